From an optimization exercise on the open Yosys and OpenROAD flow, aimed at small area and a short achievable clock period; shortcuts taken in it are not production practice. At most, simulation tests tie the RTL to the original design; equivalence was not proved. Order is by start time. A run may have started before the one above it ended, and the first run may already hold edits. The series may have gaps, and a smaller design here may also do less where the tests do not look. For runs 2 to 7, 13, 15, 16, 18 and 21, only the layout was checked, not whether the RTL still works. Power figures rest on the tool's default switching activity, not on a simulated workload.

===== design/flow/design.v =====
`timescale 1ns / 1ps
module DSP(
input clk, 
input rst,
input [15:0] dout,
output G2,
output [15:0] o
    );
reg [15:0] Output; 
reg[18:0] m0, m1, m2, m3, m4, m5, m6, m7;
wire myG = 1'b0;
   always@(posedge clk) begin  
    if (rst) begin              
      m7 <= 0;
      m6 <= 0;
      m5 <= 0;
      m4 <= 0;
      m3 <= 0;
      m2 <= 0;
      m1 <= 0;
      m0 <= 0;
      Output <= 0;
    end else begin
      m7 <= m6;                           
      m6 <= m5;
      m5 <= m4;
      m4 <= m3;
      m3 <= m2;
      m2 <= m1;
      m1 <= m0;
      m0[15:0] <= dout;
      m0[18:16] <=0;                
        Output <= ((m0+m1+m2+m3+m4+m5+m6+m7  >>3)/65);  
    end
    end 
assign o = Output;
assign G2 = myG;
endmodule

===== design/flow/run.sh =====
#!/bin/bash
# synth_recipe.tcl (not shown) runs the flow's synth.tcl, then flattens the netlist and writes it again
# the make line also repeats each setting of config.mk as NAME=value (left out here)
make -C /OpenROAD-flow-scripts/flow DESIGN_CONFIG=/design/flow/config.mk WORK_HOME=/design/flow/orfs CLKGATE_MAP_FILE= SYNTH_SCRIPT=/design/flow/synth_recipe.tcl finish

===== design/flow/config.mk =====
export PLATFORM = sky130hd
export DESIGN_NAME = DSP
export DESIGN_NICKNAME = DSP
export VERILOG_FILES = /design/flow/design.v
export SDC_FILE = /design/flow/constraint.sdc
export NUM_CORES = 4
export LEC_CHECK = 0
export CAP_MARGIN = 20
export CORE_MARGIN = 2
export CORE_UTILIZATION = 40
export SLEW_MARGIN = 20

===== design/flow/constraint.sdc =====
create_clock -name core_clock -period 16.0 [get_ports {clk}]
set_input_delay 3.2000 -clock core_clock [delete_from_list [all_inputs] [get_ports {clk}]]
set_output_delay 3.2000 -clock core_clock [all_outputs]
set_load 0.01 [all_outputs]

==> reports/qor.yml, run 1 <==
layout:
  multi_input_area_mm2: 0.00703
  area_growth_pct: 10.2
  diodes: 0
  regArea_mm2: 0.00276
  layout.nets: 1393
  drive_gt1_share_pct: 8.72
  nFillCells: 2568
  final_util_pct: 45.1
cts:
  cts_sinks: 138
  cts_tree: "yes"
  postCtsHoldBufs: 0
  clock_latency_ps: 430
  clkTransAtPathRegs_ps: 70
  h-tree-depth: 4
  cts_buffer_depth: 2
  cts_resized: 0
  cts.root.buffer_cell: "clkbuf_16"
  cts_buffers: 17
  cts_setup_buffers: 0
synth:
  synthTopCellsByArea: "dfxtp_1 26%, fa_1 18%, inv_1 6.5%"
  avgSynthCellArea_um2: 8.56
  async_flop_share_pct: 0
  synth_edf_count: 0
  synthCells: 1248
  synth_top_area_share_pct: 25.9
  synth_area_mm2: 0.0107
  yosysWarnings: 1
  dominantRegCellSynth: "dfxtp_1"
  ys_types: 111
  synth_most_common_cell: "inv_1"
  synth_top_area_cell: "dfxtp_1"
  yosys_register_bits: 138
  ys_seq_area_share_pct: 25.9
  synth_common_cells: "186 x inv_1, 138 x dfxtp_1, 138 x nor2_1"
grt:
  grt_max_degree: 94
  grt_pass1_wl_mm: 40.1
  use_met2_pct: 31.0
  met3_usage_pct: 2.41
  grt_usage_pct: 17.2
  overflow: 0
  grt_antenna_before_repair: 0
  grt.busiest_layer: "met2"
  grt_pass1_vias: 8510
  met1_usage_pct: 21.6
detailed_routing:
  antenna_left: 0
  wl_per_cell_um: 14.4
  drtIter0Drc: 574
  drt_pass1_iterations: 16
  via_per_inst: 5.33
  wirelength_mm: 23.1
  drc: 0
  vias: 8575
timing:
  hold_violations: 0
  fmax_mhz: 72.5
  min_period_ps: 13790
  relSlewSlack_pct: 34.9
  rsz0062_at_grt: "false"
  worst_pin_slew_ps: 974
  slew_violations: 0
  skew_ps: 16.1
  setup_viol_count_final: 0
  timing.setup.tns_ps: 0
  fin_crit_sh_pct: 86.2
job:
  cap_violations: 0
hold_path:
  holdPathEnd: "m6[4]$_SDFF_PP0_"
  hold_start: "m5[4]$_SDFF_PP0_"
  hold_class: "register to register"
  hold_depth: 2
power_and_ir_drop:
  power_frac_comb_pct: 61.0
  vdd_drop_max_mv: 0.0761
  power_switching_uw: 929
  seqPwrFrac_pct: 18.9
  power.density_mw_per_mm2: 162
  swShare_pct: 48.6
  p_int_uw: 983
  clock_power_share_pct: 20.1
  power_leakage_nw: 4.85
die:
  start_util_pct: 40.9
  core_mm2: 0.0261
  io_pins: 35
  die_x_um: 167
  fp.dieH_um: 167
  die_area_mm2: 0.0280
  rows: 59
place:
  gp_congestion: 0.887
  numPortBuffers: 27
  dp_hpwl_mm: 17.9
critical_path:
  crit_type: "register to register"
  cpPeakStageDelay_ps: 820
  cp_max_fo: 11
  rr_endpoint: "Output[0]$_SDFF_PP0_"
  startpoint_type: "register"
  cp.required_ps: 16350
  arrival_ps: 14140
  critPathSlowestCell: "nor4b_2"
  cp_common_cell: "inv_1"
  worst_setup_path_end_kind: "register"
  r2r-start: "m0[9]$_SDFF_PP0_"
  reg2reg_slack_ps: 2210
  rr_worst_depth: 42
run_status:
  outcome: "complete, no violations"
-- how the worst max path moves through the flow --
stage	cells past startpoint	from	slack, ps	end
floorplan	47	m0[4]$_SDFF_PP0_	4250	Output[0]$_SDFF_PP0_
global placement	43	m0[9]$_SDFF_PP0_	2640	Output[0]$_SDFF_PP0_
detailed placement	43	m0[9]$_SDFF_PP0_	2460	Output[0]$_SDFF_PP0_
CTS	43	m0[9]$_SDFF_PP0_	2380	Output[0]$_SDFF_PP0_
global route	44	m0[9]$_SDFF_PP0_	1310	Output[0]$_SDFF_PP0_
finish	42	m0[9]$_SDFF_PP0_	2210	Output[0]$_SDFF_PP0_
-- layer usage --
layer / up-vias / share of wire, %
met2: 183 / 49
met4: 0 / 1.8
met1: 4127 / 46
li1: 4226 / -
met3: 39 / 3.4
met5: - / 0
-- layout by cell type, fill, tap and decap left out, drive strengths merged, types with 7 or more instances in the layout --
master and count:
a21oi 61, clkbuf 17, nand3 29, nor2b 61, a21o 9, conb 7
o211ai 20, o21ai 64, nand4 9, ha 21, dfxtp 138, nand2b 9
or3 7, nor2 140, xnor2 26, and3 13, clkdlybuf4s50 26, a211oi 8
xor2 15, nor3 39, and2 15, o211a 9, o21a 14, inv 196
a31oi 14, or4 10, fa 94, or2 9, nor4 9, nand2 69
-- worst max-delay path: cells and delay by family (launching register included) --
kind	cells	cell delay (ps)
AOI/OAI and AO/OA	17	4940
adders and majority gates	6	2910
buffers and inverters	6	470
DFF	1	310
muxes	2	930
and+or+nand+nor	11	4180
-- power groups by stage --
stage | Sequential, mW | Clock [mW] | Combinational, mW
after floorplan | 0.373 | 0 | 0.903
after global placement | 0.369 | 0 | 1.15
after detailed placement | 0.369 | 0 | 1.14
after CTS | 0.361 | 0.399 | 1.15
after global routing | 0.362 | 0.413 | 1.29
final | 0.361 | 0.384 | 1.17
-- area by class of cell --
type | count | area share [%]
inverters | 188 | 5.99
clock buffers | 17 | 3.61
well taps | 335 | 3.56
clock inverters | 15 | 1.27
multi-input cells | 886 | 59.7
repair buffers | 29 | 2.40
flip-flops and latches | 138 | 23.5
-- cell families (layout without fill, tap and decap cells) --
logic type                 Yosys count  after routing  share of synthesized area [%]
muxes                                8              8                          0.831
AOI/OAI and AO/OA                  274            274                           19.2
and+or+nand+nor                    440            440                           21.8
adders and majority gates          116            116                           20.2
DFF                                138            138                           25.9
other                                1              7                         0.0351
buffers and inverters              230            249                           8.55
xor gates and xnor gates            41             41                           3.50
-- stage by stage --
| stage | hold WS, ps | power (mW) | worst slack [ps] | std cells | instance area [um^2] |
|---|---|---|---|---|---|
| after floorplan | 434 | 1.28 | 4250 | 1254 | 10700 |
| after global placement | 439 | 1.52 | 2640 | 1576 | 11200 |
| after detailed placement | 448 | 1.51 | 2460 | 1576 | 11200 |
| after CTS | 454 | 1.91 | 2380 | 1608 | 11800 |
| after global routing | 471 | 2.06 | 1310 | 1608 | 11800 |
| final | 445 | 1.91 | 2210 | 1608 | 11800 |
-- state kept, by name (all words and copies together), names as in the netlist --
register  cells
m5           16
m6           16
m3           16
Output       10
m2           16
m7           16
m0           16
m4           16
m1           16
==> inputs of run 2 (changes only) <==
==> design/flow/design.v (replaced) <==
module DSP(
input clk,
input rst,
input [15:0] dout,
output G2,
output [15:0] o
    );
reg [15:0] d0, d1, d2, d3, d4, d5, d6, d7;  
reg [18:0] s;                               
reg [3:0]  c;                               
reg [9:0]  q;                               
wire        old_ok = c[3];                  
wire [15:0] nd7    = ~(d7 & {16{old_ok}});    
wire [15:0] y      = s[18:3];
wire ap_g0;
wire ap_p0;
wire ap_g1;
wire ap_p1;
wire ap_g2;
wire ap_p2;
wire ap_g3;
wire ap_p3;
wire ap_g4;
wire ap_p4;
wire ap_g5;
wire ap_p5;
wire ap_g6;
wire ap_p6;
wire ap_g7;
wire ap_p7;
wire ap_g8;
wire ap_p8;
wire ap_g9;
wire ap_p9;
wire ap_g10;
wire ap_p10;
wire ap_g11;
wire ap_p11;
wire ap_g12;
wire ap_p12;
wire ap_g13;
wire ap_p13;
wire ap_g14;
wire ap_p14;
wire ap_g15;
wire ap_p15;
wire ap_g16;
wire ap_p16;
wire ap_g17;
wire ap_p17;
wire ap_g18;
wire ap_p18;
wire ap_g0c;
wire ap_G1;
wire ap_G2;
wire ap_P2;
wire ap_G3;
wire ap_P3;
wire ap_G4;
wire ap_P4;
wire ap_G5;
wire ap_P5;
wire ap_G6;
wire ap_P6;
wire ap_G7;
wire ap_P7;
wire ap_G8;
wire ap_P8;
wire ap_G9;
wire ap_P9;
wire ap_G10;
wire ap_G11;
wire ap_P11;
wire ap_G12;
wire ap_P12;
wire ap_G13;
wire ap_P13;
wire ap_G14;
wire ap_G15;
wire ap_P15;
wire ap_G16;
wire ap_G17;
wire ap_G18;
wire ap_G19;
wire ap_G20;
wire ap_G21;
wire ap_G22;
wire ap_G23;
wire ap_G24;
wire ap_G25;
wire ap_G26;
wire ap_G27;
wire ap_G28;
wire ap_G29;
wire ap_G30;
wire ap_s0;
wire ap_s1;
wire ap_s2;
wire ap_s3;
wire ap_s4;
wire ap_s5;
wire ap_s6;
wire ap_s7;
wire ap_s8;
wire ap_s9;
wire ap_s10;
wire ap_s11;
wire ap_s12;
wire ap_s13;
wire ap_s14;
wire ap_s15;
wire ap_s16;
wire ap_s17;
wire ap_s18;
wire as_g0;
wire as_p0;
wire as_g1;
wire as_p1;
wire as_g2;
wire as_p2;
wire as_g3;
wire as_p3;
wire as_g4;
wire as_p4;
wire as_g5;
wire as_p5;
wire as_g6;
wire as_p6;
wire as_g7;
wire as_p7;
wire as_g8;
wire as_p8;
wire as_g9;
wire as_p9;
wire as_g10;
wire as_p10;
wire as_g11;
wire as_p11;
wire as_g12;
wire as_p12;
wire as_g13;
wire as_p13;
wire as_g14;
wire as_p14;
wire as_g15;
wire as_p15;
wire as_G1;
wire as_G2;
wire as_P2;
wire as_G3;
wire as_P3;
wire as_G4;
wire as_P4;
wire as_G5;
wire as_P5;
wire as_G6;
wire as_P6;
wire as_G7;
wire as_P7;
wire as_G8;
wire as_P8;
wire as_G9;
wire as_G10;
wire as_G11;
wire as_P11;
wire as_G12;
wire as_P12;
wire as_G13;
wire as_P13;
wire as_G14;
wire as_P14;
wire as_G15;
wire as_P15;
wire as_G16;
wire as_P16;
wire as_G17;
wire as_G18;
wire as_G19;
wire as_G20;
wire as_G21;
wire as_P21;
wire as_G22;
wire as_P22;
wire as_G23;
wire as_P23;
wire as_G24;
wire as_P24;
wire as_G25;
wire as_G26;
wire as_G27;
wire as_G28;
wire as_G29;
wire as_G30;
wire as_G31;
wire as_G32;
wire as_s0;
wire as_s1;
wire as_s2;
wire as_s3;
wire as_s4;
wire as_s5;
wire as_s6;
wire as_s7;
wire as_s8;
wire as_s9;
wire as_s10;
wire as_s11;
wire as_s12;
wire as_s13;
wire as_s14;
wire as_s15;
wire c16;
wire [15:0] sum_lo;
wire [2:0] p_hi;
wire tx0;
wire tk1;
wire tx1;
wire tk2;
wire tx2;
wire tk3;
wire tx3;
wire tk4;
wire tx4;
wire tk5;
wire tx5;
wire tk6;
wire tx6;
wire tk7;
wire tx7;
wire tk8;
wire tx8;
wire tk9;
wire tx9;
wire tk10;
wire tx10;
wire tk11;
wire tx11;
wire tk12;
wire tx12;
wire tk13;
wire tx13;
wire tk14;
wire tx14;
wire tk15;
wire tx15;
wire tk16;
wire tx16;
wire tk17;
wire tx17;
wire tk18;
wire tx18;
wire tk19;
wire tx19;
wire tk20;
wire tx20;
wire tk21;
wire tx21;
wire tk22;
wire aq_g0;
wire aq_p0;
wire aq_g1;
wire aq_p1;
wire aq_g2;
wire aq_p2;
wire aq_g3;
wire aq_p3;
wire aq_g4;
wire aq_p4;
wire aq_g5;
wire aq_p5;
wire aq_g6;
wire aq_p6;
wire aq_g7;
wire aq_p7;
wire aq_g8;
wire aq_p8;
wire aq_g9;
wire aq_p9;
wire aq_g10;
wire aq_p10;
wire aq_g11;
wire aq_p11;
wire aq_g12;
wire aq_p12;
wire aq_g13;
wire aq_p13;
wire aq_g14;
wire aq_p14;
wire aq_g15;
wire aq_p15;
wire aq_g16;
wire aq_p16;
wire aq_g17;
wire aq_p17;
wire aq_g18;
wire aq_p18;
wire aq_g19;
wire aq_p19;
wire aq_g20;
wire aq_p20;
wire aq_g21;
wire aq_p21;
wire aq_g0c;
wire aq_G1;
wire aq_G2;
wire aq_P2;
wire aq_G3;
wire aq_P3;
wire aq_G4;
wire aq_P4;
wire aq_G5;
wire aq_P5;
wire aq_G6;
wire aq_P6;
wire aq_G7;
wire aq_P7;
wire aq_G8;
wire aq_P8;
wire aq_G9;
wire aq_P9;
wire aq_G10;
wire aq_P10;
wire aq_G11;
wire aq_P11;
wire aq_G12;
wire aq_G13;
wire aq_P13;
wire aq_G14;
wire aq_P14;
wire aq_G15;
wire aq_P15;
wire aq_G16;
wire aq_P16;
wire aq_G17;
wire aq_G18;
wire aq_P18;
wire aq_G19;
wire aq_G20;
wire aq_G21;
wire aq_G22;
wire aq_G23;
wire aq_G24;
wire aq_G25;
wire aq_G26;
wire aq_G27;
wire aq_G28;
wire aq_G29;
wire aq_G30;
wire aq_G31;
wire aq_G32;
wire aq_G33;
wire aq_G34;
wire aq_G35;
wire aq_G36;
wire aq_s0;
wire aq_s1;
wire aq_s2;
wire aq_s3;
wire aq_s4;
wire aq_s5;
wire aq_s6;
wire aq_s7;
wire aq_s8;
wire aq_s9;
wire aq_s10;
wire aq_s11;
wire aq_s12;
wire aq_s13;
wire aq_s14;
wire aq_s15;
wire aq_s16;
wire aq_s17;
wire aq_s18;
wire aq_s19;
wire aq_s20;
wire aq_s21;
wire [9:0] qn;
assign ap_g0 = s[0] & nd7[0];
assign ap_p0 = s[0] ^ nd7[0];
assign ap_g1 = s[1] & nd7[1];
assign ap_p1 = s[1] ^ nd7[1];
assign ap_g2 = s[2] & nd7[2];
assign ap_p2 = s[2] ^ nd7[2];
assign ap_g3 = s[3] & nd7[3];
assign ap_p3 = s[3] ^ nd7[3];
assign ap_g4 = s[4] & nd7[4];
assign ap_p4 = s[4] ^ nd7[4];
assign ap_g5 = s[5] & nd7[5];
assign ap_p5 = s[5] ^ nd7[5];
assign ap_g6 = s[6] & nd7[6];
assign ap_p6 = s[6] ^ nd7[6];
assign ap_g7 = s[7] & nd7[7];
assign ap_p7 = s[7] ^ nd7[7];
assign ap_g8 = s[8] & nd7[8];
assign ap_p8 = s[8] ^ nd7[8];
assign ap_g9 = s[9] & nd7[9];
assign ap_p9 = s[9] ^ nd7[9];
assign ap_g10 = s[10] & nd7[10];
assign ap_p10 = s[10] ^ nd7[10];
assign ap_g11 = s[11] & nd7[11];
assign ap_p11 = s[11] ^ nd7[11];
assign ap_g12 = s[12] & nd7[12];
assign ap_p12 = s[12] ^ nd7[12];
assign ap_g13 = s[13] & nd7[13];
assign ap_p13 = s[13] ^ nd7[13];
assign ap_g14 = s[14] & nd7[14];
assign ap_p14 = s[14] ^ nd7[14];
assign ap_g15 = s[15] & nd7[15];
assign ap_p15 = s[15] ^ nd7[15];
assign ap_g16 = s[16] & 1'b1;
assign ap_p16 = s[16] ^ 1'b1;
assign ap_g17 = s[17] & 1'b1;
assign ap_p17 = s[17] ^ 1'b1;
assign ap_g18 = s[18] & 1'b1;
assign ap_p18 = s[18] ^ 1'b1;
assign ap_g0c = ap_g0 | (ap_p0 & 1'b1);
assign ap_G1 = ap_g1 | (ap_p1 & ap_g0c);
assign ap_G2 = ap_g3 | (ap_p3 & ap_g2);
assign ap_P2 = ap_p3 & ap_p2;
assign ap_G3 = ap_g5 | (ap_p5 & ap_g4);
assign ap_P3 = ap_p5 & ap_p4;
assign ap_G4 = ap_g7 | (ap_p7 & ap_g6);
assign ap_P4 = ap_p7 & ap_p6;
assign ap_G5 = ap_g9 | (ap_p9 & ap_g8);
assign ap_P5 = ap_p9 & ap_p8;
assign ap_G6 = ap_g11 | (ap_p11 & ap_g10);
assign ap_P6 = ap_p11 & ap_p10;
assign ap_G7 = ap_g13 | (ap_p13 & ap_g12);
assign ap_P7 = ap_p13 & ap_p12;
assign ap_G8 = ap_g15 | (ap_p15 & ap_g14);
assign ap_P8 = ap_p15 & ap_p14;
assign ap_G9 = ap_g17 | (ap_p17 & ap_g16);
assign ap_P9 = ap_p17 & ap_p16;
assign ap_G10 = ap_G2 | (ap_P2 & ap_G1);
assign ap_G11 = ap_G4 | (ap_P4 & ap_G3);
assign ap_P11 = ap_P4 & ap_P3;
assign ap_G12 = ap_G6 | (ap_P6 & ap_G5);
assign ap_P12 = ap_P6 & ap_P5;
assign ap_G13 = ap_G8 | (ap_P8 & ap_G7);
assign ap_P13 = ap_P8 & ap_P7;
assign ap_G14 = ap_G11 | (ap_P11 & ap_G10);
assign ap_G15 = ap_G13 | (ap_P13 & ap_G12);
assign ap_P15 = ap_P13 & ap_P12;
assign ap_G16 = ap_G15 | (ap_P15 & ap_G14);
assign ap_G17 = ap_G12 | (ap_P12 & ap_G14);
assign ap_G18 = ap_G3 | (ap_P3 & ap_G10);
assign ap_G19 = ap_G5 | (ap_P5 & ap_G14);
assign ap_G20 = ap_G7 | (ap_P7 & ap_G17);
assign ap_G21 = ap_G9 | (ap_P9 & ap_G16);
assign ap_G22 = ap_g2 | (ap_p2 & ap_G1);
assign ap_G23 = ap_g4 | (ap_p4 & ap_G10);
assign ap_G24 = ap_g6 | (ap_p6 & ap_G18);
assign ap_G25 = ap_g8 | (ap_p8 & ap_G14);
assign ap_G26 = ap_g10 | (ap_p10 & ap_G19);
assign ap_G27 = ap_g12 | (ap_p12 & ap_G17);
assign ap_G28 = ap_g14 | (ap_p14 & ap_G20);
assign ap_G29 = ap_g16 | (ap_p16 & ap_G16);
assign ap_G30 = ap_g18 | (ap_p18 & ap_G21);
assign ap_s0 = ap_p0 ^ 1'b1;
assign ap_s1 = ap_p1 ^ ap_g0c;
assign ap_s2 = ap_p2 ^ ap_G1;
assign ap_s3 = ap_p3 ^ ap_G22;
assign ap_s4 = ap_p4 ^ ap_G10;
assign ap_s5 = ap_p5 ^ ap_G23;
assign ap_s6 = ap_p6 ^ ap_G18;
assign ap_s7 = ap_p7 ^ ap_G24;
assign ap_s8 = ap_p8 ^ ap_G14;
assign ap_s9 = ap_p9 ^ ap_G25;
assign ap_s10 = ap_p10 ^ ap_G19;
assign ap_s11 = ap_p11 ^ ap_G26;
assign ap_s12 = ap_p12 ^ ap_G17;
assign ap_s13 = ap_p13 ^ ap_G27;
assign ap_s14 = ap_p14 ^ ap_G20;
assign ap_s15 = ap_p15 ^ ap_G28;
assign ap_s16 = ap_p16 ^ ap_G16;
assign ap_s17 = ap_p17 ^ ap_G29;
assign ap_s18 = ap_p18 ^ ap_G21;
assign as_g0 = ap_s0 & dout[0];
assign as_p0 = ap_s0 ^ dout[0];
assign as_g1 = ap_s1 & dout[1];
assign as_p1 = ap_s1 ^ dout[1];
assign as_g2 = ap_s2 & dout[2];
assign as_p2 = ap_s2 ^ dout[2];
assign as_g3 = ap_s3 & dout[3];
assign as_p3 = ap_s3 ^ dout[3];
assign as_g4 = ap_s4 & dout[4];
assign as_p4 = ap_s4 ^ dout[4];
assign as_g5 = ap_s5 & dout[5];
assign as_p5 = ap_s5 ^ dout[5];
assign as_g6 = ap_s6 & dout[6];
assign as_p6 = ap_s6 ^ dout[6];
assign as_g7 = ap_s7 & dout[7];
assign as_p7 = ap_s7 ^ dout[7];
assign as_g8 = ap_s8 & dout[8];
assign as_p8 = ap_s8 ^ dout[8];
assign as_g9 = ap_s9 & dout[9];
assign as_p9 = ap_s9 ^ dout[9];
assign as_g10 = ap_s10 & dout[10];
assign as_p10 = ap_s10 ^ dout[10];
assign as_g11 = ap_s11 & dout[11];
assign as_p11 = ap_s11 ^ dout[11];
assign as_g12 = ap_s12 & dout[12];
assign as_p12 = ap_s12 ^ dout[12];
assign as_g13 = ap_s13 & dout[13];
assign as_p13 = ap_s13 ^ dout[13];
assign as_g14 = ap_s14 & dout[14];
assign as_p14 = ap_s14 ^ dout[14];
assign as_g15 = ap_s15 & dout[15];
assign as_p15 = ap_s15 ^ dout[15];
assign as_G1 = as_g1 | (as_p1 & as_g0);
assign as_G2 = as_g3 | (as_p3 & as_g2);
assign as_P2 = as_p3 & as_p2;
assign as_G3 = as_g5 | (as_p5 & as_g4);
assign as_P3 = as_p5 & as_p4;
assign as_G4 = as_g7 | (as_p7 & as_g6);
assign as_P4 = as_p7 & as_p6;
assign as_G5 = as_g9 | (as_p9 & as_g8);
assign as_P5 = as_p9 & as_p8;
assign as_G6 = as_g11 | (as_p11 & as_g10);
assign as_P6 = as_p11 & as_p10;
assign as_G7 = as_g13 | (as_p13 & as_g12);
assign as_P7 = as_p13 & as_p12;
assign as_G8 = as_g15 | (as_p15 & as_g14);
assign as_P8 = as_p15 & as_p14;
assign as_G9 = as_g2 | (as_p2 & as_G1);
assign as_G10 = as_G2 | (as_P2 & as_G1);
assign as_G11 = as_g6 | (as_p6 & as_G3);
assign as_P11 = as_p6 & as_P3;
assign as_G12 = as_G4 | (as_P4 & as_G3);
assign as_P12 = as_P4 & as_P3;
assign as_G13 = as_g10 | (as_p10 & as_G5);
assign as_P13 = as_p10 & as_P5;
assign as_G14 = as_G6 | (as_P6 & as_G5);
assign as_P14 = as_P6 & as_P5;
assign as_G15 = as_g14 | (as_p14 & as_G7);
assign as_P15 = as_p14 & as_P7;
assign as_G16 = as_G8 | (as_P8 & as_G7);
assign as_P16 = as_P8 & as_P7;
assign as_G17 = as_g4 | (as_p4 & as_G10);
assign as_G18 = as_G3 | (as_P3 & as_G10);
assign as_G19 = as_G11 | (as_P11 & as_G10);
assign as_G20 = as_G12 | (as_P12 & as_G10);
assign as_G21 = as_g12 | (as_p12 & as_G14);
assign as_P21 = as_p12 & as_P14;
assign as_G22 = as_G7 | (as_P7 & as_G14);
assign as_P22 = as_P7 & as_P14;
assign as_G23 = as_G15 | (as_P15 & as_G14);
assign as_P23 = as_P15 & as_P14;
assign as_G24 = as_G16 | (as_P16 & as_G14);
assign as_P24 = as_P16 & as_P14;
assign as_G25 = as_g8 | (as_p8 & as_G20);
assign as_G26 = as_G5 | (as_P5 & as_G20);
assign as_G27 = as_G13 | (as_P13 & as_G20);
assign as_G28 = as_G14 | (as_P14 & as_G20);
assign as_G29 = as_G21 | (as_P21 & as_G20);
assign as_G30 = as_G22 | (as_P22 & as_G20);
assign as_G31 = as_G23 | (as_P23 & as_G20);
assign as_G32 = as_G24 | (as_P24 & as_G20);
assign as_s0 = as_p0 ^ 1'b0;
assign as_s1 = as_p1 ^ as_g0;
assign as_s2 = as_p2 ^ as_G1;
assign as_s3 = as_p3 ^ as_G9;
assign as_s4 = as_p4 ^ as_G10;
assign as_s5 = as_p5 ^ as_G17;
assign as_s6 = as_p6 ^ as_G18;
assign as_s7 = as_p7 ^ as_G19;
assign as_s8 = as_p8 ^ as_G20;
assign as_s9 = as_p9 ^ as_G25;
assign as_s10 = as_p10 ^ as_G26;
assign as_s11 = as_p11 ^ as_G27;
assign as_s12 = as_p12 ^ as_G28;
assign as_s13 = as_p13 ^ as_G29;
assign as_s14 = as_p14 ^ as_G30;
assign as_s15 = as_p15 ^ as_G31;
assign c16 = as_G32;
assign sum_lo = {as_s15, as_s14, as_s13, as_s12, as_s11, as_s10, as_s9, as_s8, as_s7, as_s6, as_s5, as_s4, as_s3, as_s2, as_s1, as_s0};
assign p_hi = {ap_s18, ap_s17, ap_s16};
assign tx0 = ~y[0] ^ y[6];
assign tk1 = ~y[0] & y[6];
assign tx1 = ~y[1] ^ y[7];
assign tk2 = ~y[1] & y[7];
assign tx2 = ~y[2] ^ y[8];
assign tk3 = ~y[2] & y[8];
assign tx3 = ~y[3] ^ y[9];
assign tk4 = ~y[3] & y[9];
assign tx4 = ~y[4] ^ y[10];
assign tk5 = ~y[4] & y[10];
assign tx5 = ~y[5] ^ y[11];
assign tk6 = ~y[5] & y[11];
assign tx6 = y[0] ^ ~y[6] ^ y[12];
assign tk7 = (y[0] & ~y[6]) | (y[0] & y[12]) | (~y[6] & y[12]);
assign tx7 = y[1] ^ ~y[7] ^ y[13];
assign tk8 = (y[1] & ~y[7]) | (y[1] & y[13]) | (~y[7] & y[13]);
assign tx8 = y[2] ^ ~y[8] ^ y[14];
assign tk9 = (y[2] & ~y[8]) | (y[2] & y[14]) | (~y[8] & y[14]);
assign tx9 = y[3] ^ ~y[9] ^ y[15];
assign tk10 = (y[3] & ~y[9]) | (y[3] & y[15]) | (~y[9] & y[15]);
assign tx10 = y[4] ^ ~y[10];
assign tk11 = y[4] & ~y[10];
assign tx11 = y[5] ^ ~y[11];
assign tk12 = y[5] & ~y[11];
assign tx12 = y[6] ^ ~y[12];
assign tk13 = y[6] & ~y[12];
assign tx13 = y[7] ^ ~y[13];
assign tk14 = y[7] & ~y[13];
assign tx14 = y[8] ^ ~y[14];
assign tk15 = y[8] & ~y[14];
assign tx15 = y[9] ^ ~y[15];
assign tk16 = y[9] & ~y[15];
assign tx16 = y[10] ^ 1'b1;
assign tk17 = y[10] & 1'b1;
assign tx17 = y[11] ^ 1'b1;
assign tk18 = y[11] & 1'b1;
assign tx18 = y[12] ^ 1'b1;
assign tk19 = y[12] & 1'b1;
assign tx19 = y[13] ^ 1'b1;
assign tk20 = y[13] & 1'b1;
assign tx20 = y[14] ^ 1'b1;
assign tk21 = y[14] & 1'b1;
assign tx21 = y[15] ^ 1'b1;
assign tk22 = y[15] & 1'b1;
assign aq_g0 = tx0 & 1'b0;
assign aq_p0 = tx0 ^ 1'b0;
assign aq_g1 = tx1 & tk1;
assign aq_p1 = tx1 ^ tk1;
assign aq_g2 = tx2 & tk2;
assign aq_p2 = tx2 ^ tk2;
assign aq_g3 = tx3 & tk3;
assign aq_p3 = tx3 ^ tk3;
assign aq_g4 = tx4 & tk4;
assign aq_p4 = tx4 ^ tk4;
assign aq_g5 = tx5 & tk5;
assign aq_p5 = tx5 ^ tk5;
assign aq_g6 = tx6 & tk6;
assign aq_p6 = tx6 ^ tk6;
assign aq_g7 = tx7 & tk7;
assign aq_p7 = tx7 ^ tk7;
assign aq_g8 = tx8 & tk8;
assign aq_p8 = tx8 ^ tk8;
assign aq_g9 = tx9 & tk9;
assign aq_p9 = tx9 ^ tk9;
assign aq_g10 = tx10 & tk10;
assign aq_p10 = tx10 ^ tk10;
assign aq_g11 = tx11 & tk11;
assign aq_p11 = tx11 ^ tk11;
assign aq_g12 = tx12 & tk12;
assign aq_p12 = tx12 ^ tk12;
assign aq_g13 = tx13 & tk13;
assign aq_p13 = tx13 ^ tk13;
assign aq_g14 = tx14 & tk14;
assign aq_p14 = tx14 ^ tk14;
assign aq_g15 = tx15 & tk15;
assign aq_p15 = tx15 ^ tk15;
assign aq_g16 = tx16 & tk16;
assign aq_p16 = tx16 ^ tk16;
assign aq_g17 = tx17 & tk17;
assign aq_p17 = tx17 ^ tk17;
assign aq_g18 = tx18 & tk18;
assign aq_p18 = tx18 ^ tk18;
assign aq_g19 = tx19 & tk19;
assign aq_p19 = tx19 ^ tk19;
assign aq_g20 = tx20 & tk20;
assign aq_p20 = tx20 ^ tk20;
assign aq_g21 = tx21 & tk21;
assign aq_p21 = tx21 ^ tk21;
assign aq_g0c = aq_g0 | (aq_p0 & 1'b1);
assign aq_G1 = aq_g1 | (aq_p1 & aq_g0c);
assign aq_G2 = aq_g3 | (aq_p3 & aq_g2);
assign aq_P2 = aq_p3 & aq_p2;
assign aq_G3 = aq_g5 | (aq_p5 & aq_g4);
assign aq_P3 = aq_p5 & aq_p4;
assign aq_G4 = aq_g7 | (aq_p7 & aq_g6);
assign aq_P4 = aq_p7 & aq_p6;
assign aq_G5 = aq_g9 | (aq_p9 & aq_g8);
assign aq_P5 = aq_p9 & aq_p8;
assign aq_G6 = aq_g11 | (aq_p11 & aq_g10);
assign aq_P6 = aq_p11 & aq_p10;
assign aq_G7 = aq_g13 | (aq_p13 & aq_g12);
assign aq_P7 = aq_p13 & aq_p12;
assign aq_G8 = aq_g15 | (aq_p15 & aq_g14);
assign aq_P8 = aq_p15 & aq_p14;
assign aq_G9 = aq_g17 | (aq_p17 & aq_g16);
assign aq_P9 = aq_p17 & aq_p16;
assign aq_G10 = aq_g19 | (aq_p19 & aq_g18);
assign aq_P10 = aq_p19 & aq_p18;
assign aq_G11 = aq_g21 | (aq_p21 & aq_g20);
assign aq_P11 = aq_p21 & aq_p20;
assign aq_G12 = aq_G2 | (aq_P2 & aq_G1);
assign aq_G13 = aq_G4 | (aq_P4 & aq_G3);
assign aq_P13 = aq_P4 & aq_P3;
assign aq_G14 = aq_G6 | (aq_P6 & aq_G5);
assign aq_P14 = aq_P6 & aq_P5;
assign aq_G15 = aq_G8 | (aq_P8 & aq_G7);
assign aq_P15 = aq_P8 & aq_P7;
assign aq_G16 = aq_G10 | (aq_P10 & aq_G9);
assign aq_P16 = aq_P10 & aq_P9;
assign aq_G17 = aq_G13 | (aq_P13 & aq_G12);
assign aq_G18 = aq_G15 | (aq_P15 & aq_G14);
assign aq_P18 = aq_P15 & aq_P14;
assign aq_G19 = aq_G18 | (aq_P18 & aq_G17);
assign aq_G20 = aq_G14 | (aq_P14 & aq_G17);
assign aq_G21 = aq_G16 | (aq_P16 & aq_G19);
assign aq_G22 = aq_G3 | (aq_P3 & aq_G12);
assign aq_G23 = aq_G5 | (aq_P5 & aq_G17);
assign aq_G24 = aq_G7 | (aq_P7 & aq_G20);
assign aq_G25 = aq_G9 | (aq_P9 & aq_G19);
assign aq_G26 = aq_G11 | (aq_P11 & aq_G21);
assign aq_G27 = aq_g2 | (aq_p2 & aq_G1);
assign aq_G28 = aq_g4 | (aq_p4 & aq_G12);
assign aq_G29 = aq_g6 | (aq_p6 & aq_G22);
assign aq_G30 = aq_g8 | (aq_p8 & aq_G17);
assign aq_G31 = aq_g10 | (aq_p10 & aq_G23);
assign aq_G32 = aq_g12 | (aq_p12 & aq_G20);
assign aq_G33 = aq_g14 | (aq_p14 & aq_G24);
assign aq_G34 = aq_g16 | (aq_p16 & aq_G19);
assign aq_G35 = aq_g18 | (aq_p18 & aq_G25);
assign aq_G36 = aq_g20 | (aq_p20 & aq_G21);
assign aq_s0 = aq_p0 ^ 1'b1;
assign aq_s1 = aq_p1 ^ aq_g0c;
assign aq_s2 = aq_p2 ^ aq_G1;
assign aq_s3 = aq_p3 ^ aq_G27;
assign aq_s4 = aq_p4 ^ aq_G12;
assign aq_s5 = aq_p5 ^ aq_G28;
assign aq_s6 = aq_p6 ^ aq_G22;
assign aq_s7 = aq_p7 ^ aq_G29;
assign aq_s8 = aq_p8 ^ aq_G17;
assign aq_s9 = aq_p9 ^ aq_G30;
assign aq_s10 = aq_p10 ^ aq_G23;
assign aq_s11 = aq_p11 ^ aq_G31;
assign aq_s12 = aq_p12 ^ aq_G20;
assign aq_s13 = aq_p13 ^ aq_G32;
assign aq_s14 = aq_p14 ^ aq_G24;
assign aq_s15 = aq_p15 ^ aq_G33;
assign aq_s16 = aq_p16 ^ aq_G19;
assign aq_s17 = aq_p17 ^ aq_G34;
assign aq_s18 = aq_p18 ^ aq_G25;
assign aq_s19 = aq_p19 ^ aq_G35;
assign aq_s20 = aq_p20 ^ aq_G21;
assign aq_s21 = aq_p21 ^ aq_G36;
assign qn = {aq_s21, aq_s20, aq_s19, aq_s18, aq_s17, aq_s16, aq_s15, aq_s14, aq_s13, aq_s12};
wire [2:0]  p_hi1  = p_hi + 3'd1;
wire [18:0] s_next = {c16 ? p_hi1 : p_hi, sum_lo};
always @(posedge clk) begin
  d0 <= dout;
  d1 <= d0;
  d2 <= d1;
  d3 <= d2;
  d4 <= d3;
  d5 <= d4;
  d6 <= d5;
  d7 <= d6;
  if (rst) begin
    s <= 19'd0;
    c <= 4'd0;
    q <= 10'd0;
  end else begin
    s <= s_next;
    c <= c + {3'd0, ~old_ok};
    q <= qn;
  end
end
assign o  = {6'd0, q};
assign G2 = 1'b0;
endmodule
--- a/design/flow/config.mk
+++ b/design/flow/config.mk
@@ -8,4 +8,5 @@
 export CAP_MARGIN = 20
 export CORE_MARGIN = 2
 export CORE_UTILIZATION = 40
+export CTS_BUF_LIST = sky130_fd_sc_hd__clkbuf_4 sky130_fd_sc_hd__clkbuf_8
 export SLEW_MARGIN = 20
==> run 2 against run 1 <==
Still clean on timing, DRC and antenna. Clock-buffer cell count up 2. Wire length shrank 59%. Cell area shrank 42%. Area after synthesis decreased by 44%.
==> reports/qor.yml, run 2 <==
run_status:
  outcome: "complete, no violations"
layout:
  top_register: "s"
  area_growth_pct: 13.8
  drive_gt1_share_pct: 10.1  # +1.4 points
  nFillCells: 1332  # -48%
  fin_area_mm2: 0.00678  # -42%
  final_common_cell: "dfxtp_1"
  largest_reg_flops: 19
  diodes: 0  # unchanged
  mostFrequentLayoutCells: "161 x dfxtp_1, 71 x ha_1, 45 x inv_1"
  layout.nets: 641  # -54%
detailed_routing:
  via_per_inst: 4.55  # -15%
  wirelength_mm: 9.46  # -59%
  wl_per_cell_um: 13.0  # -9.5%
  vias: 3314  # -61%
  drc: 0  # unchanged
  drtIter0Drc: 130  # -77%
  antenna_left: 0  # unchanged
  drt_pass1_iterations: 4  # -12
timing:
  layout_setup_ws_ps: 10750  # +8540 ps
  fmax_mhz: 191  # +160%
  hold_violations: 0  # unchanged
  min_period_ps: 5250  # -8540 ps
  worst_pin_slew_ps: 716  # -259 ps
  timing.setup.tns_ps: 0  # unchanged
  skew_ps: 9.41  # -6.73 ps
  setup_viol_count_final: 0  # unchanged
  rsz0062_at_grt: "false"
  relSlewSlack_pct: 52.2  # +17 points
  slew_violations: 0  # unchanged
  fin_crit_sh_pct: 32.8  # -53 points
die:
  io_pins: 35  # unchanged
  rows: 44  # -25%
  core_mm2: 0.0145  # -44%
  start_util_pct: 41.0  # +0.086 points
  fp.dieH_um: 126  # -25%
  die_area_mm2: 0.0159  # -43%
  die_x_um: 126  # -25%
cts:
  cts_resized: 0  # unchanged
  postCtsHoldBufs: 0  # unchanged
  clkTransAtPathRegs_ps: 90  # +20 ps
  h-tree-depth: 4  # unchanged
  cts_buffers: 17  # unchanged
  cts.root.buffer_cell: "clkbuf_8"
  clock_latency_ps: 450  # +20 ps
  cts_sinks: 161  # +17%
  cts_tree: "yes"
  cts_setup_buffers: 0  # unchanged
  cts_buffer_depth: 2  # unchanged
place:
  gp_congestion: 0.792  # -11%
  pre_cts_slack_ps: 10270  # +7810 ps
  numPortBuffers: 27  # unchanged
  dp_hpwl_mm: 7.03  # -61%
  placed_area_mm2: 0.00641  # -43%
synth:
  synthTopCellsByArea: "dfxtp_1 54%, ha_1 15%, fa_1 7.1%"
  synth_common_cells: "161 x dfxtp_1, 71 x ha_1, 45 x inv_1"
  yosysWarnings: 1  # unchanged
  synth_most_common_cell: "dfxtp_1"
  dominantRegCellSynth: "dfxtp_1"
  ys_types: 46  # -59%
  yosys_register_bits: 161  # +17%
  synth_edf_count: 0  # unchanged
  synth_top_area_cell: "dfxtp_1"
  synth_top_area_share_pct: 54.1  # +28 points
  avgSynthCellArea_um2: 12.2  # +42%
  async_flop_share_pct: 0  # unchanged
  synth_area_mm2: 0.00595  # -44%
  ys_seq_area_share_pct: 54.1  # +28 points
  synthCells: 490  # -61%
hold_path:
  hold_class: "register to register"
critical_path:
  crit_start: "dout[0]"
  cp_max_fo: 4  # -7
  reg2reg_slack_ps: 11120  # +8910 ps
  cpPeakStageDelay_ps: 440  # -380 ps
  worstPathCellList: "clkdlybuf4s50_1, ha_1, fa_1, a211oi_2, o21ai_2, a21oi_1, nor2b_1, nor2_1, fa_1, nor2_1"
  arrival_ps: 5630  # -8510 ps
  worst_setup_path_end_kind: "register"
  startpoint_type: "input pin"
  rr_worst_depth: 20  # -52%
  setup.worst_path.end: "s[8]$_SDFF_PP0_"
  cp.required_ps: 16390  # +40 ps
  critPathSlowestCell: "fa_1"
  rr_endpoint: "s[18]$_SDFF_PP0_"
  r2r-start: "c[3]$_SDFF_PP0_"
  crit_type: "input pin to register"
grt:
  overflow: 0  # unchanged
  grt_antenna_before_repair: 0  # unchanged
  grt_pass1_wl_mm: 16.0  # -60%
  met1_usage_pct: 15.9  # -5.8 points
  use_met2_pct: 21.1  # -9.9 points
  grt.busiest_layer: "met2"
  grt_usage_pct: 13.1  # -4.1 points
  grt_pass1_vias: 3450  # -59%
  grt_max_degree: 34  # -64%
  met3_usage_pct: 4.59  # +2.2 points
job:
  cap_violations: 0  # unchanged
-- run 2: cells by family (layout without fill, tap and decap cells) --
group | after synthesis | in the layout | share of synthesized area, %
buffers and inverters | 57 | 105 | 4.03
multiplexers | 2 | 2 | 0.336
flip-flops | 161 | 161 | 54.1
other | 1 | 7 | 0.0630
AND/OR/NAND/NOR | 78 | 78 | 5.90
AO/OA/AOI/OAI | 68 | 68 | 8.99
XOR/XNOR | 31 | 31 | 4.56
adder cells (fa/ha/maj) | 92 | 92 | 22.0
-- run 2: metal layers --
metal	routed length, um	up-vias
met3	305	11
met4	177	0
met2	4510	48
met1	4470	1575
li1	-	1680
met5	0	-
-- run 2: worst min path at each step --
stage / startpoint / end / slack (ps) / cells past startpoint
after floorplan: d0[0]$_DFF_P_ / d1[0]$_DFF_P_ / 310 / 0
after global placement: d0[2]$_DFF_P_ / d1[2]$_DFF_P_ / 310 / 0
after detailed placement: d0[12]$_DFF_P_ / d1[12]$_DFF_P_ / 310 / 0
after CTS: d6[12]$_DFF_P_ / d7[12]$_DFF_P_ / 330 / 0
after global routing: d3[4]$_DFF_P_ / d4[4]$_DFF_P_ / 330 / 0
final: d3[4]$_DFF_P_ / d4[4]$_DFF_P_ / 320 / 0
-- run 2: per-stage QoR --
stage / util [%] / hold slack (ps) / std cells
after floorplan: - / 310 / 496
after global placement: 44.1 / 310 / 696
after detailed placement: 44.1 / 312 / 696
after CTS: 46.6 / 329 / 728
after global routing: 46.6 / 330 / 728
final: 46.6 / 325 / 728
-- run 2: layout make-up --
cell class / count / area [um^2] / area share, %
multi-input combinational: 278 / 2510 / 37.1
tap: 184 / 230 / 3.40
inverter: 45 / 169 / 2.49
sequential: 161 / 3220 / 47.6
timing repair buffer: 28 / 278 / 4.10
clock inverter: 13 / 103 / 1.51
clock buffer: 19 / 262 / 3.86
-- run 2: critical path, delay by kind of cell --
| kind | cells | cell delay [ps] |
|---|---|---|
| simple gates | 3 | 300 |
| fa+ha+maj | 3 | 1080 |
| buf+inv | 1 | 420 |
| compound gates | 3 | 620 |
Power of run 2 is not shown: the default activity estimate is doubtful for this run.
==> inputs of run 3 (changes only) <==
==> design/flow/flow/run.sh (new file) <==
#!/bin/bash
# Standard layout, with the port buffers made of buf_2 cells instead of the
# default choice (clkdlybuf4s50_1, a delay cell). Every port is still buffered.
set -euo pipefail
export BUFFER_PORTS_ARGS="-buffer_cell sky130_fd_sc_hd__buf_2"
bash standard.sh > standard.log 2>&1
==> design/flow/standard.sh (new file) <==
#!/bin/bash
# synth_recipe.tcl (not shown) runs the flow's synth.tcl, then flattens the netlist and writes it again
# the make line also repeats each setting of config.mk as NAME=value (left out here)
make -C /OpenROAD-flow-scripts/flow DESIGN_CONFIG=/design/flow/config.mk WORK_HOME=/design/flow/orfs CLKGATE_MAP_FILE= SYNTH_SCRIPT=/design/flow/synth_recipe.tcl "${@:-finish}"
removed: design/flow/run.sh
==> run 3 against run 2 <==
First-iteration DRC count grew 3.8%. Area after synthesis is the same. Non-clock buffer count down 1. Critical path depth did not move. Via count shrank 1.4%. Worst setup slack better by 320 ps. Cell count decreased by 0.14%. Cell area decreased by 1.8%. Register-to-register slack gained 50 ps. Clock skew rose by 5.3 ps. Clock-buffer cell count fell by 1. Core utilization down 0.84 points.
==> reports/qor.yml, run 3 <==
layout:
  largest_reg_flops: 19  # unchanged
  diodes: 0  # unchanged
  top_register: "s"
  mostFrequentLayoutCells: "161 x dfxtp_1, 71 x ha_1, 45 x inv_1"
  area_growth_pct: 11.8
  layout.nets: 640  # -0.16%
  instances_no_fill: 727  # -0.14%
  nFillCells: 1382  # +3.8%
  final_common_cell: "dfxtp_1"
  drive_gt1_share_pct: 14.9  # +4.8 points
place:
  dp_hpwl_mm: 6.95  # -1.2%
  dp_cells: 695  # -0.14%
  gp_congestion: 0.770  # -2.7%
  numPortBuffers: 27  # unchanged
hold_path:
  hold_class: "register to register"
  hold_start: "d4[12]$_DFF_P_"
  holdPathEnd: "d5[12]$_DFF_P_"
  hold_depth: 0  # unchanged
cts:
  cts_buffers: 17  # unchanged
  cts.root.buffer_cell: "clkbuf_8"
  cts_setup_buffers: 0  # unchanged
  clkTransAtPathRegs_ps: 90  # about the same
  clock_latency_ps: 430  # -20 ps
  h-tree-depth: 4  # unchanged
  cts_buffer_depth: 2  # unchanged
  postCtsHoldBufs: 0  # unchanged
  cts_resized: 0  # unchanged
  cts_tree: "yes"
  cts_sinks: 161  # unchanged
detailed_routing:
  vias: 3267  # -1.4%
  drtIter0Drc: 135  # +3.8%
  drc: 0  # unchanged
  antenna_left: 0  # unchanged
  drt_pass1_iterations: 6  # +2
  wl_per_cell_um: 12.8  # -1.7%
  via_per_inst: 4.49  # -1.3%
  wirelength_mm: 9.30  # -1.8%
timing:
  fmax_mhz: 203  # +6.4%
  hold_slack_ps: 323  # -2.16 ps
  min_period_ps: 4930  # -317 ps
  relSlewSlack_pct: 51.8  # -0.43 points
  skew_ps: 14.7  # +5.34 ps
  timing.setup.tns_ps: 0  # unchanged
  setup_viol_count_final: 0  # unchanged
  fin_crit_sh_pct: 30.8  # -2.0 points
  slew_violations: 0  # unchanged
  rsz0062_at_grt: "false"
  hold_violations: 0  # unchanged
  worst_pin_slew_ps: 722  # +6.43 ps
grt:
  grt_max_degree: 34  # unchanged
  grt_pass1_wl_mm: 16.1  # +0.17%
  grt_pass1_vias: 3405  # -1.3%
  grt_antenna_before_repair: 0  # unchanged
  overflow: 0  # unchanged
  grt_usage_pct: 13.1  # -0.025 points
critical_path:
  r2r-start: "c[3]$_SDFF_PP0_"
  arrival_ps: 5290  # -340 ps
  cp.required_ps: 16360  # -30 ps
  cp_max_fo: 4  # unchanged
  rr_endpoint: "s[18]$_SDFF_PP0_"
  rr_worst_depth: 20  # unchanged
  worst_setup_path_end_kind: "register"
  crit_type: "input pin to register"
  startpoint_type: "input pin"
  reg2reg_slack_ps: 11170  # +50 ps
  crit_start: "dout[0]"
synth:
  synthTopCellsByArea: "dfxtp_1 54%, ha_1 15%, fa_1 7.1%"
  synth_most_common_cell: "dfxtp_1"
  async_flop_share_pct: 0  # unchanged
  yosysWarnings: 1  # unchanged
  dominantRegCellSynth: "dfxtp_1"
  synth_edf_count: 0  # unchanged
  synth_common_cells: "161 x dfxtp_1, 71 x ha_1, 45 x inv_1"
  ys_seq_area_share_pct: 54.1  # unchanged
  synth_area_mm2: 0.00595  # unchanged
  synthCells: 490  # unchanged
  ys_types: 46  # unchanged
  synth_top_area_cell: "dfxtp_1"
  avgSynthCellArea_um2: 12.2  # unchanged
  yosys_register_bits: 161  # unchanged
  synth_top_area_share_pct: 54.1  # unchanged
job:
  cap_violations: 0  # unchanged
die:
  die_area_mm2: 0.0159  # unchanged
  die_x_um: 126  # unchanged
  start_util_pct: 41.0  # unchanged
  io_pins: 35  # unchanged
  rows: 44  # unchanged
  fp.dieH_um: 126  # unchanged
  core_mm2: 0.0145  # unchanged
run_status:
  outcome: "complete, no violations"
[run 3: cell types whose count changed in the layout (fill, tap and decap cells not counted)]
| cell | before | now |
|---|---|---|
| inv_8 | 0 | 3 |
| inv_6 | 4 | 6 |
| clkbuf_4 | 0 | 1 |
| buf_4 | 1 | 0 |
| clkinvlp_4 | 3 | 0 |
| clkbuf_8 | 19 | 17 |
| buf_2 | 0 | 27 |
| clkdlybuf4s50_1 | 27 | 0 |
| bufinv_16 | 0 | 1 |
| clkinv_4 | 4 | 2 |
[run 3: per-layer routing]
metal / vias to the layer above / routed length [um] / global-route usage (%)
met5: - / 0 / 0
met4: 0 / 153 / 5.69
met3: 14 / 374 / 4.76
met2: 55 / 4340 / 20.8
met1: 1517 / 4430 / 16.0
li1: 1681 / - / -
[run 3: worst max path at each step]
stage                            end  slack, ps  cells after the start
finish               s[8]$_SDFF_PP0_      11070                     10
global route        s[18]$_SDFF_PP0_      10780                     20
CTS                 s[18]$_SDFF_PP0_      11060                     20
detailed placement   s[8]$_SDFF_PP0_      10600                     10
global placement     s[8]$_SDFF_PP0_      10680                     10
floorplan            s[8]$_SDFF_PP0_      10930                      9
[run 3: cells by family after synthesis]
kind of cell / count (synthesis) / synth area share, %
DFF: 161 / 54.1
adders and majority gates: 92 / 22.0
and+or+nand+nor: 78 / 5.90
AOI/OAI and AO/OA: 68 / 8.99
buffers and inverters: 57 / 4.03
xor gates and xnor gates: 31 / 4.56
muxes: 2 / 0.336
other: 1 / 0.0630
[run 3: area by class of cell]
cell class                 count  area, um^2  area share (%)
sequential                   161        3220            48.4
multi-input combinational    278        2510            37.8
clock buffer                  18         241            3.63
tap                          184         230            3.46
inverter                      45         169            2.54
clock inverter                14         144            2.16
timing repair buffer          27         135            2.03
[run 3: per-stage QoR]
stage                     util, %  setup WS [ps]  instance area (um^2)
after floorplan                 -          10930                  5980
after global placement       43.1          10680                  6270
after detailed placement     43.1          10600                  6270
after CTS                    45.8          11060                  6660
after global routing         45.8          10780                  6660
final                        45.8          11070                  6660
[run 3: critical path: stages]
cell      delay (ps)
buf_2            100
ha_1             200
fa_1             430
a211oi_2         230
o21ai_2          150
a21oi_1          240
nor2b_1           80
nor2_1           130
fa_1             430
nor2_1           100
Power of run 3 is not shown: the default activity estimate is doubtful for this run.
==> inputs of run 4 (changes only) <==
==> design/flow/design.v (replaced) <==
module DSP(
input clk,
input rst,
input [15:0] dout,
output G2,
output [15:0] o
    );
reg [15:0] d0, d1, d2, d3, d4, d5, d6, d7;  
reg [18:0] sb;                              
reg [3:0]  co;                               
reg [3:0]  c;                               
reg [9:0]  q;                               
wire        old_ok = c[3];                  
wire [15:0] nd7    = ~(d7 & {16{old_ok}});    
wire [15:0] y;
wire ar_g0;
wire ar_p0;
wire ar_g1;
wire ar_p1;
wire ar_g2;
wire ar_p2;
wire ar_g3;
wire ar_p3;
wire ar_g4;
wire ar_p4;
wire ar_g5;
wire ar_p5;
wire ar_g6;
wire ar_p6;
wire ar_g7;
wire ar_p7;
wire ar_g8;
wire ar_p8;
wire ar_g9;
wire ar_p9;
wire ar_g10;
wire ar_p10;
wire ar_g11;
wire ar_p11;
wire ar_g12;
wire ar_p12;
wire ar_g13;
wire ar_p13;
wire ar_g14;
wire ar_p14;
wire ar_G1;
wire ar_G2;
wire ar_P2;
wire ar_G3;
wire ar_P3;
wire ar_G4;
wire ar_P4;
wire ar_G5;
wire ar_P5;
wire ar_G6;
wire ar_P6;
wire ar_G7;
wire ar_P7;
wire ar_G8;
wire ar_G9;
wire ar_G10;
wire ar_P10;
wire ar_G11;
wire ar_P11;
wire ar_G12;
wire ar_P12;
wire ar_G13;
wire ar_P13;
wire ar_G14;
wire ar_P14;
wire ar_G15;
wire ar_G16;
wire ar_G17;
wire ar_G18;
wire ar_G19;
wire ar_P19;
wire ar_G20;
wire ar_P20;
wire ar_G21;
wire ar_P21;
wire ar_G22;
wire ar_G23;
wire ar_G24;
wire ar_G25;
wire ar_G26;
wire ar_G27;
wire ar_G28;
wire ar_s0;
wire ar_s1;
wire ar_s2;
wire ar_s3;
wire ar_s4;
wire ar_s5;
wire ar_s6;
wire ar_s7;
wire ar_s8;
wire ar_s9;
wire ar_s10;
wire ar_s11;
wire ar_s12;
wire ar_s13;
wire ar_s14;
wire [18:0] r;
wire ap_g0;
wire ap_p0;
wire ap_g1;
wire ap_p1;
wire ap_g2;
wire ap_p2;
wire ap_g3;
wire ap_p3;
wire ap_g4;
wire ap_p4;
wire ap_g5;
wire ap_p5;
wire ap_g6;
wire ap_p6;
wire ap_g7;
wire ap_p7;
wire ap_g8;
wire ap_p8;
wire ap_g9;
wire ap_p9;
wire ap_g10;
wire ap_p10;
wire ap_g11;
wire ap_p11;
wire ap_g12;
wire ap_p12;
wire ap_g13;
wire ap_p13;
wire ap_g14;
wire ap_p14;
wire ap_g15;
wire ap_p15;
wire ap_g16;
wire ap_p16;
wire ap_g17;
wire ap_p17;
wire ap_g18;
wire ap_p18;
wire ap_g0c;
wire ap_G1;
wire ap_P1;
wire ap_G2;
wire ap_P2;
wire ap_G3;
wire ap_P3;
wire ap_G4;
wire ap_P4;
wire ap_G5;
wire ap_P5;
wire ap_G6;
wire ap_P6;
wire ap_G7;
wire ap_P7;
wire ap_G8;
wire ap_P8;
wire ap_G9;
wire ap_P9;
wire ap_G10;
wire ap_P10;
wire ap_G11;
wire ap_P11;
wire ap_G12;
wire ap_P12;
wire ap_G13;
wire ap_P13;
wire ap_G14;
wire ap_P14;
wire ap_G15;
wire ap_P15;
wire ap_G16;
wire ap_P16;
wire ap_G17;
wire ap_P17;
wire ap_G18;
wire ap_G19;
wire ap_P19;
wire ap_G20;
wire ap_P20;
wire ap_G21;
wire ap_P21;
wire ap_G22;
wire ap_P22;
wire ap_G23;
wire ap_P23;
wire ap_G24;
wire ap_P24;
wire ap_G25;
wire ap_P25;
wire ap_G26;
wire ap_P26;
wire ap_G27;
wire ap_P27;
wire ap_G28;
wire ap_P28;
wire ap_G29;
wire ap_P29;
wire ap_G30;
wire ap_P30;
wire ap_G31;
wire ap_P31;
wire ap_G32;
wire ap_P32;
wire ap_G33;
wire ap_P33;
wire ap_G34;
wire ap_G35;
wire ap_G36;
wire ap_P36;
wire ap_G37;
wire ap_P37;
wire ap_G38;
wire ap_P38;
wire ap_G39;
wire ap_P39;
wire ap_G40;
wire ap_P40;
wire ap_G41;
wire ap_P41;
wire ap_G42;
wire ap_P42;
wire ap_G43;
wire ap_P43;
wire ap_G44;
wire ap_P44;
wire ap_G45;
wire ap_P45;
wire ap_G46;
wire ap_P46;
wire ap_G47;
wire ap_G48;
wire ap_G49;
wire ap_G50;
wire ap_G51;
wire ap_P51;
wire ap_G52;
wire ap_P52;
wire ap_G53;
wire ap_P53;
wire ap_G54;
wire ap_G55;
wire ap_G56;
wire ap_G57;
wire ap_G58;
wire ap_G59;
wire ap_G60;
wire ap_G61;
wire ap_G62;
wire ap_G63;
wire ap_G64;
wire ap_s0;
wire ap_s1;
wire ap_s2;
wire ap_s3;
wire ap_s4;
wire ap_s5;
wire ap_s6;
wire ap_s7;
wire ap_s8;
wire ap_s9;
wire ap_s10;
wire ap_s11;
wire ap_s12;
wire ap_s13;
wire ap_s14;
wire ap_s15;
wire ap_s16;
wire ap_s17;
wire ap_s18;
wire [18:0] p;
wire ab0__g0;
wire ab0__p0;
wire ab0__g1;
wire ab0__p1;
wire ab0__g2;
wire ab0__p2;
wire ab0__g3;
wire ab0__p3;
wire ab0__G1;
wire ab0__P1;
wire ab0__G2;
wire ab0__P2;
wire ab0__G3;
wire ab0__G4;
wire ab0__G5;
wire ab0__s0;
wire ab0__s1;
wire ab0__s2;
wire ab0__s3;
wire ab1__g0;
wire ab1__p0;
wire ab1__g1;
wire ab1__p1;
wire ab1__g2;
wire ab1__p2;
wire ab1__g3;
wire ab1__p3;
wire ab1__G1;
wire ab1__P1;
wire ab1__G2;
wire ab1__P2;
wire ab1__G3;
wire ab1__G4;
wire ab1__G5;
wire ab1__s0;
wire ab1__s1;
wire ab1__s2;
wire ab1__s3;
wire ab2__g0;
wire ab2__p0;
wire ab2__g1;
wire ab2__p1;
wire ab2__g2;
wire ab2__p2;
wire ab2__g3;
wire ab2__p3;
wire ab2__G1;
wire ab2__P1;
wire ab2__G2;
wire ab2__P2;
wire ab2__G3;
wire ab2__G4;
wire ab2__G5;
wire ab2__s0;
wire ab2__s1;
wire ab2__s2;
wire ab2__s3;
wire ab3__g0;
wire ab3__p0;
wire ab3__g1;
wire ab3__p1;
wire ab3__g2;
wire ab3__p2;
wire ab3__g3;
wire ab3__p3;
wire ab3__G1;
wire ab3__P1;
wire ab3__G2;
wire ab3__P2;
wire ab3__G3;
wire ab3__G4;
wire ab3__G5;
wire ab3__s0;
wire ab3__s1;
wire ab3__s2;
wire ab3__s3;
wire [18:0] sb_next;
wire [3:0] co_next;
wire tx0;
wire tk1;
wire tx1;
wire tk2;
wire tx2;
wire tk3;
wire tx3;
wire tk4;
wire tx4;
wire tk5;
wire tx5;
wire tk6;
wire tx6;
wire tk7;
wire tx7;
wire tk8;
wire tx8;
wire tk9;
wire tx9;
wire tk10;
wire tx10;
wire tk11;
wire tx11;
wire tk12;
wire tx12;
wire tk13;
wire tx13;
wire tk14;
wire tx14;
wire tk15;
wire tx15;
wire tk16;
wire tx16;
wire tk17;
wire tx17;
wire tk18;
wire tx18;
wire tk19;
wire tx19;
wire tk20;
wire tx20;
wire tk21;
wire tx21;
wire tk22;
wire aq_g0;
wire aq_p0;
wire aq_g1;
wire aq_p1;
wire aq_g2;
wire aq_p2;
wire aq_g3;
wire aq_p3;
wire aq_g4;
wire aq_p4;
wire aq_g5;
wire aq_p5;
wire aq_g6;
wire aq_p6;
wire aq_g7;
wire aq_p7;
wire aq_g8;
wire aq_p8;
wire aq_g9;
wire aq_p9;
wire aq_g10;
wire aq_p10;
wire aq_g11;
wire aq_p11;
wire aq_g12;
wire aq_p12;
wire aq_g13;
wire aq_p13;
wire aq_g14;
wire aq_p14;
wire aq_g15;
wire aq_p15;
wire aq_g16;
wire aq_p16;
wire aq_g17;
wire aq_p17;
wire aq_g18;
wire aq_p18;
wire aq_g19;
wire aq_p19;
wire aq_g20;
wire aq_p20;
wire aq_g21;
wire aq_p21;
wire aq_g0c;
wire aq_G1;
wire aq_P1;
wire aq_G2;
wire aq_P2;
wire aq_G3;
wire aq_P3;
wire aq_G4;
wire aq_P4;
wire aq_G5;
wire aq_P5;
wire aq_G6;
wire aq_P6;
wire aq_G7;
wire aq_P7;
wire aq_G8;
wire aq_P8;
wire aq_G9;
wire aq_P9;
wire aq_G10;
wire aq_P10;
wire aq_G11;
wire aq_P11;
wire aq_G12;
wire aq_P12;
wire aq_G13;
wire aq_P13;
wire aq_G14;
wire aq_P14;
wire aq_G15;
wire aq_P15;
wire aq_G16;
wire aq_P16;
wire aq_G17;
wire aq_P17;
wire aq_G18;
wire aq_P18;
wire aq_G19;
wire aq_P19;
wire aq_G20;
wire aq_P20;
wire aq_G21;
wire aq_G22;
wire aq_P22;
wire aq_G23;
wire aq_P23;
wire aq_G24;
wire aq_P24;
wire aq_G25;
wire aq_P25;
wire aq_G26;
wire aq_P26;
wire aq_G27;
wire aq_P27;
wire aq_G28;
wire aq_P28;
wire aq_G29;
wire aq_P29;
wire aq_G30;
wire aq_P30;
wire aq_G31;
wire aq_P31;
wire aq_G32;
wire aq_P32;
wire aq_G33;
wire aq_P33;
wire aq_G34;
wire aq_P34;
wire aq_G35;
wire aq_P35;
wire aq_G36;
wire aq_P36;
wire aq_G37;
wire aq_P37;
wire aq_G38;
wire aq_P38;
wire aq_G39;
wire aq_P39;
wire aq_G40;
wire aq_G41;
wire aq_G42;
wire aq_P42;
wire aq_G43;
wire aq_P43;
wire aq_G44;
wire aq_P44;
wire aq_G45;
wire aq_P45;
wire aq_G46;
wire aq_P46;
wire aq_G47;
wire aq_P47;
wire aq_G48;
wire aq_P48;
wire aq_G49;
wire aq_P49;
wire aq_G50;
wire aq_P50;
wire aq_G51;
wire aq_P51;
wire aq_G52;
wire aq_P52;
wire aq_G53;
wire aq_P53;
wire aq_G54;
wire aq_P54;
wire aq_G55;
wire aq_P55;
wire aq_G56;
wire aq_G57;
wire aq_G58;
wire aq_G59;
wire aq_G60;
wire aq_P60;
wire aq_G61;
wire aq_P61;
wire aq_G62;
wire aq_P62;
wire aq_G63;
wire aq_P63;
wire aq_G64;
wire aq_P64;
wire aq_G65;
wire aq_P65;
wire aq_G66;
wire aq_G67;
wire aq_G68;
wire aq_G69;
wire aq_G70;
wire aq_G71;
wire aq_G72;
wire aq_G73;
wire aq_G74;
wire aq_G75;
wire aq_G76;
wire aq_G77;
wire aq_G78;
wire aq_G79;
wire aq_s0;
wire aq_s1;
wire aq_s2;
wire aq_s3;
wire aq_s4;
wire aq_s5;
wire aq_s6;
wire aq_s7;
wire aq_s8;
wire aq_s9;
wire aq_s10;
wire aq_s11;
wire aq_s12;
wire aq_s13;
wire aq_s14;
wire aq_s15;
wire aq_s16;
wire aq_s17;
wire aq_s18;
wire aq_s19;
wire aq_s20;
wire aq_s21;
wire [9:0] qn;
assign ar_g0 = sb[4] & co[0];
assign ar_p0 = sb[4] ^ co[0];
assign ar_g1 = sb[5] & 1'b0;
assign ar_p1 = sb[5] ^ 1'b0;
assign ar_g2 = sb[6] & 1'b0;
assign ar_p2 = sb[6] ^ 1'b0;
assign ar_g3 = sb[7] & 1'b0;
assign ar_p3 = sb[7] ^ 1'b0;
assign ar_g4 = sb[8] & co[1];
assign ar_p4 = sb[8] ^ co[1];
assign ar_g5 = sb[9] & 1'b0;
assign ar_p5 = sb[9] ^ 1'b0;
assign ar_g6 = sb[10] & 1'b0;
assign ar_p6 = sb[10] ^ 1'b0;
assign ar_g7 = sb[11] & 1'b0;
assign ar_p7 = sb[11] ^ 1'b0;
assign ar_g8 = sb[12] & co[2];
assign ar_p8 = sb[12] ^ co[2];
assign ar_g9 = sb[13] & 1'b0;
assign ar_p9 = sb[13] ^ 1'b0;
assign ar_g10 = sb[14] & 1'b0;
assign ar_p10 = sb[14] ^ 1'b0;
assign ar_g11 = sb[15] & 1'b0;
assign ar_p11 = sb[15] ^ 1'b0;
assign ar_g12 = sb[16] & co[3];
assign ar_p12 = sb[16] ^ co[3];
assign ar_g13 = sb[17] & 1'b0;
assign ar_p13 = sb[17] ^ 1'b0;
assign ar_g14 = sb[18] & 1'b0;
assign ar_p14 = sb[18] ^ 1'b0;
assign ar_G1 = ar_g1 | (ar_p1 & ar_g0);
assign ar_G2 = ar_g3 | (ar_p3 & ar_g2);
assign ar_P2 = ar_p3 & ar_p2;
assign ar_G3 = ar_g5 | (ar_p5 & ar_g4);
assign ar_P3 = ar_p5 & ar_p4;
assign ar_G4 = ar_g7 | (ar_p7 & ar_g6);
assign ar_P4 = ar_p7 & ar_p6;
assign ar_G5 = ar_g9 | (ar_p9 & ar_g8);
assign ar_P5 = ar_p9 & ar_p8;
assign ar_G6 = ar_g11 | (ar_p11 & ar_g10);
assign ar_P6 = ar_p11 & ar_p10;
assign ar_G7 = ar_g13 | (ar_p13 & ar_g12);
assign ar_P7 = ar_p13 & ar_p12;
assign ar_G8 = ar_g2 | (ar_p2 & ar_G1);
assign ar_G9 = ar_G2 | (ar_P2 & ar_G1);
assign ar_G10 = ar_g6 | (ar_p6 & ar_G3);
assign ar_P10 = ar_p6 & ar_P3;
assign ar_G11 = ar_G4 | (ar_P4 & ar_G3);
assign ar_P11 = ar_P4 & ar_P3;
assign ar_G12 = ar_g10 | (ar_p10 & ar_G5);
assign ar_P12 = ar_p10 & ar_P5;
assign ar_G13 = ar_G6 | (ar_P6 & ar_G5);
assign ar_P13 = ar_P6 & ar_P5;
assign ar_G14 = ar_g14 | (ar_p14 & ar_G7);
assign ar_P14 = ar_p14 & ar_P7;
assign ar_G15 = ar_g4 | (ar_p4 & ar_G9);
assign ar_G16 = ar_G3 | (ar_P3 & ar_G9);
assign ar_G17 = ar_G10 | (ar_P10 & ar_G9);
assign ar_G18 = ar_G11 | (ar_P11 & ar_G9);
assign ar_G19 = ar_g12 | (ar_p12 & ar_G13);
assign ar_P19 = ar_p12 & ar_P13;
assign ar_G20 = ar_G7 | (ar_P7 & ar_G13);
assign ar_P20 = ar_P7 & ar_P13;
assign ar_G21 = ar_G14 | (ar_P14 & ar_G13);
assign ar_P21 = ar_P14 & ar_P13;
assign ar_G22 = ar_g8 | (ar_p8 & ar_G18);
assign ar_G23 = ar_G5 | (ar_P5 & ar_G18);
assign ar_G24 = ar_G12 | (ar_P12 & ar_G18);
assign ar_G25 = ar_G13 | (ar_P13 & ar_G18);
assign ar_G26 = ar_G19 | (ar_P19 & ar_G18);
assign ar_G27 = ar_G20 | (ar_P20 & ar_G18);
assign ar_G28 = ar_G21 | (ar_P21 & ar_G18);
assign ar_s0 = ar_p0 ^ 1'b0;
assign ar_s1 = ar_p1 ^ ar_g0;
assign ar_s2 = ar_p2 ^ ar_G1;
assign ar_s3 = ar_p3 ^ ar_G8;
assign ar_s4 = ar_p4 ^ ar_G9;
assign ar_s5 = ar_p5 ^ ar_G15;
assign ar_s6 = ar_p6 ^ ar_G16;
assign ar_s7 = ar_p7 ^ ar_G17;
assign ar_s8 = ar_p8 ^ ar_G18;
assign ar_s9 = ar_p9 ^ ar_G22;
assign ar_s10 = ar_p10 ^ ar_G23;
assign ar_s11 = ar_p11 ^ ar_G24;
assign ar_s12 = ar_p12 ^ ar_G25;
assign ar_s13 = ar_p13 ^ ar_G26;
assign ar_s14 = ar_p14 ^ ar_G27;
assign r = {ar_s14, ar_s13, ar_s12, ar_s11, ar_s10, ar_s9, ar_s8, ar_s7, ar_s6, ar_s5, ar_s4, ar_s3, ar_s2, ar_s1, ar_s0, sb[3], sb[2], sb[1], sb[0]};
assign ap_g0 = r[0] & nd7[0];
assign ap_p0 = r[0] ^ nd7[0];
assign ap_g1 = r[1] & nd7[1];
assign ap_p1 = r[1] ^ nd7[1];
assign ap_g2 = r[2] & nd7[2];
assign ap_p2 = r[2] ^ nd7[2];
assign ap_g3 = r[3] & nd7[3];
assign ap_p3 = r[3] ^ nd7[3];
assign ap_g4 = r[4] & nd7[4];
assign ap_p4 = r[4] ^ nd7[4];
assign ap_g5 = r[5] & nd7[5];
assign ap_p5 = r[5] ^ nd7[5];
assign ap_g6 = r[6] & nd7[6];
assign ap_p6 = r[6] ^ nd7[6];
assign ap_g7 = r[7] & nd7[7];
assign ap_p7 = r[7] ^ nd7[7];
assign ap_g8 = r[8] & nd7[8];
assign ap_p8 = r[8] ^ nd7[8];
assign ap_g9 = r[9] & nd7[9];
assign ap_p9 = r[9] ^ nd7[9];
assign ap_g10 = r[10] & nd7[10];
assign ap_p10 = r[10] ^ nd7[10];
assign ap_g11 = r[11] & nd7[11];
assign ap_p11 = r[11] ^ nd7[11];
assign ap_g12 = r[12] & nd7[12];
assign ap_p12 = r[12] ^ nd7[12];
assign ap_g13 = r[13] & nd7[13];
assign ap_p13 = r[13] ^ nd7[13];
assign ap_g14 = r[14] & nd7[14];
assign ap_p14 = r[14] ^ nd7[14];
assign ap_g15 = r[15] & nd7[15];
assign ap_p15 = r[15] ^ nd7[15];
assign ap_g16 = r[16] & 1'b1;
assign ap_p16 = r[16] ^ 1'b1;
assign ap_g17 = r[17] & 1'b1;
assign ap_p17 = r[17] ^ 1'b1;
assign ap_g18 = r[18] & 1'b1;
assign ap_p18 = r[18] ^ 1'b1;
assign ap_g0c = ap_g0 | (ap_p0 & 1'b1);
assign ap_G1 = ap_g18 | (ap_p18 & ap_g17);
assign ap_P1 = ap_p18 & ap_p17;
assign ap_G2 = ap_g17 | (ap_p17 & ap_g16);
assign ap_P2 = ap_p17 & ap_p16;
assign ap_G3 = ap_g16 | (ap_p16 & ap_g15);
assign ap_P3 = ap_p16 & ap_p15;
assign ap_G4 = ap_g15 | (ap_p15 & ap_g14);
assign ap_P4 = ap_p15 & ap_p14;
assign ap_G5 = ap_g14 | (ap_p14 & ap_g13);
assign ap_P5 = ap_p14 & ap_p13;
assign ap_G6 = ap_g13 | (ap_p13 & ap_g12);
assign ap_P6 = ap_p13 & ap_p12;
assign ap_G7 = ap_g12 | (ap_p12 & ap_g11);
assign ap_P7 = ap_p12 & ap_p11;
assign ap_G8 = ap_g11 | (ap_p11 & ap_g10);
assign ap_P8 = ap_p11 & ap_p10;
assign ap_G9 = ap_g10 | (ap_p10 & ap_g9);
assign ap_P9 = ap_p10 & ap_p9;
assign ap_G10 = ap_g9 | (ap_p9 & ap_g8);
assign ap_P10 = ap_p9 & ap_p8;
assign ap_G11 = ap_g8 | (ap_p8 & ap_g7);
assign ap_P11 = ap_p8 & ap_p7;
assign ap_G12 = ap_g7 | (ap_p7 & ap_g6);
assign ap_P12 = ap_p7 & ap_p6;
assign ap_G13 = ap_g6 | (ap_p6 & ap_g5);
assign ap_P13 = ap_p6 & ap_p5;
assign ap_G14 = ap_g5 | (ap_p5 & ap_g4);
assign ap_P14 = ap_p5 & ap_p4;
assign ap_G15 = ap_g4 | (ap_p4 & ap_g3);
assign ap_P15 = ap_p4 & ap_p3;
assign ap_G16 = ap_g3 | (ap_p3 & ap_g2);
assign ap_P16 = ap_p3 & ap_p2;
assign ap_G17 = ap_g2 | (ap_p2 & ap_g1);
assign ap_P17 = ap_p2 & ap_p1;
assign ap_G18 = ap_g1 | (ap_p1 & ap_g0c);
assign ap_G19 = ap_G1 | (ap_P1 & ap_G3);
assign ap_P19 = ap_P1 & ap_P3;
assign ap_G20 = ap_G2 | (ap_P2 & ap_G4);
assign ap_P20 = ap_P2 & ap_P4;
assign ap_G21 = ap_G3 | (ap_P3 & ap_G5);
assign ap_P21 = ap_P3 & ap_P5;
assign ap_G22 = ap_G4 | (ap_P4 & ap_G6);
assign ap_P22 = ap_P4 & ap_P6;
assign ap_G23 = ap_G5 | (ap_P5 & ap_G7);
assign ap_P23 = ap_P5 & ap_P7;
assign ap_G24 = ap_G6 | (ap_P6 & ap_G8);
assign ap_P24 = ap_P6 & ap_P8;
assign ap_G25 = ap_G7 | (ap_P7 & ap_G9);
assign ap_P25 = ap_P7 & ap_P9;
assign ap_G26 = ap_G8 | (ap_P8 & ap_G10);
assign ap_P26 = ap_P8 & ap_P10;
assign ap_G27 = ap_G9 | (ap_P9 & ap_G11);
assign ap_P27 = ap_P9 & ap_P11;
assign ap_G28 = ap_G10 | (ap_P10 & ap_G12);
assign ap_P28 = ap_P10 & ap_P12;
assign ap_G29 = ap_G11 | (ap_P11 & ap_G13);
assign ap_P29 = ap_P11 & ap_P13;
assign ap_G30 = ap_G12 | (ap_P12 & ap_G14);
assign ap_P30 = ap_P12 & ap_P14;
assign ap_G31 = ap_G13 | (ap_P13 & ap_G15);
assign ap_P31 = ap_P13 & ap_P15;
assign ap_G32 = ap_G14 | (ap_P14 & ap_G16);
assign ap_P32 = ap_P14 & ap_P16;
assign ap_G33 = ap_G15 | (ap_P15 & ap_G17);
assign ap_P33 = ap_P15 & ap_P17;
assign ap_G34 = ap_G16 | (ap_P16 & ap_G18);
assign ap_G35 = ap_G17 | (ap_P17 & ap_g0c);
assign ap_G36 = ap_G19 | (ap_P19 & ap_G23);
assign ap_P36 = ap_P19 & ap_P23;
assign ap_G37 = ap_G20 | (ap_P20 & ap_G24);
assign ap_P37 = ap_P20 & ap_P24;
assign ap_G38 = ap_G21 | (ap_P21 & ap_G25);
assign ap_P38 = ap_P21 & ap_P25;
assign ap_G39 = ap_G22 | (ap_P22 & ap_G26);
assign ap_P39 = ap_P22 & ap_P26;
assign ap_G40 = ap_G23 | (ap_P23 & ap_G27);
assign ap_P40 = ap_P23 & ap_P27;
assign ap_G41 = ap_G24 | (ap_P24 & ap_G28);
assign ap_P41 = ap_P24 & ap_P28;
assign ap_G42 = ap_G25 | (ap_P25 & ap_G29);
assign ap_P42 = ap_P25 & ap_P29;
assign ap_G43 = ap_G26 | (ap_P26 & ap_G30);
assign ap_P43 = ap_P26 & ap_P30;
assign ap_G44 = ap_G27 | (ap_P27 & ap_G31);
assign ap_P44 = ap_P27 & ap_P31;
assign ap_G45 = ap_G28 | (ap_P28 & ap_G32);
assign ap_P45 = ap_P28 & ap_P32;
assign ap_G46 = ap_G29 | (ap_P29 & ap_G33);
assign ap_P46 = ap_P29 & ap_P33;
assign ap_G47 = ap_G30 | (ap_P30 & ap_G34);
assign ap_G48 = ap_G31 | (ap_P31 & ap_G35);
assign ap_G49 = ap_G32 | (ap_P32 & ap_G18);
assign ap_G50 = ap_G33 | (ap_P33 & ap_g0c);
assign ap_G51 = ap_G36 | (ap_P36 & ap_G44);
assign ap_P51 = ap_P36 & ap_P44;
assign ap_G52 = ap_G37 | (ap_P37 & ap_G45);
assign ap_P52 = ap_P37 & ap_P45;
assign ap_G53 = ap_G38 | (ap_P38 & ap_G46);
assign ap_P53 = ap_P38 & ap_P46;
assign ap_G54 = ap_G39 | (ap_P39 & ap_G47);
assign ap_G55 = ap_G40 | (ap_P40 & ap_G48);
assign ap_G56 = ap_G41 | (ap_P41 & ap_G49);
assign ap_G57 = ap_G42 | (ap_P42 & ap_G50);
assign ap_G58 = ap_G43 | (ap_P43 & ap_G34);
assign ap_G59 = ap_G44 | (ap_P44 & ap_G35);
assign ap_G60 = ap_G45 | (ap_P45 & ap_G18);
assign ap_G61 = ap_G46 | (ap_P46 & ap_g0c);
assign ap_G62 = ap_G51 | (ap_P51 & ap_G35);
assign ap_G63 = ap_G52 | (ap_P52 & ap_G18);
assign ap_G64 = ap_G53 | (ap_P53 & ap_g0c);
assign ap_s0 = ap_p0 ^ 1'b1;
assign ap_s1 = ap_p1 ^ ap_g0c;
assign ap_s2 = ap_p2 ^ ap_G18;
assign ap_s3 = ap_p3 ^ ap_G35;
assign ap_s4 = ap_p4 ^ ap_G34;
assign ap_s5 = ap_p5 ^ ap_G50;
assign ap_s6 = ap_p6 ^ ap_G49;
assign ap_s7 = ap_p7 ^ ap_G48;
assign ap_s8 = ap_p8 ^ ap_G47;
assign ap_s9 = ap_p9 ^ ap_G61;
assign ap_s10 = ap_p10 ^ ap_G60;
assign ap_s11 = ap_p11 ^ ap_G59;
assign ap_s12 = ap_p12 ^ ap_G58;
assign ap_s13 = ap_p13 ^ ap_G57;
assign ap_s14 = ap_p14 ^ ap_G56;
assign ap_s15 = ap_p15 ^ ap_G55;
assign ap_s16 = ap_p16 ^ ap_G54;
assign ap_s17 = ap_p17 ^ ap_G64;
assign ap_s18 = ap_p18 ^ ap_G63;
assign p = {ap_s18, ap_s17, ap_s16, ap_s15, ap_s14, ap_s13, ap_s12, ap_s11, ap_s10, ap_s9, ap_s8, ap_s7, ap_s6, ap_s5, ap_s4, ap_s3, ap_s2, ap_s1, ap_s0};
assign ab0__g0 = p[0] & dout[0];
assign ab0__p0 = p[0] ^ dout[0];
assign ab0__g1 = p[1] & dout[1];
assign ab0__p1 = p[1] ^ dout[1];
assign ab0__g2 = p[2] & dout[2];
assign ab0__p2 = p[2] ^ dout[2];
assign ab0__g3 = p[3] & dout[3];
assign ab0__p3 = p[3] ^ dout[3];
assign ab0__G1 = ab0__g3 | (ab0__p3 & ab0__g2);
assign ab0__P1 = ab0__p3 & ab0__p2;
assign ab0__G2 = ab0__g2 | (ab0__p2 & ab0__g1);
assign ab0__P2 = ab0__p2 & ab0__p1;
assign ab0__G3 = ab0__g1 | (ab0__p1 & ab0__g0);
assign ab0__G4 = ab0__G1 | (ab0__P1 & ab0__G3);
assign ab0__G5 = ab0__G2 | (ab0__P2 & ab0__g0);
assign ab0__s0 = ab0__p0 ^ 1'b0;
assign ab0__s1 = ab0__p1 ^ ab0__g0;
assign ab0__s2 = ab0__p2 ^ ab0__G3;
assign ab0__s3 = ab0__p3 ^ ab0__G5;
assign ab1__g0 = p[4] & dout[4];
assign ab1__p0 = p[4] ^ dout[4];
assign ab1__g1 = p[5] & dout[5];
assign ab1__p1 = p[5] ^ dout[5];
assign ab1__g2 = p[6] & dout[6];
assign ab1__p2 = p[6] ^ dout[6];
assign ab1__g3 = p[7] & dout[7];
assign ab1__p3 = p[7] ^ dout[7];
assign ab1__G1 = ab1__g3 | (ab1__p3 & ab1__g2);
assign ab1__P1 = ab1__p3 & ab1__p2;
assign ab1__G2 = ab1__g2 | (ab1__p2 & ab1__g1);
assign ab1__P2 = ab1__p2 & ab1__p1;
assign ab1__G3 = ab1__g1 | (ab1__p1 & ab1__g0);
assign ab1__G4 = ab1__G1 | (ab1__P1 & ab1__G3);
assign ab1__G5 = ab1__G2 | (ab1__P2 & ab1__g0);
assign ab1__s0 = ab1__p0 ^ 1'b0;
assign ab1__s1 = ab1__p1 ^ ab1__g0;
assign ab1__s2 = ab1__p2 ^ ab1__G3;
assign ab1__s3 = ab1__p3 ^ ab1__G5;
assign ab2__g0 = p[8] & dout[8];
assign ab2__p0 = p[8] ^ dout[8];
assign ab2__g1 = p[9] & dout[9];
assign ab2__p1 = p[9] ^ dout[9];
assign ab2__g2 = p[10] & dout[10];
assign ab2__p2 = p[10] ^ dout[10];
assign ab2__g3 = p[11] & dout[11];
assign ab2__p3 = p[11] ^ dout[11];
assign ab2__G1 = ab2__g3 | (ab2__p3 & ab2__g2);
assign ab2__P1 = ab2__p3 & ab2__p2;
assign ab2__G2 = ab2__g2 | (ab2__p2 & ab2__g1);
assign ab2__P2 = ab2__p2 & ab2__p1;
assign ab2__G3 = ab2__g1 | (ab2__p1 & ab2__g0);
assign ab2__G4 = ab2__G1 | (ab2__P1 & ab2__G3);
assign ab2__G5 = ab2__G2 | (ab2__P2 & ab2__g0);
assign ab2__s0 = ab2__p0 ^ 1'b0;
assign ab2__s1 = ab2__p1 ^ ab2__g0;
assign ab2__s2 = ab2__p2 ^ ab2__G3;
assign ab2__s3 = ab2__p3 ^ ab2__G5;
assign ab3__g0 = p[12] & dout[12];
assign ab3__p0 = p[12] ^ dout[12];
assign ab3__g1 = p[13] & dout[13];
assign ab3__p1 = p[13] ^ dout[13];
assign ab3__g2 = p[14] & dout[14];
assign ab3__p2 = p[14] ^ dout[14];
assign ab3__g3 = p[15] & dout[15];
assign ab3__p3 = p[15] ^ dout[15];
assign ab3__G1 = ab3__g3 | (ab3__p3 & ab3__g2);
assign ab3__P1 = ab3__p3 & ab3__p2;
assign ab3__G2 = ab3__g2 | (ab3__p2 & ab3__g1);
assign ab3__P2 = ab3__p2 & ab3__p1;
assign ab3__G3 = ab3__g1 | (ab3__p1 & ab3__g0);
assign ab3__G4 = ab3__G1 | (ab3__P1 & ab3__G3);
assign ab3__G5 = ab3__G2 | (ab3__P2 & ab3__g0);
assign ab3__s0 = ab3__p0 ^ 1'b0;
assign ab3__s1 = ab3__p1 ^ ab3__g0;
assign ab3__s2 = ab3__p2 ^ ab3__G3;
assign ab3__s3 = ab3__p3 ^ ab3__G5;
assign sb_next = {p[18:16], ab3__s3, ab3__s2, ab3__s1, ab3__s0, ab2__s3, ab2__s2, ab2__s1, ab2__s0, ab1__s3, ab1__s2, ab1__s1, ab1__s0, ab0__s3, ab0__s2, ab0__s1, ab0__s0};
assign co_next = {ab3__G4, ab2__G4, ab1__G4, ab0__G4};
assign tx0 = ~y[0] ^ y[6];
assign tk1 = ~y[0] & y[6];
assign tx1 = ~y[1] ^ y[7];
assign tk2 = ~y[1] & y[7];
assign tx2 = ~y[2] ^ y[8];
assign tk3 = ~y[2] & y[8];
assign tx3 = ~y[3] ^ y[9];
assign tk4 = ~y[3] & y[9];
assign tx4 = ~y[4] ^ y[10];
assign tk5 = ~y[4] & y[10];
assign tx5 = ~y[5] ^ y[11];
assign tk6 = ~y[5] & y[11];
assign tx6 = y[0] ^ ~y[6] ^ y[12];
assign tk7 = (y[0] & ~y[6]) | (y[0] & y[12]) | (~y[6] & y[12]);
assign tx7 = y[1] ^ ~y[7] ^ y[13];
assign tk8 = (y[1] & ~y[7]) | (y[1] & y[13]) | (~y[7] & y[13]);
assign tx8 = y[2] ^ ~y[8] ^ y[14];
assign tk9 = (y[2] & ~y[8]) | (y[2] & y[14]) | (~y[8] & y[14]);
assign tx9 = y[3] ^ ~y[9] ^ y[15];
assign tk10 = (y[3] & ~y[9]) | (y[3] & y[15]) | (~y[9] & y[15]);
assign tx10 = y[4] ^ ~y[10];
assign tk11 = y[4] & ~y[10];
assign tx11 = y[5] ^ ~y[11];
assign tk12 = y[5] & ~y[11];
assign tx12 = y[6] ^ ~y[12];
assign tk13 = y[6] & ~y[12];
assign tx13 = y[7] ^ ~y[13];
assign tk14 = y[7] & ~y[13];
assign tx14 = y[8] ^ ~y[14];
assign tk15 = y[8] & ~y[14];
assign tx15 = y[9] ^ ~y[15];
assign tk16 = y[9] & ~y[15];
assign tx16 = y[10] ^ 1'b1;
assign tk17 = y[10] & 1'b1;
assign tx17 = y[11] ^ 1'b1;
assign tk18 = y[11] & 1'b1;
assign tx18 = y[12] ^ 1'b1;
assign tk19 = y[12] & 1'b1;
assign tx19 = y[13] ^ 1'b1;
assign tk20 = y[13] & 1'b1;
assign tx20 = y[14] ^ 1'b1;
assign tk21 = y[14] & 1'b1;
assign tx21 = y[15] ^ 1'b1;
assign tk22 = y[15] & 1'b1;
assign aq_g0 = tx0 & 1'b0;
assign aq_p0 = tx0 ^ 1'b0;
assign aq_g1 = tx1 & tk1;
assign aq_p1 = tx1 ^ tk1;
assign aq_g2 = tx2 & tk2;
assign aq_p2 = tx2 ^ tk2;
assign aq_g3 = tx3 & tk3;
assign aq_p3 = tx3 ^ tk3;
assign aq_g4 = tx4 & tk4;
assign aq_p4 = tx4 ^ tk4;
assign aq_g5 = tx5 & tk5;
assign aq_p5 = tx5 ^ tk5;
assign aq_g6 = tx6 & tk6;
assign aq_p6 = tx6 ^ tk6;
assign aq_g7 = tx7 & tk7;
assign aq_p7 = tx7 ^ tk7;
assign aq_g8 = tx8 & tk8;
assign aq_p8 = tx8 ^ tk8;
assign aq_g9 = tx9 & tk9;
assign aq_p9 = tx9 ^ tk9;
assign aq_g10 = tx10 & tk10;
assign aq_p10 = tx10 ^ tk10;
assign aq_g11 = tx11 & tk11;
assign aq_p11 = tx11 ^ tk11;
assign aq_g12 = tx12 & tk12;
assign aq_p12 = tx12 ^ tk12;
assign aq_g13 = tx13 & tk13;
assign aq_p13 = tx13 ^ tk13;
assign aq_g14 = tx14 & tk14;
assign aq_p14 = tx14 ^ tk14;
assign aq_g15 = tx15 & tk15;
assign aq_p15 = tx15 ^ tk15;
assign aq_g16 = tx16 & tk16;
assign aq_p16 = tx16 ^ tk16;
assign aq_g17 = tx17 & tk17;
assign aq_p17 = tx17 ^ tk17;
assign aq_g18 = tx18 & tk18;
assign aq_p18 = tx18 ^ tk18;
assign aq_g19 = tx19 & tk19;
assign aq_p19 = tx19 ^ tk19;
assign aq_g20 = tx20 & tk20;
assign aq_p20 = tx20 ^ tk20;
assign aq_g21 = tx21 & tk21;
assign aq_p21 = tx21 ^ tk21;
assign aq_g0c = aq_g0 | (aq_p0 & 1'b1);
assign aq_G1 = aq_g21 | (aq_p21 & aq_g20);
assign aq_P1 = aq_p21 & aq_p20;
assign aq_G2 = aq_g20 | (aq_p20 & aq_g19);
assign aq_P2 = aq_p20 & aq_p19;
assign aq_G3 = aq_g19 | (aq_p19 & aq_g18);
assign aq_P3 = aq_p19 & aq_p18;
assign aq_G4 = aq_g18 | (aq_p18 & aq_g17);
assign aq_P4 = aq_p18 & aq_p17;
assign aq_G5 = aq_g17 | (aq_p17 & aq_g16);
assign aq_P5 = aq_p17 & aq_p16;
assign aq_G6 = aq_g16 | (aq_p16 & aq_g15);
assign aq_P6 = aq_p16 & aq_p15;
assign aq_G7 = aq_g15 | (aq_p15 & aq_g14);
assign aq_P7 = aq_p15 & aq_p14;
assign aq_G8 = aq_g14 | (aq_p14 & aq_g13);
assign aq_P8 = aq_p14 & aq_p13;
assign aq_G9 = aq_g13 | (aq_p13 & aq_g12);
assign aq_P9 = aq_p13 & aq_p12;
assign aq_G10 = aq_g12 | (aq_p12 & aq_g11);
assign aq_P10 = aq_p12 & aq_p11;
assign aq_G11 = aq_g11 | (aq_p11 & aq_g10);
assign aq_P11 = aq_p11 & aq_p10;
assign aq_G12 = aq_g10 | (aq_p10 & aq_g9);
assign aq_P12 = aq_p10 & aq_p9;
assign aq_G13 = aq_g9 | (aq_p9 & aq_g8);
assign aq_P13 = aq_p9 & aq_p8;
assign aq_G14 = aq_g8 | (aq_p8 & aq_g7);
assign aq_P14 = aq_p8 & aq_p7;
assign aq_G15 = aq_g7 | (aq_p7 & aq_g6);
assign aq_P15 = aq_p7 & aq_p6;
assign aq_G16 = aq_g6 | (aq_p6 & aq_g5);
assign aq_P16 = aq_p6 & aq_p5;
assign aq_G17 = aq_g5 | (aq_p5 & aq_g4);
assign aq_P17 = aq_p5 & aq_p4;
assign aq_G18 = aq_g4 | (aq_p4 & aq_g3);
assign aq_P18 = aq_p4 & aq_p3;
assign aq_G19 = aq_g3 | (aq_p3 & aq_g2);
assign aq_P19 = aq_p3 & aq_p2;
assign aq_G20 = aq_g2 | (aq_p2 & aq_g1);
assign aq_P20 = aq_p2 & aq_p1;
assign aq_G21 = aq_g1 | (aq_p1 & aq_g0c);
assign aq_G22 = aq_G1 | (aq_P1 & aq_G3);
assign aq_P22 = aq_P1 & aq_P3;
assign aq_G23 = aq_G2 | (aq_P2 & aq_G4);
assign aq_P23 = aq_P2 & aq_P4;
assign aq_G24 = aq_G3 | (aq_P3 & aq_G5);
assign aq_P24 = aq_P3 & aq_P5;
assign aq_G25 = aq_G4 | (aq_P4 & aq_G6);
assign aq_P25 = aq_P4 & aq_P6;
assign aq_G26 = aq_G5 | (aq_P5 & aq_G7);
assign aq_P26 = aq_P5 & aq_P7;
assign aq_G27 = aq_G6 | (aq_P6 & aq_G8);
assign aq_P27 = aq_P6 & aq_P8;
assign aq_G28 = aq_G7 | (aq_P7 & aq_G9);
assign aq_P28 = aq_P7 & aq_P9;
assign aq_G29 = aq_G8 | (aq_P8 & aq_G10);
assign aq_P29 = aq_P8 & aq_P10;
assign aq_G30 = aq_G9 | (aq_P9 & aq_G11);
assign aq_P30 = aq_P9 & aq_P11;
assign aq_G31 = aq_G10 | (aq_P10 & aq_G12);
assign aq_P31 = aq_P10 & aq_P12;
assign aq_G32 = aq_G11 | (aq_P11 & aq_G13);
assign aq_P32 = aq_P11 & aq_P13;
assign aq_G33 = aq_G12 | (aq_P12 & aq_G14);
assign aq_P33 = aq_P12 & aq_P14;
assign aq_G34 = aq_G13 | (aq_P13 & aq_G15);
assign aq_P34 = aq_P13 & aq_P15;
assign aq_G35 = aq_G14 | (aq_P14 & aq_G16);
assign aq_P35 = aq_P14 & aq_P16;
assign aq_G36 = aq_G15 | (aq_P15 & aq_G17);
assign aq_P36 = aq_P15 & aq_P17;
assign aq_G37 = aq_G16 | (aq_P16 & aq_G18);
assign aq_P37 = aq_P16 & aq_P18;
assign aq_G38 = aq_G17 | (aq_P17 & aq_G19);
assign aq_P38 = aq_P17 & aq_P19;
assign aq_G39 = aq_G18 | (aq_P18 & aq_G20);
assign aq_P39 = aq_P18 & aq_P20;
assign aq_G40 = aq_G19 | (aq_P19 & aq_G21);
assign aq_G41 = aq_G20 | (aq_P20 & aq_g0c);
assign aq_G42 = aq_G22 | (aq_P22 & aq_G26);
assign aq_P42 = aq_P22 & aq_P26;
assign aq_G43 = aq_G23 | (aq_P23 & aq_G27);
assign aq_P43 = aq_P23 & aq_P27;
assign aq_G44 = aq_G24 | (aq_P24 & aq_G28);
assign aq_P44 = aq_P24 & aq_P28;
assign aq_G45 = aq_G25 | (aq_P25 & aq_G29);
assign aq_P45 = aq_P25 & aq_P29;
assign aq_G46 = aq_G26 | (aq_P26 & aq_G30);
assign aq_P46 = aq_P26 & aq_P30;
assign aq_G47 = aq_G27 | (aq_P27 & aq_G31);
assign aq_P47 = aq_P27 & aq_P31;
assign aq_G48 = aq_G28 | (aq_P28 & aq_G32);
assign aq_P48 = aq_P28 & aq_P32;
assign aq_G49 = aq_G29 | (aq_P29 & aq_G33);
assign aq_P49 = aq_P29 & aq_P33;
assign aq_G50 = aq_G30 | (aq_P30 & aq_G34);
assign aq_P50 = aq_P30 & aq_P34;
assign aq_G51 = aq_G31 | (aq_P31 & aq_G35);
assign aq_P51 = aq_P31 & aq_P35;
assign aq_G52 = aq_G32 | (aq_P32 & aq_G36);
assign aq_P52 = aq_P32 & aq_P36;
assign aq_G53 = aq_G33 | (aq_P33 & aq_G37);
assign aq_P53 = aq_P33 & aq_P37;
assign aq_G54 = aq_G34 | (aq_P34 & aq_G38);
assign aq_P54 = aq_P34 & aq_P38;
assign aq_G55 = aq_G35 | (aq_P35 & aq_G39);
assign aq_P55 = aq_P35 & aq_P39;
assign aq_G56 = aq_G36 | (aq_P36 & aq_G40);
assign aq_G57 = aq_G37 | (aq_P37 & aq_G41);
assign aq_G58 = aq_G38 | (aq_P38 & aq_G21);
assign aq_G59 = aq_G39 | (aq_P39 & aq_g0c);
assign aq_G60 = aq_G42 | (aq_P42 & aq_G50);
assign aq_P60 = aq_P42 & aq_P50;
assign aq_G61 = aq_G43 | (aq_P43 & aq_G51);
assign aq_P61 = aq_P43 & aq_P51;
assign aq_G62 = aq_G44 | (aq_P44 & aq_G52);
assign aq_P62 = aq_P44 & aq_P52;
assign aq_G63 = aq_G45 | (aq_P45 & aq_G53);
assign aq_P63 = aq_P45 & aq_P53;
assign aq_G64 = aq_G46 | (aq_P46 & aq_G54);
assign aq_P64 = aq_P46 & aq_P54;
assign aq_G65 = aq_G47 | (aq_P47 & aq_G55);
assign aq_P65 = aq_P47 & aq_P55;
assign aq_G66 = aq_G48 | (aq_P48 & aq_G56);
assign aq_G67 = aq_G49 | (aq_P49 & aq_G57);
assign aq_G68 = aq_G50 | (aq_P50 & aq_G58);
assign aq_G69 = aq_G51 | (aq_P51 & aq_G59);
assign aq_G70 = aq_G52 | (aq_P52 & aq_G40);
assign aq_G71 = aq_G53 | (aq_P53 & aq_G41);
assign aq_G72 = aq_G54 | (aq_P54 & aq_G21);
assign aq_G73 = aq_G55 | (aq_P55 & aq_g0c);
assign aq_G74 = aq_G60 | (aq_P60 & aq_G58);
assign aq_G75 = aq_G61 | (aq_P61 & aq_G59);
assign aq_G76 = aq_G62 | (aq_P62 & aq_G40);
assign aq_G77 = aq_G63 | (aq_P63 & aq_G41);
assign aq_G78 = aq_G64 | (aq_P64 & aq_G21);
assign aq_G79 = aq_G65 | (aq_P65 & aq_g0c);
assign aq_s0 = aq_p0 ^ 1'b1;
assign aq_s1 = aq_p1 ^ aq_g0c;
assign aq_s2 = aq_p2 ^ aq_G21;
assign aq_s3 = aq_p3 ^ aq_G41;
assign aq_s4 = aq_p4 ^ aq_G40;
assign aq_s5 = aq_p5 ^ aq_G59;
assign aq_s6 = aq_p6 ^ aq_G58;
assign aq_s7 = aq_p7 ^ aq_G57;
assign aq_s8 = aq_p8 ^ aq_G56;
assign aq_s9 = aq_p9 ^ aq_G73;
assign aq_s10 = aq_p10 ^ aq_G72;
assign aq_s11 = aq_p11 ^ aq_G71;
assign aq_s12 = aq_p12 ^ aq_G70;
assign aq_s13 = aq_p13 ^ aq_G69;
assign aq_s14 = aq_p14 ^ aq_G68;
assign aq_s15 = aq_p15 ^ aq_G67;
assign aq_s16 = aq_p16 ^ aq_G66;
assign aq_s17 = aq_p17 ^ aq_G79;
assign aq_s18 = aq_p18 ^ aq_G78;
assign aq_s19 = aq_p19 ^ aq_G77;
assign aq_s20 = aq_p20 ^ aq_G76;
assign aq_s21 = aq_p21 ^ aq_G75;
assign qn = {aq_s21, aq_s20, aq_s19, aq_s18, aq_s17, aq_s16, aq_s15, aq_s14, aq_s13, aq_s12};
assign y = r[18:3];
always @(posedge clk) begin
  d0 <= dout;
  d1 <= d0;
  d2 <= d1;
  d3 <= d2;
  d4 <= d3;
  d5 <= d4;
  d6 <= d5;
  d7 <= d6;
  if (rst) begin
    sb <= 19'd0;
    co <= 4'd0;
    c  <= 4'd0;
    q  <= 10'd0;
  end else begin
    sb <= sb_next;
    co <= co_next;
    c  <= c + {3'd0, ~old_ok};
    q  <= qn;
  end
end
assign o  = {6'd0, q};
assign G2 = 1'b0;
endmodule
==> run 4 against run 3 <==
Sequential cell count rose by 4. Critical path depth grew 7. Critical path type is now register to register. Critical endpoint is now q[7]$_SDFF_PP0_. Wire length is 14% higher. Via count grew 19%. Still clean on timing, DRC and antenna. First-iteration DRC count increased by 42%. Global-route usage is 0.63 points higher. Clock skew decreased by 9.1 ps. Worst setup slack better by 560 ps. Cell area increased by 6.4%.
==> reports/qor.yml, run 4 <==
cts:
  clock_latency_ps: 450  # +20 ps
  postCtsHoldBufs: 0  # unchanged
  cts.root.buffer_cell: "clkbuf_8"
  clkTransAtPathRegs_ps: 90  # about the same
  cts_tree: "yes"
  cts_buffer_depth: 2  # unchanged
  h-tree-depth: 4  # unchanged
  cts_setup_buffers: 0  # unchanged
  cts_resized: 0  # unchanged
  cts_buffers: 17  # unchanged
  cts_sinks: 165  # +2.5%
grt:
  grt_antenna_before_repair: 0  # unchanged
  overflow: 0  # unchanged
  grt_usage_pct: 13.7  # +0.63 points
  grt_pass1_vias: 3785  # +11%
  grt_max_degree: 38  # +12%
  grt_pass1_wl_mm: 17.6  # +9.8%
place:
  dp_hpwl_mm: 7.80  # +12%
  gp_congestion: 0.788  # +2.2%
  placed_area_mm2: 0.00669  # +6.7%
  numPortBuffers: 27  # unchanged
  dp_cells: 804  # +16%
layout:
  largest_reg_flops: 19  # unchanged
  instances_no_fill: 835  # +15%
  top_register: "sb"
  fin_area_mm2: 0.00708  # +6.4%
  diodes: 0  # unchanged
  final_common_cell: "dfxtp_1"
  drive_gt1_share_pct: 10.5  # -4.4 points
  nFillCells: 1470  # +6.4%
  area_growth_pct: 11.3
  layout.nets: 709  # +11%
  mostFrequentLayoutCells: "165 x dfxtp_1, 73 x ha_1, 40 x nor2_1"
  final_util_pct: 45.1  # -0.72 points
timing:
  timing.setup.tns_ps: 0  # unchanged
  min_period_ps: 4370  # -559 ps
  hold_violations: 0  # unchanged
  setup_viol_count_final: 0  # unchanged
  relSlewSlack_pct: 53.4  # +1.6 points
  rsz0062_at_grt: "false"
  slew_violations: 0  # unchanged
  fin_crit_sh_pct: 27.3  # -3.5 points
  worst_pin_slew_ps: 699  # -23.5 ps
  fmax_mhz: 229  # +13%
  skew_ps: 5.68  # -9.07 ps
detailed_routing:
  wirelength_mm: 10.6  # +14%
  drtIter0Drc: 192  # +42%
  antenna_left: 0  # unchanged
  drt_pass1_iterations: 4  # -2
  via_per_inst: 4.67  # +3.9%
  vias: 3897  # +19%
  drc: 0  # unchanged
  wl_per_cell_um: 12.6  # -1.2%
die:
  fp.dieH_um: 130  # +3.3%
  rows: 46  # +4.5%
  start_util_pct: 40.5  # -0.47 points
  die_area_mm2: 0.0169  # +6.6%
  io_pins: 35  # unchanged
  core_mm2: 0.0157  # +8.1%
  die_x_um: 130  # +3.3%
critical_path:
  crit_type: "register to register"
  cp.required_ps: 16320  # -40 ps
  worst_setup_path_end_kind: "register"
  arrival_ps: 4690  # -600 ps
  cp_max_fo: 6  # +2
  startpoint_type: "register"
synth:
  synth_top_area_share_pct: 51.9  # -2.2 points
  yosys_register_bits: 165  # +2.5%
  avgSynthCellArea_um2: 11.1  # -8.4%
  synth_common_cells: "165 x dfxtp_1, 73 x ha_1, 40 x nor2_1"
  ys_seq_area_share_pct: 51.9  # -2.2 points
  dominantRegCellSynth: "dfxtp_1"
  async_flop_share_pct: 0  # unchanged
  yosysWarnings: 1  # unchanged
  synthCells: 572  # +17%
  synth_edf_count: 0  # unchanged
  synth_most_common_cell: "dfxtp_1"
  synthTopCellsByArea: "dfxtp_1 52%, ha_1 14%, xnor2_1 3.7%"
  synth_area_mm2: 0.00636  # +6.9%
  synth_top_area_cell: "dfxtp_1"
  ys_types: 46  # unchanged
hold_path:
  hold_class: "register to register"
job:
  cap_violations: 0  # unchanged
run_status:
  outcome: "complete, no violations"
## run 4: changes by cell type after synthesis, sizes merged, moves of 5 or more
| cell | change |
|---|---|
| xor2 | +5 |
| a21oi | +13 |
| a21o | +12 |
| nand2 | +5 |
| inv | -17 |
| o21a | +6 |
| nor2 | +9 |
| o21ai | +12 |
| nor2b | +6 |
| fa | -10 |
| xnor2 | +11 |
## run 4: cells by family after synthesis
logic type / count (synthesis) / synth area share [%]
xor gates and xnor gates: 47 / 6.47
DFF: 165 / 51.9
AOI/OAI and AO/OA: 119 / 12.4
adders and majority gates: 85 / 18.0
buffers and inverters: 45 / 3.19
and+or+nand+nor: 110 / 8.02
other: 1 / 0.0589
## run 4: worst paths after layout
check,startpoint,endpoint,slack (ps),cells after the start
setup reg to reg,co[0]$_SDFF_PP0_,q[7]$_SDFF_PP0_,11630,17
hold reg to reg,d6[1]$_DFF_P_,d7[1]$_DFF_P_,330,0
hold / removal,d6[1]$_DFF_P_,d7[1]$_DFF_P_,330,0
setup / recovery,co[0]$_SDFF_PP0_,q[7]$_SDFF_PP0_,11630,17
## run 4: layer usage
metal	global-route usage, %	wire length [um]
met5	0	0
met4	7.21	255
met3	4.39	435
met2	21.3	4640
met1	17.0	5220
## run 4: worst max-delay path, cell delays in order (launching register included)
cell and delay (ps):
dfxtp_1 340, ha_1 190, ha_1 210, a41o_1 290, a21oi_1 240, nor2_1 120, o21ai_0 250, xor2_1 330
inv_1 110, fa_1 450, ha_1 270, maj3_2 320, a2111o_1 410, nor2_1 130, a21oi_2 120, a31oi_1 220
xor2_1 160, nor2_1 50
## run 4: stage by stage
step                      hold slack, ps  worst slack [ps]
after global placement               310             11580
after floorplan                      310             11760
after global routing                 337             11240
final                                329             11630
after CTS                            330             11580
after detailed placement             312             11490
## run 4: area by class of cell
type / count / area [um^2] / share of cell area [%]
clock buffer: 18 / 241 / 3.41
clock inverter: 13 / 148 / 2.08
inverter: 28 / 105 / 1.48
multi-input combinational: 368 / 2880 / 40.7
sequential: 165 / 3300 / 46.6
tap: 216 / 270 / 3.82
timing repair buffer: 27 / 135 / 1.91
Power of run 4 is not shown: the default activity estimate is doubtful for this run.
==> inputs of run 5 (changes only) <==
==> design/flow/flow/run.sh (replaced) <==
#!/bin/bash
# Standard layout, with the port buffers made of buf_2 cells instead of the
# default choice (clkdlybuf4s50_1, a delay cell), and timing repair aiming
# for more setup slack than the clock period needs. Every port is still buffered.
set -euo pipefail
export BUFFER_PORTS_ARGS="-buffer_cell sky130_fd_sc_hd__buf_2"
export SETUP_SLACK_MARGIN=11.7
bash standard.sh > standard.log 2>&1
==> run 5 against run 4 <==
Core utilization rose by 0.45 points. Still clean. Sequential share of layout area shrank 0.46 points. Worst setup slack improved by 250 ps. Die area is the same. Global-route usage about the same. Area after synthesis unchanged. Hold slack worse by 1.4 ps. Register-to-register slack better by 250 ps. Fmax grew 6.0%. Non-clock buffer count rose by 1.
==> reports/qor.yml, run 5 <==
die:
  start_util_pct: 40.5  # unchanged
  die_x_um: 130  # unchanged
  fp.dieH_um: 130  # unchanged
  io_pins: 35  # unchanged
  rows: 46  # unchanged
  core_mm2: 0.0157  # unchanged
  die_area_mm2: 0.0169  # unchanged
cts:
  cts.root.buffer_cell: "clkbuf_8"
  cts_buffer_depth: 2  # unchanged
  clock_latency_ps: 450  # about the same
  cts_tree: "yes"
  postCtsHoldBufs: 0  # unchanged
  cts_buffers: 17  # unchanged
  h-tree-depth: 4  # unchanged
  clkTransAtPathRegs_ps: 90  # about the same
  cts_sinks: 165  # unchanged
critical_path:
  cp_top_family: "compound AO/OA/AOI/OAI gates"
  cp_max_fo: 4  # -2
  path_buf_inv: 0  # -1
  cp_common_cell: "ha_1"
  r2r-start: "co[0]$_SDFF_PP0_"
  cp.required_ps: 16310  # about the same
  crit_type: "register to register"
  worst_setup_path_end_kind: "register"
  critPathSlowestCell: "fa_1"
  rr_endpoint: "q[5]$_SDFF_PP0_"
  worstPathCellList: "ha_1, ha_1, a41o_1, a21oi_2, nor2_1, or3_1, and2_1, fa_1, ha_1, o21a_1, o31ai_1, a21oi_1, o2bb2ai_1, o21ai_2, a211oi_1, a2111oi_1"
  startpoint_type: "register"
  reg2reg_slack_ps: 11880  # +250 ps
  rr_worst_depth: 16  # -1
  arrival_ps: 4430  # -260 ps
  cpPeakStageDelay_ps: 450  # about the same
job:
  cap_violations: 0  # unchanged
synth:
  ys_seq_area_share_pct: 51.9  # unchanged
  ys_types: 46  # unchanged
  yosys_register_bits: 165  # unchanged
  synthCells: 572  # unchanged
  yosysWarnings: 1  # unchanged
  synth_area_mm2: 0.00636  # unchanged
  synth_top_area_share_pct: 51.9  # unchanged
  synth_most_common_cell: "dfxtp_1"
  dominantRegCellSynth: "dfxtp_1"
  synth_edf_count: 0  # unchanged
  synth_common_cells: "165 x dfxtp_1, 73 x ha_1, 40 x nor2_1"
  synthTopCellsByArea: "dfxtp_1 52%, ha_1 14%, xnor2_1 3.7%"
  avgSynthCellArea_um2: 11.1  # unchanged
  synth_top_area_cell: "dfxtp_1"
  async_flop_share_pct: 0  # unchanged
layout:
  area_growth_pct: 12.4
  layout.nets: 710  # +0.14%
  top_register: "sb"
  drive_gt1_share_pct: 12.1  # +1.6 points
  mostFrequentLayoutCells: "165 x dfxtp_1, 72 x ha_1, 40 x nor2_1"
  nFillCells: 1463  # -0.48%
  diodes: 0  # unchanged
  final_common_cell: "dfxtp_1"
  largest_reg_flops: 19  # unchanged
timing:
  skew_ps: 5.18  # -0.492 ps
  fmax_mhz: 243  # +6.0%
  setup_viol_count_final: 0  # unchanged
  rsz0062_at_grt: "true"
  slew_violations: 0  # unchanged
  hold_violations: 0  # unchanged
  worst_pin_slew_ps: 696  # -2.32 ps
  hold_slack_ps: 328  # -1.43 ps
  timing.setup.tns_ps: 0  # unchanged
  relSlewSlack_pct: 53.6  # +0.22 points
  min_period_ps: 4120  # -247 ps
  fin_crit_sh_pct: 25.8  # -1.5 points
place:
  numPortBuffers: 27  # unchanged
  gp_congestion: 0.788  # unchanged
  dp_hpwl_mm: 7.80  # unchanged
grt:
  grt_antenna_before_repair: 0  # unchanged
  grt_max_degree: 38  # unchanged
  grt_pass1_wl_mm: 17.6  # -0.20%
  grt_pass1_vias: 3772  # -0.34%
  overflow: 0  # unchanged
  grt_usage_pct: 13.7  # -0.025 points
detailed_routing:
  wirelength_mm: 10.6  # +0.57%
  drtIter0Drc: 232  # +21%
  drc: 0  # unchanged
  wl_per_cell_um: 12.7  # +0.45%
  drt_pass1_iterations: 4  # unchanged
  via_per_inst: 4.66  # about the same
  antenna_left: 0  # unchanged
  vias: 3898  # +0.026%
run_status:
  outcome: "complete, no violations"
hold_path:
  hold_depth: 0  # unchanged
  holdPathEnd: "d7[1]$_DFF_P_"
  hold_class: "register to register"
  hold_start: "d6[1]$_DFF_P_"
[run 5: logic make-up (layout without fill, tap and decap cells)]
kind of cell | count (synthesis) | in the layout | synth area share (%)
AO/OA/AOI/OAI | 119 | 119 | 12.4
other | 1 | 7 | 0.0589
adder cells (fa/ha/maj) | 85 | 85 | 18.0
buffers and inverters | 45 | 87 | 3.19
AND/OR/NAND/NOR | 110 | 110 | 8.02
flip-flops | 165 | 165 | 51.9
XOR/XNOR | 47 | 47 | 6.47
[run 5: how the worst max path moves through the flow]
| stage | cells past startpoint | slack [ps] | from | to |
|---|---|---|---|---|
| after detailed placement | 6 | 11490 | dout[8] | co[2]$_SDFF_PP0_ |
| after CTS | 17 | 11780 | co[0]$_SDFF_PP0_ | q[7]$_SDFF_PP0_ |
| after global routing | 16 | 11610 | co[0]$_SDFF_PP0_ | q[5]$_SDFF_PP0_ |
| after floorplan | 5 | 11760 | dout[0] | co[0]$_SDFF_PP0_ |
| after global placement | 6 | 11580 | dout[0] | co[0]$_SDFF_PP0_ |
| final | 16 | 11880 | co[0]$_SDFF_PP0_ | q[5]$_SDFF_PP0_ |
[run 5: through the flow]
| stage | instances | utilization [%] | worst slack [ps] | instance area, um^2 |
|---|---|---|---|---|
| after floorplan | 578 | - | 11760 | 6390 |
| after global placement | 804 | 42.6 | 11580 | 6690 |
| after detailed placement | 804 | 42.6 | 11490 | 6690 |
| after CTS | 836 | 45.2 | 11780 | 7100 |
| after global routing | 836 | 45.5 | 11610 | 7150 |
| final | 836 | 45.5 | 11880 | 7150 |
[run 5: cell type report]
| cell class | count | area [um^2] | area share (%) |
|---|---|---|---|
| clock inverters | 13 | 148 | 2.06 |
| repair buffers | 28 | 143 | 1.99 |
| well taps | 216 | 270 | 3.78 |
| inverters | 28 | 105 | 1.47 |
| multi-input cells | 368 | 2940 | 41.2 |
| flip-flops and latches | 165 | 3300 | 46.2 |
| clock buffers | 18 | 241 | 3.38 |
[run 5: repair_timing]
| action | in CTS | in global routing |
|---|---|---|
| gates resized for setup | 2 | 10 |
| endpoints found under the setup margin | 5 | 7 |
| pin swaps | 1 | 4 |
| buffers inserted | 1 | 0 |
[run 5: routing by layer]
metal  track usage, %  wire length (um)  up-vias
li1                 -                 -     2012
met1             17.0              5260     1790
met2             21.2              4700       75
met4             7.21               247        0
met3             4.39               407       21
met5                0                 0        -
Power of run 5 is not shown: the default activity estimate is doubtful for this run.
==> inputs of run 6 (changes only) <==
--- a/design/flow/flow/run.sh
+++ b/design/flow/flow/run.sh
@@ -4,5 +4,5 @@
 # for more setup slack than the clock period needs. Every port is still buffered.
 set -euo pipefail
 export BUFFER_PORTS_ARGS="-buffer_cell sky130_fd_sc_hd__buf_2"
-export SETUP_SLACK_MARGIN=11.7
+export SETUP_SLACK_MARGIN=12.0
 bash standard.sh > standard.log 2>&1
==> run 6 against run 5 <==
Via count grew 1.6%. Area after synthesis is the same. Register-to-register slack improved by 260 ps.
==> reports/qor.yml, run 6 <==
cts:
  cts.root.buffer_cell: "clkbuf_8"
  cts_tree: "yes"
  cts_buffers: 17  # unchanged
  h-tree-depth: 4  # unchanged
  clkTransAtPathRegs_ps: 90  # about the same
  clock_latency_ps: 450  # about the same
  cts_buffer_depth: 2  # unchanged
  cts_sinks: 165  # unchanged
layout:
  final_common_cell: "dfxtp_1"
  diodes: 0  # unchanged
  drive_gt1_share_pct: 19.8  # +7.7 points
  mostFrequentLayoutCells: "159 x dfxtp_1, 63 x ha_1, 37 x nor2_1"
  area_growth_pct: 18.8
  top_register: "sb"
  largest_reg_flops: 19  # unchanged
  layout.nets: 716  # +0.85%
  nFillCells: 1445  # -1.2%
timing:
  rsz0062_at_grt: "true"
  relSlewSlack_pct: 49.7  # -3.9 points
  timing.setup.tns_ps: 0  # unchanged
  hold_violations: 0  # unchanged
  min_period_ps: 4090  # -34.8 ps
  slew_violations: 0  # unchanged
  fin_crit_sh_pct: 25.5  # -0.22 points
  setup_viol_count_final: 0  # unchanged
  skew_ps: 6.03  # +0.842 ps
  worst_pin_slew_ps: 754  # +57.9 ps
  fmax_mhz: 245  # +0.85%
critical_path:
  cp_max_fo: 1  # -3
  crit_type: "register to primary output"
  path_buf_inv: 1  # +1
  worstPathCellList: "buf_2"
  cpPeakStageDelay_ps: 320  # -130 ps
  startpoint_type: "register"
  cp.required_ps: 12800  # -3510 ps
  critPathSlowestCell: "dfxtp_1"
  cp_top_family: "flip-flops"
  arrival_ps: 890  # -3540 ps
  worst_setup_path_end_kind: "primary output"
detailed_routing:
  wirelength_mm: 10.9  # +3.1%
  drt_pass1_iterations: 4  # unchanged
  via_per_inst: 4.70  # +0.77%
  wl_per_cell_um: 13.0  # +2.2%
  drc: 0  # unchanged
  drtIter0Drc: 201  # -13%
  antenna_left: 0  # unchanged
  vias: 3961  # +1.6%
synth:
  synth_edf_count: 0  # unchanged
  yosysWarnings: 1  # unchanged
  avgSynthCellArea_um2: 11.1  # unchanged
  synthTopCellsByArea: "dfxtp_1 52%, ha_1 14%, xnor2_1 3.7%"
  synth_most_common_cell: "dfxtp_1"
  dominantRegCellSynth: "dfxtp_1"
  yosys_register_bits: 165  # unchanged
  ys_types: 46  # unchanged
  synth_area_mm2: 0.00636  # unchanged
  synth_top_area_share_pct: 51.9  # unchanged
  ys_seq_area_share_pct: 51.9  # unchanged
  synthCells: 572  # unchanged
  synth_top_area_cell: "dfxtp_1"
  synth_common_cells: "165 x dfxtp_1, 73 x ha_1, 40 x nor2_1"
  async_flop_share_pct: 0  # unchanged
grt:
  grt_pass1_wl_mm: 18.4  # +4.4%
  grt_usage_pct: 14.1  # +0.45 points
  grt_antenna_before_repair: 0  # unchanged
  grt_pass1_vias: 3914  # +3.8%
  overflow: 0  # unchanged
  grt_max_degree: 38  # unchanged
die:
  fp.dieH_um: 130  # unchanged
  rows: 46  # unchanged
  core_mm2: 0.0157  # unchanged
  die_area_mm2: 0.0169  # unchanged
  die_x_um: 130  # unchanged
  start_util_pct: 40.5  # unchanged
  io_pins: 35  # unchanged
run_status:
  outcome: "complete, no violations"
place:
  gp_congestion: 0.807  # +2.4%
  numPortBuffers: 27  # unchanged
  dp_hpwl_mm: 7.79  # -0.21%
hold_path:
  hold_class: "register to register"
job:
  cap_violations: 0  # unchanged
==> run 6: changes by cell type in the layout (fill, tap and decap cells not counted), sizes merged <==
cell	change
buf	+6
bufinv	+3
clkbuf	-1
clkinv	-2
inv	+1
==> run 6: kinds of logic after synthesis <==
| group | count (synthesis) | share of synthesized area [%] |
|---|---|---|
| other | 1 | 0.0589 |
| flip-flops | 165 | 51.9 |
| XOR/XNOR | 47 | 6.47 |
| AND/OR/NAND/NOR | 110 | 8.02 |
| adder cells (fa/ha/maj) | 85 | 18.0 |
| AO/OA/AOI/OAI | 119 | 12.4 |
| buffers and inverters | 45 | 3.19 |
==> run 6: timing repair <==
item | in CTS | in global routing
resized for setup | 11 | 42
endpoints found under the setup margin | 20 | 25
pin swaps | 5 | 15
gates cloned | 0 | 0
setup buffers | 3 | 4
hold buffers | 0 | 0
==> run 6: through the flow <==
stage                     setup WS [ps]  cells  hold WS [ps]  area (um^2)  util, %
after CTS                         11860    839           328         7320     46.6
after floorplan                   11820    578           310         6470        -
after detailed placement          11590    804           312         6780     43.2
after global routing              11850    843           327         7560     48.1
final                             11910    843           323         7560     48.1
after global placement            11620    804           310         6780     43.2
==> run 6: path summary, 6_finish.rpt <==
check                           slack, ps        startpoint               to  depth (start not counted)
worst max-delay path                11910   q[2]$_SDFF_PP0_             o[2]                          1
worst min-delay path                  320    d4[13]$_DFF_P_   d5[13]$_DFF_P_                          0
worst max register to register      12140  co[0]$_SDFF_PP0_  q[7]$_SDFF_PP0_                         15
worst min register to register        320    d4[13]$_DFF_P_   d5[13]$_DFF_P_                          0
==> run 6: final cells by class <==
class	count	area, um^2	share of cell area (%)
clock buffers	17	234	3.09
repair buffers	34	198	2.61
flip-flops and latches	165	3310	43.8
clock inverters	15	239	3.16
multi-input cells	368	3200	42.4
well taps	216	270	3.57
inverters	28	105	1.39
==> run 6: metal layers <==
layer | vias up | share of wire [%] | global-route usage (%) | wire [um]
met5 | - | 0 | 0 | 0
met4 | 0 | 2.2 | 6.89 | 242
met3 | 18 | 3.6 | 4.76 | 397
met2 | 56 | 45 | 21.7 | 4970
met1 | 1856 | 49 | 17.9 | 5330
li1 | 2031 | - | - | -
Power of run 6 is left out: the tool's default activity adds up to more than one toggle a clock period on the data nets, which glitch-free logic cannot reach.
==> inputs of run 7 (changes only) <==
==> design/flow/design.v (replaced) <==
module DSP(
input clk,
input rst,
input [15:0] dout,
output G2,
output [15:0] o
    );
reg [15:0] d0, d1, d2, d3, d4, d5, d6, d7;  
reg [18:0] sb;                              
reg [2:0]  co;                               
reg [3:0]  c;                               
reg [9:0]  q;                               
wire        old_ok = c[3];                  
wire [15:0] nd7    = ~(d7 & {16{old_ok}});    
wire [15:0] y;
wire rc1;
wire [5:0] ri1;
wire rc2;
wire [3:0] ri2;
wire rc3;
wire [2:0] rit;
wire [18:0] r;
wire ap_g0;
wire ap_p0;
wire ap_g1;
wire ap_p1;
wire ap_g2;
wire ap_p2;
wire ap_g3;
wire ap_p3;
wire ap_g4;
wire ap_p4;
wire ap_g5;
wire ap_p5;
wire ap_g6;
wire ap_p6;
wire ap_g7;
wire ap_p7;
wire ap_g8;
wire ap_p8;
wire ap_g9;
wire ap_p9;
wire ap_g10;
wire ap_p10;
wire ap_g11;
wire ap_p11;
wire ap_g12;
wire ap_p12;
wire ap_g13;
wire ap_p13;
wire ap_g14;
wire ap_p14;
wire ap_g15;
wire ap_p15;
wire ap_g16;
wire ap_p16;
wire ap_g17;
wire ap_p17;
wire ap_g18;
wire ap_p18;
wire ap_g0c;
wire ap_G1;
wire ap_G2;
wire ap_P2;
wire ap_G3;
wire ap_P3;
wire ap_G4;
wire ap_P4;
wire ap_G5;
wire ap_P5;
wire ap_G6;
wire ap_P6;
wire ap_G7;
wire ap_P7;
wire ap_G8;
wire ap_P8;
wire ap_G9;
wire ap_P9;
wire ap_G10;
wire ap_G11;
wire ap_P11;
wire ap_G12;
wire ap_P12;
wire ap_G13;
wire ap_P13;
wire ap_G14;
wire ap_G15;
wire ap_P15;
wire ap_G16;
wire ap_G17;
wire ap_G18;
wire ap_G19;
wire ap_G20;
wire ap_G21;
wire ap_G22;
wire ap_G23;
wire ap_G24;
wire ap_G25;
wire ap_G26;
wire ap_G27;
wire ap_G28;
wire ap_G29;
wire ap_G30;
wire ap_s0;
wire ap_s1;
wire ap_s2;
wire ap_s3;
wire ap_s4;
wire ap_s5;
wire ap_s6;
wire ap_s7;
wire ap_s8;
wire ap_s9;
wire ap_s10;
wire ap_s11;
wire ap_s12;
wire ap_s13;
wire ap_s14;
wire ap_s15;
wire ap_s16;
wire ap_s17;
wire ap_s18;
wire [18:0] p;
wire ab0__g0;
wire ab0__p0;
wire ab0__g1;
wire ab0__p1;
wire ab0__g2;
wire ab0__p2;
wire ab0__g3;
wire ab0__p3;
wire ab0__g4;
wire ab0__p4;
wire ab0__g5;
wire ab0__p5;
wire ab0__G1;
wire ab0__P1;
wire ab0__G2;
wire ab0__P2;
wire ab0__G3;
wire ab0__P3;
wire ab0__G4;
wire ab0__P4;
wire ab0__G5;
wire ab0__G6;
wire ab0__P6;
wire ab0__G7;
wire ab0__P7;
wire ab0__G8;
wire ab0__G9;
wire ab0__G10;
wire ab0__G11;
wire ab0__s0;
wire ab0__s1;
wire ab0__s2;
wire ab0__s3;
wire ab0__s4;
wire ab0__s5;
wire ab1__g0;
wire ab1__p0;
wire ab1__g1;
wire ab1__p1;
wire ab1__g2;
wire ab1__p2;
wire ab1__g3;
wire ab1__p3;
wire ab1__g4;
wire ab1__p4;
wire ab1__g5;
wire ab1__p5;
wire ab1__G1;
wire ab1__P1;
wire ab1__G2;
wire ab1__P2;
wire ab1__G3;
wire ab1__P3;
wire ab1__G4;
wire ab1__P4;
wire ab1__G5;
wire ab1__G6;
wire ab1__P6;
wire ab1__G7;
wire ab1__P7;
wire ab1__G8;
wire ab1__G9;
wire ab1__G10;
wire ab1__G11;
wire ab1__s0;
wire ab1__s1;
wire ab1__s2;
wire ab1__s3;
wire ab1__s4;
wire ab1__s5;
wire ab2__g0;
wire ab2__p0;
wire ab2__g1;
wire ab2__p1;
wire ab2__g2;
wire ab2__p2;
wire ab2__g3;
wire ab2__p3;
wire ab2__G1;
wire ab2__P1;
wire ab2__G2;
wire ab2__P2;
wire ab2__G3;
wire ab2__G4;
wire ab2__G5;
wire ab2__s0;
wire ab2__s1;
wire ab2__s2;
wire ab2__s3;
wire [18:0] sb_next;
wire [2:0] co_next;
wire tx0;
wire tk1;
wire tx1;
wire tk2;
wire tx2;
wire tk3;
wire tx3;
wire tk4;
wire tx4;
wire tk5;
wire tx5;
wire tk6;
wire tx6;
wire tk7;
wire tx7;
wire tk8;
wire tx8;
wire tk9;
wire tx9;
wire tk10;
wire tx10;
wire tk11;
wire tx11;
wire tk12;
wire tx12;
wire tk13;
wire tx13;
wire tk14;
wire tx14;
wire tk15;
wire tx15;
wire tk16;
wire tx16;
wire tk17;
wire tx17;
wire tk18;
wire tx18;
wire tk19;
wire tx19;
wire tk20;
wire tx20;
wire tk21;
wire tx21;
wire tk22;
wire aq_g0;
wire aq_p0;
wire aq_g1;
wire aq_p1;
wire aq_g2;
wire aq_p2;
wire aq_g3;
wire aq_p3;
wire aq_g4;
wire aq_p4;
wire aq_g5;
wire aq_p5;
wire aq_g6;
wire aq_p6;
wire aq_g7;
wire aq_p7;
wire aq_g8;
wire aq_p8;
wire aq_g9;
wire aq_p9;
wire aq_g10;
wire aq_p10;
wire aq_g11;
wire aq_p11;
wire aq_g12;
wire aq_p12;
wire aq_g13;
wire aq_p13;
wire aq_g14;
wire aq_p14;
wire aq_g15;
wire aq_p15;
wire aq_g16;
wire aq_p16;
wire aq_g17;
wire aq_p17;
wire aq_g18;
wire aq_p18;
wire aq_g19;
wire aq_p19;
wire aq_g20;
wire aq_p20;
wire aq_g21;
wire aq_p21;
wire aq_g0c;
wire aq_G1;
wire aq_G2;
wire aq_P2;
wire aq_G3;
wire aq_P3;
wire aq_G4;
wire aq_P4;
wire aq_G5;
wire aq_P5;
wire aq_G6;
wire aq_P6;
wire aq_G7;
wire aq_P7;
wire aq_G8;
wire aq_P8;
wire aq_G9;
wire aq_P9;
wire aq_G10;
wire aq_P10;
wire aq_G11;
wire aq_P11;
wire aq_G12;
wire aq_G13;
wire aq_G14;
wire aq_P14;
wire aq_G15;
wire aq_P15;
wire aq_G16;
wire aq_P16;
wire aq_G17;
wire aq_P17;
wire aq_G18;
wire aq_P18;
wire aq_G19;
wire aq_P19;
wire aq_G20;
wire aq_P20;
wire aq_G21;
wire aq_P21;
wire aq_G22;
wire aq_G23;
wire aq_G24;
wire aq_G25;
wire aq_G26;
wire aq_P26;
wire aq_G27;
wire aq_P27;
wire aq_G28;
wire aq_P28;
wire aq_G29;
wire aq_P29;
wire aq_G30;
wire aq_P30;
wire aq_G31;
wire aq_P31;
wire aq_G32;
wire aq_G33;
wire aq_G34;
wire aq_G35;
wire aq_G36;
wire aq_G37;
wire aq_G38;
wire aq_G39;
wire aq_G40;
wire aq_G41;
wire aq_G42;
wire aq_G43;
wire aq_G44;
wire aq_G45;
wire aq_s0;
wire aq_s1;
wire aq_s2;
wire aq_s3;
wire aq_s4;
wire aq_s5;
wire aq_s6;
wire aq_s7;
wire aq_s8;
wire aq_s9;
wire aq_s10;
wire aq_s11;
wire aq_s12;
wire aq_s13;
wire aq_s14;
wire aq_s15;
wire aq_s16;
wire aq_s17;
wire aq_s18;
wire aq_s19;
wire aq_s20;
wire aq_s21;
wire [9:0] qn;
assign rc1 = co[0];
assign ri1 = sb[11:6] + 6'd1;
assign rc2 = co[1] | (sb[6] & sb[7] & sb[8] & sb[9] & sb[10] & sb[11] & rc1);
assign ri2 = sb[15:12] + 4'd1;
assign rc3 = co[2] | (sb[12] & sb[13] & sb[14] & sb[15] & rc2);
assign rit = sb[18:16] + 3'd1;
assign r = {(rc3 ? rit[2] : sb[18]), (rc3 ? rit[1] : sb[17]), (rc3 ? rit[0] : sb[16]), (rc2 ? ri2[3] : sb[15]), (rc2 ? ri2[2] : sb[14]), (rc2 ? ri2[1] : sb[13]), (rc2 ? ri2[0] : sb[12]), (rc1 ? ri1[5] : sb[11]), (rc1 ? ri1[4] : sb[10]), (rc1 ? ri1[3] : sb[9]), (rc1 ? ri1[2] : sb[8]), (rc1 ? ri1[1] : sb[7]), (rc1 ? ri1[0] : sb[6]), sb[5], sb[4], sb[3], sb[2], sb[1], sb[0]};
assign ap_g0 = r[0] & nd7[0];
assign ap_p0 = r[0] ^ nd7[0];
assign ap_g1 = r[1] & nd7[1];
assign ap_p1 = r[1] ^ nd7[1];
assign ap_g2 = r[2] & nd7[2];
assign ap_p2 = r[2] ^ nd7[2];
assign ap_g3 = r[3] & nd7[3];
assign ap_p3 = r[3] ^ nd7[3];
assign ap_g4 = r[4] & nd7[4];
assign ap_p4 = r[4] ^ nd7[4];
assign ap_g5 = r[5] & nd7[5];
assign ap_p5 = r[5] ^ nd7[5];
assign ap_g6 = r[6] & nd7[6];
assign ap_p6 = r[6] ^ nd7[6];
assign ap_g7 = r[7] & nd7[7];
assign ap_p7 = r[7] ^ nd7[7];
assign ap_g8 = r[8] & nd7[8];
assign ap_p8 = r[8] ^ nd7[8];
assign ap_g9 = r[9] & nd7[9];
assign ap_p9 = r[9] ^ nd7[9];
assign ap_g10 = r[10] & nd7[10];
assign ap_p10 = r[10] ^ nd7[10];
assign ap_g11 = r[11] & nd7[11];
assign ap_p11 = r[11] ^ nd7[11];
assign ap_g12 = r[12] & nd7[12];
assign ap_p12 = r[12] ^ nd7[12];
assign ap_g13 = r[13] & nd7[13];
assign ap_p13 = r[13] ^ nd7[13];
assign ap_g14 = r[14] & nd7[14];
assign ap_p14 = r[14] ^ nd7[14];
assign ap_g15 = r[15] & nd7[15];
assign ap_p15 = r[15] ^ nd7[15];
assign ap_g16 = r[16] & 1'b1;
assign ap_p16 = r[16] ^ 1'b1;
assign ap_g17 = r[17] & 1'b1;
assign ap_p17 = r[17] ^ 1'b1;
assign ap_g18 = r[18] & 1'b1;
assign ap_p18 = r[18] ^ 1'b1;
assign ap_g0c = ap_g0 | (ap_p0 & 1'b1);
assign ap_G1 = ap_g1 | (ap_p1 & ap_g0c);
assign ap_G2 = ap_g3 | (ap_p3 & ap_g2);
assign ap_P2 = ap_p3 & ap_p2;
assign ap_G3 = ap_g5 | (ap_p5 & ap_g4);
assign ap_P3 = ap_p5 & ap_p4;
assign ap_G4 = ap_g7 | (ap_p7 & ap_g6);
assign ap_P4 = ap_p7 & ap_p6;
assign ap_G5 = ap_g9 | (ap_p9 & ap_g8);
assign ap_P5 = ap_p9 & ap_p8;
assign ap_G6 = ap_g11 | (ap_p11 & ap_g10);
assign ap_P6 = ap_p11 & ap_p10;
assign ap_G7 = ap_g13 | (ap_p13 & ap_g12);
assign ap_P7 = ap_p13 & ap_p12;
assign ap_G8 = ap_g15 | (ap_p15 & ap_g14);
assign ap_P8 = ap_p15 & ap_p14;
assign ap_G9 = ap_g17 | (ap_p17 & ap_g16);
assign ap_P9 = ap_p17 & ap_p16;
assign ap_G10 = ap_G2 | (ap_P2 & ap_G1);
assign ap_G11 = ap_G4 | (ap_P4 & ap_G3);
assign ap_P11 = ap_P4 & ap_P3;
assign ap_G12 = ap_G6 | (ap_P6 & ap_G5);
assign ap_P12 = ap_P6 & ap_P5;
assign ap_G13 = ap_G8 | (ap_P8 & ap_G7);
assign ap_P13 = ap_P8 & ap_P7;
assign ap_G14 = ap_G11 | (ap_P11 & ap_G10);
assign ap_G15 = ap_G13 | (ap_P13 & ap_G12);
assign ap_P15 = ap_P13 & ap_P12;
assign ap_G16 = ap_G15 | (ap_P15 & ap_G14);
assign ap_G17 = ap_G12 | (ap_P12 & ap_G14);
assign ap_G18 = ap_G3 | (ap_P3 & ap_G10);
assign ap_G19 = ap_G5 | (ap_P5 & ap_G14);
assign ap_G20 = ap_G7 | (ap_P7 & ap_G17);
assign ap_G21 = ap_G9 | (ap_P9 & ap_G16);
assign ap_G22 = ap_g2 | (ap_p2 & ap_G1);
assign ap_G23 = ap_g4 | (ap_p4 & ap_G10);
assign ap_G24 = ap_g6 | (ap_p6 & ap_G18);
assign ap_G25 = ap_g8 | (ap_p8 & ap_G14);
assign ap_G26 = ap_g10 | (ap_p10 & ap_G19);
assign ap_G27 = ap_g12 | (ap_p12 & ap_G17);
assign ap_G28 = ap_g14 | (ap_p14 & ap_G20);
assign ap_G29 = ap_g16 | (ap_p16 & ap_G16);
assign ap_G30 = ap_g18 | (ap_p18 & ap_G21);
assign ap_s0 = ap_p0 ^ 1'b1;
assign ap_s1 = ap_p1 ^ ap_g0c;
assign ap_s2 = ap_p2 ^ ap_G1;
assign ap_s3 = ap_p3 ^ ap_G22;
assign ap_s4 = ap_p4 ^ ap_G10;
assign ap_s5 = ap_p5 ^ ap_G23;
assign ap_s6 = ap_p6 ^ ap_G18;
assign ap_s7 = ap_p7 ^ ap_G24;
assign ap_s8 = ap_p8 ^ ap_G14;
assign ap_s9 = ap_p9 ^ ap_G25;
assign ap_s10 = ap_p10 ^ ap_G19;
assign ap_s11 = ap_p11 ^ ap_G26;
assign ap_s12 = ap_p12 ^ ap_G17;
assign ap_s13 = ap_p13 ^ ap_G27;
assign ap_s14 = ap_p14 ^ ap_G20;
assign ap_s15 = ap_p15 ^ ap_G28;
assign ap_s16 = ap_p16 ^ ap_G16;
assign ap_s17 = ap_p17 ^ ap_G29;
assign ap_s18 = ap_p18 ^ ap_G21;
assign p = {ap_s18, ap_s17, ap_s16, ap_s15, ap_s14, ap_s13, ap_s12, ap_s11, ap_s10, ap_s9, ap_s8, ap_s7, ap_s6, ap_s5, ap_s4, ap_s3, ap_s2, ap_s1, ap_s0};
assign ab0__g0 = p[0] & dout[0];
assign ab0__p0 = p[0] ^ dout[0];
assign ab0__g1 = p[1] & dout[1];
assign ab0__p1 = p[1] ^ dout[1];
assign ab0__g2 = p[2] & dout[2];
assign ab0__p2 = p[2] ^ dout[2];
assign ab0__g3 = p[3] & dout[3];
assign ab0__p3 = p[3] ^ dout[3];
assign ab0__g4 = p[4] & dout[4];
assign ab0__p4 = p[4] ^ dout[4];
assign ab0__g5 = p[5] & dout[5];
assign ab0__p5 = p[5] ^ dout[5];
assign ab0__G1 = ab0__g5 | (ab0__p5 & ab0__g4);
assign ab0__P1 = ab0__p5 & ab0__p4;
assign ab0__G2 = ab0__g4 | (ab0__p4 & ab0__g3);
assign ab0__P2 = ab0__p4 & ab0__p3;
assign ab0__G3 = ab0__g3 | (ab0__p3 & ab0__g2);
assign ab0__P3 = ab0__p3 & ab0__p2;
assign ab0__G4 = ab0__g2 | (ab0__p2 & ab0__g1);
assign ab0__P4 = ab0__p2 & ab0__p1;
assign ab0__G5 = ab0__g1 | (ab0__p1 & ab0__g0);
assign ab0__G6 = ab0__G1 | (ab0__P1 & ab0__G3);
assign ab0__P6 = ab0__P1 & ab0__P3;
assign ab0__G7 = ab0__G2 | (ab0__P2 & ab0__G4);
assign ab0__P7 = ab0__P2 & ab0__P4;
assign ab0__G8 = ab0__G3 | (ab0__P3 & ab0__G5);
assign ab0__G9 = ab0__G4 | (ab0__P4 & ab0__g0);
assign ab0__G10 = ab0__G6 | (ab0__P6 & ab0__G5);
assign ab0__G11 = ab0__G7 | (ab0__P7 & ab0__g0);
assign ab0__s0 = ab0__p0 ^ 1'b0;
assign ab0__s1 = ab0__p1 ^ ab0__g0;
assign ab0__s2 = ab0__p2 ^ ab0__G5;
assign ab0__s3 = ab0__p3 ^ ab0__G9;
assign ab0__s4 = ab0__p4 ^ ab0__G8;
assign ab0__s5 = ab0__p5 ^ ab0__G11;
assign ab1__g0 = p[6] & dout[6];
assign ab1__p0 = p[6] ^ dout[6];
assign ab1__g1 = p[7] & dout[7];
assign ab1__p1 = p[7] ^ dout[7];
assign ab1__g2 = p[8] & dout[8];
assign ab1__p2 = p[8] ^ dout[8];
assign ab1__g3 = p[9] & dout[9];
assign ab1__p3 = p[9] ^ dout[9];
assign ab1__g4 = p[10] & dout[10];
assign ab1__p4 = p[10] ^ dout[10];
assign ab1__g5 = p[11] & dout[11];
assign ab1__p5 = p[11] ^ dout[11];
assign ab1__G1 = ab1__g5 | (ab1__p5 & ab1__g4);
assign ab1__P1 = ab1__p5 & ab1__p4;
assign ab1__G2 = ab1__g4 | (ab1__p4 & ab1__g3);
assign ab1__P2 = ab1__p4 & ab1__p3;
assign ab1__G3 = ab1__g3 | (ab1__p3 & ab1__g2);
assign ab1__P3 = ab1__p3 & ab1__p2;
assign ab1__G4 = ab1__g2 | (ab1__p2 & ab1__g1);
assign ab1__P4 = ab1__p2 & ab1__p1;
assign ab1__G5 = ab1__g1 | (ab1__p1 & ab1__g0);
assign ab1__G6 = ab1__G1 | (ab1__P1 & ab1__G3);
assign ab1__P6 = ab1__P1 & ab1__P3;
assign ab1__G7 = ab1__G2 | (ab1__P2 & ab1__G4);
assign ab1__P7 = ab1__P2 & ab1__P4;
assign ab1__G8 = ab1__G3 | (ab1__P3 & ab1__G5);
assign ab1__G9 = ab1__G4 | (ab1__P4 & ab1__g0);
assign ab1__G10 = ab1__G6 | (ab1__P6 & ab1__G5);
assign ab1__G11 = ab1__G7 | (ab1__P7 & ab1__g0);
assign ab1__s0 = ab1__p0 ^ 1'b0;
assign ab1__s1 = ab1__p1 ^ ab1__g0;
assign ab1__s2 = ab1__p2 ^ ab1__G5;
assign ab1__s3 = ab1__p3 ^ ab1__G9;
assign ab1__s4 = ab1__p4 ^ ab1__G8;
assign ab1__s5 = ab1__p5 ^ ab1__G11;
assign ab2__g0 = p[12] & dout[12];
assign ab2__p0 = p[12] ^ dout[12];
assign ab2__g1 = p[13] & dout[13];
assign ab2__p1 = p[13] ^ dout[13];
assign ab2__g2 = p[14] & dout[14];
assign ab2__p2 = p[14] ^ dout[14];
assign ab2__g3 = p[15] & dout[15];
assign ab2__p3 = p[15] ^ dout[15];
assign ab2__G1 = ab2__g3 | (ab2__p3 & ab2__g2);
assign ab2__P1 = ab2__p3 & ab2__p2;
assign ab2__G2 = ab2__g2 | (ab2__p2 & ab2__g1);
assign ab2__P2 = ab2__p2 & ab2__p1;
assign ab2__G3 = ab2__g1 | (ab2__p1 & ab2__g0);
assign ab2__G4 = ab2__G1 | (ab2__P1 & ab2__G3);
assign ab2__G5 = ab2__G2 | (ab2__P2 & ab2__g0);
assign ab2__s0 = ab2__p0 ^ 1'b0;
assign ab2__s1 = ab2__p1 ^ ab2__g0;
assign ab2__s2 = ab2__p2 ^ ab2__G3;
assign ab2__s3 = ab2__p3 ^ ab2__G5;
assign sb_next = {p[18:16], ab2__s3, ab2__s2, ab2__s1, ab2__s0, ab1__s5, ab1__s4, ab1__s3, ab1__s2, ab1__s1, ab1__s0, ab0__s5, ab0__s4, ab0__s3, ab0__s2, ab0__s1, ab0__s0};
assign co_next = {ab2__G4, ab1__G10, ab0__G10};
assign tx0 = ~y[0] ^ y[6];
assign tk1 = ~y[0] & y[6];
assign tx1 = ~y[1] ^ y[7];
assign tk2 = ~y[1] & y[7];
assign tx2 = ~y[2] ^ y[8];
assign tk3 = ~y[2] & y[8];
assign tx3 = ~y[3] ^ y[9];
assign tk4 = ~y[3] & y[9];
assign tx4 = ~y[4] ^ y[10];
assign tk5 = ~y[4] & y[10];
assign tx5 = ~y[5] ^ y[11];
assign tk6 = ~y[5] & y[11];
assign tx6 = y[0] ^ ~y[6] ^ y[12];
assign tk7 = (y[0] & ~y[6]) | (y[0] & y[12]) | (~y[6] & y[12]);
assign tx7 = y[1] ^ ~y[7] ^ y[13];
assign tk8 = (y[1] & ~y[7]) | (y[1] & y[13]) | (~y[7] & y[13]);
assign tx8 = y[2] ^ ~y[8] ^ y[14];
assign tk9 = (y[2] & ~y[8]) | (y[2] & y[14]) | (~y[8] & y[14]);
assign tx9 = y[3] ^ ~y[9] ^ y[15];
assign tk10 = (y[3] & ~y[9]) | (y[3] & y[15]) | (~y[9] & y[15]);
assign tx10 = y[4] ^ ~y[10];
assign tk11 = y[4] & ~y[10];
assign tx11 = y[5] ^ ~y[11];
assign tk12 = y[5] & ~y[11];
assign tx12 = y[6] ^ ~y[12];
assign tk13 = y[6] & ~y[12];
assign tx13 = y[7] ^ ~y[13];
assign tk14 = y[7] & ~y[13];
assign tx14 = y[8] ^ ~y[14];
assign tk15 = y[8] & ~y[14];
assign tx15 = y[9] ^ ~y[15];
assign tk16 = y[9] & ~y[15];
assign tx16 = y[10] ^ 1'b1;
assign tk17 = y[10] & 1'b1;
assign tx17 = y[11] ^ 1'b1;
assign tk18 = y[11] & 1'b1;
assign tx18 = y[12] ^ 1'b1;
assign tk19 = y[12] & 1'b1;
assign tx19 = y[13] ^ 1'b1;
assign tk20 = y[13] & 1'b1;
assign tx20 = y[14] ^ 1'b1;
assign tk21 = y[14] & 1'b1;
assign tx21 = y[15] ^ 1'b1;
assign tk22 = y[15] & 1'b1;
assign aq_g0 = tx0 & 1'b0;
assign aq_p0 = tx0 ^ 1'b0;
assign aq_g1 = tx1 & tk1;
assign aq_p1 = tx1 ^ tk1;
assign aq_g2 = tx2 & tk2;
assign aq_p2 = tx2 ^ tk2;
assign aq_g3 = tx3 & tk3;
assign aq_p3 = tx3 ^ tk3;
assign aq_g4 = tx4 & tk4;
assign aq_p4 = tx4 ^ tk4;
assign aq_g5 = tx5 & tk5;
assign aq_p5 = tx5 ^ tk5;
assign aq_g6 = tx6 & tk6;
assign aq_p6 = tx6 ^ tk6;
assign aq_g7 = tx7 & tk7;
assign aq_p7 = tx7 ^ tk7;
assign aq_g8 = tx8 & tk8;
assign aq_p8 = tx8 ^ tk8;
assign aq_g9 = tx9 & tk9;
assign aq_p9 = tx9 ^ tk9;
assign aq_g10 = tx10 & tk10;
assign aq_p10 = tx10 ^ tk10;
assign aq_g11 = tx11 & tk11;
assign aq_p11 = tx11 ^ tk11;
assign aq_g12 = tx12 & tk12;
assign aq_p12 = tx12 ^ tk12;
assign aq_g13 = tx13 & tk13;
assign aq_p13 = tx13 ^ tk13;
assign aq_g14 = tx14 & tk14;
assign aq_p14 = tx14 ^ tk14;
assign aq_g15 = tx15 & tk15;
assign aq_p15 = tx15 ^ tk15;
assign aq_g16 = tx16 & tk16;
assign aq_p16 = tx16 ^ tk16;
assign aq_g17 = tx17 & tk17;
assign aq_p17 = tx17 ^ tk17;
assign aq_g18 = tx18 & tk18;
assign aq_p18 = tx18 ^ tk18;
assign aq_g19 = tx19 & tk19;
assign aq_p19 = tx19 ^ tk19;
assign aq_g20 = tx20 & tk20;
assign aq_p20 = tx20 ^ tk20;
assign aq_g21 = tx21 & tk21;
assign aq_p21 = tx21 ^ tk21;
assign aq_g0c = aq_g0 | (aq_p0 & 1'b1);
assign aq_G1 = aq_g1 | (aq_p1 & aq_g0c);
assign aq_G2 = aq_g3 | (aq_p3 & aq_g2);
assign aq_P2 = aq_p3 & aq_p2;
assign aq_G3 = aq_g5 | (aq_p5 & aq_g4);
assign aq_P3 = aq_p5 & aq_p4;
assign aq_G4 = aq_g7 | (aq_p7 & aq_g6);
assign aq_P4 = aq_p7 & aq_p6;
assign aq_G5 = aq_g9 | (aq_p9 & aq_g8);
assign aq_P5 = aq_p9 & aq_p8;
assign aq_G6 = aq_g11 | (aq_p11 & aq_g10);
assign aq_P6 = aq_p11 & aq_p10;
assign aq_G7 = aq_g13 | (aq_p13 & aq_g12);
assign aq_P7 = aq_p13 & aq_p12;
assign aq_G8 = aq_g15 | (aq_p15 & aq_g14);
assign aq_P8 = aq_p15 & aq_p14;
assign aq_G9 = aq_g17 | (aq_p17 & aq_g16);
assign aq_P9 = aq_p17 & aq_p16;
assign aq_G10 = aq_g19 | (aq_p19 & aq_g18);
assign aq_P10 = aq_p19 & aq_p18;
assign aq_G11 = aq_g21 | (aq_p21 & aq_g20);
assign aq_P11 = aq_p21 & aq_p20;
assign aq_G12 = aq_g2 | (aq_p2 & aq_G1);
assign aq_G13 = aq_G2 | (aq_P2 & aq_G1);
assign aq_G14 = aq_g6 | (aq_p6 & aq_G3);
assign aq_P14 = aq_p6 & aq_P3;
assign aq_G15 = aq_G4 | (aq_P4 & aq_G3);
assign aq_P15 = aq_P4 & aq_P3;
assign aq_G16 = aq_g10 | (aq_p10 & aq_G5);
assign aq_P16 = aq_p10 & aq_P5;
assign aq_G17 = aq_G6 | (aq_P6 & aq_G5);
assign aq_P17 = aq_P6 & aq_P5;
assign aq_G18 = aq_g14 | (aq_p14 & aq_G7);
assign aq_P18 = aq_p14 & aq_P7;
assign aq_G19 = aq_G8 | (aq_P8 & aq_G7);
assign aq_P19 = aq_P8 & aq_P7;
assign aq_G20 = aq_g18 | (aq_p18 & aq_G9);
assign aq_P20 = aq_p18 & aq_P9;
assign aq_G21 = aq_G10 | (aq_P10 & aq_G9);
assign aq_P21 = aq_P10 & aq_P9;
assign aq_G22 = aq_g4 | (aq_p4 & aq_G13);
assign aq_G23 = aq_G3 | (aq_P3 & aq_G13);
assign aq_G24 = aq_G14 | (aq_P14 & aq_G13);
assign aq_G25 = aq_G15 | (aq_P15 & aq_G13);
assign aq_G26 = aq_g12 | (aq_p12 & aq_G17);
assign aq_P26 = aq_p12 & aq_P17;
assign aq_G27 = aq_G7 | (aq_P7 & aq_G17);
assign aq_P27 = aq_P7 & aq_P17;
assign aq_G28 = aq_G18 | (aq_P18 & aq_G17);
assign aq_P28 = aq_P18 & aq_P17;
assign aq_G29 = aq_G19 | (aq_P19 & aq_G17);
assign aq_P29 = aq_P19 & aq_P17;
assign aq_G30 = aq_g20 | (aq_p20 & aq_G21);
assign aq_P30 = aq_p20 & aq_P21;
assign aq_G31 = aq_G11 | (aq_P11 & aq_G21);
assign aq_P31 = aq_P11 & aq_P21;
assign aq_G32 = aq_g8 | (aq_p8 & aq_G25);
assign aq_G33 = aq_G5 | (aq_P5 & aq_G25);
assign aq_G34 = aq_G16 | (aq_P16 & aq_G25);
assign aq_G35 = aq_G17 | (aq_P17 & aq_G25);
assign aq_G36 = aq_G26 | (aq_P26 & aq_G25);
assign aq_G37 = aq_G27 | (aq_P27 & aq_G25);
assign aq_G38 = aq_G28 | (aq_P28 & aq_G25);
assign aq_G39 = aq_G29 | (aq_P29 & aq_G25);
assign aq_G40 = aq_g16 | (aq_p16 & aq_G39);
assign aq_G41 = aq_G9 | (aq_P9 & aq_G39);
assign aq_G42 = aq_G20 | (aq_P20 & aq_G39);
assign aq_G43 = aq_G21 | (aq_P21 & aq_G39);
assign aq_G44 = aq_G30 | (aq_P30 & aq_G39);
assign aq_G45 = aq_G31 | (aq_P31 & aq_G39);
assign aq_s0 = aq_p0 ^ 1'b1;
assign aq_s1 = aq_p1 ^ aq_g0c;
assign aq_s2 = aq_p2 ^ aq_G1;
assign aq_s3 = aq_p3 ^ aq_G12;
assign aq_s4 = aq_p4 ^ aq_G13;
assign aq_s5 = aq_p5 ^ aq_G22;
assign aq_s6 = aq_p6 ^ aq_G23;
assign aq_s7 = aq_p7 ^ aq_G24;
assign aq_s8 = aq_p8 ^ aq_G25;
assign aq_s9 = aq_p9 ^ aq_G32;
assign aq_s10 = aq_p10 ^ aq_G33;
assign aq_s11 = aq_p11 ^ aq_G34;
assign aq_s12 = aq_p12 ^ aq_G35;
assign aq_s13 = aq_p13 ^ aq_G36;
assign aq_s14 = aq_p14 ^ aq_G37;
assign aq_s15 = aq_p15 ^ aq_G38;
assign aq_s16 = aq_p16 ^ aq_G39;
assign aq_s17 = aq_p17 ^ aq_G40;
assign aq_s18 = aq_p18 ^ aq_G41;
assign aq_s19 = aq_p19 ^ aq_G42;
assign aq_s20 = aq_p20 ^ aq_G43;
assign aq_s21 = aq_p21 ^ aq_G44;
assign qn = {aq_s21, aq_s20, aq_s19, aq_s18, aq_s17, aq_s16, aq_s15, aq_s14, aq_s13, aq_s12};
assign y = r[18:3];
always @(posedge clk) begin
  d0 <= dout;
  d1 <= d0;
  d2 <= d1;
  d3 <= d2;
  d4 <= d3;
  d5 <= d4;
  d6 <= d5;
  d7 <= d6;
  if (rst) begin
    sb <= 19'd0;
    co <= 3'd0;
    c  <= 4'd0;
    q  <= 10'd0;
  end else begin
    sb <= sb_next;
    co <= co_next;
    c  <= c + {3'd0, ~old_ok};
    q  <= qn;
  end
end
assign o  = {6'd0, q};
assign G2 = 1'b0;
endmodule
==> design/flow/flow/run.sh (replaced) <==
#!/bin/bash
# Standard layout (bash standard.sh: the standard flow's own synthesis and ORFS steps), with
# two changes:
# - the port buffers are buf_2 cells instead of the default choice
#   (clkdlybuf4s50_1, a delay cell); every port is still buffered;
# - timing repair aims for 11.7 ns of setup slack at the design's clock period,
#   so the resizer speeds up the critical paths instead of stopping once the
#   16 ns period is met.
# The full output of the layout goes to standard.log.
set -euo pipefail
export BUFFER_PORTS_ARGS="-buffer_cell sky130_fd_sc_hd__buf_2"
export SETUP_SLACK_MARGIN=11.7
bash standard.sh > standard.log 2>&1
==> run 7 against run 6 <==
Critical path depth is 7 higher. Hold slack better by 1.2 ps. Cell count is 10% lower. Highest routed layer unchanged.
==> reports/qor.yml, run 7 <==
run_status:
  outcome: "complete, no violations"
timing:
  worst_pin_slew_ps: 778  # +23.6 ps
  slew_violations: 0  # unchanged
  fmax_mhz: 238  # -2.6%
  rsz0062_at_grt: "true"
  fin_crit_sh_pct: 26.2  # +0.68 points
  relSlewSlack_pct: 47.8  # -1.9 points
  hold_violations: 0  # unchanged
  setup_viol_count_final: 0  # unchanged
  min_period_ps: 4200  # +109 ps
  skew_ps: 8.86  # +2.83 ps
  timing.setup.tns_ps: 0  # unchanged
cts:
  clkTransAtPathRegs_ps: 80  # about the same
  cts_buffer_depth: 2  # unchanged
  cts_sinks: 164  # -0.61%
  cts_buffers: 17  # unchanged
  h-tree-depth: 4  # unchanged
  cts_tree: "yes"
  cts.root.buffer_cell: "clkbuf_8"
  clock_latency_ps: 450  # about the same
  postCtsHoldBufs: 0  # unchanged
grt:
  grt_pass1_vias: 3521  # -10%
  grt_pass1_wl_mm: 16.0  # -13%
  grt_max_degree: 40  # +5.3%
  overflow: 0  # unchanged
  grt_usage_pct: 12.8  # -1.3 points
  grt_antenna_before_repair: 0  # unchanged
hold_path:
  hold_class: "register to register"
die:
  fp.dieH_um: 127  # -2.4%
  start_util_pct: 41.3  # +0.83 points
  io_pins: 35  # unchanged
  die_area_mm2: 0.0161  # -4.7%
  core_mm2: 0.0146  # -6.8%
  die_x_um: 127  # -2.4%
  rows: 44  # -4.3%
critical_path:
  cp_max_fo: 2  # +1
  path_buf_inv: 1  # unchanged
  startpoint_type: "input pin"
  cp.required_ps: 16300  # +3500 ps
  worstPathCellList: "buf_2, ha_2, fa_2, a21oi_2, nor2_1, o21a_1, o21ai_1, a21oi_1"
  crit_type: "input pin to register"
  cp_top_family: "adder cells"
  critPathSlowestCell: "fa_2"
  arrival_ps: 4490  # +3600 ps
  cpPeakStageDelay_ps: 410  # +90 ps
  worst_setup_path_end_kind: "register"
synth:
  synth_top_family_by_area: "adder cells"
  synthSimpleGateAreaFrac_pct: 7.65  # -0.37 points
  synth_top_area_cell: "dfxtp_1"
  avgSynthCellArea_um2: 11.8  # +5.8%
  yosysWarnings: 1  # unchanged
  synth_common_cells: "164 x dfxtp_1, 74 x ha_1, 32 x inv_1"
  yosys_register_bits: 164  # -0.61%
  synth_most_common_cell: "dfxtp_1"
  synth_compound_area_share_pct: 8.19  # -4.2 points
  synth_top_area_share_pct: 54.2  # +2.3 points
  async_flop_share_pct: 0  # unchanged
  synth_edf_count: 0  # unchanged
  dominantRegCellSynth: "dfxtp_1"
  synth_xor_area_share_pct: 4.34  # -2.1 points
  ys_types: 45  # -2.2%
  synth_area_mm2: 0.00605  # -4.9%
  ys_seq_area_share_pct: 54.2  # +2.3 points
  synthMuxAreaShare_pct: 1.61  # +1.6 points
  synthCells: 514  # -10%
  synthTopCellsByArea: "dfxtp_1 54%, ha_1 15%, fa_1 5.3%"
  synth_fa_ha_area_share_pct: 20.6  # +2.6 points
detailed_routing:
  via_per_inst: 4.64  # -1.3%
  routed-wl-met3_um: 320  # -19%
  drtIter0Drc: 71  # -65%
  met2WireLength_mm: 4.22  # -15%
  drt_pass1_iterations: 4  # unchanged
  vias: 3512  # -11%
  wirelength_mm: 9.25  # -15%
  wl_met1_mm: 4.51  # -15%
  drc: 0  # unchanged
  wl_per_cell_um: 12.2  # -5.8%
  antenna_left: 0  # unchanged
  highest_layer: "met4"
place:
  dp_hpwl_mm: 6.80  # -13%
  numPortBuffers: 27  # unchanged
  gp_congestion: 0.801  # -0.76%
layout:
  regArea_mm2: 0.00329  # -0.53%
  largest_reg_flops: 19  # unchanged
  area_growth_pct: 14.9
  nFillCells: 1357  # -6.1%
  diodes: 0  # unchanged
  final_common_cell: "dfxtp_1"
  mostFrequentLayoutCells: "160 x dfxtp_1, 70 x ha_1, 31 x nand2_1"
  drive_gt1_share_pct: 18.2  # -1.6 points
  layout.nets: 669  # -6.6%
  top_register: "sb"
  final_util_pct: 47.5  # -0.65 points
  multi_input_area_mm2: 0.00271  # -15%
job:
  cap_violations: 0  # unchanged
[run 7: cell count changes after synthesis, moves of 11 or more]
| cell | previous run | this run |
|---|---|---|
| a21o_1 | 25 | 13 |
| nor2_1 | 40 | 28 |
| nor3_1 | 1 | 12 |
| o21ai_0 | 21 | 6 |
| xnor2_1 | 27 | 14 |
[run 7: layer usage]
layer,GRT usage [%],vias to the layer above
met5,0,-
met4,6.85,0
met3,3.48,12
met2,21.0,53
met1,15.5,1654
li1,-,1793
[run 7: area by class of cell]
cell class / count / area share, %
Tap cell: 184 / 3.31
Inverter: 32 / 1.73
Clock buffer: 22 / 4.27
Clock inverter: 9 / 1.35
Multi-Input combinational cell: 310 / 39.0
Sequential cell: 164 / 47.4
Timing Repair Buffer: 36 / 2.97
[run 7: stage by stage]
stage	instance area [um^2]	hold WS, ps	std cells	worst slack, ps
floorplan	6100	310	520	11590
global placement	6380	310	717	11390
detailed placement	6380	312	717	11350
CTS	6870	323	753	11720
global route	6950	329	757	11630
finish	6950	324	757	11800
[run 7: what timing repair did]
| item | in CTS | in global routing |
|---|---|---|
| gates cloned | 0 | 0 |
| setup endpoints to repair | 3 | 3 |
| pin swaps | 4 | 6 |
| buffers inserted | 5 | 4 |
| gates resized for setup | 9 | 17 |
[run 7: worst paths after layout]
path	startpoint	endpoint	slack, ps	depth (start not counted)
worst min-delay path	d5[9]$_DFF_P_	d6[9]$_DFF_P_	320	0
worst max register to register	sb[12]$_SDFF_PP0_	q[5]$_SDFF_PP0_	11880	18
worst max-delay path	dout[6]	co[1]$_SDFF_PP0_	11800	8
worst min register to register	d5[9]$_DFF_P_	d6[9]$_DFF_P_	320	0
[run 7: cell families (layout without fill, tap and decap cells)]
kind of cell / count (synthesis) / after routing
other cells: 1 / 7
buf+inv: 46 / 99
fa+ha+maj: 90 / 90
compound gates: 74 / 74
simple gates: 100 / 100
xor+xnor: 30 / 30
mux: 9 / 9
flops: 164 / 164
Power of run 7 is not shown: the default activity estimate is doubtful for this run.
==> inputs of run 8 (changes only) <==
--- a/design/flow/design.v
+++ b/design/flow/design.v
@@ -78,29 +78,43 @@
 wire ap_P9;
 wire ap_G10;
 wire ap_G11;
-wire ap_P11;
 wire ap_G12;
 wire ap_P12;
 wire ap_G13;
 wire ap_P13;
 wire ap_G14;
+wire ap_P14;
 wire ap_G15;
 wire ap_P15;
 wire ap_G16;
+wire ap_P16;
 wire ap_G17;
+wire ap_P17;
 wire ap_G18;
+wire ap_P18;
 wire ap_G19;
 wire ap_G20;
 wire ap_G21;
 wire ap_G22;
 wire ap_G23;
+wire ap_P23;
 wire ap_G24;
+wire ap_P24;
 wire ap_G25;
+wire ap_P25;
 wire ap_G26;
+wire ap_P26;
 wire ap_G27;
 wire ap_G28;
 wire ap_G29;
 wire ap_G30;
+wire ap_G31;
+wire ap_G32;
+wire ap_G33;
+wire ap_G34;
+wire ap_G35;
+wire ap_G36;
+wire ap_G37;
 wire ap_s0;
 wire ap_s1;
 wire ap_s2;
@@ -456,50 +470,64 @@
 assign ap_P8 = ap_p15 & ap_p14;
 assign ap_G9 = ap_g17 | (ap_p17 & ap_g16);
 assign ap_P9 = ap_p17 & ap_p16;
-assign ap_G10 = ap_G2 | (ap_P2 & ap_G1);
-assign ap_G11 = ap_G4 | (ap_P4 & ap_G3);
-assign ap_P11 = ap_P4 & ap_P3;
-assign ap_G12 = ap_G6 | (ap_P6 & ap_G5);
-assign ap_P12 = ap_P6 & ap_P5;
-assign ap_G13 = ap_G8 | (ap_P8 & ap_G7);
-assign ap_P13 = ap_P8 & ap_P7;
-assign ap_G14 = ap_G11 | (ap_P11 & ap_G10);
-assign ap_G15 = ap_G13 | (ap_P13 & ap_G12);
-assign ap_P15 = ap_P13 & ap_P12;
-assign ap_G16 = ap_G15 | (ap_P15 & ap_G14);
-assign ap_G17 = ap_G12 | (ap_P12 & ap_G14);
-assign ap_G18 = ap_G3 | (ap_P3 & ap_G10);
-assign ap_G19 = ap_G5 | (ap_P5 & ap_G14);
-assign ap_G20 = ap_G7 | (ap_P7 & ap_G17);
-assign ap_G21 = ap_G9 | (ap_P9 & ap_G16);
-assign ap_G22 = ap_g2 | (ap_p2 & ap_G1);
-assign ap_G23 = ap_g4 | (ap_p4 & ap_G10);
-assign ap_G24 = ap_g6 | (ap_p6 & ap_G18);
-assign ap_G25 = ap_g8 | (ap_p8 & ap_G14);
-assign ap_G26 = ap_g10 | (ap_p10 & ap_G19);
-assign ap_G27 = ap_g12 | (ap_p12 & ap_G17);
-assign ap_G28 = ap_g14 | (ap_p14 & ap_G20);
-assign ap_G29 = ap_g16 | (ap_p16 & ap_G16);
-assign ap_G30 = ap_g18 | (ap_p18 & ap_G21);
+assign ap_G10 = ap_g2 | (ap_p2 & ap_G1);
+assign ap_G11 = ap_G2 | (ap_P2 & ap_G1);
+assign ap_G12 = ap_g6 | (ap_p6 & ap_G3);
+assign ap_P12 = ap_p6 & ap_P3;
+assign ap_G13 = ap_G4 | (ap_P4 & ap_G3);
+assign ap_P13 = ap_P4 & ap_P3;
+assign ap_G14 = ap_g10 | (ap_p10 & ap_G5);
+assign ap_P14 = ap_p10 & ap_P5;
+assign ap_G15 = ap_G6 | (ap_P6 & ap_G5);
+assign ap_P15 = ap_P6 & ap_P5;
+assign ap_G16 = ap_g14 | (ap_p14 & ap_G7);
+assign ap_P16 = ap_p14 & ap_P7;
+assign ap_G17 = ap_G8 | (ap_P8 & ap_G7);
+assign ap_P17 = ap_P8 & ap_P7;
+assign ap_G18 = ap_g18 | (ap_p18 & ap_G9);
+assign ap_P18 = ap_p18 & ap_P9;
+assign ap_G19 = ap_g4 | (ap_p4 & ap_G11);
+assign ap_G20 = ap_G3 | (ap_P3 & ap_G11);
+assign ap_G21 = ap_G12 | (ap_P12 & ap_G11);
+assign ap_G22 = ap_G13 | (ap_P13 & ap_G11);
+assign ap_G23 = ap_g12 | (ap_p12 & ap_G15);
+assign ap_P23 = ap_p12 & ap_P15;
+assign ap_G24 = ap_G7 | (ap_P7 & ap_G15);
+assign ap_P24 = ap_P7 & ap_P15;
+assign ap_G25 = ap_G16 | (ap_P16 & ap_G15);
+assign ap_P25 = ap_P16 & ap_P15;
+assign ap_G26 = ap_G17 | (ap_P17 & ap_G15);
+assign ap_P26 = ap_P17 & ap_P15;
+assign ap_G27 = ap_g8 | (ap_p8 & ap_G22);
+assign ap_G28 = ap_G5 | (ap_P5 & ap_G22);
+assign ap_G29 = ap_G14 | (ap_P14 & ap_G22);
+assign ap_G30 = ap_G15 | (ap_P15 & ap_G22);
+assign ap_G31 = ap_G23 | (ap_P23 & ap_G22);
+assign ap_G32 = ap_G24 | (ap_P24 & ap_G22);
+assign ap_G33 = ap_G25 | (ap_P25 & ap_G22);
+assign ap_G34 = ap_G26 | (ap_P26 & ap_G22);
+assign ap_G35 = ap_g16 | (ap_p16 & ap_G34);
+assign ap_G36 = ap_G9 | (ap_P9 & ap_G34);
+assign ap_G37 = ap_G18 | (ap_P18 & ap_G34);
 assign ap_s0 = ap_p0 ^ 1'b1;
 assign ap_s1 = ap_p1 ^ ap_g0c;
 assign ap_s2 = ap_p2 ^ ap_G1;
-assign ap_s3 = ap_p3 ^ ap_G22;
-assign ap_s4 = ap_p4 ^ ap_G10;
-assign ap_s5 = ap_p5 ^ ap_G23;
-assign ap_s6 = ap_p6 ^ ap_G18;
-assign ap_s7 = ap_p7 ^ ap_G24;
-assign ap_s8 = ap_p8 ^ ap_G14;
-assign ap_s9 = ap_p9 ^ ap_G25;
-assign ap_s10 = ap_p10 ^ ap_G19;
-assign ap_s11 = ap_p11 ^ ap_G26;
-assign ap_s12 = ap_p12 ^ ap_G17;
-assign ap_s13 = ap_p13 ^ ap_G27;
-assign ap_s14 = ap_p14 ^ ap_G20;
-assign ap_s15 = ap_p15 ^ ap_G28;
-assign ap_s16 = ap_p16 ^ ap_G16;
-assign ap_s17 = ap_p17 ^ ap_G29;
-assign ap_s18 = ap_p18 ^ ap_G21;
+assign ap_s3 = ap_p3 ^ ap_G10;
+assign ap_s4 = ap_p4 ^ ap_G11;
+assign ap_s5 = ap_p5 ^ ap_G19;
+assign ap_s6 = ap_p6 ^ ap_G20;
+assign ap_s7 = ap_p7 ^ ap_G21;
+assign ap_s8 = ap_p8 ^ ap_G22;
+assign ap_s9 = ap_p9 ^ ap_G27;
+assign ap_s10 = ap_p10 ^ ap_G28;
+assign ap_s11 = ap_p11 ^ ap_G29;
+assign ap_s12 = ap_p12 ^ ap_G30;
+assign ap_s13 = ap_p13 ^ ap_G31;
+assign ap_s14 = ap_p14 ^ ap_G32;
+assign ap_s15 = ap_p15 ^ ap_G33;
+assign ap_s16 = ap_p16 ^ ap_G34;
+assign ap_s17 = ap_p17 ^ ap_G35;
+assign ap_s18 = ap_p18 ^ ap_G36;
 assign p = {ap_s18, ap_s17, ap_s16, ap_s15, ap_s14, ap_s13, ap_s12, ap_s11, ap_s10, ap_s9, ap_s8, ap_s7, ap_s6, ap_s5, ap_s4, ap_s3, ap_s2, ap_s1, ap_s0};
 assign ab0__g0 = p[0] & dout[0];
 assign ab0__p0 = p[0] ^ dout[0];
==> run 8 against run 7 <==
Critical path depth is the same. Area after synthesis shrank 0.27%. Hold slack gained 1.1 ps. Sequential cell count is the same. Via count grew 0.54%. Critical endpoint is now co[0]$_SDFF_PP0_. Global-route usage shrank 0.27 points. Wire length grew 1.1%. Synthesized cell count grew 0.97%. Non-clock buffer count shrank 3. Cell count grew 0.26%.
==> reports/qor.yml, run 8 <==
timing:
  hold_violations: 0  # unchanged
  worst_pin_slew_ps: 712  # -65.5 ps
  fin_crit_sh_pct: 26.2  # -0.073 points
  min_period_ps: 4190  # -11.7 ps
  setup_viol_count_final: 0  # unchanged
  skew_ps: 11.6  # +2.69 ps
  timing.setup.tns_ps: 0  # unchanged
  rsz0062_at_grt: "true"
  slew_violations: 0  # unchanged
  fmax_mhz: 239  # +0.28%
  relSlewSlack_pct: 52.5  # +4.7 points
critical_path:
  path_buf_inv: 1  # unchanged
  rr_worst_depth: 18  # unchanged
  r2r-start: "sb[13]$_SDFF_PP0_"
  reg2reg_slack_ps: 11960  # +80 ps
  crit_type: "input pin to register"
  worstPathCellList: "buf_2, ha_4, fa_2, a21oi_2, nor2_1, o21a_1, o21ai_1, a21oi_1"
  cp_max_fo: 2  # unchanged
  critPathSlowestCell: "fa_2"
  cpPeakStageDelay_ps: 410  # about the same
  worst_setup_path_end_kind: "register"
  cp_top_family: "adder cells"
  startpoint_type: "input pin"
  cp.required_ps: 16300  # about the same
  arrival_ps: 4480  # about the same
  rr_endpoint: "q[5]$_SDFF_PP0_"
detailed_routing:
  drc: 0  # unchanged
  wirelength_mm: 9.36  # +1.1%
  antenna_left: 0  # unchanged
  via_per_inst: 4.65  # +0.28%
  drtIter0Drc: 135  # +90%
  drt_pass1_iterations: 4  # unchanged
  routed-wl-met3_um: 409  # +28%
  vias: 3531  # +0.54%
  wl_per_cell_um: 12.3  # +0.87%
  wl_met1_mm: 4.52  # +0.18%
  met2WireLength_mm: 4.25  # +0.64%
  highest_layer: "met4"
synth:
  synth_most_common_cell: "dfxtp_1"
  synth_common_cells: "164 x dfxtp_1, 74 x ha_1, 32 x inv_1"
  synth_top_area_share_pct: 54.4  # +0.15 points
  synthTopCellsByArea: "dfxtp_1 54%, ha_1 15%, fa_1 4.0%"
  ys_seq_area_share_pct: 54.4  # +0.15 points
  synth_area_mm2: 0.00604  # -0.27%
  async_flop_share_pct: 0  # unchanged
  synthCells: 519  # +0.97%
  avgSynthCellArea_um2: 11.6  # -1.2%
  dominantRegCellSynth: "dfxtp_1"
  synth_top_area_cell: "dfxtp_1"
  yosysWarnings: 1  # unchanged
  ys_types: 44  # -2.2%
  synth_edf_count: 0  # unchanged
  yosys_register_bits: 164  # unchanged
grt:
  grt_pass1_vias: 3344  # -5.0%
  grt_antenna_before_repair: 0  # unchanged
  grt_max_degree: 41  # +2.5%
  grt_pass1_wl_mm: 15.5  # -2.9%
  overflow: 0  # unchanged
  grt_usage_pct: 12.6  # -0.27 points
layout:
  largest_reg_flops: 19  # unchanged
  top_register: "sb"
  drive_gt1_share_pct: 17.2  # -0.93 points
  diodes: 0  # unchanged
  area_growth_pct: 14.2
  nFillCells: 1353  # -0.29%
  mostFrequentLayoutCells: "163 x dfxtp_1, 72 x ha_1, 31 x inv_1"
  layout.nets: 667  # -0.30%
  final_common_cell: "dfxtp_1"
cts:
  clkTransAtPathRegs_ps: 80  # about the same
  cts_sinks: 164  # unchanged
  h-tree-depth: 4  # unchanged
  cts_buffer_depth: 2  # unchanged
  clock_latency_ps: 450  # about the same
  cts_buffers: 17  # unchanged
  cts.root.buffer_cell: "clkbuf_8"
  cts_tree: "yes"
  postCtsHoldBufs: 0  # unchanged
hold_path:
  hold_class: "register to register"
  hold_depth: 0  # unchanged
  holdPathEnd: "d1[2]$_DFF_P_"
  hold_start: "d0[2]$_DFF_P_"
die:
  die_x_um: 127  # -0.13%
  io_pins: 35  # unchanged
  rows: 44  # unchanged
  core_mm2: 0.0146  # unchanged
  fp.dieH_um: 127  # -0.13%
  die_area_mm2: 0.0161  # -0.26%
  start_util_pct: 41.2  # -0.11 points
place:
  gp_congestion: 0.837  # +4.6%
  dp_hpwl_mm: 6.89  # +1.2%
  numPortBuffers: 27  # unchanged
job:
  cap_violations: 0  # unchanged
run_status:
  outcome: "complete, no violations"
[run 8: worst max path at each step]
stage               slack, ps               end               from  cells after the start
CTS                     11760   q[5]$_SDFF_PP0_  sb[13]$_SDFF_PP0_                     18
floorplan               11590  co[0]$_SDFF_PP0_            dout[0]                      7
finish                  11810  co[0]$_SDFF_PP0_            dout[0]                      8
global route            11660   q[5]$_SDFF_PP0_  sb[13]$_SDFF_PP0_                     18
detailed placement      11360  co[0]$_SDFF_PP0_            dout[0]                      8
global placement        11390  co[0]$_SDFF_PP0_            dout[0]                      8
[run 8: logic make-up (layout without fill, tap and decap cells)]
| kind of cell | after synthesis | count (layout) | share of synthesized area (%) |
|---|---|---|---|
| buffers and inverters | 46 | 96 | 3.32 |
| XOR/XNOR | 33 | 33 | 4.79 |
| other | 1 | 7 | 0.0621 |
| AND/OR/NAND/NOR | 100 | 100 | 7.82 |
| AO/OA/AOI/OAI | 79 | 79 | 8.48 |
| adder cells (fa/ha/maj) | 86 | 86 | 19.3 |
| flip-flops | 164 | 164 | 54.4 |
| multiplexers | 10 | 10 | 1.82 |
[run 8: cell type report]
| cell class | instances | area (um^2) | area share (%) |
|---|---|---|---|
| multi-input cells | 315 | 2720 | 39.4 |
| clock buffers | 22 | 284 | 4.12 |
| flip-flops and latches | 164 | 3280 | 47.6 |
| inverters | 32 | 120 | 1.74 |
| well taps | 184 | 230 | 3.34 |
| clock inverters | 9 | 81.3 | 1.18 |
| repair buffers | 33 | 180 | 2.61 |
[run 8: per-layer routing]
layer | up-vias | global-route usage [%]
li1 | 1820 | -
met1 | 1640 | 15.5
met2 | 53 | 19.3
met3 | 18 | 5.02
met4 | 0 | 5.82
met5 | - | 0
[run 8: through the flow]
stage               setup WS [ps]  cell area, um^2  cells  hold WS, ps  utilization (%)
floorplan                   11590             6100    525          310                -
global placement            11390             6390    722          310             43.6
detailed placement          11360             6390    722          312             43.6
CTS                         11760             6780    753          324             46.3
global route                11660             6900    759          329             47.1
finish                      11810             6900    759          325             47.1
[run 8: timing repair]
action                     4_1_cts  5_1_grt
buffers inserted                 0        6
resized for setup                5       13
pin swaps                        0        3
setup endpoints to repair        4        2
gates cloned                     0        0
Power of run 8 is not shown: the default activity estimate is doubtful for this run.
==> inputs of run 9 (changes only) <==
--- a/design/flow/config.mk
+++ b/design/flow/config.mk
@@ -9,4 +9,5 @@
 export CORE_MARGIN = 2
 export CORE_UTILIZATION = 40
 export CTS_BUF_LIST = sky130_fd_sc_hd__clkbuf_4 sky130_fd_sc_hd__clkbuf_8
+export CTS_CLUSTER_SIZE = 30
 export SLEW_MARGIN = 20
==> run 9 against run 8 <==
Critical path type unchanged. Sequential share of layout area unchanged. Synthesized cell count unchanged. Via count unchanged. Sequential cell count unchanged. Global-route usage unchanged. Critical path depth unchanged. Core utilization unchanged. Fmax unchanged. Clock skew unchanged. Worst setup slack unchanged. Cell count unchanged. Still clean on timing, DRC and antenna.
==> reports/qor.yml, run 9 <==
run_status:
  outcome: "complete, no violations"
hold_path:
  hold_class: "register to register"
  hold_depth: 0  # unchanged
  hold_start: "d0[2]$_DFF_P_"
  holdPathEnd: "d1[2]$_DFF_P_"
detailed_routing:
  drt_pass1_iterations: 4  # unchanged
  drtIter0Drc: 135  # unchanged
  wl_per_cell_um: 12.3  # unchanged
  via_per_inst: 4.65  # unchanged
  wirelength_mm: 9.36  # unchanged
  vias: 3531  # unchanged
  drc: 0  # unchanged
  antenna_left: 0  # unchanged
place:
  numPortBuffers: 27  # unchanged
  gp_congestion: 0.837  # unchanged
  dp_hpwl_mm: 6.89  # unchanged
grt:
  grt_pass1_wl_mm: 15.5  # unchanged
  grt_usage_pct: 12.6  # unchanged
  grt_antenna_before_repair: 0  # unchanged
  overflow: 0  # unchanged
  grt_pass1_vias: 3344  # unchanged
  grt_max_degree: 41  # unchanged
layout:
  nFillCells: 1353  # unchanged
  top_register: "sb"
  diodes: 0  # unchanged
  regArea_mm2: 0.00328  # unchanged
  layout.nets: 667  # unchanged
  final_common_cell: "dfxtp_1"
  largest_reg_flops: 19  # unchanged
  mostFrequentLayoutCells: "163 x dfxtp_1, 72 x ha_1, 31 x inv_1"
  drive_gt1_share_pct: 17.2  # unchanged
  multi_input_area_mm2: 0.00272  # unchanged
  area_growth_pct: 14.2  # unchanged
critical_path:
  worst_setup_path_end_kind: "register"
  worstPathCellList: "buf_2, ha_4, fa_2, a21oi_2, nor2_1, o21a_1, o21ai_1, a21oi_1"
  path_buf_inv: 1  # unchanged
  rr_endpoint: "q[5]$_SDFF_PP0_"
  r2r-start: "sb[13]$_SDFF_PP0_"
  critPathSlowestCell: "fa_2"
  startpoint_type: "input pin"
  crit_start: "dout[0]"
  cpPeakStageDelay_ps: 410  # about the same
  crit_type: "input pin to register"
  cp.required_ps: 16300  # about the same
  reg2reg_slack_ps: 11960  # about the same
  arrival_ps: 4480  # about the same
  cp_max_fo: 2  # unchanged
  cp_top_family: "adder cells"
  rr_worst_depth: 18  # unchanged
timing:
  worst_pin_slew_ps: 712  # unchanged
  skew_ps: 11.6  # unchanged
  timing.setup.tns_ps: 0  # unchanged
  hold_violations: 0  # unchanged
  rsz0062_at_grt: "true"
  slew_violations: 0  # unchanged
  setup_viol_count_final: 0  # unchanged
  relSlewSlack_pct: 52.5  # unchanged
  min_period_ps: 4190  # unchanged
  fin_crit_sh_pct: 26.2  # unchanged
  fmax_mhz: 239  # unchanged
synth:
  avgSynthCellArea_um2: 11.6  # unchanged
  dominantRegCellSynth: "dfxtp_1"
  synth_area_mm2: 0.00604  # unchanged
  async_flop_share_pct: 0  # unchanged
  ys_types: 44  # unchanged
  yosys_register_bits: 164  # unchanged
  synth_top_area_share_pct: 54.4  # unchanged
  yosysWarnings: 1  # unchanged
  synth_top_area_cell: "dfxtp_1"
  synth_edf_count: 0  # unchanged
  ys_seq_area_share_pct: 54.4  # unchanged
  synthTopCellsByArea: "dfxtp_1 54%, ha_1 15%, fa_1 4.0%"
  synth_most_common_cell: "dfxtp_1"
  synthCells: 519  # unchanged
  synth_common_cells: "164 x dfxtp_1, 74 x ha_1, 32 x inv_1"
cts:
  h-tree-depth: 4  # unchanged
  cts.root.buffer_cell: "clkbuf_8"
  clkTransAtPathRegs_ps: 80  # about the same
  clock_latency_ps: 450  # about the same
  cts_buffer_depth: 2  # unchanged
  cts_tree: "yes"
  cts_sinks: 164  # unchanged
  cts_buffers: 17  # unchanged
  postCtsHoldBufs: 0  # unchanged
die:
  core_mm2: 0.0146  # unchanged
  die_area_mm2: 0.0161  # unchanged
  die_x_um: 127  # unchanged
  rows: 44  # unchanged
  fp.dieH_um: 127  # unchanged
  start_util_pct: 41.2  # unchanged
  io_pins: 35  # unchanged
job:
  cap_violations: 0  # unchanged
run 9: area by class of cell:
cell class | count | area share [%]
multi-input cells | 315 | 39.4
inverters | 32 | 1.74
clock buffers | 22 | 4.12
repair buffers | 33 | 2.61
well taps | 184 | 3.34
clock inverters | 9 | 1.18
flip-flops and latches | 164 | 47.6
run 9: how the worst max path moves through the flow:
stage	cells after the start	slack (ps)	to
2_1_floorplan	7	11590	co[0]$_SDFF_PP0_
3_3_place_gp	8	11390	co[0]$_SDFF_PP0_
3_5_place_dp	8	11360	co[0]$_SDFF_PP0_
4_1_cts	18	11760	q[5]$_SDFF_PP0_
5_1_grt	18	11660	q[5]$_SDFF_PP0_
6_report	8	11810	co[0]$_SDFF_PP0_
run 9: layer usage:
metal / part of all wire (%) / GRT usage (%) / vias to the layer above
met1: 48 / 15.5 / 1640
met2: 45 / 19.3 / 53
met5: 0 / 0 / -
met3: 4.4 / 5.02 / 18
li1: - / - / 1820
met4: 1.9 / 5.82 / 0
run 9: worst register-to-register path: stages, from the launching register on:
cell	delay, ps
dfxtp_1	370
ha_1	180
ha_1	180
nand4_1	150
o21ai_4	320
xor2_2	220
inv_2	120
fa_1	500
inv_1	50
ha_1	300
a21oi_1	160
o21a_1	150
o2bb2ai_2	110
o2111ai_2	250
nand2_1	80
a21o_1	190
fa_1	370
xnor2_1	180
nor2_1	50
run 9: timing repair:
item	in CTS	in global routing
setup buffers	0	6
resized for setup	5	13
pin swaps	0	3
setup endpoints to repair	4	2
run 9: kinds of logic after synthesis:
group	count (synthesis)	synth area share [%]
multiplexers	10	1.82
XOR/XNOR	33	4.79
other	1	0.0621
flip-flops	164	54.4
adder cells (fa/ha/maj)	86	19.3
AND/OR/NAND/NOR	100	7.82
AO/OA/AOI/OAI	79	8.48
buffers and inverters	46	3.32
run 9: metrics by stage:
stage	util, %	setup slack (ps)	hold WS (ps)	cells	cell area [um^2]
floorplan	-	11590	310	525	6100
global placement	43.6	11390	310	722	6390
detailed placement	43.6	11360	312	722	6390
CTS	46.3	11760	324	753	6780
global route	47.1	11660	329	759	6900
finish	47.1	11810	325	759	6900
Power of run 9 is not shown: the default activity estimate is doubtful for this run.
==> inputs of run 10 (changes only) <==
--- a/design/flow/flow/run.sh
+++ b/design/flow/flow/run.sh
@@ -10,4 +10,5 @@
 set -euo pipefail
 export BUFFER_PORTS_ARGS="-buffer_cell sky130_fd_sc_hd__buf_2"
 export SETUP_SLACK_MARGIN=11.7
+export CTS_ARGS="-sink_clustering_enable -repair_clock_nets -buf_list {sky130_fd_sc_hd__clkbuf_4 sky130_fd_sc_hd__clkbuf_8} -dont_use_dummy_load"
 bash standard.sh > standard.log 2>&1
--- a/design/flow/config.mk
+++ b/design/flow/config.mk
@@ -9,5 +9,4 @@
 export CORE_MARGIN = 2
 export CORE_UTILIZATION = 40
 export CTS_BUF_LIST = sky130_fd_sc_hd__clkbuf_4 sky130_fd_sc_hd__clkbuf_8
-export CTS_CLUSTER_SIZE = 30
 export SLEW_MARGIN = 20
==> run 10 against run 9 <==
Critical path type unchanged. Die area did not move. Highest routed layer unchanged. Critical endpoint unchanged. Non-clock buffer count rose by 2. Cell count fell by 1.6%.
==> reports/qor.yml, run 10 <==
die:
  core_mm2: 0.0146  # unchanged
  rows: 44  # unchanged
  fp.dieH_um: 127  # unchanged
  io_pins: 35  # unchanged
  start_util_pct: 41.2  # unchanged
  die_x_um: 127  # unchanged
  die_area_mm2: 0.0161  # unchanged
critical_path:
  crit_start: "dout[0]"
  cp_max_fo: 2  # unchanged
  crit_type: "input pin to register"
  cp.required_ps: 16280  # -20 ps
  arrival_ps: 4480  # about the same
  reg2reg_slack_ps: 11980  # +20 ps
  startpoint_type: "input pin"
  worst_setup_path_end_kind: "register"
  r2r-start: "sb[13]$_SDFF_PP0_"
  setup.worst_path.end: "co[0]$_SDFF_PP0_"
  rr_worst_depth: 16  # -2
  rr_endpoint: "q[5]$_SDFF_PP0_"
grt:
  grt_antenna_before_repair: 0  # unchanged
  overflow: 0  # unchanged
  grt_pass1_wl_mm: 15.4  # -0.84%
  grt_max_degree: 41  # unchanged
  grt_usage_pct: 12.4  # -0.13 points
  grt_pass1_vias: 3323  # -0.63%
layout:
  final_util_pct: 46.3  # -0.79 points
  drive_gt1_share_pct: 15.5  # -1.8 points
  top_register: "sb"
  final_common_cell: "dfxtp_1"
  diodes: 0  # unchanged
  mostFrequentLayoutCells: "163 x dfxtp_1, 72 x ha_1, 31 x inv_1"
  largest_reg_flops: 19  # unchanged
  area_growth_pct: 12.3
  layout.nets: 669  # +0.30%
  fin_area_mm2: 0.00678  # -1.7%
place:
  placed_area_mm2: 0.00639  # unchanged
  numPortBuffers: 27  # unchanged
  dp_hpwl_mm: 6.89  # unchanged
  gp_congestion: 0.837  # unchanged
hold_path:
  hold_class: "register to register"
detailed_routing:
  vias: 3511  # -0.57%
  via_per_inst: 4.70  # +1.0%
  drt_pass1_iterations: 4  # unchanged
  drc: 0  # unchanged
  drtIter0Drc: 140  # +3.7%
  wl_per_cell_um: 12.5  # +1.4%
  wirelength_mm: 9.34  # -0.16%
  antenna_left: 0  # unchanged
synth:
  ys_types: 44  # unchanged
  synthTopCellsByArea: "dfxtp_1 54%, ha_1 15%, fa_1 4.0%"
  synth_common_cells: "164 x dfxtp_1, 74 x ha_1, 32 x inv_1"
  yosysWarnings: 1  # unchanged
  ys_seq_area_share_pct: 54.4  # unchanged
  synth_most_common_cell: "dfxtp_1"
  synth_area_mm2: 0.00604  # unchanged
  synth_top_area_share_pct: 54.4  # unchanged
  synthCells: 519  # unchanged
  synth_edf_count: 0  # unchanged
  avgSynthCellArea_um2: 11.6  # unchanged
  dominantRegCellSynth: "dfxtp_1"
  synth_top_area_cell: "dfxtp_1"
  yosys_register_bits: 164  # unchanged
  async_flop_share_pct: 0  # unchanged
cts:
  cts_buffer_depth: 2  # unchanged
  h-tree-depth: 4  # unchanged
  cts_sinks: 164  # unchanged
  clock_latency_ps: 440  # about the same
  cts_tree: "yes"
  cts.root.buffer_cell: "clkbuf_8"
  clkTransAtPathRegs_ps: 70  # about the same
  cts_buffers: 17  # unchanged
  postCtsHoldBufs: 0  # unchanged
run_status:
  outcome: "complete, no violations"
timing:
  fmax_mhz: 238  # -0.30%
  min_period_ps: 4200  # +12.4 ps
  worst_pin_slew_ps: 707  # -4.79 ps
  timing.setup.tns_ps: 0  # unchanged
  hold_slack_ps: 312  # -13.2 ps
  skew_ps: 18.7  # +7.19 ps
  slew_violations: 0  # unchanged
  relSlewSlack_pct: 52.8  # +0.32 points
  rsz0062_at_grt: "false"
  setup_viol_count_final: 0  # unchanged
  hold_violations: 0  # unchanged
  fin_crit_sh_pct: 26.2  # +0.077 points
job:
  cap_violations: 0  # unchanged
-- run 10: cell counts after synthesis --
Identical to the previous run, type by type.
-- run 10: what timing repair did --
item	4_1_cts	5_1_grt
setup endpoints to repair	3	5
setup buffers	0	8
pin swaps	0	6
resized for setup	4	14
-- run 10: per-stage QoR --
| step | setup WS [ps] | std cells |
|---|---|---|
| 6_report | 11800 | 747 |
| 5_1_grt | 11700 | 747 |
| 4_1_cts | 11710 | 739 |
| 3_5_place_dp | 11360 | 722 |
| 3_3_place_gp | 11390 | 722 |
| 2_1_floorplan | 11590 | 525 |
-- run 10: cells by family (layout without fill, tap and decap cells) --
| logic type | Yosys count | after routing | synth area share [%] |
|---|---|---|---|
| buf+inv | 46 | 84 | 3.32 |
| xor+xnor | 33 | 33 | 4.79 |
| simple gates | 100 | 100 | 7.82 |
| mux | 10 | 10 | 1.82 |
| other cells | 1 | 7 | 0.0621 |
| fa+ha+maj | 86 | 86 | 19.3 |
| compound gates | 79 | 79 | 8.48 |
| flops | 164 | 164 | 54.4 |
-- run 10: area by class of cell --
class | count | area [um^2]
clock buffer | 17 | 234
fill | 1359 | 7870
inverter | 32 | 120
multi-input combinational | 315 | 2720
sequential | 164 | 3280
tap | 184 | 230
timing repair buffer | 35 | 195
-- run 10: worst min path at each step --
stage,endpoint,cells after the start,from,slack (ps)
global route,d1[4]$_DFF_P_,0,d0[4]$_DFF_P_,310
detailed placement,d1[13]$_DFF_P_,0,d0[13]$_DFF_P_,310
finish,d1[4]$_DFF_P_,0,d0[4]$_DFF_P_,310
global placement,d2[0]$_DFF_P_,0,d1[0]$_DFF_P_,310
floorplan,d1[0]$_DFF_P_,0,d0[0]$_DFF_P_,310
CTS,d1[4]$_DFF_P_,0,d0[4]$_DFF_P_,310
-- run 10: critical path, cell delays in order --
cell	delay, ps
buf_2	120
ha_4	160
fa_2	410
a21oi_2	140
nor2_1	60
o21a_1	190
o21ai_1	120
a21oi_1	80
-- run 10: per-layer routing --
| metal | up-vias | share of wire (%) | track usage [%] |
|---|---|---|---|
| met2 | 60 | 45 | 19.2 |
| met5 | - | 0 | 0 |
| li1 | 1811 | - | - |
| met3 | 23 | 4.1 | 4.39 |
| met1 | 1617 | 48 | 15.4 |
| met4 | 0 | 2.1 | 6.40 |
Power of run 10 is not shown: the default activity estimate is doubtful for this run.
==> inputs of run 11 (changes only) <==
--- a/design/flow/flow/run.sh
+++ b/design/flow/flow/run.sh
@@ -10,5 +10,5 @@
 set -euo pipefail
 export BUFFER_PORTS_ARGS="-buffer_cell sky130_fd_sc_hd__buf_2"
 export SETUP_SLACK_MARGIN=11.7
-export CTS_ARGS="-sink_clustering_enable -repair_clock_nets -buf_list {sky130_fd_sc_hd__clkbuf_4 sky130_fd_sc_hd__clkbuf_8} -dont_use_dummy_load"
+export CTS_ARGS="-sink_clustering_enable -repair_clock_nets -buf_list {sky130_fd_sc_hd__clkbuf_4 sky130_fd_sc_hd__clkbuf_8} -dont_use_dummy_load -sink_clustering_size 30 -sink_buffer_max_cap_derate 0.5"
 bash standard.sh > standard.log 2>&1
==> run 11 against run 10 <==
Via count about the same. Clock-buffer cell count unchanged. Cell count unchanged. Sequential share of layout area increased by 0.054 points. Die area unchanged. Hold slack improved by 0.78 ps. Synthesized cell count unchanged. Core utilization about the same. Clock skew about the same. Wire length about the same. Register-to-register slack about the same.
==> reports/qor.yml, run 11 <==
layout:
  layout.nets: 669  # unchanged
  drive_gt1_share_pct: 15.6  # +0.18 points
  multi_input_area_mm2: 0.00272  # unchanged
  top_register: "sb"
  nFillCells: 1359  # unchanged
  diodes: 0  # unchanged
  largest_reg_flops: 19  # unchanged
  mostFrequentLayoutCells: "162 x dfxtp_1, 72 x ha_1, 31 x inv_1"
  final_common_cell: "dfxtp_1"
  instances_no_fill: 747  # unchanged
  regArea_mm2: 0.00329  # about the same
  area_growth_pct: 12.2  # about the same
detailed_routing:
  drc: 0  # unchanged
  via_per_inst: 4.70  # about the same
  wirelength_mm: 9.34  # about the same
  wl_per_cell_um: 12.5  # about the same
  drt_pass1_iterations: 4  # unchanged
  vias: 3510  # -0.028%
  antenna_left: 0  # unchanged
  drtIter0Drc: 139  # -0.71%
critical_path:
  crit_type: "register to primary output"
  path_buf_inv: 1  # unchanged
  startpoint_type: "register"
  cp_max_fo: 1  # -1
  rr_endpoint: "q[5]$_SDFF_PP0_"
  r2r-start: "sb[13]$_SDFF_PP0_"
  cpPeakStageDelay_ps: 310  # -100 ps
  rr_worst_depth: 16  # unchanged
  worst_setup_path_end_kind: "primary output"
  critPathSlowestCell: "dfxtp_2"
  cp_top_family: "flip-flops"
  reg2reg_slack_ps: 11980  # about the same
  arrival_ps: 1020  # -3460 ps
  cp.required_ps: 12800  # -3480 ps
  worstPathCellList: "buf_2"
die:
  fp.dieH_um: 127  # unchanged
  io_pins: 35  # unchanged
  core_mm2: 0.0146  # unchanged
  die_area_mm2: 0.0161  # unchanged
  die_x_um: 127  # unchanged
  start_util_pct: 41.2  # unchanged
  rows: 44  # unchanged
job:
  cap_violations: 0  # unchanged
cts:
  cts_sinks: 164  # unchanged
  clock_latency_ps: 580  # +140 ps
  cts_buffer_depth: 2  # unchanged
  cts_tree: "yes"
  postCtsHoldBufs: 0  # unchanged
  cts_buffers: 17  # unchanged
  clkTransAtPathRegs_ps: 80  # about the same
  h-tree-depth: 4  # unchanged
  cts.root.buffer_cell: "clkbuf_4"
timing:
  min_period_ps: 4220  # +23.2 ps
  worst_pin_slew_ps: 710  # +2.18 ps
  skew_ps: 18.9  # +0.191 ps
  fin_crit_sh_pct: 26.4  # +0.15 points
  timing.setup.tns_ps: 0  # unchanged
  fmax_mhz: 237  # -0.55%
  setup_viol_count_final: 0  # unchanged
  rsz0062_at_grt: "false"
  slew_violations: 0  # unchanged
  relSlewSlack_pct: 52.7  # -0.15 points
  hold_violations: 0  # unchanged
synth:
  synthSimpleGateAreaFrac_pct: 7.82  # unchanged
  synth_top_family_by_area: "adder cells"
  synthCells: 519  # unchanged
  synth_common_cells: "164 x dfxtp_1, 74 x ha_1, 32 x inv_1"
  async_flop_share_pct: 0  # unchanged
  synth_xor_area_share_pct: 4.79  # unchanged
  yosysWarnings: 1  # unchanged
  avgSynthCellArea_um2: 11.6  # unchanged
  dominantRegCellSynth: "dfxtp_1"
  synth_fa_ha_area_share_pct: 19.3  # unchanged
  ys_seq_area_share_pct: 54.4  # unchanged
  synth_most_common_cell: "dfxtp_1"
  synth_top_area_cell: "dfxtp_1"
  synthTopCellsByArea: "dfxtp_1 54%, ha_1 15%, fa_1 4.0%"
  synth_area_mm2: 0.00604  # unchanged
  synth_edf_count: 0  # unchanged
  synthMuxAreaShare_pct: 1.82  # unchanged
  ys_types: 44  # unchanged
  synth_compound_area_share_pct: 8.48  # unchanged
  yosys_register_bits: 164  # unchanged
  synth_top_area_share_pct: 54.4  # unchanged
hold_path:
  hold_depth: 0  # unchanged
  hold_start: "d0[4]$_DFF_P_"
  holdPathEnd: "d1[4]$_DFF_P_"
  hold_class: "register to register"
grt:
  grt_pass1_wl_mm: 15.4  # unchanged
  grt_pass1_vias: 3323  # unchanged
  grt_antenna_before_repair: 0  # unchanged
  grt_max_degree: 41  # unchanged
  grt_usage_pct: 12.4  # unchanged
  overflow: 0  # unchanged
place:
  gp_congestion: 0.837  # unchanged
  dp_cells: 722  # unchanged
  dp_hpwl_mm: 6.89  # unchanged
  numPortBuffers: 27  # unchanged
run_status:
  outcome: "complete, no violations"
[run 11: cell types whose count changed in the layout (fill, tap and decap cells not counted)]
cell,previous run,this run
dfxtp_2,1,2
dfxtp_1,163,162
clkbuf_8,17,16
clkbuf_4,0,1
[run 11: kinds of logic (layout without fill, tap and decap cells)]
logic type                 after synthesis  in the layout
muxes                                   10             10
other                                    1              7
AOI/OAI and AO/OA                       79             79
adders and majority gates               86             86
xor gates and xnor gates                33             33
buffers and inverters                   46             84
DFF                                    164            164
and+or+nand+nor                        100            100
[run 11: what timing repair did]
item / in CTS / in global routing
resized for setup: 4 / 15
cloned: 0 / 0
pin swaps: 0 / 6
setup endpoints to repair: 4 / 6
setup buffers: 0 / 8
hold endpoints to repair: 0 / 0
[run 11: per-stage QoR]
step                      utilization, %  setup WS [ps]  hold WS [ps]  instance area, um^2
after detailed placement            43.6          11360           312                 6390
after CTS                           45.3          11710           312                 6640
final                               46.3          11780           313                 6770
after floorplan                        -          11590           310                 6100
after global placement              43.6          11390           310                 6390
after global routing                46.3          11700           312                 6770
[run 11: final cells by class]
cell class / instances / share of cell area [%]
inverters: 32 / 1.77
flip-flops and latches: 164 / 48.5
repair buffers: 35 / 2.88
multi-input cells: 315 / 40.1
clock buffers: 17 / 3.36
well taps: 184 / 3.40
[run 11: how the worst max path moves through the flow]
stage                            startpoint          endpoint  slack (ps)  depth (start not counted)
after floorplan                     dout[0]  co[0]$_SDFF_PP0_       11590                          7
after global placement              dout[0]  co[0]$_SDFF_PP0_       11390                          8
after detailed placement            dout[0]  co[0]$_SDFF_PP0_       11360                          8
after CTS                 sb[13]$_SDFF_PP0_   q[4]$_SDFF_PP0_       11710                         16
after global routing      sb[13]$_SDFF_PP0_   q[5]$_SDFF_PP0_       11700                         18
final                       q[5]$_SDFF_PP0_              o[5]       11780                          1
[run 11: metal layers]
metal | global-route usage, % | routed length (um)
met5 | 0 | 0
met4 | 6.40 | 189
met3 | 4.39 | 393
met2 | 19.2 | 4250
met1 | 15.4 | 4510
Power of run 11 is not shown: the default activity estimate is doubtful for this run.
==> inputs of run 12 (changes only) <==
==> design/flow/flow/run.sh (replaced) <==
#!/bin/bash
# Standard layout (bash standard.sh: the standard flow's own synthesis and ORFS steps), with
# two changes:
# - the port buffers are buf_2 cells instead of the default choice
#   (clkdlybuf4s50_1, a delay cell); every port is still buffered;
# - timing repair aims for 11.7 ns of setup slack at the design's clock period,
#   so the resizer speeds up the critical paths instead of stopping once the
#   16 ns period is met;
# - clock tree synthesis inserts no dummy loads.
# The full output of the layout goes to standard.log.
set -euo pipefail
export BUFFER_PORTS_ARGS="-buffer_cell sky130_fd_sc_hd__buf_2"
export SETUP_SLACK_MARGIN=11.7
export CTS_ARGS="-sink_clustering_enable -repair_clock_nets -buf_list {sky130_fd_sc_hd__clkbuf_4 sky130_fd_sc_hd__clkbuf_8} -dont_use_dummy_load"
bash standard.sh > standard.log 2>&1
--- a/design/flow/config.mk
+++ b/design/flow/config.mk
@@ -7,6 +7,6 @@
 export LEC_CHECK = 0
 export CAP_MARGIN = 20
 export CORE_MARGIN = 2
-export CORE_UTILIZATION = 40
+export CORE_UTILIZATION = 60
 export CTS_BUF_LIST = sky130_fd_sc_hd__clkbuf_4 sky130_fd_sc_hd__clkbuf_8
 export SLEW_MARGIN = 20
==> run 12 against run 11 <==
Fmax is essentially flat. Hold slack lost 6.4 ps. Wire length shrank 0.54%. Via count shrank 0.20%. Synthesized cell count is the same. Worst setup slack gained 1.4 ps. Clock-buffer cell count is the same. Register-to-register slack lost 30 ps. Clock skew grew 14 ps. Global-route usage grew 6.5 points. Non-clock buffer count grew 1. Sequential cell count is the same. Critical path type is now input pin to register.
==> reports/qor.yml, run 12 <==
detailed_routing:
  drt_pass1_iterations: 4  # unchanged
  wl_per_cell_um: 13.3  # +6.6%
  drtIter0Drc: 120  # -14%
  wirelength_mm: 9.29  # -0.54%
  antenna_left: 0  # unchanged
  via_per_inst: 5.03  # +7.0%
  vias: 3503  # -0.20%
  drc: 0  # unchanged
cts:
  cts_buffers: 17  # unchanged
  clock_latency_ps: 450  # -130 ps
  clkTransAtPathRegs_ps: 80  # about the same
  cts.root.buffer_cell: "clkbuf_8"
  cts_buffer_depth: 2  # unchanged
  postCtsHoldBufs: 0  # unchanged
  cts_tree: "yes"
  h-tree-depth: 4  # unchanged
  cts_sinks: 164  # unchanged
grt:
  grt_usage_pct: 19.0  # +6.5 points
  grt_max_degree: 41  # unchanged
  overflow: 0  # unchanged
  grt_pass1_vias: 3493  # +5.1%
  grt_antenna_before_repair: 0  # unchanged
  grt_pass1_wl_mm: 15.8  # +2.6%
critical_path:
  reg2reg_slack_ps: 11950  # -30 ps
  arrival_ps: 4510  # +3490 ps
  cpPeakStageDelay_ps: 410  # +100 ps
  cp.required_ps: 16290  # +3490 ps
  worstPathCellList: "buf_2, ha_4, fa_2, a21oi_2, nor2_1, o21a_1, o21ai_1, a21oi_1"
  cp_max_fo: 2  # +1
  critPathSlowestCell: "fa_2"
  crit_type: "input pin to register"
  worst_setup_path_end_kind: "register"
  startpoint_type: "input pin"
timing:
  skew_ps: 32.5  # +13.6 ps
  hold_violations: 0  # unchanged
  min_period_ps: 4220  # -1.40 ps
  slew_violations: 0  # unchanged
  fin_crit_sh_pct: 26.4  # about the same
  relSlewSlack_pct: 49.6  # -3.1 points
  worst_pin_slew_ps: 756  # +46.2 ps
  rsz0062_at_grt: "true"
  timing.setup.tns_ps: 0  # unchanged
  setup_viol_count_final: 0  # unchanged
  fmax_mhz: 237  # about the same
synth:
  synthTopCellsByArea: "dfxtp_1 54%, ha_1 15%, fa_1 4.0%"
  synth_area_mm2: 0.00604  # unchanged
  synthCells: 519  # unchanged
  synth_most_common_cell: "dfxtp_1"
  yosysWarnings: 1  # unchanged
  synth_common_cells: "164 x dfxtp_1, 74 x ha_1, 32 x inv_1"
  synth_top_area_cell: "dfxtp_1"
  dominantRegCellSynth: "dfxtp_1"
  yosys_register_bits: 164  # unchanged
  ys_types: 44  # unchanged
  avgSynthCellArea_um2: 11.6  # unchanged
  synth_edf_count: 0  # unchanged
  synth_top_area_share_pct: 54.4  # unchanged
  ys_seq_area_share_pct: 54.4  # unchanged
  async_flop_share_pct: 0  # unchanged
place:
  dp_hpwl_mm: 6.80  # -1.3%
  numPortBuffers: 27  # unchanged
  gp_congestion: 0.834  # -0.37%
die:
  rows: 36  # -18%
  io_pins: 35  # unchanged
  fp.dieH_um: 104  # -18%
  die_area_mm2: 0.0109  # -32%
  die_x_um: 104  # -18%
  start_util_pct: 61.8  # +21 points
  core_mm2: 0.00977  # -33%
job:
  cap_violations: 0  # unchanged
layout:
  largest_reg_flops: 19  # unchanged
  diodes: 0  # unchanged
  nFillCells: 766  # -44%
  layout.nets: 670  # +0.15%
  final_common_cell: "dfxtp_1"
  drive_gt1_share_pct: 16.3  # +0.68 points
  top_register: "sb"
  area_growth_pct: 11.4
  mostFrequentLayoutCells: "162 x dfxtp_1, 72 x ha_1, 30 x inv_1"
hold_path:
  hold_class: "register to register"
run_status:
  outcome: "complete, no violations"
-- run 12: changes by cell type in the layout (fill, tap and decap cells not counted), sizes merged --
cell	before	now
buf	35	36
-- run 12: worst paths after layout --
kind | start | cells after the start | endpoint
worst max-delay path | dout[6] | 8 | co[1]$_SDFF_PP0_
worst min-delay path | d1[9]$_DFF_P_ | 0 | d2[9]$_DFF_P_
worst max register to register | sb[12]$_SDFF_PP0_ | 16 | q[4]$_SDFF_PP0_
worst min register to register | d1[9]$_DFF_P_ | 0 | d2[9]$_DFF_P_
-- run 12: layout make-up --
type | count | area, um^2 | area share (%)
clock buffers | 17 | 234 | 3.48
inverters | 32 | 120 | 1.79
multi-input cells | 315 | 2720 | 40.4
flip-flops and latches | 164 | 3290 | 48.9
repair buffers | 36 | 203 | 3.01
well taps | 133 | 166 | 2.47
-- run 12: critical path: cells and delay by family --
family,cells,cell delay [ps]
fa+ha+maj,2,580
compound gates,4,540
buf+inv,1,120
simple gates,1,70
-- run 12: layer usage --
layer / vias to the layer above / share of wire (%) / global-route usage [%]
met3: 11 / 3.6 / 5.64
met2: 50 / 46 / 31.0
met5: - / 0 / 0
met1: 1627 / 48 / 23.2
met4: 0 / 1.9 / 8.40
li1: 1815 / - / -
-- run 12: timing repair --
item / CTS / global route
setup buffers: 0 / 9
hold endpoints to repair: 0 / 0
pin swaps: 0 / 7
setup endpoints to repair: 3 / 3
resized for setup: 5 / 17
-- run 12: through the flow --
stage                     worst slack [ps]  utilization [%]  hold slack (ps)  std cells  cell area [um^2]
final                                11780             68.8              306        697              6720
after global routing                 11670             68.8              311        697              6720
after CTS                            11700             67.4              313        688              6590
after detailed placement             11350             64.7              312        671              6320
after global placement               11390             64.7              309        671              6320
after floorplan                      11590                -              310        525              6100
-- run 12: logic make-up (layout without fill, tap and decap cells) --
group / after synthesis / after routing / synth area share [%]
flops: 164 / 164 / 54.4
simple gates: 100 / 100 / 7.82
fa+ha+maj: 86 / 86 / 19.3
compound gates: 79 / 79 / 8.48
buf+inv: 46 / 85 / 3.32
xor+xnor: 33 / 33 / 4.79
mux: 10 / 10 / 1.82
other cells: 1 / 7 / 0.0621
Power of run 12 is not shown: the default activity estimate is doubtful for this run.
==> inputs of run 13 (changes only) <==
--- a/design/flow/design.v
+++ b/design/flow/design.v
@@ -7,17 +7,23 @@
     );
 reg [15:0] d0, d1, d2, d3, d4, d5, d6, d7;  
 reg [18:0] sb;                              
-reg [2:0]  co;                               
+reg [5:0]  co;                               
 reg [3:0]  c;                               
 reg [9:0]  q;                               
 wire        old_ok = c[3];                  
 wire [15:0] nd7    = ~(d7 & {16{old_ok}});    
 wire [15:0] y;
 wire rc1;
-wire [5:0] ri1;
+wire [2:0] ri1;
 wire rc2;
-wire [3:0] ri2;
+wire [2:0] ri2;
 wire rc3;
+wire [2:0] ri3;
+wire rc4;
+wire [2:0] ri4;
+wire rc5;
+wire [0:0] ri5;
+wire rc6;
 wire [2:0] rit;
 wire [18:0] r;
 wire ap_g0;
@@ -141,91 +147,70 @@
 wire ab0__p1;
 wire ab0__g2;
 wire ab0__p2;
-wire ab0__g3;
-wire ab0__p3;
-wire ab0__g4;
-wire ab0__p4;
-wire ab0__g5;
-wire ab0__p5;
 wire ab0__G1;
 wire ab0__P1;
 wire ab0__G2;
-wire ab0__P2;
 wire ab0__G3;
-wire ab0__P3;
-wire ab0__G4;
-wire ab0__P4;
-wire ab0__G5;
-wire ab0__G6;
-wire ab0__P6;
-wire ab0__G7;
-wire ab0__P7;
-wire ab0__G8;
-wire ab0__G9;
-wire ab0__G10;
-wire ab0__G11;
 wire ab0__s0;
 wire ab0__s1;
 wire ab0__s2;
-wire ab0__s3;
-wire ab0__s4;
-wire ab0__s5;
 wire ab1__g0;
 wire ab1__p0;
 wire ab1__g1;
 wire ab1__p1;
 wire ab1__g2;
 wire ab1__p2;
-wire ab1__g3;
-wire ab1__p3;
-wire ab1__g4;
-wire ab1__p4;
-wire ab1__g5;
-wire ab1__p5;
 wire ab1__G1;
 wire ab1__P1;
 wire ab1__G2;
-wire ab1__P2;
 wire ab1__G3;
-wire ab1__P3;
-wire ab1__G4;
-wire ab1__P4;
-wire ab1__G5;
-wire ab1__G6;
-wire ab1__P6;
-wire ab1__G7;
-wire ab1__P7;
-wire ab1__G8;
-wire ab1__G9;
-wire ab1__G10;
-wire ab1__G11;
 wire ab1__s0;
 wire ab1__s1;
 wire ab1__s2;
-wire ab1__s3;
-wire ab1__s4;
-wire ab1__s5;
 wire ab2__g0;
 wire ab2__p0;
 wire ab2__g1;
 wire ab2__p1;
 wire ab2__g2;
 wire ab2__p2;
-wire ab2__g3;
-wire ab2__p3;
 wire ab2__G1;
 wire ab2__P1;
 wire ab2__G2;
-wire ab2__P2;
 wire ab2__G3;
-wire ab2__G4;
-wire ab2__G5;
 wire ab2__s0;
 wire ab2__s1;
 wire ab2__s2;
-wire ab2__s3;
+wire ab3__g0;
+wire ab3__p0;
+wire ab3__g1;
+wire ab3__p1;
+wire ab3__g2;
+wire ab3__p2;
+wire ab3__G1;
+wire ab3__P1;
+wire ab3__G2;
+wire ab3__G3;
+wire ab3__s0;
+wire ab3__s1;
+wire ab3__s2;
+wire ab4__g0;
+wire ab4__p0;
+wire ab4__g1;
+wire ab4__p1;
+wire ab4__g2;
+wire ab4__p2;
+wire ab4__G1;
+wire ab4__P1;
+wire ab4__G2;
+wire ab4__G3;
+wire ab4__s0;
+wire ab4__s1;
+wire ab4__s2;
+wire ab5__g0;
+wire ab5__p0;
+wire ab5__s0;
 wire [18:0] sb_next;
-wire [2:0] co_next;
+wire [5:0] co_next;
 wire tx0;
 wire tk1;
 wire tx1;
@@ -408,12 +393,18 @@
 wire aq_s21;
 wire [9:0] qn;
 assign rc1 = co[0];
-assign ri1 = sb[11:6] + 6'd1;
-assign rc2 = co[1] | (sb[6] & sb[7] & sb[8] & sb[9] & sb[10] & sb[11] & rc1);
-assign ri2 = sb[15:12] + 4'd1;
-assign rc3 = co[2] | (sb[12] & sb[13] & sb[14] & sb[15] & rc2);
+assign ri1 = sb[5:3] + 3'd1;
+assign rc2 = co[1] | (sb[3] & sb[4] & sb[5] & rc1);
+assign ri2 = sb[8:6] + 3'd1;
+assign rc3 = co[2] | (sb[6] & sb[7] & sb[8] & rc2);
+assign ri3 = sb[11:9] + 3'd1;
+assign rc4 = co[3] | (sb[9] & sb[10] & sb[11] & rc3);
+assign ri4 = sb[14:12] + 3'd1;
+assign rc5 = co[4] | (sb[12] & sb[13] & sb[14] & rc4);
+assign ri5 = sb[15:15] + 1'd1;
+assign rc6 = co[5] | (sb[15] & rc5);
 assign rit = sb[18:16] + 3'd1;
-assign r = {(rc3 ? rit[2] : sb[18]), (rc3 ? rit[1] : sb[17]), (rc3 ? rit[0] : sb[16]), (rc2 ? ri2[3] : sb[15]), (rc2 ? ri2[2] : sb[14]), (rc2 ? ri2[1] : sb[13]), (rc2 ? ri2[0] : sb[12]), (rc1 ? ri1[5] : sb[11]), (rc1 ? ri1[4] : sb[10]), (rc1 ? ri1[3] : sb[9]), (rc1 ? ri1[2] : sb[8]), (rc1 ? ri1[1] : sb[7]), (rc1 ? ri1[0] : sb[6]), sb[5], sb[4], sb[3], sb[2], sb[1], sb[0]};
+assign r = {(rc6 ? rit[2] : sb[18]), (rc6 ? rit[1] : sb[17]), (rc6 ? rit[0] : sb[16]), (rc5 ? ri5[0] : sb[15]), (rc4 ? ri4[2] : sb[14]), (rc4 ? ri4[1] : sb[13]), (rc4 ? ri4[0] : sb[12]), (rc3 ? ri3[2] : sb[11]), (rc3 ? ri3[1] : sb[10]), (rc3 ? ri3[0] : sb[9]), (rc2 ? ri2[2] : sb[8]), (rc2 ? ri2[1] : sb[7]), (rc2 ? ri2[0] : sb[6]), (rc1 ? ri1[2] : sb[5]), (rc1 ? ri1[1] : sb[4]), (rc1 ? ri1[0] : sb[3]), sb[2], sb[1], sb[0]};
 assign ap_g0 = r[0] & nd7[0];
 assign ap_p0 = r[0] ^ nd7[0];
 assign ap_g1 = r[1] & nd7[1];
@@ -535,91 +526,70 @@
 assign ab0__p1 = p[1] ^ dout[1];
 assign ab0__g2 = p[2] & dout[2];
 assign ab0__p2 = p[2] ^ dout[2];
-assign ab0__g3 = p[3] & dout[3];
-assign ab0__p3 = p[3] ^ dout[3];
-assign ab0__g4 = p[4] & dout[4];
-assign ab0__p4 = p[4] ^ dout[4];
-assign ab0__g5 = p[5] & dout[5];
-assign ab0__p5 = p[5] ^ dout[5];
-assign ab0__G1 = ab0__g5 | (ab0__p5 & ab0__g4);
-assign ab0__P1 = ab0__p5 & ab0__p4;
-assign ab0__G2 = ab0__g4 | (ab0__p4 & ab0__g3);
-assign ab0__P2 = ab0__p4 & ab0__p3;
-assign ab0__G3 = ab0__g3 | (ab0__p3 & ab0__g2);
-assign ab0__P3 = ab0__p3 & ab0__p2;
-assign ab0__G4 = ab0__g2 | (ab0__p2 & ab0__g1);
-assign ab0__P4 = ab0__p2 & ab0__p1;
-assign ab0__G5 = ab0__g1 | (ab0__p1 & ab0__g0);
-assign ab0__G6 = ab0__G1 | (ab0__P1 & ab0__G3);
-assign ab0__P6 = ab0__P1 & ab0__P3;
-assign ab0__G7 = ab0__G2 | (ab0__P2 & ab0__G4);
-assign ab0__P7 = ab0__P2 & ab0__P4;
-assign ab0__G8 = ab0__G3 | (ab0__P3 & ab0__G5);
-assign ab0__G9 = ab0__G4 | (ab0__P4 & ab0__g0);
-assign ab0__G10 = ab0__G6 | (ab0__P6 & ab0__G5);
-assign ab0__G11 = ab0__G7 | (ab0__P7 & ab0__g0);
+assign ab0__G1 = ab0__g2 | (ab0__p2 & ab0__g1);
+assign ab0__P1 = ab0__p2 & ab0__p1;
+assign ab0__G2 = ab0__g1 | (ab0__p1 & ab0__g0);
+assign ab0__G3 = ab0__G1 | (ab0__P1 & ab0__g0);
 assign ab0__s0 = ab0__p0 ^ 1'b0;
 assign ab0__s1 = ab0__p1 ^ ab0__g0;
-assign ab0__s2 = ab0__p2 ^ ab0__G5;
-assign ab0__s3 = ab0__p3 ^ ab0__G9;
-assign ab0__s4 = ab0__p4 ^ ab0__G8;
-assign ab0__s5 = ab0__p5 ^ ab0__G11;
-assign ab1__g0 = p[6] & dout[6];
-assign ab1__p0 = p[6] ^ dout[6];
-assign ab1__g1 = p[7] & dout[7];
-assign ab1__p1 = p[7] ^ dout[7];
-assign ab1__g2 = p[8] & dout[8];
-assign ab1__p2 = p[8] ^ dout[8];
-assign ab1__g3 = p[9] & dout[9];
-assign ab1__p3 = p[9] ^ dout[9];
-assign ab1__g4 = p[10] & dout[10];
-assign ab1__p4 = p[10] ^ dout[10];
-assign ab1__g5 = p[11] & dout[11];
-assign ab1__p5 = p[11] ^ dout[11];
-assign ab1__G1 = ab1__g5 | (ab1__p5 & ab1__g4);
-assign ab1__P1 = ab1__p5 & ab1__p4;
-assign ab1__G2 = ab1__g4 | (ab1__p4 & ab1__g3);
-assign ab1__P2 = ab1__p4 & ab1__p3;
-assign ab1__G3 = ab1__g3 | (ab1__p3 & ab1__g2);
-assign ab1__P3 = ab1__p3 & ab1__p2;
-assign ab1__G4 = ab1__g2 | (ab1__p2 & ab1__g1);
-assign ab1__P4 = ab1__p2 & ab1__p1;
-assign ab1__G5 = ab1__g1 | (ab1__p1 & ab1__g0);
-assign ab1__G6 = ab1__G1 | (ab1__P1 & ab1__G3);
-assign ab1__P6 = ab1__P1 & ab1__P3;
-assign ab1__G7 = ab1__G2 | (ab1__P2 & ab1__G4);
-assign ab1__P7 = ab1__P2 & ab1__P4;
-assign ab1__G8 = ab1__G3 | (ab1__P3 & ab1__G5);
-assign ab1__G9 = ab1__G4 | (ab1__P4 & ab1__g0);
-assign ab1__G10 = ab1__G6 | (ab1__P6 & ab1__G5);
-assign ab1__G11 = ab1__G7 | (ab1__P7 & ab1__g0);
+assign ab0__s2 = ab0__p2 ^ ab0__G2;
+assign ab1__g0 = p[3] & dout[3];
+assign ab1__p0 = p[3] ^ dout[3];
+assign ab1__g1 = p[4] & dout[4];
+assign ab1__p1 = p[4] ^ dout[4];
+assign ab1__g2 = p[5] & dout[5];
+assign ab1__p2 = p[5] ^ dout[5];
+assign ab1__G1 = ab1__g2 | (ab1__p2 & ab1__g1);
+assign ab1__P1 = ab1__p2 & ab1__p1;
+assign ab1__G2 = ab1__g1 | (ab1__p1 & ab1__g0);
+assign ab1__G3 = ab1__G1 | (ab1__P1 & ab1__g0);
 assign ab1__s0 = ab1__p0 ^ 1'b0;
 assign ab1__s1 = ab1__p1 ^ ab1__g0;
-assign ab1__s2 = ab1__p2 ^ ab1__G5;
-assign ab1__s3 = ab1__p3 ^ ab1__G9;
-assign ab1__s4 = ab1__p4 ^ ab1__G8;
-assign ab1__s5 = ab1__p5 ^ ab1__G11;
-assign ab2__g0 = p[12] & dout[12];
-assign ab2__p0 = p[12] ^ dout[12];
-assign ab2__g1 = p[13] & dout[13];
-assign ab2__p1 = p[13] ^ dout[13];
-assign ab2__g2 = p[14] & dout[14];
-assign ab2__p2 = p[14] ^ dout[14];
-assign ab2__g3 = p[15] & dout[15];
-assign ab2__p3 = p[15] ^ dout[15];
-assign ab2__G1 = ab2__g3 | (ab2__p3 & ab2__g2);
-assign ab2__P1 = ab2__p3 & ab2__p2;
-assign ab2__G2 = ab2__g2 | (ab2__p2 & ab2__g1);
-assign ab2__P2 = ab2__p2 & ab2__p1;
-assign ab2__G3 = ab2__g1 | (ab2__p1 & ab2__g0);
-assign ab2__G4 = ab2__G1 | (ab2__P1 & ab2__G3);
-assign ab2__G5 = ab2__G2 | (ab2__P2 & ab2__g0);
+assign ab1__s2 = ab1__p2 ^ ab1__G2;
+assign ab2__g0 = p[6] & dout[6];
+assign ab2__p0 = p[6] ^ dout[6];
+assign ab2__g1 = p[7] & dout[7];
+assign ab2__p1 = p[7] ^ dout[7];
+assign ab2__g2 = p[8] & dout[8];
+assign ab2__p2 = p[8] ^ dout[8];
+assign ab2__G1 = ab2__g2 | (ab2__p2 & ab2__g1);
+assign ab2__P1 = ab2__p2 & ab2__p1;
+assign ab2__G2 = ab2__g1 | (ab2__p1 & ab2__g0);
+assign ab2__G3 = ab2__G1 | (ab2__P1 & ab2__g0);
 assign ab2__s0 = ab2__p0 ^ 1'b0;
 assign ab2__s1 = ab2__p1 ^ ab2__g0;
-assign ab2__s2 = ab2__p2 ^ ab2__G3;
-assign ab2__s3 = ab2__p3 ^ ab2__G5;
-assign sb_next = {p[18:16], ab2__s3, ab2__s2, ab2__s1, ab2__s0, ab1__s5, ab1__s4, ab1__s3, ab1__s2, ab1__s1, ab1__s0, ab0__s5, ab0__s4, ab0__s3, ab0__s2, ab0__s1, ab0__s0};
-assign co_next = {ab2__G4, ab1__G10, ab0__G10};
+assign ab2__s2 = ab2__p2 ^ ab2__G2;
+assign ab3__g0 = p[9] & dout[9];
+assign ab3__p0 = p[9] ^ dout[9];
+assign ab3__g1 = p[10] & dout[10];
+assign ab3__p1 = p[10] ^ dout[10];
+assign ab3__g2 = p[11] & dout[11];
+assign ab3__p2 = p[11] ^ dout[11];
+assign ab3__G1 = ab3__g2 | (ab3__p2 & ab3__g1);
+assign ab3__P1 = ab3__p2 & ab3__p1;
+assign ab3__G2 = ab3__g1 | (ab3__p1 & ab3__g0);
+assign ab3__G3 = ab3__G1 | (ab3__P1 & ab3__g0);
+assign ab3__s0 = ab3__p0 ^ 1'b0;
+assign ab3__s1 = ab3__p1 ^ ab3__g0;
+assign ab3__s2 = ab3__p2 ^ ab3__G2;
+assign ab4__g0 = p[12] & dout[12];
+assign ab4__p0 = p[12] ^ dout[12];
+assign ab4__g1 = p[13] & dout[13];
+assign ab4__p1 = p[13] ^ dout[13];
+assign ab4__g2 = p[14] & dout[14];
+assign ab4__p2 = p[14] ^ dout[14];
+assign ab4__G1 = ab4__g2 | (ab4__p2 & ab4__g1);
+assign ab4__P1 = ab4__p2 & ab4__p1;
+assign ab4__G2 = ab4__g1 | (ab4__p1 & ab4__g0);
+assign ab4__G3 = ab4__G1 | (ab4__P1 & ab4__g0);
+assign ab4__s0 = ab4__p0 ^ 1'b0;
+assign ab4__s1 = ab4__p1 ^ ab4__g0;
+assign ab4__s2 = ab4__p2 ^ ab4__G2;
+assign ab5__g0 = p[15] & dout[15];
+assign ab5__p0 = p[15] ^ dout[15];
+assign ab5__s0 = ab5__p0 ^ 1'b0;
+assign sb_next = {p[18:16], ab5__s0, ab4__s2, ab4__s1, ab4__s0, ab3__s2, ab3__s1, ab3__s0, ab2__s2, ab2__s1, ab2__s0, ab1__s2, ab1__s1, ab1__s0, ab0__s2, ab0__s1, ab0__s0};
+assign co_next = {ab5__g0, ab4__G3, ab3__G3, ab2__G3, ab1__G3, ab0__G3};
 assign tx0 = ~y[0] ^ y[6];
 assign tk1 = ~y[0] & y[6];
 assign tx1 = ~y[1] ^ y[7];
@@ -813,7 +783,7 @@
   d7 <= d6;
   if (rst) begin
     sb <= 19'd0;
-    co <= 3'd0;
+    co <= 6'd0;
     c  <= 4'd0;
     q  <= 10'd0;
   end else begin
--- a/design/flow/config.mk
+++ b/design/flow/config.mk
@@ -7,6 +7,6 @@
 export LEC_CHECK = 0
 export CAP_MARGIN = 20
 export CORE_MARGIN = 2
-export CORE_UTILIZATION = 60
+export CORE_UTILIZATION = 40
 export CTS_BUF_LIST = sky130_fd_sc_hd__clkbuf_4 sky130_fd_sc_hd__clkbuf_8
 export SLEW_MARGIN = 20
==> run 13 against run 12 <==
Still clean. Core utilization fell by 22 points. Die area rose by 47%. Sequential share of layout area rose by 0.58 points. Cell count is 4.7% higher. Cell area up 0.74%. Clock skew decreased by 8.2 ps. Largest cell class unchanged.
==> reports/qor.yml, run 13 <==
critical_path:
  crit_cells: 19  # +11
  rr_worst_depth: 19  # +3
  crit_type: "register to register"
  arrival_ps: 4570  # +60 ps
  path_buf_inv: 3  # +2
  critPathSlowestCell: "fa_1"
  startpoint_type: "register"
  worst_setup_path_end_kind: "register"
  cp_top_family: "adder cells"
  worstPathCellList: "ha_4, ha_4, a21o_4, a21oi_4, inv_2, a21oi_4, o21bai_1, ha_2, nor2_4, buf_6, mux2i_4, fa_1, inv_1, ha_1, nand4_1, or3_4, o221ai_4, fa_1, nor2b_1"
  cp.required_ps: 16300  # about the same
  cpPeakStageDelay_ps: 510  # +100 ps
  cp_max_fo: 4  # +2
detailed_routing:
  vias: 3350  # -4.4%
  wl_per_cell_um: 12.6  # -5.7%
  drtIter0Drc: 134  # +12%
  drt_pass1_iterations: 4  # unchanged
  antenna_left: 0  # unchanged
  drc: 0  # unchanged
  wirelength_mm: 9.17  # -1.3%
  via_per_inst: 4.59  # -8.7%
synth:
  async_flop_share_pct: 0  # unchanged
  synth_area_mm2: 0.00601  # -0.48%
  ys_types: 36  # -18%
  synthTopCellsByArea: "dfxtp_1 56%, ha_1 16%, fa_1 4.7%"
  ys_seq_area_share_pct: 55.7  # +1.3 points
  dominantRegCellSynth: "dfxtp_1"
  avgSynthCellArea_um2: 12.0  # +3.3%
  yosysWarnings: 1  # unchanged
  synthSimpleGateAreaFrac_pct: 7.50  # -0.32 points
  synth_top_family_by_area: "adder cells"
  synth_xor_area_share_pct: 4.81  # +0.023 points
  yosys_register_bits: 167  # +1.8%
  synthMuxAreaShare_pct: 1.67  # -0.16 points
  synth_top_area_share_pct: 55.7  # +1.3 points
  synth_top_area_cell: "dfxtp_1"
  synth_compound_area_share_pct: 6.46  # -2.0 points
  synthCells: 500  # -3.7%
  synth_fa_ha_area_share_pct: 20.9  # +1.6 points
  synth_most_common_cell: "dfxtp_1"
  synth_common_cells: "167 x dfxtp_1, 78 x ha_1, 35 x nor2_1"
  synth_edf_count: 0  # unchanged
die:
  core_mm2: 0.0146  # +49%
  rows: 44  # +22%
  fp.dieH_um: 127  # +21%
  die_area_mm2: 0.0160  # +47%
  io_pins: 35  # unchanged
  die_x_um: 127  # +21%
  start_util_pct: 41.2  # -21 points
place:
  dp_hpwl_mm: 6.71  # -1.3%
  dp_cells: 704  # +4.9%
  gp_congestion: 0.758  # -9.2%
  numPortBuffers: 27  # unchanged
layout:
  mostFrequentLayoutCells: "164 x dfxtp_1, 74 x ha_1, 34 x nor2_1"
  final_util_pct: 46.4  # -22 points
  area_growth_pct: 12.8
  instances_no_fill: 730  # +4.7%
  nFillCells: 1324  # +73%
  layout.nets: 658  # -1.8%
  diodes: 0  # unchanged
  drive_gt1_share_pct: 15.8  # -0.56 points
  top_register: "sb"
  final_common_cell: "dfxtp_1"
  largest_reg_flops: 19  # unchanged
grt:
  grt_pass1_wl_mm: 15.9  # +0.79%
  grt_antenna_before_repair: 0  # unchanged
  overflow: 0  # unchanged
  grt_usage_pct: 12.8  # -6.2 points
  grt_pass1_vias: 3402  # -2.6%
  grt_max_degree: 42  # +2.4%
timing:
  skew_ps: 24.3  # -8.20 ps
  setup_viol_count_final: 0  # unchanged
  worst_pin_slew_ps: 742  # -13.3 ps
  fin_crit_sh_pct: 26.7  # +0.33 points
  relSlewSlack_pct: 50.5  # +0.89 points
  rsz0062_at_grt: "true"
  timing.setup.tns_ps: 0  # unchanged
  hold_violations: 0  # unchanged
  slew_violations: 0  # unchanged
  fmax_mhz: 234  # -1.2%
  min_period_ps: 4270  # +53.3 ps
job:
  cap_violations: 0  # unchanged
cts:
  cts_buffer_depth: 2  # unchanged
  cts_buffers: 17  # unchanged
  clkTransAtPathRegs_ps: 80  # about the same
  postCtsHoldBufs: 0  # unchanged
  cts_sinks: 167  # +1.8%
  cts_tree: "yes"
  cts.root.buffer_cell: "clkbuf_8"
  clock_latency_ps: 440  # about the same
  h-tree-depth: 4  # unchanged
hold_path:
  hold_depth: 0  # unchanged
  hold_class: "register to register"
run_status:
  outcome: "complete, no violations"
run 13: cell count changes in the layout (fill, tap and decap cells not counted), moves of 3 or more:
cell | before | now
a21o_1 | 17 | 11
a21oi_1 | 26 | 21
fa_1 | 10 | 14
inv_1 | 30 | 25
nand2_1 | 25 | 31
nand3_1 | 7 | 3
nand4_1 | 4 | 1
nor2_1 | 26 | 34
nor2b_1 | 13 | 17
nor3_1 | 9 | 3
o21bai_1 | 2 | 5
xnor2_1 | 18 | 21
run 13: metal layers:
layer / share of wire (%) / GRT usage [%]
met1: 49 / 16.3
met2: 46 / 19.8
met3: 3.2 / 3.75
met4: 2.0 / 6.40
met5: 0 / 0
run 13: final cells by class:
class                   instances  area [um^2]  area share [%]
inverters                      27          101            1.50
well taps                     184          230            3.40
multi-input cells             299         2650            39.2
clock buffers                  17          234            3.45
repair buffers                 36          206            3.05
flip-flops and latches        167         3350            49.4
run 13: cell families after synthesis:
| family | count (synthesis) |
|---|---|
| xor+xnor | 33 |
| simple gates | 98 |
| fa+ha+maj | 92 |
| flops | 167 |
| other cells | 1 |
| buf+inv | 40 |
| compound gates | 60 |
| mux | 9 |
run 13: worst reg2reg max path: cells and delay by family, from the launching register on:
kind | cells | cell delay (ps)
fa+ha+maj | 6 | 1740
compound gates | 5 | 910
simple gates | 4 | 850
flops | 1 | 330
buf+inv | 3 | 230
mux | 1 | 80
run 13: repair_timing:
item | CTS | global route
setup buffers | 2 | 7
setup endpoints to repair | 7 | 10
gates resized for setup | 13 | 15
pin swaps | 5 | 15
run 13: per-stage QoR:
step / hold WS [ps] / worst slack, ps / area [um^2]
6_report: 303 / 11730 / 6770
5_1_grt: 298 / 11540 / 6770
4_1_cts: 301 / 11720 / 6660
3_5_place_dp: 312 / 11290 / 6330
3_3_place_gp: 310 / 11390 / 6330
2_1_floorplan: 310 / 11730 / 6040
run 13: path summary, 6_finish.rpt:
check / startpoint / endpoint / slack [ps]
setup / recovery: sb[4]$_SDFF_PP0_ / q[4]$_SDFF_PP0_ / 11730
hold / removal: d4[12]$_DFF_P_ / d5[12]$_DFF_P_ / 300
setup reg to reg: sb[4]$_SDFF_PP0_ / q[4]$_SDFF_PP0_ / 11730
hold reg to reg: d4[12]$_DFF_P_ / d5[12]$_DFF_P_ / 300
Power of run 13 is not shown: the default activity estimate is doubtful for this run.
==> inputs of run 14 (changes only) <==
==> design/flow/design.v: back to that of run 8 <==
==> design/flow/flow/run.sh (replaced) <==
#!/bin/bash
# Standard layout (bash standard.sh: the standard flow's own synthesis and ORFS steps), with
# three changes:
# - the port buffers are buf_2 cells instead of the default choice
#   (clkdlybuf4s50_1, a delay cell); every port is still buffered;
# - timing repair aims for 11.8 ns of setup slack at the design's clock period,
#   so the resizer speeds up the critical paths instead of stopping once the
#   16 ns period is met;
# - clock tree synthesis uses a sky130_fd_sc_hd__clkbuf_16 root buffer, sky130_fd_sc_hd__clkbuf_8 buffers below it,
#   and inserts no dummy loads.
# The full output of the layout goes to standard.log.
set -euo pipefail
export BUFFER_PORTS_ARGS="-buffer_cell sky130_fd_sc_hd__buf_2"
export SETUP_SLACK_MARGIN=11.8
export CTS_ARGS="-sink_clustering_enable -repair_clock_nets -root_buf sky130_fd_sc_hd__clkbuf_16 -buf_list {sky130_fd_sc_hd__clkbuf_8} -dont_use_dummy_load"
bash standard.sh > standard.log 2>&1
--- a/design/flow/config.mk
+++ b/design/flow/config.mk
@@ -8,5 +8,4 @@
 export CAP_MARGIN = 20
 export CORE_MARGIN = 2
 export CORE_UTILIZATION = 40
-export CTS_BUF_LIST = sky130_fd_sc_hd__clkbuf_4 sky130_fd_sc_hd__clkbuf_8
 export SLEW_MARGIN = 20
==> run 14 against run 13 <==
Die area up 0.47%. Core utilization up 0.38 points. Synthesized cell count up 3.8%. Clock-buffer cell count unchanged. Register-to-register slack better by 270 ps. Wire length up 3.9%. Area after synthesis up 0.48%. Non-clock buffer count down 3. Critical endpoint is now co[0]$_SDFF_PP0_. Highest routed layer unchanged.
==> reports/qor.yml, run 14 <==
timing:
  rsz0062_at_grt: "true"
  fmax_mhz: 238  # +1.8%
  hold_slack_ps: 310  # +6.28 ps
  hold_violations: 0  # unchanged
  relSlewSlack_pct: 52.7  # +2.2 points
  timing.setup.tns_ps: 0  # unchanged
  worst_pin_slew_ps: 709  # -33.1 ps
  slew_violations: 0  # unchanged
  min_period_ps: 4200  # -74.8 ps
  skew_ps: 24.3  # -0.0111 ps
  fin_crit_sh_pct: 26.2  # -0.47 points
  setup_viol_count_final: 0  # unchanged
critical_path:
  worst_setup_path_end_kind: "register"
  cp_top_family: "compound AO/OA/AOI/OAI gates"
  arrival_ps: 4400  # -170 ps
  cpPeakStageDelay_ps: 350  # -160 ps
  crit_type: "input pin to register"
  critPathSlowestCell: "fa_2"
  r2r-start: "sb[6]$_SDFF_PP0_"
  cp_max_fo: 2  # -2
  worstPathCellList: "buf_8, ha_4, fa_2, a21oi_2, nor2_1, o21a_1, o21ai_1, a21oi_1"
  crit_start: "dout[0]"
  cp.required_ps: 16200  # -100 ps
  startpoint_type: "input pin"
  path_buf_inv: 1  # -2
cts:
  clkTransAtPathRegs_ps: 80  # about the same
  cts_buffer_depth: 2  # unchanged
  cts_buffers: 17  # unchanged
  cts_sinks: 164  # -1.8%
  cts.root.buffer_cell: "clkbuf_16"
  postCtsHoldBufs: 0  # unchanged
  clock_latency_ps: 380  # -60 ps
  cts_tree: "yes"
  h-tree-depth: 4  # unchanged
synth:
  synthMuxAreaShare_pct: 1.82  # +0.16 points
  yosys_register_bits: 164  # -1.8%
  avgSynthCellArea_um2: 11.6  # -3.2%
  synthSimpleGateAreaFrac_pct: 7.82  # +0.32 points
  dominantRegCellSynth: "dfxtp_1"
  synth_compound_area_share_pct: 8.48  # +2.0 points
  synthTopCellsByArea: "dfxtp_1 54%, ha_1 15%, fa_1 4.0%"
  synth_top_family_by_area: "adder cells"
  synth_most_common_cell: "dfxtp_1"
  synth_top_area_cell: "dfxtp_1"
  synth_common_cells: "164 x dfxtp_1, 74 x ha_1, 32 x inv_1"
  synth_top_area_share_pct: 54.4  # -1.3 points
  ys_types: 44  # +22%
  synth_xor_area_share_pct: 4.79  # -0.023 points
  synth_area_mm2: 0.00604  # +0.48%
  synth_edf_count: 0  # unchanged
  async_flop_share_pct: 0  # unchanged
  synthCells: 519  # +3.8%
  ys_seq_area_share_pct: 54.4  # -1.3 points
  synth_fa_ha_area_share_pct: 19.3  # -1.6 points
  yosysWarnings: 1  # unchanged
grt:
  grt_max_degree: 41  # -2.4%
  grt_antenna_before_repair: 0  # unchanged
  overflow: 0  # unchanged
  grt_pass1_wl_mm: 15.9  # about the same
  grt_usage_pct: 12.8  # -0.028 points
  grt_pass1_vias: 3515  # +3.3%
die:
  io_pins: 35  # unchanged
  core_mm2: 0.0146  # +0.38%
  die_x_um: 127  # +0.23%
  die_area_mm2: 0.0161  # +0.47%
  start_util_pct: 41.2  # +0.042 points
  fp.dieH_um: 127  # +0.23%
  rows: 44  # unchanged
place:
  numPortBuffers: 27  # unchanged
  placed_area_mm2: 0.00642  # +1.4%
  dp_hpwl_mm: 6.98  # +4.0%
  gp_congestion: 0.818  # +8.0%
hold_path:
  hold_start: "d1[4]$_DFF_P_"
  hold_class: "register to register"
detailed_routing:
  wirelength_mm: 9.53  # +3.9%
  drt_pass1_iterations: 4  # unchanged
  via_per_inst: 4.71  # +2.5%
  drc: 0  # unchanged
  drtIter0Drc: 133  # -0.75%
  vias: 3506  # +4.7%
  antenna_left: 0  # unchanged
  wl_per_cell_um: 12.8  # +1.8%
layout:
  nFillCells: 1341  # +1.3%
  diodes: 0  # unchanged
  regArea_mm2: 0.00329  # -1.9%
  final_util_pct: 46.8  # +0.38 points
  mostFrequentLayoutCells: "162 x dfxtp_1, 69 x ha_1, 31 x inv_1"
  top_register: "sb"
  multi_input_area_mm2: 0.00278  # +4.7%
  layout.nets: 667  # +1.4%
  drive_gt1_share_pct: 16.6  # +0.83 points
  fin_area_mm2: 0.00686  # +1.2%
  largest_reg_flops: 19  # unchanged
  final_common_cell: "dfxtp_1"
  area_growth_pct: 13.6
run_status:
  outcome: "complete, no violations"
job:
  cap_violations: 0  # unchanged
-- run 14: area by class of cell --
cell class | instances | area share, %
flip-flops and latches | 164 | 47.9
multi-input cells | 315 | 40.5
clock buffers | 17 | 3.58
well taps | 184 | 3.36
repair buffers | 33 | 2.87
inverters | 32 | 1.75
-- run 14: worst paths after layout --
path                           end  cells after the start  slack, ps
setup reg to reg   q[5]$_SDFF_PP0_                     18      12000
hold / removal       d2[4]$_DFF_P_                      0        310
setup / recovery  co[0]$_SDFF_PP0_                      8      11800
hold reg to reg      d2[4]$_DFF_P_                      0        310
-- run 14: kinds of logic after synthesis --
| family | Yosys count |
|---|---|
| AOI/OAI and AO/OA | 79 |
| xor gates and xnor gates | 33 |
| adders and majority gates | 86 |
| buffers and inverters | 46 |
| DFF | 164 |
| muxes | 10 |
| other | 1 |
| and+or+nand+nor | 100 |
-- run 14: metal layers --
| layer | global-route usage [%] | vias up | part of all wire, % |
|---|---|---|---|
| met5 | 0 | - | 0 |
| li1 | - | 1806 | - |
| met2 | 19.8 | 56 | 46 |
| met4 | 7.18 | 0 | 2.7 |
| met3 | 3.96 | 18 | 4.0 |
| met1 | 15.7 | 1626 | 48 |
-- run 14: what timing repair did --
action	CTS	global route
resized for setup	7	23
endpoints found under the setup margin	7	7
endpoints found under the hold margin	0	0
pin swaps	2	11
buffers inserted	1	5
-- run 14: through the flow --
| step | setup WS, ps | instances |
|---|---|---|
| finish | 11800 | 745 |
| global route | 11740 | 745 |
| CTS | 11800 | 740 |
| detailed placement | 11360 | 722 |
| global placement | 11390 | 722 |
| floorplan | 11590 | 525 |
Power of run 14 is not shown: the default activity estimate is doubtful for this run.
==> inputs of run 15 (changes only) <==
--- a/design/flow/design.v
+++ b/design/flow/design.v
@@ -7,17 +7,20 @@
     );
 reg [15:0] d0, d1, d2, d3, d4, d5, d6, d7;  
 reg [18:0] sb;                              
-reg [2:0]  co;                               
+reg [3:0]  co;                               
 reg [3:0]  c;                               
 reg [9:0]  q;                               
+reg        z;                               
 wire        old_ok = c[3];                  
 wire [15:0] nd7    = ~(d7 & {16{old_ok}});    
 wire [15:0] y;
 wire rc1;
-wire [5:0] ri1;
+wire [3:0] ri1;
 wire rc2;
 wire [3:0] ri2;
 wire rc3;
+wire [3:0] ri3;
+wire rc4;
 wire [2:0] rit;
 wire [18:0] r;
 wire ap_g0;
@@ -78,43 +81,29 @@
 wire ap_P9;
 wire ap_G10;
 wire ap_G11;
+wire ap_P11;
 wire ap_G12;
 wire ap_P12;
 wire ap_G13;
 wire ap_P13;
 wire ap_G14;
-wire ap_P14;
 wire ap_G15;
 wire ap_P15;
 wire ap_G16;
-wire ap_P16;
 wire ap_G17;
-wire ap_P17;
 wire ap_G18;
-wire ap_P18;
 wire ap_G19;
 wire ap_G20;
 wire ap_G21;
 wire ap_G22;
 wire ap_G23;
-wire ap_P23;
 wire ap_G24;
-wire ap_P24;
 wire ap_G25;
-wire ap_P25;
 wire ap_G26;
-wire ap_P26;
 wire ap_G27;
 wire ap_G28;
 wire ap_G29;
 wire ap_G30;
-wire ap_G31;
-wire ap_G32;
-wire ap_G33;
-wire ap_G34;
-wire ap_G35;
-wire ap_G36;
-wire ap_G37;
 wire ap_s0;
 wire ap_s1;
 wire ap_s2;
@@ -143,33 +132,17 @@
 wire ab0__p2;
 wire ab0__g3;
 wire ab0__p3;
-wire ab0__g4;
-wire ab0__p4;
-wire ab0__g5;
-wire ab0__p5;
 wire ab0__G1;
 wire ab0__P1;
 wire ab0__G2;
 wire ab0__P2;
 wire ab0__G3;
-wire ab0__P3;
 wire ab0__G4;
-wire ab0__P4;
 wire ab0__G5;
-wire ab0__G6;
-wire ab0__P6;
-wire ab0__G7;
-wire ab0__P7;
-wire ab0__G8;
-wire ab0__G9;
-wire ab0__G10;
-wire ab0__G11;
 wire ab0__s0;
 wire ab0__s1;
 wire ab0__s2;
 wire ab0__s3;
-wire ab0__s4;
-wire ab0__s5;
 wire ab1__g0;
 wire ab1__p0;
 wire ab1__g1;
@@ -178,33 +151,17 @@
 wire ab1__p2;
 wire ab1__g3;
 wire ab1__p3;
-wire ab1__g4;
-wire ab1__p4;
-wire ab1__g5;
-wire ab1__p5;
 wire ab1__G1;
 wire ab1__P1;
 wire ab1__G2;
 wire ab1__P2;
 wire ab1__G3;
-wire ab1__P3;
 wire ab1__G4;
-wire ab1__P4;
 wire ab1__G5;
-wire ab1__G6;
-wire ab1__P6;
-wire ab1__G7;
-wire ab1__P7;
-wire ab1__G8;
-wire ab1__G9;
-wire ab1__G10;
-wire ab1__G11;
 wire ab1__s0;
 wire ab1__s1;
 wire ab1__s2;
 wire ab1__s3;
-wire ab1__s4;
-wire ab1__s5;
 wire ab2__g0;
 wire ab2__p0;
 wire ab2__g1;
@@ -224,8 +181,27 @@
 wire ab2__s1;
 wire ab2__s2;
 wire ab2__s3;
+wire ab3__g0;
+wire ab3__p0;
+wire ab3__g1;
+wire ab3__p1;
+wire ab3__g2;
+wire ab3__p2;
+wire ab3__g3;
+wire ab3__p3;
+wire ab3__G1;
+wire ab3__P1;
+wire ab3__G2;
+wire ab3__P2;
+wire ab3__G3;
+wire ab3__G4;
+wire ab3__G5;
+wire ab3__s0;
+wire ab3__s1;
+wire ab3__s2;
+wire ab3__s3;
 wire [18:0] sb_next;
-wire [2:0] co_next;
+wire [3:0] co_next;
 wire tx0;
 wire tk1;
 wire tx1;
@@ -408,12 +384,14 @@
 wire aq_s21;
 wire [9:0] qn;
 assign rc1 = co[0];
-assign ri1 = sb[11:6] + 6'd1;
-assign rc2 = co[1] | (sb[6] & sb[7] & sb[8] & sb[9] & sb[10] & sb[11] & rc1);
-assign ri2 = sb[15:12] + 4'd1;
-assign rc3 = co[2] | (sb[12] & sb[13] & sb[14] & sb[15] & rc2);
+assign ri1 = sb[7:4] + 4'd1;
+assign rc2 = co[1] | (sb[4] & sb[5] & sb[6] & sb[7] & rc1);
+assign ri2 = sb[11:8] + 4'd1;
+assign rc3 = co[2] | (sb[8] & sb[9] & sb[10] & sb[11] & rc2);
+assign ri3 = sb[15:12] + 4'd1;
+assign rc4 = co[3] | (sb[12] & sb[13] & sb[14] & sb[15] & rc3);
 assign rit = sb[18:16] + 3'd1;
-assign r = {(rc3 ? rit[2] : sb[18]), (rc3 ? rit[1] : sb[17]), (rc3 ? rit[0] : sb[16]), (rc2 ? ri2[3] : sb[15]), (rc2 ? ri2[2] : sb[14]), (rc2 ? ri2[1] : sb[13]), (rc2 ? ri2[0] : sb[12]), (rc1 ? ri1[5] : sb[11]), (rc1 ? ri1[4] : sb[10]), (rc1 ? ri1[3] : sb[9]), (rc1 ? ri1[2] : sb[8]), (rc1 ? ri1[1] : sb[7]), (rc1 ? ri1[0] : sb[6]), sb[5], sb[4], sb[3], sb[2], sb[1], sb[0]};
+assign r = {(rc4 ? rit[2] : sb[18]), (rc4 ? rit[1] : sb[17]), (rc4 ? rit[0] : sb[16]), (rc3 ? ri3[3] : sb[15]), (rc3 ? ri3[2] : sb[14]), (rc3 ? ri3[1] : sb[13]), (rc3 ? ri3[0] : sb[12]), (rc2 ? ri2[3] : sb[11]), (rc2 ? ri2[2] : sb[10]), (rc2 ? ri2[1] : sb[9]), (rc2 ? ri2[0] : sb[8]), (rc1 ? ri1[3] : sb[7]), (rc1 ? ri1[2] : sb[6]), (rc1 ? ri1[1] : sb[5]), (rc1 ? ri1[0] : sb[4]), sb[3], sb[2], sb[1], sb[0]};
 assign ap_g0 = r[0] & nd7[0];
 assign ap_p0 = r[0] ^ nd7[0];
 assign ap_g1 = r[1] & nd7[1];
@@ -470,65 +448,51 @@
 assign ap_P8 = ap_p15 & ap_p14;
 assign ap_G9 = ap_g17 | (ap_p17 & ap_g16);
 assign ap_P9 = ap_p17 & ap_p16;
-assign ap_G10 = ap_g2 | (ap_p2 & ap_G1);
-assign ap_G11 = ap_G2 | (ap_P2 & ap_G1);
-assign ap_G12 = ap_g6 | (ap_p6 & ap_G3);
-assign ap_P12 = ap_p6 & ap_P3;
-assign ap_G13 = ap_G4 | (ap_P4 & ap_G3);
-assign ap_P13 = ap_P4 & ap_P3;
-assign ap_G14 = ap_g10 | (ap_p10 & ap_G5);
-assign ap_P14 = ap_p10 & ap_P5;
-assign ap_G15 = ap_G6 | (ap_P6 & ap_G5);
-assign ap_P15 = ap_P6 & ap_P5;
-assign ap_G16 = ap_g14 | (ap_p14 & ap_G7);
-assign ap_P16 = ap_p14 & ap_P7;
-assign ap_G17 = ap_G8 | (ap_P8 & ap_G7);
-assign ap_P17 = ap_P8 & ap_P7;
-assign ap_G18 = ap_g18 | (ap_p18 & ap_G9);
-assign ap_P18 = ap_p18 & ap_P9;
-assign ap_G19 = ap_g4 | (ap_p4 & ap_G11);
-assign ap_G20 = ap_G3 | (ap_P3 & ap_G11);
-assign ap_G21 = ap_G12 | (ap_P12 & ap_G11);
-assign ap_G22 = ap_G13 | (ap_P13 & ap_G11);
-assign ap_G23 = ap_g12 | (ap_p12 & ap_G15);
-assign ap_P23 = ap_p12 & ap_P15;
-assign ap_G24 = ap_G7 | (ap_P7 & ap_G15);
-assign ap_P24 = ap_P7 & ap_P15;
-assign ap_G25 = ap_G16 | (ap_P16 & ap_G15);
-assign ap_P25 = ap_P16 & ap_P15;
-assign ap_G26 = ap_G17 | (ap_P17 & ap_G15);
-assign ap_P26 = ap_P17 & ap_P15;
-assign ap_G27 = ap_g8 | (ap_p8 & ap_G22);
-assign ap_G28 = ap_G5 | (ap_P5 & ap_G22);
-assign ap_G29 = ap_G14 | (ap_P14 & ap_G22);
-assign ap_G30 = ap_G15 | (ap_P15 & ap_G22);
-assign ap_G31 = ap_G23 | (ap_P23 & ap_G22);
-assign ap_G32 = ap_G24 | (ap_P24 & ap_G22);
-assign ap_G33 = ap_G25 | (ap_P25 & ap_G22);
-assign ap_G34 = ap_G26 | (ap_P26 & ap_G22);
-assign ap_G35 = ap_g16 | (ap_p16 & ap_G34);
-assign ap_G36 = ap_G9 | (ap_P9 & ap_G34);
-assign ap_G37 = ap_G18 | (ap_P18 & ap_G34);
+assign ap_G10 = ap_G2 | (ap_P2 & ap_G1);
+assign ap_G11 = ap_G4 | (ap_P4 & ap_G3);
+assign ap_P11 = ap_P4 & ap_P3;
+assign ap_G12 = ap_G6 | (ap_P6 & ap_G5);
+assign ap_P12 = ap_P6 & ap_P5;
+assign ap_G13 = ap_G8 | (ap_P8 & ap_G7);
+assign ap_P13 = ap_P8 & ap_P7;
+assign ap_G14 = ap_G11 | (ap_P11 & ap_G10);
+assign ap_G15 = ap_G13 | (ap_P13 & ap_G12);
+assign ap_P15 = ap_P13 & ap_P12;
+assign ap_G16 = ap_G15 | (ap_P15 & ap_G14);
+assign ap_G17 = ap_G12 | (ap_P12 & ap_G14);
+assign ap_G18 = ap_G3 | (ap_P3 & ap_G10);
+assign ap_G19 = ap_G5 | (ap_P5 & ap_G14);
+assign ap_G20 = ap_G7 | (ap_P7 & ap_G17);
+assign ap_G21 = ap_G9 | (ap_P9 & ap_G16);
+assign ap_G22 = ap_g2 | (ap_p2 & ap_G1);
+assign ap_G23 = ap_g4 | (ap_p4 & ap_G10);
+assign ap_G24 = ap_g6 | (ap_p6 & ap_G18);
+assign ap_G25 = ap_g8 | (ap_p8 & ap_G14);
+assign ap_G26 = ap_g10 | (ap_p10 & ap_G19);
+assign ap_G27 = ap_g12 | (ap_p12 & ap_G17);
+assign ap_G28 = ap_g14 | (ap_p14 & ap_G20);
+assign ap_G29 = ap_g16 | (ap_p16 & ap_G16);
+assign ap_G30 = ap_g18 | (ap_p18 & ap_G21);
 assign ap_s0 = ap_p0 ^ 1'b1;
 assign ap_s1 = ap_p1 ^ ap_g0c;
 assign ap_s2 = ap_p2 ^ ap_G1;
-assign ap_s3 = ap_p3 ^ ap_G10;
-assign ap_s4 = ap_p4 ^ ap_G11;
-assign ap_s5 = ap_p5 ^ ap_G19;
-assign ap_s6 = ap_p6 ^ ap_G20;
-assign ap_s7 = ap_p7 ^ ap_G21;
-assign ap_s8 = ap_p8 ^ ap_G22;
-assign ap_s9 = ap_p9 ^ ap_G27;
-assign ap_s10 = ap_p10 ^ ap_G28;
-assign ap_s11 = ap_p11 ^ ap_G29;
-assign ap_s12 = ap_p12 ^ ap_G30;
-assign ap_s13 = ap_p13 ^ ap_G31;
-assign ap_s14 = ap_p14 ^ ap_G32;
-assign ap_s15 = ap_p15 ^ ap_G33;
-assign ap_s16 = ap_p16 ^ ap_G34;
-assign ap_s17 = ap_p17 ^ ap_G35;
-assign ap_s18 = ap_p18 ^ ap_G36;
-assign p = {ap_s18, ap_s17, ap_s16, ap_s15, ap_s14, ap_s13, ap_s12, ap_s11, ap_s10, ap_s9, ap_s8, ap_s7, ap_s6, ap_s5, ap_s4, ap_s3, ap_s2, ap_s1, ap_s0};
+assign ap_s3 = ap_p3 ^ ap_G22;
+assign ap_s4 = ap_p4 ^ ap_G10;
+assign ap_s5 = ap_p5 ^ ap_G23;
+assign ap_s6 = ap_p6 ^ ap_G18;
+assign ap_s7 = ap_p7 ^ ap_G24;
+assign ap_s8 = ap_p8 ^ ap_G14;
+assign ap_s9 = ap_p9 ^ ap_G25;
+assign ap_s10 = ap_p10 ^ ap_G19;
+assign ap_s11 = ap_p11 ^ ap_G26;
+assign ap_s12 = ap_p12 ^ ap_G17;
+assign ap_s13 = ap_p13 ^ ap_G27;
+assign ap_s14 = ap_p14 ^ ap_G20;
+assign ap_s15 = ap_p15 ^ ap_G28;
+assign ap_s16 = ap_p16 ^ ap_G16;
+assign ap_s17 = ap_p17 ^ ap_G29;
+assign ap_s18 = ap_p18 ^ ap_G21;
+assign p = {ap_s18, ap_s17, ap_s16, ap_s15, ap_s14, ap_s13, ap_s12, ap_s11, ap_s10, ap_s9, ap_s8, ap_s7, ap_s6, ap_s5, ap_s4, ap_s3, ap_s2, ap_s1, ap_s0} & {19{~z}};
 assign ab0__g0 = p[0] & dout[0];
 assign ab0__p0 = p[0] ^ dout[0];
 assign ab0__g1 = p[1] & dout[1];
@@ -537,76 +501,44 @@
 assign ab0__p2 = p[2] ^ dout[2];
 assign ab0__g3 = p[3] & dout[3];
 assign ab0__p3 = p[3] ^ dout[3];
-assign ab0__g4 = p[4] & dout[4];
-assign ab0__p4 = p[4] ^ dout[4];
-assign ab0__g5 = p[5] & dout[5];
-assign ab0__p5 = p[5] ^ dout[5];
-assign ab0__G1 = ab0__g5 | (ab0__p5 & ab0__g4);
-assign ab0__P1 = ab0__p5 & ab0__p4;
-assign ab0__G2 = ab0__g4 | (ab0__p4 & ab0__g3);
-assign ab0__P2 = ab0__p4 & ab0__p3;
-assign ab0__G3 = ab0__g3 | (ab0__p3 & ab0__g2);
-assign ab0__P3 = ab0__p3 & ab0__p2;
-assign ab0__G4 = ab0__g2 | (ab0__p2 & ab0__g1);
-assign ab0__P4 = ab0__p2 & ab0__p1;
-assign ab0__G5 = ab0__g1 | (ab0__p1 & ab0__g0);
-assign ab0__G6 = ab0__G1 | (ab0__P1 & ab0__G3);
-assign ab0__P6 = ab0__P1 & ab0__P3;
-assign ab0__G7 = ab0__G2 | (ab0__P2 & ab0__G4);
-assign ab0__P7 = ab0__P2 & ab0__P4;
-assign ab0__G8 = ab0__G3 | (ab0__P3 & ab0__G5);
-assign ab0__G9 = ab0__G4 | (ab0__P4 & ab0__g0);
-assign ab0__G10 = ab0__G6 | (ab0__P6 & ab0__G5);
-assign ab0__G11 = ab0__G7 | (ab0__P7 & ab0__g0);
+assign ab0__G1 = ab0__g3 | (ab0__p3 & ab0__g2);
+assign ab0__P1 = ab0__p3 & ab0__p2;
+assign ab0__G2 = ab0__g2 | (ab0__p2 & ab0__g1);
+assign ab0__P2 = ab0__p2 & ab0__p1;
+assign ab0__G3 = ab0__g1 | (ab0__p1 & ab0__g0);
+assign ab0__G4 = ab0__G1 | (ab0__P1 & ab0__G3);
+assign ab0__G5 = ab0__G2 | (ab0__P2 & ab0__g0);
 assign ab0__s0 = ab0__p0 ^ 1'b0;
 assign ab0__s1 = ab0__p1 ^ ab0__g0;
-assign ab0__s2 = ab0__p2 ^ ab0__G5;
-assign ab0__s3 = ab0__p3 ^ ab0__G9;
-assign ab0__s4 = ab0__p4 ^ ab0__G8;
-assign ab0__s5 = ab0__p5 ^ ab0__G11;
-assign ab1__g0 = p[6] & dout[6];
-assign ab1__p0 = p[6] ^ dout[6];
-assign ab1__g1 = p[7] & dout[7];
-assign ab1__p1 = p[7] ^ dout[7];
-assign ab1__g2 = p[8] & dout[8];
-assign ab1__p2 = p[8] ^ dout[8];
-assign ab1__g3 = p[9] & dout[9];
-assign ab1__p3 = p[9] ^ dout[9];
-assign ab1__g4 = p[10] & dout[10];
-assign ab1__p4 = p[10] ^ dout[10];
-assign ab1__g5 = p[11] & dout[11];
-assign ab1__p5 = p[11] ^ dout[11];
-assign ab1__G1 = ab1__g5 | (ab1__p5 & ab1__g4);
-assign ab1__P1 = ab1__p5 & ab1__p4;
-assign ab1__G2 = ab1__g4 | (ab1__p4 & ab1__g3);
-assign ab1__P2 = ab1__p4 & ab1__p3;
-assign ab1__G3 = ab1__g3 | (ab1__p3 & ab1__g2);
-assign ab1__P3 = ab1__p3 & ab1__p2;
-assign ab1__G4 = ab1__g2 | (ab1__p2 & ab1__g1);
-assign ab1__P4 = ab1__p2 & ab1__p1;
-assign ab1__G5 = ab1__g1 | (ab1__p1 & ab1__g0);
-assign ab1__G6 = ab1__G1 | (ab1__P1 & ab1__G3);
-assign ab1__P6 = ab1__P1 & ab1__P3;
-assign ab1__G7 = ab1__G2 | (ab1__P2 & ab1__G4);
-assign ab1__P7 = ab1__P2 & ab1__P4;
-assign ab1__G8 = ab1__G3 | (ab1__P3 & ab1__G5);
-assign ab1__G9 = ab1__G4 | (ab1__P4 & ab1__g0);
-assign ab1__G10 = ab1__G6 | (ab1__P6 & ab1__G5);
-assign ab1__G11 = ab1__G7 | (ab1__P7 & ab1__g0);
+assign ab0__s2 = ab0__p2 ^ ab0__G3;
+assign ab0__s3 = ab0__p3 ^ ab0__G5;
+assign ab1__g0 = p[4] & dout[4];
+assign ab1__p0 = p[4] ^ dout[4];
+assign ab1__g1 = p[5] & dout[5];
+assign ab1__p1 = p[5] ^ dout[5];
+assign ab1__g2 = p[6] & dout[6];
+assign ab1__p2 = p[6] ^ dout[6];
+assign ab1__g3 = p[7] & dout[7];
+assign ab1__p3 = p[7] ^ dout[7];
+assign ab1__G1 = ab1__g3 | (ab1__p3 & ab1__g2);
+assign ab1__P1 = ab1__p3 & ab1__p2;
+assign ab1__G2 = ab1__g2 | (ab1__p2 & ab1__g1);
+assign ab1__P2 = ab1__p2 & ab1__p1;
+assign ab1__G3 = ab1__g1 | (ab1__p1 & ab1__g0);
+assign ab1__G4 = ab1__G1 | (ab1__P1 & ab1__G3);
+assign ab1__G5 = ab1__G2 | (ab1__P2 & ab1__g0);
 assign ab1__s0 = ab1__p0 ^ 1'b0;
 assign ab1__s1 = ab1__p1 ^ ab1__g0;
-assign ab1__s2 = ab1__p2 ^ ab1__G5;
-assign ab1__s3 = ab1__p3 ^ ab1__G9;
-assign ab1__s4 = ab1__p4 ^ ab1__G8;
-assign ab1__s5 = ab1__p5 ^ ab1__G11;
-assign ab2__g0 = p[12] & dout[12];
-assign ab2__p0 = p[12] ^ dout[12];
-assign ab2__g1 = p[13] & dout[13];
-assign ab2__p1 = p[13] ^ dout[13];
-assign ab2__g2 = p[14] & dout[14];
-assign ab2__p2 = p[14] ^ dout[14];
-assign ab2__g3 = p[15] & dout[15];
-assign ab2__p3 = p[15] ^ dout[15];
+assign ab1__s2 = ab1__p2 ^ ab1__G3;
+assign ab1__s3 = ab1__p3 ^ ab1__G5;
+assign ab2__g0 = p[8] & dout[8];
+assign ab2__p0 = p[8] ^ dout[8];
+assign ab2__g1 = p[9] & dout[9];
+assign ab2__p1 = p[9] ^ dout[9];
+assign ab2__g2 = p[10] & dout[10];
+assign ab2__p2 = p[10] ^ dout[10];
+assign ab2__g3 = p[11] & dout[11];
+assign ab2__p3 = p[11] ^ dout[11];
 assign ab2__G1 = ab2__g3 | (ab2__p3 & ab2__g2);
 assign ab2__P1 = ab2__p3 & ab2__p2;
 assign ab2__G2 = ab2__g2 | (ab2__p2 & ab2__g1);
@@ -618,8 +550,27 @@
 assign ab2__s1 = ab2__p1 ^ ab2__g0;
 assign ab2__s2 = ab2__p2 ^ ab2__G3;
 assign ab2__s3 = ab2__p3 ^ ab2__G5;
-assign sb_next = {p[18:16], ab2__s3, ab2__s2, ab2__s1, ab2__s0, ab1__s5, ab1__s4, ab1__s3, ab1__s2, ab1__s1, ab1__s0, ab0__s5, ab0__s4, ab0__s3, ab0__s2, ab0__s1, ab0__s0};
-assign co_next = {ab2__G4, ab1__G10, ab0__G10};
+assign ab3__g0 = p[12] & dout[12];
+assign ab3__p0 = p[12] ^ dout[12];
+assign ab3__g1 = p[13] & dout[13];
+assign ab3__p1 = p[13] ^ dout[13];
+assign ab3__g2 = p[14] & dout[14];
+assign ab3__p2 = p[14] ^ dout[14];
+assign ab3__g3 = p[15] & dout[15];
+assign ab3__p3 = p[15] ^ dout[15];
+assign ab3__G1 = ab3__g3 | (ab3__p3 & ab3__g2);
+assign ab3__P1 = ab3__p3 & ab3__p2;
+assign ab3__G2 = ab3__g2 | (ab3__p2 & ab3__g1);
+assign ab3__P2 = ab3__p2 & ab3__p1;
+assign ab3__G3 = ab3__g1 | (ab3__p1 & ab3__g0);
+assign ab3__G4 = ab3__G1 | (ab3__P1 & ab3__G3);
+assign ab3__G5 = ab3__G2 | (ab3__P2 & ab3__g0);
+assign ab3__s0 = ab3__p0 ^ 1'b0;
+assign ab3__s1 = ab3__p1 ^ ab3__g0;
+assign ab3__s2 = ab3__p2 ^ ab3__G3;
+assign ab3__s3 = ab3__p3 ^ ab3__G5;
+assign sb_next = {p[18:16], ab3__s3, ab3__s2, ab3__s1, ab3__s0, ab2__s3, ab2__s2, ab2__s1, ab2__s0, ab1__s3, ab1__s2, ab1__s1, ab1__s0, ab0__s3, ab0__s2, ab0__s1, ab0__s0};
+assign co_next = {ab3__G4, ab2__G4, ab1__G4, ab0__G4};
 assign tx0 = ~y[0] ^ y[6];
 assign tk1 = ~y[0] & y[6];
 assign tx1 = ~y[1] ^ y[7];
@@ -811,16 +762,15 @@
   d5 <= d4;
   d6 <= d5;
   d7 <= d6;
+  sb <= sb_next;
+  co <= co_next;
+  z  <= rst;
   if (rst) begin
-    sb <= 19'd0;
-    co <= 3'd0;
     c  <= 4'd0;
     q  <= 10'd0;
   end else begin
-    sb <= sb_next;
-    co <= co_next;
     c  <= c + {3'd0, ~old_ok};
-    q  <= qn;
+    q  <= z ? 10'd0 : qn;
   end
 end
 assign o  = {6'd0, q};
==> run 15 against run 14 <==
Still clean. Via count grew 4.5%. Sequential share of layout area shrank 0.83 points. Register-to-register slack is essentially flat. Area after synthesis grew 3.7%. Synthesized cell count grew 4.2%. Fmax up 4.7%. First-iteration DRC count is 16% higher. Hold slack lost 8.1 ps. Critical path type is now register to register. Largest cell class unchanged.
==> reports/qor.yml, run 15 <==
synth:
  synthCells: 541  # +4.2%
  synthTopCellsByArea: "dfxtp_1 53%, ha_1 15%, fa_1 5.4%"
  avgSynthCellArea_um2: 11.6  # -0.49%
  ys_types: 47  # +6.8%
  ys_seq_area_share_pct: 53.1  # -1.3 points
  async_flop_share_pct: 0  # unchanged
  synth_area_mm2: 0.00626  # +3.7%
  yosysWarnings: 1  # unchanged
  yosys_register_bits: 166  # +1.2%
  synth_top_area_cell: "dfxtp_1"
  synth_common_cells: "166 x dfxtp_1, 76 x ha_1, 50 x inv_1"
  synth_fa_ha_area_share_pct: 20.6  # +1.3 points
  dominantRegCellSynth: "dfxtp_1"
  synth_edf_count: 0  # unchanged
  synth_top_family_by_area: "adder cells"
  synth_top_area_share_pct: 53.1  # -1.3 points
  synthSimpleGateAreaFrac_pct: 8.61  # +0.80 points
  synthMuxAreaShare_pct: 1.62  # -0.21 points
  synth_most_common_cell: "dfxtp_1"
  synth_xor_area_share_pct: 4.92  # +0.13 points
  synth_compound_area_share_pct: 6.93  # -1.5 points
layout:
  top_register: "sb"
  instances_no_fill: 799  # +7.2%
  area_growth_pct: 12.7
  mostFrequentLayoutCells: "165 x dfxtp_1, 75 x ha_1, 49 x inv_1"
  diodes: 0  # unchanged
  drive_gt1_share_pct: 13.9  # -2.6 points
  largest_reg_flops: 19  # unchanged
  final_util_pct: 46.3  # -0.56 points
  layout.nets: 701  # +5.1%
  final_common_cell: "dfxtp_1"
critical_path:
  critPathSlowestCell: "fa_1"
  crit_type: "register to register"
  arrival_ps: 4280  # -120 ps
  reg2reg_slack_ps: 11990  # about the same
  worst_setup_path_end_kind: "register"
  cp_top_family: "adder cells"
  setup.worst_path.end: "q[5]$_SDFF_PP0_"
  rr_endpoint: "q[5]$_SDFF_PP0_"
  cp_max_fo: 7  # +5
  crit_cells: 16  # +8
  startpoint_type: "register"
  cpPeakStageDelay_ps: 480  # +130 ps
  cp_common_cell: "ha_1"
  crit_start: "sb[8]$_DFF_P_"
  r2r-start: "sb[8]$_DFF_P_"
  path_buf_inv: 2  # +1
  rr_worst_depth: 16  # -2
  cp.required_ps: 16270  # +70 ps
  worstPathCellList: "ha_1, ha_1, a211oi_1, a211oi_4, buf_12, xnor2_2, fa_1, inv_1, ha_1, a21oi_1, o21ai_1, a32oi_2, nand2_1, fa_1, xnor2_1, nor2_1"
die:
  io_pins: 35  # unchanged
  start_util_pct: 41.0  # -0.18 points
  die_area_mm2: 0.0167  # +3.6%
  fp.dieH_um: 129  # +1.8%
  die_x_um: 129  # +1.8%
  rows: 45  # +2.3%
  core_mm2: 0.0153  # +4.2%
timing:
  worst_pin_slew_ps: 799  # +89.8 ps
  timing.setup.tns_ps: 0  # unchanged
  min_period_ps: 4010  # -188 ps
  fmax_mhz: 249  # +4.7%
  fin_crit_sh_pct: 25.1  # -1.2 points
  hold_violations: 0  # unchanged
  relSlewSlack_pct: 46.6  # -6.1 points
  setup_viol_count_final: 0  # unchanged
  skew_ps: 33.4  # +9.06 ps
  slew_violations: 0  # unchanged
  rsz0062_at_grt: "true"
place:
  gp_congestion: 0.864  # +5.6%
  numPortBuffers: 27  # unchanged
  dp_cells: 773  # +7.1%
  dp_hpwl_mm: 7.91  # +13%
detailed_routing:
  wl_per_cell_um: 12.8  # +0.29%
  vias: 3664  # +4.5%
  antenna_left: 0  # unchanged
  via_per_inst: 4.59  # -2.6%
  drtIter0Drc: 154  # +16%
  drc: 0  # unchanged
  wirelength_mm: 10.3  # +7.6%
  drt_pass1_iterations: 4  # unchanged
grt:
  grt_pass1_vias: 3822  # +8.7%
  overflow: 0  # unchanged
  grt_antenna_before_repair: 0  # unchanged
  grt_usage_pct: 13.7  # +0.98 points
  grt_pass1_wl_mm: 17.4  # +9.4%
  grt_max_degree: 23  # -44%
cts:
  h-tree-depth: 4  # unchanged
  clock_latency_ps: 370  # about the same
  clkTransAtPathRegs_ps: 80  # about the same
  cts_tree: "yes"
  cts_sinks: 166  # +1.2%
  cts_buffer_depth: 2  # unchanged
  cts.root.buffer_cell: "clkbuf_16"
  cts_buffers: 17  # unchanged
run_status:
  outcome: "complete, no violations"
hold_path:
  hold_class: "register to register"
job:
  cap_violations: 0  # unchanged
run 15: cell types whose count changed after synthesis, moves of 3 or more:
cell       before  now
inv_1          32   50
nand2b_1        2   10
a21o_1         17   10
a21oi_1        30   24
xor2_1         13    7
fa_1           12   17
nand3_1         8   13
xnor2_1        20   25
mux2_2          8    5
nor2b_1        13   10
o2111ai_1       3    0
run 15: worst register-to-register path, cell delays in order (launching register included):
cell	delay [ps]
dfxtp_1	340
ha_1	210
ha_1	220
a211oi_1	400
a211oi_4	70
buf_12	150
xnor2_2	410
fa_1	480
inv_1	70
ha_1	260
a21oi_1	160
o21ai_1	130
a32oi_2	280
nand2_1	110
fa_1	380
xnor2_1	210
nor2_1	60
run 15: timing repair:
| action | CTS | global route |
|---|---|---|
| hold buffers | 0 | 0 |
| gates resized for setup | 10 | 12 |
| setup endpoints to repair | 10 | 9 |
| pin swaps | 0 | 10 |
| gates cloned | 0 | 0 |
| buffers inserted | 0 | 9 |
run 15: logic make-up after synthesis:
logic type      after synthesis
flops                       166
simple gates                109
fa+ha+maj                    93
compound gates               68
buf+inv                      62
xor+xnor                     33
mux                           9
other cells                   1
run 15: final cells by class:
class                   count  area [um^2]
multi-input cells         319         2820
well taps                 211          264
clock buffers              17          245
fillers                  1403         8200
flip-flops and latches    166         3320
repair buffers             36          215
inverters                  50          188
run 15: how the worst min path moves through the flow:
stage	slack (ps)	startpoint	cells past startpoint	to
2_1_floorplan	310	d0[0]$_DFF_P_	0	d1[0]$_DFF_P_
3_3_place_gp	310	d2[9]$_DFF_P_	0	d3[9]$_DFF_P_
3_5_place_dp	310	d1[15]$_DFF_P_	0	d2[15]$_DFF_P_
4_1_cts	300	d6[12]$_DFF_P_	0	d7[12]$_DFF_P_
5_1_grt	310	d6[12]$_DFF_P_	0	d7[12]$_DFF_P_
6_report	300	d6[12]$_DFF_P_	0	d7[12]$_DFF_P_
run 15: stage by stage:
stage	instance area, um^2	hold WS [ps]	setup slack, ps
finish	7060	301	11990
floorplan	6280	310	11880
detailed placement	6610	312	11380
global route	7060	308	11760
global placement	6610	310	11490
CTS	6920	301	11810
run 15: per-layer routing:
layer / vias to the layer above / GRT usage (%) / share of wire [%]
li1: 1863 / - / -
met1: 1720 / 16.0 / 46
met2: 61 / 23.5 / 48
met3: 20 / 4.00 / 3.5
met4: 0 / 6.07 / 2.5
met5: - / 0 / 0
Power of run 15 is left out: the tool's default activity adds up to more than one toggle a clock period on the data nets, which glitch-free logic cannot reach.
==> inputs of run 16 (changes only) <==
--- a/design/flow/design.v
+++ b/design/flow/design.v
@@ -7,21 +7,15 @@
     );
 reg [15:0] d0, d1, d2, d3, d4, d5, d6, d7;  
 reg [18:0] sb;                              
-reg [3:0]  co;                               
+reg [2:0]  co;                               
 reg [3:0]  c;                               
 reg [9:0]  q;                               
-reg        z;                               
 wire        old_ok = c[3];                  
 wire [15:0] nd7    = ~(d7 & {16{old_ok}});    
 wire [15:0] y;
 wire rc1;
-wire [3:0] ri1;
 wire rc2;
-wire [3:0] ri2;
 wire rc3;
-wire [3:0] ri3;
-wire rc4;
-wire [2:0] rit;
 wire [18:0] r;
 wire ap_g0;
 wire ap_p0;
@@ -81,29 +75,43 @@
 wire ap_P9;
 wire ap_G10;
 wire ap_G11;
-wire ap_P11;
 wire ap_G12;
 wire ap_P12;
 wire ap_G13;
 wire ap_P13;
 wire ap_G14;
+wire ap_P14;
 wire ap_G15;
 wire ap_P15;
 wire ap_G16;
+wire ap_P16;
 wire ap_G17;
+wire ap_P17;
 wire ap_G18;
+wire ap_P18;
 wire ap_G19;
 wire ap_G20;
 wire ap_G21;
 wire ap_G22;
 wire ap_G23;
+wire ap_P23;
 wire ap_G24;
+wire ap_P24;
 wire ap_G25;
+wire ap_P25;
 wire ap_G26;
+wire ap_P26;
 wire ap_G27;
 wire ap_G28;
 wire ap_G29;
 wire ap_G30;
+wire ap_G31;
+wire ap_G32;
+wire ap_G33;
+wire ap_G34;
+wire ap_G35;
+wire ap_G36;
+wire ap_G37;
 wire ap_s0;
 wire ap_s1;
 wire ap_s2;
@@ -132,17 +140,33 @@
 wire ab0__p2;
 wire ab0__g3;
 wire ab0__p3;
+wire ab0__g4;
+wire ab0__p4;
+wire ab0__g5;
+wire ab0__p5;
 wire ab0__G1;
 wire ab0__P1;
 wire ab0__G2;
 wire ab0__P2;
 wire ab0__G3;
+wire ab0__P3;
 wire ab0__G4;
+wire ab0__P4;
 wire ab0__G5;
+wire ab0__G6;
+wire ab0__P6;
+wire ab0__G7;
+wire ab0__P7;
+wire ab0__G8;
+wire ab0__G9;
+wire ab0__G10;
+wire ab0__G11;
 wire ab0__s0;
 wire ab0__s1;
 wire ab0__s2;
 wire ab0__s3;
+wire ab0__s4;
+wire ab0__s5;
 wire ab1__g0;
 wire ab1__p0;
 wire ab1__g1;
@@ -151,17 +175,33 @@
 wire ab1__p2;
 wire ab1__g3;
 wire ab1__p3;
+wire ab1__g4;
+wire ab1__p4;
+wire ab1__g5;
+wire ab1__p5;
 wire ab1__G1;
 wire ab1__P1;
 wire ab1__G2;
 wire ab1__P2;
 wire ab1__G3;
+wire ab1__P3;
 wire ab1__G4;
+wire ab1__P4;
 wire ab1__G5;
+wire ab1__G6;
+wire ab1__P6;
+wire ab1__G7;
+wire ab1__P7;
+wire ab1__G8;
+wire ab1__G9;
+wire ab1__G10;
+wire ab1__G11;
 wire ab1__s0;
 wire ab1__s1;
 wire ab1__s2;
 wire ab1__s3;
+wire ab1__s4;
+wire ab1__s5;
 wire ab2__g0;
 wire ab2__p0;
 wire ab2__g1;
@@ -181,27 +221,8 @@
 wire ab2__s1;
 wire ab2__s2;
 wire ab2__s3;
-wire ab3__g0;
-wire ab3__p0;
-wire ab3__g1;
-wire ab3__p1;
-wire ab3__g2;
-wire ab3__p2;
-wire ab3__g3;
-wire ab3__p3;
-wire ab3__G1;
-wire ab3__P1;
-wire ab3__G2;
-wire ab3__P2;
-wire ab3__G3;
-wire ab3__G4;
-wire ab3__G5;
-wire ab3__s0;
-wire ab3__s1;
-wire ab3__s2;
-wire ab3__s3;
 wire [18:0] sb_next;
-wire [3:0] co_next;
+wire [2:0] co_next;
 wire tx0;
 wire tk1;
 wire tx1;
@@ -384,14 +405,9 @@
 wire aq_s21;
 wire [9:0] qn;
 assign rc1 = co[0];
-assign ri1 = sb[7:4] + 4'd1;
-assign rc2 = co[1] | (sb[4] & sb[5] & sb[6] & sb[7] & rc1);
-assign ri2 = sb[11:8] + 4'd1;
-assign rc3 = co[2] | (sb[8] & sb[9] & sb[10] & sb[11] & rc2);
-assign ri3 = sb[15:12] + 4'd1;
-assign rc4 = co[3] | (sb[12] & sb[13] & sb[14] & sb[15] & rc3);
-assign rit = sb[18:16] + 3'd1;
-assign r = {(rc4 ? rit[2] : sb[18]), (rc4 ? rit[1] : sb[17]), (rc4 ? rit[0] : sb[16]), (rc3 ? ri3[3] : sb[15]), (rc3 ? ri3[2] : sb[14]), (rc3 ? ri3[1] : sb[13]), (rc3 ? ri3[0] : sb[12]), (rc2 ? ri2[3] : sb[11]), (rc2 ? ri2[2] : sb[10]), (rc2 ? ri2[1] : sb[9]), (rc2 ? ri2[0] : sb[8]), (rc1 ? ri1[3] : sb[7]), (rc1 ? ri1[2] : sb[6]), (rc1 ? ri1[1] : sb[5]), (rc1 ? ri1[0] : sb[4]), sb[3], sb[2], sb[1], sb[0]};
+assign rc2 = co[1] | (sb[6] & sb[7] & sb[8] & sb[9] & sb[10] & sb[11] & rc1);
+assign rc3 = co[2] | (sb[12] & sb[13] & sb[14] & sb[15] & rc2);
+assign r = {(sb[18] ^ (rc3 & sb[16] & sb[17])), (sb[17] ^ (rc3 & sb[16])), (sb[16] ^ (rc3)), (sb[15] ^ (rc2 & sb[12] & sb[13] & sb[14])), (sb[14] ^ (rc2 & sb[12] & sb[13])), (sb[13] ^ (rc2 & sb[12])), (sb[12] ^ (rc2)), (sb[11] ^ (rc1 & sb[6] & sb[7] & sb[8] & sb[9] & sb[10])), (sb[10] ^ (rc1 & sb[6] & sb[7] & sb[8] & sb[9])), (sb[9] ^ (rc1 & sb[6] & sb[7] & sb[8])), (sb[8] ^ (rc1 & sb[6] & sb[7])), (sb[7] ^ (rc1 & sb[6])), (sb[6] ^ (rc1)), sb[5], sb[4], sb[3], sb[2], sb[1], sb[0]};
 assign ap_g0 = r[0] & nd7[0];
 assign ap_p0 = r[0] ^ nd7[0];
 assign ap_g1 = r[1] & nd7[1];
@@ -448,51 +464,65 @@
 assign ap_P8 = ap_p15 & ap_p14;
 assign ap_G9 = ap_g17 | (ap_p17 & ap_g16);
 assign ap_P9 = ap_p17 & ap_p16;
-assign ap_G10 = ap_G2 | (ap_P2 & ap_G1);
-assign ap_G11 = ap_G4 | (ap_P4 & ap_G3);
-assign ap_P11 = ap_P4 & ap_P3;
-assign ap_G12 = ap_G6 | (ap_P6 & ap_G5);
-assign ap_P12 = ap_P6 & ap_P5;
-assign ap_G13 = ap_G8 | (ap_P8 & ap_G7);
-assign ap_P13 = ap_P8 & ap_P7;
-assign ap_G14 = ap_G11 | (ap_P11 & ap_G10);
-assign ap_G15 = ap_G13 | (ap_P13 & ap_G12);
-assign ap_P15 = ap_P13 & ap_P12;
-assign ap_G16 = ap_G15 | (ap_P15 & ap_G14);
-assign ap_G17 = ap_G12 | (ap_P12 & ap_G14);
-assign ap_G18 = ap_G3 | (ap_P3 & ap_G10);
-assign ap_G19 = ap_G5 | (ap_P5 & ap_G14);
-assign ap_G20 = ap_G7 | (ap_P7 & ap_G17);
-assign ap_G21 = ap_G9 | (ap_P9 & ap_G16);
-assign ap_G22 = ap_g2 | (ap_p2 & ap_G1);
-assign ap_G23 = ap_g4 | (ap_p4 & ap_G10);
-assign ap_G24 = ap_g6 | (ap_p6 & ap_G18);
-assign ap_G25 = ap_g8 | (ap_p8 & ap_G14);
-assign ap_G26 = ap_g10 | (ap_p10 & ap_G19);
-assign ap_G27 = ap_g12 | (ap_p12 & ap_G17);
-assign ap_G28 = ap_g14 | (ap_p14 & ap_G20);
-assign ap_G29 = ap_g16 | (ap_p16 & ap_G16);
-assign ap_G30 = ap_g18 | (ap_p18 & ap_G21);
+assign ap_G10 = ap_g2 | (ap_p2 & ap_G1);
+assign ap_G11 = ap_G2 | (ap_P2 & ap_G1);
+assign ap_G12 = ap_g6 | (ap_p6 & ap_G3);
+assign ap_P12 = ap_p6 & ap_P3;
+assign ap_G13 = ap_G4 | (ap_P4 & ap_G3);
+assign ap_P13 = ap_P4 & ap_P3;
+assign ap_G14 = ap_g10 | (ap_p10 & ap_G5);
+assign ap_P14 = ap_p10 & ap_P5;
+assign ap_G15 = ap_G6 | (ap_P6 & ap_G5);
+assign ap_P15 = ap_P6 & ap_P5;
+assign ap_G16 = ap_g14 | (ap_p14 & ap_G7);
+assign ap_P16 = ap_p14 & ap_P7;
+assign ap_G17 = ap_G8 | (ap_P8 & ap_G7);
+assign ap_P17 = ap_P8 & ap_P7;
+assign ap_G18 = ap_g18 | (ap_p18 & ap_G9);
+assign ap_P18 = ap_p18 & ap_P9;
+assign ap_G19 = ap_g4 | (ap_p4 & ap_G11);
+assign ap_G20 = ap_G3 | (ap_P3 & ap_G11);
+assign ap_G21 = ap_G12 | (ap_P12 & ap_G11);
+assign ap_G22 = ap_G13 | (ap_P13 & ap_G11);
+assign ap_G23 = ap_g12 | (ap_p12 & ap_G15);
+assign ap_P23 = ap_p12 & ap_P15;
+assign ap_G24 = ap_G7 | (ap_P7 & ap_G15);
+assign ap_P24 = ap_P7 & ap_P15;
+assign ap_G25 = ap_G16 | (ap_P16 & ap_G15);
+assign ap_P25 = ap_P16 & ap_P15;
+assign ap_G26 = ap_G17 | (ap_P17 & ap_G15);
+assign ap_P26 = ap_P17 & ap_P15;
+assign ap_G27 = ap_g8 | (ap_p8 & ap_G22);
+assign ap_G28 = ap_G5 | (ap_P5 & ap_G22);
+assign ap_G29 = ap_G14 | (ap_P14 & ap_G22);
+assign ap_G30 = ap_G15 | (ap_P15 & ap_G22);
+assign ap_G31 = ap_G23 | (ap_P23 & ap_G22);
+assign ap_G32 = ap_G24 | (ap_P24 & ap_G22);
+assign ap_G33 = ap_G25 | (ap_P25 & ap_G22);
+assign ap_G34 = ap_G26 | (ap_P26 & ap_G22);
+assign ap_G35 = ap_g16 | (ap_p16 & ap_G34);
+assign ap_G36 = ap_G9 | (ap_P9 & ap_G34);
+assign ap_G37 = ap_G18 | (ap_P18 & ap_G34);
 assign ap_s0 = ap_p0 ^ 1'b1;
 assign ap_s1 = ap_p1 ^ ap_g0c;
 assign ap_s2 = ap_p2 ^ ap_G1;
-assign ap_s3 = ap_p3 ^ ap_G22;
-assign ap_s4 = ap_p4 ^ ap_G10;
-assign ap_s5 = ap_p5 ^ ap_G23;
-assign ap_s6 = ap_p6 ^ ap_G18;
-assign ap_s7 = ap_p7 ^ ap_G24;
-assign ap_s8 = ap_p8 ^ ap_G14;
-assign ap_s9 = ap_p9 ^ ap_G25;
-assign ap_s10 = ap_p10 ^ ap_G19;
-assign ap_s11 = ap_p11 ^ ap_G26;
-assign ap_s12 = ap_p12 ^ ap_G17;
-assign ap_s13 = ap_p13 ^ ap_G27;
-assign ap_s14 = ap_p14 ^ ap_G20;
-assign ap_s15 = ap_p15 ^ ap_G28;
-assign ap_s16 = ap_p16 ^ ap_G16;
-assign ap_s17 = ap_p17 ^ ap_G29;
-assign ap_s18 = ap_p18 ^ ap_G21;
-assign p = {ap_s18, ap_s17, ap_s16, ap_s15, ap_s14, ap_s13, ap_s12, ap_s11, ap_s10, ap_s9, ap_s8, ap_s7, ap_s6, ap_s5, ap_s4, ap_s3, ap_s2, ap_s1, ap_s0} & {19{~z}};
+assign ap_s3 = ap_p3 ^ ap_G10;
+assign ap_s4 = ap_p4 ^ ap_G11;
+assign ap_s5 = ap_p5 ^ ap_G19;
+assign ap_s6 = ap_p6 ^ ap_G20;
+assign ap_s7 = ap_p7 ^ ap_G21;
+assign ap_s8 = ap_p8 ^ ap_G22;
+assign ap_s9 = ap_p9 ^ ap_G27;
+assign ap_s10 = ap_p10 ^ ap_G28;
+assign ap_s11 = ap_p11 ^ ap_G29;
+assign ap_s12 = ap_p12 ^ ap_G30;
+assign ap_s13 = ap_p13 ^ ap_G31;
+assign ap_s14 = ap_p14 ^ ap_G32;
+assign ap_s15 = ap_p15 ^ ap_G33;
+assign ap_s16 = ap_p16 ^ ap_G34;
+assign ap_s17 = ap_p17 ^ ap_G35;
+assign ap_s18 = ap_p18 ^ ap_G36;
+assign p = {ap_s18, ap_s17, ap_s16, ap_s15, ap_s14, ap_s13, ap_s12, ap_s11, ap_s10, ap_s9, ap_s8, ap_s7, ap_s6, ap_s5, ap_s4, ap_s3, ap_s2, ap_s1, ap_s0};
 assign ab0__g0 = p[0] & dout[0];
 assign ab0__p0 = p[0] ^ dout[0];
 assign ab0__g1 = p[1] & dout[1];
@@ -501,44 +531,76 @@
 assign ab0__p2 = p[2] ^ dout[2];
 assign ab0__g3 = p[3] & dout[3];
 assign ab0__p3 = p[3] ^ dout[3];
-assign ab0__G1 = ab0__g3 | (ab0__p3 & ab0__g2);
-assign ab0__P1 = ab0__p3 & ab0__p2;
-assign ab0__G2 = ab0__g2 | (ab0__p2 & ab0__g1);
-assign ab0__P2 = ab0__p2 & ab0__p1;
-assign ab0__G3 = ab0__g1 | (ab0__p1 & ab0__g0);
-assign ab0__G4 = ab0__G1 | (ab0__P1 & ab0__G3);
-assign ab0__G5 = ab0__G2 | (ab0__P2 & ab0__g0);
+assign ab0__g4 = p[4] & dout[4];
+assign ab0__p4 = p[4] ^ dout[4];
+assign ab0__g5 = p[5] & dout[5];
+assign ab0__p5 = p[5] ^ dout[5];
+assign ab0__G1 = ab0__g5 | (ab0__p5 & ab0__g4);
+assign ab0__P1 = ab0__p5 & ab0__p4;
+assign ab0__G2 = ab0__g4 | (ab0__p4 & ab0__g3);
+assign ab0__P2 = ab0__p4 & ab0__p3;
+assign ab0__G3 = ab0__g3 | (ab0__p3 & ab0__g2);
+assign ab0__P3 = ab0__p3 & ab0__p2;
+assign ab0__G4 = ab0__g2 | (ab0__p2 & ab0__g1);
+assign ab0__P4 = ab0__p2 & ab0__p1;
+assign ab0__G5 = ab0__g1 | (ab0__p1 & ab0__g0);
+assign ab0__G6 = ab0__G1 | (ab0__P1 & ab0__G3);
+assign ab0__P6 = ab0__P1 & ab0__P3;
+assign ab0__G7 = ab0__G2 | (ab0__P2 & ab0__G4);
+assign ab0__P7 = ab0__P2 & ab0__P4;
+assign ab0__G8 = ab0__G3 | (ab0__P3 & ab0__G5);
+assign ab0__G9 = ab0__G4 | (ab0__P4 & ab0__g0);
+assign ab0__G10 = ab0__G6 | (ab0__P6 & ab0__G5);
+assign ab0__G11 = ab0__G7 | (ab0__P7 & ab0__g0);
 assign ab0__s0 = ab0__p0 ^ 1'b0;
 assign ab0__s1 = ab0__p1 ^ ab0__g0;
-assign ab0__s2 = ab0__p2 ^ ab0__G3;
-assign ab0__s3 = ab0__p3 ^ ab0__G5;
-assign ab1__g0 = p[4] & dout[4];
-assign ab1__p0 = p[4] ^ dout[4];
-assign ab1__g1 = p[5] & dout[5];
-assign ab1__p1 = p[5] ^ dout[5];
-assign ab1__g2 = p[6] & dout[6];
-assign ab1__p2 = p[6] ^ dout[6];
-assign ab1__g3 = p[7] & dout[7];
-assign ab1__p3 = p[7] ^ dout[7];
-assign ab1__G1 = ab1__g3 | (ab1__p3 & ab1__g2);
-assign ab1__P1 = ab1__p3 & ab1__p2;
-assign ab1__G2 = ab1__g2 | (ab1__p2 & ab1__g1);
-assign ab1__P2 = ab1__p2 & ab1__p1;
-assign ab1__G3 = ab1__g1 | (ab1__p1 & ab1__g0);
-assign ab1__G4 = ab1__G1 | (ab1__P1 & ab1__G3);
-assign ab1__G5 = ab1__G2 | (ab1__P2 & ab1__g0);
+assign ab0__s2 = ab0__p2 ^ ab0__G5;
+assign ab0__s3 = ab0__p3 ^ ab0__G9;
+assign ab0__s4 = ab0__p4 ^ ab0__G8;
+assign ab0__s5 = ab0__p5 ^ ab0__G11;
+assign ab1__g0 = p[6] & dout[6];
+assign ab1__p0 = p[6] ^ dout[6];
+assign ab1__g1 = p[7] & dout[7];
+assign ab1__p1 = p[7] ^ dout[7];
+assign ab1__g2 = p[8] & dout[8];
+assign ab1__p2 = p[8] ^ dout[8];
+assign ab1__g3 = p[9] & dout[9];
+assign ab1__p3 = p[9] ^ dout[9];
+assign ab1__g4 = p[10] & dout[10];
+assign ab1__p4 = p[10] ^ dout[10];
+assign ab1__g5 = p[11] & dout[11];
+assign ab1__p5 = p[11] ^ dout[11];
+assign ab1__G1 = ab1__g5 | (ab1__p5 & ab1__g4);
+assign ab1__P1 = ab1__p5 & ab1__p4;
+assign ab1__G2 = ab1__g4 | (ab1__p4 & ab1__g3);
+assign ab1__P2 = ab1__p4 & ab1__p3;
+assign ab1__G3 = ab1__g3 | (ab1__p3 & ab1__g2);
+assign ab1__P3 = ab1__p3 & ab1__p2;
+assign ab1__G4 = ab1__g2 | (ab1__p2 & ab1__g1);
+assign ab1__P4 = ab1__p2 & ab1__p1;
+assign ab1__G5 = ab1__g1 | (ab1__p1 & ab1__g0);
+assign ab1__G6 = ab1__G1 | (ab1__P1 & ab1__G3);
+assign ab1__P6 = ab1__P1 & ab1__P3;
+assign ab1__G7 = ab1__G2 | (ab1__P2 & ab1__G4);
+assign ab1__P7 = ab1__P2 & ab1__P4;
+assign ab1__G8 = ab1__G3 | (ab1__P3 & ab1__G5);
+assign ab1__G9 = ab1__G4 | (ab1__P4 & ab1__g0);
+assign ab1__G10 = ab1__G6 | (ab1__P6 & ab1__G5);
+assign ab1__G11 = ab1__G7 | (ab1__P7 & ab1__g0);
 assign ab1__s0 = ab1__p0 ^ 1'b0;
 assign ab1__s1 = ab1__p1 ^ ab1__g0;
-assign ab1__s2 = ab1__p2 ^ ab1__G3;
-assign ab1__s3 = ab1__p3 ^ ab1__G5;
-assign ab2__g0 = p[8] & dout[8];
-assign ab2__p0 = p[8] ^ dout[8];
-assign ab2__g1 = p[9] & dout[9];
-assign ab2__p1 = p[9] ^ dout[9];
-assign ab2__g2 = p[10] & dout[10];
-assign ab2__p2 = p[10] ^ dout[10];
-assign ab2__g3 = p[11] & dout[11];
-assign ab2__p3 = p[11] ^ dout[11];
+assign ab1__s2 = ab1__p2 ^ ab1__G5;
+assign ab1__s3 = ab1__p3 ^ ab1__G9;
+assign ab1__s4 = ab1__p4 ^ ab1__G8;
+assign ab1__s5 = ab1__p5 ^ ab1__G11;
+assign ab2__g0 = p[12] & dout[12];
+assign ab2__p0 = p[12] ^ dout[12];
+assign ab2__g1 = p[13] & dout[13];
+assign ab2__p1 = p[13] ^ dout[13];
+assign ab2__g2 = p[14] & dout[14];
+assign ab2__p2 = p[14] ^ dout[14];
+assign ab2__g3 = p[15] & dout[15];
+assign ab2__p3 = p[15] ^ dout[15];
 assign ab2__G1 = ab2__g3 | (ab2__p3 & ab2__g2);
 assign ab2__P1 = ab2__p3 & ab2__p2;
 assign ab2__G2 = ab2__g2 | (ab2__p2 & ab2__g1);
@@ -550,27 +612,8 @@
 assign ab2__s1 = ab2__p1 ^ ab2__g0;
 assign ab2__s2 = ab2__p2 ^ ab2__G3;
 assign ab2__s3 = ab2__p3 ^ ab2__G5;
-assign ab3__g0 = p[12] & dout[12];
-assign ab3__p0 = p[12] ^ dout[12];
-assign ab3__g1 = p[13] & dout[13];
-assign ab3__p1 = p[13] ^ dout[13];
-assign ab3__g2 = p[14] & dout[14];
-assign ab3__p2 = p[14] ^ dout[14];
-assign ab3__g3 = p[15] & dout[15];
-assign ab3__p3 = p[15] ^ dout[15];
-assign ab3__G1 = ab3__g3 | (ab3__p3 & ab3__g2);
-assign ab3__P1 = ab3__p3 & ab3__p2;
-assign ab3__G2 = ab3__g2 | (ab3__p2 & ab3__g1);
-assign ab3__P2 = ab3__p2 & ab3__p1;
-assign ab3__G3 = ab3__g1 | (ab3__p1 & ab3__g0);
-assign ab3__G4 = ab3__G1 | (ab3__P1 & ab3__G3);
-assign ab3__G5 = ab3__G2 | (ab3__P2 & ab3__g0);
-assign ab3__s0 = ab3__p0 ^ 1'b0;
-assign ab3__s1 = ab3__p1 ^ ab3__g0;
-assign ab3__s2 = ab3__p2 ^ ab3__G3;
-assign ab3__s3 = ab3__p3 ^ ab3__G5;
-assign sb_next = {p[18:16], ab3__s3, ab3__s2, ab3__s1, ab3__s0, ab2__s3, ab2__s2, ab2__s1, ab2__s0, ab1__s3, ab1__s2, ab1__s1, ab1__s0, ab0__s3, ab0__s2, ab0__s1, ab0__s0};
-assign co_next = {ab3__G4, ab2__G4, ab1__G4, ab0__G4};
+assign sb_next = {p[18:16], ab2__s3, ab2__s2, ab2__s1, ab2__s0, ab1__s5, ab1__s4, ab1__s3, ab1__s2, ab1__s1, ab1__s0, ab0__s5, ab0__s4, ab0__s3, ab0__s2, ab0__s1, ab0__s0};
+assign co_next = {ab2__G4, ab1__G10, ab0__G10};
 assign tx0 = ~y[0] ^ y[6];
 assign tk1 = ~y[0] & y[6];
 assign tx1 = ~y[1] ^ y[7];
@@ -762,15 +805,16 @@
   d5 <= d4;
   d6 <= d5;
   d7 <= d6;
-  sb <= sb_next;
-  co <= co_next;
-  z  <= rst;
   if (rst) begin
+    sb <= 19'd0;
+    co <= 3'd0;
     c  <= 4'd0;
     q  <= 10'd0;
   end else begin
+    sb <= sb_next;
+    co <= co_next;
     c  <= c + {3'd0, ~old_ok};
-    q  <= z ? 10'd0 : qn;
+    q  <= qn;
   end
 end
 assign o  = {6'd0, q};
==> design/flow/flow/run.sh (replaced) <==
#!/bin/bash
# Standard layout (bash standard.sh: the standard flow's own synthesis and ORFS steps), with
# three changes:
# - the port buffers are buf_2 cells instead of the default choice
#   (clkdlybuf4s50_1, a delay cell); every port is still buffered;
# - timing repair aims for 11.7 ns of setup slack at the design's clock period,
#   so the resizer speeds up the critical paths instead of stopping once the
#   16 ns period is met;
# - clock tree synthesis uses a sky130_fd_sc_hd__clkbuf_4 root buffer, sky130_fd_sc_hd__clkbuf_4 sky130_fd_sc_hd__clkbuf_8 buffers below it,
#   and inserts no dummy loads.
# The full output of the layout goes to standard.log.
set -euo pipefail
export BUFFER_PORTS_ARGS="-buffer_cell sky130_fd_sc_hd__buf_2"
export SETUP_SLACK_MARGIN=11.7
export CTS_ARGS="-sink_clustering_enable -repair_clock_nets -buf_list {sky130_fd_sc_hd__clkbuf_4 sky130_fd_sc_hd__clkbuf_8} -dont_use_dummy_load"
bash standard.sh > standard.log 2>&1
==> run 16 against run 15 <==
Hold slack gained 8.4 ps. Cell count down 9.8%. Area after synthesis shrank 4.3%. Clock-buffer cell count did not move. Die area shrank 4.2%. Worst setup slack worse by 200 ps. Sequential cell count shrank 2.
==> reports/qor.yml, run 16 <==
synth:
  ys_types: 48  # +2.1%
  yosys_register_bits: 164  # -1.2%
  synth_top_area_cell: "dfxtp_1"
  synthCells: 500  # -7.6%
  dominantRegCellSynth: "dfxtp_1"
  yosysWarnings: 1  # unchanged
  ys_seq_area_share_pct: 54.8  # +1.7 points
  async_flop_share_pct: 0  # unchanged
  synth_top_area_share_pct: 54.8  # +1.7 points
  synth_area_mm2: 0.00599  # -4.3%
  synth_common_cells: "164 x dfxtp_1, 80 x ha_1, 29 x a21oi_1, 29 x inv_1, 26 x nor2_1"
  synth_most_common_cell: "dfxtp_1"
  avgSynthCellArea_um2: 12.0  # +3.5%
  synthTopCellsByArea: "dfxtp_1 55%, ha_1 17%, fa_1 3.7%"
  synth_edf_count: 0  # unchanged
critical_path:
  crit_type: "input pin to register"
  cp.required_ps: 16290  # +20 ps
  setup.worst_path.end: "co[1]$_SDFF_PP0_"
  worst_setup_path_end_kind: "register"
  r2r-start: "co[0]$_SDFF_PP0_"
  startpoint_type: "input pin"
  arrival_ps: 4500  # +220 ps
  rr_worst_depth: 17  # +1
  cp_max_fo: 2  # -5
  crit_start: "dout[6]"
  reg2reg_slack_ps: 11980  # about the same
  rr_endpoint: "q[5]$_SDFF_PP0_"
timing:
  fmax_mhz: 238  # -4.7%
  fin_crit_sh_pct: 26.3  # +1.2 points
  rsz0062_at_grt: "true"
  skew_ps: 21.9  # -11.5 ps
  setup_viol_count_final: 0  # unchanged
  worst_pin_slew_ps: 785  # -14.0 ps
  hold_violations: 0  # unchanged
  relSlewSlack_pct: 47.3  # +0.63 points
  hold_slack_ps: 310  # +8.38 ps
  timing.setup.tns_ps: 0  # unchanged
  slew_violations: 0  # unchanged
  min_period_ps: 4210  # +199 ps
layout:
  drive_gt1_share_pct: 13.2  # -0.72 points
  largest_reg_flops: 19  # unchanged
  layout.nets: 648  # -7.6%
  final_util_pct: 45.0  # -1.2 points
  top_register: "sb"
  nFillCells: 1385  # -1.3%
  mostFrequentLayoutCells: "163 x dfxtp_1, 78 x ha_1, 29 x inv_1"
  diodes: 0  # unchanged
  area_growth_pct: 9.69
  final_common_cell: "dfxtp_1"
cts:
  h-tree-depth: 4  # unchanged
  cts_sinks: 164  # -1.2%
  cts.root.buffer_cell: "clkbuf_8"
  postCtsHoldBufs: 0  # unchanged
  cts_tree: "yes"
  clock_latency_ps: 440  # +70 ps
  clkTransAtPathRegs_ps: 80  # about the same
  cts_buffers: 17  # unchanged
  cts_buffer_depth: 2  # unchanged
die:
  die_area_mm2: 0.0160  # -4.2%
  core_mm2: 0.0146  # -4.4%
  io_pins: 35  # unchanged
  rows: 44  # -2.2%
  die_x_um: 126  # -2.1%
  start_util_pct: 41.1  # about the same
  fp.dieH_um: 126  # -2.1%
place:
  numPortBuffers: 27  # unchanged
  gp_congestion: 0.791  # -8.5%
  dp_hpwl_mm: 6.88  # -13%
grt:
  grt_antenna_before_repair: 0  # unchanged
  grt_max_degree: 43  # +87%
  grt_pass1_wl_mm: 15.5  # -11%
  overflow: 0  # unchanged
  grt_usage_pct: 12.4  # -1.3 points
  grt_pass1_vias: 3390  # -11%
hold_path:
  hold_class: "register to register"
detailed_routing:
  drc: 0  # unchanged
  drtIter0Drc: 128  # -17%
  antenna_left: 0  # unchanged
  drt_pass1_iterations: 4  # unchanged
  wirelength_mm: 9.01  # -12%
  wl_per_cell_um: 12.5  # -2.6%
  via_per_inst: 4.65  # +1.4%
  vias: 3352  # -8.5%
run_status:
  outcome: "complete, no violations"
job:
  cap_violations: 0  # unchanged
## run 16: cells by family after synthesis
group,Yosys count,share of synthesized area [%]
muxes,4,0.752
xor gates and xnor gates,29,4.24
AOI/OAI and AO/OA,82,9.34
other,1,0.0626
DFF,164,54.8
and+or+nand+nor,87,7.33
buffers and inverters,42,3.07
adders and majority gates,91,20.4
## run 16: how the worst min path moves through the flow
| stage | to | from | cells after the start | slack (ps) |
|---|---|---|---|---|
| 4_1_cts | d2[5]$_DFF_P_ | d1[5]$_DFF_P_ | 0 | 320 |
| 5_1_grt | d5[11]$_DFF_P_ | d4[11]$_DFF_P_ | 0 | 310 |
| 3_3_place_gp | d2[14]$_DFF_P_ | d1[14]$_DFF_P_ | 0 | 310 |
| 3_5_place_dp | d2[9]$_DFF_P_ | d1[9]$_DFF_P_ | 0 | 310 |
| 6_report | d2[5]$_DFF_P_ | d1[5]$_DFF_P_ | 0 | 310 |
| 2_1_floorplan | d1[0]$_DFF_P_ | d0[0]$_DFF_P_ | 0 | 310 |
## run 16: stage by stage
stage	std cells	worst slack (ps)	area (um^2)
after global routing	721	11700	6570
after floorplan	506	11590	6040
after global placement	704	11390	6330
after CTS	721	11810	6560
final	721	11790	6570
after detailed placement	704	11350	6330
## run 16: cell type report
type / count / area (um^2) / share of cell area (%)
clock buffer: 17 / 234 / 3.56
inverter: 29 / 109 / 1.66
sequential: 164 / 3280 / 50.0
multi-input combinational: 300 / 2580 / 39.2
timing repair buffer: 27 / 135 / 2.06
tap: 184 / 230 / 3.50
## run 16: critical path, stage by stage
cell and delay [ps]:
buf_2 110, ha_2 200, fa_2 410, a21oi_2 130, nor2_1 60, o21a_1 180
o21ai_1 130, a21oi_1 80
## run 16: what timing repair did
item | in CTS | in global routing
resized for setup | 0 | 2
setup buffers | 0 | 0
endpoints found under the setup margin | 0 | 6
## run 16: layer usage
metal	GRT usage [%]	part of all wire [%]	vias up
met4	5.24	1.7	0
li1	-	-	1735
met5	0	0	-
met2	20.2	45	49
met1	15.1	49	1555
met3	4.18	3.8	13
Power of run 16 is not shown: the default activity estimate is doubtful for this run.
==> inputs of run 17 (changes only) <==
--- a/design/flow/design.v
+++ b/design/flow/design.v
@@ -7,7 +7,7 @@
     );
 reg [15:0] d0, d1, d2, d3, d4, d5, d6, d7;  
 reg [18:0] sb;                              
-reg [2:0]  co;                               
+reg [3:0]  co;                               
 reg [3:0]  c;                               
 reg [9:0]  q;                               
 wire        old_ok = c[3];                  
@@ -16,6 +16,7 @@
 wire rc1;
 wire rc2;
 wire rc3;
+wire rc4;
 wire [18:0] r;
 wire ap_g0;
 wire ap_p0;
@@ -140,33 +141,17 @@
 wire ab0__p2;
 wire ab0__g3;
 wire ab0__p3;
-wire ab0__g4;
-wire ab0__p4;
-wire ab0__g5;
-wire ab0__p5;
 wire ab0__G1;
 wire ab0__P1;
 wire ab0__G2;
 wire ab0__P2;
 wire ab0__G3;
-wire ab0__P3;
 wire ab0__G4;
-wire ab0__P4;
 wire ab0__G5;
-wire ab0__G6;
-wire ab0__P6;
-wire ab0__G7;
-wire ab0__P7;
-wire ab0__G8;
-wire ab0__G9;
-wire ab0__G10;
-wire ab0__G11;
 wire ab0__s0;
 wire ab0__s1;
 wire ab0__s2;
 wire ab0__s3;
-wire ab0__s4;
-wire ab0__s5;
 wire ab1__g0;
 wire ab1__p0;
 wire ab1__g1;
@@ -175,33 +160,17 @@
 wire ab1__p2;
 wire ab1__g3;
 wire ab1__p3;
-wire ab1__g4;
-wire ab1__p4;
-wire ab1__g5;
-wire ab1__p5;
 wire ab1__G1;
 wire ab1__P1;
 wire ab1__G2;
 wire ab1__P2;
 wire ab1__G3;
-wire ab1__P3;
 wire ab1__G4;
-wire ab1__P4;
 wire ab1__G5;
-wire ab1__G6;
-wire ab1__P6;
-wire ab1__G7;
-wire ab1__P7;
-wire ab1__G8;
-wire ab1__G9;
-wire ab1__G10;
-wire ab1__G11;
 wire ab1__s0;
 wire ab1__s1;
 wire ab1__s2;
 wire ab1__s3;
-wire ab1__s4;
-wire ab1__s5;
 wire ab2__g0;
 wire ab2__p0;
 wire ab2__g1;
@@ -221,8 +190,27 @@
 wire ab2__s1;
 wire ab2__s2;
 wire ab2__s3;
+wire ab3__g0;
+wire ab3__p0;
+wire ab3__g1;
+wire ab3__p1;
+wire ab3__g2;
+wire ab3__p2;
+wire ab3__g3;
+wire ab3__p3;
+wire ab3__G1;
+wire ab3__P1;
+wire ab3__G2;
+wire ab3__P2;
+wire ab3__G3;
+wire ab3__G4;
+wire ab3__G5;
+wire ab3__s0;
+wire ab3__s1;
+wire ab3__s2;
+wire ab3__s3;
 wire [18:0] sb_next;
-wire [2:0] co_next;
+wire [3:0] co_next;
 wire tx0;
 wire tk1;
 wire tx1;
@@ -405,9 +393,10 @@
 wire aq_s21;
 wire [9:0] qn;
 assign rc1 = co[0];
-assign rc2 = co[1] | (sb[6] & sb[7] & sb[8] & sb[9] & sb[10] & sb[11] & rc1);
-assign rc3 = co[2] | (sb[12] & sb[13] & sb[14] & sb[15] & rc2);
-assign r = {(sb[18] ^ (rc3 & sb[16] & sb[17])), (sb[17] ^ (rc3 & sb[16])), (sb[16] ^ (rc3)), (sb[15] ^ (rc2 & sb[12] & sb[13] & sb[14])), (sb[14] ^ (rc2 & sb[12] & sb[13])), (sb[13] ^ (rc2 & sb[12])), (sb[12] ^ (rc2)), (sb[11] ^ (rc1 & sb[6] & sb[7] & sb[8] & sb[9] & sb[10])), (sb[10] ^ (rc1 & sb[6] & sb[7] & sb[8] & sb[9])), (sb[9] ^ (rc1 & sb[6] & sb[7] & sb[8])), (sb[8] ^ (rc1 & sb[6] & sb[7])), (sb[7] ^ (rc1 & sb[6])), (sb[6] ^ (rc1)), sb[5], sb[4], sb[3], sb[2], sb[1], sb[0]};
+assign rc2 = co[1] | (sb[4] & sb[5] & sb[6] & sb[7] & rc1);
+assign rc3 = co[2] | (sb[8] & sb[9] & sb[10] & sb[11] & rc2);
+assign rc4 = co[3] | (sb[12] & sb[13] & sb[14] & sb[15] & rc3);
+assign r = {(sb[18] ^ (rc4 & sb[16] & sb[17])), (sb[17] ^ (rc4 & sb[16])), (sb[16] ^ (rc4)), (sb[15] ^ (rc3 & sb[12] & sb[13] & sb[14])), (sb[14] ^ (rc3 & sb[12] & sb[13])), (sb[13] ^ (rc3 & sb[12])), (sb[12] ^ (rc3)), (sb[11] ^ (rc2 & sb[8] & sb[9] & sb[10])), (sb[10] ^ (rc2 & sb[8] & sb[9])), (sb[9] ^ (rc2 & sb[8])), (sb[8] ^ (rc2)), (sb[7] ^ (rc1 & sb[4] & sb[5] & sb[6])), (sb[6] ^ (rc1 & sb[4] & sb[5])), (sb[5] ^ (rc1 & sb[4])), (sb[4] ^ (rc1)), sb[3], sb[2], sb[1], sb[0]};
 assign ap_g0 = r[0] & nd7[0];
 assign ap_p0 = r[0] ^ nd7[0];
 assign ap_g1 = r[1] & nd7[1];
@@ -531,76 +520,44 @@
 assign ab0__p2 = p[2] ^ dout[2];
 assign ab0__g3 = p[3] & dout[3];
 assign ab0__p3 = p[3] ^ dout[3];
-assign ab0__g4 = p[4] & dout[4];
-assign ab0__p4 = p[4] ^ dout[4];
-assign ab0__g5 = p[5] & dout[5];
-assign ab0__p5 = p[5] ^ dout[5];
-assign ab0__G1 = ab0__g5 | (ab0__p5 & ab0__g4);
-assign ab0__P1 = ab0__p5 & ab0__p4;
-assign ab0__G2 = ab0__g4 | (ab0__p4 & ab0__g3);
-assign ab0__P2 = ab0__p4 & ab0__p3;
-assign ab0__G3 = ab0__g3 | (ab0__p3 & ab0__g2);
-assign ab0__P3 = ab0__p3 & ab0__p2;
-assign ab0__G4 = ab0__g2 | (ab0__p2 & ab0__g1);
-assign ab0__P4 = ab0__p2 & ab0__p1;
-assign ab0__G5 = ab0__g1 | (ab0__p1 & ab0__g0);
-assign ab0__G6 = ab0__G1 | (ab0__P1 & ab0__G3);
-assign ab0__P6 = ab0__P1 & ab0__P3;
-assign ab0__G7 = ab0__G2 | (ab0__P2 & ab0__G4);
-assign ab0__P7 = ab0__P2 & ab0__P4;
-assign ab0__G8 = ab0__G3 | (ab0__P3 & ab0__G5);
-assign ab0__G9 = ab0__G4 | (ab0__P4 & ab0__g0);
-assign ab0__G10 = ab0__G6 | (ab0__P6 & ab0__G5);
-assign ab0__G11 = ab0__G7 | (ab0__P7 & ab0__g0);
+assign ab0__G1 = ab0__g3 | (ab0__p3 & ab0__g2);
+assign ab0__P1 = ab0__p3 & ab0__p2;
+assign ab0__G2 = ab0__g2 | (ab0__p2 & ab0__g1);
+assign ab0__P2 = ab0__p2 & ab0__p1;
+assign ab0__G3 = ab0__g1 | (ab0__p1 & ab0__g0);
+assign ab0__G4 = ab0__G1 | (ab0__P1 & ab0__G3);
+assign ab0__G5 = ab0__G2 | (ab0__P2 & ab0__g0);
 assign ab0__s0 = ab0__p0 ^ 1'b0;
 assign ab0__s1 = ab0__p1 ^ ab0__g0;
-assign ab0__s2 = ab0__p2 ^ ab0__G5;
-assign ab0__s3 = ab0__p3 ^ ab0__G9;
-assign ab0__s4 = ab0__p4 ^ ab0__G8;
-assign ab0__s5 = ab0__p5 ^ ab0__G11;
-assign ab1__g0 = p[6] & dout[6];
-assign ab1__p0 = p[6] ^ dout[6];
-assign ab1__g1 = p[7] & dout[7];
-assign ab1__p1 = p[7] ^ dout[7];
-assign ab1__g2 = p[8] & dout[8];
-assign ab1__p2 = p[8] ^ dout[8];
-assign ab1__g3 = p[9] & dout[9];
-assign ab1__p3 = p[9] ^ dout[9];
-assign ab1__g4 = p[10] & dout[10];
-assign ab1__p4 = p[10] ^ dout[10];
-assign ab1__g5 = p[11] & dout[11];
-assign ab1__p5 = p[11] ^ dout[11];
-assign ab1__G1 = ab1__g5 | (ab1__p5 & ab1__g4);
-assign ab1__P1 = ab1__p5 & ab1__p4;
-assign ab1__G2 = ab1__g4 | (ab1__p4 & ab1__g3);
-assign ab1__P2 = ab1__p4 & ab1__p3;
-assign ab1__G3 = ab1__g3 | (ab1__p3 & ab1__g2);
-assign ab1__P3 = ab1__p3 & ab1__p2;
-assign ab1__G4 = ab1__g2 | (ab1__p2 & ab1__g1);
-assign ab1__P4 = ab1__p2 & ab1__p1;
-assign ab1__G5 = ab1__g1 | (ab1__p1 & ab1__g0);
-assign ab1__G6 = ab1__G1 | (ab1__P1 & ab1__G3);
-assign ab1__P6 = ab1__P1 & ab1__P3;
-assign ab1__G7 = ab1__G2 | (ab1__P2 & ab1__G4);
-assign ab1__P7 = ab1__P2 & ab1__P4;
-assign ab1__G8 = ab1__G3 | (ab1__P3 & ab1__G5);
-assign ab1__G9 = ab1__G4 | (ab1__P4 & ab1__g0);
-assign ab1__G10 = ab1__G6 | (ab1__P6 & ab1__G5);
-assign ab1__G11 = ab1__G7 | (ab1__P7 & ab1__g0);
+assign ab0__s2 = ab0__p2 ^ ab0__G3;
+assign ab0__s3 = ab0__p3 ^ ab0__G5;
+assign ab1__g0 = p[4] & dout[4];
+assign ab1__p0 = p[4] ^ dout[4];
+assign ab1__g1 = p[5] & dout[5];
+assign ab1__p1 = p[5] ^ dout[5];
+assign ab1__g2 = p[6] & dout[6];
+assign ab1__p2 = p[6] ^ dout[6];
+assign ab1__g3 = p[7] & dout[7];
+assign ab1__p3 = p[7] ^ dout[7];
+assign ab1__G1 = ab1__g3 | (ab1__p3 & ab1__g2);
+assign ab1__P1 = ab1__p3 & ab1__p2;
+assign ab1__G2 = ab1__g2 | (ab1__p2 & ab1__g1);
+assign ab1__P2 = ab1__p2 & ab1__p1;
+assign ab1__G3 = ab1__g1 | (ab1__p1 & ab1__g0);
+assign ab1__G4 = ab1__G1 | (ab1__P1 & ab1__G3);
+assign ab1__G5 = ab1__G2 | (ab1__P2 & ab1__g0);
 assign ab1__s0 = ab1__p0 ^ 1'b0;
 assign ab1__s1 = ab1__p1 ^ ab1__g0;
-assign ab1__s2 = ab1__p2 ^ ab1__G5;
-assign ab1__s3 = ab1__p3 ^ ab1__G9;
-assign ab1__s4 = ab1__p4 ^ ab1__G8;
-assign ab1__s5 = ab1__p5 ^ ab1__G11;
-assign ab2__g0 = p[12] & dout[12];
-assign ab2__p0 = p[12] ^ dout[12];
-assign ab2__g1 = p[13] & dout[13];
-assign ab2__p1 = p[13] ^ dout[13];
-assign ab2__g2 = p[14] & dout[14];
-assign ab2__p2 = p[14] ^ dout[14];
-assign ab2__g3 = p[15] & dout[15];
-assign ab2__p3 = p[15] ^ dout[15];
+assign ab1__s2 = ab1__p2 ^ ab1__G3;
+assign ab1__s3 = ab1__p3 ^ ab1__G5;
+assign ab2__g0 = p[8] & dout[8];
+assign ab2__p0 = p[8] ^ dout[8];
+assign ab2__g1 = p[9] & dout[9];
+assign ab2__p1 = p[9] ^ dout[9];
+assign ab2__g2 = p[10] & dout[10];
+assign ab2__p2 = p[10] ^ dout[10];
+assign ab2__g3 = p[11] & dout[11];
+assign ab2__p3 = p[11] ^ dout[11];
 assign ab2__G1 = ab2__g3 | (ab2__p3 & ab2__g2);
 assign ab2__P1 = ab2__p3 & ab2__p2;
 assign ab2__G2 = ab2__g2 | (ab2__p2 & ab2__g1);
@@ -612,8 +569,27 @@
 assign ab2__s1 = ab2__p1 ^ ab2__g0;
 assign ab2__s2 = ab2__p2 ^ ab2__G3;
 assign ab2__s3 = ab2__p3 ^ ab2__G5;
-assign sb_next = {p[18:16], ab2__s3, ab2__s2, ab2__s1, ab2__s0, ab1__s5, ab1__s4, ab1__s3, ab1__s2, ab1__s1, ab1__s0, ab0__s5, ab0__s4, ab0__s3, ab0__s2, ab0__s1, ab0__s0};
-assign co_next = {ab2__G4, ab1__G10, ab0__G10};
+assign ab3__g0 = p[12] & dout[12];
+assign ab3__p0 = p[12] ^ dout[12];
+assign ab3__g1 = p[13] & dout[13];
+assign ab3__p1 = p[13] ^ dout[13];
+assign ab3__g2 = p[14] & dout[14];
+assign ab3__p2 = p[14] ^ dout[14];
+assign ab3__g3 = p[15] & dout[15];
+assign ab3__p3 = p[15] ^ dout[15];
+assign ab3__G1 = ab3__g3 | (ab3__p3 & ab3__g2);
+assign ab3__P1 = ab3__p3 & ab3__p2;
+assign ab3__G2 = ab3__g2 | (ab3__p2 & ab3__g1);
+assign ab3__P2 = ab3__p2 & ab3__p1;
+assign ab3__G3 = ab3__g1 | (ab3__p1 & ab3__g0);
+assign ab3__G4 = ab3__G1 | (ab3__P1 & ab3__G3);
+assign ab3__G5 = ab3__G2 | (ab3__P2 & ab3__g0);
+assign ab3__s0 = ab3__p0 ^ 1'b0;
+assign ab3__s1 = ab3__p1 ^ ab3__g0;
+assign ab3__s2 = ab3__p2 ^ ab3__G3;
+assign ab3__s3 = ab3__p3 ^ ab3__G5;
+assign sb_next = {p[18:16], ab3__s3, ab3__s2, ab3__s1, ab3__s0, ab2__s3, ab2__s2, ab2__s1, ab2__s0, ab1__s3, ab1__s2, ab1__s1, ab1__s0, ab0__s3, ab0__s2, ab0__s1, ab0__s0};
+assign co_next = {ab3__G4, ab2__G4, ab1__G4, ab0__G4};
 assign tx0 = ~y[0] ^ y[6];
 assign tk1 = ~y[0] & y[6];
 assign tx1 = ~y[1] ^ y[7];
@@ -807,7 +783,7 @@
   d7 <= d6;
   if (rst) begin
     sb <= 19'd0;
-    co <= 3'd0;
+    co <= 4'd0;
     c  <= 4'd0;
     q  <= 10'd0;
   end else begin
==> design/flow/flow/run.sh (replaced) <==
#!/bin/bash
# Standard layout (bash standard.sh: the standard flow's own synthesis and ORFS steps), with
# three changes:
# - the port buffers are buf_2 cells instead of the default choice
#   (clkdlybuf4s50_1, a delay cell); every port is still buffered;
# - timing repair aims for 11.9 ns of setup slack at the design's clock period,
#   so the resizer speeds up the critical paths instead of stopping once the
#   16 ns period is met;
# - clock tree synthesis uses a sky130_fd_sc_hd__clkbuf_16 root buffer, sky130_fd_sc_hd__clkbuf_8 buffers below it,
#   and inserts no dummy loads.
# The full output of the layout goes to standard.log.
set -euo pipefail
export BUFFER_PORTS_ARGS="-buffer_cell sky130_fd_sc_hd__buf_2"
export SETUP_SLACK_MARGIN=11.9
export CTS_ARGS="-sink_clustering_enable -repair_clock_nets -root_buf sky130_fd_sc_hd__clkbuf_16 -buf_list {sky130_fd_sc_hd__clkbuf_8} -dont_use_dummy_load"
bash standard.sh > standard.log 2>&1
==> run 17 against run 16 <==
Worst setup slack improved by 170 ps. Via count increased by 0.84%. Cell count increased by 2.2%. Register-to-register slack improved by 40 ps. Fmax increased by 4.1%. Clock-buffer cell count unchanged. Cell area increased by 2.8%. Non-clock buffer count increased by 2. Sequential share of layout area decreased by 1.1 points. Sequential cell count increased by 1. Critical endpoint is now co[3]$_SDFF_PP0_. Highest routed layer unchanged.
==> reports/qor.yml, run 17 <==
cts:
  clkTransAtPathRegs_ps: 70  # about the same
  cts_buffer_depth: 2  # unchanged
  clock_latency_ps: 360  # -80 ps
  cts_tree: "yes"
  cts_buffers: 17  # unchanged
  cts.root.buffer_cell: "clkbuf_16"
  cts_sinks: 165  # +0.61%
  h-tree-depth: 4  # unchanged
die:
  rows: 44  # unchanged
  io_pins: 35  # unchanged
  die_area_mm2: 0.0160  # +0.49%
  fp.dieH_um: 127  # +0.25%
  start_util_pct: 41.1  # +0.051 points
  core_mm2: 0.0146  # +0.38%
  die_x_um: 127  # +0.25%
critical_path:
  cp.required_ps: 16210  # -80 ps
  cp_max_fo: 2  # unchanged
  arrival_ps: 4260  # -240 ps
  reg2reg_slack_ps: 12020  # +40 ps
  rr_endpoint: "q[5]$_SDFF_PP0_"
  r2r-start: "sb[5]$_SDFF_PP0_"
  startpoint_type: "input pin"
  rr_worst_depth: 18  # +1
  worst_setup_path_end_kind: "register"
  crit_type: "input pin to register"
timing:
  fin_crit_sh_pct: 25.3  # -1.0 points
  fmax_mhz: 247  # +4.1%
  timing.setup.tns_ps: 0  # unchanged
  skew_ps: 18.7  # -3.26 ps
  rsz0062_at_grt: "true"
  min_period_ps: 4040  # -165 ps
  worst_pin_slew_ps: 736  # -49.3 ps
  hold_violations: 0  # unchanged
  slew_violations: 0  # unchanged
  setup_viol_count_final: 0  # unchanged
  relSlewSlack_pct: 50.9  # +3.7 points
detailed_routing:
  wirelength_mm: 9.31  # +3.2%
  wl_per_cell_um: 12.6  # +1.0%
  via_per_inst: 4.59  # -1.4%
  vias: 3380  # +0.84%
  drtIter0Drc: 111  # -13%
  drt_pass1_iterations: 6  # +2
  drc: 0  # unchanged
  antenna_left: 0  # unchanged
synth:
  synthCells: 514  # +2.8%
  yosys_register_bits: 165  # +0.61%
  yosysWarnings: 1  # unchanged
  synth_area_mm2: 0.00602  # +0.50%
  avgSynthCellArea_um2: 11.7  # -2.2%
  synthTopCellsByArea: "dfxtp_1 55%, ha_1 17%, fa_1 4.0%"
  synth_edf_count: 0  # unchanged
  synth_top_area_share_pct: 54.9  # +0.059 points
  synth_common_cells: "165 x dfxtp_1, 82 x ha_1, 39 x nor2_1"
  dominantRegCellSynth: "dfxtp_1"
  synth_most_common_cell: "dfxtp_1"
  async_flop_share_pct: 0  # unchanged
  ys_seq_area_share_pct: 54.9  # +0.059 points
  ys_types: 42  # -13%
  synth_top_area_cell: "dfxtp_1"
job:
  cap_violations: 0  # unchanged
place:
  dp_hpwl_mm: 7.01  # +2.0%
  gp_congestion: 0.823  # +4.0%
  dp_cells: 718  # +2.0%
  numPortBuffers: 27  # unchanged
layout:
  nFillCells: 1333  # -3.8%
  mostFrequentLayoutCells: "164 x dfxtp_1, 75 x ha_1, 39 x nor2_1"
  diodes: 0  # unchanged
  regArea_mm2: 0.00330  # +0.61%
  layout.nets: 667  # +2.9%
  top_register: "sb"
  largest_reg_flops: 19  # unchanged
  instances_no_fill: 737  # +2.2%
  drive_gt1_share_pct: 14.1  # +0.88 points
  multi_input_area_mm2: 0.00271  # +5.1%
  area_growth_pct: 12.2
  final_common_cell: "dfxtp_1"
hold_path:
  holdPathEnd: "d7[2]$_DFF_P_"
  hold_class: "register to register"
  hold_start: "d6[2]$_DFF_P_"
  hold_depth: 0  # unchanged
grt:
  grt_max_degree: 41  # -4.7%
  grt_pass1_wl_mm: 16.0  # +3.1%
  grt_pass1_vias: 3424  # +1.0%
  overflow: 0  # unchanged
  grt_usage_pct: 12.8  # +0.33 points
  grt_antenna_before_repair: 0  # unchanged
run_status:
  outcome: "complete, no violations"
==> run 17: kinds of logic (layout without fill, tap and decap cells) <==
group | after synthesis | in the layout | share of synthesized area (%)
and+or+nand+nor | 100 | 100 | 7.73
AOI/OAI and AO/OA | 77 | 77 | 8.19
xor gates and xnor gates | 33 | 33 | 4.80
adders and majority gates | 94 | 94 | 21.0
buffers and inverters | 43 | 76 | 3.12
muxes | 1 | 1 | 0.187
DFF | 165 | 165 | 54.9
other | 1 | 7 | 0.0623
==> run 17: stage by stage <==
stage               instance area [um^2]  hold slack (ps)  worst slack [ps]  util (%)
floorplan                           6110              310             11820         -
global placement                    6400              310             11630      43.7
global route                        6750              312             11810      46.1
finish                              6750              314             11960      46.1
CTS                                 6690              312             11900      45.7
detailed placement                  6400              312             11590      43.7
==> run 17: worst max path at each step <==
stage	from	endpoint
after detailed placement	dout[12]	co[3]$_SDFF_PP0_
after floorplan	dout[12]	co[3]$_SDFF_PP0_
final	dout[12]	co[3]$_SDFF_PP0_
after global routing	sb[5]$_SDFF_PP0_	q[5]$_SDFF_PP0_
after CTS	sb[5]$_SDFF_PP0_	sb[15]$_SDFF_PP0_
after global placement	dout[0]	co[0]$_SDFF_PP0_
==> run 17: worst max-delay path, stage by stage <==
cell     delay (ps)
buf_2           130
ha_4            170
fa_2            400
a21o_1          190
a21oi_1         130
nor2_1           50
==> run 17: cell type report <==
type                    count  area share [%]
flip-flops and latches    165            48.9
multi-input cells         312            40.1
clock buffers              17            3.63
well taps                 184            3.41
repair buffers             29            2.22
inverters                  30            1.67
==> run 17: layer usage <==
metal	up-vias	share of wire (%)	GRT usage (%)
li1	1775	-	-
met1	1533	50	16.7
met2	58	44	19.3
met3	14	4.0	4.43
met4	0	2.1	5.37
met5	-	0	0
==> run 17: repair_timing <==
action                                  CTS  global route
pin swaps                                 1             4
hold buffers                              0             0
endpoints found under the setup margin    6            14
resized for setup                         7             9
setup buffers                             1             1
Power of run 17 is not shown: the default activity estimate is doubtful for this run.
==> inputs of run 18 (changes only) <==
--- a/design/flow/design.v
+++ b/design/flow/design.v
@@ -76,43 +76,29 @@
 wire ap_P9;
 wire ap_G10;
 wire ap_G11;
+wire ap_P11;
 wire ap_G12;
 wire ap_P12;
 wire ap_G13;
 wire ap_P13;
 wire ap_G14;
-wire ap_P14;
 wire ap_G15;
 wire ap_P15;
 wire ap_G16;
-wire ap_P16;
 wire ap_G17;
-wire ap_P17;
 wire ap_G18;
-wire ap_P18;
 wire ap_G19;
 wire ap_G20;
 wire ap_G21;
 wire ap_G22;
 wire ap_G23;
-wire ap_P23;
 wire ap_G24;
-wire ap_P24;
 wire ap_G25;
-wire ap_P25;
 wire ap_G26;
-wire ap_P26;
 wire ap_G27;
 wire ap_G28;
 wire ap_G29;
 wire ap_G30;
-wire ap_G31;
-wire ap_G32;
-wire ap_G33;
-wire ap_G34;
-wire ap_G35;
-wire ap_G36;
-wire ap_G37;
 wire ap_s0;
 wire ap_s1;
 wire ap_s2;
@@ -323,6 +309,7 @@
 wire aq_P11;
 wire aq_G12;
 wire aq_G13;
+wire aq_P13;
 wire aq_G14;
 wire aq_P14;
 wire aq_G15;
@@ -330,45 +317,26 @@
 wire aq_G16;
 wire aq_P16;
 wire aq_G17;
-wire aq_P17;
 wire aq_G18;
 wire aq_P18;
 wire aq_G19;
-wire aq_P19;
 wire aq_G20;
-wire aq_P20;
 wire aq_G21;
-wire aq_P21;
 wire aq_G22;
 wire aq_G23;
 wire aq_G24;
 wire aq_G25;
 wire aq_G26;
-wire aq_P26;
 wire aq_G27;
-wire aq_P27;
 wire aq_G28;
-wire aq_P28;
 wire aq_G29;
-wire aq_P29;
 wire aq_G30;
-wire aq_P30;
 wire aq_G31;
-wire aq_P31;
 wire aq_G32;
 wire aq_G33;
 wire aq_G34;
 wire aq_G35;
 wire aq_G36;
-wire aq_G37;
-wire aq_G38;
-wire aq_G39;
-wire aq_G40;
-wire aq_G41;
-wire aq_G42;
-wire aq_G43;
-wire aq_G44;
-wire aq_G45;
 wire aq_s0;
 wire aq_s1;
 wire aq_s2;
@@ -453,64 +421,50 @@
 assign ap_P8 = ap_p15 & ap_p14;
 assign ap_G9 = ap_g17 | (ap_p17 & ap_g16);
 assign ap_P9 = ap_p17 & ap_p16;
-assign ap_G10 = ap_g2 | (ap_p2 & ap_G1);
-assign ap_G11 = ap_G2 | (ap_P2 & ap_G1);
-assign ap_G12 = ap_g6 | (ap_p6 & ap_G3);
-assign ap_P12 = ap_p6 & ap_P3;
-assign ap_G13 = ap_G4 | (ap_P4 & ap_G3);
-assign ap_P13 = ap_P4 & ap_P3;
-assign ap_G14 = ap_g10 | (ap_p10 & ap_G5);
-assign ap_P14 = ap_p10 & ap_P5;
-assign ap_G15 = ap_G6 | (ap_P6 & ap_G5);
-assign ap_P15 = ap_P6 & ap_P5;
-assign ap_G16 = ap_g14 | (ap_p14 & ap_G7);
-assign ap_P16 = ap_p14 & ap_P7;
-assign ap_G17 = ap_G8 | (ap_P8 & ap_G7);
-assign ap_P17 = ap_P8 & ap_P7;
-assign ap_G18 = ap_g18 | (ap_p18 & ap_G9);
-assign ap_P18 = ap_p18 & ap_P9;
-assign ap_G19 = ap_g4 | (ap_p4 & ap_G11);
-assign ap_G20 = ap_G3 | (ap_P3 & ap_G11);
-assign ap_G21 = ap_G12 | (ap_P12 & ap_G11);
-assign ap_G22 = ap_G13 | (ap_P13 & ap_G11);
-assign ap_G23 = ap_g12 | (ap_p12 & ap_G15);
-assign ap_P23 = ap_p12 & ap_P15;
-assign ap_G24 = ap_G7 | (ap_P7 & ap_G15);
-assign ap_P24 = ap_P7 & ap_P15;
-assign ap_G25 = ap_G16 | (ap_P16 & ap_G15);
-assign ap_P25 = ap_P16 & ap_P15;
-assign ap_G26 = ap_G17 | (ap_P17 & ap_G15);
-assign ap_P26 = ap_P17 & ap_P15;
-assign ap_G27 = ap_g8 | (ap_p8 & ap_G22);
-assign ap_G28 = ap_G5 | (ap_P5 & ap_G22);
-assign ap_G29 = ap_G14 | (ap_P14 & ap_G22);
-assign ap_G30 = ap_G15 | (ap_P15 & ap_G22);
-assign ap_G31 = ap_G23 | (ap_P23 & ap_G22);
-assign ap_G32 = ap_G24 | (ap_P24 & ap_G22);
-assign ap_G33 = ap_G25 | (ap_P25 & ap_G22);
-assign ap_G34 = ap_G26 | (ap_P26 & ap_G22);
-assign ap_G35 = ap_g16 | (ap_p16 & ap_G34);
-assign ap_G36 = ap_G9 | (ap_P9 & ap_G34);
-assign ap_G37 = ap_G18 | (ap_P18 & ap_G34);
+assign ap_G10 = ap_G2 | (ap_P2 & ap_G1);
+assign ap_G11 = ap_G4 | (ap_P4 & ap_G3);
+assign ap_P11 = ap_P4 & ap_P3;
+assign ap_G12 = ap_G6 | (ap_P6 & ap_G5);
+assign ap_P12 = ap_P6 & ap_P5;
+assign ap_G13 = ap_G8 | (ap_P8 & ap_G7);
+assign ap_P13 = ap_P8 & ap_P7;
+assign ap_G14 = ap_G11 | (ap_P11 & ap_G10);
+assign ap_G15 = ap_G13 | (ap_P13 & ap_G12);
+assign ap_P15 = ap_P13 & ap_P12;
+assign ap_G16 = ap_G15 | (ap_P15 & ap_G14);
+assign ap_G17 = ap_G12 | (ap_P12 & ap_G14);
+assign ap_G18 = ap_G3 | (ap_P3 & ap_G10);
+assign ap_G19 = ap_G5 | (ap_P5 & ap_G14);
+assign ap_G20 = ap_G7 | (ap_P7 & ap_G17);
+assign ap_G21 = ap_G9 | (ap_P9 & ap_G16);
+assign ap_G22 = ap_g2 | (ap_p2 & ap_G1);
+assign ap_G23 = ap_g4 | (ap_p4 & ap_G10);
+assign ap_G24 = ap_g6 | (ap_p6 & ap_G18);
+assign ap_G25 = ap_g8 | (ap_p8 & ap_G14);
+assign ap_G26 = ap_g10 | (ap_p10 & ap_G19);
+assign ap_G27 = ap_g12 | (ap_p12 & ap_G17);
+assign ap_G28 = ap_g14 | (ap_p14 & ap_G20);
+assign ap_G29 = ap_g16 | (ap_p16 & ap_G16);
+assign ap_G30 = ap_g18 | (ap_p18 & ap_G21);
 assign ap_s0 = ap_p0 ^ 1'b1;
 assign ap_s1 = ap_p1 ^ ap_g0c;
 assign ap_s2 = ap_p2 ^ ap_G1;
-assign ap_s3 = ap_p3 ^ ap_G10;
-assign ap_s4 = ap_p4 ^ ap_G11;
-assign ap_s5 = ap_p5 ^ ap_G19;
-assign ap_s6 = ap_p6 ^ ap_G20;
-assign ap_s7 = ap_p7 ^ ap_G21;
-assign ap_s8 = ap_p8 ^ ap_G22;
-assign ap_s9 = ap_p9 ^ ap_G27;
-assign ap_s10 = ap_p10 ^ ap_G28;
-assign ap_s11 = ap_p11 ^ ap_G29;
-assign ap_s12 = ap_p12 ^ ap_G30;
-assign ap_s13 = ap_p13 ^ ap_G31;
-assign ap_s14 = ap_p14 ^ ap_G32;
-assign ap_s15 = ap_p15 ^ ap_G33;
-assign ap_s16 = ap_p16 ^ ap_G34;
-assign ap_s17 = ap_p17 ^ ap_G35;
-assign ap_s18 = ap_p18 ^ ap_G36;
+assign ap_s3 = ap_p3 ^ ap_G22;
+assign ap_s4 = ap_p4 ^ ap_G10;
+assign ap_s5 = ap_p5 ^ ap_G23;
+assign ap_s6 = ap_p6 ^ ap_G18;
+assign ap_s7 = ap_p7 ^ ap_G24;
+assign ap_s8 = ap_p8 ^ ap_G14;
+assign ap_s9 = ap_p9 ^ ap_G25;
+assign ap_s10 = ap_p10 ^ ap_G19;
+assign ap_s11 = ap_p11 ^ ap_G26;
+assign ap_s12 = ap_p12 ^ ap_G17;
+assign ap_s13 = ap_p13 ^ ap_G27;
+assign ap_s14 = ap_p14 ^ ap_G20;
+assign ap_s15 = ap_p15 ^ ap_G28;
+assign ap_s16 = ap_p16 ^ ap_G16;
+assign ap_s17 = ap_p17 ^ ap_G29;
+assign ap_s18 = ap_p18 ^ ap_G21;
 assign p = {ap_s18, ap_s17, ap_s16, ap_s15, ap_s14, ap_s13, ap_s12, ap_s11, ap_s10, ap_s9, ap_s8, ap_s7, ap_s6, ap_s5, ap_s4, ap_s3, ap_s2, ap_s1, ap_s0};
 assign ab0__g0 = p[0] & dout[0];
 assign ab0__p0 = p[0] ^ dout[0];
@@ -700,76 +654,58 @@
 assign aq_P10 = aq_p19 & aq_p18;
 assign aq_G11 = aq_g21 | (aq_p21 & aq_g20);
 assign aq_P11 = aq_p21 & aq_p20;
-assign aq_G12 = aq_g2 | (aq_p2 & aq_G1);
-assign aq_G13 = aq_G2 | (aq_P2 & aq_G1);
-assign aq_G14 = aq_g6 | (aq_p6 & aq_G3);
-assign aq_P14 = aq_p6 & aq_P3;
-assign aq_G15 = aq_G4 | (aq_P4 & aq_G3);
-assign aq_P15 = aq_P4 & aq_P3;
-assign aq_G16 = aq_g10 | (aq_p10 & aq_G5);
-assign aq_P16 = aq_p10 & aq_P5;
-assign aq_G17 = aq_G6 | (aq_P6 & aq_G5);
-assign aq_P17 = aq_P6 & aq_P5;
-assign aq_G18 = aq_g14 | (aq_p14 & aq_G7);
-assign aq_P18 = aq_p14 & aq_P7;
-assign aq_G19 = aq_G8 | (aq_P8 & aq_G7);
-assign aq_P19 = aq_P8 & aq_P7;
-assign aq_G20 = aq_g18 | (aq_p18 & aq_G9);
-assign aq_P20 = aq_p18 & aq_P9;
-assign aq_G21 = aq_G10 | (aq_P10 & aq_G9);
-assign aq_P21 = aq_P10 & aq_P9;
-assign aq_G22 = aq_g4 | (aq_p4 & aq_G13);
-assign aq_G23 = aq_G3 | (aq_P3 & aq_G13);
-assign aq_G24 = aq_G14 | (aq_P14 & aq_G13);
-assign aq_G25 = aq_G15 | (aq_P15 & aq_G13);
-assign aq_G26 = aq_g12 | (aq_p12 & aq_G17);
-assign aq_P26 = aq_p12 & aq_P17;
-assign aq_G27 = aq_G7 | (aq_P7 & aq_G17);
-assign aq_P27 = aq_P7 & aq_P17;
-assign aq_G28 = aq_G18 | (aq_P18 & aq_G17);
-assign aq_P28 = aq_P18 & aq_P17;
-assign aq_G29 = aq_G19 | (aq_P19 & aq_G17);
-assign aq_P29 = aq_P19 & aq_P17;
-assign aq_G30 = aq_g20 | (aq_p20 & aq_G21);
-assign aq_P30 = aq_p20 & aq_P21;
-assign aq_G31 = aq_G11 | (aq_P11 & aq_G21);
-assign aq_P31 = aq_P11 & aq_P21;
-assign aq_G32 = aq_g8 | (aq_p8 & aq_G25);
-assign aq_G33 = aq_G5 | (aq_P5 & aq_G25);
-assign aq_G34 = aq_G16 | (aq_P16 & aq_G25);
-assign aq_G35 = aq_G17 | (aq_P17 & aq_G25);
-assign aq_G36 = aq_G26 | (aq_P26 & aq_G25);
-assign aq_G37 = aq_G27 | (aq_P27 & aq_G25);
-assign aq_G38 = aq_G28 | (aq_P28 & aq_G25);
-assign aq_G39 = aq_G29 | (aq_P29 & aq_G25);
-assign aq_G40 = aq_g16 | (aq_p16 & aq_G39);
-assign aq_G41 = aq_G9 | (aq_P9 & aq_G39);
-assign aq_G42 = aq_G20 | (aq_P20 & aq_G39);
-assign aq_G43 = aq_G21 | (aq_P21 & aq_G39);
-assign aq_G44 = aq_G30 | (aq_P30 & aq_G39);
-assign aq_G45 = aq_G31 | (aq_P31 & aq_G39);
+assign aq_G12 = aq_G2 | (aq_P2 & aq_G1);
+assign aq_G13 = aq_G4 | (aq_P4 & aq_G3);
+assign aq_P13 = aq_P4 & aq_P3;
+assign aq_G14 = aq_G6 | (aq_P6 & aq_G5);
+assign aq_P14 = aq_P6 & aq_P5;
+assign aq_G15 = aq_G8 | (aq_P8 & aq_G7);
+assign aq_P15 = aq_P8 & aq_P7;
+assign aq_G16 = aq_G10 | (aq_P10 & aq_G9);
+assign aq_P16 = aq_P10 & aq_P9;
+assign aq_G17 = aq_G13 | (aq_P13 & aq_G12);
+assign aq_G18 = aq_G15 | (aq_P15 & aq_G14);
+assign aq_P18 = aq_P15 & aq_P14;
+assign aq_G19 = aq_G18 | (aq_P18 & aq_G17);
+assign aq_G20 = aq_G14 | (aq_P14 & aq_G17);
+assign aq_G21 = aq_G16 | (aq_P16 & aq_G19);
+assign aq_G22 = aq_G3 | (aq_P3 & aq_G12);
+assign aq_G23 = aq_G5 | (aq_P5 & aq_G17);
+assign aq_G24 = aq_G7 | (aq_P7 & aq_G20);
+assign aq_G25 = aq_G9 | (aq_P9 & aq_G19);
+assign aq_G26 = aq_G11 | (aq_P11 & aq_G21);
+assign aq_G27 = aq_g2 | (aq_p2 & aq_G1);
+assign aq_G28 = aq_g4 | (aq_p4 & aq_G12);
+assign aq_G29 = aq_g6 | (aq_p6 & aq_G22);
+assign aq_G30 = aq_g8 | (aq_p8 & aq_G17);
+assign aq_G31 = aq_g10 | (aq_p10 & aq_G23);
+assign aq_G32 = aq_g12 | (aq_p12 & aq_G20);
+assign aq_G33 = aq_g14 | (aq_p14 & aq_G24);
+assign aq_G34 = aq_g16 | (aq_p16 & aq_G19);
+assign aq_G35 = aq_g18 | (aq_p18 & aq_G25);
+assign aq_G36 = aq_g20 | (aq_p20 & aq_G21);
 assign aq_s0 = aq_p0 ^ 1'b1;
 assign aq_s1 = aq_p1 ^ aq_g0c;
 assign aq_s2 = aq_p2 ^ aq_G1;
-assign aq_s3 = aq_p3 ^ aq_G12;
-assign aq_s4 = aq_p4 ^ aq_G13;
-assign aq_s5 = aq_p5 ^ aq_G22;
-assign aq_s6 = aq_p6 ^ aq_G23;
-assign aq_s7 = aq_p7 ^ aq_G24;
-assign aq_s8 = aq_p8 ^ aq_G25;
-assign aq_s9 = aq_p9 ^ aq_G32;
-assign aq_s10 = aq_p10 ^ aq_G33;
-assign aq_s11 = aq_p11 ^ aq_G34;
-assign aq_s12 = aq_p12 ^ aq_G35;
-assign aq_s13 = aq_p13 ^ aq_G36;
-assign aq_s14 = aq_p14 ^ aq_G37;
-assign aq_s15 = aq_p15 ^ aq_G38;
-assign aq_s16 = aq_p16 ^ aq_G39;
-assign aq_s17 = aq_p17 ^ aq_G40;
-assign aq_s18 = aq_p18 ^ aq_G41;
-assign aq_s19 = aq_p19 ^ aq_G42;
-assign aq_s20 = aq_p20 ^ aq_G43;
-assign aq_s21 = aq_p21 ^ aq_G44;
+assign aq_s3 = aq_p3 ^ aq_G27;
+assign aq_s4 = aq_p4 ^ aq_G12;
+assign aq_s5 = aq_p5 ^ aq_G28;
+assign aq_s6 = aq_p6 ^ aq_G22;
+assign aq_s7 = aq_p7 ^ aq_G29;
+assign aq_s8 = aq_p8 ^ aq_G17;
+assign aq_s9 = aq_p9 ^ aq_G30;
+assign aq_s10 = aq_p10 ^ aq_G23;
+assign aq_s11 = aq_p11 ^ aq_G31;
+assign aq_s12 = aq_p12 ^ aq_G20;
+assign aq_s13 = aq_p13 ^ aq_G32;
+assign aq_s14 = aq_p14 ^ aq_G24;
+assign aq_s15 = aq_p15 ^ aq_G33;
+assign aq_s16 = aq_p16 ^ aq_G19;
+assign aq_s17 = aq_p17 ^ aq_G34;
+assign aq_s18 = aq_p18 ^ aq_G25;
+assign aq_s19 = aq_p19 ^ aq_G35;
+assign aq_s20 = aq_p20 ^ aq_G21;
+assign aq_s21 = aq_p21 ^ aq_G36;
 assign qn = {aq_s21, aq_s20, aq_s19, aq_s18, aq_s17, aq_s16, aq_s15, aq_s14, aq_s13, aq_s12};
 assign y = r[18:3];
 always @(posedge clk) begin
==> run 18 against run 17 <==
Die area fell by 1.2%. Non-clock buffer count increased by 5. First-iteration DRC count decreased by 14%. Fmax is essentially flat. Cell count is 3.5% lower. Synthesized cell count fell by 6.0%. Sequential share of layout area decreased by 0.78 points. Hold slack got worse by 8.8 ps. Core utilization rose by 1.2 points.
==> reports/qor.yml, run 18 <==
run_status:
  outcome: "complete, no violations"
grt:
  grt_pass1_wl_mm: 15.1  # -5.3%
  grt_antenna_before_repair: 0  # unchanged
  grt_pass1_vias: 3254  # -5.0%
  grt_usage_pct: 12.4  # -0.36 points
  grt_max_degree: 39  # -4.9%
  overflow: 0  # unchanged
timing:
  slew_violations: 0  # unchanged
  skew_ps: 23.2  # +4.56 ps
  min_period_ps: 4050  # +3.70 ps
  fmax_mhz: 247  # about the same
  worst_pin_slew_ps: 675  # -61.2 ps
  rsz0062_at_grt: "true"
  relSlewSlack_pct: 55.0  # +4.1 points
  hold_violations: 0  # unchanged
  hold_slack_ps: 305  # -8.83 ps
  fin_crit_sh_pct: 25.3  # about the same
  timing.setup.tns_ps: 0  # unchanged
  setup_viol_count_final: 0  # unchanged
critical_path:
  cpPeakStageDelay_ps: 400  # about the same
  r2r-start: "sb[5]$_SDFF_PP0_"
  arrival_ps: 4260  # about the same
  cp_max_fo: 2  # unchanged
  rr_worst_depth: 19  # +1
  crit_start: "dout[8]"
  cp.required_ps: 16220  # about the same
  cp_top_family: "adder cells"
  worstPathCellList: "buf_2, ha_4, fa_2, a21o_1, a21oi_1, nor2_1"
  crit_type: "input pin to register"
  rr_endpoint: "q[6]$_SDFF_PP0_"
  reg2reg_slack_ps: 11970  # -50 ps
  worst_setup_path_end_kind: "register"
  startpoint_type: "input pin"
  critPathSlowestCell: "fa_2"
  path_buf_inv: 1  # unchanged
layout:
  multi_input_area_mm2: 0.00277  # +2.1%
  mostFrequentLayoutCells: "161 x dfxtp_1, 65 x ha_1, 30 x inv_1"
  drive_gt1_share_pct: 19.5  # +5.4 points
  largest_reg_flops: 19  # unchanged
  final_common_cell: "dfxtp_1"
  final_util_pct: 47.3  # +1.2 points
  diodes: 0  # unchanged
  top_register: "sb"
  layout.nets: 649  # -2.7%
  regArea_mm2: 0.00331  # +0.19%
  nFillCells: 1339  # +0.45%
  area_growth_pct: 15.7
job:
  cap_violations: 0  # unchanged
cts:
  h-tree-depth: 4  # unchanged
  cts_tree: "yes"
  clkTransAtPathRegs_ps: 90  # +20 ps
  cts.root.buffer_cell: "clkbuf_16"
  postCtsHoldBufs: 0  # unchanged
  cts_sinks: 165  # unchanged
  cts_buffers: 17  # unchanged
  clock_latency_ps: 380  # +20 ps
  cts_buffer_depth: 2  # unchanged
die:
  core_mm2: 0.0145  # -0.75%
  start_util_pct: 40.9  # -0.21 points
  die_x_um: 126  # -0.61%
  fp.dieH_um: 126  # -0.61%
  die_area_mm2: 0.0159  # -1.2%
  rows: 44  # unchanged
  io_pins: 35  # unchanged
synth:
  synth_area_mm2: 0.00594  # -1.2%
  synth_common_cells: "165 x dfxtp_1, 82 x ha_1, 35 x inv_1"
  synthCells: 483  # -6.0%
  synthTopCellsByArea: "dfxtp_1 56%, ha_1 17%, fa_1 6.7%"
  yosys_register_bits: 165  # unchanged
  dominantRegCellSynth: "dfxtp_1"
  synth_most_common_cell: "dfxtp_1"
  synth_top_area_cell: "dfxtp_1"
  yosysWarnings: 1  # unchanged
  avgSynthCellArea_um2: 12.3  # +5.1%
  synth_edf_count: 0  # unchanged
  ys_seq_area_share_pct: 55.6  # +0.69 points
  ys_types: 32  # -24%
  async_flop_share_pct: 0  # unchanged
  synth_top_area_share_pct: 55.6  # +0.69 points
detailed_routing:
  wl_per_cell_um: 12.7  # +0.64%
  drc: 0  # unchanged
  drtIter0Drc: 96  # -14%
  antenna_left: 0  # unchanged
  via_per_inst: 4.55  # -0.73%
  vias: 3237  # -4.2%
  wirelength_mm: 9.04  # -2.9%
  drt_pass1_iterations: 4  # -2
hold_path:
  hold_start: "d1[5]$_DFF_P_"
  holdPathEnd: "d2[5]$_DFF_P_"
  hold_depth: 0  # unchanged
  hold_class: "register to register"
place:
  gp_congestion: 0.796  # -3.2%
  dp_hpwl_mm: 6.55  # -6.5%
  numPortBuffers: 27  # unchanged
==> run 18: changes by cell type after synthesis, moves of 3 or more <==
cell,previous run,this run
xnor2_1,16,12
a31oi_1,7,3
o21ai_0,10,7
nor3_1,3,0
fa_1,12,20
inv_1,30,35
nor2_1,39,29
a21oi_2,4,0
a21oi_1,26,22
==> run 18: kinds of logic (layout without fill, tap and decap cells) <==
logic type,count (synthesis),after routing,synth area share [%]
xor+xnor,29,29,4.27
compound gates,60,60,6.55
simple gates,77,77,5.89
fa+ha+maj,102,102,24.0
flops,165,165,55.6
mux,1,1,0.189
other cells,1,7,0.0631
buf+inv,48,86,3.47
==> run 18: metal layers <==
layer	part of all wire, %	vias up	wire length, um	global-route usage [%]
li1	-	1650	-	-
met1	48	1523	4360	15.4
met2	45	49	4110	19.3
met3	4.2	15	376	4.72
met4	2.1	0	192	5.43
met5	0	-	0	0
==> run 18: how the worst max path moves through the flow <==
stage                             to  slack (ps)  cells after the start
finish              co[2]$_SDFF_PP0_       11950                      6
global route         q[9]$_SDFF_PP0_       11840                     21
CTS                  q[9]$_SDFF_PP0_       11910                     18
detailed placement   q[9]$_SDFF_PP0_       11400                     21
global placement     q[9]$_SDFF_PP0_       11500                     21
floorplan           co[1]$_SDFF_PP0_       11820                      5
==> run 18: metrics by stage <==
stage / std cells / setup slack (ps) / cell area (um^2)
floorplan: 489 / 11820 / 6030
global placement: 687 / 11500 / 6320
detailed placement: 687 / 11400 / 6320
CTS: 708 / 11910 / 6730
global route: 711 / 11840 / 6880
finish: 711 / 11950 / 6880
==> run 18: worst reg2reg max path: stages, from the launching register on <==
cell	delay, ps
dfxtp_2	320
and3_4	180
a31oi_4	160
inv_1	60
ha_1	180
ha_2	190
ha_4	180
xor2_4	190
buf_4	170
fa_1	490
inv_1	40
ha_1	180
a21o_1	170
a21o_1	190
a21oi_2	130
o21ai_2	80
and4_4	200
a211oi_1	280
fa_1	470
nor2_1	100
==> run 18: layout make-up <==
| class | instances | share of cell area, % |
|---|---|---|
| Clock buffer | 17 | 3.57 |
| Inverter | 35 | 1.97 |
| Timing Repair Buffer | 34 | 2.73 |
| Tap cell | 184 | 3.35 |
| Multi-Input combinational cell | 276 | 40.2 |
| Sequential cell | 165 | 48.2 |
==> run 18: repair_timing <==
| action | in CTS | in global routing |
|---|---|---|
| pin swaps | 8 | 16 |
| gates resized for setup | 22 | 26 |
| buffers inserted | 4 | 3 |
| setup endpoints to repair | 13 | 7 |
Power of run 18 is not shown: the default activity estimate is doubtful for this run.
==> inputs of run 19 (changes only) <==
==> design/flow/design.v: back to that of run 17 <==
==> design/flow/flow/run.sh (replaced) <==
#!/bin/bash
# Standard layout (bash standard.sh: the standard flow's own synthesis and ORFS steps), with
# three changes:
# - the port buffers are buf_2 cells instead of the default choice
#   (clkdlybuf4s50_1, a delay cell); every port is still buffered;
# - timing repair aims for 11.9 ns of setup slack at the design's clock period,
#   so the resizer speeds up the critical paths instead of stopping once the
#   16 ns period is met;
# - clock tree synthesis uses a sky130_fd_sc_hd__clkbuf_16 root buffer, sky130_fd_sc_hd__clkbuf_4 sky130_fd_sc_hd__clkbuf_8 buffers below it,
#   and inserts no dummy loads.
# The full output of the layout goes to standard.log.
set -euo pipefail
export BUFFER_PORTS_ARGS="-buffer_cell sky130_fd_sc_hd__buf_2"
export SETUP_SLACK_MARGIN=11.9
export CTS_ARGS="-sink_clustering_enable -repair_clock_nets -root_buf sky130_fd_sc_hd__clkbuf_16 -buf_list {sky130_fd_sc_hd__clkbuf_4 sky130_fd_sc_hd__clkbuf_8} -dont_use_dummy_load"
bash standard.sh > standard.log 2>&1
==> run 19 against run 18 <==
Non-clock buffer count shrank 5. Core utilization is 1.2 points lower. Fmax barely moved. Register-to-register slack improved by 50 ps. Die area is 1.2% higher. Cell count up 3.7%. First-iteration DRC count rose by 16%.
==> reports/qor.yml, run 19 <==
synth:
  synth_edf_count: 0  # unchanged
  synth_top_area_share_pct: 54.9  # -0.69 points
  async_flop_share_pct: 0  # unchanged
  ys_seq_area_share_pct: 54.9  # -0.69 points
  dominantRegCellSynth: "dfxtp_1"
  synthTopCellsByArea: "dfxtp_1 55%, ha_1 17%, fa_1 4.0%"
  synthCells: 514  # +6.4%
  avgSynthCellArea_um2: 11.7  # -4.8%
  synth_top_area_cell: "dfxtp_1"
  synth_most_common_cell: "dfxtp_1"
  synth_common_cells: "165 x dfxtp_1, 82 x ha_1, 39 x nor2_1"
  synth_area_mm2: 0.00602  # +1.3%
  ys_types: 42  # +31%
  yosys_register_bits: 165  # unchanged
  yosysWarnings: 1  # unchanged
timing:
  fin_crit_sh_pct: 25.3  # about the same
  skew_ps: 18.7  # -4.56 ps
  hold_violations: 0  # unchanged
  timing.setup.tns_ps: 0  # unchanged
  slew_violations: 0  # unchanged
  relSlewSlack_pct: 50.9  # -4.1 points
  fmax_mhz: 247  # about the same
  layout_setup_ws_ps: 11960  # +3.70 ps
  rsz0062_at_grt: "true"
  worst_pin_slew_ps: 736  # +61.2 ps
  setup_viol_count_final: 0  # unchanged
  min_period_ps: 4040  # -3.70 ps
cts:
  cts_buffer_depth: 2  # unchanged
  cts_sinks: 165  # unchanged
  postCtsHoldBufs: 0  # unchanged
  cts_buffers: 17  # unchanged
  clock_latency_ps: 360  # -20 ps
  h-tree-depth: 4  # unchanged
  clkTransAtPathRegs_ps: 70  # -20 ps
  cts_tree: "yes"
  cts.root.buffer_cell: "clkbuf_16"
layout:
  multi_input_area_mm2: 0.00271  # -2.0%
  area_growth_pct: 12.2
  mostFrequentLayoutCells: "164 x dfxtp_1, 75 x ha_1, 39 x nor2_1"
  fin_area_mm2: 0.00675  # -1.8%
  top_register: "sb"
  regArea_mm2: 0.00330  # -0.19%
  largest_reg_flops: 19  # unchanged
  layout.nets: 667  # +2.8%
  diodes: 0  # unchanged
  drive_gt1_share_pct: 14.1  # -5.4 points
  final_common_cell: "dfxtp_1"
  nFillCells: 1333  # -0.45%
detailed_routing:
  wl_per_cell_um: 12.6  # -0.63%
  via_per_inst: 4.59  # +0.73%
  routed-wl-met3_um: 372  # -1.1%
  drc: 0  # unchanged
  met2WireLength_mm: 4.09  # -0.41%
  highest_layer: "met4"
  vias: 3380  # +4.4%
  wirelength_mm: 9.31  # +3.0%
  drtIter0Drc: 111  # +16%
  antenna_left: 0  # unchanged
  drt_pass1_iterations: 6  # +2
  wl_met1_mm: 4.65  # +6.7%
hold_path:
  hold_class: "register to register"
  hold_start: "d6[2]$_DFF_P_"
place:
  numPortBuffers: 27  # unchanged
  gp_congestion: 0.823  # +3.3%
  pre_cts_slack_ps: 11590  # +190 ps
  dp_hpwl_mm: 7.01  # +7.0%
  placed_area_mm2: 0.00640  # +1.2%
critical_path:
  crit_type: "input pin to register"
  r2r-start: "sb[5]$_SDFF_PP0_"
  arrival_ps: 4260  # about the same
  worst_setup_path_end_kind: "register"
  cp_max_fo: 2  # unchanged
  cp.required_ps: 16210  # about the same
  crit_start: "dout[12]"
  startpoint_type: "input pin"
grt:
  grt_antenna_before_repair: 0  # unchanged
  overflow: 0  # unchanged
  grt_pass1_wl_mm: 16.0  # +5.6%
  grt_usage_pct: 12.8  # +0.36 points
  grt_max_degree: 41  # +5.1%
  grt_pass1_vias: 3424  # +5.2%
run_status:
  outcome: "complete, no violations"
die:
  fp.dieH_um: 127  # +0.61%
  rows: 44  # unchanged
  die_x_um: 127  # +0.61%
  core_mm2: 0.0146  # +0.76%
  io_pins: 35  # unchanged
  start_util_pct: 41.1  # +0.21 points
  die_area_mm2: 0.0160  # +1.2%
job:
  cap_violations: 0  # unchanged
## run 19: cells by family (layout without fill, tap and decap cells)
family                   after synthesis  count (layout)  synth area share, %
buffers and inverters                 43              76                 3.12
flip-flops                           165             165                 54.9
XOR/XNOR                              33              33                 4.80
other                                  1               7               0.0623
multiplexers                           1               1                0.187
AO/OA/AOI/OAI                         77              77                 8.19
AND/OR/NAND/NOR                      100             100                 7.73
adder cells (fa/ha/maj)               94              94                 21.0
## run 19: path summary, 6_finish.rpt
| path | end | slack (ps) | cells past startpoint |
|---|---|---|---|
| setup / recovery | co[3]$_SDFF_PP0_ | 11960 | 6 |
| hold / removal | d7[2]$_DFF_P_ | 310 | 0 |
| setup reg to reg | q[5]$_SDFF_PP0_ | 12020 | 18 |
| hold reg to reg | d7[2]$_DFF_P_ | 310 | 0 |
## run 19: cell type report
type / count / share of cell area, %
clock buffers: 17 / 3.63
flip-flops and latches: 165 / 48.9
inverters: 30 / 1.67
repair buffers: 29 / 2.22
multi-input cells: 312 / 40.1
well taps: 184 / 3.41
## run 19: critical path: stages
cell,delay [ps]
buf_2,130
ha_4,170
fa_2,400
a21o_1,190
a21oi_1,130
nor2_1,50
## run 19: timing repair
action	in CTS	in global routing
pin swaps	1	4
setup endpoints to repair	6	14
buffers inserted	1	1
cloned	0	0
resized for setup	7	9
## run 19: per-stage QoR
| step | utilization (%) | cells | hold slack (ps) |
|---|---|---|---|
| 6_report | 46.1 | 737 | 314 |
| 4_1_cts | 45.7 | 736 | 312 |
| 3_3_place_gp | 43.7 | 718 | 310 |
| 2_1_floorplan | - | 520 | 310 |
| 3_5_place_dp | 43.7 | 718 | 312 |
| 5_1_grt | 46.1 | 737 | 312 |
## run 19: per-layer routing
metal	global-route usage [%]	up-vias
li1	-	1775
met1	16.7	1533
met3	4.43	14
met4	5.37	0
met2	19.3	58
met5	0	-
Power of run 19 is not shown: the default activity estimate is doubtful for this run.
==> inputs of run 20 (changes only) <==
==> design/flow/flow/run.sh (replaced) <==
#!/bin/bash
# Standard layout (bash standard.sh: the standard flow's own synthesis and ORFS steps), with
# three changes:
# - the port buffers are buf_2 cells instead of the default choice
#   (clkdlybuf4s50_1, a delay cell); every port is still buffered;
# - timing repair aims for 12.0 ns of setup slack at the design's clock period,
#   so the resizer speeds up the critical paths instead of stopping once the
#   16 ns period is met;
# - clock tree synthesis uses a sky130_fd_sc_hd__clkbuf_16 root buffer, sky130_fd_sc_hd__clkbuf_8 buffers below it,
#   and inserts no dummy loads.
# The full output of the layout goes to standard.log.
set -euo pipefail
export BUFFER_PORTS_ARGS="-buffer_cell sky130_fd_sc_hd__buf_2"
export SETUP_SLACK_MARGIN=12.0
export CTS_ARGS="-sink_clustering_enable -repair_clock_nets -root_buf sky130_fd_sc_hd__clkbuf_16 -buf_list {sky130_fd_sc_hd__clkbuf_8} -dont_use_dummy_load"
bash standard.sh > standard.log 2>&1
==> run 20 against run 19 <==
Cell area up 2.9%. Die area unchanged. Core utilization up 1.4 points. First-iteration DRC count is 6.3% higher. Synthesized cell count stayed put. Cell count increased by 0.68%.
==> reports/qor.yml, run 20 <==
synth:
  synth_area_mm2: 0.00602  # unchanged
  synth_compound_area_share_pct: 8.19  # unchanged
  async_flop_share_pct: 0  # unchanged
  synthTopCellsByArea: "dfxtp_1 55%, ha_1 17%, fa_1 4.0%"
  synth_top_area_share_pct: 54.9  # unchanged
  synthCells: 514  # unchanged
  synth_top_family_by_area: "adder cells"
  synthSimpleGateAreaFrac_pct: 7.73  # unchanged
  yosys_register_bits: 165  # unchanged
  ys_types: 42  # unchanged
  synth_fa_ha_area_share_pct: 21.0  # unchanged
  synth_common_cells: "165 x dfxtp_1, 82 x ha_1, 39 x nor2_1"
  synth_most_common_cell: "dfxtp_1"
  ys_seq_area_share_pct: 54.9  # unchanged
  synth_xor_area_share_pct: 4.80  # unchanged
  yosysWarnings: 1  # unchanged
  dominantRegCellSynth: "dfxtp_1"
  synth_top_area_cell: "dfxtp_1"
  synth_edf_count: 0  # unchanged
  avgSynthCellArea_um2: 11.7  # unchanged
  synthMuxAreaShare_pct: 0.187  # unchanged
hold_path:
  holdPathEnd: "d7[6]$_DFF_P_"
  hold_depth: 0  # unchanged
  hold_class: "register to register"
  hold_start: "d6[6]$_DFF_P_"
cts:
  postCtsHoldBufs: 0  # unchanged
  clkTransAtPathRegs_ps: 70  # about the same
  cts_tree: "yes"
  cts_buffer_depth: 2  # unchanged
  h-tree-depth: 4  # unchanged
  cts.root.buffer_cell: "clkbuf_16"
  cts_buffers: 17  # unchanged
  clock_latency_ps: 370  # about the same
  cts_sinks: 165  # unchanged
layout:
  mostFrequentLayoutCells: "163 x dfxtp_1, 69 x ha_1, 39 x nor2_1"
  top_register: "sb"
  drive_gt1_share_pct: 18.3  # +4.2 points
  layout.nets: 672  # +0.75%
  diodes: 0  # unchanged
  largest_reg_flops: 19  # unchanged
  final_common_cell: "dfxtp_1"
  area_growth_pct: 15.5
run_status:
  outcome: "complete, no violations"
critical_path:
  worstPathCellList: "buf_2"
  cp_top_family: "flip-flops"
  worst_setup_path_end_kind: "primary output"
  rr_worst_depth: 19  # +1
  arrival_ps: 790  # -3470 ps
  cp.required_ps: 12800  # -3410 ps
  r2r-start: "sb[5]$_SDFF_PP0_"
  cp_max_fo: 1  # -1
  path_buf_inv: 1  # unchanged
  reg2reg_slack_ps: 12150  # +130 ps
  startpoint_type: "register"
  critPathSlowestCell: "dfxtp_1"
  rr_endpoint: "q[5]$_SDFF_PP0_"
  crit_type: "register to primary output"
  cpPeakStageDelay_ps: 300  # -100 ps
detailed_routing:
  met2WireLength_mm: 4.25  # +3.9%
  wirelength_mm: 9.47  # +1.8%
  antenna_left: 0  # unchanged
  drt_pass1_iterations: 4  # -2
  routed-wl-met3_um: 368  # -1.1%
  vias: 3469  # +2.6%
  drtIter0Drc: 118  # +6.3%
  drc: 0  # unchanged
  via_per_inst: 4.68  # +1.9%
  wl_per_cell_um: 12.8  # +1.1%
  wl_met1_mm: 4.66  # +0.32%
  highest_layer: "met4"
die:
  start_util_pct: 41.1  # unchanged
  die_area_mm2: 0.0160  # unchanged
  io_pins: 35  # unchanged
  die_x_um: 127  # unchanged
  rows: 44  # unchanged
  fp.dieH_um: 127  # unchanged
  core_mm2: 0.0146  # unchanged
place:
  numPortBuffers: 27  # unchanged
  gp_congestion: 0.853  # +3.7%
  dp_hpwl_mm: 7.01  # about the same
grt:
  grt_pass1_vias: 3423  # -0.029%
  grt_pass1_wl_mm: 16.0  # about the same
  overflow: 0  # unchanged
  grt_usage_pct: 12.8  # +0.068 points
  grt_antenna_before_repair: 0  # unchanged
  grt_max_degree: 41  # unchanged
timing:
  fin_crit_sh_pct: 24.9  # -0.36 points
  slew_violations: 0  # unchanged
  min_period_ps: 3990  # -57.2 ps
  setup_viol_count_final: 0  # unchanged
  timing.setup.tns_ps: 0  # unchanged
  hold_violations: 0  # unchanged
  skew_ps: 25.4  # +6.70 ps
  fmax_mhz: 251  # +1.4%
  rsz0062_at_grt: "true"
job:
  cap_violations: 0  # unchanged
[run 20: final cells by class]
class	instances	area, um^2
flip-flops and latches	165	3310
clock buffers	17	245
fillers	1326	7690
inverters	30	113
repair buffers	34	214
multi-input cells	312	2840
well taps	184	230
[run 20: logic make-up after synthesis]
kind of cell    count (synthesis)
simple gates                  100
xor+xnor                       33
flops                         165
fa+ha+maj                      94
other cells                     1
compound gates                 77
mux                             1
buf+inv                        43
[run 20: layer usage]
| layer | GRT usage, % | vias to the layer above |
|---|---|---|
| met5 | 0 | - |
| met4 | 5.62 | 0 |
| met3 | 4.39 | 14 |
| met2 | 19.7 | 69 |
| met1 | 16.5 | 1608 |
| li1 | - | 1778 |
[run 20: per-stage QoR]
step           cells  setup WS (ps)  cell area, um^2  hold WS (ps)  utilization (%)
2_1_floorplan    520          11820             6150           310                -
3_3_place_gp     718          11630             6440           310             44.0
3_5_place_dp     718          11580             6440           312             44.0
4_1_cts          736          11980             6730           312             46.0
5_1_grt          742          11930             6950           313             47.5
6_report         742          12010             6950           307             47.5
[run 20: how the worst max path moves through the flow]
stage	startpoint	to	slack, ps	depth (start not counted)
CTS	q[5]$_SDFF_PP0_	o[5]	11980	1
floorplan	dout[12]	co[3]$_SDFF_PP0_	11820	5
global placement	dout[0]	co[0]$_SDFF_PP0_	11630	6
finish	q[5]$_SDFF_PP0_	o[5]	12010	1
detailed placement	dout[4]	co[1]$_SDFF_PP0_	11580	6
global route	sb[5]$_SDFF_PP0_	q[9]$_SDFF_PP0_	11930	17
[run 20: what timing repair did]
item	4_1_cts	5_1_grt
endpoints found under the setup margin	17	28
pin swaps	5	17
gates resized for setup	8	34
buffers inserted	1	6
Power of run 20 is not shown: the default activity estimate is doubtful for this run.
==> inputs of run 21 (changes only) <==
--- a/design/flow/design.v
+++ b/design/flow/design.v
@@ -10,13 +10,21 @@
 reg [3:0]  co;                               
 reg [3:0]  c;                               
 reg [9:0]  q;                               
+reg        z;                               
 wire        old_ok = c[3];                  
 wire [15:0] nd7    = ~(d7 & {16{old_ok}});    
 wire [15:0] y;
-wire rc1;
-wire rc2;
-wire rc3;
-wire rc4;
+wire ra0;
+wire ra1;
+wire ra2;
+wire ra3;
+wire rp_G1;
+wire rp_P1;
+wire rp_G2;
+wire rp_P2;
+wire rp_G3;
+wire rp_G4;
+wire rp_G5;
 wire [18:0] r;
 wire ap_g0;
 wire ap_p0;
@@ -301,6 +309,7 @@
 wire aq_p21;
 wire aq_g0c;
 wire aq_G1;
+wire aq_P1;
 wire aq_G2;
 wire aq_P2;
 wire aq_G3;
@@ -322,7 +331,9 @@
 wire aq_G11;
 wire aq_P11;
 wire aq_G12;
+wire aq_P12;
 wire aq_G13;
+wire aq_P13;
 wire aq_G14;
 wire aq_P14;
 wire aq_G15;
@@ -338,11 +349,14 @@
 wire aq_G20;
 wire aq_P20;
 wire aq_G21;
-wire aq_P21;
 wire aq_G22;
+wire aq_P22;
 wire aq_G23;
+wire aq_P23;
 wire aq_G24;
+wire aq_P24;
 wire aq_G25;
+wire aq_P25;
 wire aq_G26;
 wire aq_P26;
 wire aq_G27;
@@ -356,19 +370,81 @@
 wire aq_G31;
 wire aq_P31;
 wire aq_G32;
+wire aq_P32;
 wire aq_G33;
+wire aq_P33;
 wire aq_G34;
+wire aq_P34;
 wire aq_G35;
+wire aq_P35;
 wire aq_G36;
+wire aq_P36;
 wire aq_G37;
+wire aq_P37;
 wire aq_G38;
+wire aq_P38;
 wire aq_G39;
+wire aq_P39;
 wire aq_G40;
 wire aq_G41;
 wire aq_G42;
+wire aq_P42;
 wire aq_G43;
+wire aq_P43;
 wire aq_G44;
+wire aq_P44;
 wire aq_G45;
+wire aq_P45;
+wire aq_G46;
+wire aq_P46;
+wire aq_G47;
+wire aq_P47;
+wire aq_G48;
+wire aq_P48;
+wire aq_G49;
+wire aq_P49;
+wire aq_G50;
+wire aq_P50;
+wire aq_G51;
+wire aq_P51;
+wire aq_G52;
+wire aq_P52;
+wire aq_G53;
+wire aq_P53;
+wire aq_G54;
+wire aq_P54;
+wire aq_G55;
+wire aq_P55;
+wire aq_G56;
+wire aq_G57;
+wire aq_G58;
+wire aq_G59;
+wire aq_G60;
+wire aq_P60;
+wire aq_G61;
+wire aq_P61;
+wire aq_G62;
+wire aq_P62;
+wire aq_G63;
+wire aq_P63;
+wire aq_G64;
+wire aq_P64;
+wire aq_G65;
+wire aq_P65;
+wire aq_G66;
+wire aq_G67;
+wire aq_G68;
+wire aq_G69;
+wire aq_G70;
+wire aq_G71;
+wire aq_G72;
+wire aq_G73;
+wire aq_G74;
+wire aq_G75;
+wire aq_G76;
+wire aq_G77;
+wire aq_G78;
+wire aq_G79;
 wire aq_s0;
 wire aq_s1;
 wire aq_s2;
@@ -392,11 +468,18 @@
 wire aq_s20;
 wire aq_s21;
 wire [9:0] qn;
-assign rc1 = co[0];
-assign rc2 = co[1] | (sb[4] & sb[5] & sb[6] & sb[7] & rc1);
-assign rc3 = co[2] | (sb[8] & sb[9] & sb[10] & sb[11] & rc2);
-assign rc4 = co[3] | (sb[12] & sb[13] & sb[14] & sb[15] & rc3);
-assign r = {(sb[18] ^ (rc4 & sb[16] & sb[17])), (sb[17] ^ (rc4 & sb[16])), (sb[16] ^ (rc4)), (sb[15] ^ (rc3 & sb[12] & sb[13] & sb[14])), (sb[14] ^ (rc3 & sb[12] & sb[13])), (sb[13] ^ (rc3 & sb[12])), (sb[12] ^ (rc3)), (sb[11] ^ (rc2 & sb[8] & sb[9] & sb[10])), (sb[10] ^ (rc2 & sb[8] & sb[9])), (sb[9] ^ (rc2 & sb[8])), (sb[8] ^ (rc2)), (sb[7] ^ (rc1 & sb[4] & sb[5] & sb[6])), (sb[6] ^ (rc1 & sb[4] & sb[5])), (sb[5] ^ (rc1 & sb[4])), (sb[4] ^ (rc1)), sb[3], sb[2], sb[1], sb[0]};
+assign ra0 = sb[0] & sb[1] & sb[2] & sb[3];
+assign ra1 = sb[4] & sb[5] & sb[6] & sb[7];
+assign ra2 = sb[8] & sb[9] & sb[10] & sb[11];
+assign ra3 = sb[12] & sb[13] & sb[14] & sb[15];
+assign rp_G1 = co[3] | (ra3 & co[2]);
+assign rp_P1 = ra3 & ra2;
+assign rp_G2 = co[2] | (ra2 & co[1]);
+assign rp_P2 = ra2 & ra1;
+assign rp_G3 = co[1] | (ra1 & co[0]);
+assign rp_G4 = rp_G1 | (rp_P1 & rp_G3);
+assign rp_G5 = rp_G2 | (rp_P2 & co[0]);
+assign r = {(sb[18] ^ (rp_G4 & sb[16] & sb[17])), (sb[17] ^ (rp_G4 & sb[16])), (sb[16] ^ (rp_G4)), (sb[15] ^ (rp_G5 & sb[12] & sb[13] & sb[14])), (sb[14] ^ (rp_G5 & sb[12] & sb[13])), (sb[13] ^ (rp_G5 & sb[12])), (sb[12] ^ (rp_G5)), (sb[11] ^ (rp_G3 & sb[8] & sb[9] & sb[10])), (sb[10] ^ (rp_G3 & sb[8] & sb[9])), (sb[9] ^ (rp_G3 & sb[8])), (sb[8] ^ (rp_G3)), (sb[7] ^ (co[0] & sb[4] & sb[5] & sb[6])), (sb[6] ^ (co[0] & sb[4] & sb[5])), (sb[5] ^ (co[0] & sb[4])), (sb[4] ^ (co[0])), sb[3], sb[2], sb[1], sb[0]};
 assign ap_g0 = r[0] & nd7[0];
 assign ap_p0 = r[0] ^ nd7[0];
 assign ap_g1 = r[1] & nd7[1];
@@ -511,7 +594,7 @@
 assign ap_s16 = ap_p16 ^ ap_G34;
 assign ap_s17 = ap_p17 ^ ap_G35;
 assign ap_s18 = ap_p18 ^ ap_G36;
-assign p = {ap_s18, ap_s17, ap_s16, ap_s15, ap_s14, ap_s13, ap_s12, ap_s11, ap_s10, ap_s9, ap_s8, ap_s7, ap_s6, ap_s5, ap_s4, ap_s3, ap_s2, ap_s1, ap_s0};
+assign p = {ap_s18, ap_s17, ap_s16, ap_s15, ap_s14, ap_s13, ap_s12, ap_s11, ap_s10, ap_s9, ap_s8, ap_s7, ap_s6, ap_s5, ap_s4, ap_s3, ap_s2, ap_s1, ap_s0} & {19{~z}};
 assign ab0__g0 = p[0] & dout[0];
 assign ab0__p0 = p[0] ^ dout[0];
 assign ab0__g1 = p[1] & dout[1];
@@ -679,97 +762,165 @@
 assign aq_g21 = tx21 & tk21;
 assign aq_p21 = tx21 ^ tk21;
 assign aq_g0c = aq_g0 | (aq_p0 & 1'b1);
-assign aq_G1 = aq_g1 | (aq_p1 & aq_g0c);
-assign aq_G2 = aq_g3 | (aq_p3 & aq_g2);
-assign aq_P2 = aq_p3 & aq_p2;
-assign aq_G3 = aq_g5 | (aq_p5 & aq_g4);
-assign aq_P3 = aq_p5 & aq_p4;
-assign aq_G4 = aq_g7 | (aq_p7 & aq_g6);
-assign aq_P4 = aq_p7 & aq_p6;
-assign aq_G5 = aq_g9 | (aq_p9 & aq_g8);
-assign aq_P5 = aq_p9 & aq_p8;
-assign aq_G6 = aq_g11 | (aq_p11 & aq_g10);
-assign aq_P6 = aq_p11 & aq_p10;
-assign aq_G7 = aq_g13 | (aq_p13 & aq_g12);
-assign aq_P7 = aq_p13 & aq_p12;
-assign aq_G8 = aq_g15 | (aq_p15 & aq_g14);
-assign aq_P8 = aq_p15 & aq_p14;
-assign aq_G9 = aq_g17 | (aq_p17 & aq_g16);
-assign aq_P9 = aq_p17 & aq_p16;
-assign aq_G10 = aq_g19 | (aq_p19 & aq_g18);
-assign aq_P10 = aq_p19 & aq_p18;
-assign aq_G11 = aq_g21 | (aq_p21 & aq_g20);
-assign aq_P11 = aq_p21 & aq_p20;
-assign aq_G12 = aq_g2 | (aq_p2 & aq_G1);
-assign aq_G13 = aq_G2 | (aq_P2 & aq_G1);
-assign aq_G14 = aq_g6 | (aq_p6 & aq_G3);
-assign aq_P14 = aq_p6 & aq_P3;
-assign aq_G15 = aq_G4 | (aq_P4 & aq_G3);
-assign aq_P15 = aq_P4 & aq_P3;
-assign aq_G16 = aq_g10 | (aq_p10 & aq_G5);
-assign aq_P16 = aq_p10 & aq_P5;
-assign aq_G17 = aq_G6 | (aq_P6 & aq_G5);
-assign aq_P17 = aq_P6 & aq_P5;
-assign aq_G18 = aq_g14 | (aq_p14 & aq_G7);
-assign aq_P18 = aq_p14 & aq_P7;
-assign aq_G19 = aq_G8 | (aq_P8 & aq_G7);
-assign aq_P19 = aq_P8 & aq_P7;
-assign aq_G20 = aq_g18 | (aq_p18 & aq_G9);
-assign aq_P20 = aq_p18 & aq_P9;
-assign aq_G21 = aq_G10 | (aq_P10 & aq_G9);
-assign aq_P21 = aq_P10 & aq_P9;
-assign aq_G22 = aq_g4 | (aq_p4 & aq_G13);
-assign aq_G23 = aq_G3 | (aq_P3 & aq_G13);
-assign aq_G24 = aq_G14 | (aq_P14 & aq_G13);
-assign aq_G25 = aq_G15 | (aq_P15 & aq_G13);
-assign aq_G26 = aq_g12 | (aq_p12 & aq_G17);
-assign aq_P26 = aq_p12 & aq_P17;
-assign aq_G27 = aq_G7 | (aq_P7 & aq_G17);
-assign aq_P27 = aq_P7 & aq_P17;
-assign aq_G28 = aq_G18 | (aq_P18 & aq_G17);
-assign aq_P28 = aq_P18 & aq_P17;
-assign aq_G29 = aq_G19 | (aq_P19 & aq_G17);
-assign aq_P29 = aq_P19 & aq_P17;
-assign aq_G30 = aq_g20 | (aq_p20 & aq_G21);
-assign aq_P30 = aq_p20 & aq_P21;
-assign aq_G31 = aq_G11 | (aq_P11 & aq_G21);
-assign aq_P31 = aq_P11 & aq_P21;
-assign aq_G32 = aq_g8 | (aq_p8 & aq_G25);
-assign aq_G33 = aq_G5 | (aq_P5 & aq_G25);
-assign aq_G34 = aq_G16 | (aq_P16 & aq_G25);
-assign aq_G35 = aq_G17 | (aq_P17 & aq_G25);
-assign aq_G36 = aq_G26 | (aq_P26 & aq_G25);
-assign aq_G37 = aq_G27 | (aq_P27 & aq_G25);
-assign aq_G38 = aq_G28 | (aq_P28 & aq_G25);
-assign aq_G39 = aq_G29 | (aq_P29 & aq_G25);
-assign aq_G40 = aq_g16 | (aq_p16 & aq_G39);
-assign aq_G41 = aq_G9 | (aq_P9 & aq_G39);
-assign aq_G42 = aq_G20 | (aq_P20 & aq_G39);
-assign aq_G43 = aq_G21 | (aq_P21 & aq_G39);
-assign aq_G44 = aq_G30 | (aq_P30 & aq_G39);
-assign aq_G45 = aq_G31 | (aq_P31 & aq_G39);
+assign aq_G1 = aq_g21 | (aq_p21 & aq_g20);
+assign aq_P1 = aq_p21 & aq_p20;
+assign aq_G2 = aq_g20 | (aq_p20 & aq_g19);
+assign aq_P2 = aq_p20 & aq_p19;
+assign aq_G3 = aq_g19 | (aq_p19 & aq_g18);
+assign aq_P3 = aq_p19 & aq_p18;
+assign aq_G4 = aq_g18 | (aq_p18 & aq_g17);
+assign aq_P4 = aq_p18 & aq_p17;
+assign aq_G5 = aq_g17 | (aq_p17 & aq_g16);
+assign aq_P5 = aq_p17 & aq_p16;
+assign aq_G6 = aq_g16 | (aq_p16 & aq_g15);
+assign aq_P6 = aq_p16 & aq_p15;
+assign aq_G7 = aq_g15 | (aq_p15 & aq_g14);
+assign aq_P7 = aq_p15 & aq_p14;
+assign aq_G8 = aq_g14 | (aq_p14 & aq_g13);
+assign aq_P8 = aq_p14 & aq_p13;
+assign aq_G9 = aq_g13 | (aq_p13 & aq_g12);
+assign aq_P9 = aq_p13 & aq_p12;
+assign aq_G10 = aq_g12 | (aq_p12 & aq_g11);
+assign aq_P10 = aq_p12 & aq_p11;
+assign aq_G11 = aq_g11 | (aq_p11 & aq_g10);
+assign aq_P11 = aq_p11 & aq_p10;
+assign aq_G12 = aq_g10 | (aq_p10 & aq_g9);
+assign aq_P12 = aq_p10 & aq_p9;
+assign aq_G13 = aq_g9 | (aq_p9 & aq_g8);
+assign aq_P13 = aq_p9 & aq_p8;
+assign aq_G14 = aq_g8 | (aq_p8 & aq_g7);
+assign aq_P14 = aq_p8 & aq_p7;
+assign aq_G15 = aq_g7 | (aq_p7 & aq_g6);
+assign aq_P15 = aq_p7 & aq_p6;
+assign aq_G16 = aq_g6 | (aq_p6 & aq_g5);
+assign aq_P16 = aq_p6 & aq_p5;
+assign aq_G17 = aq_g5 | (aq_p5 & aq_g4);
+assign aq_P17 = aq_p5 & aq_p4;
+assign aq_G18 = aq_g4 | (aq_p4 & aq_g3);
+assign aq_P18 = aq_p4 & aq_p3;
+assign aq_G19 = aq_g3 | (aq_p3 & aq_g2);
+assign aq_P19 = aq_p3 & aq_p2;
+assign aq_G20 = aq_g2 | (aq_p2 & aq_g1);
+assign aq_P20 = aq_p2 & aq_p1;
+assign aq_G21 = aq_g1 | (aq_p1 & aq_g0c);
+assign aq_G22 = aq_G1 | (aq_P1 & aq_G3);
+assign aq_P22 = aq_P1 & aq_P3;
+assign aq_G23 = aq_G2 | (aq_P2 & aq_G4);
+assign aq_P23 = aq_P2 & aq_P4;
+assign aq_G24 = aq_G3 | (aq_P3 & aq_G5);
+assign aq_P24 = aq_P3 & aq_P5;
+assign aq_G25 = aq_G4 | (aq_P4 & aq_G6);
+assign aq_P25 = aq_P4 & aq_P6;
+assign aq_G26 = aq_G5 | (aq_P5 & aq_G7);
+assign aq_P26 = aq_P5 & aq_P7;
+assign aq_G27 = aq_G6 | (aq_P6 & aq_G8);
+assign aq_P27 = aq_P6 & aq_P8;
+assign aq_G28 = aq_G7 | (aq_P7 & aq_G9);
+assign aq_P28 = aq_P7 & aq_P9;
+assign aq_G29 = aq_G8 | (aq_P8 & aq_G10);
+assign aq_P29 = aq_P8 & aq_P10;
+assign aq_G30 = aq_G9 | (aq_P9 & aq_G11);
+assign aq_P30 = aq_P9 & aq_P11;
+assign aq_G31 = aq_G10 | (aq_P10 & aq_G12);
+assign aq_P31 = aq_P10 & aq_P12;
+assign aq_G32 = aq_G11 | (aq_P11 & aq_G13);
+assign aq_P32 = aq_P11 & aq_P13;
+assign aq_G33 = aq_G12 | (aq_P12 & aq_G14);
+assign aq_P33 = aq_P12 & aq_P14;
+assign aq_G34 = aq_G13 | (aq_P13 & aq_G15);
+assign aq_P34 = aq_P13 & aq_P15;
+assign aq_G35 = aq_G14 | (aq_P14 & aq_G16);
+assign aq_P35 = aq_P14 & aq_P16;
+assign aq_G36 = aq_G15 | (aq_P15 & aq_G17);
+assign aq_P36 = aq_P15 & aq_P17;
+assign aq_G37 = aq_G16 | (aq_P16 & aq_G18);
+assign aq_P37 = aq_P16 & aq_P18;
+assign aq_G38 = aq_G17 | (aq_P17 & aq_G19);
+assign aq_P38 = aq_P17 & aq_P19;
+assign aq_G39 = aq_G18 | (aq_P18 & aq_G20);
+assign aq_P39 = aq_P18 & aq_P20;
+assign aq_G40 = aq_G19 | (aq_P19 & aq_G21);
+assign aq_G41 = aq_G20 | (aq_P20 & aq_g0c);
+assign aq_G42 = aq_G22 | (aq_P22 & aq_G26);
+assign aq_P42 = aq_P22 & aq_P26;
+assign aq_G43 = aq_G23 | (aq_P23 & aq_G27);
+assign aq_P43 = aq_P23 & aq_P27;
+assign aq_G44 = aq_G24 | (aq_P24 & aq_G28);
+assign aq_P44 = aq_P24 & aq_P28;
+assign aq_G45 = aq_G25 | (aq_P25 & aq_G29);
+assign aq_P45 = aq_P25 & aq_P29;
+assign aq_G46 = aq_G26 | (aq_P26 & aq_G30);
+assign aq_P46 = aq_P26 & aq_P30;
+assign aq_G47 = aq_G27 | (aq_P27 & aq_G31);
+assign aq_P47 = aq_P27 & aq_P31;
+assign aq_G48 = aq_G28 | (aq_P28 & aq_G32);
+assign aq_P48 = aq_P28 & aq_P32;
+assign aq_G49 = aq_G29 | (aq_P29 & aq_G33);
+assign aq_P49 = aq_P29 & aq_P33;
+assign aq_G50 = aq_G30 | (aq_P30 & aq_G34);
+assign aq_P50 = aq_P30 & aq_P34;
+assign aq_G51 = aq_G31 | (aq_P31 & aq_G35);
+assign aq_P51 = aq_P31 & aq_P35;
+assign aq_G52 = aq_G32 | (aq_P32 & aq_G36);
+assign aq_P52 = aq_P32 & aq_P36;
+assign aq_G53 = aq_G33 | (aq_P33 & aq_G37);
+assign aq_P53 = aq_P33 & aq_P37;
+assign aq_G54 = aq_G34 | (aq_P34 & aq_G38);
+assign aq_P54 = aq_P34 & aq_P38;
+assign aq_G55 = aq_G35 | (aq_P35 & aq_G39);
+assign aq_P55 = aq_P35 & aq_P39;
+assign aq_G56 = aq_G36 | (aq_P36 & aq_G40);
+assign aq_G57 = aq_G37 | (aq_P37 & aq_G41);
+assign aq_G58 = aq_G38 | (aq_P38 & aq_G21);
+assign aq_G59 = aq_G39 | (aq_P39 & aq_g0c);
+assign aq_G60 = aq_G42 | (aq_P42 & aq_G50);
+assign aq_P60 = aq_P42 & aq_P50;
+assign aq_G61 = aq_G43 | (aq_P43 & aq_G51);
+assign aq_P61 = aq_P43 & aq_P51;
+assign aq_G62 = aq_G44 | (aq_P44 & aq_G52);
+assign aq_P62 = aq_P44 & aq_P52;
+assign aq_G63 = aq_G45 | (aq_P45 & aq_G53);
+assign aq_P63 = aq_P45 & aq_P53;
+assign aq_G64 = aq_G46 | (aq_P46 & aq_G54);
+assign aq_P64 = aq_P46 & aq_P54;
+assign aq_G65 = aq_G47 | (aq_P47 & aq_G55);
+assign aq_P65 = aq_P47 & aq_P55;
+assign aq_G66 = aq_G48 | (aq_P48 & aq_G56);
+assign aq_G67 = aq_G49 | (aq_P49 & aq_G57);
+assign aq_G68 = aq_G50 | (aq_P50 & aq_G58);
+assign aq_G69 = aq_G51 | (aq_P51 & aq_G59);
+assign aq_G70 = aq_G52 | (aq_P52 & aq_G40);
+assign aq_G71 = aq_G53 | (aq_P53 & aq_G41);
+assign aq_G72 = aq_G54 | (aq_P54 & aq_G21);
+assign aq_G73 = aq_G55 | (aq_P55 & aq_g0c);
+assign aq_G74 = aq_G60 | (aq_P60 & aq_G58);
+assign aq_G75 = aq_G61 | (aq_P61 & aq_G59);
+assign aq_G76 = aq_G62 | (aq_P62 & aq_G40);
+assign aq_G77 = aq_G63 | (aq_P63 & aq_G41);
+assign aq_G78 = aq_G64 | (aq_P64 & aq_G21);
+assign aq_G79 = aq_G65 | (aq_P65 & aq_g0c);
 assign aq_s0 = aq_p0 ^ 1'b1;
 assign aq_s1 = aq_p1 ^ aq_g0c;
-assign aq_s2 = aq_p2 ^ aq_G1;
-assign aq_s3 = aq_p3 ^ aq_G12;
-assign aq_s4 = aq_p4 ^ aq_G13;
-assign aq_s5 = aq_p5 ^ aq_G22;
-assign aq_s6 = aq_p6 ^ aq_G23;
-assign aq_s7 = aq_p7 ^ aq_G24;
-assign aq_s8 = aq_p8 ^ aq_G25;
-assign aq_s9 = aq_p9 ^ aq_G32;
-assign aq_s10 = aq_p10 ^ aq_G33;
-assign aq_s11 = aq_p11 ^ aq_G34;
-assign aq_s12 = aq_p12 ^ aq_G35;
-assign aq_s13 = aq_p13 ^ aq_G36;
-assign aq_s14 = aq_p14 ^ aq_G37;
-assign aq_s15 = aq_p15 ^ aq_G38;
-assign aq_s16 = aq_p16 ^ aq_G39;
-assign aq_s17 = aq_p17 ^ aq_G40;
-assign aq_s18 = aq_p18 ^ aq_G41;
-assign aq_s19 = aq_p19 ^ aq_G42;
-assign aq_s20 = aq_p20 ^ aq_G43;
-assign aq_s21 = aq_p21 ^ aq_G44;
+assign aq_s2 = aq_p2 ^ aq_G21;
+assign aq_s3 = aq_p3 ^ aq_G41;
+assign aq_s4 = aq_p4 ^ aq_G40;
+assign aq_s5 = aq_p5 ^ aq_G59;
+assign aq_s6 = aq_p6 ^ aq_G58;
+assign aq_s7 = aq_p7 ^ aq_G57;
+assign aq_s8 = aq_p8 ^ aq_G56;
+assign aq_s9 = aq_p9 ^ aq_G73;
+assign aq_s10 = aq_p10 ^ aq_G72;
+assign aq_s11 = aq_p11 ^ aq_G71;
+assign aq_s12 = aq_p12 ^ aq_G70;
+assign aq_s13 = aq_p13 ^ aq_G69;
+assign aq_s14 = aq_p14 ^ aq_G68;
+assign aq_s15 = aq_p15 ^ aq_G67;
+assign aq_s16 = aq_p16 ^ aq_G66;
+assign aq_s17 = aq_p17 ^ aq_G79;
+assign aq_s18 = aq_p18 ^ aq_G78;
+assign aq_s19 = aq_p19 ^ aq_G77;
+assign aq_s20 = aq_p20 ^ aq_G76;
+assign aq_s21 = aq_p21 ^ aq_G75;
 assign qn = {aq_s21, aq_s20, aq_s19, aq_s18, aq_s17, aq_s16, aq_s15, aq_s14, aq_s13, aq_s12};
 assign y = r[18:3];
 always @(posedge clk) begin
@@ -781,16 +932,15 @@
   d5 <= d4;
   d6 <= d5;
   d7 <= d6;
+  sb <= sb_next;
+  co <= co_next;
+  z  <= rst;
   if (rst) begin
-    sb <= 19'd0;
-    co <= 4'd0;
     c  <= 4'd0;
     q  <= 10'd0;
   end else begin
-    sb <= sb_next;
-    co <= co_next;
     c  <= c + {3'd0, ~old_ok};
-    q  <= qn;
+    q  <= z ? 10'd0 : qn;
   end
 end
 assign o  = {6'd0, q};
==> design/flow/flow/run.sh (replaced) <==
#!/bin/bash
# Standard layout (bash standard.sh: the standard flow's own synthesis and ORFS steps), with
# three changes:
# - the port buffers are buf_2 cells instead of the default choice
#   (clkdlybuf4s50_1, a delay cell); every port is still buffered;
# - timing repair aims for 11.9 ns of setup slack at the design's clock period,
#   so the resizer speeds up the critical paths instead of stopping once the
#   16 ns period is met;
# - clock tree synthesis uses a sky130_fd_sc_hd__clkbuf_16 root buffer, sky130_fd_sc_hd__clkbuf_8 buffers below it,
#   and inserts no dummy loads.
# The full output of the layout goes to standard.log.
set -euo pipefail
export BUFFER_PORTS_ARGS="-buffer_cell sky130_fd_sc_hd__buf_2"
export SETUP_SLACK_MARGIN=11.9
export CTS_ARGS="-sink_clustering_enable -repair_clock_nets -root_buf sky130_fd_sc_hd__clkbuf_16 -buf_list {sky130_fd_sc_hd__clkbuf_8} -dont_use_dummy_load"
bash standard.sh > standard.log 2>&1
==> run 21 against run 20 <==
Still clean on timing, DRC and antenna. Hold slack improved by 2.0 ps. Cell area fell by 1.4%. Worst setup slack got worse by 62 ps. Core utilization fell by 2.0 points. Sequential share of layout area rose by 0.92 points. Via count increased by 3.2%. Critical path depth increased by 3. Non-clock buffer count increased by 1. Critical path type is now input pin to register. Highest routed layer unchanged.
==> reports/qor.yml, run 21 <==
run_status:
  outcome: "complete, no violations"
synth:
  synthCells: 529  # +2.9%
  async_flop_share_pct: 0  # unchanged
  avgSynthCellArea_um2: 11.6  # -0.92%
  ys_seq_area_share_pct: 54.1  # -0.74 points
  synth_top_area_share_pct: 54.1  # -0.74 points
  yosys_register_bits: 166  # +0.61%
  yosysWarnings: 1  # unchanged
  ys_types: 49  # +17%
  synthTopCellsByArea: "dfxtp_1 54%, ha_1 16%, xnor2_1 3.9%"
  synth_common_cells: "166 x dfxtp_1, 78 x ha_1, 44 x inv_1"
  synth_area_mm2: 0.00614  # +2.0%
  synth_most_common_cell: "dfxtp_1"
  synth_top_area_cell: "dfxtp_1"
  dominantRegCellSynth: "dfxtp_1"
  synth_edf_count: 0  # unchanged
critical_path:
  cpPeakStageDelay_ps: 530  # +230 ps
  cp_max_fo: 12  # +11
  arrival_ps: 4330  # +3540 ps
  startpoint_type: "input pin"
  worstPathCellList: "buf_2, or2_2, or4_1, nand3_1"
  cp.required_ps: 16280  # +3480 ps
  worst_setup_path_end_kind: "register"
  critPathSlowestCell: "or4_1"
  crit_type: "input pin to register"
job:
  cap_violations: 0  # unchanged
layout:
  top_register: "sb"
  final_common_cell: "dfxtp_1"
  layout.nets: 682  # +1.5%
  diodes: 0  # unchanged
  mostFrequentLayoutCells: "166 x dfxtp_1, 76 x ha_1, 43 x inv_1"
  nFillCells: 1387  # +4.6%
  area_growth_pct: 11.7
  largest_reg_flops: 19  # unchanged
  instances_no_fill: 762  # +2.7%
  drive_gt1_share_pct: 13.1  # -5.2 points
hold_path:
  hold_class: "register to register"
cts:
  cts.root.buffer_cell: "clkbuf_16"
  clock_latency_ps: 370  # about the same
  clkTransAtPathRegs_ps: 70  # about the same
  cts_sinks: 166  # +0.61%
  cts_buffer_depth: 2  # unchanged
  cts_tree: "yes"
  h-tree-depth: 4  # unchanged
  cts_buffers: 17  # unchanged
  postCtsHoldBufs: 0  # unchanged
place:
  numPortBuffers: 27  # unchanged
  pre_cts_slack_ps: 11610  # +27.9 ps
  gp_congestion: 0.799  # -6.4%
  dp_cells: 739  # +2.9%
  dp_hpwl_mm: 7.35  # +4.8%
detailed_routing:
  vias: 3579  # +3.2%
  drtIter0Drc: 163  # +38%
  wl_per_cell_um: 13.0  # +1.8%
  drc: 0  # unchanged
  antenna_left: 0  # unchanged
  wirelength_mm: 9.90  # +4.5%
  drt_pass1_iterations: 4  # unchanged
  via_per_inst: 4.70  # +0.46%
timing:
  slew_violations: 0  # unchanged
  fmax_mhz: 247  # -1.5%
  skew_ps: 30.8  # +5.47 ps
  min_period_ps: 4050  # +62.4 ps
  setup_viol_count_final: 0  # unchanged
  hold_violations: 0  # unchanged
  layout_setup_ws_ps: 11950  # -62.4 ps
  hold_slack_ps: 310  # +2.04 ps
  rsz0062_at_grt: "true"
  timing.setup.tns_ps: 0  # unchanged
  fin_crit_sh_pct: 25.3  # +0.39 points
die:
  die_x_um: 128  # +0.95%
  fp.dieH_um: 128  # +0.95%
  core_mm2: 0.0151  # +3.0%
  start_util_pct: 40.7  # -0.43 points
  die_area_mm2: 0.0164  # +1.9%
  io_pins: 35  # unchanged
  rows: 45  # +2.3%
grt:
  grt_pass1_vias: 3630  # +6.0%
  use_met2_pct: 22.1  # +2.4 points
  overflow: 0  # unchanged
  grt.busiest_layer: "met2"
  grt_usage_pct: 13.4  # +0.62 points
  met1_usage_pct: 16.6  # +0.18 points
  grt_max_degree: 26  # -37%
  grt_antenna_before_repair: 0  # unchanged
  grt_pass1_wl_mm: 17.0  # +6.3%
  met3_usage_pct: 4.38  # about the same
-- run 21: cell count changes after synthesis, sizes merged, moves of 6 or more --
cell	previous run	this run
xor2	17	11
xnor2	16	27
a21oi	30	18
inv	30	44
nand2b	0	11
nor2	39	31
-- run 21: cell type report --
cell class	count	area, um^2	area share, %
Timing Repair Buffer	35	195	2.85
Sequential cell	166	3320	48.5
Clock buffer	17	245	3.58
Multi-Input combinational cell	312	2690	39.3
Inverter	44	165	2.41
Tap cell	188	235	3.43
-- run 21: logic make-up after synthesis --
family,synth area share (%)
AOI/OAI and AO/OA,8.15
xor gates and xnor gates,5.42
adders and majority gates,19.3
buffers and inverters,3.95
DFF,54.1
other,0.0611
and+or+nand+nor,8.95
-- run 21: metal layers --
| layer | vias up | wire length [um] |
|---|---|---|
| met2 | 68 | 4640 |
| met3 | 18 | 331 |
| met1 | 1656 | 4740 |
| met5 | - | 0 |
| li1 | 1837 | - |
| met4 | 0 | 190 |
-- run 21: what timing repair did --
item | in CTS | in global routing
buffers inserted | 1 | 5
setup endpoints to repair | 4 | 7
resized for setup | 5 | 11
pin swaps | 1 | 6
-- run 21: final timing paths --
check	start	end	slack, ps	cells after the start
worst max register to register	sb[6]$_DFF_P_	q[9]$_SDFF_PP0_	12020	17
worst min register to register	d3[11]$_DFF_P_	d4[11]$_DFF_P_	310	0
worst max-delay path	rst	q[9]$_SDFF_PP0_	11950	4
worst min-delay path	d3[11]$_DFF_P_	d4[11]$_DFF_P_	310	0
-- run 21: through the flow --
stage          utilization, %  area [um^2]
6_report                 45.4         6860
5_1_grt                  45.4         6860
3_5_place_dp             42.9         6470
2_1_floorplan               -         6160
3_3_place_gp             42.9         6470
4_1_cts                  44.8         6760
-- run 21: worst max-delay path, delay by kind of cell --
kind	cells	cell delay, ps
buffers and inverters	1	140
and+or+nand+nor	3	990
Power of run 21 is not shown: default switching activity piles up to over one toggle a cycle in this logic, so the estimate is an artifact.
==> inputs of run 22 (changes only) <==
--- a/design/flow/design.v
+++ b/design/flow/design.v
@@ -10,21 +10,13 @@
 reg [3:0]  co;                               
 reg [3:0]  c;                               
 reg [9:0]  q;                               
-reg        z;                               
 wire        old_ok = c[3];                  
 wire [15:0] nd7    = ~(d7 & {16{old_ok}});    
 wire [15:0] y;
-wire ra0;
-wire ra1;
-wire ra2;
-wire ra3;
-wire rp_G1;
-wire rp_P1;
-wire rp_G2;
-wire rp_P2;
-wire rp_G3;
-wire rp_G4;
-wire rp_G5;
+wire rc1;
+wire rc2;
+wire rc3;
+wire rc4;
 wire [18:0] r;
 wire ap_g0;
 wire ap_p0;
@@ -468,18 +460,11 @@
 wire aq_s20;
 wire aq_s21;
 wire [9:0] qn;
-assign ra0 = sb[0] & sb[1] & sb[2] & sb[3];
-assign ra1 = sb[4] & sb[5] & sb[6] & sb[7];
-assign ra2 = sb[8] & sb[9] & sb[10] & sb[11];
-assign ra3 = sb[12] & sb[13] & sb[14] & sb[15];
-assign rp_G1 = co[3] | (ra3 & co[2]);
-assign rp_P1 = ra3 & ra2;
-assign rp_G2 = co[2] | (ra2 & co[1]);
-assign rp_P2 = ra2 & ra1;
-assign rp_G3 = co[1] | (ra1 & co[0]);
-assign rp_G4 = rp_G1 | (rp_P1 & rp_G3);
-assign rp_G5 = rp_G2 | (rp_P2 & co[0]);
-assign r = {(sb[18] ^ (rp_G4 & sb[16] & sb[17])), (sb[17] ^ (rp_G4 & sb[16])), (sb[16] ^ (rp_G4)), (sb[15] ^ (rp_G5 & sb[12] & sb[13] & sb[14])), (sb[14] ^ (rp_G5 & sb[12] & sb[13])), (sb[13] ^ (rp_G5 & sb[12])), (sb[12] ^ (rp_G5)), (sb[11] ^ (rp_G3 & sb[8] & sb[9] & sb[10])), (sb[10] ^ (rp_G3 & sb[8] & sb[9])), (sb[9] ^ (rp_G3 & sb[8])), (sb[8] ^ (rp_G3)), (sb[7] ^ (co[0] & sb[4] & sb[5] & sb[6])), (sb[6] ^ (co[0] & sb[4] & sb[5])), (sb[5] ^ (co[0] & sb[4])), (sb[4] ^ (co[0])), sb[3], sb[2], sb[1], sb[0]};
+assign rc1 = co[0];
+assign rc2 = co[1] | (sb[4] & sb[5] & sb[6] & sb[7] & rc1);
+assign rc3 = co[2] | (sb[8] & sb[9] & sb[10] & sb[11] & rc2);
+assign rc4 = co[3] | (sb[12] & sb[13] & sb[14] & sb[15] & rc3);
+assign r = {(sb[18] ^ (rc4 & sb[16] & sb[17])), (sb[17] ^ (rc4 & sb[16])), (sb[16] ^ (rc4)), (sb[15] ^ (rc3 & sb[12] & sb[13] & sb[14])), (sb[14] ^ (rc3 & sb[12] & sb[13])), (sb[13] ^ (rc3 & sb[12])), (sb[12] ^ (rc3)), (sb[11] ^ (rc2 & sb[8] & sb[9] & sb[10])), (sb[10] ^ (rc2 & sb[8] & sb[9])), (sb[9] ^ (rc2 & sb[8])), (sb[8] ^ (rc2)), (sb[7] ^ (rc1 & sb[4] & sb[5] & sb[6])), (sb[6] ^ (rc1 & sb[4] & sb[5])), (sb[5] ^ (rc1 & sb[4])), (sb[4] ^ (rc1)), sb[3], sb[2], sb[1], sb[0]};
 assign ap_g0 = r[0] & nd7[0];
 assign ap_p0 = r[0] ^ nd7[0];
 assign ap_g1 = r[1] & nd7[1];
@@ -594,7 +579,7 @@
 assign ap_s16 = ap_p16 ^ ap_G34;
 assign ap_s17 = ap_p17 ^ ap_G35;
 assign ap_s18 = ap_p18 ^ ap_G36;
-assign p = {ap_s18, ap_s17, ap_s16, ap_s15, ap_s14, ap_s13, ap_s12, ap_s11, ap_s10, ap_s9, ap_s8, ap_s7, ap_s6, ap_s5, ap_s4, ap_s3, ap_s2, ap_s1, ap_s0} & {19{~z}};
+assign p = {ap_s18, ap_s17, ap_s16, ap_s15, ap_s14, ap_s13, ap_s12, ap_s11, ap_s10, ap_s9, ap_s8, ap_s7, ap_s6, ap_s5, ap_s4, ap_s3, ap_s2, ap_s1, ap_s0};
 assign ab0__g0 = p[0] & dout[0];
 assign ab0__p0 = p[0] ^ dout[0];
 assign ab0__g1 = p[1] & dout[1];
@@ -932,15 +917,16 @@
   d5 <= d4;
   d6 <= d5;
   d7 <= d6;
-  sb <= sb_next;
-  co <= co_next;
-  z  <= rst;
   if (rst) begin
+    sb <= 19'd0;
+    co <= 4'd0;
     c  <= 4'd0;
     q  <= 10'd0;
   end else begin
+    sb <= sb_next;
+    co <= co_next;
     c  <= c + {3'd0, ~old_ok};
-    q  <= z ? 10'd0 : qn;
+    q  <= qn;
   end
 end
 assign o  = {6'd0, q};
==> run 22 against run 21 <==
Still clean. Sequential cell count fell by 1. Area after synthesis fell by 1.6%. Register-to-register slack barely moved. Worst setup slack improved by 33 ps. Synthesized cell count fell by 2.8%. Hold slack barely moved. Largest cell class unchanged.
==> reports/qor.yml, run 22 <==
run_status:
  outcome: "complete, no violations"
layout:
  mostFrequentLayoutCells: "164 x dfxtp_1, 79 x ha_1, 36 x nor2_1"
  drive_gt1_share_pct: 12.8  # -0.27 points
  final_common_cell: "dfxtp_1"
  regArea_mm2: 0.00331  # -0.49%
  largest_reg_flops: 19  # unchanged
  area_growth_pct: 11.6  # about the same
  layout.nets: 670  # -1.8%
  diodes: 0  # unchanged
  multi_input_area_mm2: 0.00267  # -0.79%
  nFillCells: 1352  # -2.5%
  top_register: "sb"
die:
  start_util_pct: 41.2  # +0.56 points
  fp.dieH_um: 127  # -0.79%
  rows: 44  # -2.2%
  die_x_um: 127  # -0.79%
  io_pins: 35  # unchanged
  core_mm2: 0.0146  # -3.0%
  die_area_mm2: 0.0161  # -1.6%
synth:
  synth_edf_count: 0  # unchanged
  synth_area_mm2: 0.00604  # -1.6%
  synth_common_cells: "165 x dfxtp_1, 83 x ha_1, 37 x nor2_1"
  synthCells: 514  # -2.8%
  ys_types: 43  # -12%
  dominantRegCellSynth: "dfxtp_1"
  async_flop_share_pct: 0  # unchanged
  synth_top_area_share_pct: 54.7  # +0.55 points
  ys_seq_area_share_pct: 54.7  # +0.55 points
  synthTopCellsByArea: "dfxtp_1 55%, ha_1 17%, fa_1 4.0%"
  yosysWarnings: 1  # unchanged
  synth_most_common_cell: "dfxtp_1"
  synth_top_area_cell: "dfxtp_1"
  avgSynthCellArea_um2: 11.8  # +1.3%
  yosys_register_bits: 165  # -0.60%
critical_path:
  crit_start: "dout[0]"
  arrival_ps: 4230  # -100 ps
  critPathSlowestCell: "fa_2"
  worstPathCellList: "buf_2, ha_4, fa_2, a21o_1, a21oi_1, nor2_1"
  startpoint_type: "input pin"
  crit_type: "input pin to register"
  cp.required_ps: 16210  # -70 ps
  cp_max_fo: 2  # -10
  r2r-start: "sb[5]$_SDFF_PP0_"
  rr_worst_depth: 18  # +1
  reg2reg_slack_ps: 12030  # about the same
  path_buf_inv: 1  # unchanged
  cpPeakStageDelay_ps: 390  # -140 ps
  cp_top_family: "adder cells"
  crit_cells: 6  # +2
  worst_setup_path_end_kind: "register"
timing:
  min_period_ps: 4020  # -32.8 ps
  hold_violations: 0  # unchanged
  fmax_mhz: 249  # +0.82%
  setup_viol_count_final: 0  # unchanged
  slew_violations: 0  # unchanged
  worst_pin_slew_ps: 739
  rsz0062_at_grt: "true"
  fin_crit_sh_pct: 25.1  # -0.21 points
  skew_ps: 22.6  # -8.20 ps
  timing.setup.tns_ps: 0  # unchanged
  relSlewSlack_pct: 50.7
detailed_routing:
  drt_pass1_iterations: 4  # unchanged
  vias: 3469  # -3.1%
  drc: 0  # unchanged
  antenna_left: 0  # unchanged
  via_per_inst: 4.69  # about the same
  wl_per_cell_um: 13.1  # +0.73%
  wirelength_mm: 9.67  # -2.3%
  drtIter0Drc: 150  # -8.0%
grt:
  grt_pass1_vias: 3587  # -1.2%
  grt_max_degree: 39  # +50%
  grt_usage_pct: 13.1  # -0.35 points
  overflow: 0  # unchanged
  grt_pass1_wl_mm: 16.4  # -3.3%
  grt_antenna_before_repair: 0  # unchanged
cts:
  h-tree-depth: 4  # unchanged
  cts.root.buffer_cell: "clkbuf_16"
  clkTransAtPathRegs_ps: 80  # about the same
  postCtsHoldBufs: 0  # unchanged
  cts_tree: "yes"
  cts_buffer_depth: 2  # unchanged
  cts_sinks: 165  # -0.60%
  clock_latency_ps: 370  # about the same
  cts_buffers: 17  # unchanged
place:
  dp_hpwl_mm: 7.17  # -2.4%
  gp_congestion: 0.757  # -5.2%
  numPortBuffers: 27  # unchanged
hold_path:
  hold_start: "d4[1]$_DFF_P_"
  hold_class: "register to register"
  hold_depth: 0  # unchanged
job:
  cap_violations: 0  # unchanged
==> run 22: kinds of logic after synthesis <==
logic type	count (synthesis)	share of synthesized area, %
flip-flops	165	54.7
multiplexers	1	0.186
adder cells (fa/ha/maj)	95	21.2
AO/OA/AOI/OAI	79	8.49
buffers and inverters	46	3.29
XOR/XNOR	33	4.79
AND/OR/NAND/NOR	94	7.31
other	1	0.0621
==> run 22: worst paths after layout <==
check / to
max: co[0]$_SDFF_PP0_
min: d5[1]$_DFF_P_
max reg2reg: q[3]$_SDFF_PP0_
min reg2reg: d5[1]$_DFF_P_
==> run 22: final cells by class <==
class	count	share of cell area [%]
clock buffer	17	3.64
inverter	33	1.84
multi-input combinational	309	39.6
sequential	165	49.1
tap	184	3.41
timing repair buffer	31	2.45
==> run 22: timing repair <==
action / 4_1_cts / 5_1_grt
endpoints found under the setup margin: 5 / 8
pin swaps: 0 / 3
gates resized for setup: 3 / 7
buffers inserted: 0 / 4
==> run 22: worst reg2reg max path: stages (launching register included) <==
cell and delay [ps]:
dfxtp_1 310, and3_1 180, a31oi_2 210, o21bai_1 140
a21o_1 190, ha_1 180, ha_1 200, xor2_2 190
inv_1 100, fa_1 490, inv_1 50, ha_1 310
nand4_1 120, nor2_1 60, a311oi_2 260, nand2_1 160
a21o_1 240, a21oi_2 140, mux2_1 330
==> run 22: per-layer routing <==
metal | wire length, um | global-route usage, % | up-vias
li1 | - | - | 1770
met1 | 4670 | 16.0 | 1600
met2 | 4310 | 20.5 | 78
met3 | 418 | 4.72 | 21
met4 | 273 | 6.46 | 0
met5 | 0 | 0 | -
==> run 22: metrics by stage <==
| stage | worst slack, ps | util [%] | std cells | cell area [um^2] | hold slack [ps] |
|---|---|---|---|---|---|
| floorplan | 11820 | - | 520 | 6130 | 310 |
| global placement | 11630 | 43.8 | 718 | 6420 | 310 |
| detailed placement | 11590 | 43.8 | 718 | 6420 | 312 |
| CTS | 11790 | 45.6 | 735 | 6680 | 312 |
| global route | 11830 | 46.0 | 739 | 6740 | 313 |
| finish | 11980 | 46.0 | 739 | 6740 | 309 |
Power of run 22 is not shown: the default activity estimate is doubtful for this run.
==> inputs of run 23 (changes only) <==
==> design/flow/flow/run.sh (replaced) <==
#!/bin/bash
# Standard layout (bash standard.sh: the standard flow's own synthesis and ORFS steps), with
# three changes:
# - the port buffers are buf_2 cells instead of the default choice
#   (clkdlybuf4s50_1, a delay cell); every port is still buffered;
# - timing repair aims for 11.8 ns of setup slack at the design's clock period,
#   so the resizer speeds up the critical paths instead of stopping once the
#   16 ns period is met;
# - clock tree synthesis uses a sky130_fd_sc_hd__clkbuf_16 root buffer, sky130_fd_sc_hd__clkbuf_8 buffers below it,
#   and inserts no dummy loads.
# The full output of the layout goes to standard.log.
set -euo pipefail
export BUFFER_PORTS_ARGS="-buffer_cell sky130_fd_sc_hd__buf_2"
export SETUP_SLACK_MARGIN=11.8
export CTS_ARGS="-sink_clustering_enable -repair_clock_nets -root_buf sky130_fd_sc_hd__clkbuf_16 -buf_list {sky130_fd_sc_hd__clkbuf_8} -dont_use_dummy_load"
bash standard.sh > standard.log 2>&1
==> run 23 against run 22 <==
Synthesized cell count is the same. Hold slack improved by 3.8 ps. Cell count is 0.14% lower. Still clean. Clock skew decreased by 1.1 ps. Area after synthesis unchanged. Via count is 0.35% lower. Cell area is 1.1% lower. Non-clock buffer count decreased by 1. Sequential cell count did not move. Wire length shrank 3.6%. Critical endpoint is now q[3]$_SDFF_PP0_.
==> reports/qor.yml, run 23 <==
detailed_routing:
  wl_met1_mm: 4.55  # -2.6%
  antenna_left: 0  # unchanged
  drtIter0Drc: 114  # -24%
  wl_per_cell_um: 12.6  # -3.4%
  met2WireLength_mm: 4.24  # -1.6%
  via_per_inst: 4.68  # -0.21%
  highest_layer: "met4"
  routed-wl-met3_um: 327  # -22%
  drc: 0  # unchanged
  vias: 3457  # -0.35%
  drt_pass1_iterations: 4  # unchanged
  wirelength_mm: 9.32  # -3.6%
timing:
  fin_crit_sh_pct: 25.2  # +0.10 points
  fmax_mhz: 248  # -0.41%
  setup_viol_count_final: 0  # unchanged
  hold_slack_ps: 313  # +3.82 ps
  hold_violations: 0  # unchanged
  relSlewSlack_pct: 52.6  # +1.8 points
  rsz0062_at_grt: "true"
  slew_violations: 0  # unchanged
  worst_pin_slew_ps: 712  # -27.5 ps
  timing.setup.tns_ps: 0  # unchanged
  min_period_ps: 4030  # +16.4 ps
  skew_ps: 21.6  # -1.06 ps
cts:
  cts_tree: "yes"
  cts_sinks: 165  # unchanged
  cts_buffer_depth: 2  # unchanged
  postCtsHoldBufs: 0  # unchanged
  cts_buffers: 17  # unchanged
  h-tree-depth: 4  # unchanged
  cts.root.buffer_cell: "clkbuf_16"
  clkTransAtPathRegs_ps: 80  # about the same
  clock_latency_ps: 370  # about the same
layout:
  multi_input_area_mm2: 0.00260  # -2.5%
  largest_reg_flops: 19  # unchanged
  diodes: 0  # unchanged
  top_register: "sb"
  regArea_mm2: 0.00330  # about the same
  layout.nets: 669  # -0.15%
  drive_gt1_share_pct: 11.2  # -1.6 points
  final_common_cell: "dfxtp_1"
  area_growth_pct: 10.4
  mostFrequentLayoutCells: "164 x dfxtp_1, 83 x ha_1, 37 x nor2_1"
  nFillCells: 1353  # +0.074%
synth:
  async_flop_share_pct: 0  # unchanged
  synth_common_cells: "165 x dfxtp_1, 83 x ha_1, 37 x nor2_1"
  synthCells: 514  # unchanged
  synth_edf_count: 0  # unchanged
  synthSimpleGateAreaFrac_pct: 7.31  # unchanged
  synth_top_family_by_area: "adder cells"
  ys_types: 43  # unchanged
  ys_seq_area_share_pct: 54.7  # unchanged
  synthMuxAreaShare_pct: 0.186  # unchanged
  synthTopCellsByArea: "dfxtp_1 55%, ha_1 17%, fa_1 4.0%"
  synth_top_area_share_pct: 54.7  # unchanged
  yosys_register_bits: 165  # unchanged
  dominantRegCellSynth: "dfxtp_1"
  synth_compound_area_share_pct: 8.49  # unchanged
  synth_most_common_cell: "dfxtp_1"
  yosysWarnings: 1  # unchanged
  synth_xor_area_share_pct: 4.79  # unchanged
  avgSynthCellArea_um2: 11.8  # unchanged
  synth_top_area_cell: "dfxtp_1"
  synth_fa_ha_area_share_pct: 21.2  # unchanged
  synth_area_mm2: 0.00604  # unchanged
die:
  die_x_um: 127  # unchanged
  rows: 44  # unchanged
  fp.dieH_um: 127  # unchanged
  die_area_mm2: 0.0161  # unchanged
  start_util_pct: 41.2  # unchanged
  core_mm2: 0.0146  # unchanged
  io_pins: 35  # unchanged
run_status:
  outcome: "complete, no violations"
grt:
  grt_antenna_before_repair: 0  # unchanged
  overflow: 0  # unchanged
  grt_pass1_wl_mm: 16.0  # -2.7%
  grt_usage_pct: 12.8  # -0.33 points
  grt_max_degree: 39  # unchanged
  grt_pass1_vias: 3569  # -0.50%
place:
  dp_hpwl_mm: 6.98  # -2.7%
  numPortBuffers: 27  # unchanged
  gp_congestion: 0.775  # +2.4%
hold_path:
  hold_class: "register to register"
critical_path:
  cp.required_ps: 16240  # +30 ps
  worstPathCellList: "and3_1, a31oi_1, o21bai_1, a21o_1, ha_1, ha_1, xor2_2, inv_1, fa_1, inv_1, ha_1, nand4_1, nor2_1, a311oi_2, nand2_1, a21o_1, a21oi_1, mux2_1"
  arrival_ps: 4270  # +40 ps
  cp_max_fo: 3  # +1
  cpPeakStageDelay_ps: 490  # +100 ps
  worst_setup_path_end_kind: "register"
  critPathSlowestCell: "fa_1"
  cp_common_cell: "ha_1"
  crit_type: "register to register"
  startpoint_type: "register"
job:
  cap_violations: 0  # unchanged
-- run 23: worst max-delay path, delay by kind of cell, from the launching register on --
family                   cells  cell delay (ps)
buffers and inverters        2              130
adder cells (fa/ha/maj)      4             1180
AND/OR/NAND/NOR              4              510
AO/OA/AOI/OAI                6             1230
flip-flops                   1              310
XOR/XNOR                     1              190
multiplexers                 1              350
-- run 23: area by class of cell --
cell class                 count  area share [%]
multi-input combinational    309            39.1
inverter                      33            1.86
tap                          184            3.45
clock buffer                  17            3.68
timing repair buffer          30            2.37
sequential                   165            49.6
-- run 23: metal layers --
layer | up-vias | global-route usage [%]
met4 | 0 | 5.69
li1 | 1776 | -
met5 | - | 0
met3 | 16 | 4.30
met1 | 1619 | 15.8
met2 | 46 | 20.3
-- run 23: logic make-up (layout without fill, tap and decap cells) --
logic type                 count (synthesis)  in the layout
AOI/OAI and AO/OA                         79             79
xor gates and xnor gates                  33             33
adders and majority gates                 95             95
buffers and inverters                     46             80
DFF                                      165            165
muxes                                      1              1
other                                      1              7
and+or+nand+nor                           94             94
-- run 23: what timing repair did --
action / in CTS / in global routing
resized for setup: 3 / 2
endpoints found under the setup margin: 1 / 14
pin swaps: 0 / 1
cloned: 0 / 0
buffers inserted: 0 / 3
-- run 23: path summary, 6_finish.rpt --
check                   startpoint  depth (start not counted)              end  slack, ps
setup reg to reg  sb[5]$_SDFF_PP0_                         18  q[3]$_SDFF_PP0_      11970
setup / recovery  sb[5]$_SDFF_PP0_                         18  q[3]$_SDFF_PP0_      11970
hold / removal      d0[14]$_DFF_P_                          0   d1[14]$_DFF_P_        310
hold reg to reg     d0[14]$_DFF_P_                          0   d1[14]$_DFF_P_        310
-- run 23: stage by stage --
step	instances	util, %	area, um^2	setup slack, ps
global placement	718	43.4	6360	11630
CTS	735	45.3	6630	11810
floorplan	520	-	6070	11810
global route	738	45.5	6670	11660
finish	738	45.5	6670	11970
detailed placement	718	43.4	6360	11570
Power of run 23 is not shown: the default activity estimate is doubtful for this run.
==> inputs of run 24 (changes only) <==
==> design/flow/flow/run.sh (replaced) <==
#!/bin/bash
# Standard layout (bash standard.sh: the standard flow's own synthesis and ORFS steps), with
# three changes:
# - the port buffers are buf_2 cells instead of the default choice
#   (clkdlybuf4s50_1, a delay cell); every port is still buffered;
# - timing repair aims for 11.9 ns of setup slack at the design's clock period,
#   so the resizer speeds up the critical paths instead of stopping once the
#   16 ns period is met;
# - clock tree synthesis uses a sky130_fd_sc_hd__clkbuf_16 root buffer, sky130_fd_sc_hd__clkbuf_8 buffers below it,
#   and inserts no dummy loads.
# The full output of the layout goes to standard.log.
set -euo pipefail
export BUFFER_PORTS_ARGS="-buffer_cell sky130_fd_sc_hd__buf_2"
export SETUP_SLACK_MARGIN=11.9
export CTS_ARGS="-sink_clustering_enable -repair_clock_nets -root_buf sky130_fd_sc_hd__clkbuf_16 -buf_list {sky130_fd_sc_hd__clkbuf_8} -dont_use_dummy_load"
bash standard.sh > standard.log 2>&1
--- a/design/flow/config.mk
+++ b/design/flow/config.mk
@@ -7,5 +7,5 @@
 export LEC_CHECK = 0
 export CAP_MARGIN = 20
 export CORE_MARGIN = 2
-export CORE_UTILIZATION = 40
+export CORE_UTILIZATION = 30
 export SLEW_MARGIN = 20
==> run 24 against run 23 <==
Hold slack got worse by 5.6 ps. Cell area increased by 3.5%. Via count is 1.5% higher. Clock skew is 4.4 ps higher. Global-route usage decreased by 2.8 points.
==> reports/qor.yml, run 24 <==
timing:
  fin_crit_sh_pct: 25.1  # -0.054 points
  fmax_mhz: 249  # +0.21%
  rsz0062_at_grt: "true"
  slew_violations: 0  # unchanged
  min_period_ps: 4020  # -8.60 ps
  timing.setup.tns_ps: 0  # unchanged
  setup_viol_count_final: 0  # unchanged
  skew_ps: 25.9  # +4.37 ps
  relSlewSlack_pct: 50.8  # -1.8 points
  hold_violations: 0  # unchanged
  worst_pin_slew_ps: 738  # +26.5 ps
die:
  start_util_pct: 30.8  # -10 points
  rows: 51  # +16%
  die_area_mm2: 0.0213  # +32%
  io_pins: 35  # unchanged
  core_mm2: 0.0196  # +34%
  die_x_um: 146  # +15%
  fp.dieH_um: 146  # +15%
place:
  dp_hpwl_mm: 7.41  # +6.1%
  gp_congestion: 0.767  # -1.0%
  numPortBuffers: 27  # unchanged
cts:
  cts_sinks: 165  # unchanged
  cts_buffer_depth: 2  # unchanged
  clkTransAtPathRegs_ps: 70  # about the same
  clock_latency_ps: 370  # about the same
  h-tree-depth: 4  # unchanged
  postCtsHoldBufs: 0  # unchanged
  cts_buffers: 17  # unchanged
  cts_tree: "yes"
  cts.root.buffer_cell: "clkbuf_16"
grt:
  grt_pass1_wl_mm: 16.7  # +4.3%
  grt_usage_pct: 9.97  # -2.8 points
  overflow: 0  # unchanged
  grt_antenna_before_repair: 0  # unchanged
  grt_max_degree: 39  # unchanged
  grt_pass1_vias: 3623  # +1.5%
detailed_routing:
  drtIter0Drc: 145  # +27%
  via_per_inst: 4.25  # -9.2%
  drt_pass1_iterations: 4  # unchanged
  wirelength_mm: 9.95  # +6.8%
  drc: 0  # unchanged
  wl_per_cell_um: 12.1  # -4.5%
  vias: 3508  # +1.5%
  antenna_left: 0  # unchanged
critical_path:
  cp.required_ps: 16220  # -20 ps
  startpoint_type: "input pin"
  crit_type: "input pin to register"
  worst_setup_path_end_kind: "register"
  arrival_ps: 4250  # -20 ps
  cp_max_fo: 2  # -1
synth:
  yosys_register_bits: 165  # unchanged
  synth_area_mm2: 0.00604  # unchanged
  synth_edf_count: 0  # unchanged
  dominantRegCellSynth: "dfxtp_1"
  synthTopCellsByArea: "dfxtp_1 55%, ha_1 17%, fa_1 4.0%"
  async_flop_share_pct: 0  # unchanged
  synth_top_area_cell: "dfxtp_1"
  ys_seq_area_share_pct: 54.7  # unchanged
  synthCells: 514  # unchanged
  yosysWarnings: 1  # unchanged
  avgSynthCellArea_um2: 11.8  # unchanged
  synth_common_cells: "165 x dfxtp_1, 83 x ha_1, 37 x nor2_1"
  synth_most_common_cell: "dfxtp_1"
  ys_types: 43  # unchanged
  synth_top_area_share_pct: 54.7  # unchanged
layout:
  diodes: 0  # unchanged
  mostFrequentLayoutCells: "164 x dfxtp_1, 78 x ha_1, 37 x nor2_1"
  layout.nets: 675  # +0.90%
  final_util_pct: 35.2  # -10 points
  drive_gt1_share_pct: 13.6  # +2.4 points
  final_common_cell: "dfxtp_1"
  largest_reg_flops: 19  # unchanged
  top_register: "sb"
  area_growth_pct: 14.3
job:
  cap_violations: 0  # unchanged
run_status:
  outcome: "complete, no violations"
hold_path:
  hold_class: "register to register"
-- run 24: final cells by class --
type | instances | area [um^2]
Sequential cell | 165 | 3310
Inverter | 33 | 124
Multi-Input combinational cell | 309 | 2690
Clock buffer | 17 | 245
Tap cell | 265 | 332
Timing Repair Buffer | 36 | 203
Fill cell | 1950 | 12700
-- run 24: stage by stage --
step	setup slack, ps	area (um^2)	hold slack (ps)	cells
4_1_cts	11850	6790	310	816
3_5_place_dp	11590	6520	312	799
3_3_place_gp	11620	6520	310	799
5_1_grt	11840	6900	314	825
2_1_floorplan	11820	6130	310	520
6_report	11980	6900	308	825
-- run 24: path summary, 6_finish.rpt --
| kind | from | end | slack, ps | cells after the start |
|---|---|---|---|---|
| max | dout[12] | co[3]$_SDFF_PP0_ | 11980 | 6 |
| max reg2reg | sb[5]$_SDFF_PP0_ | q[3]$_SDFF_PP0_ | 12060 | 18 |
| min reg2reg | d4[4]$_DFF_P_ | d5[4]$_DFF_P_ | 310 | 0 |
| min | d4[4]$_DFF_P_ | d5[4]$_DFF_P_ | 310 | 0 |
-- run 24: timing repair --
item / in CTS / in global routing
pin swaps: 1 / 5
endpoints found under the hold margin: 0 / 0
resized for setup: 4 / 8
endpoints found under the setup margin: 5 / 9
setup buffers: 0 / 9
-- run 24: worst max-delay path, stage by stage --
cell and delay, ps:
buf_2 130, ha_4 160, fa_2 390, a21o_1 190, a21oi_1 120, nor2_1 50
-- run 24: cell families after synthesis --
family,count (synthesis),synth area share [%]
AOI/OAI and AO/OA,79,8.49
adders and majority gates,95,21.2
and+or+nand+nor,94,7.31
buffers and inverters,46,3.29
DFF,165,54.7
other,1,0.0621
xor gates and xnor gates,33,4.79
muxes,1,0.186
-- run 24: routing by layer --
layer / global-route usage (%) / up-vias / part of all wire, %
met5: 0 / - / 0
met4: 4.71 / 0 / 1.8
li1: - / 1781 / -
met1: 12.3 / 1640 / 49
met2: 15.5 / 73 / 46
met3: 3.54 / 14 / 4.1
Power of run 24 is not shown: the default activity estimate is doubtful for this run.
==> inputs of run 25 (changes only) <==
--- a/design/flow/config.mk
+++ b/design/flow/config.mk
@@ -7,5 +7,5 @@
 export LEC_CHECK = 0
 export CAP_MARGIN = 20
 export CORE_MARGIN = 2
-export CORE_UTILIZATION = 30
+export CORE_UTILIZATION = 50
 export SLEW_MARGIN = 20
==> run 25 against run 24 <==
Hold slack worse by 5.7 ps. Clock skew is 6.6 ps lower. Wire length is 9.3% lower. Sequential share of layout area is 1.3 points higher. Clock-buffer cell count stayed put. Worst setup slack worse by 2.8 ps. Register-to-register slack better by 80 ps. Via count is 2.5% lower. Synthesized cell count stayed put. Area after synthesis stayed put. Largest cell class unchanged.
==> reports/qor.yml, run 25 <==
run_status:
  outcome: "complete, no violations"
layout:
  top_register: "sb"
  nFillCells: 1040  # -47%
  mostFrequentLayoutCells: "164 x dfxtp_1, 78 x ha_1, 37 x nor2_1"
  diodes: 0  # unchanged
  largest_reg_flops: 19  # unchanged
  drive_gt1_share_pct: 13.0  # -0.60 points
  layout.nets: 670  # -0.74%
  fin_area_mm2: 0.00672  # -2.6%
  final_common_cell: "dfxtp_1"
  instances_no_fill: 702  # -15%
  area_growth_pct: 11.2
grt:
  grt_pass1_wl_mm: 15.5  # -7.3%
  grt_pass1_vias: 3423  # -5.5%
  overflow: 0  # unchanged
  grt_usage_pct: 15.5  # +5.6 points
  grt_antenna_before_repair: 0  # unchanged
  grt_max_degree: 39  # unchanged
job:
  cap_violations: 0  # unchanged
timing:
  fmax_mhz: 248  # about the same
  hold_violations: 0  # unchanged
  relSlewSlack_pct: 53.0  # +2.2 points
  skew_ps: 19.3  # -6.64 ps
  rsz0062_at_grt: "false"
  slew_violations: 0  # unchanged
  min_period_ps: 4030  # +2.80 ps
  worst_pin_slew_ps: 705  # -33.2 ps
  layout_setup_ws_ps: 11970  # -2.80 ps
  setup_viol_count_final: 0  # unchanged
  fin_crit_sh_pct: 25.2  # about the same
  timing.setup.tns_ps: 0  # unchanged
cts:
  cts_buffer_depth: 2  # unchanged
  postCtsHoldBufs: 0  # unchanged
  cts.root.buffer_cell: "clkbuf_16"
  cts_buffers: 17  # unchanged
  clock_latency_ps: 360  # about the same
  cts_sinks: 165  # unchanged
  clkTransAtPathRegs_ps: 70  # about the same
  h-tree-depth: 4  # unchanged
  cts_tree: "yes"
synth:
  synth_edf_count: 0  # unchanged
  yosys_register_bits: 165  # unchanged
  yosysWarnings: 1  # unchanged
  synth_common_cells: "165 x dfxtp_1, 83 x ha_1, 37 x nor2_1"
  synthSimpleGateAreaFrac_pct: 7.31  # unchanged
  ys_types: 43  # unchanged
  synth_top_family_by_area: "adder cells"
  synth_most_common_cell: "dfxtp_1"
  synth_fa_ha_area_share_pct: 21.2  # unchanged
  synth_xor_area_share_pct: 4.79  # unchanged
  synthCells: 514  # unchanged
  dominantRegCellSynth: "dfxtp_1"
  synth_top_area_cell: "dfxtp_1"
  async_flop_share_pct: 0  # unchanged
  synth_area_mm2: 0.00604  # unchanged
  synth_top_area_share_pct: 54.7  # unchanged
  synth_compound_area_share_pct: 8.49  # unchanged
  ys_seq_area_share_pct: 54.7  # unchanged
  avgSynthCellArea_um2: 11.8  # unchanged
  synthTopCellsByArea: "dfxtp_1 55%, ha_1 17%, fa_1 4.0%"
  synthMuxAreaShare_pct: 0.186  # unchanged
detailed_routing:
  drc: 0  # unchanged
  via_per_inst: 4.87  # +15%
  drtIter0Drc: 117  # -19%
  wirelength_mm: 9.03  # -9.3%
  drt_pass1_iterations: 4  # unchanged
  wl_per_cell_um: 12.9  # +6.6%
  antenna_left: 0  # unchanged
  vias: 3419  # -2.5%
die:
  rows: 40  # -22%
  die_area_mm2: 0.0130  # -39%
  die_x_um: 114  # -22%
  fp.dieH_um: 114  # -22%
  io_pins: 35  # unchanged
  start_util_pct: 50.7  # +20 points
  core_mm2: 0.0119  # -39%
critical_path:
  cpPeakStageDelay_ps: 390  # about the same
  worstPathCellList: "buf_2, ha_4, fa_2, a21o_1, a21oi_1, nor2_1"
  cp.required_ps: 16220  # about the same
  worst_setup_path_end_kind: "register"
  crit_type: "input pin to register"
  critPathSlowestCell: "fa_2"
  cp_max_fo: 2  # unchanged
  arrival_ps: 4240  # about the same
  startpoint_type: "input pin"
place:
  dp_hpwl_mm: 6.75  # -8.8%
  dp_cells: 681  # -15%
  placed_area_mm2: 0.00637  # -2.3%
  gp_congestion: 0.790  # +3.0%
  pre_cts_slack_ps: 11600  # +6.70 ps
  numPortBuffers: 27  # unchanged
hold_path:
  hold_class: "register to register"
==> run 25: cell counts after synthesis <==
No cell type changed its count.
==> run 25: worst paths after layout <==
path,startpoint,to,slack (ps),cells past startpoint
worst max-delay path,dout[8],co[2]$_SDFF_PP0_,11970,6
worst min-delay path,d5[1]$_DFF_P_,d6[1]$_DFF_P_,300,0
worst max register to register,sb[5]$_SDFF_PP0_,q[3]$_SDFF_PP0_,12140,18
worst min register to register,d5[1]$_DFF_P_,d6[1]$_DFF_P_,300,0
==> run 25: area by class of cell <==
type / count / area (um^2) / area share, %
inverter: 33 / 124 / 1.84
multi-input combinational: 309 / 2690 / 40.1
sequential: 165 / 3310 / 49.2
timing repair buffer: 31 / 165 / 2.46
tap: 147 / 184 / 2.74
clock buffer: 17 / 245 / 3.65
==> run 25: worst max-delay path: cells and delay by family <==
| kind | cells | cell delay, ps |
|---|---|---|
| AOI/OAI and AO/OA | 2 | 320 |
| adders and majority gates | 2 | 550 |
| buffers and inverters | 1 | 120 |
| and+or+nand+nor | 1 | 50 |
==> run 25: cell families (layout without fill, tap and decap cells) <==
kind of cell,after synthesis,in the layout
DFF,165,165
buffers and inverters,46,81
xor gates and xnor gates,33,33
adders and majority gates,95,95
AOI/OAI and AO/OA,79,79
muxes,1,1
other,1,7
and+or+nand+nor,94,94
==> run 25: repair_timing <==
action | 4_1_cts | 5_1_grt
setup buffers | 0 | 4
gates resized for setup | 5 | 9
pin swaps | 1 | 6
endpoints found under the setup margin | 7 | 10
==> run 25: metal layers <==
layer / track usage, % / wire length [um]
met1: 20.5 / 4430
met2: 23.9 / 4060
met5: 0 / 0
met3: 4.78 / 375
met4: 6.42 / 170
==> run 25: through the flow <==
stage | utilization, % | hold slack, ps
floorplan | - | 310
global placement | 53.5 | 309
detailed placement | 53.5 | 312
CTS | 55.8 | 298
global route | 56.4 | 312
finish | 56.4 | 302
Power of run 25 is not shown: the default activity estimate is doubtful for this run.

[port drivers added, routing unchanged]
The results above use ideal ports. As a check the final layouts listed here were re-extracted and re-timed, cells and wires unchanged.
Step 1 assumes that a clkbuf_16 drives the clock port and a buf_2 every other input.
Step 2 times the ports against the registers' clock, not the clock port: input delays grow and output delays shrink by t, the midpoint of the rising clock arrivals with the driver on.
a / b / c = ideal ports / drivers / drivers and shift; a / b = the first two.
run	shift t [ns]	setup WS [ns]	hold WS [ns]	worst setup path after step 2	worst data-port slew with drivers (ns)
run 1	0.457	2.212 / 2.212 / 2.212	0.445 / 0.445 / 0.445	register to register	0.03
run 2	0.478	10.753 / 10.768 / 10.289	0.325 / 0.325 / 0.325	input to register	0.04
run 3	0.468	11.071 / 11.091 / 10.623	0.323 / 0.323 / 0.323	input to register	0.03
run 4	0.488	11.630 / 11.630 / 11.501	0.329 / 0.329 / 0.329	input to register	0.03
run 5	0.488	11.877 / 11.874 / 11.499	0.328 / 0.328 / 0.328	input to register	0.03
run 6	0.488	11.912 / 11.876 / 11.584	0.323 / 0.323 / 0.323	input to register	0.04
run 7	0.478	11.803 / 11.818 / 11.340	0.324 / 0.324 / 0.324	input to register	0.03
run 8	0.477	11.815 / 11.831 / 11.354	0.325 / 0.325 / 0.325	input to register	0.03
run 9	0.477	11.815 / 11.831 / 11.354	0.325 / 0.325 / 0.325	input to register	0.03
run 10	0.471	11.802 / 11.819 / 11.349	0.312 / 0.312 / 0.312	input to register	0.03
run 11	0.609	11.779 / 11.745 / 11.349	0.313 / 0.313 / 0.313	input to register	0.03
run 12	0.465	11.781 / 11.792 / 11.328	0.306 / 0.306 / 0.306	input to register	0.03
run 13	0.466	11.727 / 11.727 / 11.596	0.303 / 0.303 / 0.303	input to register	0.03
run 14	0.398	11.802 / 11.802 / 11.404	0.310 / 0.310 / 0.310	input to register	0.05
run 15	0.401	11.990 / 11.950 / 11.742	0.301 / 0.301 / 0.301	input to register	0.03
run 16	0.462	11.791 / 11.804 / 11.343	0.310 / 0.310 / 0.310	input to register	0.03
run 17	0.395	11.957 / 11.966 / 11.581	0.314 / 0.314 / 0.314	input to register	0.03
run 18	0.403	11.953 / 11.962 / 11.573	0.305 / 0.305 / 0.305	input to register	0.04
run 19	0.395	11.957 / 11.966 / 11.581	0.314 / 0.314 / 0.314	input to register	0.03
run 20	0.396	12.014 / 11.974 / 11.632	0.307 / 0.307 / 0.307	input to register	0.05
run 21	0.391	11.952 / 11.970 / 11.578	0.310 / 0.310 / 0.310	input to register	0.03
run 22	0.398	11.984 / 11.965 / 11.606	0.309 / 0.309 / 0.309	input to register	0.03
run 23	0.400	11.968 / 11.968 / 11.588	0.313 / 0.313 / 0.313	input to register	0.03
run 24	0.399	11.977 / 11.958 / 11.594	0.308 / 0.308 / 0.308	input to register	0.03
run 25	0.398	11.974 / 11.975 / 11.599	0.302 / 0.302 / 0.302	input to register	0.03
After both steps every run listed still meets setup and hold. For run 2, which loses most, drivers alone change the setup slack by +0.015 ns; drivers and shift together by -0.464 ns.
